From an optimization exercise on the open Yosys and OpenROAD flow, aimed at small area, a short achievable clock period and few clock cycles per item; shortcuts taken in it are not production practice.
Where RTL was checked, it was by simulation tests only, not by an equivalence proof against the original.
Order is by start time. A run may have started before the one above it ended, and the first run may already hold edits.
Not every run is shown, and edits may drop behaviour that the tests do not exercise.
Function not checked in runs 3 to 7, 11 to 14, 19 to 22, 25, 34, 35, 37, 42 to 44, 54 and 55: the RTL went through the layout flow alone.

<file path="flow/design.v">
module huffman(clk, reset, gray_valid, gray_data , CNT_valid, CNT1, CNT2, CNT3, CNT4, CNT5, CNT6, code_valid, HC1, HC2, HC3, HC4, HC5, HC6 , M1, M2, M3, M4, M5, M6);
input clk;
input reset;
input gray_valid;
input [7:0] gray_data;
output CNT_valid;
output reg [7:0] CNT1, CNT2, CNT3, CNT4, CNT5, CNT6;
output reg code_valid;
output reg [7:0] HC1, HC2, HC3, HC4, HC5, HC6; 	 
output reg [7:0] M1, M2, M3, M4, M5, M6; 		 
reg gray_valid_1T, gray_valid_2T;
reg [7:0] gray_data_1T;
reg [13:0] CNT1_temp, CNT2_temp, CNT3_temp, CNT4_temp, CNT5_temp, CNT6_temp;
reg [2:0] sort_con;
assign CNT_valid = ~gray_valid_1T & gray_valid_2T;
reg [2:0] comb_con;
reg first_sort;
reg hf_add_0_valid;
reg hf_add_1_valid;
reg [6:1] hf_add_0_data;
reg [6:1] hf_add_1_data;
reg [7:0] M1_sel;
reg [7:0] M2_sel;
reg [7:0] M3_sel;
reg [7:0] M4_sel;
reg [7:0] M5_sel;
reg [7:0] M6_sel;
reg [1:0] huffman_state;
always@(posedge clk, posedge reset)begin
	if(reset)begin
		gray_valid_1T <= 0;
		gray_valid_2T <= 0;
		gray_data_1T  <= 0;
	end else begin
		gray_valid_1T <= gray_valid;
		gray_valid_2T <= gray_valid_1T;
		gray_data_1T  <= gray_data;
	end
end
always@(posedge clk, posedge reset)begin
	if(reset)begin
		CNT1 <= 0;
		CNT2 <= 0;
		CNT3 <= 0;
		CNT4 <= 0;
		CNT5 <= 0;
		CNT6 <= 0;
	end else begin
		if(gray_valid_1T)begin
			case(gray_data_1T[2:0])
				3'd1: CNT1 <= CNT1 + 1;
				3'd2: CNT2 <= CNT2 + 1;
				3'd3: CNT3 <= CNT3 + 1;
				3'd4: CNT4 <= CNT4 + 1;
				3'd5: CNT5 <= CNT5 + 1;
				3'd6: CNT6 <= CNT6 + 1;
			endcase
		end
	end
end
always@(posedge clk, posedge reset)begin
	if(reset)begin
		CNT1_temp <= 0;
		CNT2_temp <= 0;
		CNT3_temp <= 0;
		CNT4_temp <= 0;
		CNT5_temp <= 0;
		CNT6_temp <= 0;
		sort_con  <= 0;
		comb_con  <= 0;
		code_valid <= 0;
		first_sort <= 0;
		huffman_state  <= 0;
		hf_add_0_valid <= 0;
		hf_add_1_valid <= 0;
		hf_add_0_data  <= 0;
		hf_add_1_data  <= 0;
	end else begin
		case(huffman_state)
			2'd0: begin
				if(CNT_valid)begin
					CNT1_temp  <= {6'b000001, CNT1};
					CNT2_temp  <= {6'b000010, CNT2};
					CNT3_temp  <= {6'b000100, CNT3};
					CNT4_temp  <= {6'b001000, CNT4};
					CNT5_temp  <= {6'b010000, CNT5};
					CNT6_temp  <= {6'b100000, CNT6};
					first_sort <= 1;
					huffman_state <= 2'd1;
				end
				code_valid <= 0;
			end
			2'd1: begin
				if(~sort_con[0])begin
					if( (CNT1_temp[7:0]>CNT2_temp[7:0]) | (CNT1_temp[7:0]==CNT2_temp[7:0] && CNT1_temp[13:8]<CNT2_temp[13:8] && first_sort) )begin
						CNT1_temp <= CNT2_temp;
						CNT2_temp <= CNT1_temp;
					end
					if( (CNT3_temp[7:0]>CNT4_temp[7:0]) | (CNT3_temp[7:0]==CNT4_temp[7:0] && CNT3_temp[13:8]<CNT4_temp[13:8] && first_sort) )begin
						CNT3_temp <= CNT4_temp;
						CNT4_temp <= CNT3_temp;
					end
					if( (CNT5_temp[7:0]>CNT6_temp[7:0]) | (CNT5_temp[7:0]==CNT6_temp[7:0] && CNT5_temp[13:8]<CNT6_temp[13:8] && first_sort) )begin
						CNT5_temp <= CNT6_temp;
						CNT6_temp <= CNT5_temp;
					end	
				end else begin
					if( (CNT2_temp[7:0]>CNT3_temp[7:0]) | (CNT2_temp[7:0]==CNT3_temp[7:0] && CNT2_temp[13:8]<CNT3_temp[13:8] && first_sort) )begin
						CNT2_temp <= CNT3_temp;
						CNT3_temp <= CNT2_temp;
					end
					if( (CNT4_temp[7:0]>CNT5_temp[7:0]) | (CNT4_temp[7:0]==CNT5_temp[7:0] && CNT4_temp[13:8]<CNT5_temp[13:8] && first_sort) )begin
						CNT4_temp <= CNT5_temp;
						CNT5_temp <= CNT4_temp;
					end
				end
				if(sort_con==5)begin
					sort_con <= 0;
					huffman_state <= 2'd2;
				end else begin
					sort_con <= sort_con + 1;
					huffman_state <= 2'd1;
				end
				hf_add_0_valid <= 0;
				hf_add_1_valid <= 0;
			end
			2'd2: begin
				first_sort <= 0;
				hf_add_0_valid <= 1;
				hf_add_1_valid <= 1;
				hf_add_0_data <= CNT2_temp[13:8];
				hf_add_1_data <= CNT1_temp[13:8];
				CNT1_temp <= CNT2_temp + CNT1_temp;
				CNT2_temp <= CNT3_temp;
				CNT3_temp <= CNT4_temp;
				CNT4_temp <= CNT5_temp;
				CNT5_temp <= CNT6_temp;
				CNT6_temp <= 14'h3fff;
				if(comb_con == 4)begin
					comb_con <= 0;
					huffman_state <= 2'd3;
				end else begin
					comb_con <= comb_con + 1;
					huffman_state <= 2'd1;
				end
			end
			2'd3: begin
				code_valid     <= 1;
				hf_add_0_valid <= 0;
				hf_add_1_valid <= 0;
				huffman_state  <= 2'd0;
			end
		endcase
	end
end
always@(posedge clk, posedge reset)begin
	if(reset)begin
		M1 <= 0; M2 <= 0; M3 <= 0; M4 <= 0; M5 <= 0; M6 <= 0;
		M1_sel <= 0; M2_sel <= 0; M3_sel <= 0; M4_sel<= 0; M5_sel <= 0; M6_sel <= 0;	
	end else begin
		if( (hf_add_0_valid & hf_add_0_data[1]) | (hf_add_1_valid & hf_add_1_data[1]) ) begin M1 <= (M1<<1) + 1; M1_sel <= M1_sel + 1; end
		if( (hf_add_0_valid & hf_add_0_data[2]) | (hf_add_1_valid & hf_add_1_data[2]) ) begin M2 <= (M2<<1) + 1; M2_sel <= M2_sel + 1; end
		if( (hf_add_0_valid & hf_add_0_data[3]) | (hf_add_1_valid & hf_add_1_data[3]) ) begin M3 <= (M3<<1) + 1; M3_sel <= M3_sel + 1; end
		if( (hf_add_0_valid & hf_add_0_data[4]) | (hf_add_1_valid & hf_add_1_data[4]) ) begin M4 <= (M4<<1) + 1; M4_sel <= M4_sel + 1; end
		if( (hf_add_0_valid & hf_add_0_data[5]) | (hf_add_1_valid & hf_add_1_data[5]) ) begin M5 <= (M5<<1) + 1; M5_sel <= M5_sel + 1; end
		if( (hf_add_0_valid & hf_add_0_data[6]) | (hf_add_1_valid & hf_add_1_data[6]) ) begin M6 <= (M6<<1) + 1; M6_sel <= M6_sel + 1; end
	end
end
always@(posedge clk, posedge reset)begin
	if(reset)begin
		HC1 <= 0; HC2 <= 0; HC3 <= 0; HC4 <= 0; HC5 <= 0; HC6 <= 0;
	end else begin
		if(hf_add_1_valid & hf_add_1_data[1]) HC1[M1_sel] <= 1;
		if(hf_add_1_valid & hf_add_1_data[2]) HC2[M2_sel] <= 1;
		if(hf_add_1_valid & hf_add_1_data[3]) HC3[M3_sel] <= 1;
		if(hf_add_1_valid & hf_add_1_data[4]) HC4[M4_sel] <= 1;
		if(hf_add_1_valid & hf_add_1_data[5]) HC5[M5_sel] <= 1;
		if(hf_add_1_valid & hf_add_1_data[6]) HC6[M6_sel] <= 1;
	end
end
endmodule
</file>
<file path="flow/constraint.sdc">
create_clock -name core_clock -period 4.0 [get_ports {clk}]
set_input_delay 0.8000 -clock core_clock [delete_from_list [all_inputs] [get_ports {clk}]]
set_output_delay 0.8000 -clock core_clock [all_outputs]
set_load 0.01 [all_outputs]
</file>
<file path="flow/run.sh">
#!/bin/bash
# synth_recipe.tcl (not shown) runs the flow's synth.tcl, then flattens the netlist and writes it again
# the make line also repeats each setting of config.mk as NAME=value (left out here)
make -C /OpenROAD-flow-scripts/flow DESIGN_CONFIG=/design/flow/config.mk WORK_HOME=/design/flow/orfs CLKGATE_MAP_FILE= SYNTH_SCRIPT=/design/flow/synth_recipe.tcl finish
</file>
<file path="flow/config.mk">
export PLATFORM = sky130hd
export DESIGN_NAME = huffman
export DESIGN_NICKNAME = huffman
export VERILOG_FILES = /design/flow/design.v
export SDC_FILE = /design/flow/constraint.sdc
export NUM_CORES = 4
export LEC_CHECK = 0
export CAP_MARGIN = 20
export CORE_MARGIN = 2
export CORE_UTILIZATION = 40
export SLEW_MARGIN = 20
</file>
==> impl_metrics.ini, run 1 <==
[clocking]
hold_buffers = 0
clk_pin_slew_ps = 60
worst_skew_pair.late_latency_ps = 540
cts_tree = built
cts.sinks = 304
ctsLongestPathBuffers = 3
cts_setup_buffers = 0
cts_root_buffer = sky130_fd_sc_hd__clkbuf_16
tritoncts.num_buffers = 36
ctsResizeCount = 0
cts_max_level = 2

[timing]
maxSlewViolCount = 0
post-route-period-util_pct = 76.8
slew_headroom_pct = 31.6
maxClockFrequency_ghz = 0.325
final-hold-violation-count = 0
hold_ws_ps = 434
report.final.setup_viol = 0
finalCriticalPeriod_ps = 3070
finalClockSkew_ps = 22.0
rsz0062_at_grt = no
slew_at_the_pin_closest_to_its_max_slew_limit_ps = 1030

[detailed_routing]
first_iter_violations = 700
wl_final_um = 40000
remaining_drc_errors = 0
via_per_inst = 5.33
detailedRoute.firstPassIterationCount = 5
routed_wire_length_per_instance_um = 17.1
ant_nets = 0
vias = 12504

[setup_path]
critical_path.max_fanout = 24
arrival_time_worst_endpoint_ps = 3480
critical_path.startpoint_type = flip-flop
worstSetupPathType = flip-flop to flip-flop
timing.critical_path.required_ps = 4410
critical_path.endpoint_type = flip-flop

[placement]
finalWeightedCongestion = 0.803
detailed_place_hpwl_um = 28200
port_buffers = 151

[floorplanning]
die_area_sq_mm = 0.0426
fp-row-count = 74
chipWidth_um = 206
die_height_um = 206
ioPinCount = 157
core_region_area_sq_mm = 0.0406
initial_utilization_pct = 40.3

[finish]
fillers = 3758
design.final.nets = 1906
antenna_cells = 0
final-seq-area_sq_mm = 0.00761
drive_above_1_share_pct = 8.33
syn_to_final_growth_pct = 20.3
multi_input_area_sq_mm = 0.00803

[synthesis]
syn_avg_cell_area_sq_um = 9.98
mappedNetlistArea_sq_mm = 0.0164
synthDistinctLibCells = 86
synth_edf_count = 0
netlist_instances = 1642
synth_ff_type = sky130_fd_sc_hd__dfrtp_1
synth_async_sr_flop_share_pct = 100
synth-seq-area-share_pct = 46.4
yosys_register_bits = 304
yosysWarnings = 1

[run_status]
status = timing/DRC/antenna clean

[global_route]
wire_length_of_the_first_global_routing_pass_um = 66600
grt_remaining_overflow = 0
track_usage_pct = 19.3
antenna_found_initial = 1
first_global_vias = 12626
maximum_number_of_pins_on_one_net_before_global_route_repair = 70

[flow_run]
max_cap_violation_count = 0

[worst_hold_path]
worst_hold_path_type = flip-flop to flip-flop
-- registers in the layout, indices dropped and copies added, names as in the netlist, 14 cells and up --
register	flops
CNT1_temp	14
CNT5_temp	14
CNT4_temp	14
CNT6_temp	14
CNT3_temp	14
CNT2_temp	14
-- metrics by stage --
stage / instance area (sq um) / utilization (%) / std cells / setup WS (ps) / TNS [ps]
final: 19700 / 48.5 / 2344 / 927 / 0
after global routing: 19700 / 48.5 / 2344 / 776 / 0
after CTS: 19700 / 48.5 / 2344 / 945 / 0
after detailed placement: 18500 / 45.4 / 2283 / 941 / 0
after global placement: 18500 / 45.4 / 2283 / 1020 / 0
after floorplan: 16400 / - / 1642 / -843 / -256270
-- critical path, stage by stage (launching register included) --
cell and delay (ps):
sky130_fd_sc_hd__dfrtp_1 430, sky130_fd_sc_hd__inv_1 120, sky130_fd_sc_hd__ha_1 350, sky130_fd_sc_hd__buf_4 230, sky130_fd_sc_hd__nand2_1 70, sky130_fd_sc_hd__buf_4 200, sky130_fd_sc_hd__and2_1 240, sky130_fd_sc_hd__o311a_1 880
sky130_fd_sc_hd__mux2_2 410
-- cells in the final DEF, fill, tap and decap left out, types with 13 or more instances in the layout --
master,count
sky130_fd_sc_hd__a21o_1,13
sky130_fd_sc_hd__a21oi_1,42
sky130_fd_sc_hd__a221o_1,35
sky130_fd_sc_hd__buf_4,18
sky130_fd_sc_hd__clkbuf_16,37
sky130_fd_sc_hd__clkdlybuf4s50_1,151
sky130_fd_sc_hd__dfrtp_1,304
sky130_fd_sc_hd__ha_1,103
sky130_fd_sc_hd__inv_1,107
sky130_fd_sc_hd__mux2_2,30
sky130_fd_sc_hd__mux2i_1,68
sky130_fd_sc_hd__nand2_1,258
sky130_fd_sc_hd__nand2b_1,24
sky130_fd_sc_hd__nand3_1,33
sky130_fd_sc_hd__nand4_1,32
sky130_fd_sc_hd__nor2_1,89
sky130_fd_sc_hd__nor2b_1,13
sky130_fd_sc_hd__nor3_1,16
sky130_fd_sc_hd__o211ai_1,13
sky130_fd_sc_hd__o21ai_0,92
sky130_fd_sc_hd__o21bai_1,26
sky130_fd_sc_hd__xnor2_1,73
sky130_fd_sc_hd__xor2_1,32
-- logic make-up (layout without fill, tap and decap cells) --
group / after synthesis / in the layout / share of synthesized area, %
muxes: 99 / 99 / 6.28
xor gates and xnor gates: 105 / 105 / 5.61
and+or+nand+nor: 522 / 522 / 14.6
adders and majority gates: 106 / 106 / 8.14
DFF: 304 / 304 / 46.4
AOI/OAI and AO/OA: 330 / 330 / 14.3
buffers and inverters: 176 / 346 / 4.63
-- Yosys cell counts, types with 6 or more instances --
master                     count  area [sq um]
sky130_fd_sc_hd__a211oi_1      8          60.1
sky130_fd_sc_hd__a21o_1       13          97.6
sky130_fd_sc_hd__a21oi_1      42           210
sky130_fd_sc_hd__a221o_1      35           350
sky130_fd_sc_hd__a22oi_1       7          52.6
sky130_fd_sc_hd__a31o_2       12           105
sky130_fd_sc_hd__and3_1        9          56.3
sky130_fd_sc_hd__buf_2        15          75.1
sky130_fd_sc_hd__buf_6         6          67.6
sky130_fd_sc_hd__clkbuf_1     36           135
sky130_fd_sc_hd__dfrtp_1     304          7610
sky130_fd_sc_hd__ha_1        105          1310
sky130_fd_sc_hd__inv_1       108           405
sky130_fd_sc_hd__mux2_2       30           338
sky130_fd_sc_hd__mux2i_1      68           681
sky130_fd_sc_hd__nand2_1     258           968
sky130_fd_sc_hd__nand2b_1     24           150
sky130_fd_sc_hd__nand3_1      33           165
sky130_fd_sc_hd__nand4_1      32           200
sky130_fd_sc_hd__nor2_1       89           334
sky130_fd_sc_hd__nor2b_1      13          81.3
sky130_fd_sc_hd__nor3_1       16          80.1
sky130_fd_sc_hd__nor4_1       12          75.1
sky130_fd_sc_hd__o211ai_1     13          97.6
sky130_fd_sc_hd__o21a_1        8          60.1
sky130_fd_sc_hd__o21ai_0      92           460
sky130_fd_sc_hd__o21ai_1      12          60.1
sky130_fd_sc_hd__o21bai_1     26           195
sky130_fd_sc_hd__xnor2_1      73           639
sky130_fd_sc_hd__xor2_1       32           280
-- per-layer routing --
metal	GRT usage [%]	up-vias	share of wire [%]
met3	3.47	68	3.9
met2	31.6	231	47
li1	-	6037	-
met1	26.1	6166	46
met5	0	-	0.030
met4	5.84	2	2.3
-- cell type report --
type / count / share of cell area (%)
multi-input cells: 1162 / 40.7
flip-flops and latches: 304 / 38.6
repair buffers: 174 / 8.86
clock buffers: 43 / 5.01
well taps: 532 / 3.38
inverters: 111 / 2.13
clock inverters: 18 / 1.34
-- worst paths after layout --
kind / from / to / slack [ps] / cells after the start
max: huffman_state[1] / CNT1_temp[9] / 930 / 8
min: gray_valid_1T / gray_valid_2T / 430 / 0
max reg2reg: huffman_state[1] / CNT1_temp[9] / 930 / 8
min reg2reg: gray_valid_1T / gray_valid_2T / 430 / 0
max in group asynchronous: reset / gray_valid_1T / 2410 / 3
min in group asynchronous: reset / CNT1[5] / 730 / 2
Testbench counts, summed over its fixed seeds: cycles 26,688, images 192.
Power of run 1 is not shown: the default activity estimate is doubtful for this run.
==> run 2, diff against run 1 <==
==> flow/design.v (replaced) <==
module huffman(clk, reset, gray_valid, gray_data, CNT_valid, CNT1, CNT2, CNT3, CNT4, CNT5, CNT6,
               code_valid, HC1, HC2, HC3, HC4, HC5, HC6, M1, M2, M3, M4, M5, M6);
input clk;
input reset;
input gray_valid;
input [7:0] gray_data;
output CNT_valid;
output [7:0] CNT1, CNT2, CNT3, CNT4, CNT5, CNT6;
output code_valid;
output [7:0] HC1, HC2, HC3, HC4, HC5, HC6;
output [7:0] M1, M2, M3, M4, M5, M6;
localparam ST_COUNT = 2'd0, ST_SORT = 2'd1, ST_MERGE = 2'd2, ST_DONE = 2'd3;
reg  [1:0] st;
reg  [1:0] mc;           
reg        par;          
reg        gv1;
reg  [7:0] w [0:5];      
reg  [2:0] ptr [1:6];    
reg  [2:0] dep [1:6];    
reg  [4:0] hc  [1:6];    
wire fin = gv1 & ~gray_valid;
assign CNT_valid = fin;
assign CNT1 = w[5]; assign CNT2 = w[4]; assign CNT3 = w[3];
assign CNT4 = w[2]; assign CNT5 = w[1]; assign CNT6 = w[0];
wire [4:0] inv;
genvar gi;
generate for (gi = 0; gi < 5; gi = gi + 1) begin : g_inv
  assign inv[gi] = w[gi] > w[gi+1];
end endgenerate
wire sorted = ~|inv;
wire inv_even = inv[0] | inv[2] | inv[4];
wire inv_odd  = inv[1] | inv[3];
wire rpar = par ? inv_odd : ~inv_even;
wire [4:0] swp = inv & (rpar ? 5'b01010 : 5'b10101);
wire [7:0] sum = w[0] + w[1];
wire [5:2] lt;
generate for (gi = 2; gi < 6; gi = gi + 1) begin : g_lt
  assign lt[gi] = w[gi] < sum;
end endgenerate
wire [2:0] pos = {lt[5], lt[3] & ~lt[5], (lt[2] & ~lt[3]) | (lt[4] & ~lt[5])};
wire counting = (st == ST_COUNT) & ~fin;
wire active   = (st == ST_SORT) | ((st == ST_COUNT) & fin);
wire do_sort  = active & ~sorted;
wire do_merge = (active & sorted) | ((st == ST_MERGE) & (mc != 2'd3));
assign code_valid = (st == ST_MERGE) & (mc == 2'd3);
always @(posedge clk or posedge reset) begin
  if (reset) begin
    st <= ST_COUNT; mc <= 2'd0; par <= 1'b0; gv1 <= 1'b0;
  end else begin
    gv1 <= gray_valid;
    if (do_sort) begin
      st <= ST_SORT;
      par <= ~rpar;
    end
    if (do_merge) begin
      st <= ST_MERGE;
      if (st == ST_MERGE) mc <= mc + 2'd1;
    end
    if (code_valid) st <= ST_DONE;
  end
end
integer i;
always @(posedge clk or posedge reset) begin
  if (reset) begin
    for (i = 0; i < 6; i = i + 1) w[i] <= 8'd0;
  end else if (counting) begin
    if (gray_valid)
      for (i = 0; i < 6; i = i + 1)
        if (gray_data[2:0] == 6 - i) w[i] <= w[i] + 8'd1;
  end else if (do_sort) begin
    for (i = 0; i < 5; i = i + 1)
      if (swp[i]) begin w[i] <= w[i+1]; w[i+1] <= w[i]; end
  end else if (do_merge) begin
    w[0] <= lt[2] ? w[2] : sum;
    w[1] <= lt[3] ? w[3] : lt[2] ? sum : w[2];
    w[2] <= lt[4] ? w[4] : lt[3] ? sum : w[3];
    w[3] <= lt[5] ? w[5] : lt[4] ? sum : w[4];
    w[4] <= lt[5] ? sum : w[5];
    w[5] <= 8'hff;
  end
end
genvar k;
generate for (k = 1; k <= 6; k = k + 1) begin : g_lvl
  wire [2:0] p = ptr[k];
  always @(posedge clk or posedge reset) begin
    if (reset) begin
      ptr[k] <= 6 - k; dep[k] <= 3'd0; hc[k] <= 5'd0;
    end else if (do_sort) begin
      if (p != 3'd5 && swp[p])           ptr[k] <= p + 3'd1;
      else if (p != 3'd0 && swp[p - 1])  ptr[k] <= p - 3'd1;
    end else if (do_merge) begin
      if (p[2:1] == 2'b00) begin
        ptr[k] <= pos;
        dep[k] <= dep[k] + 3'd1;
        if (~p[0]) hc[k] <= hc[k] | (5'd1 << dep[k]);
      end else begin
        ptr[k] <= lt[p] ? p - 3'd2 : p - 3'd1;
      end
    end
  end
end endgenerate
function [7:0] mask_of(input [2:0] d);
  mask_of = (8'd1 << (d + 3'd1)) - 8'd1;
endfunction
function [7:0] code_of(input [4:0] h, input [2:0] d, input [2:0] p);
  code_of = {3'b000, h} | ((p == 3'd0) ? (8'd1 << d) : 8'd0);
endfunction
assign M1 = mask_of(dep[1]); assign HC1 = code_of(hc[1], dep[1], ptr[1]);
assign M2 = mask_of(dep[2]); assign HC2 = code_of(hc[2], dep[2], ptr[2]);
assign M3 = mask_of(dep[3]); assign HC3 = code_of(hc[3], dep[3], ptr[3]);
assign M4 = mask_of(dep[4]); assign HC4 = code_of(hc[4], dep[4], ptr[4]);
assign M5 = mask_of(dep[5]); assign HC5 = code_of(hc[5], dep[5], ptr[5]);
assign M6 = mask_of(dep[6]); assign HC6 = code_of(hc[6], dep[6], ptr[6]);
endmodule
==> run 2 against run 1 <==
  * The layout now fails its checks (setup timing)
  * Synthesized cell count up 4.0%
  * Clock-buffer cell count is 25 lower
  * Register-to-register slack lost 990 ps
  * Non-clock buffer count grew 201
  * Cell count increased by 5.0%
  * Die area is 18% lower
  * Design area decreased by 8.3%
  * Global-route usage up 6.6 points
  * Wire length grew 16%
  * Maximum frequency shrank 24%
  * Via count rose by 15%
==> impl_metrics.ini, run 2 <==
[clocking]
worst_skew_pair.late_latency_ps = 440
cts_root_buffer = sky130_fd_sc_hd__clkbuf_16
cts_tree = built
ctsLongestPathBuffers = 2
cts_max_level = 4
cts.sinks = 120
clk_pin_slew_ps = 60
tritoncts.num_buffers = 17

[setup_path]
cp_cell_sequence = ha_4 -> fa_2 -> nor2b_4 -> nor2_2 -> nor2_1 -> nor2_2 -> xnor2_2 -> inv_4 -> ha_4 -> nand2_1 -> a211oi_2 -> a211o_1 -> maj3_2 -> maj3_2 -> a21o_4 -> buf_12 -> nor2_4 -> buf_4 -> a221o_1 -> nor3_2 -> a211oi_2
arrival_time_worst_endpoint_ps = 4420
worst_path_max_delay_cell = sky130_fd_sc_hd__dfrtp_2
worstSetupPathType = flip-flop to flip-flop
critical_path.endpoint_type = flip-flop
timing.critical_path.required_ps = 4360
critical_path.max_fanout = 7
critical_path.startpoint_type = flip-flop
critPathMaxStageDelay_ps = 420
timing.critical_path.max_delay_family = adder cells
cp_num_buf_inv = 3

[finish]
final_cell_area_sq_mm = 0.0181
layoutNonFillerInstCount = 2461
antenna_cells = 0
commonest_non_fill_non_tap_cells_in_the_layout = sky130_fd_sc_hd__buf_4 (194), sky130_fd_sc_hd__ha_1 (163), sky130_fd_sc_hd__nand2_1 (157)
reg_top3 = w x48, hc x30
design.final.nets = 2188
syn_to_final_growth_pct = 35.1
top_register = w
drive_above_1_share_pct = 20.1
largest_register_ffs = 48
layout_commonest_cell = sky130_fd_sc_hd__buf_4

[global_route]
wire_length_of_the_first_global_routing_pass_um = 73400
grt_remaining_overflow = 0
busiest_layer = met2
first_global_vias = 14028
maximum_number_of_pins_on_one_net_before_global_route_repair = 121
antenna_found_initial = 0
track_usage_pct = 25.9
met1_usage_pct = 32.8
groute.layer.met2.usage_pct = 43.4
gr-usage-met3_pct = 4.35

[timing]
post-route-period-util_pct = 102
maxSlewViolCount = 0
timing.final.ws_setup_ps = -60.5
finalClockSkew_ps = 9.64
maxClockFrequency_ghz = 0.246
finalCriticalPeriod_ps = 4060
report.final.setup_viol = 9
slew_at_the_pin_closest_to_its_max_slew_limit_ps = 822
rsz0062_at_grt = yes
slew_headroom_pct = 44.6
final-hold-violation-count = 0

[detailed_routing]
ant_nets = 0
wl_final_um = 46500
remaining_drc_errors = 0
via_per_inst = 5.87
first_iter_violations = 1039
vias = 14435
detailedRoute.firstPassIterationCount = 5
routed_wire_length_per_instance_um = 18.9

[floorplanning]
core_region_area_sq_mm = 0.0327
die_height_um = 187
die_area_sq_mm = 0.0349
ioPinCount = 157
initial_utilization_pct = 40.9
chipWidth_um = 187
fp-row-count = 66

[run_status]
status = finished with violations
checkFailReasons = setup timing

[synthesis]
netlist_instances = 1708
synthDistinctLibCells = 86
yosys_register_bits = 120
synth-seq-area-share_pct = 22.5
most_common_cell_in_the_synthesized_netlist = sky130_fd_sc_hd__ha_1
yosysTopAreaCellShare_pct = 21.1
yosys-top-cells-area = sky130_fd_sc_hd__dfrtp_1 (21%), sky130_fd_sc_hd__ha_1 (16%), sky130_fd_sc_hd__o21ai_0 (5.0%), sky130_fd_sc_hd__a21oi_1 (4.7%), sky130_fd_sc_hd__nand2_1 (4.5%)
syn_avg_cell_area_sq_um = 7.83
post-synth-top-area-cell = sky130_fd_sc_hd__dfrtp_1
synth_ff_type = sky130_fd_sc_hd__dfrtp_1
synth_edf_count = 0
synth_async_sr_flop_share_pct = 100
netlist_top_cells_count = sky130_fd_sc_hd__ha_1 (170), sky130_fd_sc_hd__nand2_1 (160), sky130_fd_sc_hd__nor2_1 (140)
mappedNetlistArea_sq_mm = 0.0134
yosysWarnings = 5

[flow_run]
max_cap_violation_count = 0

[placement]
port_buffers = 151
placed_cell_area_sq_mm = 0.0168
detailed_place_hpwl_um = 34300
placed_cells_incl_taps = 2411
finalWeightedCongestion = 0.921

[worst_hold_path]
worst_hold_path_type = flip-flop to flip-flop
==> run 2: cell types whose count changed in the layout (fill, tap and decap cells not counted), moves of 44 or more <==
cell	previous run	this run
sky130_fd_sc_hd__buf_4	18	194
sky130_fd_sc_hd__nand2_1	258	157
sky130_fd_sc_hd__a21oi_1	42	119
sky130_fd_sc_hd__ha_1	103	163
sky130_fd_sc_hd__nor2_1	89	133
sky130_fd_sc_hd__dfrtp_1	304	109
sky130_fd_sc_hd__xnor2_1	73	29
==> run 2: kinds of logic after synthesis <==
family | count (synthesis) | share of synthesized area (%)
simple gates | 555 | 19.8
buf+inv | 199 | 5.78
mux | 50 | 4.59
flops | 120 | 22.5
compound gates | 571 | 28.4
xor+xnor | 36 | 2.36
fa+ha+maj | 177 | 16.5
==> run 2: metal layers <==
layer | wire, um | up-vias
li1 | - | 6920
met1 | 20100 | 6942
met2 | 22200 | 481
met3 | 2630 | 92
met4 | 1520 | 0
met5 | 0 | -
==> run 2: per-stage QoR <==
stage | TNS, ps | worst slack (ps) | util (%) | hold slack (ps)
final | -350 | -60.5 | 55.3 | 454
after global routing | -3750 | -250 | 55.3 | 464
after CTS | -99.1 | -25.0 | 53.8 | 460
after detailed placement | -7350 | -269 | 51.3 | 446
after global placement | -6340 | -251 | 51.3 | 440
after floorplan | -26.7 | -26.7 | - | 430
==> run 2: worst paths after layout <==
path                          start  slack [ps]         to  depth (start not counted)
setup / recovery            w[0][0]         -60  ptr[1][2]                         21
hold / removal             hc[4][2]         450   hc[4][2]                          1
setup reg to reg            w[0][0]         -60  ptr[1][2]                         21
hold reg to reg            hc[4][2]         450   hc[4][2]                          1
max in group asynchronous     reset        2540    w[2][1]                          3
min in group asynchronous     reset         900   hc[4][4]                          3
==> run 2: final cells by class <==
type                       instances  area [sq um]
multi-input combinational       1389         10100
sequential                       120          3020
inverter                         103           393
clock inverter                    14           151
timing repair buffer             375          3400
tap                              442           553
clock buffer                      18           439
fill                            3079         14600
==> run 2: what timing repair did <==
item                                    4_1_cts  5_1_grt
hold buffers                                  0        0
gates cloned                                  0        1
pin swaps                                    19       65
gates resized for setup                      42       86
buffers inserted                              5       13
endpoints found under the setup margin       51       55
hold endpoints to repair                      0        0
Testbench counts for the RTL of run 2, summed over its fixed seeds: cycles 20,962, images 192.
Power of run 2 is not shown: default switching activity piles up to over one toggle a cycle in this logic, so the estimate is an artifact.
==> run 3, diff against run 2 <==
==> flow/design.v (replaced) <==
module huffman(clk, reset, gray_valid, gray_data, CNT_valid, CNT1, CNT2, CNT3, CNT4, CNT5, CNT6,
               code_valid, HC1, HC2, HC3, HC4, HC5, HC6, M1, M2, M3, M4, M5, M6);
input clk;
input reset;
input gray_valid;
input [7:0] gray_data;
output CNT_valid;
output [7:0] CNT1, CNT2, CNT3, CNT4, CNT5, CNT6;
output code_valid;
output [7:0] HC1, HC2, HC3, HC4, HC5, HC6;
output [7:0] M1, M2, M3, M4, M5, M6;
reg        gv1;
reg        run;          
reg  [3:0] tc;           
reg  [7:0] w [0:5];      
reg  [5:0] m [0:5];      
reg  [4:0] r [1:6];      
wire fin = gv1 & ~gray_valid;
assign CNT_valid = fin;
assign CNT1 = w[5]; assign CNT2 = w[0]; assign CNT3 = w[1];
assign CNT4 = w[2]; assign CNT5 = w[3]; assign CNT6 = w[4];
wire step   = (fin | run) & (tc < 4'd9);
wire sort   = tc < 4'd5;
wire merge  = ~sort;
assign code_valid = run & (tc == 4'd9);
wire [7:0] sum = w[0] + w[1];
wire [7:0] X   = sort ? w[0] : sum;
wire [5:0] XM  = sort ? m[0] : (m[0] | m[1]);
wire [5:1] uns;
assign uns[1] = tc < 4'd4;
assign uns[2] = tc < 4'd3;
assign uns[3] = tc < 4'd2;
assign uns[4] = tc < 4'd1;
assign uns[5] = 1'b0;
wire [5:1] lt;
genvar gi;
generate for (gi = 1; gi < 6; gi = gi + 1) begin : g_lt
  assign lt[gi] = w[gi] < X;
end endgenerate
wire [5:0] c;
assign c[0] = sort ? (uns[1] | lt[1]) : lt[2];
assign c[1] = sort ? (uns[2] | lt[2]) : lt[3];
assign c[2] = sort ? (uns[3] | lt[3]) : lt[4];
assign c[3] = sort ? (uns[4] | lt[4]) : lt[5];
assign c[4] = sort ? lt[5] : 1'b0;
assign c[5] = 1'b0;
integer i;
always @(posedge clk or posedge reset) begin
  if (reset) begin
    gv1 <= 1'b0; run <= 1'b0; tc <= 4'd0;
  end else begin
    gv1 <= gray_valid;
    if (fin) run <= 1'b1;
    if (step | code_valid) tc <= tc + 4'd1;
  end
end
always @(posedge clk or posedge reset) begin
  if (reset) begin
    for (i = 0; i < 6; i = i + 1) w[i] <= 8'd0;
    m[0] <= 6'b000010; m[1] <= 6'b000100; m[2] <= 6'b001000;
    m[3] <= 6'b010000; m[4] <= 6'b100000; m[5] <= 6'b000001;
  end else if (step) begin
    for (i = 0; i < 6; i = i + 1) begin
      if (c[i]) begin
        w[i] <= sort ? w[i+1] : (i < 4 ? w[i+2] : 8'hff);
        m[i] <= sort ? m[i+1] : (i < 4 ? m[i+2] : 6'd0);
      end else if (i == 0 || c[i-1]) begin
        w[i] <= X;
        m[i] <= XM;
      end else if (merge) begin
        w[i] <= (i < 5) ? w[i+1] : 8'hff;
        m[i] <= (i < 5) ? m[i+1] : 6'd0;
      end
    end
  end else if (gray_valid & ~run) begin
    for (i = 0; i < 5; i = i + 1)
      if (gray_data[2:0] == i + 2) w[i] <= w[i] + 8'd1;
    if (gray_data[2:0] == 3'd1) w[5] <= w[5] + 8'd1;
  end
end
function [4:0] lead(input [4:0] v);    
  lead = {v[4], v[3] & ~v[4], v[2] & ~|v[4:3], v[1] & ~|v[4:2], v[0] & ~|v[4:1]};
endfunction
function [4:0] add_bit(input [4:0] v, input b);   
  reg [4:0] l;
  begin
    l = lead(v);
    add_bit = (v & ~l) | (l & {5{b}}) | {l[3:0], 1'b0};
  end
endfunction
genvar k;
generate for (k = 1; k <= 6; k = k + 1) begin : g_lvl
  wire a = m[0][k-1];
  wire b = m[1][k-1];
  always @(posedge clk or posedge reset) begin
    if (reset) r[k] <= 5'b00001;
    else if (step & merge & (a | b)) r[k] <= add_bit(r[k], a);
  end
end endgenerate
function [7:0] mask_of(input [4:0] v);
  mask_of = {3'b000, |v[4], |v[4:3], |v[4:2], |v[4:1], |v[4:0]};
endfunction
function [7:0] code_of(input [4:0] v, input b);
  code_of = {3'b000, (v & {1'b0, |v[4], |v[4:3], |v[4:2], |v[4:1]}) | (lead(v) & {5{b}})};
endfunction
assign M1 = mask_of(r[1]); assign HC1 = code_of(r[1], m[0][0]);
assign M2 = mask_of(r[2]); assign HC2 = code_of(r[2], m[0][1]);
assign M3 = mask_of(r[3]); assign HC3 = code_of(r[3], m[0][2]);
assign M4 = mask_of(r[4]); assign HC4 = code_of(r[4], m[0][3]);
assign M5 = mask_of(r[5]); assign HC5 = code_of(r[5], m[0][4]);
assign M6 = mask_of(r[6]); assign HC6 = code_of(r[6], m[0][5]);
endmodule
==> run 3 against run 2 <==
  * The layout still fails its checks (setup timing)
  * Sequential share of layout area is 6.0 points higher
  * Clock-buffer cell count up 1
  * Clock skew hardly changed
  * Synthesized cell count is 33% lower
  * Critical path type unchanged
  * Die area down 28%
  * Wire length shrank 30%
  * Maximum frequency fell by 3.2%
  * Flip-flop and latch count unchanged
  * Global-route usage fell by 0.22 points
  * Worst hold slack improved by 20 ps
  * Non-clock buffer count is 104 lower
==> impl_metrics.ini, run 3 <==
[timing]
final.setup.tns_ps = -7750
finalCriticalPeriod_ps = 4190
maxClockFrequency_ghz = 0.238
post-route-period-util_pct = 105
rsz0062_at_grt = yes
report.final.setup_viol = 68
finalClockSkew_ps = 10.1
timing.final.ws_setup_ps = -193
final-hold-violation-count = 0
maxSlewViolCount = 0
hold_ws_ps = 473
slew_headroom_pct = 46.8
slew_at_the_pin_closest_to_its_max_slew_limit_ps = 799

[setup_path]
cp_num_buf_inv = 3
arrival_time_worst_endpoint_ps = 4490
worst_path_max_delay_cell = sky130_fd_sc_hd__dfrtp_2
critical_path.max_fanout = 6
critical-path-top-cell-by-count = sky130_fd_sc_hd__buf_6
critPathMaxStageDelay_ps = 430
timing.critical_path.required_ps = 4290
timing.critical_path.max_delay_family = compound AO/OA/AOI/OAI gates
worstSetupPathType = flip-flop to flip-flop
cp_cell_sequence = ha_4 -> fa_2 -> a21o_1 -> a21oi_2 -> xor2_1 -> nor2_1 -> a21oi_2 -> buf_6 -> buf_6 -> ha_4 -> o211ai_1 -> nor2_1 -> a221o_1 -> a21oi_1 -> o31a_1 -> o2bb2ai_4 -> buf_6 -> mux2_2 -> a222oi_1 -> a221oi_1
critical_path.endpoint_type = flip-flop
critical_path.startpoint_type = flip-flop

[finish]
reg_top3 = w x48, m x36, r x24
fillers = 2102
final_cell_area_sq_mm = 0.0133
syn_to_final_growth_pct = 40.3
top_register = w
antenna_cells = 0
drive_above_1_share_pct = 26.2
layout_commonest_cell = sky130_fd_sc_hd__nand2_1
commonest_non_fill_non_tap_cells_in_the_layout = sky130_fd_sc_hd__nand2_1 (118), sky130_fd_sc_hd__clkdlybuf4s50_1 (115), sky130_fd_sc_hd__buf_4 (113)
largest_register_ffs = 48
finish.utilization_pct = 56.9
layoutNonFillerInstCount = 1687
design.final.nets = 1409

[detailed_routing]
remaining_drc_errors = 0
routed_wire_length_per_instance_um = 19.2
first_iter_violations = 889
wl_final_um = 32400
ant_nets = 0
via_per_inst = 5.80
detailedRoute.firstPassIterationCount = 8
vias = 9785

[placement]
port_buffers = 115
pre_cts_slack_ps = -281
detailed_place_hpwl_um = 21600
placed_cell_area_sq_mm = 0.0115
placed_cells_incl_taps = 1610
finalWeightedCongestion = 0.907

[global_route]
grt_remaining_overflow = 0
maximum_number_of_pins_on_one_net_before_global_route_repair = 59
track_usage_pct = 25.7
antenna_found_initial = 0
wire_length_of_the_first_global_routing_pass_um = 50000
first_global_vias = 8981

[floorplanning]
die_area_sq_mm = 0.0250
fp-row-count = 56
chipWidth_um = 158
initial_utilization_pct = 40.6
die_height_um = 158
ioPinCount = 157
core_region_area_sq_mm = 0.0234

[synthesis]
netlist_instances = 1146
post-synth-top-area-cell = sky130_fd_sc_hd__dfrtp_1
synth_async_sr_flop_share_pct = 100
synth-seq-area-share_pct = 31.8
most_common_cell_in_the_synthesized_netlist = sky130_fd_sc_hd__nand2_1
yosysWarnings = 5
yosys_register_bits = 120
netlist_top_cells_count = sky130_fd_sc_hd__nand2_1 (123), sky130_fd_sc_hd__dfrtp_1 (108), sky130_fd_sc_hd__a21oi_1 (97)
synth_ff_type = sky130_fd_sc_hd__dfrtp_1
yosysTopAreaCellShare_pct = 28.5
synthDistinctLibCells = 71
syn_avg_cell_area_sq_um = 8.29
mappedNetlistArea_sq_mm = 0.00950
synth_edf_count = 0
yosys-top-cells-area = sky130_fd_sc_hd__dfrtp_1 (28%), sky130_fd_sc_hd__ha_1 (5.5%), sky130_fd_sc_hd__mux2i_1 (5.3%), sky130_fd_sc_hd__a21oi_1 (5.1%), sky130_fd_sc_hd__nand2_1 (4.9%)

[worst_hold_path]
worst_hold_path_type = flip-flop to flip-flop

[clocking]
hold_buffers = 0
clk_pin_slew_ps = 60
cts_setup_buffers = 32
ctsResizeCount = 89
cts_tree = built
ctsLongestPathBuffers = 2
tritoncts.num_buffers = 17
cts.sinks = 120
cts_root_buffer = sky130_fd_sc_hd__clkbuf_16
worst_skew_pair.late_latency_ps = 430
cts_max_level = 4

[flow_run]
max_cap_violation_count = 0

[run_status]
checkFailReasons = setup timing
status = finished with violations
-- run 3: changes by cell type after synthesis, sizes merged, moves of 24 or more --
| cell | change |
|---|---|
| ha | -128 |
| inv | -66 |
| o21ai | -66 |
| nor2 | -51 |
| a21o | -40 |
| nand2 | -37 |
| buf | +33 |
| a21oi | -32 |
| nor3 | -27 |
| nand3 | -24 |
| o211ai | -24 |
-- run 3: cell families (layout without fill, tap and decap cells) --
| logic type | Yosys count | after routing | synth area share (%) |
|---|---|---|---|
| AOI/OAI and AO/OA | 371 | 371 | 25.7 |
| xor gates and xnor gates | 35 | 35 | 3.23 |
| adders and majority gates | 45 | 45 | 5.98 |
| buffers and inverters | 152 | 339 | 8.10 |
| DFF | 120 | 120 | 31.8 |
| muxes | 75 | 75 | 8.27 |
| other | 1 | 36 | 0.0395 |
| and+or+nand+nor | 347 | 347 | 16.9 |
-- run 3: path summary, 6_finish.rpt --
check                      slack (ps)     from  cells after the start      end
max reg2reg                      -190  w[0][0]                     20  m[3][1]
min reg2reg                       470  m[5][0]                      2  m[5][0]
min in group asynchronous         860    reset                      2  w[2][2]
max                              -190  w[0][0]                     20  m[3][1]
min                               470  m[5][0]                      2  m[5][0]
max in group asynchronous        2230    reset                      3    tc[2]
-- run 3: worst register-to-register path, delay by kind of cell (launching register included) --
family,cells,cell delay (ps)
xor gates and xnor gates,1,80
DFF,1,430
AOI/OAI and AO/OA,10,1750
and+or+nand+nor,2,260
muxes,1,340
buffers and inverters,3,440
adders and majority gates,3,780
-- run 3: cell type report --
| cell class | instances | area, sq um | share of cell area, % |
|---|---|---|---|
| clock inverter | 13 | 146 | 1.10 |
| inverter | 36 | 138 | 1.03 |
| multi-input combinational | 909 | 6590 | 49.4 |
| sequential | 120 | 3020 | 22.7 |
| timing repair buffer | 271 | 2590 | 19.4 |
| clock buffer | 19 | 443 | 3.32 |
| tap | 319 | 399 | 3.00 |
-- run 3: metal layers --
layer / track usage [%] / up-vias / routed length (um)
met5: 0 / - / 0
met4: 7.72 / 0 / 643
met3: 4.35 / 56 / 2120
met2: 38.9 / 414 / 14600
met1: 37.5 / 4749 / 15000
li1: - / 4566 / -
Power of run 3 is left out for the same reason.
==> run 4, diff against run 3 <==
==> flow/design.v (replaced) <==
module huffman(clk, reset, gray_valid, gray_data, CNT_valid, CNT1, CNT2, CNT3, CNT4, CNT5, CNT6,
               code_valid, HC1, HC2, HC3, HC4, HC5, HC6, M1, M2, M3, M4, M5, M6);
input clk;
input reset;
input gray_valid;
input [7:0] gray_data;
output CNT_valid;
output [7:0] CNT1, CNT2, CNT3, CNT4, CNT5, CNT6;
output code_valid;
output [7:0] HC1, HC2, HC3, HC4, HC5, HC6;
output [7:0] M1, M2, M3, M4, M5, M6;
reg        gv1;
reg        run;          
reg  [3:0] tc;           
reg  [7:0] w [0:5];      
reg  [2:0] p [1:6];      
reg  [4:0] r [1:6];      
wire fin = gv1 & ~gray_valid;
assign CNT_valid = fin;
assign CNT1 = w[5]; assign CNT2 = w[0]; assign CNT3 = w[1];
assign CNT4 = w[2]; assign CNT5 = w[3]; assign CNT6 = w[4];
wire step    = (fin | run) & (tc < 4'd12);
wire combine = (tc > 4'd4) & tc[0];
assign code_valid = run & (tc == 4'd12);
wire [5:1] uns;
assign uns[1] = tc < 4'd4;
assign uns[2] = tc < 4'd3;
assign uns[3] = tc < 4'd2;
assign uns[4] = tc < 4'd1;
assign uns[5] = 1'b0;
wire [5:1] lt;
genvar gi;
generate for (gi = 1; gi < 6; gi = gi + 1) begin : g_lt
  assign lt[gi] = w[gi] < w[0];
end endgenerate
wire [4:0] c = uns | lt;
wire [2:0] q = c[4] ? 3'd5 : c[3] ? 3'd4 : c[2] ? 3'd3 : c[1] ? 3'd2 : c[0] ? 3'd1 : 3'd0;
integer i;
always @(posedge clk or posedge reset) begin
  if (reset) begin
    gv1 <= 1'b0; run <= 1'b0; tc <= 4'd0;
  end else begin
    gv1 <= gray_valid;
    if (fin) run <= 1'b1;
    if (step | code_valid) tc <= tc + 4'd1;
  end
end
always @(posedge clk or posedge reset) begin
  if (reset) begin
    for (i = 0; i < 6; i = i + 1) w[i] <= 8'd0;
  end else if (step) begin
    if (combine) begin
      w[0] <= w[0] + w[1];
      for (i = 1; i < 5; i = i + 1) w[i] <= w[i+1];
      w[5] <= 8'hff;
    end else begin
      for (i = 0; i < 5; i = i + 1)
        if (c[i]) w[i] <= w[i+1];
        else if (i == 0 || c[i-1]) w[i] <= w[0];
      if (c[4]) w[5] <= w[0];
    end
  end else if (gray_valid & ~run) begin
    for (i = 0; i < 5; i = i + 1)
      if (gray_data[2:0] == i + 2) w[i] <= w[i] + 8'd1;
    if (gray_data[2:0] == 3'd1) w[5] <= w[5] + 8'd1;
  end
end
function [4:0] lead(input [4:0] v);    
  lead = {v[4], v[3] & ~v[4], v[2] & ~|v[4:3], v[1] & ~|v[4:2], v[0] & ~|v[4:1]};
endfunction
function [4:0] add_bit(input [4:0] v, input b);   
  reg [4:0] l;
  begin
    l = lead(v);
    add_bit = (v & ~l) | (l & {5{b}}) | {l[3:0], 1'b0};
  end
endfunction
genvar k;
generate for (k = 1; k <= 6; k = k + 1) begin : g_lvl
  wire [2:0] pk = p[k];
  wire top = (pk[2:1] == 2'b00);
  always @(posedge clk or posedge reset) begin
    if (reset) begin
      p[k] <= (k == 1) ? 3'd5 : k - 2;
      r[k] <= 5'b00001;
    end else if (step) begin
      if (combine) begin
        p[k] <= top ? 3'd0 : pk - 3'd1;
        if (top) r[k] <= add_bit(r[k], ~pk[0]);
      end else begin
        if (pk == 3'd0) p[k] <= q;
        else if (c[pk - 3'd1]) p[k] <= pk - 3'd1;
      end
    end
  end
end endgenerate
function [7:0] mask_of(input [4:0] v);
  mask_of = {3'b000, |v[4], |v[4:3], |v[4:2], |v[4:1], |v[4:0]};
endfunction
function [7:0] code_of(input [4:0] v, input b);
  code_of = {3'b000, (v & {1'b0, |v[4], |v[4:3], |v[4:2], |v[4:1]}) | (lead(v) & {5{b}})};
endfunction
wire sw = lt[1];
assign M1 = mask_of(r[1]); assign HC1 = code_of(r[1], (p[1] == 3'd0) ^ sw);
assign M2 = mask_of(r[2]); assign HC2 = code_of(r[2], (p[2] == 3'd0) ^ sw);
assign M3 = mask_of(r[3]); assign HC3 = code_of(r[3], (p[3] == 3'd0) ^ sw);
assign M4 = mask_of(r[4]); assign HC4 = code_of(r[4], (p[4] == 3'd0) ^ sw);
assign M5 = mask_of(r[5]); assign HC5 = code_of(r[5], (p[5] == 3'd0) ^ sw);
assign M6 = mask_of(r[6]); assign HC6 = code_of(r[6], (p[6] == 3'd0) ^ sw);
endmodule
==> run 4 against run 3 <==
  * Now clean on timing, DRC and antenna
  * Flip-flop and latch count is 18 lower
  * Maximum frequency is 8.6% higher
  * Wire length is 23% lower
  * Clock skew is 1.6 ps lower
  * Global-route usage is 3.6 points lower
  * Non-clock buffer count is 128 lower
  * Worst hold slack worse by 0.71 ps
  * Design area is 22% lower
  * Critical path depth is 11 lower
  * Highest routed layer unchanged
==> impl_metrics.ini, run 4 <==
[synthesis]
netlist_top_cells_count = sky130_fd_sc_hd__a21oi_1 (89), sky130_fd_sc_hd__dfrtp_1 (89), sky130_fd_sc_hd__nand2_1 (82)
yosysWarnings = 5
mappedNetlistArea_sq_mm = 0.00871
yosys-top-cells-area = sky130_fd_sc_hd__dfrtp_1 (26%), sky130_fd_sc_hd__ha_1 (9.2%), sky130_fd_sc_hd__a21oi_1 (5.1%), sky130_fd_sc_hd__dfstp_2 (3.9%), sky130_fd_sc_hd__buf_4 (3.9%)
synth_ff_type = sky130_fd_sc_hd__dfrtp_1
synthDistinctLibCells = 80
yosys_register_bits = 102
post-synth-top-area-cell = sky130_fd_sc_hd__dfrtp_1
synth-seq-area-share_pct = 29.5
syn_avg_cell_area_sq_um = 8.42
netlist_instances = 1035
synth_async_sr_flop_share_pct = 100
yosysTopAreaCellShare_pct = 25.6
synth_edf_count = 0

[clocking]
worst_skew_pair.late_latency_ps = 370
clk_pin_slew_ps = 70
cts_tree = built
hold_buffers = 0
cts_root_buffer = sky130_fd_sc_hd__clkbuf_16
ctsLongestPathBuffers = 2
cts_max_level = 3
tritoncts.num_buffers = 9
cts.sinks = 102
cts_setup_buffers = 0
ctsResizeCount = 0

[timing]
maxSlewViolCount = 0
final-hold-violation-count = 0
slew_headroom_pct = 43.3
slew_at_the_pin_closest_to_its_max_slew_limit_ps = 851
post-route-period-util_pct = 96.5
finalCriticalPeriod_ps = 3860
maxClockFrequency_ghz = 0.259
rsz0062_at_grt = yes
report.final.setup_viol = 0
finalClockSkew_ps = 8.49

[global_route]
antenna_found_initial = 0
track_usage_pct = 22.1
wire_length_of_the_first_global_routing_pass_um = 39900
grt_remaining_overflow = 0
maximum_number_of_pins_on_one_net_before_global_route_repair = 60
first_global_vias = 7474

[setup_path]
critPathMaxStageDelay_ps = 500
critical_path_depth = 9
cp_cell_sequence = ha_1 -> nor2b_1 -> o211ai_1 -> a21oi_1 -> nor2_1 -> buf_4 -> xor2_1 -> a21boi_0 -> clkdlybuf4s50_1
ff2ff_path_depth = 10
worstSetupPathType = flip-flop to output pin
worstReg2RegStart = w[0][7]
cp_num_buf_inv = 2
worst_path_max_delay_cell = sky130_fd_sc_hd__clkdlybuf4s50_1
timing.critical_path.required_ps = 3200
critical_path.endpoint_type = output pin
timing.critical_path.max_delay_family = buffers and inverters
rr_endpoint = p[2][1]
critical_path.startpoint_type = flip-flop
critical_path.max_fanout = 8
r2r_setup_slack_ps = 940
arrival_time_worst_endpoint_ps = 3060

[finish]
reg_top3 = w x48, r x24, p x18
syn_to_final_growth_pct = 19.6
largest_register_ffs = 48
commonest_non_fill_non_tap_cells_in_the_layout = sky130_fd_sc_hd__clkdlybuf4s50_1 (115), sky130_fd_sc_hd__a21oi_1 (89), sky130_fd_sc_hd__dfrtp_1 (89)
layout_commonest_cell = sky130_fd_sc_hd__clkdlybuf4s50_1
design.final.nets = 1217
multi_input_area_sq_mm = 0.00556
drive_above_1_share_pct = 9.16
final-seq-area_sq_mm = 0.00257
antenna_cells = 0
fillers = 2148
top_register = w
final_cell_area_sq_mm = 0.0104

[floorplanning]
initial_utilization_pct = 41.0
core_region_area_sq_mm = 0.0212
ioPinCount = 157
die_height_um = 152
die_area_sq_mm = 0.0230
fp-row-count = 53
chipWidth_um = 152

[run_status]
status = timing/DRC/antenna clean

[worst_hold_path]
worst_hold_path_type = flip-flop to flip-flop
hold_path_depth = 1

[detailed_routing]
wl_final_um = 25100
detailedRoute.firstPassIterationCount = 6
routed_wire_length_per_instance_um = 17.7
ant_nets = 0
remaining_drc_errors = 0
via_per_inst = 5.71
vias = 8107
first_iter_violations = 409

[placement]
detailed_place_hpwl_um = 18100
port_buffers = 115
finalWeightedCongestion = 0.863
placed_cell_area_sq_mm = 0.0101

[flow_run]
max_cap_violation_count = 0
==> run 4: changes by cell type after synthesis, sizes merged, moves of 14 or more <==
cell	previous run	this run
nand3	31	55
mux2i	50	20
nand2	123	83
clkbuf	60	22
a31oi	38	21
xnor2	24	8
ha	42	64
a221oi	15	1
inv	36	65
o22a	1	15
dfrtp	108	89
==> run 4: how the worst max path moves through the flow <==
stage / end / startpoint
after global routing: HC6[1] / w[1][1]
after floorplan: gv1 / reset
after detailed placement: HC5[1] / w[1][1]
after global placement: HC5[1] / w[1][1]
after CTS: HC5[2] / w[1][1]
final: HC6[1] / w[1][1]
==> run 4: per-layer routing <==
layer | wire, um | global-route usage (%) | share of wire, %
met4 | 361 | 6.02 | 1.4
met5 | 0 | 0 | 0
met3 | 1100 | 3.20 | 4.4
met1 | 11500 | 29.7 | 46
met2 | 12100 | 37.2 | 48
==> run 4: logic make-up (layout without fill, tap and decap cells) <==
kind of cell | Yosys count | count (layout) | share of synthesized area [%]
adders and majority gates | 65 | 65 | 9.42
xor gates and xnor gates | 20 | 20 | 2.01
other | 1 | 36 | 0.0431
and+or+nand+nor | 301 | 301 | 16.6
buffers and inverters | 148 | 224 | 8.62
muxes | 40 | 40 | 4.88
DFF | 102 | 102 | 29.5
AOI/OAI and AO/OA | 358 | 358 | 28.9
==> run 4: per-stage QoR <==
stage / utilization, % / setup slack (ps) / cells / hold WS, ps / TNS [ps]
final: 49.1 / 138 / 1421 / 473 / 0
after global routing: 49.1 / -76.2 / 1421 / 481 / -636
after CTS: 49.0 / 109 / 1421 / 474 / 0
after detailed placement: 47.5 / 511 / 1405 / 465 / 0
after global placement: 47.5 / 529 / 1405 / 462 / 0
after floorplan: - / 546 / 1070 / 451 / 0
==> run 4: final cells by class <==
| cell class | instances | area share [%] |
|---|---|---|
| multi-input cells | 820 | 53.3 |
| clock inverters | 4 | 0.673 |
| well taps | 275 | 3.30 |
| clock buffers | 12 | 2.37 |
| inverters | 65 | 2.37 |
| flip-flops and latches | 102 | 24.7 |
| repair buffers | 143 | 13.3 |
==> run 4: worst register-to-register path: cells and delay by family (launching register included) <==
family / cells / cell delay, ps
mux: 1 / 170
fa+ha+maj: 1 / 280
buf+inv: 3 / 280
flops: 1 / 350
compound gates: 3 / 740
simple gates: 2 / 1160
Power of run 4 is not shown: the default activity estimate is doubtful for this run.
==> run 5, diff against run 4 <==
--- a/flow/design.v
+++ b/flow/design.v
@@ -6,8 +6,9 @@
 input [7:0] gray_data;
-output CNT_valid;
+output reg CNT_valid;
 output [7:0] CNT1, CNT2, CNT3, CNT4, CNT5, CNT6;
-output code_valid;
+output reg code_valid;
 output [7:0] HC1, HC2, HC3, HC4, HC5, HC6;
 output [7:0] M1, M2, M3, M4, M5, M6;
-reg        gv1;
+reg        pv;           
+reg  [2:0] pd;
 reg        run;          
@@ -17,15 +18,13 @@
 reg  [4:0] r [1:6];      
-wire fin = gv1 & ~gray_valid;
-assign CNT_valid = fin;
 assign CNT1 = w[5]; assign CNT2 = w[0]; assign CNT3 = w[1];
 assign CNT4 = w[2]; assign CNT5 = w[3]; assign CNT6 = w[4];
-wire step    = (fin | run) & (tc < 4'd12);
-wire combine = (tc > 4'd4) & tc[0];
-assign code_valid = run & (tc == 4'd12);
-wire [5:1] uns;
-assign uns[1] = tc < 4'd4;
-assign uns[2] = tc < 4'd3;
-assign uns[3] = tc < 4'd2;
-assign uns[4] = tc < 4'd1;
-assign uns[5] = 1'b0;
+wire go      = run | CNT_valid;
+wire step    = go & (~tc[3] | (tc[2:0] < 3'd5));    
+wire combine = (tc > 4'd4) & tc[0] & (tc != 4'd13);
+wire [4:0] uns;
+assign uns[0] = tc < 4'd4;
+assign uns[1] = tc < 4'd3;
+assign uns[2] = tc < 4'd2;
+assign uns[3] = tc < 4'd1;
+assign uns[4] = 1'b0;
 wire [5:1] lt;
@@ -37,12 +36,29 @@
 wire [2:0] q = c[4] ? 3'd5 : c[3] ? 3'd4 : c[2] ? 3'd3 : c[1] ? 3'd2 : c[0] ? 3'd1 : 3'd0;
-integer i;
+reg  [7:0] wsel;
+always @* begin
+  case (pd)
+    3'd1: wsel = w[5];
+    3'd2: wsel = w[0];
+    3'd3: wsel = w[1];
+    3'd4: wsel = w[2];
+    3'd5: wsel = w[3];
+    default: wsel = w[4];
+  endcase
+end
+wire [7:0] sum = (run ? w[0] : wsel) + (run ? w[1] : 8'd1);
 always @(posedge clk or posedge reset) begin
   if (reset) begin
-    gv1 <= 1'b0; run <= 1'b0; tc <= 4'd0;
+    pv <= 1'b0; pd <= 3'd0; CNT_valid <= 1'b0; code_valid <= 1'b0;
+    run <= 1'b0; tc <= 4'd0;
   end else begin
-    gv1 <= gray_valid;
-    if (fin) run <= 1'b1;
-    if (step | code_valid) tc <= tc + 4'd1;
+    pv <= gray_valid & ~run;
+    pd <= gray_data[2:0];
+    CNT_valid <= pv & ~gray_valid;
+    if (CNT_valid) run <= 1'b1;
+    if (step) tc <= tc + 4'd1;
+    code_valid <= step & (tc == 4'd12);
   end
 end
+wire cnt = pv & (pd != 3'd0) & (pd != 3'd7);
+integer i;
 always @(posedge clk or posedge reset) begin
@@ -52,3 +68,3 @@
     if (combine) begin
-      w[0] <= w[0] + w[1];
+      w[0] <= sum;
       for (i = 1; i < 5; i = i + 1) w[i] <= w[i+1];
@@ -61,6 +77,6 @@
     end
-  end else if (gray_valid & ~run) begin
+  end else if (cnt) begin
     for (i = 0; i < 5; i = i + 1)
-      if (gray_data[2:0] == i + 2) w[i] <= w[i] + 8'd1;
-    if (gray_data[2:0] == 3'd1) w[5] <= w[5] + 8'd1;
+      if (pd == i + 2) w[i] <= sum;
+    if (pd == 3'd1) w[5] <= sum;
   end
@@ -91,3 +107,3 @@
         if (pk == 3'd0) p[k] <= q;
-        else if (c[pk - 3'd1]) p[k] <= pk - 3'd1;
+        else if (pk <= q) p[k] <= pk - 3'd1;
       end
@@ -102,9 +118,8 @@
 endfunction
-wire sw = lt[1];
-assign M1 = mask_of(r[1]); assign HC1 = code_of(r[1], (p[1] == 3'd0) ^ sw);
-assign M2 = mask_of(r[2]); assign HC2 = code_of(r[2], (p[2] == 3'd0) ^ sw);
-assign M3 = mask_of(r[3]); assign HC3 = code_of(r[3], (p[3] == 3'd0) ^ sw);
-assign M4 = mask_of(r[4]); assign HC4 = code_of(r[4], (p[4] == 3'd0) ^ sw);
-assign M5 = mask_of(r[5]); assign HC5 = code_of(r[5], (p[5] == 3'd0) ^ sw);
-assign M6 = mask_of(r[6]); assign HC6 = code_of(r[6], (p[6] == 3'd0) ^ sw);
+assign M1 = mask_of(r[1]); assign HC1 = code_of(r[1], p[1] == 3'd0);
+assign M2 = mask_of(r[2]); assign HC2 = code_of(r[2], p[2] == 3'd0);
+assign M3 = mask_of(r[3]); assign HC3 = code_of(r[3], p[3] == 3'd0);
+assign M4 = mask_of(r[4]); assign HC4 = code_of(r[4], p[4] == 3'd0);
+assign M5 = mask_of(r[5]); assign HC5 = code_of(r[5], p[5] == 3'd0);
+assign M6 = mask_of(r[6]); assign HC6 = code_of(r[6], p[6] == 3'd0);
 endmodule
==> run 5 against run 4 <==
  * Register-to-register slack got worse by 680 ps
  * Worst setup slack improved by 120 ps
  * Synthesized cell count decreased by 6.5%
  * Global-route usage increased by 0.17 points
  * Synthesized area decreased by 1.7%
  * Critical path depth increased by 8
  * Critical path type is now flip-flop to flip-flop
==> impl_metrics.ini, run 5 <==
[setup_path]
critPathMaxStageDelay_ps = 380
critical_path.startpoint_type = flip-flop
critical_path.max_fanout = 9
ff2ff_path_depth = 17
timing.critical_path.required_ps = 4260
timing.critical_path.max_delay_family = compound AO/OA/AOI/OAI gates
r2r_setup_slack_ps = 260
critical-path-top-cell-by-count = sky130_fd_sc_hd__o21ai_0
worstReg2RegStart = w[0][2]
cp_cell_sequence = inv_1 -> ha_1 -> a211o_1 -> a31oi_1 -> or3_1 -> a31oi_1 -> o21ai_0 -> a21oi_1 -> inv_1 -> ha_1 -> nor2b_1 -> o21ai_0 -> nand2b_1 -> a31oi_2 -> o21ai_0 -> a21oi_1 -> nand2_1
worstSetupPathType = flip-flop to flip-flop
rr_endpoint = p[5][2]
worst_path_max_delay_cell = sky130_fd_sc_hd__dfrtp_1
cp_num_buf_inv = 2
critical_path.endpoint_type = flip-flop
arrival_time_worst_endpoint_ps = 4000

[clocking]
cts_setup_buffers = 0
ctsLongestPathBuffers = 2
cts_tree = built
cts_root_buffer = sky130_fd_sc_hd__clkbuf_16
worst_skew_pair.late_latency_ps = 370
cts_max_level = 3
cts.sinks = 107
tritoncts.num_buffers = 9
clk_pin_slew_ps = 80

[timing]
hold_ws_ps = 476
timing.final.ws_setup_ps = 259
post-route-period-util_pct = 93.5
report.final.setup_viol = 0
maxSlewViolCount = 0
slew_at_the_pin_closest_to_its_max_slew_limit_ps = 834
finalClockSkew_ps = 10.6
finalCriticalPeriod_ps = 3740
final.setup.tns_ps = 0
maxClockFrequency_ghz = 0.267
slew_headroom_pct = 44.3
rsz0062_at_grt = no
final-hold-violation-count = 0

[floorplanning]
fp-row-count = 53
die_area_sq_mm = 0.0226
core_region_area_sq_mm = 0.0210
ioPinCount = 157
initial_utilization_pct = 40.7
chipWidth_um = 150
die_height_um = 150

[global_route]
antenna_found_initial = 0
grt_remaining_overflow = 0
wire_length_of_the_first_global_routing_pass_um = 39100
first_global_vias = 7268
track_usage_pct = 22.3
maximum_number_of_pins_on_one_net_before_global_route_repair = 50

[finish]
multi_input_area_sq_mm = 0.00534
drive_above_1_share_pct = 11.9
design.final.nets = 1177
final_cell_area_sq_mm = 0.0104
commonest_non_fill_non_tap_cells_in_the_layout = sky130_fd_sc_hd__clkdlybuf4s50_1 (115), sky130_fd_sc_hd__dfrtp_1 (93), sky130_fd_sc_hd__ha_1 (76)
antenna_cells = 0
fillers = 2010
reg_top3 = w x48, r x24, p x18
syn_to_final_growth_pct = 20.9
top_register = w
final-seq-area_sq_mm = 0.00270
layout_commonest_cell = sky130_fd_sc_hd__clkdlybuf4s50_1
largest_register_ffs = 48

[synthesis]
synth_async_sr_flop_share_pct = 100
synth_edf_count = 0
netlist_instances = 968
synth_ff_type = sky130_fd_sc_hd__dfrtp_1
syn_avg_cell_area_sq_um = 8.85
yosysTopAreaCellShare_pct = 27.5
yosys_register_bits = 107
synth-seq-area-share_pct = 31.5
synthDistinctLibCells = 81
yosysWarnings = 5
netlist_top_cells_count = sky130_fd_sc_hd__dfrtp_1 (94), sky130_fd_sc_hd__ha_1 (76), sky130_fd_sc_hd__nand2_1 (68)
most_common_cell_in_the_synthesized_netlist = sky130_fd_sc_hd__dfrtp_1
yosys-top-cells-area = sky130_fd_sc_hd__dfrtp_1 (27%), sky130_fd_sc_hd__ha_1 (11%), sky130_fd_sc_hd__dfstp_2 (4.0%), sky130_fd_sc_hd__buf_4 (3.9%), sky130_fd_sc_hd__o21ai_0 (3.8%)
post-synth-top-area-cell = sky130_fd_sc_hd__dfrtp_1
mappedNetlistArea_sq_mm = 0.00856

[detailed_routing]
vias = 7695
routed_wire_length_per_instance_um = 18.3
remaining_drc_errors = 0
detailedRoute.firstPassIterationCount = 6
first_iter_violations = 520
drt-met1-wl_um = 11200
via_per_inst = 5.62
detailroute.wirelength.met2_um = 11800
ant_nets = 0
wl_final_um = 25000
route.top_layer_used = met4
detailroute.wirelength.met3_um = 1100

[worst_hold_path]
worst_hold_path_type = flip-flop to flip-flop
hold_path_depth = 1

[flow_run]
max_cap_violation_count = 0

[placement]
pre_cts_slack_ps = 250
port_buffers = 115
placed_cell_area_sq_mm = 0.0100
finalWeightedCongestion = 0.884
detailed_place_hpwl_um = 18500

[run_status]
status = timing/DRC/antenna clean
-- run 5: cell count changes after synthesis, moves of 15 or more --
cell	delta
sky130_fd_sc_hd__a21boi_0	-18
sky130_fd_sc_hd__a21oi_1	-27
sky130_fd_sc_hd__a31oi_1	+31
sky130_fd_sc_hd__inv_1	-24
sky130_fd_sc_hd__nand2b_1	+18
sky130_fd_sc_hd__nand3_1	-35
sky130_fd_sc_hd__nor2_1	-24
sky130_fd_sc_hd__nor2b_1	+20
sky130_fd_sc_hd__o21a_1	+22
sky130_fd_sc_hd__o22a_1	-15
-- run 5: kinds of logic after synthesis --
| logic type | after synthesis | synth area share (%) |
|---|---|---|
| AO/OA/AOI/OAI | 313 | 23.9 |
| AND/OR/NAND/NOR | 283 | 17.3 |
| buffers and inverters | 125 | 7.85 |
| flip-flops | 107 | 31.5 |
| adder cells (fa/ha/maj) | 77 | 11.3 |
| multiplexers | 52 | 7.07 |
| XOR/XNOR | 10 | 1.02 |
| other | 1 | 0.0438 |
-- run 5: layer usage --
metal | vias up | track usage [%]
met2 | 228 | 36.5
met4 | 0 | 10.4
met5 | - | 0
met1 | 3688 | 29.1
met3 | 61 | 2.94
li1 | 3718 | -
-- run 5: through the flow --
stage	util [%]	instances
2_1_floorplan	-	1003
3_3_place_gp	47.6	1353
3_5_place_dp	47.6	1353
4_1_cts	49.2	1369
5_1_grt	49.3	1369
6_report	49.3	1369
-- run 5: area by class of cell --
| cell class | count | share of cell area [%] |
|---|---|---|
| multi-input cells | 771 | 51.6 |
| well taps | 275 | 3.32 |
| inverters | 41 | 1.51 |
| repair buffers | 159 | 14.3 |
| flip-flops and latches | 107 | 26.0 |
| clock inverters | 5 | 0.797 |
| clock buffers | 11 | 2.44 |
-- run 5: how the worst max path moves through the flow --
stage / start / depth (start not counted) / end
floorplan: reset / 1 / CNT_valid
global placement: pd[2] / 14 / w[1][6]
detailed placement: w[0][1] / 14 / p[3][0]
CTS: pd[2] / 14 / w[3][6]
global route: w[0][6] / 18 / p[6][0]
finish: w[0][2] / 17 / p[5][2]
-- run 5: what timing repair did --
item,CTS,global route
endpoints found under the setup margin,0,5
hold buffers,0,0
gates resized for setup,0,3
Power of run 5 is not shown: the default activity estimate is doubtful for this run.
==> run 6, diff against run 5 <==
--- a/flow/config.mk
+++ b/flow/config.mk
@@ -10,2 +10,3 @@
 export CORE_UTILIZATION = 40
+export SETUP_SLACK_MARGIN = 1.6
 export SLEW_MARGIN = 20
==> run 6 against run 5 <==
  * Still clean on timing, DRC and antenna
  * Design area up 27%
  * Sequential share of layout area down 5.2 points
  * Synthesized cell count unchanged
  * Worst setup slack better by 460 ps
  * First-iteration DRC count up 2.1%
  * Worst hold slack worse by 2.1 ps
  * Maximum frequency up 14%
  * Utilization up 13 points
  * Die area unchanged
  * Non-clock buffer count up 175
  * Clock skew down 0.50 ps
==> impl_metrics.ini, run 6 <==
[run_status]
status = timing/DRC/antenna clean

[floorplanning]
ioPinCount = 157
initial_utilization_pct = 40.7
die_area_sq_mm = 0.0226
die_height_um = 150
core_region_area_sq_mm = 0.0210
fp-row-count = 53
chipWidth_um = 150

[global_route]
track_usage_pct = 25.7
grt_remaining_overflow = 0
antenna_found_initial = 0
wire_length_of_the_first_global_routing_pass_um = 45200
maximum_number_of_pins_on_one_net_before_global_route_repair = 39
first_global_vias = 8334

[finish]
commonest_non_fill_non_tap_cells_in_the_layout = sky130_fd_sc_hd__buf_4 (171), sky130_fd_sc_hd__dfrtp_1 (64), sky130_fd_sc_hd__clkdlybuf4s50_1 (63)
layoutNonFillerInstCount = 1545
syn_to_final_growth_pct = 53.3
layout_commonest_cell = sky130_fd_sc_hd__buf_4
drive_above_1_share_pct = 45.2
antenna_cells = 0
top_register = w
reg_top3 = w x48, r x24, p x18
design.final.nets = 1353
largest_register_ffs = 48

[clocking]
cts_max_level = 3
cts_tree = built
worst_skew_pair.late_latency_ps = 360
cts.sinks = 107
tritoncts.num_buffers = 9
ctsLongestPathBuffers = 2
cts_root_buffer = sky130_fd_sc_hd__clkbuf_16
clk_pin_slew_ps = 70
hold_buffers = 0

[setup_path]
critical_path.endpoint_type = flip-flop
cp_num_buf_inv = 3
arrival_time_worst_endpoint_ps = 3560
rr_endpoint = p[3][0]
timing.critical_path.required_ps = 4290
critical_path_depth = 17
critical_path.max_fanout = 5
ff2ff_path_depth = 17
critical_path.startpoint_type = flip-flop
cp_cell_sequence = inv_4 -> buf_4 -> ha_1 -> a211oi_2 -> o21bai_4 -> and3_1 -> nand2_1 -> nand2_4 -> buf_6 -> ha_4 -> nor2b_2 -> o21ai_1 -> nand2b_1 -> a31oi_4 -> nor2b_1 -> o21ai_1 -> a31oi_1
timing.critical_path.max_delay_family = compound AO/OA/AOI/OAI gates
critPathMaxStageDelay_ps = 410
r2r_setup_slack_ps = 720
worstReg2RegStart = w[0][1]
worstSetupPathType = flip-flop to flip-flop
worst_path_max_delay_cell = sky130_fd_sc_hd__dfrtp_2
critical-path-top-cell-by-count = sky130_fd_sc_hd__o21ai_1

[timing]
maxClockFrequency_ghz = 0.305
post-route-period-util_pct = 81.9
finalClockSkew_ps = 10.1
final.setup.tns_ps = 0
rsz0062_at_grt = yes
report.final.setup_viol = 0
maxSlewViolCount = 0
slew_headroom_pct = 39.9
final-hold-violation-count = 0
finalCriticalPeriod_ps = 3280
slew_at_the_pin_closest_to_its_max_slew_limit_ps = 898

[synthesis]
synthDistinctLibCells = 81
yosysTopAreaCellShare_pct = 27.5
mappedNetlistArea_sq_mm = 0.00856
yosys-top-cells-area = sky130_fd_sc_hd__dfrtp_1 (27%), sky130_fd_sc_hd__ha_1 (11%), sky130_fd_sc_hd__dfstp_2 (4.0%), sky130_fd_sc_hd__buf_4 (3.9%), sky130_fd_sc_hd__o21ai_0 (3.8%)
syn_avg_cell_area_sq_um = 8.85
netlist_instances = 968
synth_async_sr_flop_share_pct = 100
synth_edf_count = 0
synth-seq-area-share_pct = 31.5
most_common_cell_in_the_synthesized_netlist = sky130_fd_sc_hd__dfrtp_1
yosysWarnings = 5
post-synth-top-area-cell = sky130_fd_sc_hd__dfrtp_1
yosys_register_bits = 107
synth_ff_type = sky130_fd_sc_hd__dfrtp_1
netlist_top_cells_count = sky130_fd_sc_hd__dfrtp_1 (94), sky130_fd_sc_hd__ha_1 (76), sky130_fd_sc_hd__nand2_1 (68)

[detailed_routing]
vias = 8700
wl_final_um = 29600
via_per_inst = 5.63
detailroute.wirelength.met3_um = 1620
first_iter_violations = 531
detailedRoute.firstPassIterationCount = 6
ant_nets = 0
remaining_drc_errors = 0
detailroute.wirelength.met2_um = 15100
route.top_layer_used = met4
drt-met1-wl_um = 11600
routed_wire_length_per_instance_um = 19.2

[flow_run]
max_cap_violation_count = 0

[placement]
placed_cells_incl_taps = 1334
detailed_place_hpwl_um = 18600
port_buffers = 115
finalWeightedCongestion = 0.857

[worst_hold_path]
hold_path_depth = 1
worst_hold_path_type = flip-flop to flip-flop
run 6: cell counts after synthesis:
Identical to the previous run, type by type.
run 6: cell type report:
class / count / area, sq um
well taps: 275 / 344
flip-flops and latches: 107 / 2730
inverters: 41 / 195
clock inverters: 4 / 50.0
repair buffers: 334 / 2870
clock buffers: 12 / 246
multi-input cells: 772 / 6690
fillers: 1742 / 7900
run 6: per-layer routing:
metal / up-vias / GRT usage (%)
met5: - / 0
met4: 0 / 11.4
met3: 84 / 3.85
met2: 317 / 45.5
met1: 4230 / 30.8
li1: 4069 / -
run 6: worst max-delay path by stage:
| stage | from | slack [ps] | end |
|---|---|---|---|
| 2_1_floorplan | w[0][7] | 850 | p[3][0] |
| 3_3_place_gp | pd[0] | 430 | w[4][7] |
| 3_5_place_dp | pd[0] | 400 | w[4][7] |
| 4_1_cts | pd[2] | 800 | w[1][6] |
| 5_1_grt | pd[2] | 600 | w[3][7] |
| 6_report | w[0][1] | 720 | p[3][0] |
run 6: cell families (layout without fill, tap and decap cells):
logic type	Yosys count	count (layout)	share of synthesized area, %
and+or+nand+nor	283	283	17.3
muxes	52	52	7.07
buffers and inverters	125	391	7.85
DFF	107	107	31.5
xor gates and xnor gates	10	10	1.02
adders and majority gates	77	77	11.3
other	1	36	0.0438
AOI/OAI and AO/OA	313	314	23.9
run 6: metrics by stage:
stage / utilization (%) / hold slack [ps] / worst slack (ps) / area [sq um]
after floorplan: - / 449 / 855 / 9000
after global placement: 48.2 / 460 / 434 / 10100
after detailed placement: 48.2 / 465 / 399 / 10100
after CTS: 59.0 / 477 / 802 / 12400
after global routing: 62.4 / 489 / 598 / 13100
final: 62.4 / 474 / 724 / 13100
run 6: timing repair:
action,CTS,global route
cloned,3,0
pin swaps,68,57
endpoints found under the setup margin,151,138
buffers inserted,146,46
resized for setup,395,112
Power of run 6 is not shown: the default activity estimate is doubtful for this run.
==> run 7, diff against run 6 <==
--- a/flow/design.v
+++ b/flow/design.v
@@ -16,3 +16,3 @@
 reg  [7:0] w [0:5];      
-reg  [2:0] p [1:6];      
+reg  [5:0] m [0:5];      
 reg  [4:0] r [1:6];      
@@ -35,3 +35,2 @@
 wire [4:0] c = uns | lt;
-wire [2:0] q = c[4] ? 3'd5 : c[3] ? 3'd4 : c[2] ? 3'd3 : c[1] ? 3'd2 : c[0] ? 3'd1 : 3'd0;
 reg  [7:0] wsel;
@@ -66,2 +65,4 @@
     for (i = 0; i < 6; i = i + 1) w[i] <= 8'd0;
+    m[0] <= 6'b000010; m[1] <= 6'b000100; m[2] <= 6'b001000;
+    m[3] <= 6'b010000; m[4] <= 6'b100000; m[5] <= 6'b000001;
   end else if (step) begin
@@ -69,9 +70,11 @@
       w[0] <= sum;
-      for (i = 1; i < 5; i = i + 1) w[i] <= w[i+1];
+      m[0] <= m[0] | m[1];
+      for (i = 1; i < 5; i = i + 1) begin w[i] <= w[i+1]; m[i] <= m[i+1]; end
       w[5] <= 8'hff;
+      m[5] <= 6'd0;
     end else begin
       for (i = 0; i < 5; i = i + 1)
-        if (c[i]) w[i] <= w[i+1];
-        else if (i == 0 || c[i-1]) w[i] <= w[0];
-      if (c[4]) w[5] <= w[0];
+        if (c[i]) begin w[i] <= w[i+1]; m[i] <= m[i+1]; end
+        else if (i == 0 || c[i-1]) begin w[i] <= w[0]; m[i] <= m[0]; end
+      if (c[4]) begin w[5] <= w[0]; m[5] <= m[0]; end
     end
@@ -95,17 +98,7 @@
 generate for (k = 1; k <= 6; k = k + 1) begin : g_lvl
-  wire [2:0] pk = p[k];
-  wire top = (pk[2:1] == 2'b00);
+  wire a = m[0][k-1];
+  wire b = m[1][k-1];
   always @(posedge clk or posedge reset) begin
-    if (reset) begin
-      p[k] <= (k == 1) ? 3'd5 : k - 2;
-      r[k] <= 5'b00001;
-    end else if (step) begin
-      if (combine) begin
-        p[k] <= top ? 3'd0 : pk - 3'd1;
-        if (top) r[k] <= add_bit(r[k], ~pk[0]);
-      end else begin
-        if (pk == 3'd0) p[k] <= q;
-        else if (pk <= q) p[k] <= pk - 3'd1;
-      end
-    end
+    if (reset) r[k] <= 5'b00001;
+    else if (step & combine & (a | b)) r[k] <= add_bit(r[k], a);
   end
@@ -118,8 +111,8 @@
 endfunction
-assign M1 = mask_of(r[1]); assign HC1 = code_of(r[1], p[1] == 3'd0);
-assign M2 = mask_of(r[2]); assign HC2 = code_of(r[2], p[2] == 3'd0);
-assign M3 = mask_of(r[3]); assign HC3 = code_of(r[3], p[3] == 3'd0);
-assign M4 = mask_of(r[4]); assign HC4 = code_of(r[4], p[4] == 3'd0);
-assign M5 = mask_of(r[5]); assign HC5 = code_of(r[5], p[5] == 3'd0);
-assign M6 = mask_of(r[6]); assign HC6 = code_of(r[6], p[6] == 3'd0);
+assign M1 = mask_of(r[1]); assign HC1 = code_of(r[1], m[0][0]);
+assign M2 = mask_of(r[2]); assign HC2 = code_of(r[2], m[0][1]);
+assign M3 = mask_of(r[3]); assign HC3 = code_of(r[3], m[0][2]);
+assign M4 = mask_of(r[4]); assign HC4 = code_of(r[4], m[0][3]);
+assign M5 = mask_of(r[5]); assign HC5 = code_of(r[5], m[0][4]);
+assign M6 = mask_of(r[6]); assign HC6 = code_of(r[6], m[0][5]);
 endmodule
--- a/flow/config.mk
+++ b/flow/config.mk
@@ -10,3 +10,2 @@
 export CORE_UTILIZATION = 40
-export SETUP_SLACK_MARGIN = 1.6
 export SLEW_MARGIN = 20
==> run 7 against run 6 <==
  * Still clean
  * Non-clock buffer count is 190 lower
  * Via count is 16% lower
  * Die area is 2.2% lower
  * Global-route usage is 3.7 points lower
  * Design area is 22% lower
  * First-iteration DRC count is 12% higher
  * Wire length is 19% lower
  * Sequential share of layout area is 9.8 points higher
  * Critical path type unchanged
==> impl_metrics.ini, run 7 <==
[clocking]
cts_root_buffer = sky130_fd_sc_hd__clkbuf_16
clk_pin_slew_ps = 60
ctsResizeCount = 0
ctsLongestPathBuffers = 2
worst_skew_pair.late_latency_ps = 430
tritoncts.num_buffers = 17
cts_tree = built
cts_max_level = 4
hold_buffers = 0
cts.sinks = 125
cts_setup_buffers = 0

[detailed_routing]
vias = 7344
routed_wire_length_per_instance_um = 18.2
ant_nets = 0
wl_final_um = 24100
via_per_inst = 5.56
first_iter_violations = 595
remaining_drc_errors = 0
detailedRoute.firstPassIterationCount = 5

[timing]
maxClockFrequency_ghz = 0.268
post-route-period-util_pct = 93.4
finalClockSkew_ps = 10.3
maxSlewViolCount = 0
rsz0062_at_grt = no
slew_headroom_pct = 44.4
finalCriticalPeriod_ps = 3740
report.final.setup_viol = 0
final.setup.tns_ps = 0
final-hold-violation-count = 0
slew_at_the_pin_closest_to_its_max_slew_limit_ps = 834

[setup_path]
arrival_time_worst_endpoint_ps = 4040
timing.critical_path.required_ps = 4300
critical_path.endpoint_type = flip-flop
critical-path-top-cell-by-count = sky130_fd_sc_hd__a21oi_1
ff2ff_path_depth = 12
worst_path_max_delay_cell = sky130_fd_sc_hd__dfrtp_1
critical_path.startpoint_type = flip-flop
critPathMaxStageDelay_ps = 630
cp_cell_sequence = buf_4 -> mux2_2 -> a22oi_1 -> nor2_1 -> a2111oi_0 -> a21oi_1 -> ha_1 -> o21a_1 -> a21oi_1 -> xnor2_1 -> a221oi_1 -> mux2_1
critical_path.max_fanout = 13
worstSetupPathType = flip-flop to flip-flop

[finish]
fillers = 1951
design.final.nets = 1096
syn_to_final_growth_pct = 22.4
drive_above_1_share_pct = 12.9
antenna_cells = 0
final_cell_area_sq_mm = 0.0102
largest_register_ffs = 48
layout_commonest_cell = sky130_fd_sc_hd__clkdlybuf4s50_1
commonest_non_fill_non_tap_cells_in_the_layout = sky130_fd_sc_hd__clkdlybuf4s50_1 (115), sky130_fd_sc_hd__dfrtp_1 (113), sky130_fd_sc_hd__a21oi_1 (86)
top_register = w
reg_top3 = w x48, m x36, r x24

[synthesis]
synth_ff_type = sky130_fd_sc_hd__dfrtp_1
yosys_register_bits = 125
netlist_instances = 937
synth_async_sr_flop_share_pct = 100
yosys-top-cells-area = sky130_fd_sc_hd__dfrtp_1 (34%), sky130_fd_sc_hd__ha_1 (6.7%), sky130_fd_sc_hd__a21oi_1 (5.1%), sky130_fd_sc_hd__mux2_2 (4.3%), sky130_fd_sc_hd__buf_4 (3.9%)
post-synth-top-area-cell = sky130_fd_sc_hd__dfrtp_1
synthDistinctLibCells = 67
yosysTopAreaCellShare_pct = 33.8
synth_edf_count = 0
most_common_cell_in_the_synthesized_netlist = sky130_fd_sc_hd__dfrtp_1
netlist_top_cells_count = sky130_fd_sc_hd__dfrtp_1 (113), sky130_fd_sc_hd__a21oi_1 (86), sky130_fd_sc_hd__nor2_1 (81)
yosysWarnings = 5
syn_avg_cell_area_sq_um = 8.94
mappedNetlistArea_sq_mm = 0.00837
synth-seq-area-share_pct = 37.5

[global_route]
grt_remaining_overflow = 0
track_usage_pct = 22.0
wire_length_of_the_first_global_routing_pass_um = 37700
first_global_vias = 6699
maximum_number_of_pins_on_one_net_before_global_route_repair = 66
antenna_found_initial = 0

[placement]
placed_cell_area_sq_mm = 0.00970
finalWeightedCongestion = 0.845
detailed_place_hpwl_um = 17100
port_buffers = 115

[floorplanning]
fp-row-count = 52
initial_utilization_pct = 41.1
die_height_um = 149
die_area_sq_mm = 0.0221
core_region_area_sq_mm = 0.0204
ioPinCount = 157
chipWidth_um = 149

[run_status]
status = timing/DRC/antenna clean

[worst_hold_path]
worst_hold_path_type = flip-flop to flip-flop
hold_path_depth = 2

[flow_run]
max_cap_violation_count = 0
==> run 7: cell types whose count changed after synthesis, moves of 21 or more <==
cell and change:
sky130_fd_sc_hd__nand2b_1 -21, sky130_fd_sc_hd__nor2_1 +26, sky130_fd_sc_hd__a21oi_1 +24, sky130_fd_sc_hd__ha_1 -31, sky130_fd_sc_hd__a31oi_1 -25
==> run 7: layout make-up <==
class                           instances  area, sq um  share of cell area (%)
Multi-Input combinational cell        717         4700                    45.8
Clock buffer                           18          439                    4.28
Clock inverter                         14          109                    1.06
Inverter                               34          131                    1.28
Tap cell                              270          338                    3.30
Timing Repair Buffer                  144         1390                    13.6
Sequential cell                       125         3140                    30.7
==> run 7: worst paths after layout <==
kind / startpoint / endpoint / slack (ps)
setup / recovery: pd[2] / w[2][7] / 260
hold / removal: m[2][3] / m[2][3] / 480
setup reg to reg: pd[2] / w[2][7] / 260
hold reg to reg: m[2][3] / m[2][3] / 480
max in group asynchronous: reset / async pin / 2800
min in group asynchronous: reset / w[0][6] / 840
==> run 7: per-layer routing <==
layer | track usage, % | routed length [um]
met4 | 6.57 | 369
met2 | 34.0 | 10700
met3 | 3.83 | 1540
met1 | 31.6 | 11500
met5 | 0 | 0
==> run 7: per-stage QoR <==
step	hold slack, ps	cells	setup WS, ps	utilization (%)
finish	477	1322	263	50.3
floorplan	448	972	551	-
global route	487	1322	182	50.3
CTS	476	1322	344	50.3
detailed placement	466	1290	371	47.6
global placement	460	1290	391	47.6
==> run 7: worst max-delay path: cells and delay by family (launching register included) <==
kind | cells | cell delay, ps
simple gates | 1 | 60
mux | 2 | 650
flops | 1 | 630
buf+inv | 1 | 250
xor+xnor | 1 | 330
compound gates | 6 | 1350
fa+ha+maj | 1 | 360
==> run 7: logic make-up (layout without fill, tap and decap cells) <==
logic type	count (synthesis)	count (layout)	share of synthesized area [%]
compound gates	300	300	23.2
simple gates	257	257	14.1
buf+inv	130	210	7.99
flops	125	125	37.5
mux	69	69	9.22
fa+ha+maj	46	46	6.96
xor+xnor	9	9	0.941
other cells	1	36	0.0448
Power of run 7 is not shown: the default activity estimate is doubtful for this run.
==> run 8, diff against run 7 <==
--- a/flow/design.v
+++ b/flow/design.v
@@ -29,2 +29,21 @@
 assign uns[4] = 1'b0;
+function lt8(input [7:0] a, input [7:0] b);   
+  reg [7:0] l, g;
+  reg [3:0] l1, g1;
+  reg [1:0] l2, g2;
+  integer j;
+  begin
+    l = ~a & b;
+    g = a & ~b;
+    for (j = 0; j < 4; j = j + 1) begin
+      l1[j] = l[2*j+1] | ~g[2*j+1] & l[2*j];
+      g1[j] = g[2*j+1] | ~l[2*j+1] & g[2*j];
+    end
+    for (j = 0; j < 2; j = j + 1) begin
+      l2[j] = l1[2*j+1] | ~g1[2*j+1] & l1[2*j];
+      g2[j] = g1[2*j+1] | ~l1[2*j+1] & g1[2*j];
+    end
+    lt8 = l2[1] | ~g2[1] & l2[0];
+  end
+endfunction
 wire [5:1] lt;
@@ -32,17 +51,6 @@
 generate for (gi = 1; gi < 6; gi = gi + 1) begin : g_lt
-  assign lt[gi] = w[gi] < w[0];
+  assign lt[gi] = lt8(w[gi], w[0]);
 end endgenerate
 wire [4:0] c = uns | lt;
-reg  [7:0] wsel;
-always @* begin
-  case (pd)
-    3'd1: wsel = w[5];
-    3'd2: wsel = w[0];
-    3'd3: wsel = w[1];
-    3'd4: wsel = w[2];
-    3'd5: wsel = w[3];
-    default: wsel = w[4];
-  endcase
-end
-wire [7:0] sum = (run ? w[0] : wsel) + (run ? w[1] : 8'd1);
+wire [7:0] sum = w[0] + w[1];
 always @(posedge clk or posedge reset) begin
@@ -60,3 +68,2 @@
 end
-wire cnt = pv & (pd != 3'd0) & (pd != 3'd7);
 integer i;
@@ -80,6 +87,6 @@
     end
-  end else if (cnt) begin
+  end else if (pv) begin
     for (i = 0; i < 5; i = i + 1)
-      if (pd == i + 2) w[i] <= sum;
-    if (pd == 3'd1) w[5] <= sum;
+      if (pd == i + 2) w[i] <= w[i] + 8'd1;
+    if (pd == 3'd1) w[5] <= w[5] + 8'd1;
   end
@@ -109,3 +116,3 @@
 function [7:0] code_of(input [4:0] v, input b);
-  code_of = {3'b000, (v & {1'b0, |v[4], |v[4:3], |v[4:2], |v[4:1]}) | (lead(v) & {5{b}})};
+  code_of = {3'b000, v & ({1'b0, |v[4], |v[4:3], |v[4:2], |v[4:1]} | {5{b}})};
 endfunction
==> run 8 against run 7 <==
  * Still clean on timing, DRC and antenna
  * Design area rose by 2.3%
  * Via count is 11% higher
  * Cell count up 7.7%
  * Clock skew rose by 2.6 ps
  * Synthesized area grew 1.6%
  * Non-clock buffer count up 6
  * First-iteration DRC count increased by 18%
  * Maximum frequency grew 9.6%
  * Flip-flop and latch count stayed put
  * Die area is 1.6% higher
  * Critical path type unchanged
  * Critical endpoint is now w[5][6]
==> impl_metrics.ini, run 8 <==
[setup_path]
timing.critical_path.required_ps = 4300
worstReg2RegStart = tc[0]
rr_endpoint = w[5][6]
cp_cell_sequence = inv_1 -> ha_1 -> nor2b_1 -> o21ai_0 -> nand2b_1 -> buf_4 -> nand2_1 -> nor2_1 -> nor2_1 -> buf_4 -> a311oi_1 -> a21oi_1
critical_path.endpoint_type = flip-flop
arrival_time_worst_endpoint_ps = 3710
r2r_setup_slack_ps = 590
worstSetupPathType = flip-flop to flip-flop
critical_path.startpoint_type = flip-flop
critical_path.max_fanout = 17
ff2ff_path_depth = 12
critPathMaxStageDelay_ps = 700
worst_path_max_delay_cell = sky130_fd_sc_hd__nor2_1

[synthesis]
synthDistinctLibCells = 75
netlist_instances = 1033
yosysWarnings = 5
synth_ff_type = sky130_fd_sc_hd__dfrtp_1
synth_async_sr_flop_share_pct = 100
post-synth-top-area-cell = sky130_fd_sc_hd__dfrtp_1
yosys_register_bits = 125
syn_avg_cell_area_sq_um = 8.24
mappedNetlistArea_sq_mm = 0.00851
netlist_top_cells_count = sky130_fd_sc_hd__dfrtp_1 (113), sky130_fd_sc_hd__nor2_1 (104), sky130_fd_sc_hd__a21oi_1 (98)
yosysTopAreaCellShare_pct = 33.2
synth_edf_count = 0
most_common_cell_in_the_synthesized_netlist = sky130_fd_sc_hd__dfrtp_1
synth-seq-area-share_pct = 36.9
yosys-top-cells-area = sky130_fd_sc_hd__dfrtp_1 (33%), sky130_fd_sc_hd__a21oi_1 (5.8%), sky130_fd_sc_hd__nor2_1 (4.6%), sky130_fd_sc_hd__ha_1 (4.6%), sky130_fd_sc_hd__o21ai_0 (3.9%)

[floorplanning]
ioPinCount = 157
die_area_sq_mm = 0.0225
core_region_area_sq_mm = 0.0210
fp-row-count = 53
die_height_um = 150
initial_utilization_pct = 40.6
chipWidth_um = 150

[clocking]
worst_skew_pair.late_latency_ps = 440
cts_max_level = 4
hold_buffers = 0
cts_setup_buffers = 0
cts_root_buffer = sky130_fd_sc_hd__clkbuf_16
clk_pin_slew_ps = 60
cts_tree = built
cts.sinks = 125
ctsLongestPathBuffers = 2
ctsResizeCount = 0
tritoncts.num_buffers = 17

[detailed_routing]
via_per_inst = 5.73
vias = 8155
ant_nets = 0
remaining_drc_errors = 0
wl_final_um = 26000
routed_wire_length_per_instance_um = 18.3
detailedRoute.firstPassIterationCount = 5
first_iter_violations = 704

[finish]
reg_top3 = w x48, m x36, r x24
design.final.nets = 1179
largest_register_ffs = 48
top_register = w
layout_commonest_cell = sky130_fd_sc_hd__clkdlybuf4s50_1
final-seq-area_sq_mm = 0.00314
syn_to_final_growth_pct = 23.2
drive_above_1_share_pct = 9.23
commonest_non_fill_non_tap_cells_in_the_layout = sky130_fd_sc_hd__clkdlybuf4s50_1 (115), sky130_fd_sc_hd__dfrtp_1 (113), sky130_fd_sc_hd__nor2_1 (103)
multi_input_area_sq_mm = 0.00469
fillers = 2060
finish.utilization_pct = 50.0
antenna_cells = 0

[worst_hold_path]
min_delay_worst_endpoint = pv
worst_hold_path_type = flip-flop to flip-flop
worst_hold_startpoint = run
hold_path_depth = 1

[global_route]
grt_remaining_overflow = 0
track_usage_pct = 23.6
antenna_found_initial = 0
first_global_vias = 7608
maximum_number_of_pins_on_one_net_before_global_route_repair = 126
wire_length_of_the_first_global_routing_pass_um = 41500

[timing]
finalCriticalPeriod_ps = 3410
post-route-period-util_pct = 85.2
report.final.setup_viol = 0
final-hold-violation-count = 0
rsz0062_at_grt = no
slew_at_the_pin_closest_to_its_max_slew_limit_ps = 900
maxSlewViolCount = 0
slew_headroom_pct = 39.8
final.setup.tns_ps = 0
maxClockFrequency_ghz = 0.293
finalClockSkew_ps = 12.9

[placement]
port_buffers = 115
finalWeightedCongestion = 0.895
detailed_place_hpwl_um = 18400

[run_status]
status = timing/DRC/antenna clean

[flow_run]
max_cap_violation_count = 0
[run 8: cell count changes after synthesis, sizes merged, moves of 14 or more]
cell,before,now
mux2,41,4
inv,34,66
nor2,81,104
nand3,26,45
nand2,79,61
nand4,7,23
clkbuf,36,50
ha,45,31
nor2b,6,20
[run 8: critical path: cells and delay by family, from the launching register on]
| family | cells | cell delay [ps] |
|---|---|---|
| buffers and inverters | 3 | 670 |
| DFF | 1 | 450 |
| and+or+nand+nor | 5 | 1350 |
| adders and majority gates | 1 | 310 |
| AOI/OAI and AO/OA | 3 | 510 |
[run 8: logic make-up (layout without fill, tap and decap cells)]
kind of cell,count (synthesis),in the layout,synth area share (%)
AO/OA/AOI/OAI,340,340,25.7
XOR/XNOR,10,10,1.03
adder cells (fa/ha/maj),44,44,6.25
buffers and inverters,169,250,9.57
flip-flops,125,125,36.9
multiplexers,19,19,2.29
other,1,36,0.0441
AND/OR/NAND/NOR,325,325,18.2
[run 8: worst max path at each step]
stage,startpoint,endpoint,slack [ps],depth (start not counted)
3_3_place_gp,tc[0],w[5][2],670,12
4_1_cts,tc[0],w[5][6],620,12
6_report,tc[0],w[5][6],590,12
2_1_floorplan,w[0][5],w[0][7],1050,12
5_1_grt,tc[0],w[5][2],200,12
3_5_place_dp,tc[0],w[5][6],630,12
[run 8: cell type report]
| class | count | share of cell area (%) |
|---|---|---|
| Multi-Input combinational cell | 774 | 44.8 |
| Sequential cell | 125 | 30.0 |
| Timing Repair Buffer | 150 | 13.6 |
| Clock buffer | 18 | 4.19 |
| Tap cell | 275 | 3.28 |
| Inverter | 68 | 2.47 |
| Clock inverter | 14 | 1.73 |
[run 8: layer usage]
layer	track usage [%]	vias up	part of all wire, %
li1	-	3854	-
met3	3.41	62	5.7
met1	32.6	3954	45
met5	0	-	0
met4	9.58	0	2.9
met2	37.3	285	47
[run 8: per-stage QoR]
step	worst slack, ps	area, sq um	hold slack, ps	cells
after floorplan	1050	8640	394	1068
after global placement	669	9870	400	1392
after detailed placement	635	9870	415	1392
after CTS	625	10500	422	1424
after global routing	199	10500	437	1424
final	591	10500	416	1424
Testbench counts for the RTL of run 8, summed over its fixed seeds: cycles 22,080, images 192.
Power of run 8 is not shown: the default activity estimate is doubtful for this run.
==> run 9, diff against run 8 <==
--- a/flow/config.mk
+++ b/flow/config.mk
@@ -10,2 +10,3 @@
 export CORE_UTILIZATION = 40
+export SETUP_SLACK_MARGIN = 1.2
 export SLEW_MARGIN = 20
==> run 9 against run 8 <==
  * Still clean
  * Wire length rose by 4.8%
  * Flip-flop and latch count unchanged
  * Via count grew 3.1%
  * Critical endpoint is now w[3][1]
  * Cell count rose by 3.2%
  * Register-to-register slack better by 660 ps
  * Sequential share of layout area fell by 1.3 points
==> impl_metrics.ini, run 9 <==
[timing]
post-route-period-util_pct = 68.7
slew_headroom_pct = 51.3
maxSlewViolCount = 0
finalClockSkew_ps = 10.6
rsz0062_at_grt = yes
final-hold-violation-count = 0
slew_at_the_pin_closest_to_its_max_slew_limit_ps = 726
report.final.setup_viol = 0
finalCriticalPeriod_ps = 2750
final.setup.tns_ps = 0
hold_ws_ps = 411
maxClockFrequency_ghz = 0.364

[synthesis]
netlist_instances = 1033
netlist_top_cells_count = sky130_fd_sc_hd__dfrtp_1 (113), sky130_fd_sc_hd__nor2_1 (104), sky130_fd_sc_hd__a21oi_1 (98)
post-synth-top-area-cell = sky130_fd_sc_hd__dfrtp_1
mappedNetlistArea_sq_mm = 0.00851
syn_avg_cell_area_sq_um = 8.24
yosysTopAreaCellShare_pct = 33.2
yosys-top-cells-area = sky130_fd_sc_hd__dfrtp_1 (33%), sky130_fd_sc_hd__a21oi_1 (5.8%), sky130_fd_sc_hd__nor2_1 (4.6%), sky130_fd_sc_hd__ha_1 (4.6%), sky130_fd_sc_hd__o21ai_0 (3.9%)
synth_async_sr_flop_share_pct = 100
synth_edf_count = 0
most_common_cell_in_the_synthesized_netlist = sky130_fd_sc_hd__dfrtp_1
synthDistinctLibCells = 75
yosysWarnings = 5
synth_ff_type = sky130_fd_sc_hd__dfrtp_1
synth-seq-area-share_pct = 36.9
yosys_register_bits = 125

[clocking]
cts.sinks = 125
worst_skew_pair.late_latency_ps = 430
cts_root_buffer = sky130_fd_sc_hd__clkbuf_16
ctsLongestPathBuffers = 2
cts_tree = built
tritoncts.num_buffers = 17
hold_buffers = 0
cts_max_level = 4
clk_pin_slew_ps = 60

[finish]
reg_top3 = w x48, m x36, r x24
final_cell_area_sq_mm = 0.0110
top_register = w
layout_commonest_cell = sky130_fd_sc_hd__clkdlybuf4s50_1
drive_above_1_share_pct = 18.3
commonest_non_fill_non_tap_cells_in_the_layout = sky130_fd_sc_hd__clkdlybuf4s50_1 (97), sky130_fd_sc_hd__a21oi_1 (95), sky130_fd_sc_hd__dfrtp_1 (90)
design.final.nets = 1225
fillers = 2049
largest_register_ffs = 48
syn_to_final_growth_pct = 29.8
antenna_cells = 0

[setup_path]
timing.critical_path.max_delay_family = adder cells
ff2ff_path_depth = 10
worst_path_max_delay_cell = sky130_fd_sc_hd__dfrtp_2
arrival_time_worst_endpoint_ps = 3120
critical-path-top-cell-by-count = sky130_fd_sc_hd__maj3_2
worstSetupPathType = flip-flop to flip-flop
critical_path_depth = 10
critical_path.startpoint_type = flip-flop
cp_num_buf_inv = 2
timing.critical_path.required_ps = 4370
critical_path.max_fanout = 5
critPathMaxStageDelay_ps = 440
cp_cell_sequence = nor2b_4 -> maj3_2 -> maj3_2 -> maj3_2 -> a2111oi_4 -> buf_6 -> buf_4 -> nor3_1 -> a311oi_1 -> mux2_4
critical_path.endpoint_type = flip-flop

[global_route]
wire_length_of_the_first_global_routing_pass_um = 41600
first_global_vias = 7527
track_usage_pct = 23.8
maximum_number_of_pins_on_one_net_before_global_route_repair = 56
grt_remaining_overflow = 0
antenna_found_initial = 0

[floorplanning]
ioPinCount = 157
initial_utilization_pct = 40.6
die_height_um = 150
fp-row-count = 53
core_region_area_sq_mm = 0.0210
die_area_sq_mm = 0.0225
chipWidth_um = 150

[detailed_routing]
wl_final_um = 27300
vias = 8405
ant_nets = 0
via_per_inst = 5.72
first_iter_violations = 675
detailedRoute.firstPassIterationCount = 5
routed_wire_length_per_instance_um = 18.6
remaining_drc_errors = 0

[flow_run]
max_cap_violation_count = 0

[worst_hold_path]
worst_hold_path_type = flip-flop to flip-flop
hold_path_depth = 1

[placement]
port_buffers = 115
finalWeightedCongestion = 0.883
placed_cell_area_sq_mm = 0.00986
detailed_place_hpwl_um = 18600

[run_status]
status = timing/DRC/antenna clean
run 9: worst paths after layout:
kind,from,end,slack (ps)
max reg2reg,w[0][4],w[3][1],1250
min,run,pv,410
min reg2reg,run,pv,410
min in group asynchronous,reset,m[5][4],790
max,w[0][4],w[3][1],1250
max in group asynchronous,reset,m[4][5],2450
run 9: repair_timing:
| item | 4_1_cts | 5_1_grt |
|---|---|---|
| pin swaps | 12 | 15 |
| hold endpoints to repair | 0 | 0 |
| setup endpoints to repair | 97 | 102 |
| setup buffers | 28 | 18 |
| gates cloned | 0 | 1 |
| gates resized for setup | 73 | 42 |
run 9: worst register-to-register path: cells and delay by family (launching register included):
family	cells	cell delay [ps]
and+or+nand+nor	2	190
DFF	1	440
muxes	1	210
adders and majority gates	3	980
buffers and inverters	2	280
AOI/OAI and AO/OA	2	600
run 9: metrics by stage:
| stage | std cells | worst slack [ps] | utilization [%] |
|---|---|---|---|
| 2_1_floorplan | 1068 | 1200 | - |
| 3_3_place_gp | 1391 | 646 | 47.1 |
| 3_5_place_dp | 1391 | 604 | 47.1 |
| 4_1_cts | 1451 | 1120 | 51.4 |
| 5_1_grt | 1470 | 1170 | 52.7 |
| 6_report | 1470 | 1250 | 52.7 |
run 9: logic make-up after synthesis:
kind of cell / after synthesis / synth area share (%)
fa+ha+maj: 44 / 6.25
simple gates: 325 / 18.2
other cells: 1 / 0.0441
flops: 125 / 36.9
compound gates: 340 / 25.7
xor+xnor: 10 / 1.03
buf+inv: 169 / 9.57
mux: 19 / 2.29
run 9: final cells by class:
class	count	area, sq um	area share, %
multi-input combinational	774	4940	44.7
sequential	125	3170	28.7
timing repair buffer	196	1750	15.9
clock buffer	19	443	4.01
tap	275	344	3.11
inverter	68	264	2.39
clock inverter	13	139	1.26
run 9: per-layer routing:
metal / up-vias / GRT usage [%] / part of all wire [%]
met1: 4051 / 31.9 / 44
met5: - / 0 / 0
li1: 3948 / - / -
met2: 353 / 38.5 / 47
met4: 0 / 7.74 / 2.5
met3: 53 / 4.73 / 6.5
Power of run 9 is not shown: the default activity estimate is doubtful for this run.
==> run 10, diff against run 9 <==
--- a/flow/config.mk
+++ b/flow/config.mk
@@ -10,3 +10,3 @@
 export CORE_UTILIZATION = 40
-export SETUP_SLACK_MARGIN = 1.2
+export SETUP_SLACK_MARGIN = 1.6
 export SLEW_MARGIN = 20
==> run 10 against run 9 <==
  * Still clean
  * Cell count increased by 9.4%
  * Sequential share of layout area decreased by 4.6 points
  * Die area is the same
  * Critical path depth fell by 1
  * Clock-buffer cell count down 2
  * Clock skew about the same
  * Worst setup slack worse by 28 ps
  * Global-route usage is 3.1 points higher
  * Worst hold slack improved by 9.3 ps
  * Maximum frequency shrank 1.0%
  * Synthesized area did not move
  * Highest routed layer unchanged
==> impl_metrics.ini, run 10 <==
[setup_path]
rr_endpoint = w[3][2]
critical_path.endpoint_type = flip-flop
ff2ff_path_depth = 9
cp_num_buf_inv = 1
timing.critical_path.max_delay_family = adder cells
r2r_setup_slack_ps = 1220
critical_path.max_fanout = 5
critPathMaxStageDelay_ps = 510
worstReg2RegStart = w[0][4]
timing.critical_path.required_ps = 4310
critical-path-top-cell-by-count = sky130_fd_sc_hd__maj3_2
arrival_time_worst_endpoint_ps = 3090
worstSetupPathType = flip-flop to flip-flop
critical_path.startpoint_type = flip-flop
cp_cell_sequence = nor2b_4 -> maj3_2 -> maj3_2 -> maj3_2 -> a2111oi_4 -> buf_4 -> mux2_4 -> o21ai_2 -> a21oi_1
worst_path_max_delay_cell = sky130_fd_sc_hd__dfrtp_4

[floorplanning]
initial_utilization_pct = 40.6
fp-row-count = 53
chipWidth_um = 150
ioPinCount = 157
die_area_sq_mm = 0.0225
die_height_um = 150
core_region_area_sq_mm = 0.0210

[detailed_routing]
ant_nets = 0
wl_final_um = 31200
vias = 9250
first_iter_violations = 628
remaining_drc_errors = 0
detailedRoute.firstPassIterationCount = 6
via_per_inst = 5.75
routed_wire_length_per_instance_um = 19.4

[finish]
reg_top3 = w x48, m x36, r x24
fillers = 1715
layout_commonest_cell = sky130_fd_sc_hd__buf_4
largest_register_ffs = 48
final-seq-area_sq_mm = 0.00320
multi_input_area_sq_mm = 0.00572
antenna_cells = 0
drive_above_1_share_pct = 39.5
design.final.nets = 1363
commonest_non_fill_non_tap_cells_in_the_layout = sky130_fd_sc_hd__buf_4 (150), sky130_fd_sc_hd__a21oi_1 (77), sky130_fd_sc_hd__dfrtp_1 (71)
top_register = w
syn_to_final_growth_pct = 55.9

[global_route]
maximum_number_of_pins_on_one_net_before_global_route_repair = 69
wire_length_of_the_first_global_routing_pass_um = 47500
grt_remaining_overflow = 0
track_usage_pct = 26.8
antenna_found_initial = 0
first_global_vias = 8736

[timing]
rsz0062_at_grt = yes
final-hold-violation-count = 0
hold_ws_ps = 420
finalClockSkew_ps = 11.0
maxClockFrequency_ghz = 0.360
slew_at_the_pin_closest_to_its_max_slew_limit_ps = 909
report.final.setup_viol = 0
finalCriticalPeriod_ps = 2780
slew_headroom_pct = 39.3
final.setup.tns_ps = 0
post-route-period-util_pct = 69.4
maxSlewViolCount = 0

[synthesis]
yosys-top-cells-area = sky130_fd_sc_hd__dfrtp_1 (33%), sky130_fd_sc_hd__a21oi_1 (5.8%), sky130_fd_sc_hd__nor2_1 (4.6%), sky130_fd_sc_hd__ha_1 (4.6%), sky130_fd_sc_hd__o21ai_0 (3.9%)
netlist_top_cells_count = sky130_fd_sc_hd__dfrtp_1 (113), sky130_fd_sc_hd__nor2_1 (104), sky130_fd_sc_hd__a21oi_1 (98)
mappedNetlistArea_sq_mm = 0.00851
synthDistinctLibCells = 75
synth_edf_count = 0
syn_avg_cell_area_sq_um = 8.24
synth-seq-area-share_pct = 36.9
most_common_cell_in_the_synthesized_netlist = sky130_fd_sc_hd__dfrtp_1
post-synth-top-area-cell = sky130_fd_sc_hd__dfrtp_1
yosysTopAreaCellShare_pct = 33.2
yosys_register_bits = 125
synth_ff_type = sky130_fd_sc_hd__dfrtp_1
yosysWarnings = 5
synth_async_sr_flop_share_pct = 100
netlist_instances = 1033

[run_status]
status = timing/DRC/antenna clean

[flow_run]
max_cap_violation_count = 0

[placement]
port_buffers = 115
finalWeightedCongestion = 0.891
detailed_place_hpwl_um = 18200

[worst_hold_path]
worst_hold_path_type = flip-flop to flip-flop
min_delay_worst_endpoint = pv
worst_hold_startpoint = run
hold_path_depth = 1

[clocking]
cts_max_level = 4
clk_pin_slew_ps = 60
cts_tree = built
ctsLongestPathBuffers = 2
hold_buffers = 0
cts.sinks = 125
tritoncts.num_buffers = 17
ctsResizeCount = 310
cts_root_buffer = sky130_fd_sc_hd__clkbuf_16
cts_setup_buffers = 153
worst_skew_pair.late_latency_ps = 430
-- run 10: cell count changes in the layout (fill, tap and decap cells not counted), sizes merged --
cell and change:
buf +157, nor2 +1, dlygate4sd2 +12, bufinv +4, clkdlybuf4s15 +2, clkinvlp -3, dlymetal6s2s +3, clkdlybuf4s50 -41
inv +1, clkbuf +2
-- run 10: final cells by class --
type / count / area share [%]
Multi-Input combinational cell: 775 / 43.1
Tap cell: 275 / 2.59
Inverter: 68 / 2.16
Timing Repair Buffer: 333 / 22.9
Clock inverter: 15 / 1.93
Clock buffer: 17 / 3.21
Sequential cell: 125 / 24.1
-- run 10: metrics by stage --
| stage | cell area (sq um) | util [%] | worst slack (ps) | cells |
|---|---|---|---|---|
| 2_1_floorplan | 8780 | - | 1250 | 1068 |
| 3_3_place_gp | 9870 | 47.1 | 844 | 1379 |
| 3_5_place_dp | 9870 | 47.1 | 841 | 1379 |
| 4_1_cts | 12300 | 58.7 | 1330 | 1566 |
| 5_1_grt | 13300 | 63.3 | 1160 | 1608 |
| 6_report | 13300 | 63.3 | 1220 | 1608 |
-- run 10: routing by layer --
layer  part of all wire (%)  track usage (%)  vias to the layer above  wire length (um)
met2                     50             44.6                      405             15500
met3                    6.4             4.66                       82              1990
li1                       -                -                     4230                 -
met1                     41             35.2                     4533             12800
met4                    3.1             9.48                        0               957
met5                      0                0                        -                 0
-- run 10: kinds of logic (layout without fill, tap and decap cells) --
logic type               count (synthesis)  after routing  share of synthesized area [%]
buffers and inverters                  169            433                           9.57
AO/OA/AOI/OAI                          340            340                           25.7
multiplexers                            19             19                           2.29
AND/OR/NAND/NOR                        325            326                           18.2
other                                    1             36                         0.0441
flip-flops                             125            125                           36.9
adder cells (fa/ha/maj)                 44             44                           6.25
XOR/XNOR                                10             10                           1.03
-- run 10: how the worst max path moves through the flow --
| stage | from | end | depth (start not counted) |
|---|---|---|---|
| 2_1_floorplan | w[0][5] | w[3][2] | 8 |
| 3_3_place_gp | w[0][4] | w[3][1] | 8 |
| 3_5_place_dp | w[0][4] | w[3][1] | 8 |
| 4_1_cts | w[0][4] | w[3][5] | 9 |
| 5_1_grt | w[0][4] | w[3][1] | 10 |
| 6_report | w[0][4] | w[3][2] | 9 |
Power of run 10 is not shown: the default activity estimate is doubtful for this run.
==> run 11, diff against run 10 <==
--- a/flow/design.v
+++ b/flow/design.v
@@ -29,21 +29,2 @@
 assign uns[4] = 1'b0;
-function lt8(input [7:0] a, input [7:0] b);   
-  reg [7:0] l, g;
-  reg [3:0] l1, g1;
-  reg [1:0] l2, g2;
-  integer j;
-  begin
-    l = ~a & b;
-    g = a & ~b;
-    for (j = 0; j < 4; j = j + 1) begin
-      l1[j] = l[2*j+1] | ~g[2*j+1] & l[2*j];
-      g1[j] = g[2*j+1] | ~l[2*j+1] & g[2*j];
-    end
-    for (j = 0; j < 2; j = j + 1) begin
-      l2[j] = l1[2*j+1] | ~g1[2*j+1] & l1[2*j];
-      g2[j] = g1[2*j+1] | ~l1[2*j+1] & g1[2*j];
-    end
-    lt8 = l2[1] | ~g2[1] & l2[0];
-  end
-endfunction
 wire [5:1] lt;
@@ -51,3 +32,3 @@
 generate for (gi = 1; gi < 6; gi = gi + 1) begin : g_lt
-  assign lt[gi] = lt8(w[gi], w[0]);
+  assign lt[gi] = w[gi] < w[0];
 end endgenerate
@@ -69,7 +50,5 @@
 integer i;
-always @(posedge clk or posedge reset) begin
+always @(posedge clk) begin
   if (reset) begin
     for (i = 0; i < 6; i = i + 1) w[i] <= 8'd0;
-    m[0] <= 6'b000010; m[1] <= 6'b000100; m[2] <= 6'b001000;
-    m[3] <= 6'b010000; m[4] <= 6'b100000; m[5] <= 6'b000001;
   end else if (step) begin
@@ -77,11 +56,9 @@
       w[0] <= sum;
-      m[0] <= m[0] | m[1];
-      for (i = 1; i < 5; i = i + 1) begin w[i] <= w[i+1]; m[i] <= m[i+1]; end
+      for (i = 1; i < 5; i = i + 1) w[i] <= w[i+1];
       w[5] <= 8'hff;
-      m[5] <= 6'd0;
     end else begin
       for (i = 0; i < 5; i = i + 1)
-        if (c[i]) begin w[i] <= w[i+1]; m[i] <= m[i+1]; end
-        else if (i == 0 || c[i-1]) begin w[i] <= w[0]; m[i] <= m[0]; end
-      if (c[4]) begin w[5] <= w[0]; m[5] <= m[0]; end
+        if (c[i]) w[i] <= w[i+1];
+        else if (i == 0 || c[i-1]) w[i] <= w[0];
+      if (c[4]) w[5] <= w[0];
     end
@@ -91,2 +68,18 @@
     if (pd == 3'd1) w[5] <= w[5] + 8'd1;
+  end
+end
+always @* m[5] = ~(m[0] | m[1] | m[2] | m[3] | m[4]);
+always @(posedge clk or posedge reset) begin
+  if (reset) begin
+    m[0] <= 6'b000010; m[1] <= 6'b000100; m[2] <= 6'b001000;
+    m[3] <= 6'b010000; m[4] <= 6'b100000;
+  end else if (step) begin
+    if (combine) begin
+      m[0] <= m[0] | m[1];
+      for (i = 1; i < 5; i = i + 1) m[i] <= m[i+1];
+    end else begin
+      for (i = 0; i < 5; i = i + 1)
+        if (c[i]) m[i] <= m[i+1];
+        else if (i == 0 || c[i-1]) m[i] <= m[0];
+    end
   end
@@ -113,3 +106,3 @@
 function [7:0] mask_of(input [4:0] v);
-  mask_of = {3'b000, |v[4], |v[4:3], |v[4:2], |v[4:1], |v[4:0]};
+  mask_of = {3'b000, |v[4], |v[4:3], |v[4:2], |v[4:1], 1'b1};   
 endfunction
--- a/flow/config.mk
+++ b/flow/config.mk
@@ -10,3 +10,3 @@
 export CORE_UTILIZATION = 40
-export SETUP_SLACK_MARGIN = 1.6
+export SETUP_SLACK_MARGIN = 1.4
 export SLEW_MARGIN = 20
==> run 11 against run 10 <==
  * Utilization decreased by 12 points
  * Design area decreased by 15%
  * Non-clock buffer count decreased by 150
  * Maximum frequency increased by 8.1%
  * Synthesized cell count increased by 3.5%
  * Register-to-register slack improved by 220 ps
  * First-iteration DRC count increased by 7.2%
  * Worst hold slack improved by 8.7 ps
  * Via count decreased by 5.9%
  * Critical path depth decreased by 5
  * Critical path type is now flip-flop to output pin
  * Critical endpoint is now HC4[0]
  * Largest cell class unchanged
  * Highest routed layer unchanged
==> impl_metrics.ini, run 11 <==
[synthesis]
synth_async_sr_flop_share_pct = 59.7
post-synth-top-area-cell = sky130_fd_sc_hd__dfrtp_1
syn_avg_cell_area_sq_um = 8.21
yosys_register_bits = 119
yosys-top-cells-area = sky130_fd_sc_hd__dfrtp_1 (17%), sky130_fd_sc_hd__dfxtp_1 (11%), sky130_fd_sc_hd__ha_1 (7.4%), sky130_fd_sc_hd__nor2_1 (5.8%), sky130_fd_sc_hd__a21oi_1 (5.6%)
synth_ff_type = sky130_fd_sc_hd__dfrtp_1
yosysWarnings = 6
most_common_cell_in_the_synthesized_netlist = sky130_fd_sc_hd__nor2_1
mappedNetlistArea_sq_mm = 0.00878
netlist_top_cells_count = sky130_fd_sc_hd__nor2_1 (135), sky130_fd_sc_hd__a21oi_1 (99), sky130_fd_sc_hd__nand2_1 (67)
synthDistinctLibCells = 84
netlist_instances = 1069
synth-seq-area-share_pct = 31.3
synth_edf_count = 0
yosysTopAreaCellShare_pct = 17.1

[setup_path]
cp_cell_sequence = or3_4 -> or2_4 -> o21a_1 -> buf_2
worst_path_max_delay_cell = sky130_fd_sc_hd__or3_4
timing.critical_path.required_ps = 3200
timing.critical_path.max_delay_family = simple AND/OR/NAND/NOR gates
critical_path.startpoint_type = flip-flop
cp_num_buf_inv = 1
critical_path.endpoint_type = output pin
arrival_time_worst_endpoint_ps = 1770
worstSetupPathType = flip-flop to output pin
critical_path.max_fanout = 4
critPathMaxStageDelay_ps = 410

[global_route]
antenna_found_initial = 0
wire_length_of_the_first_global_routing_pass_um = 44600
track_usage_pct = 23.8
grt_remaining_overflow = 0
groute.layer.met2.usage_pct = 36.0
busiest_layer = met2
maximum_number_of_pins_on_one_net_before_global_route_repair = 49
first_global_vias = 7977
gr-usage-met3_pct = 4.86
met1_usage_pct = 33.9

[clocking]
cts_tree = built
cts_max_level = 4
ctsLongestPathBuffers = 2
worst_skew_pair.late_latency_ps = 430
tritoncts.num_buffers = 17
cts_root_buffer = sky130_fd_sc_hd__clkbuf_16
cts.sinks = 119
hold_buffers = 0
clk_pin_slew_ps = 50

[timing]
finalClockSkew_ps = 17.7
maxSlewViolCount = 0
slew_headroom_pct = 42.6
finalCriticalPeriod_ps = 2570
maxClockFrequency_ghz = 0.389
final.setup.tns_ps = 0
report.final.setup_viol = 0
rsz0062_at_grt = yes
post-route-period-util_pct = 64.2
timing.final.ws_setup_ps = 1430
hold_ws_ps = 429
final-hold-violation-count = 0
slew_at_the_pin_closest_to_its_max_slew_limit_ps = 861

[flow_run]
max_cap_violation_count = 0

[finish]
fillers = 2019
antenna_cells = 0
largest_register_ffs = 48
design.final.nets = 1272
multi_input_area_sq_mm = 0.00569
commonest_non_fill_non_tap_cells_in_the_layout = sky130_fd_sc_hd__nor2_1 (116), sky130_fd_sc_hd__a21oi_1 (94), sky130_fd_sc_hd__clkdlybuf4s50_1 (89)
final-seq-area_sq_mm = 0.00278
syn_to_final_growth_pct = 28.0
layout_commonest_cell = sky130_fd_sc_hd__nor2_1
reg_top3 = w x48, m x30, r x24
top_register = w
drive_above_1_share_pct = 21.0

[floorplanning]
die_area_sq_mm = 0.0231
fp-row-count = 54
die_height_um = 152
core_region_area_sq_mm = 0.0217
ioPinCount = 157
initial_utilization_pct = 40.5
chipWidth_um = 152

[detailed_routing]
first_iter_violations = 673
wl_final_um = 28000
via_per_inst = 5.80
detailedRoute.firstPassIterationCount = 6
routed_wire_length_per_instance_um = 18.7
ant_nets = 0
vias = 8708
remaining_drc_errors = 0

[run_status]
status = timing/DRC/antenna clean

[placement]
detailed_place_hpwl_um = 18600
finalWeightedCongestion = 0.887
port_buffers = 109
pre_cts_slack_ps = 978

[worst_hold_path]
worst_hold_path_type = flip-flop to flip-flop
-- run 11: cell types whose count changed after synthesis, moves of 10 or more --
cell,change
sky130_fd_sc_hd__ha_1,+21
sky130_fd_sc_hd__dfrtp_1,-53
sky130_fd_sc_hd__o32ai_1,+13
sky130_fd_sc_hd__nand4_1,-13
sky130_fd_sc_hd__inv_1,-18
sky130_fd_sc_hd__nand3_1,-13
sky130_fd_sc_hd__o22ai_1,-16
sky130_fd_sc_hd__clkbuf_1,-16
sky130_fd_sc_hd__buf_2,+11
sky130_fd_sc_hd__nor2b_1,-10
sky130_fd_sc_hd__dfxtp_1,+48
sky130_fd_sc_hd__nor2_1,+31
sky130_fd_sc_hd__a22oi_1,-14
-- run 11: cell families after synthesis --
family / Yosys count / synth area share [%]
AO/OA/AOI/OAI: 353 / 27.5
XOR/XNOR: 13 / 1.30
multiplexers: 30 / 3.55
flip-flops: 119 / 31.3
AND/OR/NAND/NOR: 347 / 19.3
other: 2 / 0.0856
adder cells (fa/ha/maj): 53 / 7.64
buffers and inverters: 152 / 9.32
-- run 11: path summary, 6_finish.rpt --
kind / start / end / slack [ps] / depth (start not counted)
worst min register to register: run / pv / 430 / 1
worst max register to register: w[0][2] / w[1][6] / 1440 / 9
worst min-delay path: run / pv / 430 / 1
worst max-delay path: r[4][3] / HC4[0] / 1430 / 4
min in group asynchronous: reset / code_valid / 870 / 2
max in group asynchronous: reset / async pin / 2310 / 3
-- run 11: layer usage --
metal	part of all wire, %	up-vias
li1	-	4121
met1	46	4180
met2	44	359
met3	7.1	48
met4	2.2	0
met5	0	-
-- run 11: metrics by stage --
step	std cells	area, sq um	util, %
after global placement	1420	9950	45.9
after CTS	1480	10900	50.1
after floorplan	1109	8930	-
final	1501	11200	51.8
after global routing	1501	11200	51.8
after detailed placement	1420	9950	45.9
-- run 11: cell type report --
cell class,count,area share [%]
Timing Repair Buffer,183,14.8
Tap cell,280,3.12
Inverter,47,1.61
Clock buffer,24,4.20
Multi-Input combinational cell,840,50.6
Clock inverter,8,0.891
Sequential cell,119,24.8
-- run 11: timing repair --
item                       CTS  global route
setup endpoints to repair   85            74
gates cloned                 1             1
buffers inserted            27            20
pin swaps                   17            30
resized for setup          109            55
Power of run 11 is not shown: the default activity estimate is doubtful for this run.
==> run 12, diff against run 11 <==
--- a/flow/design.v
+++ b/flow/design.v
@@ -29,2 +29,21 @@
 assign uns[4] = 1'b0;
+function lt8(input [7:0] a, input [7:0] b);   
+  reg [7:0] l, g;
+  reg [3:0] l1, g1;
+  reg [1:0] l2, g2;
+  integer j;
+  begin
+    l = ~a & b;
+    g = a & ~b;
+    for (j = 0; j < 4; j = j + 1) begin
+      l1[j] = l[2*j+1] | ~g[2*j+1] & l[2*j];
+      g1[j] = g[2*j+1] | ~l[2*j+1] & g[2*j];
+    end
+    for (j = 0; j < 2; j = j + 1) begin
+      l2[j] = l1[2*j+1] | ~g1[2*j+1] & l1[2*j];
+      g2[j] = g1[2*j+1] | ~l1[2*j+1] & g1[2*j];
+    end
+    lt8 = l2[1] | ~g2[1] & l2[0];
+  end
+endfunction
 wire [5:1] lt;
@@ -32,3 +51,3 @@
 generate for (gi = 1; gi < 6; gi = gi + 1) begin : g_lt
-  assign lt[gi] = w[gi] < w[0];
+  assign lt[gi] = lt8(w[gi], w[0]);
 end endgenerate
--- a/flow/config.mk
+++ b/flow/config.mk
@@ -10,3 +10,3 @@
 export CORE_UTILIZATION = 40
-export SETUP_SLACK_MARGIN = 1.4
+export SETUP_SLACK_MARGIN = 1.3
 export SLEW_MARGIN = 20
==> run 12 against run 11 <==
  * Still clean
  * Cell count rose by 1.1%
  * Global-route usage barely moved
  * Synthesized area fell by 3.8%
  * Via count fell by 2.2%
  * Die area fell by 3.7%
  * Clock-buffer cell count fell by 6
  * Sequential share of layout area rose by 0.17 points
  * Worst setup slack got worse by 100 ps
  * Wire length fell by 5.1%
  * Critical path type is now flip-flop to flip-flop
==> impl_metrics.ini, run 12 <==
[timing]
post-route-period-util_pct = 66.8
report.final.setup_viol = 0
rsz0062_at_grt = yes
slew_at_the_pin_closest_to_its_max_slew_limit_ps = 688
finalCriticalPeriod_ps = 2670
final-hold-violation-count = 0
maxSlewViolCount = 0
slew_headroom_pct = 53.7
hold_ws_ps = 437
maxClockFrequency_ghz = 0.374
finalClockSkew_ps = 9.03
final.setup.tns_ps = 0

[setup_path]
critPathMaxStageDelay_ps = 420
ff2ff_path_depth = 19
cp_cell_sequence = or3_4 -> or2_4 -> nor2_4 -> buf_6 -> buf_6 -> buf_4 -> buf_6 -> buf_6 -> buf_6 -> buf_6 -> buf_6 -> buf_4 -> buf_4 -> buf_4 -> buf_6 -> buf_6 -> buf_6 -> buf_6 -> a31oi_4
timing.critical_path.required_ps = 4330
critical_path.endpoint_type = flip-flop
arrival_time_worst_endpoint_ps = 3000
critical-path-top-cell-by-count = sky130_fd_sc_hd__buf_6
r2r_setup_slack_ps = 1330
worstSetupPathType = flip-flop to flip-flop
critical_path.max_fanout = 4
critical_path.startpoint_type = flip-flop
worstReg2RegStart = r[5][3]
worst_path_max_delay_cell = sky130_fd_sc_hd__or3_4

[synthesis]
synthDistinctLibCells = 86
synth-seq-area-share_pct = 32.6
synth_top_family_by_area = compound AO/OA/AOI/OAI gates
synthMuxAreaShare_pct = 2.52
synth_ff_type = sky130_fd_sc_hd__dfrtp_1
synth_async_sr_flop_share_pct = 59.7
synth_adder_area_share_pct = 5.67
synth_xor_area_share_pct = 1.14
netlist_instances = 1070
yosys-top-cells-area = sky130_fd_sc_hd__dfrtp_1 (18%), sky130_fd_sc_hd__dfxtp_1 (11%), sky130_fd_sc_hd__a21oi_1 (5.7%), sky130_fd_sc_hd__buf_4 (4.7%), sky130_fd_sc_hd__ha_1 (4.6%)
post_synth_and_or_nand_nor_area_fraction_pct = 19.6
netlist_top_cells_count = sky130_fd_sc_hd__nor2_1 (101), sky130_fd_sc_hd__a21oi_1 (97), sky130_fd_sc_hd__o21ai_0 (72)
yosys_register_bits = 119
yosysTopAreaCellShare_pct = 17.8
post-synth-top-area-cell = sky130_fd_sc_hd__dfrtp_1
yosysWarnings = 6
share_of_the_synthesized_area_in_compound_gates_ao_oa_aoi_oai_pct = 27.6
most_common_cell_in_the_synthesized_netlist = sky130_fd_sc_hd__nor2_1
syn_avg_cell_area_sq_um = 7.89
synth_edf_count = 0
mappedNetlistArea_sq_mm = 0.00844

[worst_hold_path]
worst_hold_path_type = flip-flop to flip-flop
hold_path_depth = 1
min_delay_worst_endpoint = pv
worst_hold_startpoint = run

[finish]
reg_top3 = w x48, m x30, r x24
top_register = w
syn_to_final_growth_pct = 31.9
antenna_cells = 0
drive_above_1_share_pct = 20.9
layout_commonest_cell = sky130_fd_sc_hd__a21oi_1
largest_register_ffs = 48
design.final.nets = 1272
final_cell_area_sq_mm = 0.0111
commonest_non_fill_non_tap_cells_in_the_layout = sky130_fd_sc_hd__a21oi_1 (97), sky130_fd_sc_hd__clkdlybuf4s50_1 (89), sky130_fd_sc_hd__buf_4 (87)

[placement]
port_buffers = 109
placed_cell_area_sq_mm = 0.00960
finalWeightedCongestion = 0.850
detailed_place_hpwl_um = 17600

[clocking]
tritoncts.num_buffers = 17
hold_buffers = 0
ctsLongestPathBuffers = 2
cts.sinks = 119
cts_root_buffer = sky130_fd_sc_hd__clkbuf_16
clk_pin_slew_ps = 60
cts_max_level = 4
cts_tree = built
worst_skew_pair.late_latency_ps = 430

[floorplanning]
die_area_sq_mm = 0.0223
die_height_um = 149
core_region_area_sq_mm = 0.0209
chipWidth_um = 149
initial_utilization_pct = 40.4
ioPinCount = 157
fp-row-count = 53

[detailed_routing]
ant_nets = 0
via_per_inst = 5.62
remaining_drc_errors = 0
first_iter_violations = 616
detailedRoute.firstPassIterationCount = 5
vias = 8519
wl_final_um = 26600
routed_wire_length_per_instance_um = 17.5

[run_status]
status = timing/DRC/antenna clean

[global_route]
grt_remaining_overflow = 0
gr-usage-met3_pct = 4.16
maximum_number_of_pins_on_one_net_before_global_route_repair = 43
antenna_found_initial = 0
busiest_layer = met2
wire_length_of_the_first_global_routing_pass_um = 42200
first_global_vias = 7917
groute.layer.met2.usage_pct = 39.9
met1_usage_pct = 31.0
track_usage_pct = 23.8

[flow_run]
max_cap_violation_count = 0
[run 12: logic make-up (layout without fill, tap and decap cells)]
group           after synthesis  in the layout
compound gates              354            355
buf+inv                     181            312
xor+xnor                     11             11
flops                       119            119
other cells                   2             42
mux                          21             21
simple gates                343            343
fa+ha+maj                    39             39
[run 12: metal layers]
metal  share of wire (%)  up-vias
li1                    -     4102
met4                 2.6        0
met5                   0        -
met1                  45     4065
met2                  47      308
met3                 5.6       44
[run 12: through the flow]
step / util (%) / cells / setup WS [ps]
2_1_floorplan: - / 1110 / 1340
3_3_place_gp: 45.9 / 1407 / 876
3_5_place_dp: 45.9 / 1407 / 781
4_1_cts: 51.7 / 1497 / 1190
5_1_grt: 53.3 / 1517 / 1200
6_report: 53.3 / 1517 / 1330
[run 12: worst max-delay path, delay by kind of cell (launching register included)]
kind	cells	cell delay [ps]
compound gates	1	70
simple gates	3	800
buf+inv	15	1260
flops	1	400
[run 12: cell type report]
type / count / area, sq um
clock inverters: 14 / 174
inverters: 67 / 258
clock buffers: 18 / 439
repair buffers: 213 / 1950
flip-flops and latches: 119 / 2780
fillers: 1971 / 9750
well taps: 275 / 344
multi-input cells: 811 / 5200
[run 12: repair_timing]
action | CTS | global route
cloned | 1 | 0
setup endpoints to repair | 104 | 78
pin swaps | 17 | 20
resized for setup | 79 | 61
buffers inserted | 57 | 20
[run 12: how the worst max path moves through the flow]
stage | start | end | slack, ps | depth (start not counted)
6_report | r[5][3] | flip-flop | 1330 | 19
3_5_place_dp | tc[0] | w[3][2] | 780 | 10
3_3_place_gp | tc[0] | w[3][2] | 880 | 10
2_1_floorplan | reset | w[1][5] | 1340 | 5
5_1_grt | r[3][3] | HC3[0] | 1200 | 8
4_1_cts | r[6][4] | HC6[0] | 1190 | 7
Power of run 12 is not shown: the default activity estimate is doubtful for this run.
==> run 13, diff against run 12 <==
--- a/flow/design.v
+++ b/flow/design.v
@@ -29,21 +29,2 @@
 assign uns[4] = 1'b0;
-function lt8(input [7:0] a, input [7:0] b);   
-  reg [7:0] l, g;
-  reg [3:0] l1, g1;
-  reg [1:0] l2, g2;
-  integer j;
-  begin
-    l = ~a & b;
-    g = a & ~b;
-    for (j = 0; j < 4; j = j + 1) begin
-      l1[j] = l[2*j+1] | ~g[2*j+1] & l[2*j];
-      g1[j] = g[2*j+1] | ~l[2*j+1] & g[2*j];
-    end
-    for (j = 0; j < 2; j = j + 1) begin
-      l2[j] = l1[2*j+1] | ~g1[2*j+1] & l1[2*j];
-      g2[j] = g1[2*j+1] | ~l1[2*j+1] & g1[2*j];
-    end
-    lt8 = l2[1] | ~g2[1] & l2[0];
-  end
-endfunction
 wire [5:1] lt;
@@ -51,3 +32,3 @@
 generate for (gi = 1; gi < 6; gi = gi + 1) begin : g_lt
-  assign lt[gi] = lt8(w[gi], w[0]);
+  assign lt[gi] = w[gi] < w[0];
 end endgenerate
--- a/flow/config.mk
+++ b/flow/config.mk
@@ -10,3 +10,3 @@
 export CORE_UTILIZATION = 40
-export SETUP_SLACK_MARGIN = 1.3
+export SETUP_SLACK_MARGIN = 1.55
 export SLEW_MARGIN = 20
==> run 13 against run 12 <==
  * Utilization is 4.1 points higher
  * Flip-flop and latch count did not move
  * Wire length increased by 15%
  * Still clean on timing, DRC and antenna
  * Worst setup slack improved by 120 ps
  * Critical path type is now flip-flop to output pin
  * Non-clock buffer count grew 61
  * Cell count rose by 5.1%
  * Critical path depth shrank 15
==> impl_metrics.ini, run 13 <==
[run_status]
status = timing/DRC/antenna clean

[timing]
report.final.setup_viol = 0
maxSlewViolCount = 0
maxClockFrequency_ghz = 0.392
finalCriticalPeriod_ps = 2550
final-hold-violation-count = 0
timing.final.ws_setup_ps = 1450
slew_headroom_pct = 46.3
slew_at_the_pin_closest_to_its_max_slew_limit_ps = 799
finalClockSkew_ps = 6.89
rsz0062_at_grt = yes
post-route-period-util_pct = 63.8
final.setup.tns_ps = 0

[detailed_routing]
ant_nets = 0
route.top_layer_used = met4
detailroute.wirelength.met2_um = 13400
detailroute.wirelength.met3_um = 2480
vias = 9269
wl_final_um = 30600
detailedRoute.firstPassIterationCount = 5
first_iter_violations = 1025
remaining_drc_errors = 0
via_per_inst = 5.81
drt-met1-wl_um = 13600
routed_wire_length_per_instance_um = 19.2

[finish]
design.final.nets = 1366
layout_commonest_cell = sky130_fd_sc_hd__buf_4
layoutNonFillerInstCount = 1595
reg_top3 = w x48, m x30, r x24
top_register = w
largest_register_ffs = 48
finish.utilization_pct = 57.4
commonest_non_fill_non_tap_cells_in_the_layout = sky130_fd_sc_hd__buf_4 (139), sky130_fd_sc_hd__nor2_1 (110), sky130_fd_sc_hd__a21oi_1 (85)
drive_above_1_share_pct = 31.8
syn_to_final_growth_pct = 41.8
antenna_cells = 0

[synthesis]
synth_ff_type = sky130_fd_sc_hd__dfrtp_1
syn_avg_cell_area_sq_um = 8.21
synth-seq-area-share_pct = 31.3
yosysTopAreaCellShare_pct = 17.1
synth_edf_count = 0
synth_xor_area_share_pct = 1.30
synth_async_sr_flop_share_pct = 59.7
netlist_instances = 1069
most_common_cell_in_the_synthesized_netlist = sky130_fd_sc_hd__nor2_1
synth_top_family_by_area = compound AO/OA/AOI/OAI gates
post_synth_and_or_nand_nor_area_fraction_pct = 19.3
yosysWarnings = 6
yosys_register_bits = 119
netlist_top_cells_count = sky130_fd_sc_hd__nor2_1 (135), sky130_fd_sc_hd__a21oi_1 (99), sky130_fd_sc_hd__nand2_1 (67)
share_of_the_synthesized_area_in_compound_gates_ao_oa_aoi_oai_pct = 27.5
post-synth-top-area-cell = sky130_fd_sc_hd__dfrtp_1
synth_adder_area_share_pct = 7.64
yosys-top-cells-area = sky130_fd_sc_hd__dfrtp_1 (17%), sky130_fd_sc_hd__dfxtp_1 (11%), sky130_fd_sc_hd__ha_1 (7.4%), sky130_fd_sc_hd__nor2_1 (5.8%), sky130_fd_sc_hd__a21oi_1 (5.6%)
synthDistinctLibCells = 84
mappedNetlistArea_sq_mm = 0.00878
synthMuxAreaShare_pct = 3.55

[global_route]
maximum_number_of_pins_on_one_net_before_global_route_repair = 45
antenna_found_initial = 0
grt_remaining_overflow = 0
track_usage_pct = 25.3
groute.layer.met2.usage_pct = 38.6
first_global_vias = 8467
gr-usage-met3_pct = 4.27
met1_usage_pct = 35.9
wire_length_of_the_first_global_routing_pass_um = 47000
busiest_layer = met2

[worst_hold_path]
worst_hold_path_type = flip-flop to flip-flop
min_delay_worst_endpoint = pv
worst_hold_startpoint = run
hold_path_depth = 1

[clocking]
tritoncts.num_buffers = 17
ctsLongestPathBuffers = 2
worst_skew_pair.late_latency_ps = 430
cts_tree = built
cts_root_buffer = sky130_fd_sc_hd__clkbuf_16
clk_pin_slew_ps = 60
cts_max_level = 4
cts.sinks = 119

[setup_path]
critical_path.max_fanout = 3
arrival_time_worst_endpoint_ps = 1750
worstSetupPathType = flip-flop to output pin
rr_endpoint = w[4][2]
critical_path.startpoint_type = flip-flop
ff2ff_path_depth = 11
timing.critical_path.required_ps = 3200
worstReg2RegStart = w[0][5]
critical_path.endpoint_type = output pin
r2r_setup_slack_ps = 1470

[floorplanning]
core_region_area_sq_mm = 0.0217
chipWidth_um = 152
ioPinCount = 157
initial_utilization_pct = 40.5
die_area_sq_mm = 0.0231
fp-row-count = 54
die_height_um = 152

[placement]
pre_cts_slack_ps = 971
finalWeightedCongestion = 0.897
placed_cells_incl_taps = 1418
detailed_place_hpwl_um = 18400
port_buffers = 109

[flow_run]
max_cap_violation_count = 0
==> run 13: changes by cell type in the layout (fill, tap and decap cells not counted), moves of 20 or more <==
cell                              previous run  this run
sky130_fd_sc_hd__buf_4                      87       139
sky130_fd_sc_hd__inv_1                      58        26
sky130_fd_sc_hd__nor2_1                     82       110
sky130_fd_sc_hd__clkdlybuf4s50_1            89        64
sky130_fd_sc_hd__o21ai_0                    70        50
==> run 13: logic make-up (layout without fill, tap and decap cells) <==
group                    after synthesis  after routing
other                                  2             42
buffers and inverters                152            353
AO/OA/AOI/OAI                        353            353
flip-flops                           119            119
multiplexers                          30             30
AND/OR/NAND/NOR                      347            352
XOR/XNOR                              13             13
adder cells (fa/ha/maj)               53             53
==> run 13: worst max-delay path: stages, from the launching register on <==
cell                      delay, ps
sky130_fd_sc_hd__dfrtp_2        400
sky130_fd_sc_hd__or3_4          390
sky130_fd_sc_hd__or2_4          240
sky130_fd_sc_hd__o21a_1         160
sky130_fd_sc_hd__buf_2          130
==> run 13: area by class of cell <==
class	count	area, sq um
clock buffer	18	429
clock inverter	14	163
fill	1932	9240
inverter	47	189
multi-input combinational	843	6120
sequential	119	2790
tap	280	350
timing repair buffer	274	2410
==> run 13: through the flow <==
stage          hold WS, ps  instance area, sq um
2_1_floorplan          395                  8960
3_3_place_gp           423                  9930
3_5_place_dp           417                  9930
4_1_cts                434                 11800
5_1_grt                439                 12400
6_report               437                 12400
==> run 13: timing repair <==
| item | 4_1_cts | 5_1_grt |
|---|---|---|
| setup endpoints to repair | 148 | 104 |
| pin swaps | 46 | 56 |
| buffers inserted | 111 | 28 |
| hold buffers | 0 | 0 |
| gates resized for setup | 211 | 117 |
| gates cloned | 4 | 2 |
==> run 13: worst max path at each step <==
stage,slack (ps),to,from,cells past startpoint
floorplan,1540,w[3][1],w[0][7],11
global placement,960,w[4][1],w[0][5],10
detailed placement,970,w[4][1],w[0][5],10
CTS,1410,HC4[0],r[4][3],4
global route,1380,w[4][7],w[0][5],11
finish,1450,HC4[0],r[4][4],4
Power of run 13 is not shown: the default activity estimate is doubtful for this run.
==> run 14, diff against run 13 <==
--- a/flow/config.mk
+++ b/flow/config.mk
@@ -9,4 +9,4 @@
 export CORE_MARGIN = 2
-export CORE_UTILIZATION = 40
-export SETUP_SLACK_MARGIN = 1.55
+export CORE_UTILIZATION = 65
+export SETUP_SLACK_MARGIN = 1.4
 export SLEW_MARGIN = 20
==> run 14 against run 13 <==
  * Still clean
  * Worst hold slack improved by 0.60 ps
  * Design area down 7.0%
  * Die area decreased by 38%
  * Wire length decreased by 0.44%
  * Critical path depth grew 6
  * Critical endpoint is now w[3][0]
  * Largest cell class unchanged
==> impl_metrics.ini, run 14 <==
[global_route]
wire_length_of_the_first_global_routing_pass_um = 44000
antenna_found_initial = 0
track_usage_pct = 38.8
first_global_vias = 8460
maximum_number_of_pins_on_one_net_before_global_route_repair = 45
grt_remaining_overflow = 0

[synthesis]
synth-seq-area-share_pct = 31.3
syn_avg_cell_area_sq_um = 8.21
synth_ff_type = sky130_fd_sc_hd__dfrtp_1
synth_async_sr_flop_share_pct = 59.7
synthDistinctLibCells = 84
netlist_instances = 1069
synth_edf_count = 0
most_common_cell_in_the_synthesized_netlist = sky130_fd_sc_hd__nor2_1
post-synth-top-area-cell = sky130_fd_sc_hd__dfrtp_1
netlist_top_cells_count = sky130_fd_sc_hd__nor2_1 (135), sky130_fd_sc_hd__a21oi_1 (99), sky130_fd_sc_hd__nand2_1 (67)
yosysTopAreaCellShare_pct = 17.1
yosysWarnings = 6
yosys_register_bits = 119
mappedNetlistArea_sq_mm = 0.00878
yosys-top-cells-area = sky130_fd_sc_hd__dfrtp_1 (17%), sky130_fd_sc_hd__dfxtp_1 (11%), sky130_fd_sc_hd__ha_1 (7.4%), sky130_fd_sc_hd__nor2_1 (5.8%), sky130_fd_sc_hd__a21oi_1 (5.6%)

[setup_path]
critical_path_depth = 10
ff2ff_path_depth = 10
cp_num_buf_inv = 2
arrival_time_worst_endpoint_ps = 3010
critPathMaxStageDelay_ps = 390
worstSetupPathType = flip-flop to flip-flop
timing.critical_path.required_ps = 4350
r2r_setup_slack_ps = 1340
critical_path.startpoint_type = flip-flop
worst_path_max_delay_cell = sky130_fd_sc_hd__a2111o_1
timing.critical_path.max_delay_family = compound AO/OA/AOI/OAI gates
critical_path.endpoint_type = flip-flop
cp_cell_sequence = inv_1 -> ha_1 -> o21a_1 -> nor2_1 -> o32a_1 -> o31ai_4 -> buf_6 -> and2_4 -> a2111o_1 -> a21oi_1
critical_path.max_fanout = 9

[timing]
rsz0062_at_grt = yes
final-hold-violation-count = 0
final.setup.tns_ps = 0
post-route-period-util_pct = 66.5
maxSlewViolCount = 0
report.final.setup_viol = 0
slew_at_the_pin_closest_to_its_max_slew_limit_ps = 639
finalCriticalPeriod_ps = 2660
slew_headroom_pct = 57.2
maxClockFrequency_ghz = 0.376
finalClockSkew_ps = 12.1

[finish]
syn_to_final_growth_pct = 31.8
largest_register_ffs = 48
top_register = w
antenna_cells = 0
layout_commonest_cell = sky130_fd_sc_hd__nor2_1
final_cell_area_sq_mm = 0.0116
commonest_non_fill_non_tap_cells_in_the_layout = sky130_fd_sc_hd__nor2_1 (116), sky130_fd_sc_hd__buf_4 (102), sky130_fd_sc_hd__a21oi_1 (95)
design.final.nets = 1310
drive_above_1_share_pct = 23.7
reg_top3 = w x48, m x30, r x24

[detailed_routing]
wl_final_um = 30400
routed_wire_length_per_instance_um = 21.2
via_per_inst = 6.81
ant_nets = 0
vias = 9774
remaining_drc_errors = 0
detailedRoute.firstPassIterationCount = 6
first_iter_violations = 1463

[clocking]
ctsLongestPathBuffers = 2
cts_root_buffer = sky130_fd_sc_hd__clkbuf_16
cts_max_level = 4
cts_tree = built
tritoncts.num_buffers = 17
worst_skew_pair.late_latency_ps = 430
cts.sinks = 119
clk_pin_slew_ps = 60
hold_buffers = 0

[floorplanning]
chipWidth_um = 120
ioPinCount = 157
die_area_sq_mm = 0.0145
die_height_um = 120
core_region_area_sq_mm = 0.0132
fp-row-count = 42
initial_utilization_pct = 66.6

[flow_run]
max_cap_violation_count = 0

[run_status]
status = timing/DRC/antenna clean

[worst_hold_path]
worst_hold_path_type = flip-flop to flip-flop
hold_path_depth = 1

[placement]
finalWeightedCongestion = 0.960
detailed_place_hpwl_um = 17300
placed_cell_area_sq_mm = 0.00982
port_buffers = 109
## run 14: cell counts after synthesis
Identical to the previous run, type by type.
## run 14: worst register-to-register path, cell delays in order, from the launching register on
cell and delay (ps):
sky130_fd_sc_hd__dfxtp_1 310, sky130_fd_sc_hd__inv_1 300, sky130_fd_sc_hd__ha_1 310, sky130_fd_sc_hd__o21a_1 170, sky130_fd_sc_hd__nor2_1 230, sky130_fd_sc_hd__o32a_1 350, sky130_fd_sc_hd__o31ai_4 90, sky130_fd_sc_hd__buf_6 140
sky130_fd_sc_hd__and2_4 160, sky130_fd_sc_hd__a2111o_1 390, sky130_fd_sc_hd__a21oi_1 150
## run 14: layout make-up
class                           instances  area (sq um)
Clock inverter                         14           221
Tap cell                              176           220
Multi-Input combinational cell        841          5760
Inverter                               47           195
Fill cell                             679          1620
Sequential cell                       119          2780
Clock buffer                           18           429
Timing Repair Buffer                  220          1960
## run 14: path summary, 6_finish.rpt
| kind | from | end |
|---|---|---|
| setup / recovery | w[0][2] | w[3][0] |
| hold / removal | run | pv |
| setup reg to reg | w[0][2] | w[3][0] |
| hold reg to reg | run | pv |
| max in group asynchronous | reset | m[0][1] |
| min in group asynchronous | reset | m[3][5] |
## run 14: cell families after synthesis
group	synth area share [%]
AO/OA/AOI/OAI	27.5
AND/OR/NAND/NOR	19.3
buffers and inverters	9.32
flip-flops	31.3
adder cells (fa/ha/maj)	7.64
multiplexers	3.55
XOR/XNOR	1.30
other	0.0856
## run 14: metal layers
| metal | wire length (um) | vias up | share of wire, % | track usage, % |
|---|---|---|---|---|
| met1 | 11300 | 4616 | 37 | 51.1 |
| li1 | - | 4182 | - | - |
| met2 | 13500 | 809 | 44 | 59.7 |
| met3 | 4070 | 167 | 13 | 8.87 |
| met5 | 0 | - | 0 | 0 |
| met4 | 1560 | 0 | 5.1 | 20.1 |
## run 14: timing repair
action / 4_1_cts / 5_1_grt
setup buffers: 53 / 30
cloned: 2 / 1
endpoints found under the setup margin: 130 / 73
gates resized for setup: 117 / 59
pin swaps: 23 / 33
## run 14: through the flow
stage,setup slack (ps),hold slack [ps],instances,util [%]
after floorplan,1410,395,1109,-
after global placement,894,419,1317,74.4
after detailed placement,863,411,1317,74.4
after CTS,1230,432,1404,84.1
after global routing,1290,455,1435,87.7
final,1340,438,1435,87.7
Power of run 14 is not shown: the default activity estimate is doubtful for this run.
==> run 15, diff against run 14 <==
--- a/flow/design.v
+++ b/flow/design.v
@@ -11,4 +11,3 @@
 output [7:0] M1, M2, M3, M4, M5, M6;
-reg        pv;           
-reg  [2:0] pd;
+reg        gv1;          
 reg        run;          
@@ -38,8 +37,7 @@
   if (reset) begin
-    pv <= 1'b0; pd <= 3'd0; CNT_valid <= 1'b0; code_valid <= 1'b0;
+    gv1 <= 1'b0; CNT_valid <= 1'b0; code_valid <= 1'b0;
     run <= 1'b0; tc <= 4'd0;
   end else begin
-    pv <= gray_valid & ~run;
-    pd <= gray_data[2:0];
-    CNT_valid <= pv & ~gray_valid;
+    gv1 <= gray_valid;
+    CNT_valid <= gv1 & ~gray_valid;
     if (CNT_valid) run <= 1'b1;
@@ -64,6 +62,6 @@
     end
-  end else if (pv) begin
+  end else if (gray_valid & ~run) begin
     for (i = 0; i < 5; i = i + 1)
-      if (pd == i + 2) w[i] <= w[i] + 8'd1;
-    if (pd == 3'd1) w[5] <= w[5] + 8'd1;
+      if (gray_data[2:0] == i + 2) w[i] <= w[i] + 8'd1;
+    if (gray_data[2:0] == 3'd1) w[5] <= w[5] + 8'd1;
   end
--- a/flow/config.mk
+++ b/flow/config.mk
@@ -9,3 +9,3 @@
 export CORE_MARGIN = 2
-export CORE_UTILIZATION = 65
+export CORE_UTILIZATION = 40
 export SETUP_SLACK_MARGIN = 1.4
==> run 15 against run 14 <==
  * Still clean on timing, DRC and antenna
  * Flip-flop and latch count fell by 3
  * Maximum frequency rose by 3.0%
  * Register-to-register slack improved by 80 ps
  * Largest cell class unchanged
==> impl_metrics.ini, run 15 <==
[synthesis]
synth_xor_area_share_pct = 1.13
yosysTopAreaCellShare_pct = 16.7
yosysWarnings = 6
netlist_top_cells_count = sky130_fd_sc_hd__a21oi_1 (109), sky130_fd_sc_hd__nor2_1 (94), sky130_fd_sc_hd__nand2_1 (74)
synth_adder_area_share_pct = 7.87
netlist_instances = 1054
synthDistinctLibCells = 83
synthMuxAreaShare_pct = 3.80
synth_top_family_by_area = compound AO/OA/AOI/OAI gates
yosys-top-cells-area = sky130_fd_sc_hd__dfrtp_1 (17%), sky130_fd_sc_hd__dfxtp_1 (11%), sky130_fd_sc_hd__ha_1 (7.6%), sky130_fd_sc_hd__a21oi_1 (6.4%), sky130_fd_sc_hd__buf_4 (4.7%)
yosys_register_bits = 116
synth_ff_type = sky130_fd_sc_hd__dfrtp_1
syn_avg_cell_area_sq_um = 8.08
post-synth-top-area-cell = sky130_fd_sc_hd__dfrtp_1
post_synth_and_or_nand_nor_area_fraction_pct = 18.3
share_of_the_synthesized_area_in_compound_gates_ao_oa_aoi_oai_pct = 26.9
mappedNetlistArea_sq_mm = 0.00852
synth_async_sr_flop_share_pct = 58.6
synth_edf_count = 0
most_common_cell_in_the_synthesized_netlist = sky130_fd_sc_hd__a21oi_1
synth-seq-area-share_pct = 31.4

[setup_path]
arrival_time_worst_endpoint_ps = 2900
critical_path.startpoint_type = flip-flop
timing.critical_path.required_ps = 4320
worstSetupPathType = flip-flop to flip-flop
ff2ff_path_depth = 11
critical_path_depth = 11
worstReg2RegStart = w[0][5]
r2r_setup_slack_ps = 1420
critPathMaxStageDelay_ps = 390
rr_endpoint = w[4][0]
cp_cell_sequence = clkinvlp_4 -> buf_6 -> ha_4 -> nand4_1 -> nor2_2 -> a211oi_2 -> buf_4 -> nor2_4 -> a31o_2 -> nor2_1 -> a2111oi_2
timing.critical_path.max_delay_family = compound AO/OA/AOI/OAI gates
critical_path.endpoint_type = flip-flop
crit_path_end = w[4][0]
startpoint = w[0][5]
cp_num_buf_inv = 3
worst_path_max_delay_cell = sky130_fd_sc_hd__a31o_2
critical_path.max_fanout = 17

[timing]
finalCriticalPeriod_ps = 2580
rsz0062_at_grt = yes
final-hold-violation-count = 0
report.final.setup_viol = 0
maxClockFrequency_ghz = 0.387
hold_ws_ps = 461
finalClockSkew_ps = 12.7
slew_at_the_pin_closest_to_its_max_slew_limit_ps = 857
slew_headroom_pct = 42.9
post-route-period-util_pct = 64.5
maxSlewViolCount = 0
final.setup.tns_ps = 0

[detailed_routing]
via_per_inst = 5.60
ant_nets = 0
vias = 8586
first_iter_violations = 705
wl_final_um = 27000
detailedRoute.firstPassIterationCount = 5
routed_wire_length_per_instance_um = 17.6
remaining_drc_errors = 0

[floorplanning]
die_area_sq_mm = 0.0225
initial_utilization_pct = 40.6
fp-row-count = 53
die_height_um = 150
core_region_area_sq_mm = 0.0210
ioPinCount = 157
chipWidth_um = 150

[worst_hold_path]
worst_hold_path_type = flip-flop to flip-flop

[global_route]
antenna_found_initial = 0
first_global_vias = 7643
maximum_number_of_pins_on_one_net_before_global_route_repair = 69
grt_remaining_overflow = 0
track_usage_pct = 23.5
wire_length_of_the_first_global_routing_pass_um = 41400

[finish]
design.final.nets = 1308
layoutNonFillerInstCount = 1532
largest_register_ffs = 48
drive_above_1_share_pct = 25.1
commonest_non_fill_non_tap_cells_in_the_layout = sky130_fd_sc_hd__buf_4 (116), sky130_fd_sc_hd__a21oi_1 (106), sky130_fd_sc_hd__clkdlybuf4s50_1 (82)
reg_top3 = w x48, m x30, r x24
layout_commonest_cell = sky130_fd_sc_hd__buf_4
antenna_cells = 0
top_register = w
fillers = 1944
syn_to_final_growth_pct = 35.7

[clocking]
worst_skew_pair.late_latency_ps = 430
hold_buffers = 0
cts_root_buffer = sky130_fd_sc_hd__clkbuf_16
cts_tree = built
ctsLongestPathBuffers = 2
clk_pin_slew_ps = 60
cts.sinks = 116
tritoncts.num_buffers = 17
cts_max_level = 4

[placement]
detailed_place_hpwl_um = 16900
finalWeightedCongestion = 0.851
port_buffers = 109
placed_cells_incl_taps = 1390

[run_status]
status = timing/DRC/antenna clean

[flow_run]
max_cap_violation_count = 0
-- run 15: cell types whose count changed in the layout (fill, tap and decap cells not counted), moves of 6 or more --
cell,previous run,this run
sky130_fd_sc_hd__a21oi_1,95,106
sky130_fd_sc_hd__and3_1,13,7
sky130_fd_sc_hd__buf_4,102,116
sky130_fd_sc_hd__inv_1,27,41
sky130_fd_sc_hd__nand2_1,65,71
sky130_fd_sc_hd__nand3_1,32,47
sky130_fd_sc_hd__nor2_1,116,76
sky130_fd_sc_hd__nor3_1,15,25
-- run 15: through the flow --
stage	cell area, sq um	utilization (%)	setup WS, ps
after floorplan	8690	-	1400
after global placement	9640	46.0	1080
after detailed placement	9640	46.0	1060
after CTS	11100	52.8	1230
after global routing	11600	55.1	1300
final	11600	55.1	1420
-- run 15: cell families after synthesis --
group | after synthesis
simple gates | 324
other cells | 2
buf+inv | 167
compound gates | 350
flops | 116
mux | 31
xor+xnor | 11
fa+ha+maj | 53
-- run 15: metal layers --
metal  wire, um  up-vias  track usage [%]
met4        825        0             8.21
li1           -     4126                -
met3       1500       57             5.00
met1      12200     4109             31.6
met5          0        -                0
met2      12500      294             37.3
-- run 15: final cells by class --
cell class / instances / area, sq um / share of cell area (%)
clock buffer: 21 / 480 / 4.16
clock inverter: 11 / 148 / 1.28
inverter: 57 / 230 / 1.99
multi-input combinational: 813 / 5540 / 47.9
sequential: 116 / 2710 / 23.4
tap: 275 / 344 / 2.98
timing repair buffer: 239 / 2110 / 18.2
-- run 15: how the worst min path moves through the flow --
stage               from   endpoint  slack, ps  cells after the start
4_1_cts              gv1  CNT_valid        460                      1
2_1_floorplan        gv1  CNT_valid        440                      1
3_5_place_dp         gv1  CNT_valid        450                      1
5_1_grt        flip-flop  flip-flop        490                      2
3_3_place_gp         gv1  CNT_valid        440                      1
6_report             gv1  CNT_valid        460                      1
-- run 15: what timing repair did --
action,in CTS,in global routing
setup buffers,79,28
endpoints found under the setup margin,128,95
cloned,2,1
pin swaps,22,38
resized for setup,107,73
Testbench counts for the RTL of run 15, summed over its fixed seeds: cycles 22,080, images 192.
Power of run 15 is not shown: the default activity estimate is doubtful for this run.
==> run 16, diff against run 15 <==
--- a/flow/config.mk
+++ b/flow/config.mk
@@ -10,3 +10,3 @@
 export CORE_UTILIZATION = 40
-export SETUP_SLACK_MARGIN = 1.4
+export SETUP_SLACK_MARGIN = 1.25
 export SLEW_MARGIN = 20
==> run 16 against run 15 <==
  * Via count fell by 4.2%
  * First-iteration DRC count fell by 20%
  * Clock skew is 1.5 ps lower
  * Worst setup slack got worse by 190 ps
  * Still clean on timing, DRC and antenna
  * Wire length shrank 4.2%
  * Design area shrank 6.6%
  * Die area unchanged
  * Global-route usage shrank 0.90 points
==> impl_metrics.ini, run 16 <==
[run_status]
status = timing/DRC/antenna clean

[global_route]
busiest_layer = met2
met1_usage_pct = 30.3
first_global_vias = 7506
wire_length_of_the_first_global_routing_pass_um = 40000
groute.layer.met2.usage_pct = 37.3
grt_remaining_overflow = 0
antenna_found_initial = 0
track_usage_pct = 22.6
gr-usage-met3_pct = 4.24
maximum_number_of_pins_on_one_net_before_global_route_repair = 46

[synthesis]
synth_ff_type = sky130_fd_sc_hd__dfrtp_1
yosys_register_bits = 116
yosysTopAreaCellShare_pct = 16.7
yosys-top-cells-area = sky130_fd_sc_hd__dfrtp_1 (17%), sky130_fd_sc_hd__dfxtp_1 (11%), sky130_fd_sc_hd__ha_1 (7.6%), sky130_fd_sc_hd__a21oi_1 (6.4%), sky130_fd_sc_hd__buf_4 (4.7%)
netlist_instances = 1054
syn_avg_cell_area_sq_um = 8.08
post-synth-top-area-cell = sky130_fd_sc_hd__dfrtp_1
mappedNetlistArea_sq_mm = 0.00852
synth_edf_count = 0
most_common_cell_in_the_synthesized_netlist = sky130_fd_sc_hd__a21oi_1
synthDistinctLibCells = 83
yosysWarnings = 6
netlist_top_cells_count = sky130_fd_sc_hd__a21oi_1 (109), sky130_fd_sc_hd__nor2_1 (94), sky130_fd_sc_hd__nand2_1 (74)
synth-seq-area-share_pct = 31.4
synth_async_sr_flop_share_pct = 58.6

[worst_hold_path]
hold_path_depth = 2
worst_hold_path_type = flip-flop to flip-flop

[timing]
slew_at_the_pin_closest_to_its_max_slew_limit_ps = 1080
hold_ws_ps = 467
slew_headroom_pct = 27.8
maxClockFrequency_ghz = 0.360
finalClockSkew_ps = 11.2
final-hold-violation-count = 0
maxSlewViolCount = 0
timing.final.ws_setup_ps = 1220
rsz0062_at_grt = yes
finalCriticalPeriod_ps = 2780
report.final.setup_viol = 0
final.setup.tns_ps = 0
post-route-period-util_pct = 69.4

[setup_path]
worst_path_max_delay_cell = sky130_fd_sc_hd__clkdlybuf4s50_1
arrival_time_worst_endpoint_ps = 1980
cp_num_buf_inv = 2
worstSetupPathType = flip-flop to output pin
r2r_setup_slack_ps = 1310
rr_endpoint = w[2][2]
cp_cell_sequence = inv_1 -> a21boi_0 -> clkdlybuf4s50_1
timing.critical_path.max_delay_family = buffers and inverters
critical_path.endpoint_type = output pin
timing.critical_path.required_ps = 3200
critical_path.max_fanout = 8
critical_path.startpoint_type = flip-flop
critPathMaxStageDelay_ps = 600
startpoint = m[0][3]
ff2ff_path_depth = 12
worstReg2RegStart = w[0][5]

[detailed_routing]
vias = 8227
detailedRoute.firstPassIterationCount = 5
first_iter_violations = 565
routed_wire_length_per_instance_um = 17.6
remaining_drc_errors = 0
ant_nets = 0
wl_final_um = 25900
via_per_inst = 5.60

[finish]
layout_commonest_cell = sky130_fd_sc_hd__a21oi_1
fillers = 2016
design.final.nets = 1245
largest_register_ffs = 48
antenna_cells = 0
finish.utilization_pct = 51.5
commonest_non_fill_non_tap_cells_in_the_layout = sky130_fd_sc_hd__a21oi_1 (106), sky130_fd_sc_hd__clkdlybuf4s50_1 (94), sky130_fd_sc_hd__nor2_1 (79)
reg_top3 = w x48, m x30, r x24
syn_to_final_growth_pct = 26.7
drive_above_1_share_pct = 18.3
top_register = w

[floorplanning]
ioPinCount = 157
die_height_um = 150
die_area_sq_mm = 0.0225
core_region_area_sq_mm = 0.0210
chipWidth_um = 150
initial_utilization_pct = 40.6
fp-row-count = 53

[clocking]
cts_tree = built
clk_pin_slew_ps = 60
cts.sinks = 116
cts_root_buffer = sky130_fd_sc_hd__clkbuf_16
hold_buffers = 0
cts_max_level = 4
worst_skew_pair.late_latency_ps = 420
tritoncts.num_buffers = 17
ctsLongestPathBuffers = 2

[flow_run]
max_cap_violation_count = 0

[placement]
detailed_place_hpwl_um = 17000
finalWeightedCongestion = 0.824
port_buffers = 109
pre_cts_slack_ps = 880
[run 16: cell counts after synthesis]
Identical to the previous run, type by type.
[run 16: metal layers]
metal | vias to the layer above | wire length, um
li1 | 3993 | -
met1 | 3917 | 11900
met2 | 278 | 12200
met3 | 39 | 1360
met4 | 0 | 480
met5 | - | 0
[run 16: final cells by class]
class                      count  area, sq um  area share, %
sequential                   116         2700           25.0
timing repair buffer         177         1590           14.8
tap                          275          344           3.19
inverter                      57          226           2.10
clock inverter                12          179           1.66
multi-input combinational    812         5290           49.0
clock buffer                  20          457           4.23
[run 16: kinds of logic (layout without fill, tap and decap cells)]
| kind of cell | Yosys count | count (layout) | synth area share [%] |
|---|---|---|---|
| compound gates | 350 | 350 | 26.9 |
| simple gates | 324 | 325 | 18.3 |
| other cells | 2 | 42 | 0.0882 |
| flops | 116 | 116 | 31.4 |
| buf+inv | 167 | 266 | 10.4 |
| xor+xnor | 11 | 11 | 1.13 |
| mux | 31 | 31 | 3.80 |
| fa+ha+maj | 53 | 53 | 7.87 |
[run 16: how the worst max path moves through the flow]
| stage | to | slack [ps] | depth (start not counted) |
|---|---|---|---|
| 2_1_floorplan | w[3][2] | 1300 | 11 |
| 3_3_place_gp | w[0][4] | 930 | 9 |
| 3_5_place_dp | w[4][0] | 880 | 9 |
| 4_1_cts | HC3[0] | 1100 | 7 |
| 5_1_grt | HC4[2] | 1100 | 3 |
| 6_report | HC4[2] | 1220 | 3 |
[run 16: worst register-to-register path, delay by kind of cell (launching register included)]
kind | cells | cell delay [ps]
buffers and inverters | 4 | 620
adders and majority gates | 1 | 300
and+or+nand+nor | 1 | 360
AOI/OAI and AO/OA | 6 | 990
DFF | 1 | 320
[run 16: stage by stage]
stage          cell area, sq um  cells
2_1_floorplan              8670   1094
3_3_place_gp               9610   1390
3_5_place_dp               9610   1390
4_1_cts                   10600   1463
5_1_grt                   10800   1469
6_report                  10800   1469
[run 16: timing repair]
| action | in CTS | in global routing |
|---|---|---|
| endpoints found under the setup margin | 86 | 91 |
| gates cloned | 0 | 1 |
| pin swaps | 11 | 12 |
| setup buffers | 41 | 5 |
| endpoints found under the hold margin | 0 | 0 |
| gates resized for setup | 52 | 45 |
Power of run 16 is not shown: the default activity estimate is doubtful for this run.
==> run 17, diff against run 16 <==
--- a/flow/config.mk
+++ b/flow/config.mk
@@ -10,3 +10,4 @@
 export CORE_UTILIZATION = 40
-export SETUP_SLACK_MARGIN = 1.25
+export SETUP_SLACK_MARGIN = 1.4
 export SLEW_MARGIN = 20
+export TNS_END_PERCENT = 5
==> run 17 against run 16 <==
  * Clock skew is essentially flat
  * Die area did not move
  * First-iteration DRC count rose by 10%
  * Clock-buffer cell count is the same
  * Synthesized cell count unchanged
  * Critical path type unchanged
  * Cell count increased by 3.4%
  * Still clean
  * Worst setup slack improved by 97 ps
  * Maximum frequency increased by 3.6%
  * Flip-flop and latch count is the same
  * Synthesized area unchanged
  * Critical path depth stayed put
==> impl_metrics.ini, run 17 <==
[run_status]
status = timing/DRC/antenna clean

[synthesis]
syn_avg_cell_area_sq_um = 8.08
synth-seq-area-share_pct = 31.4
netlist_top_cells_count = sky130_fd_sc_hd__a21oi_1 (109), sky130_fd_sc_hd__nor2_1 (94), sky130_fd_sc_hd__nand2_1 (74)
most_common_cell_in_the_synthesized_netlist = sky130_fd_sc_hd__a21oi_1
yosysWarnings = 6
netlist_instances = 1054
yosys_register_bits = 116
synthDistinctLibCells = 83
synth_edf_count = 0
yosysTopAreaCellShare_pct = 16.7
yosys-top-cells-area = sky130_fd_sc_hd__dfrtp_1 (17%), sky130_fd_sc_hd__dfxtp_1 (11%), sky130_fd_sc_hd__ha_1 (7.6%), sky130_fd_sc_hd__a21oi_1 (6.4%), sky130_fd_sc_hd__buf_4 (4.7%)
synth_async_sr_flop_share_pct = 58.6
synth_ff_type = sky130_fd_sc_hd__dfrtp_1
mappedNetlistArea_sq_mm = 0.00852
post-synth-top-area-cell = sky130_fd_sc_hd__dfrtp_1

[timing]
slew_at_the_pin_closest_to_its_max_slew_limit_ps = 738
maxClockFrequency_ghz = 0.373
post-route-period-util_pct = 66.9
finalClockSkew_ps = 10.8
report.final.setup_viol = 0
rsz0062_at_grt = yes
final.setup.tns_ps = 0
maxSlewViolCount = 0
finalCriticalPeriod_ps = 2680
slew_headroom_pct = 50.7
timing.final.ws_setup_ps = 1320
final-hold-violation-count = 0

[worst_hold_path]
hold_path_depth = 2
worst_hold_path_type = flip-flop to flip-flop

[detailed_routing]
wl_final_um = 26600
ant_nets = 0
detailedRoute.firstPassIterationCount = 4
remaining_drc_errors = 0
first_iter_violations = 623
via_per_inst = 5.54
vias = 8410
routed_wire_length_per_instance_um = 17.5

[setup_path]
worstSetupPathType = flip-flop to output pin
critical_path.max_fanout = 7
worst_path_max_delay_cell = sky130_fd_sc_hd__clkdlybuf4s50_1
critical_path.endpoint_type = output pin
timing.critical_path.max_delay_family = buffers and inverters
cp_cell_sequence = or3_4 -> o21a_1 -> clkdlybuf4s50_1
critPathMaxStageDelay_ps = 470
critical_path.startpoint_type = flip-flop
timing.critical_path.required_ps = 3200
ff2ff_path_depth = 12
arrival_time_worst_endpoint_ps = 1880
critical_path_depth = 3
cp_num_buf_inv = 1

[finish]
top_register = w
layout_commonest_cell = sky130_fd_sc_hd__a21oi_1
finish.utilization_pct = 53.4
syn_to_final_growth_pct = 31.4
largest_register_ffs = 48
layoutNonFillerInstCount = 1519
reg_top3 = w x48, m x30, r x24
drive_above_1_share_pct = 21.1
design.final.nets = 1295
antenna_cells = 0
commonest_non_fill_non_tap_cells_in_the_layout = sky130_fd_sc_hd__a21oi_1 (107), sky130_fd_sc_hd__buf_4 (99), sky130_fd_sc_hd__clkdlybuf4s50_1 (96)

[floorplanning]
die_area_sq_mm = 0.0225
fp-row-count = 53
core_region_area_sq_mm = 0.0210
chipWidth_um = 150
die_height_um = 150
initial_utilization_pct = 40.6
ioPinCount = 157

[clocking]
cts_tree = built
worst_skew_pair.late_latency_ps = 420
tritoncts.num_buffers = 17
cts.sinks = 116
clk_pin_slew_ps = 60
cts_max_level = 4
cts_root_buffer = sky130_fd_sc_hd__clkbuf_16
ctsLongestPathBuffers = 2

[global_route]
first_global_vias = 7833
antenna_found_initial = 0
wire_length_of_the_first_global_routing_pass_um = 41300
maximum_number_of_pins_on_one_net_before_global_route_repair = 46
track_usage_pct = 23.3
grt_remaining_overflow = 0

[placement]
placed_cells_incl_taps = 1390
finalWeightedCongestion = 0.824
detailed_place_hpwl_um = 17000
pre_cts_slack_ps = 880
port_buffers = 109

[flow_run]
max_cap_violation_count = 0
run 17: cell counts after synthesis:
No cell type changed its count.
run 17: cell type report:
class / instances / area (sq um)
clock buffer: 20 / 457
clock inverter: 12 / 179
fill: 1971 / 9760
inverter: 57 / 219
multi-input combinational: 812 / 5280
sequential: 116 / 2700
tap: 275 / 344
timing repair buffer: 227 / 2020
run 17: cells by family after synthesis:
kind of cell	Yosys count	synth area share, %
AO/OA/AOI/OAI	350	26.9
XOR/XNOR	11	1.13
adder cells (fa/ha/maj)	53	7.87
buffers and inverters	167	10.4
flip-flops	116	31.4
multiplexers	31	3.80
other	2	0.0882
AND/OR/NAND/NOR	324	18.3
run 17: metrics by stage:
step,hold WS (ps),area (sq um)
6_report,467,11200
5_1_grt,481,11200
4_1_cts,467,11100
3_5_place_dp,448,9610
3_3_place_gp,444,9610
2_1_floorplan,439,8670
run 17: timing repair:
| item | in CTS | in global routing |
|---|---|---|
| buffers inserted | 92 | 4 |
| pin swaps | 18 | 11 |
| gates cloned | 0 | 1 |
| hold buffers | 0 | 0 |
| setup endpoints to repair | 127 | 131 |
| resized for setup | 91 | 21 |
run 17: worst paths after layout:
path	start	endpoint	slack [ps]
min in group asynchronous	reset	m[1][3]	770
worst min-delay path	flip-flop	flip-flop	470
worst min register to register	flip-flop	flip-flop	470
worst max-delay path	r[6][3]	HC6[1]	1320
max in group asynchronous	reset	r[3][4]	2210
worst max register to register	w[0][5]	w[2][2]	1340
run 17: worst register-to-register path, cell delays in order, from the launching register on:
cell and delay (ps):
sky130_fd_sc_hd__dfxtp_1 320, sky130_fd_sc_hd__buf_6 110, sky130_fd_sc_hd__clkinvlp_4 170, sky130_fd_sc_hd__ha_1 340
sky130_fd_sc_hd__and3_1 200, sky130_fd_sc_hd__a221oi_2 240, sky130_fd_sc_hd__o31ai_2 90, sky130_fd_sc_hd__buf_4 170
sky130_fd_sc_hd__o2111ai_1 150, sky130_fd_sc_hd__a21boi_2 110, sky130_fd_sc_hd__buf_6 190, sky130_fd_sc_hd__or3_1 350
sky130_fd_sc_hd__o32ai_1 110
run 17: routing by layer:
metal | vias up | global-route usage [%] | wire, um
met5 | - | 0 | 0
met1 | 4026 | 30.6 | 11900
li1 | 4087 | - | -
met2 | 267 | 39.2 | 12900
met4 | 0 | 6.51 | 420
met3 | 30 | 4.27 | 1340
Power of run 17 is not shown: the default activity estimate is doubtful for this run.
==> run 18, diff against run 17 <==
--- a/flow/config.mk
+++ b/flow/config.mk
@@ -10,3 +10,3 @@
 export CORE_UTILIZATION = 40
-export SETUP_SLACK_MARGIN = 1.4
+export SETUP_SLACK_MARGIN = 1.6
 export SLEW_MARGIN = 20
==> run 18 against run 17 <==
  * Clock skew up 1.3 ps
  * Synthesized area unchanged
  * Non-clock buffer count is 36 higher
  * Critical path depth increased by 18
  * Sequential share of layout area decreased by 0.93 points
==> impl_metrics.ini, run 18 <==
[clocking]
tritoncts.num_buffers = 17
cts_root_buffer = sky130_fd_sc_hd__clkbuf_16
hold_buffers = 0
cts.sinks = 116
cts_max_level = 4
ctsLongestPathBuffers = 2
cts_tree = built
ctsResizeCount = 125
worst_skew_pair.late_latency_ps = 430
clk_pin_slew_ps = 60
cts_setup_buffers = 121

[detailed_routing]
vias = 8556
wl_final_um = 27300
remaining_drc_errors = 0
first_iter_violations = 667
via_per_inst = 5.50
detailedRoute.firstPassIterationCount = 6
ant_nets = 0
routed_wire_length_per_instance_um = 17.5

[global_route]
first_global_vias = 8025
track_usage_pct = 24.0
wire_length_of_the_first_global_routing_pass_um = 42500
grt_remaining_overflow = 0
maximum_number_of_pins_on_one_net_before_global_route_repair = 46
antenna_found_initial = 0

[flow_run]
max_cap_violation_count = 0

[synthesis]
synth_async_sr_flop_share_pct = 58.6
yosysWarnings = 6
yosys_register_bits = 116
synth_ff_type = sky130_fd_sc_hd__dfrtp_1
netlist_instances = 1054
most_common_cell_in_the_synthesized_netlist = sky130_fd_sc_hd__a21oi_1
synth-seq-area-share_pct = 31.4
syn_avg_cell_area_sq_um = 8.08
synthDistinctLibCells = 83
yosys-top-cells-area = sky130_fd_sc_hd__dfrtp_1 (17%), sky130_fd_sc_hd__dfxtp_1 (11%), sky130_fd_sc_hd__ha_1 (7.6%), sky130_fd_sc_hd__a21oi_1 (6.4%), sky130_fd_sc_hd__buf_4 (4.7%)
synth_edf_count = 0
yosysTopAreaCellShare_pct = 16.7
post-synth-top-area-cell = sky130_fd_sc_hd__dfrtp_1
netlist_top_cells_count = sky130_fd_sc_hd__a21oi_1 (109), sky130_fd_sc_hd__nor2_1 (94), sky130_fd_sc_hd__nand2_1 (74)
mappedNetlistArea_sq_mm = 0.00852

[finish]
syn_to_final_growth_pct = 36.8
layout_commonest_cell = sky130_fd_sc_hd__buf_4
largest_register_ffs = 48
antenna_cells = 0
commonest_non_fill_non_tap_cells_in_the_layout = sky130_fd_sc_hd__buf_4 (142), sky130_fd_sc_hd__a21oi_1 (106), sky130_fd_sc_hd__clkdlybuf4s50_1 (89)
top_register = w
finish.utilization_pct = 55.6
layoutNonFillerInstCount = 1556
reg_top3 = w x48, m x30, r x24
fillers = 1920
design.final.nets = 1332
drive_above_1_share_pct = 25.4
final_cell_area_sq_mm = 0.0117

[timing]
slew_headroom_pct = 49.9
timing.final.ws_setup_ps = 1350
hold_ws_ps = 467
rsz0062_at_grt = yes
finalClockSkew_ps = 12.1
final-hold-violation-count = 0
post-route-period-util_pct = 66.3
maxSlewViolCount = 0
slew_at_the_pin_closest_to_its_max_slew_limit_ps = 751
final.setup.tns_ps = 0
report.final.setup_viol = 0
maxClockFrequency_ghz = 0.377
finalCriticalPeriod_ps = 2650

[setup_path]
worstSetupPathType = flip-flop to flip-flop
timing.critical_path.required_ps = 4350
critical_path.endpoint_type = flip-flop
worstReg2RegStart = r[4][4]
arrival_time_worst_endpoint_ps = 3000
critical_path.startpoint_type = flip-flop
startpoint = r[4][4]
critical_path.max_fanout = 3
r2r_setup_slack_ps = 1350

[placement]
finalWeightedCongestion = 0.824
detailed_place_hpwl_um = 17000
pre_cts_slack_ps = 880
placed_cell_area_sq_mm = 0.00961
port_buffers = 109
placed_cells_incl_taps = 1390

[floorplanning]
initial_utilization_pct = 40.6
ioPinCount = 157
die_height_um = 150
chipWidth_um = 150
die_area_sq_mm = 0.0225
core_region_area_sq_mm = 0.0210
fp-row-count = 53

[worst_hold_path]
worst_hold_path_type = flip-flop to flip-flop

[run_status]
status = timing/DRC/antenna clean
run 18: cell counts after synthesis:
No cell type changed its count.
run 18: logic make-up after synthesis:
| family | after synthesis | synth area share (%) |
|---|---|---|
| AO/OA/AOI/OAI | 350 | 26.9 |
| AND/OR/NAND/NOR | 324 | 18.3 |
| buffers and inverters | 167 | 10.4 |
| flip-flops | 116 | 31.4 |
| adder cells (fa/ha/maj) | 53 | 7.87 |
| multiplexers | 31 | 3.80 |
| XOR/XNOR | 11 | 1.13 |
| other | 2 | 0.0882 |
run 18: worst max-delay path, stage by stage (launching register included):
cell and delay (ps):
sky130_fd_sc_hd__dfrtp_2 380, sky130_fd_sc_hd__nor2_4 50, sky130_fd_sc_hd__inv_2 70, sky130_fd_sc_hd__nor2_4 40, sky130_fd_sc_hd__inv_2 70, sky130_fd_sc_hd__or2_4 120, sky130_fd_sc_hd__nor2_4 40, sky130_fd_sc_hd__buf_4 130
sky130_fd_sc_hd__buf_4 130, sky130_fd_sc_hd__buf_4 130, sky130_fd_sc_hd__buf_4 130, sky130_fd_sc_hd__buf_4 120, sky130_fd_sc_hd__buf_4 120, sky130_fd_sc_hd__buf_4 120, sky130_fd_sc_hd__buf_4 120, sky130_fd_sc_hd__buf_4 120
sky130_fd_sc_hd__buf_4 120, sky130_fd_sc_hd__buf_4 120, sky130_fd_sc_hd__buf_4 120, sky130_fd_sc_hd__buf_4 120, sky130_fd_sc_hd__buf_6 110, sky130_fd_sc_hd__a31oi_4 110
run 18: routing by layer:
metal | vias up | part of all wire [%] | GRT usage [%]
li1 | 4166 | - | -
met1 | 4057 | 44 | 31.7
met2 | 277 | 47 | 40.0
met3 | 56 | 5.8 | 4.30
met4 | 0 | 2.6 | 7.36
met5 | - | 0 | 0
run 18: final timing paths:
check | to | cells after the start
min reg2reg | flip-flop | 2
min | flip-flop | 2
max reg2reg | flip-flop | 21
max in group asynchronous | tc[0] | 3
min in group asynchronous | m[1][3] | 2
max | flip-flop | 21
run 18: layout make-up:
cell class / instances / area, sq um / area share (%)
inverters: 57 / 226 / 1.94
clock buffers: 20 / 457 / 3.92
flip-flops and latches: 116 / 2700 / 23.2
repair buffers: 263 / 2270 / 19.5
multi-input cells: 813 / 5480 / 47.0
clock inverters: 12 / 179 / 1.53
well taps: 275 / 344 / 2.95
Power of run 18 is not shown: the default activity estimate is doubtful for this run.
==> run 19, diff against run 18 <==
--- a/flow/design.v
+++ b/flow/design.v
@@ -16,3 +16,4 @@
 reg  [5:0] m [0:5];      
-reg  [4:0] r [1:6];      
+reg  [3:0] t [1:6];      
+reg  [3:0] h [1:6];      
 assign CNT1 = w[5]; assign CNT2 = w[0]; assign CNT3 = w[1];
@@ -35,2 +36,4 @@
 wire [7:0] sum = w[0] + w[1];
+wire [7:0] mo [1:6];
+wire [7:0] ho [1:6];
 always @(posedge clk or posedge reset) begin
@@ -84,12 +87,2 @@
 end
-function [4:0] lead(input [4:0] v);    
-  lead = {v[4], v[3] & ~v[4], v[2] & ~|v[4:3], v[1] & ~|v[4:2], v[0] & ~|v[4:1]};
-endfunction
-function [4:0] add_bit(input [4:0] v, input b);   
-  reg [4:0] l;
-  begin
-    l = lead(v);
-    add_bit = (v & ~l) | (l & {5{b}}) | {l[3:0], 1'b0};
-  end
-endfunction
 genvar k;
@@ -98,19 +91,22 @@
   wire b = m[1][k-1];
+  wire [3:0] nxt = {t[k][2:0], 1'b1} & ~t[k];    
   always @(posedge clk or posedge reset) begin
-    if (reset) r[k] <= 5'b00001;
-    else if (step & combine & (a | b)) r[k] <= add_bit(r[k], a);
+    if (reset) begin
+      t[k] <= 4'd0;
+      h[k] <= 4'd0;
+    end else if (step & combine & (a | b)) begin
+      t[k] <= {t[k][2:0], 1'b1};
+      if (a) h[k] <= h[k] | nxt;
+    end
   end
+  wire [4:0] nx5 = {t[k], 1'b1} & ~{1'b0, t[k]};
+  assign mo[k] = {3'b000, t[k], 1'b1};
+  assign ho[k] = {3'b000, {1'b0, h[k]} | (nx5 & {5{a}})};
 end endgenerate
-function [7:0] mask_of(input [4:0] v);
-  mask_of = {3'b000, |v[4], |v[4:3], |v[4:2], |v[4:1], 1'b1};   
-endfunction
-function [7:0] code_of(input [4:0] v, input b);
-  code_of = {3'b000, v & ({1'b0, |v[4], |v[4:3], |v[4:2], |v[4:1]} | {5{b}})};
-endfunction
-assign M1 = mask_of(r[1]); assign HC1 = code_of(r[1], m[0][0]);
-assign M2 = mask_of(r[2]); assign HC2 = code_of(r[2], m[0][1]);
-assign M3 = mask_of(r[3]); assign HC3 = code_of(r[3], m[0][2]);
-assign M4 = mask_of(r[4]); assign HC4 = code_of(r[4], m[0][3]);
-assign M5 = mask_of(r[5]); assign HC5 = code_of(r[5], m[0][4]);
-assign M6 = mask_of(r[6]); assign HC6 = code_of(r[6], m[0][5]);
+assign M1 = mo[1]; assign HC1 = ho[1];
+assign M2 = mo[2]; assign HC2 = ho[2];
+assign M3 = mo[3]; assign HC3 = ho[3];
+assign M4 = mo[4]; assign HC4 = ho[4];
+assign M5 = mo[5]; assign HC5 = ho[5];
+assign M6 = mo[6]; assign HC6 = ho[6];
 endmodule
--- a/flow/config.mk
+++ b/flow/config.mk
@@ -10,4 +10,3 @@
 export CORE_UTILIZATION = 40
-export SETUP_SLACK_MARGIN = 1.6
+export SETUP_SLACK_MARGIN = 1.7
 export SLEW_MARGIN = 20
-export TNS_END_PERCENT = 5
==> run 19 against run 18 <==
  * First-iteration DRC count up 17%
  * Utilization up 3.3 points
  * Global-route usage up 0.57 points
  * Worst setup slack worse by 10 ps
  * Non-clock buffer count down 26
  * Worst hold slack worse by 3.9 ps
  * Critical path type unchanged
  * Highest routed layer unchanged
==> impl_metrics.ini, run 19 <==
[timing]
slew_headroom_pct = 49.3
slew_at_the_pin_closest_to_its_max_slew_limit_ps = 761
rsz0062_at_grt = yes
maxSlewViolCount = 0
final.setup.tns_ps = 0
final-hold-violation-count = 0
hold_ws_ps = 463
post-route-period-util_pct = 66.5
maxClockFrequency_ghz = 0.376
report.final.setup_viol = 0
finalCriticalPeriod_ps = 2660
timing.final.ws_setup_ps = 1340
finalClockSkew_ps = 9.13

[floorplanning]
initial_utilization_pct = 40.8
core_region_area_sq_mm = 0.0210
die_area_sq_mm = 0.0226
die_height_um = 150
fp-row-count = 53
chipWidth_um = 150
ioPinCount = 157

[clocking]
tritoncts.num_buffers = 17
cts_tree = built
hold_buffers = 0
cts_root_buffer = sky130_fd_sc_hd__clkbuf_16
clk_pin_slew_ps = 60
cts_max_level = 4
cts.sinks = 134
ctsLongestPathBuffers = 2
worst_skew_pair.late_latency_ps = 430

[setup_path]
timing.critical_path.max_delay_family = compound AO/OA/AOI/OAI gates
cp_num_buf_inv = 3
critical-path-top-cell-by-count = sky130_fd_sc_hd__buf_6
worstReg2RegStart = w[0][3]
startpoint = w[0][3]
worstSetupPathType = flip-flop to flip-flop
cp_cell_sequence = clkinv_8 -> ha_4 -> or4_4 -> a21oi_4 -> o32ai_4 -> o2111a_2 -> buf_6 -> buf_6 -> nor3_2 -> a311oi_1 -> a32o_1
critical_path.max_fanout = 6
critical_path.startpoint_type = flip-flop
critPathMaxStageDelay_ps = 490
worst_path_max_delay_cell = sky130_fd_sc_hd__or4_4
critical_path.endpoint_type = flip-flop
arrival_time_worst_endpoint_ps = 2980
r2r_setup_slack_ps = 1340
timing.critical_path.required_ps = 4320

[finish]
commonest_non_fill_non_tap_cells_in_the_layout = sky130_fd_sc_hd__buf_4 (86), sky130_fd_sc_hd__dfrtp_1 (72), sky130_fd_sc_hd__nand2_1 (69)
largest_register_ffs = 48
fillers = 1773
design.final.nets = 1236
drive_above_1_share_pct = 34.5
layout_commonest_cell = sky130_fd_sc_hd__buf_4
reg_top3 = w x48, m x30
syn_to_final_growth_pct = 44.4
top_register = w
antenna_cells = 0

[global_route]
wire_length_of_the_first_global_routing_pass_um = 43100
track_usage_pct = 24.6
maximum_number_of_pins_on_one_net_before_global_route_repair = 46
antenna_found_initial = 0
first_global_vias = 7682
grt_remaining_overflow = 0

[synthesis]
post-synth-top-area-cell = sky130_fd_sc_hd__dfrtp_1
yosys-top-cells-area = sky130_fd_sc_hd__dfrtp_1 (24%), sky130_fd_sc_hd__dfxtp_1 (11%), sky130_fd_sc_hd__ha_1 (7.7%), sky130_fd_sc_hd__a21oi_1 (4.5%), sky130_fd_sc_hd__buf_4 (3.8%)
most_common_cell_in_the_synthesized_netlist = sky130_fd_sc_hd__dfrtp_1
synthDistinctLibCells = 78
syn_avg_cell_area_sq_um = 8.89
mappedNetlistArea_sq_mm = 0.00858
synth_ff_type = sky130_fd_sc_hd__dfrtp_1
netlist_top_cells_count = sky130_fd_sc_hd__dfrtp_1 (81), sky130_fd_sc_hd__a21oi_1 (78), sky130_fd_sc_hd__nand2_1 (71)
synth_async_sr_flop_share_pct = 64.2
synth-seq-area-share_pct = 36.3
netlist_instances = 965
synth_edf_count = 0
yosysWarnings = 7
yosysTopAreaCellShare_pct = 23.6
yosys_register_bits = 134

[detailed_routing]
vias = 8403
ant_nets = 0
routed_wire_length_per_instance_um = 19.6
first_iter_violations = 779
detailedRoute.firstPassIterationCount = 5
wl_final_um = 28500
via_per_inst = 5.76
remaining_drc_errors = 0

[placement]
pre_cts_slack_ps = 717
detailed_place_hpwl_um = 16300
finalWeightedCongestion = 0.857
port_buffers = 109

[flow_run]
max_cap_violation_count = 0

[run_status]
status = timing/DRC/antenna clean

[worst_hold_path]
worst_hold_startpoint = gv1
worst_hold_path_type = flip-flop to flip-flop
[run 19: logic make-up after synthesis]
kind of cell,synth area share (%)
AOI/OAI and AO/OA,25.3
DFF,36.3
other,0.0875
adders and majority gates,7.96
muxes,4.81
buffers and inverters,8.78
xor gates and xnor gates,1.22
and+or+nand+nor,15.5
[run 19: final timing paths]
check / end / cells past startpoint
max in group asynchronous: m[0][0] / 3
min reg2reg: CNT_valid / 1
min in group asynchronous: code_valid / 2
max reg2reg: w[1][6] / 11
min: CNT_valid / 1
max: w[1][6] / 11
[run 19: layout make-up]
cell class	instances	area, sq um	area share, %
Clock buffer	18	429	3.46
Clock inverter	14	189	1.52
Inverter	52	234	1.89
Multi-Input combinational cell	729	5720	46.1
Sequential cell	134	3200	25.9
Tap cell	275	344	2.78
Timing Repair Buffer	237	2270	18.3
[run 19: per-stage QoR]
stage,instances,util [%],instance area (sq um)
2_1_floorplan,1005,-,8810
3_3_place_gp,1312,46.6,9800
3_5_place_dp,1312,46.6,9800
4_1_cts,1429,55.8,11700
5_1_grt,1459,58.9,12400
6_report,1459,58.9,12400
[run 19: worst reg2reg max path, delay by kind of cell, from the launching register on]
kind            cells  cell delay, ps
simple gates        2             620
buf+inv             3             400
compound gates      5             920
flops               1             430
fa+ha+maj           1             190
[run 19: routing by layer]
metal	GRT usage [%]	vias up	part of all wire (%)
met5	0	-	0
li1	-	3876	-
met2	37.9	419	45
met4	10.9	0	4.7
met1	33.0	4015	42
met3	5.52	93	8.0
[run 19: timing repair]
action	CTS	global route
pin swaps	38	47
gates cloned	8	1
endpoints found under the setup margin	179	131
resized for setup	184	147
buffers inserted	77	29
Power of run 19 is not shown: the default activity estimate is doubtful for this run.
==> run 20, diff against run 19 <==
--- a/flow/config.mk
+++ b/flow/config.mk
@@ -10,3 +10,3 @@
 export CORE_UTILIZATION = 40
-export SETUP_SLACK_MARGIN = 1.7
+export SETUP_SLACK_MARGIN = 1.4
 export SLEW_MARGIN = 20
==> run 20 against run 19 <==
  * Non-clock buffer count decreased by 46
  * Cell count decreased by 3.2%
  * Worst hold slack improved by 1.7 ps
  * Wire length decreased by 8.5%
  * Maximum frequency increased by 0.12%
  * Synthesized cell count unchanged
  * Clock-buffer cell count unchanged
  * Utilization decreased by 3.9 points
  * Flip-flop and latch count unchanged
  * Synthesized area unchanged
  * Design area decreased by 6.6%
  * Critical path type unchanged
  * Highest routed layer unchanged
==> impl_metrics.ini, run 20 <==
[run_status]
status = timing/DRC/antenna clean

[synthesis]
most_common_cell_in_the_synthesized_netlist = sky130_fd_sc_hd__dfrtp_1
syn_avg_cell_area_sq_um = 8.89
synth_ff_type = sky130_fd_sc_hd__dfrtp_1
synthDistinctLibCells = 78
mappedNetlistArea_sq_mm = 0.00858
synth_edf_count = 0
netlist_instances = 965
yosys-top-cells-area = sky130_fd_sc_hd__dfrtp_1 (24%), sky130_fd_sc_hd__dfxtp_1 (11%), sky130_fd_sc_hd__ha_1 (7.7%), sky130_fd_sc_hd__a21oi_1 (4.5%), sky130_fd_sc_hd__buf_4 (3.8%)
post-synth-top-area-cell = sky130_fd_sc_hd__dfrtp_1
yosysWarnings = 7
synth_async_sr_flop_share_pct = 64.2
synth-seq-area-share_pct = 36.3
netlist_top_cells_count = sky130_fd_sc_hd__dfrtp_1 (81), sky130_fd_sc_hd__a21oi_1 (78), sky130_fd_sc_hd__nand2_1 (71)
yosys_register_bits = 134
yosysTopAreaCellShare_pct = 23.6

[clocking]
cts_root_buffer = sky130_fd_sc_hd__clkbuf_16
clk_pin_slew_ps = 60
hold_buffers = 0
cts.sinks = 134
tritoncts.num_buffers = 17
ctsLongestPathBuffers = 2
cts_max_level = 4
ctsResizeCount = 51
worst_skew_pair.late_latency_ps = 430
cts_setup_buffers = 29
cts_tree = built

[placement]
port_buffers = 109
pre_cts_slack_ps = 788
detailed_place_hpwl_um = 16400
finalWeightedCongestion = 0.834

[finish]
non_clock_inverter_total_of_the_final_layout = 52
design.final.nets = 1190
top_register = w
layout.non_clock_buffers = 191
clock_tree_cell_share_of_total_cell_area_pct = 5.40
fillers = 1866
final-seq-area_sq_mm = 0.00315
multi_input_area_share_pct = 47.2
nFlopsAndLatches = 134
commonest_non_fill_non_tap_cells_in_the_layout = sky130_fd_sc_hd__clkdlybuf4s50_1 (106), sky130_fd_sc_hd__dfrtp_1 (74), sky130_fd_sc_hd__nand2_1 (69)
multi_input_gates = 729
buf_share_pct = 15.5
num-clock-buffers = 18
syn_to_final_growth_pct = 34.9
largest_register_ffs = 48
dominant_cells = multi-input gates
reg_top3 = w x48, m x30
drive_above_1_share_pct = 24.0
layout_commonest_cell = sky130_fd_sc_hd__clkdlybuf4s50_1
multi_input_area_sq_mm = 0.00546
antenna_cells = 0
seq_share_pct = 27.2

[floorplanning]
fp-row-count = 53
die_height_um = 150
core_region_area_sq_mm = 0.0210
die_area_sq_mm = 0.0226
chipWidth_um = 150
ioPinCount = 157
initial_utilization_pct = 40.8
floorplan.tapcells = 275

[global_route]
grt_remaining_overflow = 0
antenna_found_initial = 0
wire_length_of_the_first_global_routing_pass_um = 40100
track_usage_pct = 22.6
first_global_vias = 7317
maximum_number_of_pins_on_one_net_before_global_route_repair = 57

[timing]
timing.final.ws_setup_ps = 1340
report.final.setup_viol = 0
final-hold-violation-count = 0
maxSlewViolCount = 0
rsz0062_at_grt = yes
slew_headroom_pct = 50.3
final.setup.tns_ps = 0
finalClockSkew_ps = 7.31
maxClockFrequency_ghz = 0.376
post-route-period-util_pct = 66.4
finalCriticalPeriod_ps = 2660
slew_at_the_pin_closest_to_its_max_slew_limit_ps = 737

[flow_run]
max_cap_violation_count = 0

[setup_path]
critPathMaxStageDelay_ps = 490
critical_path.endpoint_type = flip-flop
worstSetupPathType = flip-flop to flip-flop
arrival_time_worst_endpoint_ps = 3030
critical_path.max_fanout = 8
cp_cell_sequence = clkinvlp_4 -> ha_4 -> or4_4 -> a21oi_4 -> o32ai_4 -> o2111a_2 -> buf_12 -> mux2i_4 -> a2111oi_4 -> a31o_2
critical_path.startpoint_type = flip-flop
timing.critical_path.required_ps = 4370
worst_path_max_delay_cell = sky130_fd_sc_hd__or4_4

[detailed_routing]
remaining_drc_errors = 0
detailedRoute.firstPassIterationCount = 5
wl_final_um = 26100
via_per_inst = 5.63
vias = 7954
first_iter_violations = 619
ant_nets = 0
routed_wire_length_per_instance_um = 18.5

[worst_hold_path]
worst_hold_path_type = flip-flop to flip-flop
-- run 20: cell types whose count changed in the layout (fill, tap and decap cells not counted), moves of 10 or more --
| cell | previous run | this run |
|---|---|---|
| sky130_fd_sc_hd__dlygate4sd2_1 | 14 | 1 |
| sky130_fd_sc_hd__buf_6 | 29 | 14 |
| sky130_fd_sc_hd__buf_4 | 86 | 64 |
| sky130_fd_sc_hd__nor3_1 | 17 | 27 |
| sky130_fd_sc_hd__clkdlybuf4s50_1 | 68 | 106 |
| sky130_fd_sc_hd__dfxtp_1 | 5 | 40 |
| sky130_fd_sc_hd__dfxtp_2 | 35 | 5 |
-- run 20: stage by stage --
| step | hold slack [ps] | area, sq um | instances | util, % |
|---|---|---|---|---|
| floorplan | 439 | 8740 | 1005 | - |
| global placement | 447 | 9830 | 1322 | 46.8 |
| detailed placement | 451 | 9830 | 1322 | 46.8 |
| CTS | 471 | 10900 | 1387 | 52.1 |
| global route | 499 | 11600 | 1413 | 55.1 |
| finish | 465 | 11600 | 1413 | 55.1 |
-- run 20: metal layers --
metal	up-vias	global-route usage (%)	part of all wire, %
li1	3764	-	-
met1	3831	30.9	45
met2	308	35.2	46
met3	51	4.70	6.4
met4	0	8.30	2.5
met5	-	0	0
-- run 20: logic make-up after synthesis --
family	after synthesis	synth area share, %
mux	40	4.81
xor+xnor	12	1.22
fa+ha+maj	54	7.96
simple gates	267	15.5
other cells	2	0.0875
buf+inv	146	8.78
flops	134	36.3
compound gates	310	25.3
-- run 20: worst max-delay path: cells and delay by family (launching register included) --
| family | cells | cell delay (ps) |
|---|---|---|
| multiplexers | 1 | 190 |
| AO/OA/AOI/OAI | 5 | 1000 |
| flip-flops | 1 | 350 |
| adder cells (fa/ha/maj) | 1 | 220 |
| AND/OR/NAND/NOR | 1 | 490 |
| buffers and inverters | 2 | 330 |
-- run 20: final timing paths --
kind                         start        end  cells past startpoint  slack (ps)
setup / recovery           w[0][2]    w[1][0]                     10        1340
hold / removal                 gv1  CNT_valid                      1         460
setup reg to reg           w[0][2]    w[1][0]                     10        1340
hold reg to reg                gv1  CNT_valid                      1         460
max in group asynchronous    reset    m[2][3]                      3        2720
min in group asynchronous    reset    h[3][0]                      2         490
Power of run 20 is not shown: the default activity estimate is doubtful for this run.
==> run 21, diff against run 20 <==
--- a/flow/design.v
+++ b/flow/design.v
@@ -20,11 +20,9 @@
 assign CNT4 = w[2]; assign CNT5 = w[3]; assign CNT6 = w[4];
-wire go      = run | CNT_valid;
-wire step    = go & (~tc[3] | (tc[2:0] < 3'd5));    
-wire combine = (tc > 4'd4) & tc[0] & (tc != 4'd13);
-wire [4:0] uns;
-assign uns[0] = tc < 4'd4;
-assign uns[1] = tc < 4'd3;
-assign uns[2] = tc < 4'd2;
-assign uns[3] = tc < 4'd1;
-assign uns[4] = 1'b0;
+reg        ins;          
+reg        cmb;          
+reg  [3:0] uns;          
+wire       step = ins | cmb;
+function lt8(input [7:0] a, input [7:0] b);
+  lt8 = (a[7:4] < b[7:4]) | ((a[7:4] == b[7:4]) & (a[3:0] < b[3:0]));
+endfunction
 wire [5:1] lt;
@@ -32,5 +30,6 @@
 generate for (gi = 1; gi < 6; gi = gi + 1) begin : g_lt
-  assign lt[gi] = w[gi] < w[0];
+  assign lt[gi] = lt8(w[gi], w[0]);
 end endgenerate
-wire [4:0] c = uns | lt;
+wire cntg = gray_valid & ~run;       
+wire [4:0] c = {5{ins}} & ({1'b0, uns} | lt);
 wire [7:0] sum = w[0] + w[1];
@@ -41,3 +40,3 @@
     gv1 <= 1'b0; CNT_valid <= 1'b0; code_valid <= 1'b0;
-    run <= 1'b0; tc <= 4'd0;
+    run <= 1'b0; tc <= 4'd0; ins <= 1'b0; cmb <= 1'b0; uns <= 4'b1111;
   end else begin
@@ -45,4 +44,7 @@
     CNT_valid <= gv1 & ~gray_valid;
-    if (CNT_valid) run <= 1'b1;
+    if (gv1 & ~gray_valid) run <= 1'b1;
     if (step) tc <= tc + 4'd1;
+    if (step) uns <= {1'b0, uns[3:1]};
+    ins <= (gv1 & ~gray_valid) | step & (tc < 4'd4 | (tc[0] & tc < 4'd12));
+    cmb <= step & ~tc[0] & (tc > 4'd3) & (tc < 4'd11);
     code_valid <= step & (tc == 4'd12);
@@ -50,21 +52,38 @@
 end
+function [7:0] inc8(input [7:0] v);   
+  integer j;
+  reg cy;
+  begin
+    cy = 1'b1;
+    for (j = 0; j < 8; j = j + 1) begin
+      inc8[j] = v[j] ^ cy;
+      cy = cy & v[j];
+    end
+  end
+endfunction
 integer i;
-always @(posedge clk) begin
+reg [7:0] wa [0:5];
+reg [5:0] ma [0:4];
+always @* begin
+  for (i = 0; i < 6; i = i + 1) wa[i] = w[i];
+  for (i = 0; i < 5; i = i + 1) ma[i] = m[i];
+  if (cmb) begin
+    wa[0] = sum;
+    ma[0] = m[0] | m[1];
+    for (i = 1; i < 5; i = i + 1) begin wa[i] = w[i+1]; ma[i] = m[i+1]; end
+    wa[5] = 8'hff;
+  end else if (cntg) begin
+    for (i = 0; i < 5; i = i + 1)
+      if (gray_data[2:0] == i + 2) wa[i] = inc8(w[i]);
+    if (gray_data[2:0] == 3'd1) wa[5] = inc8(w[5]);
+  end
+end
+always @(posedge clk or posedge reset) begin
   if (reset) begin
     for (i = 0; i < 6; i = i + 1) w[i] <= 8'd0;
-  end else if (step) begin
-    if (combine) begin
-      w[0] <= sum;
-      for (i = 1; i < 5; i = i + 1) w[i] <= w[i+1];
-      w[5] <= 8'hff;
-    end else begin
-      for (i = 0; i < 5; i = i + 1)
-        if (c[i]) w[i] <= w[i+1];
-        else if (i == 0 || c[i-1]) w[i] <= w[0];
-      if (c[4]) w[5] <= w[0];
-    end
-  end else if (gray_valid & ~run) begin
-    for (i = 0; i < 5; i = i + 1)
-      if (gray_data[2:0] == i + 2) w[i] <= w[i] + 8'd1;
-    if (gray_data[2:0] == 3'd1) w[5] <= w[5] + 8'd1;
+  end else begin
+    w[0] <= c[0] ? w[1] : wa[0];
+    for (i = 1; i < 5; i = i + 1)
+      w[i] <= c[i] ? w[i+1] : c[i-1] ? w[0] : wa[i];
+    w[5] <= c[4] ? w[0] : wa[5];
   end
@@ -76,11 +95,6 @@
     m[3] <= 6'b010000; m[4] <= 6'b100000;
-  end else if (step) begin
-    if (combine) begin
-      m[0] <= m[0] | m[1];
-      for (i = 1; i < 5; i = i + 1) m[i] <= m[i+1];
-    end else begin
-      for (i = 0; i < 5; i = i + 1)
-        if (c[i]) m[i] <= m[i+1];
-        else if (i == 0 || c[i-1]) m[i] <= m[0];
-    end
+  end else begin
+    m[0] <= c[0] ? m[1] : ma[0];
+    for (i = 1; i < 5; i = i + 1)
+      m[i] <= c[i] ? m[i+1] : c[i-1] ? m[0] : ma[i];
   end
@@ -96,3 +110,3 @@
       h[k] <= 4'd0;
-    end else if (step & combine & (a | b)) begin
+    end else if (cmb & (a | b)) begin
       t[k] <= {t[k][2:0], 1'b1};
==> run 21 against run 20 <==
  * Clock-buffer cell count up 3
  * Worst hold slack improved by 5.3 ps
  * Flip-flop and latch count up 6
  * Die area up 6.2%
  * Global-route usage fell by 0.85 points
  * Utilization shrank 2.3 points
  * Largest cell class unchanged
==> impl_metrics.ini, run 21 <==
[run_status]
status = timing/DRC/antenna clean

[timing]
finalClockSkew_ps = 10.3
report.final.setup_viol = 0
rsz0062_at_grt = yes
slew_headroom_pct = 51.4
final.setup.tns_ps = 0
maxSlewViolCount = 0
maxClockFrequency_ghz = 0.369
finalCriticalPeriod_ps = 2710
post-route-period-util_pct = 67.7
slew_at_the_pin_closest_to_its_max_slew_limit_ps = 729
final-hold-violation-count = 0

[synthesis]
post-synth-top-area-cell = sky130_fd_sc_hd__dfrtp_1
yosys_register_bits = 140
most_common_cell_in_the_synthesized_netlist = sky130_fd_sc_hd__dfrtp_1
yosys-top-cells-area = sky130_fd_sc_hd__dfrtp_1 (36%), sky130_fd_sc_hd__ha_1 (11%), sky130_fd_sc_hd__mux2i_1 (4.1%), sky130_fd_sc_hd__o21ai_0 (4.1%), sky130_fd_sc_hd__nand2_1 (4.0%)
synth_async_sr_flop_share_pct = 100
yosysWarnings = 8
synth_edf_count = 0
netlist_instances = 971
synth-seq-area-share_pct = 38.5
syn_avg_cell_area_sq_um = 9.41
synth_ff_type = sky130_fd_sc_hd__dfrtp_1
synthDistinctLibCells = 70
netlist_top_cells_count = sky130_fd_sc_hd__dfrtp_1 (131), sky130_fd_sc_hd__nand2_1 (98), sky130_fd_sc_hd__ha_1 (81)
mappedNetlistArea_sq_mm = 0.00913
yosysTopAreaCellShare_pct = 35.9

[detailed_routing]
ant_nets = 0
remaining_drc_errors = 0
wl_final_um = 26400
vias = 8000
routed_wire_length_per_instance_um = 18.5
via_per_inst = 5.61
first_iter_violations = 610
detailedRoute.firstPassIterationCount = 6

[finish]
largest_register_ffs = 48
layout_commonest_cell = sky130_fd_sc_hd__dfrtp_1
top_register = w
antenna_cells = 0
drive_above_1_share_pct = 19.6
syn_to_final_growth_pct = 30.0
final_cell_area_sq_mm = 0.0119
design.final.nets = 1221
reg_top3 = w x48, m x30
commonest_non_fill_non_tap_cells_in_the_layout = sky130_fd_sc_hd__dfrtp_1 (120), sky130_fd_sc_hd__clkdlybuf4s50_1 (109), sky130_fd_sc_hd__nand2_1 (94)

[placement]
placed_cell_area_sq_mm = 0.0104
detailed_place_hpwl_um = 17600
port_buffers = 109
finalWeightedCongestion = 0.858

[setup_path]
cp_cell_sequence = clkinvlp_4 -> buf_12 -> ha_4 -> nor2b_4 -> o211ai_1 -> buf_4 -> a21o_1 -> buf_6 -> o41ai_4 -> buf_4 -> nand3_4 -> mux2_4
ff2ff_path_depth = 12
arrival_time_worst_endpoint_ps = 3020
r2r_setup_slack_ps = 1290
startpoint = w[0][5]
rr_endpoint = w[3][2]
critical-path-top-cell-by-count = sky130_fd_sc_hd__buf_4
critical_path.endpoint_type = flip-flop
critPathMaxStageDelay_ps = 390
critical_path.max_fanout = 8
critical_path.startpoint_type = flip-flop
worstReg2RegStart = w[0][5]
worstSetupPathType = flip-flop to flip-flop
worst_path_max_delay_cell = sky130_fd_sc_hd__dfrtp_1
timing.critical_path.required_ps = 4310

[clocking]
hold_buffers = 0
worst_skew_pair.late_latency_ps = 430
cts_max_level = 4
tritoncts.num_buffers = 17
cts_root_buffer = sky130_fd_sc_hd__clkbuf_16
ctsLongestPathBuffers = 2
cts.sinks = 140
clk_pin_slew_ps = 60
cts_tree = built

[floorplanning]
die_area_sq_mm = 0.0241
chipWidth_um = 155
die_height_um = 155
core_region_area_sq_mm = 0.0225
ioPinCount = 157
fp-row-count = 55
initial_utilization_pct = 40.6

[worst_hold_path]
hold_path_depth = 1
worst_hold_startpoint = h[4][1]
min_delay_worst_endpoint = h[4][1]
worst_hold_path_type = flip-flop to flip-flop

[flow_run]
max_cap_violation_count = 0

[global_route]
grt_remaining_overflow = 0
wire_length_of_the_first_global_routing_pass_um = 41200
first_global_vias = 7593
antenna_found_initial = 0
maximum_number_of_pins_on_one_net_before_global_route_repair = 53
track_usage_pct = 21.7
## run 21: changes by cell type in the layout (fill, tap and decap cells not counted), moves of 18 or more
cell                      before  now
sky130_fd_sc_hd__a21oi_1      67   18
sky130_fd_sc_hd__dfrtp_1      74  120
sky130_fd_sc_hd__dfxtp_1      40    0
sky130_fd_sc_hd__ha_1         42   77
sky130_fd_sc_hd__o21a_1       33    3
sky130_fd_sc_hd__nand2_1      69   94
sky130_fd_sc_hd__a31oi_1       2   26
sky130_fd_sc_hd__o21ai_1       7   29
sky130_fd_sc_hd__a41o_1        1   19
## run 21: cell families after synthesis
family	Yosys count	share of synthesized area [%]
simple gates	258	13.3
flops	140	38.5
buf+inv	144	8.18
other cells	2	0.0822
mux	50	5.70
compound gates	279	21.4
fa+ha+maj	83	11.4
xor+xnor	15	1.44
## run 21: layout make-up
class                           instances  area (sq um)
Clock buffer                           21           470
Clock inverter                         10           139
Fill cell                            2037         10600
Inverter                               53           218
Multi-Input combinational cell        730          5370
Sequential cell                       140          3530
Tap cell                              285           357
Timing Repair Buffer                  186          1790
## run 21: repair_timing
item	4_1_cts	5_1_grt
buffers inserted	15	32
endpoints found under the setup margin	93	67
gates resized for setup	30	81
pin swaps	7	36
hold endpoints to repair	0	0
gates cloned	0	4
## run 21: how the worst max path moves through the flow
stage	end	slack, ps	cells past startpoint
final	w[3][2]	1290	12
after detailed placement	w[0][1]	960	7
after floorplan	CNT_valid	1460	1
after global routing	w[3][1]	1200	12
after global placement	w[2][6]	950	7
after CTS	w[3][1]	1400	11
## run 21: stage by stage
step | hold WS (ps) | utilization [%] | instances | worst slack (ps)
floorplan | 438 | - | 1011 | 1460
global placement | 448 | 46.4 | 1343 | 952
detailed placement | 457 | 46.4 | 1343 | 957
CTS | 472 | 50.1 | 1389 | 1400
global route | 489 | 52.8 | 1425 | 1200
finish | 470 | 52.8 | 1425 | 1290
## run 21: critical path: cells and delay by family, from the launching register on
family                   cells  cell delay, ps
AO/OA/AOI/OAI                3             520
adder cells (fa/ha/maj)      1             260
buffers and inverters        5             760
flip-flops                   1             390
multiplexers                 1             370
AND/OR/NAND/NOR              2             280
## run 21: routing by layer
metal	global-route usage, %	vias to the layer above	wire [um]
li1	-	3760	-
met1	28.9	3940	11800
met2	35.4	256	12500
met3	3.76	44	1340
met4	8.42	0	658
met5	0	-	0
Power of run 21 is not shown: the default activity estimate is doubtful for this run.
==> run 22, diff against run 21 <==
--- a/flow/config.mk
+++ b/flow/config.mk
@@ -10,3 +10,3 @@
 export CORE_UTILIZATION = 40
-export SETUP_SLACK_MARGIN = 1.4
+export SETUP_SLACK_MARGIN = 1.6
 export SLEW_MARGIN = 20
==> run 22 against run 21 <==
  * First-iteration DRC count is 20% lower
  * Die area did not move
  * Via count grew 6.5%
  * Maximum frequency is 2.4% higher
  * Design area rose by 9.4%
  * Still clean
  * Non-clock buffer count is 81 higher
==> impl_metrics.ini, run 22 <==
[run_status]
status = timing/DRC/antenna clean

[placement]
port_buffers = 109
finalWeightedCongestion = 0.814
detailed_place_hpwl_um = 17200

[finish]
drive_above_1_share_pct = 30.6
top_register = w
layout_commonest_cell = sky130_fd_sc_hd__dfrtp_1
commonest_non_fill_non_tap_cells_in_the_layout = sky130_fd_sc_hd__dfrtp_1 (113), sky130_fd_sc_hd__buf_4 (100), sky130_fd_sc_hd__nand2_1 (87)
antenna_cells = 0
design.final.nets = 1305
syn_to_final_growth_pct = 42.3
fillers = 1895
largest_register_ffs = 48
reg_top3 = w x48, m x30

[synthesis]
mappedNetlistArea_sq_mm = 0.00913
post_synth_and_or_nand_nor_area_fraction_pct = 13.3
yosys_register_bits = 140
share_of_the_synthesized_area_in_compound_gates_ao_oa_aoi_oai_pct = 21.4
synth_top_family_by_area = compound AO/OA/AOI/OAI gates
synth_async_sr_flop_share_pct = 100
synthDistinctLibCells = 70
post-synth-top-area-cell = sky130_fd_sc_hd__dfrtp_1
netlist_top_cells_count = sky130_fd_sc_hd__dfrtp_1 (131), sky130_fd_sc_hd__nand2_1 (98), sky130_fd_sc_hd__ha_1 (81)
syn_avg_cell_area_sq_um = 9.41
synth_xor_area_share_pct = 1.44
yosys-top-cells-area = sky130_fd_sc_hd__dfrtp_1 (36%), sky130_fd_sc_hd__ha_1 (11%), sky130_fd_sc_hd__mux2i_1 (4.1%), sky130_fd_sc_hd__o21ai_0 (4.1%), sky130_fd_sc_hd__nand2_1 (4.0%)
yosysTopAreaCellShare_pct = 35.9
netlist_instances = 971
synth-seq-area-share_pct = 38.5
synth_adder_area_share_pct = 11.4
synth_edf_count = 0
yosysWarnings = 8
synth_ff_type = sky130_fd_sc_hd__dfrtp_1
synthMuxAreaShare_pct = 5.70
most_common_cell_in_the_synthesized_netlist = sky130_fd_sc_hd__dfrtp_1

[floorplanning]
die_area_sq_mm = 0.0241
ioPinCount = 157
initial_utilization_pct = 40.6
chipWidth_um = 155
fp-row-count = 55
die_height_um = 155
core_region_area_sq_mm = 0.0225

[clocking]
worst_skew_pair.late_latency_ps = 440
cts.sinks = 140
ctsLongestPathBuffers = 2
cts_max_level = 4
clk_pin_slew_ps = 70
tritoncts.num_buffers = 17
cts_tree = built
cts_root_buffer = sky130_fd_sc_hd__clkbuf_16
hold_buffers = 0

[setup_path]
rr_endpoint = w[0][1]
ff2ff_path_depth = 8
r2r_setup_slack_ps = 1360
critical_path.endpoint_type = flip-flop
crit_path_end = w[0][1]
worstReg2RegStart = w[0][7]
timing.critical_path.required_ps = 4320
worstSetupPathType = flip-flop to flip-flop
arrival_time_worst_endpoint_ps = 2970
startpoint = w[0][7]
critical_path.max_fanout = 6
critical_path.startpoint_type = flip-flop

[detailed_routing]
ant_nets = 0
wl_final_um = 29300
via_per_inst = 5.64
remaining_drc_errors = 0
routed_wire_length_per_instance_um = 19.4
vias = 8523
first_iter_violations = 491
detailedRoute.firstPassIterationCount = 5

[worst_hold_path]
worst_hold_path_type = flip-flop to flip-flop

[timing]
post-route-period-util_pct = 66.1
final.setup.tns_ps = 0
final-hold-violation-count = 0
finalClockSkew_ps = 10.4
maxSlewViolCount = 0
finalCriticalPeriod_ps = 2640
hold_ws_ps = 468
slew_headroom_pct = 42.5
rsz0062_at_grt = yes
maxClockFrequency_ghz = 0.378
report.final.setup_viol = 0
slew_at_the_pin_closest_to_its_max_slew_limit_ps = 861

[global_route]
track_usage_pct = 23.4
first_global_vias = 8126
grt_remaining_overflow = 0
antenna_found_initial = 0
wire_length_of_the_first_global_routing_pass_um = 44100
maximum_number_of_pins_on_one_net_before_global_route_repair = 73

[flow_run]
max_cap_violation_count = 0
run 22: final cells by class:
cell class,instances,area (sq um),share of cell area (%)
timing repair buffer,267,2550,19.6
inverter,53,221,1.70
clock inverter,15,150,1.16
multi-input combinational,733,5750,44.2
sequential,140,3540,27.3
tap,285,357,2.74
clock buffer,17,425,3.27
run 22: stage by stage:
stage                     instance area [sq um]  instances  utilization, %  worst slack (ps)
after floorplan                            9290       1011               -              1460
after global placement                    10400       1336            46.2               993
after detailed placement                  10400       1336            46.2               948
after CTS                                 12300       1475            54.7              1440
after global routing                      13000       1510            57.7              1280
final                                     13000       1510            57.7              1360
run 22: worst min-delay path by stage:
stage,from,endpoint,slack [ps],depth (start not counted)
5_1_grt,h[5][1],h[5][1],480,1
3_3_place_gp,h[1][1],h[1][1],450,1
2_1_floorplan,h[1][1],h[1][1],440,1
3_5_place_dp,h[4][0],h[4][0],460,1
6_report,h[5][0],h[5][0],470,1
4_1_cts,h[4][0],h[4][0],470,1
run 22: repair_timing:
| action | 4_1_cts | 5_1_grt |
|---|---|---|
| buffers inserted | 102 | 32 |
| endpoints found under the setup margin | 107 | 82 |
| gates cloned | 5 | 3 |
| pin swaps | 41 | 43 |
| resized for setup | 154 | 112 |
run 22: critical path, stage by stage (launching register included):
cell and delay (ps):
sky130_fd_sc_hd__dfrtp_1 400, sky130_fd_sc_hd__clkinvlp_4 180, sky130_fd_sc_hd__buf_4 180, sky130_fd_sc_hd__ha_4 270, sky130_fd_sc_hd__nand2_1 100, sky130_fd_sc_hd__o21a_1 260, sky130_fd_sc_hd__o31a_1 380, sky130_fd_sc_hd__or3_4 460
sky130_fd_sc_hd__mux2_4 310
run 22: kinds of logic after synthesis:
family,after synthesis
adder cells (fa/ha/maj),83
AO/OA/AOI/OAI,279
buffers and inverters,144
other,2
flip-flops,140
multiplexers,50
XOR/XNOR,15
AND/OR/NAND/NOR,258
run 22: routing by layer:
layer,up-vias,track usage (%),part of all wire [%]
li1,3942,-,-
met1,4154,30.7,43
met3,79,4.51,5.9
met5,-,0,0
met4,0,10.4,4.4
met2,348,37.8,46
Power of run 22 is not shown: the default activity estimate is doubtful for this run.
==> run 23, diff against run 22 <==
==> flow/design.v: back to that of run 15 <==
--- a/flow/config.mk
+++ b/flow/config.mk
@@ -10,3 +10,4 @@
 export CORE_UTILIZATION = 40
-export SETUP_SLACK_MARGIN = 1.6
+export PLACE_DENSITY = 0.75
+export SETUP_SLACK_MARGIN = 1.3
 export SLEW_MARGIN = 20
==> run 23 against run 22 <==
  * Still clean
  * Critical path depth unchanged
  * Register-to-register slack lost 60 ps
  * Utilization is 4.1 points lower
  * Die area is 6.6% lower
  * Via count up 2.2%
  * Critical path type is now flip-flop to output pin
  * Largest cell class unchanged
==> impl_metrics.ini, run 23 <==
[clocking]
cts_max_level = 4
cts_tree = built
ctsLongestPathBuffers = 2
cts.sinks = 116
worst_skew_pair.late_latency_ps = 420
clk_pin_slew_ps = 60
tritoncts.num_buffers = 17
hold_buffers = 0
cts_root_buffer = sky130_fd_sc_hd__clkbuf_16

[setup_path]
cp_num_buf_inv = 3
critical_path.max_fanout = 4
rr_endpoint = w[1][7]
timing.critical_path.max_delay_family = simple AND/OR/NAND/NOR gates
timing.critical_path.required_ps = 3200
critical_path.startpoint_type = flip-flop
r2r_setup_slack_ps = 1300
cp_cell_sequence = nor2_4 -> inv_2 -> nor2_4 -> inv_2 -> or2_2 -> nor2_2 -> nor2_1 -> clkdlybuf4s15_1
ff2ff_path_depth = 10
worst_path_max_delay_cell = sky130_fd_sc_hd__dfrtp_2
critPathMaxStageDelay_ps = 430
critical_path.endpoint_type = output pin
arrival_time_worst_endpoint_ps = 1950
worstReg2RegStart = w[0][3]
worstSetupPathType = flip-flop to output pin

[detailed_routing]
wl_final_um = 26800
detailroute.wirelength.met2_um = 12400
detailedRoute.firstPassIterationCount = 6
first_iter_violations = 691
remaining_drc_errors = 0
drt-met1-wl_um = 11200
via_per_inst = 5.74
vias = 8713
route.top_layer_used = met4
detailroute.wirelength.met3_um = 2190
routed_wire_length_per_instance_um = 17.7
ant_nets = 0

[timing]
finalCriticalPeriod_ps = 2750
finalClockSkew_ps = 6.92
rsz0062_at_grt = yes
report.final.setup_viol = 0
slew_at_the_pin_closest_to_its_max_slew_limit_ps = 829
timing.final.ws_setup_ps = 1250
slew_headroom_pct = 44.7
final-hold-violation-count = 0
maxClockFrequency_ghz = 0.363
final.setup.tns_ps = 0
maxSlewViolCount = 0
post-route-period-util_pct = 68.8
hold_ws_ps = 468

[finish]
final_cell_area_sq_mm = 0.0112
antenna_cells = 0
final-seq-area_sq_mm = 0.00270
reg_top3 = w x48, m x30, r x24
multi_input_area_sq_mm = 0.00537
fillers = 1903
layout_commonest_cell = sky130_fd_sc_hd__buf_4
top_register = w
largest_register_ffs = 48
finish.utilization_pct = 53.7
drive_above_1_share_pct = 21.9
syn_to_final_growth_pct = 32.0
layoutNonFillerInstCount = 1517
commonest_non_fill_non_tap_cells_in_the_layout = sky130_fd_sc_hd__buf_4 (113), sky130_fd_sc_hd__a21oi_1 (106), sky130_fd_sc_hd__clkdlybuf4s50_1 (90)
design.final.nets = 1293

[floorplanning]
ioPinCount = 157
die_area_sq_mm = 0.0225
fp-row-count = 53
die_height_um = 150
chipWidth_um = 150
core_region_area_sq_mm = 0.0210
initial_utilization_pct = 40.6

[flow_run]
max_cap_violation_count = 0

[global_route]
maximum_number_of_pins_on_one_net_before_global_route_repair = 65
first_global_vias = 7797
antenna_found_initial = 0
grt_remaining_overflow = 0
wire_length_of_the_first_global_routing_pass_um = 40700
met1_usage_pct = 29.6
busiest_layer = met2
groute.layer.met2.usage_pct = 37.1
track_usage_pct = 22.8
gr-usage-met3_pct = 4.57

[synthesis]
netlist_instances = 1054
most_common_cell_in_the_synthesized_netlist = sky130_fd_sc_hd__a21oi_1
synth_edf_count = 0
syn_avg_cell_area_sq_um = 8.08
yosysTopAreaCellShare_pct = 16.7
mappedNetlistArea_sq_mm = 0.00852
post-synth-top-area-cell = sky130_fd_sc_hd__dfrtp_1
yosys_register_bits = 116
netlist_top_cells_count = sky130_fd_sc_hd__a21oi_1 (109), sky130_fd_sc_hd__nor2_1 (94), sky130_fd_sc_hd__nand2_1 (74)
synth_ff_type = sky130_fd_sc_hd__dfrtp_1
synthDistinctLibCells = 83
synth-seq-area-share_pct = 31.4
yosys-top-cells-area = sky130_fd_sc_hd__dfrtp_1 (17%), sky130_fd_sc_hd__dfxtp_1 (11%), sky130_fd_sc_hd__ha_1 (7.6%), sky130_fd_sc_hd__a21oi_1 (6.4%), sky130_fd_sc_hd__buf_4 (4.7%)
yosysWarnings = 6
synth_async_sr_flop_share_pct = 58.6

[placement]
placed_cells_incl_taps = 1392
port_buffers = 109
finalWeightedCongestion = 0.869
pre_cts_slack_ps = 933
placed_cell_area_sq_mm = 0.00961
detailed_place_hpwl_um = 16700

[worst_hold_path]
hold_path_depth = 2
worst_hold_path_type = flip-flop to flip-flop

[run_status]
status = timing/DRC/antenna clean
## run 23: cell count changes in the layout (fill, tap and decap cells not counted), sizes merged, moves of 14 or more
| cell | before | now |
|---|---|---|
| dfrtp | 131 | 57 |
| o21a | 5 | 19 |
| o21ai | 89 | 73 |
| nand2 | 98 | 75 |
| a41o | 19 | 1 |
| nor2 | 59 | 100 |
| a21oi | 21 | 110 |
| a31o | 24 | 2 |
| buf | 153 | 117 |
| dlygate4sd2 | 26 | 7 |
| nand3 | 18 | 48 |
| mux2i | 37 | 23 |
| dfxtp | 0 | 48 |
| ha | 81 | 52 |
## run 23: cell type report
cell class	count	area share [%]
flip-flops and latches	116	24.0
multi-input cells	811	47.8
clock buffers	20	3.97
well taps	275	3.06
clock inverters	12	1.60
inverters	57	2.01
repair buffers	226	17.5
## run 23: worst register-to-register path, stage by stage (launching register included)
cell and delay (ps):
sky130_fd_sc_hd__dfxtp_1 330, sky130_fd_sc_hd__inv_1 220, sky130_fd_sc_hd__ha_4 370, sky130_fd_sc_hd__o211ai_1 160
sky130_fd_sc_hd__a2111oi_4 470, sky130_fd_sc_hd__o211ai_1 180, sky130_fd_sc_hd__a2bb2oi_1 210, sky130_fd_sc_hd__buf_4 180
sky130_fd_sc_hd__clkbuf_4 200, sky130_fd_sc_hd__a21oi_1 60, sky130_fd_sc_hd__o32ai_1 220
## run 23: cells by family (layout without fill, tap and decap cells)
kind of cell | Yosys count | count (layout) | share of synthesized area (%)
AOI/OAI and AO/OA | 350 | 350 | 26.9
xor gates and xnor gates | 11 | 11 | 1.13
adders and majority gates | 53 | 53 | 7.87
buffers and inverters | 167 | 315 | 10.4
DFF | 116 | 116 | 31.4
muxes | 31 | 31 | 3.80
other | 2 | 42 | 0.0882
and+or+nand+nor | 324 | 324 | 18.3
## run 23: how the worst max path moves through the flow
stage                 start      end  slack, ps  cells after the start
floorplan           w[0][5]  w[3][2]       1300                     11
global placement    w[0][5]  w[0][1]        910                      8
detailed placement    tc[0]  w[4][0]        930                      9
CTS                 r[4][3]   HC4[0]       1110                      8
global route        r[4][3]   HC4[0]       1160                      8
finish              r[4][3]   HC4[0]       1250                      8
## run 23: what timing repair did
action / in CTS / in global routing
resized for setup: 65 / 59
setup endpoints to repair: 87 / 83
pin swaps: 15 / 11
buffers inserted: 66 / 27
Testbench counts for the RTL of run 23, summed over its fixed seeds: cycles 22,080, images 192.
Power of run 23 is not shown: the default activity estimate is doubtful for this run.
==> run 24, diff against run 23 <==
--- a/flow/config.mk
+++ b/flow/config.mk
@@ -7,2 +7,3 @@
 export LEC_CHECK = 0
+export ABC_AREA = 1
 export CAP_MARGIN = 20
@@ -10,4 +11,3 @@
 export CORE_UTILIZATION = 40
-export PLACE_DENSITY = 0.75
-export SETUP_SLACK_MARGIN = 1.3
+export SETUP_SLACK_MARGIN = 1.6
 export SLEW_MARGIN = 20
==> run 24 against run 23 <==
  * Clock skew up 1.3 ps
  * Cell count up 15%
  * Worst setup slack better by 370 ps
  * Clock-buffer cell count down 2
==> impl_metrics.ini, run 24 <==
[run_status]
status = timing/DRC/antenna clean

[finish]
largest_register_ffs = 48
layoutNonFillerInstCount = 1749
design.final.nets = 1525
syn_to_final_growth_pct = 33.5
fillers = 2032
layout_commonest_cell = sky130_fd_sc_hd__nand2_1
drive_above_1_share_pct = 16.8
top_register = w
antenna_cells = 0
commonest_non_fill_non_tap_cells_in_the_layout = sky130_fd_sc_hd__nand2_1 (315), sky130_fd_sc_hd__nor2_1 (163), sky130_fd_sc_hd__inv_1 (141)
reg_top3 = w x48, m x30, r x24

[synthesis]
post-synth-top-area-cell = sky130_fd_sc_hd__dfrtp_1
synthDistinctLibCells = 47
synth_ff_type = sky130_fd_sc_hd__dfrtp_1
synth_async_sr_flop_share_pct = 58.6
netlist_instances = 1305
synth-seq-area-share_pct = 30.9
most_common_cell_in_the_synthesized_netlist = sky130_fd_sc_hd__nand2_1
yosysWarnings = 6
yosys-top-cells-area = sky130_fd_sc_hd__dfrtp_1 (16%), sky130_fd_sc_hd__nand2_1 (15%), sky130_fd_sc_hd__dfxtp_1 (11%), sky130_fd_sc_hd__ha_1 (7.5%), sky130_fd_sc_hd__nor2_1 (7.5%)
syn_avg_cell_area_sq_um = 6.63
netlist_top_cells_count = sky130_fd_sc_hd__nand2_1 (340), sky130_fd_sc_hd__nor2_1 (172), sky130_fd_sc_hd__inv_1 (150)
yosysTopAreaCellShare_pct = 16.5
mappedNetlistArea_sq_mm = 0.00865
synth_edf_count = 0
yosys_register_bits = 116

[timing]
timing.final.ws_setup_ps = 1610
maxSlewViolCount = 0
finalClockSkew_ps = 8.18
final.setup.tns_ps = 0
final-hold-violation-count = 0
post-route-period-util_pct = 59.7
rsz0062_at_grt = yes
slew_at_the_pin_closest_to_its_max_slew_limit_ps = 752
report.final.setup_viol = 0
maxClockFrequency_ghz = 0.419
finalCriticalPeriod_ps = 2390
hold_ws_ps = 457
slew_headroom_pct = 49.9

[setup_path]
critical-path-top-cell-by-count = sky130_fd_sc_hd__buf_4
critical_path.startpoint_type = flip-flop
arrival_time_worst_endpoint_ps = 1590
timing.critical_path.max_delay_family = buffers and inverters
critical_path.max_fanout = 3
critPathMaxStageDelay_ps = 390
cp_cell_sequence = nor2_4 -> buf_4 -> buf_4 -> a21oi_1 -> dlygate4sd2_1
worstReg2RegStart = w[0][1]
timing.critical_path.required_ps = 3200
worstSetupPathType = flip-flop to output pin
critical_path.endpoint_type = output pin
worst_path_max_delay_cell = sky130_fd_sc_hd__dfrtp_1
cp_num_buf_inv = 3
startpoint = r[3][4]

[placement]
finalWeightedCongestion = 0.883
detailed_place_hpwl_um = 17700
port_buffers = 109
placed_cells_incl_taps = 1661
pre_cts_slack_ps = 955

[global_route]
track_usage_pct = 23.0
first_global_vias = 7961
antenna_found_initial = 0
grt_remaining_overflow = 0
maximum_number_of_pins_on_one_net_before_global_route_repair = 61
wire_length_of_the_first_global_routing_pass_um = 41300

[clocking]
cts_root_buffer = sky130_fd_sc_hd__clkbuf_16
cts_max_level = 4
tritoncts.num_buffers = 17
ctsLongestPathBuffers = 2
hold_buffers = 0
clk_pin_slew_ps = 60
cts.sinks = 116
worst_skew_pair.late_latency_ps = 420
cts_tree = built

[floorplanning]
chipWidth_um = 151
ioPinCount = 157
initial_utilization_pct = 40.9
die_area_sq_mm = 0.0228
fp-row-count = 53
core_region_area_sq_mm = 0.0212
die_height_um = 151

[detailed_routing]
ant_nets = 0
first_iter_violations = 493
wl_final_um = 26900
remaining_drc_errors = 0
detailedRoute.firstPassIterationCount = 5
routed_wire_length_per_instance_um = 15.4
via_per_inst = 5.11
vias = 8930

[worst_hold_path]
worst_hold_startpoint = gv1
worst_hold_path_type = flip-flop to flip-flop

[flow_run]
max_cap_violation_count = 0
run 24: tightest hold or removal path, cell delays in order, from the launching register on:
cell and delay (ps):
sky130_fd_sc_hd__dfrtp_1 320, sky130_fd_sc_hd__inv_1 30, sky130_fd_sc_hd__nor2_1 70
run 24: layout make-up:
| type | count | area, sq um | area share (%) |
|---|---|---|---|
| repair buffers | 176 | 1760 | 15.2 |
| clock inverters | 14 | 221 | 1.92 |
| flip-flops and latches | 116 | 2700 | 23.4 |
| well taps | 275 | 344 | 2.98 |
| clock buffers | 18 | 439 | 3.80 |
| inverters | 161 | 638 | 5.53 |
| multi-input cells | 989 | 5440 | 47.1 |
run 24: cells by family after synthesis:
family | synth area share (%)
and+or+nand+nor | 33.0
buffers and inverters | 13.4
AOI/OAI and AO/OA | 13.0
DFF | 30.9
adders and majority gates | 7.75
xor gates and xnor gates | 1.62
other | 0.0868
muxes | 0.130
run 24: what timing repair did:
item                       in CTS  in global routing
setup buffers                  27                 25
pin swaps                      15                 34
resized for setup              99                121
setup endpoints to repair     126                114
gates cloned                    2                  2
run 24: per-layer routing:
layer	vias to the layer above	part of all wire [%]	GRT usage, %
met2	289	48	37.5
met1	4129	44	30.5
met3	53	5.0	3.64
li1	4459	-	-
met4	0	3.2	9.25
met5	-	0	0
run 24: final timing paths:
check,end,slack [ps],cells after the start
worst max-delay path,HC3[2],1610,5
worst min-delay path,CNT_valid,460,2
worst max register to register,w[3][1],1660,17
worst min register to register,CNT_valid,460,2
max in group asynchronous,m[3][4],2120,3
min in group asynchronous,r[5][2],1110,2
run 24: stage by stage:
step | util [%] | instance area [sq um]
CTS | 51.8 | 11000
global placement | 46.3 | 9800
detailed placement | 46.3 | 9800
global route | 54.6 | 11500
finish | 54.6 | 11500
floorplan | - | 8800
Power of run 24 is not shown: the default activity estimate is doubtful for this run.
==> run 25, diff against run 24 <==
==> flow/design.v: back to that of run 21 <==
--- a/flow/config.mk
+++ b/flow/config.mk
@@ -11,3 +11,3 @@
 export CORE_UTILIZATION = 40
-export SETUP_SLACK_MARGIN = 1.6
+export SETUP_SLACK_MARGIN = 1.5
 export SLEW_MARGIN = 20
==> run 25 against run 24 <==
  * First-iteration DRC count is 70% higher
  * Flip-flop and latch count rose by 24
  * Synthesized area up 12%
  * Synthesized cell count increased by 1.0%
  * Critical path type unchanged
  * Design area increased by 6.2%
  * Clock-buffer cell count decreased by 1
  * Maximum frequency fell by 5.3%
  * Register-to-register slack lost 120 ps
  * Via count is 2.9% higher
  * Critical path depth shrank 2
==> impl_metrics.ini, run 25 <==
[run_status]
status = timing/DRC/antenna clean

[synthesis]
yosysTopAreaCellShare_pct = 33.9
netlist_instances = 1318
synth_async_sr_flop_share_pct = 100
mappedNetlistArea_sq_mm = 0.00968
yosys_register_bits = 140
synth_ff_type = sky130_fd_sc_hd__dfrtp_1
synth_edf_count = 0
netlist_top_cells_count = sky130_fd_sc_hd__nand2_1 (435), sky130_fd_sc_hd__inv_1 (141), sky130_fd_sc_hd__dfrtp_1 (131)
synth-seq-area-share_pct = 36.3
synthDistinctLibCells = 42
most_common_cell_in_the_synthesized_netlist = sky130_fd_sc_hd__nand2_1
yosysWarnings = 8
yosys-top-cells-area = sky130_fd_sc_hd__dfrtp_1 (34%), sky130_fd_sc_hd__nand2_1 (17%), sky130_fd_sc_hd__ha_1 (10%), sky130_fd_sc_hd__nand3_1 (6.6%), sky130_fd_sc_hd__o21ai_0 (6.0%)
syn_avg_cell_area_sq_um = 7.34
post-synth-top-area-cell = sky130_fd_sc_hd__dfrtp_1

[finish]
antenna_cells = 0
commonest_non_fill_non_tap_cells_in_the_layout = sky130_fd_sc_hd__nand2_1 (427), sky130_fd_sc_hd__inv_1 (129), sky130_fd_sc_hd__nand3_1 (124)
syn_to_final_growth_pct = 26.6
multi_input_area_sq_mm = 0.00539
layoutNonFillerInstCount = 1807
largest_register_ffs = 48
top_register = w
layout_commonest_cell = sky130_fd_sc_hd__nand2_1
design.final.nets = 1569
reg_top3 = w x48, m x30
drive_above_1_share_pct = 12.6
final-seq-area_sq_mm = 0.00353
fillers = 2276

[detailed_routing]
vias = 9187
wl_final_um = 28600
detailedRoute.firstPassIterationCount = 5
routed_wire_length_per_instance_um = 15.8
remaining_drc_errors = 0
via_per_inst = 5.08
first_iter_violations = 836
ant_nets = 0

[clocking]
tritoncts.num_buffers = 17
clk_pin_slew_ps = 60
cts_max_level = 4
cts_tree = built
worst_skew_pair.late_latency_ps = 430
cts_root_buffer = sky130_fd_sc_hd__clkbuf_16
ctsLongestPathBuffers = 2
cts.sinks = 140

[timing]
final-hold-violation-count = 0
final.setup.tns_ps = 0
slew_at_the_pin_closest_to_its_max_slew_limit_ps = 733
maxSlewViolCount = 0
report.final.setup_viol = 0
post-route-period-util_pct = 63.0
maxClockFrequency_ghz = 0.397
slew_headroom_pct = 51.1
finalCriticalPeriod_ps = 2520
finalClockSkew_ps = 8.94
rsz0062_at_grt = yes

[setup_path]
worstSetupPathType = flip-flop to output pin
crit_path_end = CNT2[3]
critPathMaxStageDelay_ps = 570
critical_path_depth = 3
timing.critical_path.required_ps = 3200
ff2ff_path_depth = 14
cp_cell_sequence = buf_4 -> buf_4 -> clkdlybuf4s50_1
critical-path-top-cell-by-count = sky130_fd_sc_hd__buf_4
worst_path_max_delay_cell = sky130_fd_sc_hd__clkdlybuf4s50_1
r2r_setup_slack_ps = 1540
timing.critical_path.max_delay_family = buffers and inverters
critical_path.startpoint_type = flip-flop
critical_path.endpoint_type = output pin
critical_path.max_fanout = 8
worstReg2RegStart = w[0][5]
cp_num_buf_inv = 3
arrival_time_worst_endpoint_ps = 1720
rr_endpoint = w[0][4]
startpoint = w[0][3]

[floorplanning]
chipWidth_um = 160
fp-row-count = 56
initial_utilization_pct = 41.0
core_region_area_sq_mm = 0.0236
die_area_sq_mm = 0.0255
die_height_um = 160
ioPinCount = 157

[global_route]
wire_length_of_the_first_global_routing_pass_um = 46600
first_global_vias = 8589
antenna_found_initial = 0
maximum_number_of_pins_on_one_net_before_global_route_repair = 47
track_usage_pct = 22.7
grt_remaining_overflow = 0

[placement]
finalWeightedCongestion = 0.871
placed_cells_incl_taps = 1726
port_buffers = 109
detailed_place_hpwl_um = 20100

[worst_hold_path]
worst_hold_path_type = flip-flop to flip-flop
hold_path_depth = 2

[flow_run]
max_cap_violation_count = 0
run 25: cell types whose count changed after synthesis, sizes merged, moves of 10 or more:
cell | before | now
nand2 | 350 | 445
dfrtp | 57 | 131
clkbuf | 6 | 16
dfxtp | 48 | 0
buf | 76 | 63
ha | 52 | 81
nor3 | 19 | 7
a21oi | 35 | 23
nor2 | 182 | 47
o211ai | 8 | 19
nand3 | 92 | 129
o22ai | 13 | 3
run 25: logic make-up (layout without fill, tap and decap cells):
group,after synthesis,after routing,share of synthesized area (%)
AND/OR/NAND/NOR,664,665,29.9
buffers and inverters,231,360,11.3
AO/OA/AOI/OAI,192,192,11.1
flip-flops,140,140,36.3
adder cells (fa/ha/maj),82,82,10.7
XOR/XNOR,7,7,0.633
other,2,42,0.0776
run 25: timing repair:
action                     4_1_cts  5_1_grt
cloned                           2        0
resized for setup               62       28
hold buffers                     0        0
pin swaps                        3        9
setup endpoints to repair       98       72
setup buffers                   25       23
run 25: metrics by stage:
step	util (%)	hold slack [ps]	worst slack, ps	area [sq um]
2_1_floorplan	-	424	1460	9830
3_3_place_gp	46.5	436	1150	11000
3_5_place_dp	46.5	444	1110	11000
6_report	51.9	454	1480	12300
5_1_grt	51.9	487	1440	12300
4_1_cts	50.7	460	1440	12000
run 25: worst min-delay path by stage:
stage | start | end
floorplan | h[1][0] | h[1][0]
global placement | h[2][2] | h[2][2]
detailed placement | h[2][2] | h[2][2]
CTS | h[2][2] | h[2][2]
global route | h[6][0] | h[6][0]
finish | h[2][0] | h[2][0]
run 25: tightest hold or removal path, delay by kind of cell (launching register included):
family                 cells  cell delay [ps]
buffers and inverters      1               40
AOI/OAI and AO/OA          1               60
DFF                        1              320
run 25: cell type report:
type | instances | share of cell area (%)
repair buffers | 176 | 13.6
inverters | 152 | 5.08
well taps | 319 | 3.26
clock buffers | 17 | 3.47
flip-flops and latches | 140 | 28.8
multi-input cells | 988 | 44.0
clock inverters | 14 | 1.70
repair inverters | 1 | 0.0612
run 25: layer usage:
layer	routed length, um	vias up	GRT usage (%)
met2	12900	277	35.5
met5	0	-	0
met3	1830	42	3.96
met1	13300	4315	32.0
li1	-	4553	-
met4	560	0	6.69
Power of run 25 is not shown: the default activity estimate is doubtful for this run.
==> run 26, diff against run 25 <==
==> flow/design.v: back to that of run 15 <==
--- a/flow/config.mk
+++ b/flow/config.mk
@@ -11,3 +11,3 @@
 export CORE_UTILIZATION = 40
-export SETUP_SLACK_MARGIN = 1.5
+export SETUP_SLACK_MARGIN = 1.4
 export SLEW_MARGIN = 20
==> run 26 against run 25 <==
  * Worst hold slack better by 6.8 ps
  * Flip-flop and latch count fell by 24
  * Design area decreased by 12%
  * Largest cell class unchanged
  * Highest routed layer unchanged
==> impl_metrics.ini, run 26 <==
[run_status]
status = timing/DRC/antenna clean

[setup_path]
critical_path.max_fanout = 3
critical_path.endpoint_type = output pin
ff2ff_path_depth = 15
worst_path_max_delay_cell = sky130_fd_sc_hd__clkdlybuf4s50_1
timing.critical_path.required_ps = 3200
cp_num_buf_inv = 2
worstReg2RegStart = w[0][5]
worstSetupPathType = flip-flop to output pin
timing.critical_path.max_delay_family = buffers and inverters
rr_endpoint = w[0][6]
critPathMaxStageDelay_ps = 460
cp_cell_sequence = nor2_2 -> nand3_1 -> o21ai_2 -> inv_1 -> clkdlybuf4s50_1
r2r_setup_slack_ps = 1520
critical_path.startpoint_type = flip-flop
arrival_time_worst_endpoint_ps = 1760

[detailed_routing]
via_per_inst = 5.12
detailedRoute.firstPassIterationCount = 5
remaining_drc_errors = 0
vias = 8773
wl_final_um = 25600
first_iter_violations = 507
routed_wire_length_per_instance_um = 14.9
ant_nets = 0

[finish]
drive_above_1_share_pct = 10.7
design.final.nets = 1490
antenna_cells = 0
fillers = 2129
syn_to_final_growth_pct = 25.2
top_register = w
reg_top3 = w x48, m x30, r x24
multi_input_area_sq_mm = 0.00514
layout_commonest_cell = sky130_fd_sc_hd__nand2_1
commonest_non_fill_non_tap_cells_in_the_layout = sky130_fd_sc_hd__nand2_1 (337), sky130_fd_sc_hd__nor2_1 (166), sky130_fd_sc_hd__inv_1 (146)
final-seq-area_sq_mm = 0.00269
largest_register_ffs = 48

[worst_hold_path]
worst_hold_startpoint = gv1
worst_hold_path_type = flip-flop to flip-flop
min_delay_worst_endpoint = CNT_valid
hold_path_depth = 2

[floorplanning]
core_region_area_sq_mm = 0.0212
initial_utilization_pct = 40.9
ioPinCount = 157
fp-row-count = 53
die_height_um = 151
chipWidth_um = 151
die_area_sq_mm = 0.0228

[timing]
finalCriticalPeriod_ps = 2560
post-route-period-util_pct = 64.1
slew_at_the_pin_closest_to_its_max_slew_limit_ps = 794
maxSlewViolCount = 0
slew_headroom_pct = 47.1
final-hold-violation-count = 0
rsz0062_at_grt = yes
maxClockFrequency_ghz = 0.390
final.setup.tns_ps = 0
report.final.setup_viol = 0
finalClockSkew_ps = 10.8

[global_route]
grt_remaining_overflow = 0
first_global_vias = 7802
wire_length_of_the_first_global_routing_pass_um = 40800
antenna_found_initial = 0
maximum_number_of_pins_on_one_net_before_global_route_repair = 67
track_usage_pct = 22.8

[clocking]
cts_root_buffer = sky130_fd_sc_hd__clkbuf_16
worst_skew_pair.late_latency_ps = 430
cts.sinks = 116
cts_max_level = 4
cts_tree = built
tritoncts.num_buffers = 17
ctsLongestPathBuffers = 2
clk_pin_slew_ps = 60

[synthesis]
yosys-top-cells-area = sky130_fd_sc_hd__dfrtp_1 (16%), sky130_fd_sc_hd__nand2_1 (15%), sky130_fd_sc_hd__dfxtp_1 (11%), sky130_fd_sc_hd__ha_1 (7.5%), sky130_fd_sc_hd__nor2_1 (7.5%)
post-synth-top-area-cell = sky130_fd_sc_hd__dfrtp_1
synth-seq-area-share_pct = 30.9
yosysTopAreaCellShare_pct = 16.5
synth_ff_type = sky130_fd_sc_hd__dfrtp_1
most_common_cell_in_the_synthesized_netlist = sky130_fd_sc_hd__nand2_1
synthDistinctLibCells = 47
netlist_instances = 1305
syn_avg_cell_area_sq_um = 6.63
yosys_register_bits = 116
synth_async_sr_flop_share_pct = 58.6
yosysWarnings = 6
synth_edf_count = 0
netlist_top_cells_count = sky130_fd_sc_hd__nand2_1 (340), sky130_fd_sc_hd__nor2_1 (172), sky130_fd_sc_hd__inv_1 (150)
mappedNetlistArea_sq_mm = 0.00865

[placement]
detailed_place_hpwl_um = 17800
finalWeightedCongestion = 0.876
port_buffers = 109

[flow_run]
max_cap_violation_count = 0
==> run 26: worst max path at each step <==
stage          slack, ps  depth (start not counted)     from       to
3_5_place_dp         900                         10  w[0][6]  w[4][2]
3_3_place_gp         870                         10  w[0][6]  w[4][2]
5_1_grt             1340                         15  w[0][5]  w[0][4]
6_report            1440                          5  r[6][4]   HC6[0]
4_1_cts             1380                         14  w[0][7]  w[3][1]
2_1_floorplan       1580                          5    reset  w[0][0]
==> run 26: cell families after synthesis <==
logic type | Yosys count | share of synthesized area [%]
adders and majority gates | 53 | 7.75
xor gates and xnor gates | 16 | 1.62
other | 2 | 0.0868
buffers and inverters | 243 | 13.4
AOI/OAI and AO/OA | 203 | 13.0
DFF | 116 | 30.9
and+or+nand+nor | 671 | 33.0
muxes | 1 | 0.130
==> run 26: layout make-up <==
type                       instances  area share (%)
inverter                         161            5.81
clock buffer                      17            3.93
sequential                       116            24.8
multi-input combinational        988            47.5
clock inverter                    15            2.00
timing repair buffer             142            12.8
tap                              275            3.18
==> run 26: what timing repair did <==
item | in CTS | in global routing
endpoints found under the setup margin | 94 | 88
gates resized for setup | 49 | 33
setup buffers | 14 | 6
hold buffers | 0 | 0
cloned | 1 | 1
pin swaps | 7 | 5
==> run 26: tightest hold or removal path: cells and delay by family, from the launching register on <==
kind                   cells  cell delay [ps]
buffers and inverters      1               30
flip-flops                 1              320
AND/OR/NAND/NOR            1               70
==> run 26: stage by stage <==
| step | cells | hold slack (ps) | util [%] | cell area, sq um | setup WS (ps) |
|---|---|---|---|---|---|
| after floorplan | 1345 | 434 | - | 8800 | 1580 |
| after global placement | 1660 | 441 | 46.2 | 9780 | 874 |
| after detailed placement | 1660 | 448 | 46.2 | 9780 | 896 |
| after CTS | 1707 | 461 | 50.4 | 10700 | 1380 |
| after global routing | 1714 | 507 | 51.2 | 10800 | 1340 |
| final | 1714 | 461 | 51.2 | 10800 | 1440 |
==> run 26: routing by layer <==
metal  vias up  share of wire [%]  GRT usage [%]  wire length (um)
met2       280                 47           37.9             12000
met3        52                6.1           3.73              1550
met4         0                2.5           8.08               652
met1      4050                 45           29.9             11400
met5         -                  0              0                 0
li1       4391                  -              -                 -
Testbench counts for the RTL of run 26, summed over its fixed seeds: cycles 22,080, images 192.
Power of run 26 is not shown: the default activity estimate is doubtful for this run.
==> run 27, diff against run 26 <==
--- a/flow/config.mk
+++ b/flow/config.mk
@@ -11,3 +11,3 @@
 export CORE_UTILIZATION = 40
-export SETUP_SLACK_MARGIN = 1.4
+export SETUP_SLACK_MARGIN = 1.8
 export SLEW_MARGIN = 20
==> run 27 against run 26 <==
  * Non-clock buffer count increased by 86
  * Cell count increased by 5.1%
  * Register-to-register slack improved by 180 ps
  * Via count increased by 6.1%
  * Maximum frequency increased by 12%
  * Wire length increased by 12%
  * Worst setup slack improved by 270 ps
  * Clock-buffer cell count unchanged
  * Clock skew decreased by 2.1 ps
  * Die area unchanged
  * Synthesized area unchanged
  * Worst hold slack got worse by 6.5 ps
  * Critical endpoint is now m[3][0]
  * Largest cell class unchanged
==> impl_metrics.ini, run 27 <==
[run_status]
status = timing/DRC/antenna clean

[finish]
layout_commonest_cell = sky130_fd_sc_hd__nand2_1
syn_to_final_growth_pct = 40.2
layoutNonFillerInstCount = 1801
drive_above_1_share_pct = 26.3
design.final.nets = 1577
finish.utilization_pct = 57.3
antenna_cells = 0
top_register = w
fillers = 1961
final_cell_area_sq_mm = 0.0121
commonest_non_fill_non_tap_cells_in_the_layout = sky130_fd_sc_hd__nand2_1 (312), sky130_fd_sc_hd__nor2_1 (154), sky130_fd_sc_hd__inv_1 (131)
reg_top3 = w x48, m x30, r x24
largest_register_ffs = 48

[global_route]
track_usage_pct = 24.6
first_global_vias = 8442
groute.layer.met2.usage_pct = 41.1
antenna_found_initial = 0
wire_length_of_the_first_global_routing_pass_um = 43800
maximum_number_of_pins_on_one_net_before_global_route_repair = 59
met1_usage_pct = 31.8
gr-usage-met3_pct = 3.61
busiest_layer = met2
grt_remaining_overflow = 0

[timing]
maxSlewViolCount = 0
final.setup.tns_ps = 0
slew_headroom_pct = 65.2
maxClockFrequency_ghz = 0.435
hold_ws_ps = 455
slew_at_the_pin_closest_to_its_max_slew_limit_ps = 522
rsz0062_at_grt = yes
finalClockSkew_ps = 8.74
finalCriticalPeriod_ps = 2300
report.final.setup_viol = 0
post-route-period-util_pct = 57.4
final-hold-violation-count = 0
timing.final.ws_setup_ps = 1700

[synthesis]
synth-seq-area-share_pct = 30.9
synth_ff_type = sky130_fd_sc_hd__dfrtp_1
synth_xor_area_share_pct = 1.62
synth_top_family_by_area = simple AND/OR/NAND/NOR gates
synthMuxAreaShare_pct = 0.130
synth_async_sr_flop_share_pct = 58.6
yosys_register_bits = 116
syn_avg_cell_area_sq_um = 6.63
netlist_instances = 1305
synth_adder_area_share_pct = 7.75
post_synth_and_or_nand_nor_area_fraction_pct = 33.0
most_common_cell_in_the_synthesized_netlist = sky130_fd_sc_hd__nand2_1
post-synth-top-area-cell = sky130_fd_sc_hd__dfrtp_1
synthDistinctLibCells = 47
yosys-top-cells-area = sky130_fd_sc_hd__dfrtp_1 (16%), sky130_fd_sc_hd__nand2_1 (15%), sky130_fd_sc_hd__dfxtp_1 (11%), sky130_fd_sc_hd__ha_1 (7.5%), sky130_fd_sc_hd__nor2_1 (7.5%)
synth_edf_count = 0
mappedNetlistArea_sq_mm = 0.00865
yosysTopAreaCellShare_pct = 16.5
share_of_the_synthesized_area_in_compound_gates_ao_oa_aoi_oai_pct = 13.0
yosysWarnings = 6
netlist_top_cells_count = sky130_fd_sc_hd__nand2_1 (340), sky130_fd_sc_hd__nor2_1 (172), sky130_fd_sc_hd__inv_1 (150)

[detailed_routing]
wl_final_um = 28800
via_per_inst = 5.17
detailroute.wirelength.met2_um = 13800
vias = 9308
drt-met1-wl_um = 12400
routed_wire_length_per_instance_um = 16.0
ant_nets = 0
route.top_layer_used = met4
detailroute.wirelength.met3_um = 1720
remaining_drc_errors = 0
first_iter_violations = 669
detailedRoute.firstPassIterationCount = 6

[worst_hold_path]
worst_hold_path_type = flip-flop to flip-flop
worst_hold_startpoint = gv1
hold_path_depth = 2
min_delay_worst_endpoint = CNT_valid

[floorplanning]
ioPinCount = 157
die_area_sq_mm = 0.0228
initial_utilization_pct = 40.9
fp-row-count = 53
core_region_area_sq_mm = 0.0212
die_height_um = 151
chipWidth_um = 151

[clocking]
cts_root_buffer = sky130_fd_sc_hd__clkbuf_16
hold_buffers = 0
cts_tree = built
cts.sinks = 116
tritoncts.num_buffers = 17
ctsLongestPathBuffers = 2
worst_skew_pair.late_latency_ps = 430
cts_max_level = 4
clk_pin_slew_ps = 60

[setup_path]
crit_path_end = m[3][0]
timing.critical_path.required_ps = 4320
critical_path.endpoint_type = flip-flop
startpoint = w[0][7]
critical_path.startpoint_type = flip-flop
rr_endpoint = m[3][0]
arrival_time_worst_endpoint_ps = 2610
worstSetupPathType = flip-flop to flip-flop
ff2ff_path_depth = 14
r2r_setup_slack_ps = 1700
worstReg2RegStart = w[0][7]
critical_path.max_fanout = 6

[placement]
placed_cell_area_sq_mm = 0.00980
finalWeightedCongestion = 0.886
port_buffers = 109
pre_cts_slack_ps = 1130
placed_cells_incl_taps = 1662
detailed_place_hpwl_um = 17900

[flow_run]
max_cap_violation_count = 0
==> run 27: cell count changes in the layout (fill, tap and decap cells not counted), moves of 18 or more <==
| cell | delta |
|---|---|
| sky130_fd_sc_hd__buf_4 | +54 |
| sky130_fd_sc_hd__dfxtp_2 | +28 |
| sky130_fd_sc_hd__clkdlybuf4s50_1 | -71 |
| sky130_fd_sc_hd__dlygate4sd2_1 | +25 |
| sky130_fd_sc_hd__clkbuf_2 | +18 |
| sky130_fd_sc_hd__nand2_1 | -25 |
| sky130_fd_sc_hd__dfxtp_1 | -35 |
| sky130_fd_sc_hd__buf_6 | +23 |
==> run 27: logic make-up (layout without fill, tap and decap cells) <==
group | after synthesis | in the layout
flops | 116 | 116
xor+xnor | 16 | 16
fa+ha+maj | 53 | 53
mux | 1 | 1
other cells | 2 | 42
buf+inv | 243 | 421
compound gates | 203 | 203
simple gates | 671 | 674
==> run 27: final cells by class <==
class | instances | area, sq um | area share (%)
well taps | 275 | 344 | 2.84
inverters | 161 | 671 | 5.53
multi-input cells | 989 | 5670 | 46.7
clock buffers | 17 | 425 | 3.51
clock inverters | 15 | 158 | 1.30
repair buffers | 228 | 2110 | 17.4
flip-flops and latches | 116 | 2750 | 22.7
==> run 27: critical path, stage by stage, from the launching register on <==
cell,delay (ps)
sky130_fd_sc_hd__dfxtp_4,380
sky130_fd_sc_hd__clkinvlp_4,140
sky130_fd_sc_hd__buf_6,160
sky130_fd_sc_hd__ha_4,260
sky130_fd_sc_hd__nand2_2,60
sky130_fd_sc_hd__nor2_1,190
sky130_fd_sc_hd__nor3_4,70
sky130_fd_sc_hd__nand2_4,90
sky130_fd_sc_hd__buf_12,100
sky130_fd_sc_hd__nand3_4,120
sky130_fd_sc_hd__o21ai_4,260
sky130_fd_sc_hd__buf_4,170
sky130_fd_sc_hd__inv_2,60
sky130_fd_sc_hd__nand2_1,60
sky130_fd_sc_hd__nand2_1,50
==> run 27: timing repair <==
| item | CTS | global route |
|---|---|---|
| hold endpoints to repair | 0 | 0 |
| pin swaps | 33 | 58 |
| buffers inserted | 53 | 44 |
| cloned | 7 | 3 |
| setup endpoints to repair | 205 | 165 |
| resized for setup | 280 | 182 |
Power of run 27 is not shown: the default activity estimate is doubtful for this run.
==> run 28, diff against run 27 <==
--- a/flow/config.mk
+++ b/flow/config.mk
@@ -11,3 +11,5 @@
 export CORE_UTILIZATION = 40
-export SETUP_SLACK_MARGIN = 1.8
+export CTS_CLUSTER_DIAMETER = 150
+export CTS_CLUSTER_SIZE = 40
+export SETUP_SLACK_MARGIN = 1.6
 export SLEW_MARGIN = 20
==> run 28 against run 27 <==
  * Utilization is 2.8 points lower
  * First-iteration DRC count is 26% lower
  * Synthesized area stayed put
  * Via count is 4.1% lower
  * Clock skew is 0.56 ps lower
  * Non-clock buffer count is 52 lower
  * Register-to-register slack worse by 40 ps
  * Critical path type is now flip-flop to output pin
==> impl_metrics.ini, run 28 <==
[synthesis]
yosysWarnings = 6
yosys_register_bits = 116
synth_ff_type = sky130_fd_sc_hd__dfrtp_1
synthDistinctLibCells = 47
synth_edf_count = 0
synth-seq-area-share_pct = 30.9
syn_avg_cell_area_sq_um = 6.63
netlist_top_cells_count = sky130_fd_sc_hd__nand2_1 (340), sky130_fd_sc_hd__nor2_1 (172), sky130_fd_sc_hd__inv_1 (150)
most_common_cell_in_the_synthesized_netlist = sky130_fd_sc_hd__nand2_1
synth_async_sr_flop_share_pct = 58.6
yosys-top-cells-area = sky130_fd_sc_hd__dfrtp_1 (16%), sky130_fd_sc_hd__nand2_1 (15%), sky130_fd_sc_hd__dfxtp_1 (11%), sky130_fd_sc_hd__ha_1 (7.5%), sky130_fd_sc_hd__nor2_1 (7.5%)
mappedNetlistArea_sq_mm = 0.00865
post-synth-top-area-cell = sky130_fd_sc_hd__dfrtp_1
yosysTopAreaCellShare_pct = 16.5
netlist_instances = 1305

[global_route]
grt_remaining_overflow = 0
maximum_number_of_pins_on_one_net_before_global_route_repair = 61
antenna_found_initial = 0
wire_length_of_the_first_global_routing_pass_um = 41300
first_global_vias = 7961
track_usage_pct = 23.0

[setup_path]
critical_path.max_fanout = 3
critical_path.startpoint_type = flip-flop
worstReg2RegStart = w[0][1]
rr_endpoint = w[3][1]
arrival_time_worst_endpoint_ps = 1590
worstSetupPathType = flip-flop to output pin
critical_path.endpoint_type = output pin
ff2ff_path_depth = 17
timing.critical_path.required_ps = 3200
r2r_setup_slack_ps = 1660

[placement]
detailed_place_hpwl_um = 17700
port_buffers = 109
finalWeightedCongestion = 0.883
placed_cell_area_sq_mm = 0.00980

[floorplanning]
chipWidth_um = 151
die_area_sq_mm = 0.0228
core_region_area_sq_mm = 0.0212
die_height_um = 151
initial_utilization_pct = 40.9
ioPinCount = 157
fp-row-count = 53

[timing]
final-hold-violation-count = 0
finalClockSkew_ps = 8.18
maxSlewViolCount = 0
rsz0062_at_grt = yes
post-route-period-util_pct = 59.7
slew_at_the_pin_closest_to_its_max_slew_limit_ps = 752
report.final.setup_viol = 0
slew_headroom_pct = 49.9
hold_ws_ps = 457
finalCriticalPeriod_ps = 2390
maxClockFrequency_ghz = 0.419
final.setup.tns_ps = 0

[detailed_routing]
detailedRoute.firstPassIterationCount = 5
ant_nets = 0
first_iter_violations = 493
wl_final_um = 26900
via_per_inst = 5.11
routed_wire_length_per_instance_um = 15.4
vias = 8930
remaining_drc_errors = 0

[finish]
reg_top3 = w x48, m x30, r x24
commonest_non_fill_non_tap_cells_in_the_layout = sky130_fd_sc_hd__nand2_1 (315), sky130_fd_sc_hd__nor2_1 (163), sky130_fd_sc_hd__inv_1 (141)
drive_above_1_share_pct = 16.8
layout_commonest_cell = sky130_fd_sc_hd__nand2_1
largest_register_ffs = 48
syn_to_final_growth_pct = 33.5
top_register = w
design.final.nets = 1525
final_cell_area_sq_mm = 0.0115
antenna_cells = 0
finish.utilization_pct = 54.6
fillers = 2032

[worst_hold_path]
min_delay_worst_endpoint = CNT_valid
hold_path_depth = 2
worst_hold_startpoint = gv1
worst_hold_path_type = flip-flop to flip-flop

[flow_run]
max_cap_violation_count = 0

[clocking]
clk_pin_slew_ps = 60
hold_buffers = 0
worst_skew_pair.late_latency_ps = 420
cts_root_buffer = sky130_fd_sc_hd__clkbuf_16
tritoncts.num_buffers = 17
cts_max_level = 4
cts_tree = built
cts.sinks = 116
ctsLongestPathBuffers = 2

[run_status]
status = timing/DRC/antenna clean
-- run 28: worst max path at each step --
| stage | startpoint | endpoint | slack [ps] | depth (start not counted) |
|---|---|---|---|---|
| after detailed placement | w[0][3] | w[4][3] | 950 | 13 |
| final | r[3][4] | HC3[2] | 1610 | 5 |
| after global routing | w[0][1] | w[0][2] | 1480 | 17 |
| after floorplan | w[0][6] | w[3][4] | 1770 | 11 |
| after global placement | w[0][3] | w[4][1] | 970 | 13 |
| after CTS | r[3][3] | HC3[0] | 1590 | 5 |
-- run 28: metrics by stage --
| step | cells | worst slack (ps) |
|---|---|---|
| floorplan | 1345 | 1770 |
| global placement | 1661 | 968 |
| detailed placement | 1661 | 955 |
| CTS | 1722 | 1590 |
| global route | 1749 | 1480 |
| finish | 1749 | 1610 |
-- run 28: metal layers --
metal	global-route usage [%]	vias up	share of wire [%]
met5	0	-	0
met4	9.25	0	3.2
met3	3.64	53	5.0
met2	37.5	289	48
met1	30.5	4129	44
li1	-	4459	-
-- run 28: worst max-delay path, stage by stage (launching register included) --
cell                            delay (ps)
sky130_fd_sc_hd__dfrtp_1               390
sky130_fd_sc_hd__nor2_4                 70
sky130_fd_sc_hd__buf_4                 130
sky130_fd_sc_hd__buf_4                 120
sky130_fd_sc_hd__a21oi_1               160
sky130_fd_sc_hd__dlygate4sd2_1         290
-- run 28: final cells by class --
cell class / instances / area (sq um) / share of cell area, %
Clock buffer: 18 / 439 / 3.80
Clock inverter: 14 / 221 / 1.92
Inverter: 161 / 638 / 5.53
Multi-Input combinational cell: 989 / 5440 / 47.1
Sequential cell: 116 / 2700 / 23.4
Tap cell: 275 / 344 / 2.98
Timing Repair Buffer: 176 / 1760 / 15.2
-- run 28: cells by family after synthesis --
kind of cell	after synthesis	share of synthesized area, %
and+or+nand+nor	671	33.0
buffers and inverters	243	13.4
AOI/OAI and AO/OA	203	13.0
DFF	116	30.9
adders and majority gates	53	7.75
xor gates and xnor gates	16	1.62
other	2	0.0868
muxes	1	0.130
-- run 28: timing repair --
| item | in CTS | in global routing |
|---|---|---|
| endpoints found under the setup margin | 126 | 114 |
| hold endpoints to repair | 0 | 0 |
| buffers inserted | 27 | 25 |
| pin swaps | 15 | 34 |
| gates resized for setup | 99 | 121 |
| cloned | 2 | 2 |
Power of run 28 is not shown: the default activity estimate is doubtful for this run.
==> run 29, diff against run 28 <==
--- a/flow/design.v
+++ b/flow/design.v
@@ -11,3 +11,4 @@
 output [7:0] M1, M2, M3, M4, M5, M6;
-reg        gv1;          
+reg        pv;           
+reg  [2:0] pd;
 reg        run;          
@@ -28,2 +29,21 @@
 assign uns[4] = 1'b0;
+function lt8(input [7:0] a, input [7:0] b);   
+  reg [7:0] l, g;
+  reg [3:0] l1, g1;
+  reg [1:0] l2, g2;
+  integer j;
+  begin
+    l = ~a & b;
+    g = a & ~b;
+    for (j = 0; j < 4; j = j + 1) begin
+      l1[j] = l[2*j+1] | ~g[2*j+1] & l[2*j];
+      g1[j] = g[2*j+1] | ~l[2*j+1] & g[2*j];
+    end
+    for (j = 0; j < 2; j = j + 1) begin
+      l2[j] = l1[2*j+1] | ~g1[2*j+1] & l1[2*j];
+      g2[j] = g1[2*j+1] | ~l1[2*j+1] & g1[2*j];
+    end
+    lt8 = l2[1] | ~g2[1] & l2[0];
+  end
+endfunction
 wire [5:1] lt;
@@ -31,3 +51,3 @@
 generate for (gi = 1; gi < 6; gi = gi + 1) begin : g_lt
-  assign lt[gi] = w[gi] < w[0];
+  assign lt[gi] = lt8(w[gi], w[0]);
 end endgenerate
@@ -35,9 +55,22 @@
 wire [7:0] sum = w[0] + w[1];
+reg  [7:0] wsel;
+always @* begin
+  case (pd)
+    3'd1: wsel = w[5];
+    3'd2: wsel = w[0];
+    3'd3: wsel = w[1];
+    3'd4: wsel = w[2];
+    3'd5: wsel = w[3];
+    default: wsel = w[4];
+  endcase
+end
+wire [7:0] winc = wsel + 8'd1;
 always @(posedge clk or posedge reset) begin
   if (reset) begin
-    gv1 <= 1'b0; CNT_valid <= 1'b0; code_valid <= 1'b0;
+    pv <= 1'b0; pd <= 3'd0; CNT_valid <= 1'b0; code_valid <= 1'b0;
     run <= 1'b0; tc <= 4'd0;
   end else begin
-    gv1 <= gray_valid;
-    CNT_valid <= gv1 & ~gray_valid;
+    pv <= gray_valid & ~run;
+    pd <= gray_data[2:0];
+    CNT_valid <= pv & ~gray_valid;
     if (CNT_valid) run <= 1'b1;
@@ -62,6 +95,6 @@
     end
-  end else if (gray_valid & ~run) begin
+  end else if (pv) begin
     for (i = 0; i < 5; i = i + 1)
-      if (gray_data[2:0] == i + 2) w[i] <= w[i] + 8'd1;
-    if (gray_data[2:0] == 3'd1) w[5] <= w[5] + 8'd1;
+      if (pd == i + 2) w[i] <= winc;
+    if (pd == 3'd1) w[5] <= winc;
   end
--- a/flow/config.mk
+++ b/flow/config.mk
@@ -11,4 +11,2 @@
 export CORE_UTILIZATION = 40
-export CTS_CLUSTER_DIAMETER = 150
-export CTS_CLUSTER_SIZE = 40
 export SETUP_SLACK_MARGIN = 1.6
==> run 29 against run 28 <==
  * Still clean on timing, DRC and antenna
  * Clock skew grew 3.1 ps
  * Design area shrank 5.0%
  * Register-to-register slack gained 30 ps
  * Sequential share of layout area grew 1.9 points
  * Utilization shrank 2.2 points
  * First-iteration DRC count grew 28%
  * Synthesized cell count shrank 4.1%
  * Worst setup slack gained 29 ps
  * Cell count shrank 3.4%
  * Maximum frequency grew 1.2%
  * Highest routed layer unchanged
==> impl_metrics.ini, run 29 <==
[finish]
reg_top3 = w x48, m x30, r x24
design.final.nets = 1440
final-seq-area_sq_mm = 0.00278
antenna_cells = 0
multi_input_area_sq_mm = 0.00482
drive_above_1_share_pct = 17.2
syn_to_final_growth_pct = 29.1
fillers = 2113
commonest_non_fill_non_tap_cells_in_the_layout = sky130_fd_sc_hd__nand2_1 (243), sky130_fd_sc_hd__inv_1 (184), sky130_fd_sc_hd__o21ai_0 (126)
layout_commonest_cell = sky130_fd_sc_hd__nand2_1
top_register = w
largest_register_ffs = 48

[global_route]
grt_remaining_overflow = 0
first_global_vias = 7975
maximum_number_of_pins_on_one_net_before_global_route_repair = 79
track_usage_pct = 23.4
antenna_found_initial = 0
wire_length_of_the_first_global_routing_pass_um = 41300

[synthesis]
mappedNetlistArea_sq_mm = 0.00850
most_common_cell_in_the_synthesized_netlist = sky130_fd_sc_hd__nand2_1
yosysTopAreaCellShare_pct = 17.7
synth_async_sr_flop_share_pct = 59.7
netlist_instances = 1252
synth-seq-area-share_pct = 32.4
synth_ff_type = sky130_fd_sc_hd__dfrtp_1
synth_edf_count = 0
yosysWarnings = 6
synthDistinctLibCells = 47
post-synth-top-area-cell = sky130_fd_sc_hd__dfrtp_1
syn_avg_cell_area_sq_um = 6.79
yosys-top-cells-area = sky130_fd_sc_hd__dfrtp_1 (18%), sky130_fd_sc_hd__dfxtp_1 (11%), sky130_fd_sc_hd__nand2_1 (11%), sky130_fd_sc_hd__inv_1 (8.3%), sky130_fd_sc_hd__o21ai_0 (8.1%)
netlist_top_cells_count = sky130_fd_sc_hd__nand2_1 (255), sky130_fd_sc_hd__inv_1 (188), sky130_fd_sc_hd__o21ai_0 (138)
yosys_register_bits = 119

[timing]
final-hold-violation-count = 0
report.final.setup_viol = 0
maxClockFrequency_ghz = 0.424
post-route-period-util_pct = 58.9
finalCriticalPeriod_ps = 2360
timing.final.ws_setup_ps = 1640
finalClockSkew_ps = 11.3
slew_at_the_pin_closest_to_its_max_slew_limit_ps = 643
rsz0062_at_grt = yes
slew_headroom_pct = 57.2
maxSlewViolCount = 0
final.setup.tns_ps = 0

[detailed_routing]
ant_nets = 0
first_iter_violations = 630
vias = 8775
remaining_drc_errors = 0
routed_wire_length_per_instance_um = 15.9
detailedRoute.firstPassIterationCount = 7
wl_final_um = 26900
via_per_inst = 5.19

[setup_path]
arrival_time_worst_endpoint_ps = 1560
worstSetupPathType = flip-flop to output pin
timing.critical_path.required_ps = 3200
cp_cell_sequence = nor2_2 -> nand2_2 -> clkdlybuf4s50_1
critical_path.endpoint_type = output pin
timing.critical_path.max_delay_family = buffers and inverters
critical_path.max_fanout = 3
cp_num_buf_inv = 1
critical_path.startpoint_type = flip-flop
worst_path_max_delay_cell = sky130_fd_sc_hd__clkdlybuf4s50_1
critPathMaxStageDelay_ps = 480

[floorplanning]
core_region_area_sq_mm = 0.0210
fp-row-count = 53
die_area_sq_mm = 0.0224
die_height_um = 150
ioPinCount = 157
initial_utilization_pct = 40.5
chipWidth_um = 150

[clocking]
worst_skew_pair.late_latency_ps = 420
cts_root_buffer = sky130_fd_sc_hd__clkbuf_16
cts_tree = built
tritoncts.num_buffers = 17
ctsLongestPathBuffers = 2
clk_pin_slew_ps = 50
cts.sinks = 119
cts_max_level = 4

[run_status]
status = timing/DRC/antenna clean

[placement]
pre_cts_slack_ps = 1150
port_buffers = 109
finalWeightedCongestion = 0.949
detailed_place_hpwl_um = 18500

[flow_run]
max_cap_violation_count = 0

[worst_hold_path]
worst_hold_path_type = flip-flop to flip-flop
==> run 29: cell types whose count changed in the layout (fill, tap and decap cells not counted), sizes merged, moves of 26 or more <==
| cell | delta |
|---|---|
| a21oi | +30 |
| ha | -26 |
| inv | +44 |
| nand2 | -83 |
| nor2 | -36 |
| o21ai | +42 |
==> run 29: cells by family after synthesis <==
group / share of synthesized area, %
xor gates and xnor gates: 0.516
adders and majority gates: 4.06
other: 0.0884
AOI/OAI and AO/OA: 18.7
and+or+nand+nor: 27.7
buffers and inverters: 16.4
DFF: 32.4
muxes: 0.133
==> run 29: worst paths after layout <==
check | from | endpoint | slack (ps) | cells past startpoint
min | run | pv | 420 | 1
max reg2reg | pd[0] | w[3][1] | 1690 | 11
min in group asynchronous | reset | tc[2] | 1060 | 2
min reg2reg | run | pv | 420 | 1
max in group asynchronous | reset | async pin | 2170 | 3
max | r[6][3] | M6[2] | 1640 | 3
==> run 29: what timing repair did <==
item | in CTS | in global routing
resized for setup | 88 | 74
hold buffers | 0 | 0
endpoints found under the setup margin | 139 | 110
gates cloned | 0 | 3
buffers inserted | 31 | 27
pin swaps | 11 | 21
==> run 29: metrics by stage <==
step | cell area, sq um | hold slack, ps | std cells | utilization, %
after floorplan | 8650 | 393 | 1292 | -
after global placement | 9520 | 402 | 1597 | 45.4
after detailed placement | 9520 | 400 | 1597 | 45.4
after CTS | 10500 | 409 | 1660 | 50.2
after global routing | 11000 | 436 | 1690 | 52.3
final | 11000 | 420 | 1690 | 52.3
==> run 29: layer usage <==
metal  GRT usage (%)  vias up  share of wire, %
li1                -     4267                 -
met2            39.0      349                46
met3            3.51       68               6.7
met4            9.86        0               3.5
met1            30.4     4091                44
met5               0        -                 0
==> run 29: worst register-to-register path: cells and delay by family (launching register included) <==
kind,cells,cell delay (ps)
flops,1,380
buf+inv,2,210
fa+ha+maj,1,310
simple gates,3,410
compound gates,5,880
==> run 29: final cells by class <==
class / count / area share (%)
well taps: 275 / 3.14
flip-flops and latches: 119 / 25.3
clock inverters: 13 / 1.85
inverters: 202 / 7.27
repair buffers: 176 / 14.6
multi-input cells: 886 / 43.9
clock buffers: 19 / 3.95
Testbench counts for the RTL of run 29, summed over its fixed seeds: cycles 22,080, images 192.
Power of run 29 is not shown: the default activity estimate is doubtful for this run.
==> run 30, diff against run 29 <==
--- a/flow/config.mk
+++ b/flow/config.mk
@@ -11,3 +11,3 @@
 export CORE_UTILIZATION = 40
-export SETUP_SLACK_MARGIN = 1.6
+export SETUP_SLACK_MARGIN = 1.4
 export SLEW_MARGIN = 20
==> run 30 against run 29 <==
  * Maximum frequency is 7.2% lower
  * Wire length is 3.1% lower
  * Clock-buffer cell count is 2 higher
  * Critical path type unchanged
==> impl_metrics.ini, run 30 <==
[run_status]
status = timing/DRC/antenna clean

[finish]
final_cell_area_sq_mm = 0.0106
antenna_cells = 0
final-seq-area_sq_mm = 0.00277
top_register = w
drive_above_1_share_pct = 13.2
fillers = 2123
largest_register_ffs = 48
syn_to_final_growth_pct = 24.4
multi_input_area_sq_mm = 0.00467
reg_top3 = w x48, m x30, r x24
commonest_non_fill_non_tap_cells_in_the_layout = sky130_fd_sc_hd__nand2_1 (251), sky130_fd_sc_hd__inv_1 (184), sky130_fd_sc_hd__o21ai_0 (127)
layout_commonest_cell = sky130_fd_sc_hd__nand2_1
design.final.nets = 1408

[setup_path]
worst_path_max_delay_cell = sky130_fd_sc_hd__clkdlybuf4s50_1
cp_num_buf_inv = 2
critical_path.startpoint_type = flip-flop
critPathMaxStageDelay_ps = 470
critical_path.max_fanout = 3
rr_endpoint = w[1][3]
cp_cell_sequence = nor2_4 -> nand2_1 -> o21ai_1 -> inv_1 -> clkdlybuf4s50_1
critical_path_depth = 5
worstReg2RegStart = tc[0]
arrival_time_worst_endpoint_ps = 1740
worstSetupPathType = flip-flop to output pin
r2r_setup_slack_ps = 1550
timing.critical_path.max_delay_family = buffers and inverters
timing.critical_path.required_ps = 3200
critical_path.endpoint_type = output pin
ff2ff_path_depth = 12

[global_route]
antenna_found_initial = 0
wire_length_of_the_first_global_routing_pass_um = 40900
first_global_vias = 7666
grt_remaining_overflow = 0
maximum_number_of_pins_on_one_net_before_global_route_repair = 83
track_usage_pct = 23.3

[worst_hold_path]
min_delay_worst_endpoint = pv
worst_hold_startpoint = run
worst_hold_path_type = flip-flop to flip-flop
hold_path_depth = 1

[floorplanning]
chipWidth_um = 150
fp-row-count = 53
initial_utilization_pct = 40.5
die_area_sq_mm = 0.0224
die_height_um = 150
ioPinCount = 157
core_region_area_sq_mm = 0.0210

[clocking]
cts_root_buffer = sky130_fd_sc_hd__clkbuf_16
hold_buffers = 0
ctsLongestPathBuffers = 2
cts_max_level = 4
tritoncts.num_buffers = 17
cts_tree = built
worst_skew_pair.late_latency_ps = 430
clk_pin_slew_ps = 60
cts.sinks = 119

[timing]
slew_at_the_pin_closest_to_its_max_slew_limit_ps = 908
post-route-period-util_pct = 63.5
report.final.setup_viol = 0
slew_headroom_pct = 39.5
rsz0062_at_grt = yes
finalCriticalPeriod_ps = 2540
hold_ws_ps = 417
maxClockFrequency_ghz = 0.394
final.setup.tns_ps = 0
final-hold-violation-count = 0
finalClockSkew_ps = 9.74
maxSlewViolCount = 0

[synthesis]
post-synth-top-area-cell = sky130_fd_sc_hd__dfrtp_1
synth_ff_type = sky130_fd_sc_hd__dfrtp_1
netlist_top_cells_count = sky130_fd_sc_hd__nand2_1 (255), sky130_fd_sc_hd__inv_1 (188), sky130_fd_sc_hd__o21ai_0 (138)
synthDistinctLibCells = 47
yosysTopAreaCellShare_pct = 17.7
syn_avg_cell_area_sq_um = 6.79
synth-seq-area-share_pct = 32.4
synth_async_sr_flop_share_pct = 59.7
yosysWarnings = 6
most_common_cell_in_the_synthesized_netlist = sky130_fd_sc_hd__nand2_1
yosys_register_bits = 119
synth_edf_count = 0
mappedNetlistArea_sq_mm = 0.00850
netlist_instances = 1252
yosys-top-cells-area = sky130_fd_sc_hd__dfrtp_1 (18%), sky130_fd_sc_hd__dfxtp_1 (11%), sky130_fd_sc_hd__nand2_1 (11%), sky130_fd_sc_hd__inv_1 (8.3%), sky130_fd_sc_hd__o21ai_0 (8.1%)

[detailed_routing]
wl_final_um = 26100
routed_wire_length_per_instance_um = 15.7
ant_nets = 0
first_iter_violations = 619
via_per_inst = 5.09
detailedRoute.firstPassIterationCount = 5
remaining_drc_errors = 0
vias = 8443

[placement]
detailed_place_hpwl_um = 18500
placed_cell_area_sq_mm = 0.00951
port_buffers = 109
finalWeightedCongestion = 0.928

[flow_run]
max_cap_violation_count = 0
run 30: logic make-up after synthesis:
family / share of synthesized area, %
adder cells (fa/ha/maj): 4.06
buffers and inverters: 16.4
XOR/XNOR: 0.516
other: 0.0884
AND/OR/NAND/NOR: 27.7
multiplexers: 0.133
AO/OA/AOI/OAI: 18.7
flip-flops: 32.4
run 30: worst max path at each step:
stage                 start       to  slack (ps)
floorplan             reset  w[1][1]        1560
global placement      tc[0]  w[0][7]        1160
detailed placement    tc[0]  w[0][7]        1100
CTS                 m[0][3]   HC4[3]        1400
global route        r[5][3]   HC5[1]        1360
finish              r[5][3]   HC5[1]        1460
run 30: worst reg2reg max path, delay by kind of cell, from the launching register on:
family | cells | cell delay, ps
adders and majority gates | 1 | 220
DFF | 1 | 430
and+or+nand+nor | 7 | 1120
AOI/OAI and AO/OA | 1 | 260
buffers and inverters | 3 | 320
run 30: stage by stage:
stage	util, %	worst slack (ps)	cells
5_1_grt	50.4	1360	1658
3_3_place_gp	45.4	1160	1596
3_5_place_dp	45.4	1100	1596
6_report	50.4	1460	1658
2_1_floorplan	-	1560	1292
4_1_cts	49.3	1400	1645
run 30: per-layer routing:
metal	track usage, %	part of all wire (%)
met3	3.45	5.7
met1	30.5	45
met5	0	0
met4	7.92	2.1
met2	39.4	47
run 30: layout make-up:
| class | count | share of cell area, % |
|---|---|---|
| inverter | 202 | 7.33 |
| clock inverter | 11 | 1.61 |
| timing repair buffer | 145 | 13.0 |
| multi-input combinational | 885 | 44.2 |
| sequential | 119 | 26.2 |
| clock buffer | 21 | 4.36 |
| tap | 275 | 3.26 |
run 30: repair_timing:
item,CTS,global route
gates resized for setup,37,40
endpoints found under the setup margin,83,72
buffers inserted,17,11
cloned,0,2
pin swaps,4,4
Power of run 30 is not shown: the default activity estimate is doubtful for this run.
==> run 31, diff against run 30 <==
--- a/flow/config.mk
+++ b/flow/config.mk
@@ -11,3 +11,3 @@
 export CORE_UTILIZATION = 40
-export SETUP_SLACK_MARGIN = 1.4
+export SETUP_SLACK_MARGIN = 1.75
 export SLEW_MARGIN = 20
==> run 31 against run 30 <==
  * Design area increased by 11%
  * Clock-buffer cell count decreased by 2
  * Clock skew increased by 1.3 ps
  * Utilization increased by 5.6 points
  * Synthesized cell count unchanged
  * Critical path type unchanged
  * Highest routed layer unchanged
==> impl_metrics.ini, run 31 <==
[detailed_routing]
remaining_drc_errors = 0
wl_final_um = 28500
vias = 9086
first_iter_violations = 620
via_per_inst = 5.18
routed_wire_length_per_instance_um = 16.3
ant_nets = 0
detailedRoute.firstPassIterationCount = 5

[timing]
final-hold-violation-count = 0
finalCriticalPeriod_ps = 2300
hold_ws_ps = 420
final.setup.tns_ps = 0
report.final.setup_viol = 0
timing.final.ws_setup_ps = 1700
slew_headroom_pct = 56.9
maxSlewViolCount = 0
post-route-period-util_pct = 57.5
maxClockFrequency_ghz = 0.434
finalClockSkew_ps = 11.0
rsz0062_at_grt = yes
slew_at_the_pin_closest_to_its_max_slew_limit_ps = 646

[setup_path]
critPathMaxStageDelay_ps = 390
cp_cell_sequence = nor2_2 -> buf_6 -> nand3_4 -> o21ai_2 -> inv_1 -> buf_2
worstSetupPathType = flip-flop to output pin
critical_path.endpoint_type = output pin
arrival_time_worst_endpoint_ps = 1500
worst_path_max_delay_cell = sky130_fd_sc_hd__dfrtp_1
critical_path.startpoint_type = flip-flop
critical_path.max_fanout = 3
timing.critical_path.required_ps = 3200

[worst_hold_path]
worst_hold_path_type = flip-flop to flip-flop

[global_route]
groute.layer.met2.usage_pct = 41.2
track_usage_pct = 24.8
busiest_layer = met2
met1_usage_pct = 32.1
antenna_found_initial = 0
maximum_number_of_pins_on_one_net_before_global_route_repair = 79
grt_remaining_overflow = 0
wire_length_of_the_first_global_routing_pass_um = 43400
first_global_vias = 8256
gr-usage-met3_pct = 3.75

[clocking]
clk_pin_slew_ps = 50
worst_skew_pair.late_latency_ps = 430
cts_max_level = 4
cts_root_buffer = sky130_fd_sc_hd__clkbuf_16
tritoncts.num_buffers = 17
cts_tree = built
cts.sinks = 119
ctsLongestPathBuffers = 2

[placement]
finalWeightedCongestion = 0.949
pre_cts_slack_ps = 1150
port_buffers = 109
detailed_place_hpwl_um = 18500

[finish]
antenna_cells = 0
drive_above_1_share_pct = 26.6
layout_commonest_cell = sky130_fd_sc_hd__nand2_1
top_register = w
largest_register_ffs = 48
commonest_non_fill_non_tap_cells_in_the_layout = sky130_fd_sc_hd__nand2_1 (236), sky130_fd_sc_hd__inv_1 (180), sky130_fd_sc_hd__o21ai_0 (120)
syn_to_final_growth_pct = 38.1
fillers = 2036
reg_top3 = w x48, m x30, r x24
design.final.nets = 1504

[run_status]
status = timing/DRC/antenna clean

[synthesis]
yosysTopAreaCellShare_pct = 17.7
mappedNetlistArea_sq_mm = 0.00850
yosys-top-cells-area = sky130_fd_sc_hd__dfrtp_1 (18%), sky130_fd_sc_hd__dfxtp_1 (11%), sky130_fd_sc_hd__nand2_1 (11%), sky130_fd_sc_hd__inv_1 (8.3%), sky130_fd_sc_hd__o21ai_0 (8.1%)
syn_avg_cell_area_sq_um = 6.79
yosys_register_bits = 119
netlist_instances = 1252
synth_ff_type = sky130_fd_sc_hd__dfrtp_1
post-synth-top-area-cell = sky130_fd_sc_hd__dfrtp_1
synth_async_sr_flop_share_pct = 59.7
synth-seq-area-share_pct = 32.4
synthDistinctLibCells = 47
synth_edf_count = 0
yosysWarnings = 6
most_common_cell_in_the_synthesized_netlist = sky130_fd_sc_hd__nand2_1
netlist_top_cells_count = sky130_fd_sc_hd__nand2_1 (255), sky130_fd_sc_hd__inv_1 (188), sky130_fd_sc_hd__o21ai_0 (138)

[flow_run]
max_cap_violation_count = 0

[floorplanning]
ioPinCount = 157
initial_utilization_pct = 40.5
die_height_um = 150
die_area_sq_mm = 0.0224
fp-row-count = 53
chipWidth_um = 150
core_region_area_sq_mm = 0.0210
## run 31: cell types whose count changed in the layout (fill, tap and decap cells not counted), sizes merged, moves of 3 or more
cell / before / now
clkbuf: 21 / 27
clkdlybuf4s50: 96 / 50
clkinv: 4 / 7
clkdlybuf4s15: 0 / 5
buf: 36 / 145
dlygate4sd2: 5 / 24
## run 31: kinds of logic (layout without fill, tap and decap cells)
kind of cell,Yosys count,count (layout),synth area share [%]
AOI/OAI and AO/OA,287,288,18.7
xor gates and xnor gates,5,5,0.516
muxes,1,1,0.133
other,2,42,0.0884
buffers and inverters,290,474,16.4
and+or+nand+nor,521,523,27.7
DFF,119,119,32.4
adders and majority gates,27,27,4.06
## run 31: timing repair
action | 4_1_cts | 5_1_grt
hold buffers | 0 | 0
pin swaps | 24 | 53
hold endpoints to repair | 0 | 0
cloned | 4 | 0
buffers inserted | 64 | 57
gates resized for setup | 233 | 130
setup endpoints to repair | 188 | 125
## run 31: cell type report
type                    instances  area, sq um  area share [%]
clock buffers                  19          433            3.69
clock inverters                13          203            1.73
inverters                     202          816            6.95
multi-input cells             886         4990            42.5
flip-flops and latches        119         2830            24.1
well taps                     275          344            2.93
repair buffers                239         2110            18.0
repair inverters                1         8.76          0.0747
## run 31: critical path, delay by kind of cell, from the launching register on
kind	cells	cell delay, ps
DFF	1	390
AOI/OAI and AO/OA	1	150
buffers and inverters	3	330
and+or+nand+nor	2	220
## run 31: metrics by stage
| stage | cell area [sq um] | instances | util (%) |
|---|---|---|---|
| global placement | 9520 | 1597 | 45.4 |
| detailed placement | 9520 | 1597 | 45.4 |
| floorplan | 8650 | 1292 | - |
| CTS | 11000 | 1697 | 52.3 |
| finish | 11700 | 1754 | 56.0 |
| global route | 11700 | 1754 | 56.0 |
## run 31: routing by layer
| metal | wire, um | up-vias |
|---|---|---|
| li1 | - | 4395 |
| met2 | 13400 | 371 |
| met1 | 12100 | 4252 |
| met4 | 1100 | 0 |
| met5 | 0 | - |
| met3 | 1970 | 68 |
## run 31: worst paths after layout
kind                            startpoint   endpoint  slack, ps  depth (start not counted)
worst max register to register       pd[2]    w[4][6]       1780                         14
worst min-delay path                   run         pv        420                          1
max in group asynchronous            reset  async pin       2160                          3
worst max-delay path               r[5][3]     HC5[0]       1700                          6
min in group asynchronous            reset      tc[2]       1070                          2
worst min register to register         run         pv        420                          1
Power of run 31 is not shown: the default activity estimate is doubtful for this run.
==> run 32, diff against run 31 <==
==> flow/flow/run.sh (new file) <==
#!/bin/bash
# The standard layout (standard.sh, which runs ORFS with the standard
# synthesis), except that the port buffers are the platform's smallest
# buffer instead of the delay cell buffer_ports picks by default. Every port
# still gets its own buffer. make's full output goes to standard.log here;
# ORFS keeps each step's log under orfs/logs.
set -euo pipefail
bash standard.sh "BUFFER_PORTS_ARGS=-buffer_cell sky130_fd_sc_hd__buf_1" finish > standard.log 2>&1
==> flow/standard.sh (new file) <==
#!/bin/bash
# synth_recipe.tcl (not shown) runs the flow's synth.tcl, then flattens the netlist and writes it again
# the make line also repeats each setting of config.mk as NAME=value (left out here)
make -C /OpenROAD-flow-scripts/flow DESIGN_CONFIG=/design/flow/config.mk WORK_HOME=/design/flow/orfs CLKGATE_MAP_FILE= SYNTH_SCRIPT=/design/flow/synth_recipe.tcl "${@:-finish}"
--- a/flow/config.mk
+++ b/flow/config.mk
@@ -11,3 +11,3 @@
 export CORE_UTILIZATION = 40
-export SETUP_SLACK_MARGIN = 1.75
+export SETUP_SLACK_MARGIN = 1.5
 export SLEW_MARGIN = 20
removed: flow/run.sh
==> run 32 against run 31 <==
  * Critical endpoint is now m[3][0]
  * First-iteration DRC count fell by 11%
  * Worst hold slack got worse by 3.3 ps
  * Design area fell by 17%
  * Highest routed layer unchanged
  * Synthesized area did not move
  * Sequential share of layout area rose by 4.5 points
  * Utilization fell by 9.8 points
  * Maximum frequency fell by 4.5%
  * Global-route usage fell by 1.9 points
  * Die area did not move
  * Flip-flop and latch count did not move
  * Cell count fell by 6.3%
  * Via count fell by 7.4%
==> impl_metrics.ini, run 32 <==
[run_status]
status = timing/DRC/antenna clean

[synthesis]
most_common_cell_in_the_synthesized_netlist = sky130_fd_sc_hd__nand2_1
yosysWarnings = 6
synth_ff_type = sky130_fd_sc_hd__dfrtp_1
synth_edf_count = 0
mappedNetlistArea_sq_mm = 0.00850
syn_avg_cell_area_sq_um = 6.79
post-synth-top-area-cell = sky130_fd_sc_hd__dfrtp_1
synth_async_sr_flop_share_pct = 59.7
synthDistinctLibCells = 47
synth-seq-area-share_pct = 32.4
yosysTopAreaCellShare_pct = 17.7
netlist_top_cells_count = sky130_fd_sc_hd__nand2_1 (255), sky130_fd_sc_hd__inv_1 (188), sky130_fd_sc_hd__o21ai_0 (138)
netlist_instances = 1252
yosys_register_bits = 119
yosys-top-cells-area = sky130_fd_sc_hd__dfrtp_1 (18%), sky130_fd_sc_hd__dfxtp_1 (11%), sky130_fd_sc_hd__nand2_1 (11%), sky130_fd_sc_hd__inv_1 (8.3%), sky130_fd_sc_hd__o21ai_0 (8.1%)

[timing]
report.final.setup_viol = 0
slew_headroom_pct = 35.9
maxSlewViolCount = 0
final-hold-violation-count = 0
post-route-period-util_pct = 60.3
maxClockFrequency_ghz = 0.415
timing.final.ws_setup_ps = 1590
finalCriticalPeriod_ps = 2410
finalClockSkew_ps = 10.2
final.setup.tns_ps = 0
slew_at_the_pin_closest_to_its_max_slew_limit_ps = 961
rsz0062_at_grt = no

[global_route]
first_global_vias = 7590
antenna_found_initial = 0
maximum_number_of_pins_on_one_net_before_global_route_repair = 84
track_usage_pct = 22.9
grt_remaining_overflow = 0
wire_length_of_the_first_global_routing_pass_um = 40000

[worst_hold_path]
worst_hold_path_type = flip-flop to flip-flop

[floorplanning]
ioPinCount = 157
fp-row-count = 53
die_height_um = 150
chipWidth_um = 150
die_area_sq_mm = 0.0224
initial_utilization_pct = 40.5
core_region_area_sq_mm = 0.0210

[setup_path]
critical_path.startpoint_type = flip-flop
worstSetupPathType = flip-flop to flip-flop
critical_path.endpoint_type = flip-flop
arrival_time_worst_endpoint_ps = 2710
timing.critical_path.required_ps = 4300
critical_path.max_fanout = 12

[detailed_routing]
ant_nets = 0
via_per_inst = 5.12
routed_wire_length_per_instance_um = 15.5
vias = 8412
first_iter_violations = 549
remaining_drc_errors = 0
detailedRoute.firstPassIterationCount = 5
wl_final_um = 25500

[placement]
detailed_place_hpwl_um = 18400
finalWeightedCongestion = 0.910
pre_cts_slack_ps = 1110
port_buffers = 109

[finish]
syn_to_final_growth_pct = 13.9
commonest_non_fill_non_tap_cells_in_the_layout = sky130_fd_sc_hd__nand2_1 (250), sky130_fd_sc_hd__inv_1 (183), sky130_fd_sc_hd__o21ai_0 (135)
finish.utilization_pct = 46.2
final-seq-area_sq_mm = 0.00277
layout_commonest_cell = sky130_fd_sc_hd__nand2_1
antenna_cells = 0
largest_register_ffs = 48
reg_top3 = w x48, m x30, r x24
design.final.nets = 1393
multi_input_area_sq_mm = 0.00460
fillers = 2183
drive_above_1_share_pct = 11.9
top_register = w

[clocking]
worst_skew_pair.late_latency_ps = 430
cts_max_level = 4
clk_pin_slew_ps = 60
cts_root_buffer = sky130_fd_sc_hd__clkbuf_16
tritoncts.num_buffers = 17
cts_tree = built
cts.sinks = 119
ctsLongestPathBuffers = 2

[flow_run]
max_cap_violation_count = 0
==> run 32: repair_timing <==
action,CTS,global route
hold buffers,0,0
buffers inserted,7,9
resized for setup,19,32
setup endpoints to repair,78,87
pin swaps,2,4
==> run 32: path summary, 6_finish.rpt <==
| kind | start | end | slack (ps) | cells past startpoint |
|---|---|---|---|---|
| worst max-delay path | tc[0] | m[3][0] | 1590 | 11 |
| worst min-delay path | run | pv | 420 | 1 |
| worst max register to register | tc[0] | m[3][0] | 1590 | 11 |
| worst min register to register | run | pv | 420 | 1 |
| max in group asynchronous | reset | async pin | 2230 | 3 |
| min in group asynchronous | reset | tc[1] | 750 | 2 |
==> run 32: layout make-up <==
class                           count  share of cell area [%]
Clock inverter                     13                    1.27
Timing Repair Buffer              132                    6.18
Clock buffer                       19                    4.68
Tap cell                          275                    3.55
Sequential cell                   119                    28.6
Inverter                          202                    8.12
Multi-Input combinational cell    883                    47.6
==> run 32: cell families after synthesis <==
kind of cell	share of synthesized area [%]
DFF	32.4
adders and majority gates	4.06
buffers and inverters	16.4
and+or+nand+nor	27.7
muxes	0.133
AOI/OAI and AO/OA	18.7
other	0.0884
xor gates and xnor gates	0.516
==> run 32: stage by stage <==
stage	hold WS (ps)	instances	cell area [sq um]
floorplan	393	1292	8650
global placement	399	1595	8820
detailed placement	405	1595	8820
CTS	414	1634	9500
global route	431	1643	9680
finish	417	1643	9680
==> run 32: per-layer routing <==
layer,up-vias,track usage [%],share of wire (%)
li1,4161,-,-
met5,-,0,0
met2,292,37.9,48
met3,34,4.18,5.5
met1,3925,30.0,45
met4,0,7.97,2.1
==> run 32: critical path, cell delays in order (launching register included) <==
cell and delay (ps):
sky130_fd_sc_hd__dfrtp_2 400, sky130_fd_sc_hd__inv_1 100, sky130_fd_sc_hd__ha_1 230, sky130_fd_sc_hd__a21oi_2 180
sky130_fd_sc_hd__nand3_4 210, sky130_fd_sc_hd__buf_4 220, sky130_fd_sc_hd__nand3_1 70, sky130_fd_sc_hd__buf_4 200
sky130_fd_sc_hd__clkinvlp_4 220, sky130_fd_sc_hd__buf_12 190, sky130_fd_sc_hd__o211ai_1 140, sky130_fd_sc_hd__o21ai_0 110
Power of run 32 is not shown: the default activity estimate is doubtful for this run.
==> run 33, diff against run 32 <==
--- a/flow/config.mk
+++ b/flow/config.mk
@@ -11,3 +11,3 @@
 export CORE_UTILIZATION = 40
-export SETUP_SLACK_MARGIN = 1.5
+export SETUP_SLACK_MARGIN = 1.75
 export SLEW_MARGIN = 20
==> run 33 against run 32 <==
  * Utilization increased by 6.1 points
  * Still clean on timing, DRC and antenna
  * Clock skew decreased by 2.2 ps
  * Global-route usage increased by 1.0 points
  * Highest routed layer unchanged
  * Flip-flop and latch count unchanged
  * Critical path depth decreased by 6
  * Critical endpoint is now HC1[0]
  * Worst setup slack improved by 150 ps
  * Wire length increased by 9.6%
==> impl_metrics.ini, run 33 <==
[detailed_routing]
route.top_layer_used = met4
ant_nets = 0
vias = 9000
via_per_inst = 5.19
detailedRoute.firstPassIterationCount = 5
detailroute.wirelength.met2_um = 13100
first_iter_violations = 681
detailroute.wirelength.met3_um = 1990
remaining_drc_errors = 0
wl_final_um = 28000
drt-met1-wl_um = 12000
routed_wire_length_per_instance_um = 16.1

[clocking]
cts.sinks = 119
tritoncts.num_buffers = 17
cts_tree = built
cts_max_level = 4
ctsLongestPathBuffers = 2
clk_pin_slew_ps = 60
cts_root_buffer = sky130_fd_sc_hd__clkbuf_16
hold_buffers = 0
worst_skew_pair.late_latency_ps = 430

[floorplanning]
die_height_um = 150
die_area_sq_mm = 0.0224
core_region_area_sq_mm = 0.0210
chipWidth_um = 150
ioPinCount = 157
initial_utilization_pct = 40.5
fp-row-count = 53

[worst_hold_path]
worst_hold_startpoint = run
hold_path_depth = 1
min_delay_worst_endpoint = pv
worst_hold_path_type = flip-flop to flip-flop

[setup_path]
r2r_setup_slack_ps = 1820
worstSetupPathType = flip-flop to output pin
arrival_time_worst_endpoint_ps = 1460
worstReg2RegStart = w[0][1]
critical_path.endpoint_type = output pin
critical_path.startpoint_type = flip-flop
ff2ff_path_depth = 13
critical_path.max_fanout = 3
rr_endpoint = w[3][2]
timing.critical_path.required_ps = 3200

[placement]
pre_cts_slack_ps = 1170
detailed_place_hpwl_um = 18400
placed_cells_incl_taps = 1597
finalWeightedCongestion = 0.891
port_buffers = 109
placed_cell_area_sq_mm = 0.00884

[finish]
layoutNonFillerInstCount = 1733
reg_top3 = w x48, m x30, r x24
design.final.nets = 1483
largest_register_ffs = 48
fillers = 2098
final_cell_area_sq_mm = 0.0110
syn_to_final_growth_pct = 29.0
final-seq-area_sq_mm = 0.00279
commonest_non_fill_non_tap_cells_in_the_layout = sky130_fd_sc_hd__nand2_1 (235), sky130_fd_sc_hd__inv_1 (180), sky130_fd_sc_hd__o21ai_0 (116)
layout_commonest_cell = sky130_fd_sc_hd__nand2_1
drive_above_1_share_pct = 22.5
top_register = w
multi_input_area_sq_mm = 0.00502
antenna_cells = 0

[timing]
slew_at_the_pin_closest_to_its_max_slew_limit_ps = 972
final.setup.tns_ps = 0
slew_headroom_pct = 35.2
rsz0062_at_grt = yes
post-route-period-util_pct = 56.4
report.final.setup_viol = 0
final-hold-violation-count = 0
maxClockFrequency_ghz = 0.443
maxSlewViolCount = 0
timing.final.ws_setup_ps = 1740
finalCriticalPeriod_ps = 2260
finalClockSkew_ps = 7.94

[synthesis]
yosysWarnings = 6
yosys_register_bits = 119
most_common_cell_in_the_synthesized_netlist = sky130_fd_sc_hd__nand2_1
netlist_instances = 1252
synth_async_sr_flop_share_pct = 59.7
syn_avg_cell_area_sq_um = 6.79
netlist_top_cells_count = sky130_fd_sc_hd__nand2_1 (255), sky130_fd_sc_hd__inv_1 (188), sky130_fd_sc_hd__o21ai_0 (138)
synth_edf_count = 0
post-synth-top-area-cell = sky130_fd_sc_hd__dfrtp_1
mappedNetlistArea_sq_mm = 0.00850
synthDistinctLibCells = 47
synth-seq-area-share_pct = 32.4
yosysTopAreaCellShare_pct = 17.7
yosys-top-cells-area = sky130_fd_sc_hd__dfrtp_1 (18%), sky130_fd_sc_hd__dfxtp_1 (11%), sky130_fd_sc_hd__nand2_1 (11%), sky130_fd_sc_hd__inv_1 (8.3%), sky130_fd_sc_hd__o21ai_0 (8.1%)
synth_ff_type = sky130_fd_sc_hd__dfrtp_1

[global_route]
wire_length_of_the_first_global_routing_pass_um = 41200
track_usage_pct = 23.9
maximum_number_of_pins_on_one_net_before_global_route_repair = 85
grt_remaining_overflow = 0
antenna_found_initial = 0
first_global_vias = 7735

[flow_run]
max_cap_violation_count = 0

[run_status]
status = timing/DRC/antenna clean
[run 33: changes by cell type in the layout (fill, tap and decap cells not counted), moves of 9 or more]
cell,before,now
sky130_fd_sc_hd__nor2_1,126,114
sky130_fd_sc_hd__o21ai_0,135,116
sky130_fd_sc_hd__nor2_4,6,20
sky130_fd_sc_hd__a21oi_1,59,49
sky130_fd_sc_hd__nand3_1,58,49
sky130_fd_sc_hd__nand2_1,250,235
sky130_fd_sc_hd__buf_4,21,97
sky130_fd_sc_hd__o21ai_2,2,12
sky130_fd_sc_hd__nand2_2,10,20
[run 33: final cells by class]
type,count,area share (%)
flip-flops and latches,119,25.4
clock buffers,21,4.11
repair inverters,2,0.148
multi-input cells,885,45.8
well taps,275,3.14
repair buffers,218,12.6
inverters,202,7.42
clock inverters,11,1.36
[run 33: worst max-delay path by stage]
stage | start | end | depth (start not counted)
after floorplan | w[0][1] | w[0][6] | 14
after global placement | tc[0] | w[5][4] | 12
after detailed placement | tc[0] | w[5][3] | 12
after CTS | run | w[0][2] | 9
after global routing | r[2][4] | HC2[1] | 7
final | r[1][3] | HC1[0] | 5
[run 33: stage by stage]
stage,util (%),hold slack [ps]
after global routing,52.3,430
after detailed placement,42.2,403
final,52.3,411
after floorplan,-,393
after CTS,47.8,412
after global placement,42.2,399
[run 33: repair_timing]
item                       in CTS  in global routing
setup endpoints to repair     116                111
gates resized for setup        89                119
buffers inserted               39                 59
cloned                          2                  4
pin swaps                      17                 48
[run 33: cell families after synthesis]
group,synth area share (%)
AOI/OAI and AO/OA,18.7
xor gates and xnor gates,0.516
adders and majority gates,4.06
buffers and inverters,16.4
DFF,32.4
muxes,0.133
other,0.0884
and+or+nand+nor,27.7
[run 33: layer usage]
layer	up-vias	track usage [%]
met5	-	0
met4	0	8.30
met3	68	4.54
met2	377	39.7
met1	4194	31.1
li1	4361	-
[run 33: worst max-delay path: stages, from the launching register on]
cell and delay, ps:
sky130_fd_sc_hd__dfrtp_1 410, sky130_fd_sc_hd__nor2_4 150, sky130_fd_sc_hd__nand3_2 110, sky130_fd_sc_hd__o21ai_2 170, sky130_fd_sc_hd__inv_1 60, sky130_fd_sc_hd__clkbuf_2 120
Power of run 33 is not shown: the default activity estimate is doubtful for this run.
==> run 34, diff against run 33 <==
--- a/flow/design.v
+++ b/flow/design.v
@@ -20,11 +20,7 @@
 assign CNT4 = w[2]; assign CNT5 = w[3]; assign CNT6 = w[4];
-wire go      = run | CNT_valid;
-wire step    = go & (~tc[3] | (tc[2:0] < 3'd5));    
-wire combine = (tc > 4'd4) & tc[0] & (tc != 4'd13);
-wire [4:0] uns;
-assign uns[0] = tc < 4'd4;
-assign uns[1] = tc < 4'd3;
-assign uns[2] = tc < 4'd2;
-assign uns[3] = tc < 4'd1;
-assign uns[4] = 1'b0;
+reg        ins;          
+reg        combine;      
+reg  [3:0] uns3;         
+wire       step = ins | combine;
+wire [4:0] uns  = {1'b0, uns3};
 function lt8(input [7:0] a, input [7:0] b);   
@@ -70,3 +66,3 @@
     pv <= 1'b0; pd <= 3'd0; CNT_valid <= 1'b0; code_valid <= 1'b0;
-    run <= 1'b0; tc <= 4'd0;
+    run <= 1'b0; tc <= 4'd0; ins <= 1'b0; combine <= 1'b0; uns3 <= 4'b1111;
   end else begin
@@ -77,2 +73,5 @@
     if (step) tc <= tc + 4'd1;
+    if (step) uns3 <= {1'b0, uns3[3:1]};
+    ins <= (pv & ~gray_valid) | step & (tc < 4'd4 | (tc[0] & tc < 4'd12));
+    combine <= step & ~tc[0] & (tc > 4'd3) & (tc < 4'd11);
     code_valid <= step & (tc == 4'd12);
--- a/flow/config.mk
+++ b/flow/config.mk
@@ -11,3 +11,3 @@
 export CORE_UTILIZATION = 40
-export SETUP_SLACK_MARGIN = 1.75
+export SETUP_SLACK_MARGIN = 1.65
 export SLEW_MARGIN = 20
==> run 34 against run 33 <==
  * Highest routed layer unchanged
  * Clock skew increased by 3.5 ps
  * Design area is 4.9% lower
  * Global-route usage is 0.097 points higher
  * Still clean
  * Clock-buffer cell count decreased by 2
  * Flip-flop and latch count up 6
  * Largest cell class unchanged
==> impl_metrics.ini, run 34 <==
[run_status]
status = timing/DRC/antenna clean

[placement]
finalWeightedCongestion = 0.916
port_buffers = 109
detailed_place_hpwl_um = 19200

[clocking]
cts_tree = built
cts_max_level = 4
tritoncts.num_buffers = 17
clk_pin_slew_ps = 60
cts_root_buffer = sky130_fd_sc_hd__clkbuf_16
ctsLongestPathBuffers = 2
worst_skew_pair.late_latency_ps = 420
cts.sinks = 125

[synthesis]
syn_avg_cell_area_sq_um = 6.46
synth_edf_count = 0
synth-seq-area-share_pct = 34.0
yosys_register_bits = 125
mappedNetlistArea_sq_mm = 0.00856
yosysWarnings = 6
yosysTopAreaCellShare_pct = 18.1
synth_ff_type = sky130_fd_sc_hd__dfrtp_1
yosys-top-cells-area = sky130_fd_sc_hd__dfrtp_1 (18%), sky130_fd_sc_hd__nand2_1 (16%), sky130_fd_sc_hd__dfxtp_1 (11%), sky130_fd_sc_hd__inv_1 (8.7%), sky130_fd_sc_hd__o21ai_0 (7.6%)
most_common_cell_in_the_synthesized_netlist = sky130_fd_sc_hd__nand2_1
netlist_instances = 1325
synth_async_sr_flop_share_pct = 61.6
post-synth-top-area-cell = sky130_fd_sc_hd__dfrtp_1
netlist_top_cells_count = sky130_fd_sc_hd__nand2_1 (370), sky130_fd_sc_hd__inv_1 (198), sky130_fd_sc_hd__nor2_1 (155)
synthDistinctLibCells = 46

[timing]
finalClockSkew_ps = 11.5
final.setup.tns_ps = 0
post-route-period-util_pct = 60.3
maxSlewViolCount = 0
rsz0062_at_grt = yes
report.final.setup_viol = 0
slew_at_the_pin_closest_to_its_max_slew_limit_ps = 785
slew_headroom_pct = 47.7
maxClockFrequency_ghz = 0.414
finalCriticalPeriod_ps = 2410
final-hold-violation-count = 0

[setup_path]
ff2ff_path_depth = 14
startpoint = r[6][4]
arrival_time_worst_endpoint_ps = 1610
worstReg2RegStart = pd[1]
worstSetupPathType = flip-flop to output pin
critical_path.startpoint_type = flip-flop
critical_path.max_fanout = 3
timing.critical_path.required_ps = 3200
critical_path.endpoint_type = output pin

[floorplanning]
die_area_sq_mm = 0.0226
chipWidth_um = 150
core_region_area_sq_mm = 0.0210
ioPinCount = 157
die_height_um = 150
fp-row-count = 53
initial_utilization_pct = 40.7

[global_route]
first_global_vias = 7957
antenna_found_initial = 0
wire_length_of_the_first_global_routing_pass_um = 42200
maximum_number_of_pins_on_one_net_before_global_route_repair = 95
track_usage_pct = 24.0
grt_remaining_overflow = 0

[finish]
final-seq-area_sq_mm = 0.00293
largest_register_ffs = 48
layout_commonest_cell = sky130_fd_sc_hd__nand2_1
fillers = 2155
top_register = w
antenna_cells = 0
syn_to_final_growth_pct = 21.7
design.final.nets = 1518
reg_top3 = w x48, m x30, r x24
drive_above_1_share_pct = 16.7
multi_input_area_sq_mm = 0.00476
commonest_non_fill_non_tap_cells_in_the_layout = sky130_fd_sc_hd__nand2_1 (354), sky130_fd_sc_hd__inv_1 (180), sky130_fd_sc_hd__nor2_1 (134)

[flow_run]
max_cap_violation_count = 0

[detailed_routing]
first_iter_violations = 803
remaining_drc_errors = 0
vias = 8989
routed_wire_length_per_instance_um = 15.2
wl_final_um = 27000
via_per_inst = 5.08
ant_nets = 0
detailedRoute.firstPassIterationCount = 5

[worst_hold_path]
worst_hold_startpoint = run
hold_path_depth = 1
worst_hold_path_type = flip-flop to flip-flop
==> run 34: path summary, 6_finish.rpt <==
path / endpoint / slack (ps)
min in group asynchronous: tc[0] / 570
setup / recovery: HC6[0] / 1590
hold / removal: pv / 420
max in group asynchronous: m[2][3] / 2570
setup reg to reg: w[2][4] / 1760
hold reg to reg: pv / 420
==> run 34: routing by layer <==
metal | up-vias | track usage, % | share of wire [%]
met2 | 356 | 36.2 | 44
met4 | 0 | 9.10 | 2.7
li1 | 4439 | - | -
met1 | 4139 | 34.0 | 46
met3 | 55 | 4.55 | 7.6
met5 | - | 0 | 0
==> run 34: cell type report <==
cell class,count,share of cell area [%]
Multi-Input combinational cell,949,45.7
Clock inverter,13,1.36
Timing Repair Buffer,181,9.70
Inverter,207,7.73
Tap cell,275,3.30
Sequential cell,125,28.1
Clock buffer,19,4.15
==> run 34: cells by family (layout without fill, tap and decap cells) <==
family | Yosys count | after routing | synth area share, %
and+or+nand+nor | 610 | 610 | 29.0
DFF | 125 | 125 | 34.0
AOI/OAI and AO/OA | 266 | 266 | 17.1
other | 2 | 42 | 0.0877
buffers and inverters | 291 | 420 | 15.4
xor gates and xnor gates | 5 | 5 | 0.512
adders and majority gates | 26 | 26 | 3.89
==> run 34: per-stage QoR <==
stage,worst slack (ps),instance area (sq um),instances,util (%),hold WS (ps)
floorplan,1850,8710,1365,-,393
global placement,1260,9040,1680,43.0,404
detailed placement,1170,9040,1680,43.0,410
CTS,1560,9970,1742,47.4,418
global route,1480,10400,1769,49.6,423
finish,1590,10400,1769,49.6,416
==> run 34: timing repair <==
item,CTS,global route
resized for setup,54,95
pin swaps,9,24
cloned,0,1
setup buffers,30,26
endpoints found under the hold margin,0,0
hold buffers,0,0
endpoints found under the setup margin,81,90
==> run 34: critical path, stage by stage, from the launching register on <==
cell	delay, ps
sky130_fd_sc_hd__dfrtp_1	390
sky130_fd_sc_hd__nor2_2	150
sky130_fd_sc_hd__inv_2	60
sky130_fd_sc_hd__nor2_4	90
sky130_fd_sc_hd__inv_2	40
sky130_fd_sc_hd__nor2_1	70
sky130_fd_sc_hd__inv_1	70
sky130_fd_sc_hd__o21ai_2	150
sky130_fd_sc_hd__inv_1	50
sky130_fd_sc_hd__clkbuf_2	120
Power of run 34 is not shown: the default activity estimate is doubtful for this run.
==> run 35, diff against run 34 <==
--- a/flow/design.v
+++ b/flow/design.v
@@ -101,3 +101,3 @@
 always @* m[5] = ~(m[0] | m[1] | m[2] | m[3] | m[4]);
-always @(posedge clk or posedge reset) begin
+always @(posedge clk) begin
   if (reset) begin
@@ -130,3 +130,3 @@
   wire b = m[1][k-1];
-  always @(posedge clk or posedge reset) begin
+  always @(posedge clk) begin
     if (reset) r[k] <= 5'b00001;
--- a/flow/config.mk
+++ b/flow/config.mk
@@ -11,3 +11,3 @@
 export CORE_UTILIZATION = 40
-export SETUP_SLACK_MARGIN = 1.65
+export SETUP_SLACK_MARGIN = 1.5
 export SLEW_MARGIN = 20
==> run 35 against run 34 <==
  * Synthesized cell count rose by 1.1%
  * Worst hold slack improved by 12 ps
  * Sequential share of layout area fell by 1.4 points
  * Flip-flop and latch count did not move
  * Cell count fell by 1.9%
  * Register-to-register slack got worse by 180 ps
  * Utilization fell by 2.7 points
  * Clock skew barely moved
  * Via count fell by 2.1%
  * First-iteration DRC count fell by 18%
  * Design area fell by 6.1%
==> impl_metrics.ini, run 35 <==
[floorplanning]
fp-row-count = 53
initial_utilization_pct = 40.6
chipWidth_um = 150
core_region_area_sq_mm = 0.0209
die_area_sq_mm = 0.0224
ioPinCount = 157
die_height_um = 150

[synthesis]
mappedNetlistArea_sq_mm = 0.00848
synthDistinctLibCells = 50
synth_ff_type = sky130_fd_sc_hd__dfxtp_1
synth-seq-area-share_pct = 30.6
netlist_top_cells_count = sky130_fd_sc_hd__nand2_1 (324), sky130_fd_sc_hd__inv_1 (175), sky130_fd_sc_hd__nor2_1 (163)
synth_edf_count = 0
yosys_register_bits = 125
yosysTopAreaCellShare_pct = 25.5
netlist_instances = 1340
most_common_cell_in_the_synthesized_netlist = sky130_fd_sc_hd__nand2_1
post-synth-top-area-cell = sky130_fd_sc_hd__dfxtp_1
yosys-top-cells-area = sky130_fd_sc_hd__dfxtp_1 (25%), sky130_fd_sc_hd__nand2_1 (14%), sky130_fd_sc_hd__o21ai_0 (8.1%), sky130_fd_sc_hd__inv_1 (7.7%), sky130_fd_sc_hd__nor2_1 (7.2%)
syn_avg_cell_area_sq_um = 6.33
synth_async_sr_flop_share_pct = 13.6
yosysWarnings = 6

[detailed_routing]
remaining_drc_errors = 0
first_iter_violations = 657
wl_final_um = 26100
vias = 8797
ant_nets = 0
detailedRoute.firstPassIterationCount = 6
routed_wire_length_per_instance_um = 15.0
via_per_inst = 5.07

[clocking]
tritoncts.num_buffers = 17
cts_root_buffer = sky130_fd_sc_hd__clkbuf_16
cts_tree = built
cts_max_level = 4
worst_skew_pair.late_latency_ps = 440
clk_pin_slew_ps = 60
cts.sinks = 125
hold_buffers = 0
ctsLongestPathBuffers = 2

[timing]
rsz0062_at_grt = yes
report.final.setup_viol = 0
maxSlewViolCount = 0
final.setup.tns_ps = 0
slew_at_the_pin_closest_to_its_max_slew_limit_ps = 607
finalCriticalPeriod_ps = 2420
slew_headroom_pct = 59.5
post-route-period-util_pct = 60.5
maxClockFrequency_ghz = 0.413
final-hold-violation-count = 0
finalClockSkew_ps = 11.5

[setup_path]
critical-path-top-cell-by-count = sky130_fd_sc_hd__nand2_1
worstSetupPathType = flip-flop to flip-flop
cp_cell_sequence = clkinv_4 -> buf_4 -> nand4_1 -> nand2_1 -> nor2_1 -> a21oi_2 -> ha_2 -> nand2_2 -> clkinv_1 -> nand2_1 -> nand2_1 -> nor2_4 -> inv_2 -> a21oi_2
critical_path.max_fanout = 8
arrival_time_worst_endpoint_ps = 2790
critical_path.endpoint_type = flip-flop
worst_path_max_delay_cell = sky130_fd_sc_hd__dfrtp_2
critical_path.startpoint_type = flip-flop
critPathMaxStageDelay_ps = 520
timing.critical_path.required_ps = 4370

[global_route]
first_global_vias = 7490
track_usage_pct = 23.0
antenna_found_initial = 0
maximum_number_of_pins_on_one_net_before_global_route_repair = 49
grt_remaining_overflow = 0
wire_length_of_the_first_global_routing_pass_um = 39900

[finish]
largest_register_ffs = 48
commonest_non_fill_non_tap_cells_in_the_layout = sky130_fd_sc_hd__nand2_1 (320), sky130_fd_sc_hd__inv_1 (167), sky130_fd_sc_hd__nor2_1 (152)
layout_commonest_cell = sky130_fd_sc_hd__nand2_1
antenna_cells = 0
drive_above_1_share_pct = 11.1
design.final.nets = 1484
syn_to_final_growth_pct = 15.4
top_register = w
reg_top3 = w x48, m x30, r x24

[flow_run]
max_cap_violation_count = 0

[placement]
detailed_place_hpwl_um = 19100
port_buffers = 109
finalWeightedCongestion = 0.912

[run_status]
status = timing/DRC/antenna clean

[worst_hold_path]
worst_hold_path_type = flip-flop to flip-flop
## run 35: path summary, 6_finish.rpt
check | from | endpoint | slack (ps) | cells after the start
setup / recovery | pd[2] | w[0][4] | 1580 | 14
hold / removal | run | pv | 430 | 1
setup reg to reg | pd[2] | w[0][4] | 1580 | 14
hold reg to reg | run | pv | 430 | 1
max in group asynchronous | reset | uns3[3] | 2570 | 4
min in group asynchronous | reset | CNT_valid | 670 | 3
## run 35: metal layers
layer / global-route usage (%) / vias to the layer above / share of wire (%)
li1: - / 4436 / -
met1: 30.5 / 3979 / 44
met2: 37.2 / 335 / 46
met3: 3.93 / 47 / 7.6
met4: 8.71 / 0 / 2.6
met5: 0 / - / 0
## run 35: cell type report
type,count,area (sq um)
multi-input cells,976,4890
inverters,193,756
flip-flops and latches,125,2610
well taps,275,344
clock inverters,13,108
fillers,2277,11100
repair buffers,134,622
clock buffers,19,453
## run 35: per-stage QoR
step | utilization, % | hold slack, ps | cells | setup WS [ps] | area, sq um
final | 46.9 | 428 | 1735 | 1580 | 9790
after global routing | 46.9 | 460 | 1735 | 1470 | 9790
after CTS | 45.6 | 428 | 1721 | 1490 | 9520
after detailed placement | 42.7 | 419 | 1688 | 1150 | 8920
after global placement | 42.7 | 410 | 1688 | 1220 | 8920
after floorplan | - | 393 | 1380 | 1580 | 8630
## run 35: timing repair
action / in CTS / in global routing
endpoints found under the setup margin: 51 / 72
resized for setup: 15 / 48
pin swaps: 0 / 5
setup buffers: 1 / 14
## run 35: logic make-up (layout without fill, tap and decap cells)
logic type | after synthesis | count (layout) | share of synthesized area (%)
AOI/OAI and AO/OA | 297 | 297 | 19.7
xor gates and xnor gates | 5 | 5 | 0.516
adders and majority gates | 26 | 26 | 3.92
buffers and inverters | 279 | 359 | 15.1
DFF | 125 | 125 | 30.6
other | 2 | 42 | 0.0885
and+or+nand+nor | 606 | 606 | 30.1
## run 35: critical path: cells and delay by family (launching register included)
kind	cells	cell delay, ps
and+or+nand+nor	7	830
buffers and inverters	4	560
DFF	1	520
AOI/OAI and AO/OA	2	240
adders and majority gates	1	210
Power of run 35 is not shown: the default activity estimate is doubtful for this run.
==> run 36, diff against run 35 <==
--- a/flow/design.v
+++ b/flow/design.v
@@ -20,7 +20,11 @@
 assign CNT4 = w[2]; assign CNT5 = w[3]; assign CNT6 = w[4];
-reg        ins;          
-reg        combine;      
-reg  [3:0] uns3;         
-wire       step = ins | combine;
-wire [4:0] uns  = {1'b0, uns3};
+wire go      = run | CNT_valid;
+wire step    = go & (~tc[3] | (tc[2:0] < 3'd5));    
+wire combine = (tc > 4'd4) & tc[0] & (tc != 4'd13);
+wire [4:0] uns;
+assign uns[0] = tc < 4'd4;
+assign uns[1] = tc < 4'd3;
+assign uns[2] = tc < 4'd2;
+assign uns[3] = tc < 4'd1;
+assign uns[4] = 1'b0;
 function lt8(input [7:0] a, input [7:0] b);   
@@ -66,3 +70,3 @@
     pv <= 1'b0; pd <= 3'd0; CNT_valid <= 1'b0; code_valid <= 1'b0;
-    run <= 1'b0; tc <= 4'd0; ins <= 1'b0; combine <= 1'b0; uns3 <= 4'b1111;
+    run <= 1'b0; tc <= 4'd0;
   end else begin
@@ -73,5 +77,2 @@
     if (step) tc <= tc + 4'd1;
-    if (step) uns3 <= {1'b0, uns3[3:1]};
-    ins <= (pv & ~gray_valid) | step & (tc < 4'd4 | (tc[0] & tc < 4'd12));
-    combine <= step & ~tc[0] & (tc > 4'd3) & (tc < 4'd11);
     code_valid <= step & (tc == 4'd12);
@@ -101,3 +102,3 @@
 always @* m[5] = ~(m[0] | m[1] | m[2] | m[3] | m[4]);
-always @(posedge clk) begin
+always @(posedge clk or posedge reset) begin
   if (reset) begin
@@ -130,3 +131,3 @@
   wire b = m[1][k-1];
-  always @(posedge clk) begin
+  always @(posedge clk or posedge reset) begin
     if (reset) r[k] <= 5'b00001;
--- a/flow/config.mk
+++ b/flow/config.mk
@@ -11,3 +11,3 @@
 export CORE_UTILIZATION = 40
-export SETUP_SLACK_MARGIN = 1.5
+export SETUP_SLACK_MARGIN = 1.35
 export SLEW_MARGIN = 20
==> run 36 against run 35 <==
  * Worst hold slack worse by 11 ps
  * Clock-buffer cell count unchanged
  * Sequential share of layout area up 2.2 points
  * Via count down 5.0%
==> impl_metrics.ini, run 36 <==
[setup_path]
critical_path.startpoint_type = flip-flop
critical_path.endpoint_type = flip-flop
timing.critical_path.required_ps = 4310
cp_num_buf_inv = 3
worstSetupPathType = flip-flop to flip-flop
timing.critical_path.max_delay_family = simple AND/OR/NAND/NOR gates
critical_path.max_fanout = 11
worstReg2RegStart = tc[0]
worst_path_max_delay_cell = sky130_fd_sc_hd__dfrtp_1
critical_path_depth = 12
critPathMaxStageDelay_ps = 430
ff2ff_path_depth = 12
cp_cell_sequence = inv_1 -> ha_1 -> a21oi_1 -> nand3_4 -> inv_2 -> nor3_2 -> nand2_2 -> nand2_4 -> o21ai_4 -> inv_2 -> nor2_1 -> a21oi_1
rr_endpoint = w[5][3]
r2r_setup_slack_ps = 1500
arrival_time_worst_endpoint_ps = 2810

[global_route]
gr-usage-met3_pct = 4.09
met1_usage_pct = 30.0
track_usage_pct = 22.9
first_global_vias = 7568
grt_remaining_overflow = 0
groute.layer.met2.usage_pct = 38.0
busiest_layer = met2
antenna_found_initial = 0
wire_length_of_the_first_global_routing_pass_um = 40000
maximum_number_of_pins_on_one_net_before_global_route_repair = 84

[placement]
placed_cell_area_sq_mm = 0.00882
detailed_place_hpwl_um = 18400
finalWeightedCongestion = 0.910
port_buffers = 109
placed_cells_incl_taps = 1595

[finish]
final-seq-area_sq_mm = 0.00276
syn_to_final_growth_pct = 12.7
reg_top3 = w x48, m x30, r x24
drive_above_1_share_pct = 10.8
finish.utilization_pct = 45.7
layoutNonFillerInstCount = 1641
fillers = 2205
antenna_cells = 0
commonest_non_fill_non_tap_cells_in_the_layout = sky130_fd_sc_hd__nand2_1 (252), sky130_fd_sc_hd__inv_1 (184), sky130_fd_sc_hd__o21ai_0 (137)
final_cell_area_sq_mm = 0.00957
design.final.nets = 1391
largest_register_ffs = 48
multi_input_area_sq_mm = 0.00455
top_register = w
layout_commonest_cell = sky130_fd_sc_hd__nand2_1

[clocking]
ctsLongestPathBuffers = 2
cts_tree = built
cts_max_level = 4
clk_pin_slew_ps = 60
cts_root_buffer = sky130_fd_sc_hd__clkbuf_16
worst_skew_pair.late_latency_ps = 430
hold_buffers = 0
tritoncts.num_buffers = 17
cts.sinks = 119

[synthesis]
yosys-top-cells-area = sky130_fd_sc_hd__dfrtp_1 (18%), sky130_fd_sc_hd__dfxtp_1 (11%), sky130_fd_sc_hd__nand2_1 (11%), sky130_fd_sc_hd__inv_1 (8.3%), sky130_fd_sc_hd__o21ai_0 (8.1%)
synth_async_sr_flop_share_pct = 59.7
synthDistinctLibCells = 47
netlist_instances = 1252
most_common_cell_in_the_synthesized_netlist = sky130_fd_sc_hd__nand2_1
netlist_top_cells_count = sky130_fd_sc_hd__nand2_1 (255), sky130_fd_sc_hd__inv_1 (188), sky130_fd_sc_hd__o21ai_0 (138)
post-synth-top-area-cell = sky130_fd_sc_hd__dfrtp_1
synth-seq-area-share_pct = 32.4
syn_avg_cell_area_sq_um = 6.79
yosys_register_bits = 119
mappedNetlistArea_sq_mm = 0.00850
synth_ff_type = sky130_fd_sc_hd__dfrtp_1
yosysWarnings = 6
synth_edf_count = 0
yosysTopAreaCellShare_pct = 17.7

[floorplanning]
die_area_sq_mm = 0.0224
initial_utilization_pct = 40.5
ioPinCount = 157
core_region_area_sq_mm = 0.0210
die_height_um = 150
chipWidth_um = 150
fp-row-count = 53

[detailed_routing]
first_iter_violations = 510
remaining_drc_errors = 0
routed_wire_length_per_instance_um = 15.5
via_per_inst = 5.09
vias = 8359
ant_nets = 0
wl_final_um = 25400
detailedRoute.firstPassIterationCount = 5

[timing]
final-hold-violation-count = 0
post-route-period-util_pct = 62.5
maxClockFrequency_ghz = 0.400
slew_at_the_pin_closest_to_its_max_slew_limit_ps = 950
report.final.setup_viol = 0
rsz0062_at_grt = no
finalCriticalPeriod_ps = 2500
slew_headroom_pct = 36.7
final.setup.tns_ps = 0
maxSlewViolCount = 0
finalClockSkew_ps = 9.98

[worst_hold_path]
worst_hold_startpoint = run
hold_path_depth = 1
worst_hold_path_type = flip-flop to flip-flop
min_delay_worst_endpoint = pv

[run_status]
status = timing/DRC/antenna clean

[flow_run]
max_cap_violation_count = 0
run 36: metrics by stage:
| step | setup slack (ps) | hold slack (ps) |
|---|---|---|
| final | 1500 | 417 |
| after global routing | 1340 | 431 |
| after CTS | 1390 | 414 |
| after detailed placement | 1110 | 405 |
| after global placement | 1160 | 399 |
| after floorplan | 1560 | 393 |
run 36: cell families (layout without fill, tap and decap cells):
logic type / after synthesis / count (layout) / share of synthesized area, %
multiplexers: 1 / 1 / 0.133
XOR/XNOR: 5 / 5 / 0.516
AND/OR/NAND/NOR: 521 / 521 / 27.7
AO/OA/AOI/OAI: 287 / 287 / 18.7
other: 2 / 42 / 0.0884
adder cells (fa/ha/maj): 27 / 27 / 4.06
buffers and inverters: 290 / 364 / 16.4
flip-flops: 119 / 119 / 32.4
run 36: timing repair:
item / CTS / global route
endpoints found under the hold margin: 0 / 0
resized for setup: 10 / 14
pin swaps: 0 / 2
endpoints found under the setup margin: 37 / 58
buffers inserted: 5 / 9
run 36: worst max path at each step:
stage / start / endpoint / slack [ps]
global route: tc[0] / w[5][4] / 1340
global placement: tc[0] / w[5][7] / 1160
detailed placement: tc[0] / w[5][5] / 1110
floorplan: reset / w[1][1] / 1560
finish: tc[0] / w[5][3] / 1500
CTS: tc[0] / w[4][1] / 1390
run 36: final cells by class:
cell class | instances | area share (%)
multi-input cells | 883 | 47.5
flip-flops and latches | 119 | 28.9
inverters | 202 | 8.06
repair buffers | 130 | 5.96
clock buffers | 19 | 4.73
well taps | 275 | 3.59
clock inverters | 13 | 1.28
run 36: metal layers:
layer	wire [um]	vias to the layer above
met4	675	0
met5	0	-
met3	1430	49
met1	11500	3884
li1	-	4154
met2	11800	272
Testbench counts for the RTL of run 36, summed over its fixed seeds: cycles 22,080, images 192.
Power of run 36 is not shown: the default activity estimate is doubtful for this run.
==> run 37, diff against run 36 <==
--- a/flow/design.v
+++ b/flow/design.v
@@ -20,11 +20,7 @@
 assign CNT4 = w[2]; assign CNT5 = w[3]; assign CNT6 = w[4];
-wire go      = run | CNT_valid;
-wire step    = go & (~tc[3] | (tc[2:0] < 3'd5));    
-wire combine = (tc > 4'd4) & tc[0] & (tc != 4'd13);
-wire [4:0] uns;
-assign uns[0] = tc < 4'd4;
-assign uns[1] = tc < 4'd3;
-assign uns[2] = tc < 4'd2;
-assign uns[3] = tc < 4'd1;
-assign uns[4] = 1'b0;
+reg        ins;          
+reg        combine;      
+reg  [3:0] uns3;         
+wire       step = ins | combine;
+wire [4:0] uns  = {1'b0, uns3};
 function lt8(input [7:0] a, input [7:0] b);   
@@ -70,3 +66,3 @@
     pv <= 1'b0; pd <= 3'd0; CNT_valid <= 1'b0; code_valid <= 1'b0;
-    run <= 1'b0; tc <= 4'd0;
+    run <= 1'b0; tc <= 4'd0; ins <= 1'b0; combine <= 1'b0; uns3 <= 4'b1111;
   end else begin
@@ -77,2 +73,5 @@
     if (step) tc <= tc + 4'd1;
+    if (step) uns3 <= {1'b0, uns3[3:1]};
+    ins <= (pv & ~gray_valid) | step & (tc < 4'd4 | (tc[0] & tc < 4'd12));
+    combine <= step & ~tc[0] & (tc > 4'd3) & (tc < 4'd11);
     code_valid <= step & (tc == 4'd12);
--- a/flow/config.mk
+++ b/flow/config.mk
@@ -11,3 +11,3 @@
 export CORE_UTILIZATION = 40
-export SETUP_SLACK_MARGIN = 1.35
+export SETUP_SLACK_MARGIN = 1.5
 export SLEW_MARGIN = 20
==> run 37 against run 36 <==
  * Wire length increased by 2.4%
  * Synthesized cell count increased by 5.8%
  * Maximum frequency increased by 1.9%
  * Worst setup slack improved by 47 ps
  * Global-route usage increased by 0.47 points
  * Synthesized area increased by 0.77%
  * Non-clock buffer count increased by 16
  * Sequential share of layout area increased by 0.35 points
  * Register-to-register slack improved by 120 ps
  * First-iteration DRC count increased by 75%
  * Critical path type is now flip-flop to output pin
  * Highest routed layer unchanged
==> impl_metrics.ini, run 37 <==
[synthesis]
synth-seq-area-share_pct = 34.0
synth_edf_count = 0
post-synth-top-area-cell = sky130_fd_sc_hd__dfrtp_1
synth_async_sr_flop_share_pct = 61.6
synth_ff_type = sky130_fd_sc_hd__dfrtp_1
synth_xor_area_share_pct = 0.512
most_common_cell_in_the_synthesized_netlist = sky130_fd_sc_hd__nand2_1
share_of_the_synthesized_area_in_compound_gates_ao_oa_aoi_oai_pct = 17.1
post_synth_and_or_nand_nor_area_fraction_pct = 29.0
yosys-top-cells-area = sky130_fd_sc_hd__dfrtp_1 (18%), sky130_fd_sc_hd__nand2_1 (16%), sky130_fd_sc_hd__dfxtp_1 (11%), sky130_fd_sc_hd__inv_1 (8.7%), sky130_fd_sc_hd__o21ai_0 (7.6%)
yosysWarnings = 6
synthMuxAreaShare_pct = 0
synth_adder_area_share_pct = 3.89
yosys_register_bits = 125
netlist_top_cells_count = sky130_fd_sc_hd__nand2_1 (370), sky130_fd_sc_hd__inv_1 (198), sky130_fd_sc_hd__nor2_1 (155)
mappedNetlistArea_sq_mm = 0.00856
synthDistinctLibCells = 46
netlist_instances = 1325
syn_avg_cell_area_sq_um = 6.46
synth_top_family_by_area = simple AND/OR/NAND/NOR gates
yosysTopAreaCellShare_pct = 18.1

[global_route]
grt_remaining_overflow = 0
antenna_found_initial = 0
maximum_number_of_pins_on_one_net_before_global_route_repair = 95
first_global_vias = 7711
track_usage_pct = 23.4
wire_length_of_the_first_global_routing_pass_um = 41000

[clocking]
tritoncts.num_buffers = 17
worst_skew_pair.late_latency_ps = 430
cts.sinks = 125
clk_pin_slew_ps = 60
cts_max_level = 4
cts_tree = built
ctsLongestPathBuffers = 2
cts_root_buffer = sky130_fd_sc_hd__clkbuf_16

[placement]
finalWeightedCongestion = 0.916
port_buffers = 109
detailed_place_hpwl_um = 19200

[timing]
finalCriticalPeriod_ps = 2450
post-route-period-util_pct = 61.3
rsz0062_at_grt = yes
slew_headroom_pct = 48.0
final.setup.tns_ps = 0
slew_at_the_pin_closest_to_its_max_slew_limit_ps = 780
finalClockSkew_ps = 12.4
report.final.setup_viol = 0
maxSlewViolCount = 0
maxClockFrequency_ghz = 0.408
final-hold-violation-count = 0

[finish]
antenna_cells = 0
syn_to_final_growth_pct = 17.0
commonest_non_fill_non_tap_cells_in_the_layout = sky130_fd_sc_hd__nand2_1 (359), sky130_fd_sc_hd__inv_1 (186), sky130_fd_sc_hd__nor2_1 (142)
design.final.nets = 1483
top_register = w
reg_top3 = w x48, m x30, r x24
layout_commonest_cell = sky130_fd_sc_hd__nand2_1
drive_above_1_share_pct = 11.9
largest_register_ffs = 48

[worst_hold_path]
worst_hold_startpoint = run
worst_hold_path_type = flip-flop to flip-flop

[setup_path]
ff2ff_path_depth = 8
worst_path_max_delay_cell = sky130_fd_sc_hd__dfrtp_1
arrival_time_worst_endpoint_ps = 1650
rr_endpoint = w[1][1]
crit_path_end = HC6[0]
critPathMaxStageDelay_ps = 400
critical_path.max_fanout = 3
r2r_setup_slack_ps = 1620
cp_cell_sequence = nor2_2 -> inv_2 -> nor2_4 -> inv_2 -> nor2_1 -> inv_1 -> o21ai_2 -> inv_1 -> clkbuf_2
worstSetupPathType = flip-flop to output pin
timing.critical_path.required_ps = 3200
worstReg2RegStart = combine
critical_path.endpoint_type = output pin
startpoint = r[6][3]
critical_path.startpoint_type = flip-flop

[detailed_routing]
detailedRoute.firstPassIterationCount = 6
vias = 8780
ant_nets = 0
wl_final_um = 26000
routed_wire_length_per_instance_um = 15.0
via_per_inst = 5.06
first_iter_violations = 893
remaining_drc_errors = 0

[floorplanning]
fp-row-count = 53
die_height_um = 150
die_area_sq_mm = 0.0226
chipWidth_um = 150
ioPinCount = 157
core_region_area_sq_mm = 0.0210
initial_utilization_pct = 40.7

[flow_run]
max_cap_violation_count = 0

[run_status]
status = timing/DRC/antenna clean
## run 37: metal layers
layer / track usage (%) / vias up / routed length, um
li1: - / 4371 / -
met1: 33.6 / 4024 / 12200
met2: 35.3 / 333 / 11200
met3: 4.15 / 52 / 1980
met4: 7.97 / 0 / 665
met5: 0 / - / 0
## run 37: worst max-delay path, delay by kind of cell, from the launching register on
family                 cells  cell delay, ps
AO/OA/AOI/OAI              1             150
buffers and inverters      5             340
flip-flops                 1             400
AND/OR/NAND/NOR            3             330
## run 37: stage by stage
stage	cells	worst slack (ps)	instance area [sq um]	utilization, %	hold WS (ps)
final	1734	1550	10000	47.7	416
after global routing	1734	1410	10000	47.7	423
after CTS	1713	1460	9670	46.0	418
after detailed placement	1680	1170	9040	43.0	410
after global placement	1680	1260	9040	43.0	404
after floorplan	1365	1850	8710	-	393
## run 37: how the worst min path moves through the flow
stage,to,depth (start not counted)
finish,pv,1
global route,pv,1
CTS,pv,1
detailed placement,pv,1
global placement,pv,1
floorplan,pv,1
## run 37: kinds of logic (layout without fill, tap and decap cells)
family / count (synthesis) / in the layout
AOI/OAI and AO/OA: 266 / 266
buffers and inverters: 291 / 385
DFF: 125 / 125
other: 2 / 42
and+or+nand+nor: 610 / 610
xor gates and xnor gates: 5 / 5
adders and majority gates: 26 / 26
## run 37: layout make-up
| cell class | instances | area [sq um] |
|---|---|---|
| fillers | 2210 | 11000 |
| multi-input cells | 949 | 4680 |
| flip-flops and latches | 125 | 2930 |
| inverters | 207 | 805 |
| repair buffers | 146 | 693 |
| clock buffers | 19 | 433 |
| well taps | 275 | 344 |
| clock inverters | 13 | 141 |
## run 37: repair_timing
action / CTS / global route
buffers inserted: 1 / 21
hold buffers: 0 / 0
pin swaps: 0 / 13
setup endpoints to repair: 47 / 73
resized for setup: 24 / 70
Power of run 37 is not shown: the default activity estimate is doubtful for this run.
==> run 38, diff against run 37 <==
--- a/flow/design.v
+++ b/flow/design.v
@@ -20,7 +20,11 @@
 assign CNT4 = w[2]; assign CNT5 = w[3]; assign CNT6 = w[4];
-reg        ins;          
-reg        combine;      
-reg  [3:0] uns3;         
-wire       step = ins | combine;
-wire [4:0] uns  = {1'b0, uns3};
+wire go      = run | CNT_valid;
+wire step    = go & (~tc[3] | (tc[2:0] < 3'd5));    
+wire combine = (tc > 4'd4) & tc[0] & (tc != 4'd13);
+wire [4:0] uns;
+assign uns[0] = tc < 4'd4;
+assign uns[1] = tc < 4'd3;
+assign uns[2] = tc < 4'd2;
+assign uns[3] = tc < 4'd1;
+assign uns[4] = 1'b0;
 function lt8(input [7:0] a, input [7:0] b);   
@@ -66,3 +70,3 @@
     pv <= 1'b0; pd <= 3'd0; CNT_valid <= 1'b0; code_valid <= 1'b0;
-    run <= 1'b0; tc <= 4'd0; ins <= 1'b0; combine <= 1'b0; uns3 <= 4'b1111;
+    run <= 1'b0; tc <= 4'd0;
   end else begin
@@ -73,5 +77,2 @@
     if (step) tc <= tc + 4'd1;
-    if (step) uns3 <= {1'b0, uns3[3:1]};
-    ins <= (pv & ~gray_valid) | step & (tc < 4'd4 | (tc[0] & tc < 4'd12));
-    combine <= step & ~tc[0] & (tc > 4'd3) & (tc < 4'd11);
     code_valid <= step & (tc == 4'd12);
--- a/flow/config.mk
+++ b/flow/config.mk
@@ -8,3 +8,3 @@
 export ABC_AREA = 1
-export CAP_MARGIN = 20
+export CAP_MARGIN = 5
 export CORE_MARGIN = 2
@@ -12,2 +12,2 @@
 export SETUP_SLACK_MARGIN = 1.5
-export SLEW_MARGIN = 20
+export SLEW_MARGIN = 5
==> run 38 against run 37 <==
  * Still clean
  * Worst hold slack about the same
  * Cell count decreased by 5.2%
  * Design area decreased by 3.4%
  * Non-clock buffer count decreased by 14
  * Register-to-register slack got worse by 30 ps
  * Clock-buffer cell count unchanged
  * Critical endpoint is now m[3][0]
==> impl_metrics.ini, run 38 <==
[run_status]
status = timing/DRC/antenna clean

[detailed_routing]
detailroute.wirelength.met2_um = 12200
remaining_drc_errors = 0
detailroute.wirelength.met3_um = 1400
vias = 8412
first_iter_violations = 549
detailedRoute.firstPassIterationCount = 5
routed_wire_length_per_instance_um = 15.5
ant_nets = 0
drt-met1-wl_um = 11400
via_per_inst = 5.12
wl_final_um = 25500
route.top_layer_used = met4

[setup_path]
cp_cell_sequence = inv_1 -> ha_1 -> a21oi_2 -> nand3_4 -> buf_4 -> nand3_1 -> buf_4 -> clkinvlp_4 -> buf_12 -> o211ai_1 -> o21ai_0
worst_path_max_delay_cell = sky130_fd_sc_hd__dfrtp_2
timing.critical_path.required_ps = 4300
critical_path.max_fanout = 12
worstSetupPathType = flip-flop to flip-flop
ff2ff_path_depth = 11
critical_path.endpoint_type = flip-flop
critical_path.startpoint_type = flip-flop
critPathMaxStageDelay_ps = 400
arrival_time_worst_endpoint_ps = 2710
critical-path-top-cell-by-count = sky130_fd_sc_hd__buf_4

[floorplanning]
core_region_area_sq_mm = 0.0210
die_height_um = 150
die_area_sq_mm = 0.0224
initial_utilization_pct = 40.5
fp-row-count = 53
chipWidth_um = 150
ioPinCount = 157

[synthesis]
yosys_register_bits = 119
post-synth-top-area-cell = sky130_fd_sc_hd__dfrtp_1
yosysTopAreaCellShare_pct = 17.7
synth_async_sr_flop_share_pct = 59.7
synth_ff_type = sky130_fd_sc_hd__dfrtp_1
netlist_instances = 1252
synthDistinctLibCells = 47
most_common_cell_in_the_synthesized_netlist = sky130_fd_sc_hd__nand2_1
mappedNetlistArea_sq_mm = 0.00850
synth_edf_count = 0
yosysWarnings = 6
yosys-top-cells-area = sky130_fd_sc_hd__dfrtp_1 (18%), sky130_fd_sc_hd__dfxtp_1 (11%), sky130_fd_sc_hd__nand2_1 (11%), sky130_fd_sc_hd__inv_1 (8.3%), sky130_fd_sc_hd__o21ai_0 (8.1%)
netlist_top_cells_count = sky130_fd_sc_hd__nand2_1 (255), sky130_fd_sc_hd__inv_1 (188), sky130_fd_sc_hd__o21ai_0 (138)
syn_avg_cell_area_sq_um = 6.79
synth-seq-area-share_pct = 32.4

[timing]
timing.final.ws_setup_ps = 1590
slew_headroom_pct = 35.9
final-hold-violation-count = 0
report.final.setup_viol = 0
rsz0062_at_grt = no
maxSlewViolCount = 0
finalCriticalPeriod_ps = 2410
finalClockSkew_ps = 10.2
slew_at_the_pin_closest_to_its_max_slew_limit_ps = 961
maxClockFrequency_ghz = 0.415
post-route-period-util_pct = 60.3
final.setup.tns_ps = 0

[finish]
largest_register_ffs = 48
top_register = w
commonest_non_fill_non_tap_cells_in_the_layout = sky130_fd_sc_hd__nand2_1 (250), sky130_fd_sc_hd__inv_1 (183), sky130_fd_sc_hd__o21ai_0 (135)
fillers = 2183
drive_above_1_share_pct = 11.9
design.final.nets = 1393
antenna_cells = 0
layout_commonest_cell = sky130_fd_sc_hd__nand2_1
syn_to_final_growth_pct = 13.9
reg_top3 = w x48, m x30, r x24

[placement]
detailed_place_hpwl_um = 18400
pre_cts_slack_ps = 1110
finalWeightedCongestion = 0.910
port_buffers = 109

[worst_hold_path]
hold_path_depth = 1
worst_hold_path_type = flip-flop to flip-flop

[clocking]
ctsLongestPathBuffers = 2
clk_pin_slew_ps = 60
cts.sinks = 119
hold_buffers = 0
cts_root_buffer = sky130_fd_sc_hd__clkbuf_16
cts_max_level = 4
worst_skew_pair.late_latency_ps = 430
tritoncts.num_buffers = 17
cts_tree = built

[global_route]
track_usage_pct = 22.9
grt_remaining_overflow = 0
antenna_found_initial = 0
maximum_number_of_pins_on_one_net_before_global_route_repair = 84
first_global_vias = 7590
wire_length_of_the_first_global_routing_pass_um = 40000

[flow_run]
max_cap_violation_count = 0
-- run 38: through the flow --
stage                     instances  instance area (sq um)  utilization (%)  hold slack [ps]
final                          1643                   9680             46.2              417
after global routing           1643                   9680             46.2              431
after CTS                      1634                   9500             45.4              414
after detailed placement       1595                   8820             42.1              405
after global placement         1595                   8820             42.1              399
after floorplan                1292                   8650                -              393
-- run 38: layout make-up --
class	count	area (sq um)	share of cell area [%]
well taps	275	344	3.55
flip-flops and latches	119	2770	28.6
inverters	202	786	8.12
repair buffers	132	598	6.18
clock buffers	19	453	4.68
clock inverters	13	123	1.27
multi-input cells	883	4600	47.6
-- run 38: what timing repair did --
action,in CTS,in global routing
pin swaps,2,4
endpoints found under the setup margin,78,87
gates resized for setup,19,32
cloned,0,0
setup buffers,7,9
-- run 38: critical path, delay by kind of cell (launching register included) --
family	cells	cell delay [ps]
compound gates	3	430
simple gates	2	280
flops	1	400
fa+ha+maj	1	230
buf+inv	5	930
-- run 38: path summary, 6_finish.rpt --
path	to	slack [ps]	start
max	m[3][0]	1590	tc[0]
min	pv	420	run
max reg2reg	m[3][0]	1590	tc[0]
min reg2reg	pv	420	run
max in group asynchronous	async pin	2230	reset
min in group asynchronous	tc[1]	750	reset
-- run 38: logic make-up (layout without fill, tap and decap cells) --
| family | after synthesis | after routing | share of synthesized area, % |
|---|---|---|---|
| buf+inv | 290 | 366 | 16.4 |
| fa+ha+maj | 27 | 27 | 4.06 |
| xor+xnor | 5 | 5 | 0.516 |
| simple gates | 521 | 521 | 27.7 |
| mux | 1 | 1 | 0.133 |
| other cells | 2 | 42 | 0.0884 |
| flops | 119 | 119 | 32.4 |
| compound gates | 287 | 287 | 18.7 |
-- run 38: layer usage --
metal	GRT usage (%)	vias to the layer above
li1	-	4161
met1	30.0	3925
met2	37.9	292
met3	4.18	34
met4	7.97	0
met5	0	-
Testbench counts for the RTL of run 38, summed over its fixed seeds: cycles 22,080, images 192.
Power of run 38 is not shown: the default activity estimate is doubtful for this run.
==> run 39, diff against run 38 <==
--- a/flow/config.mk
+++ b/flow/config.mk
@@ -8,3 +8,3 @@
 export ABC_AREA = 1
-export CAP_MARGIN = 5
+export CAP_MARGIN = 20
 export CORE_MARGIN = 2
@@ -12,2 +12,3 @@
 export SETUP_SLACK_MARGIN = 1.5
-export SLEW_MARGIN = 5
+export SLEW_MARGIN = 20
+export TNS_END_PERCENT = 10
==> run 39 against run 38 <==
  * Cell count is the same
  * Wire length is essentially flat
  * Worst hold slack is essentially flat
  * Synthesized area is the same
  * Non-clock buffer count is the same
  * Utilization shrank 0.13 points
  * Register-to-register slack is essentially flat
==> impl_metrics.ini, run 39 <==
[synthesis]
synthDistinctLibCells = 47
yosys-top-cells-area = sky130_fd_sc_hd__dfrtp_1 (18%), sky130_fd_sc_hd__dfxtp_1 (11%), sky130_fd_sc_hd__nand2_1 (11%), sky130_fd_sc_hd__inv_1 (8.3%), sky130_fd_sc_hd__o21ai_0 (8.1%)
yosysTopAreaCellShare_pct = 17.7
syn_avg_cell_area_sq_um = 6.79
share_of_the_synthesized_area_in_compound_gates_ao_oa_aoi_oai_pct = 18.7
netlist_instances = 1252
synth_top_family_by_area = simple AND/OR/NAND/NOR gates
synth_edf_count = 0
synth_xor_area_share_pct = 0.515
synth_ff_type = sky130_fd_sc_hd__dfrtp_1
synthMuxAreaShare_pct = 0.133
netlist_top_cells_count = sky130_fd_sc_hd__nand2_1 (255), sky130_fd_sc_hd__inv_1 (188), sky130_fd_sc_hd__o21ai_0 (138)
post_synth_and_or_nand_nor_area_fraction_pct = 27.7
mappedNetlistArea_sq_mm = 0.00850
synth-seq-area-share_pct = 32.4
synth_async_sr_flop_share_pct = 59.7
yosys_register_bits = 119
synth_adder_area_share_pct = 4.06
yosysWarnings = 6
post-synth-top-area-cell = sky130_fd_sc_hd__dfrtp_1
most_common_cell_in_the_synthesized_netlist = sky130_fd_sc_hd__nand2_1

[placement]
port_buffers = 109
finalWeightedCongestion = 0.910
detailed_place_hpwl_um = 18400

[finish]
reg_top3 = w x48, m x30, r x24
largest_register_ffs = 48
design.final.nets = 1393
commonest_non_fill_non_tap_cells_in_the_layout = sky130_fd_sc_hd__nand2_1 (251), sky130_fd_sc_hd__inv_1 (183), sky130_fd_sc_hd__o21ai_0 (137)
top_register = w
drive_above_1_share_pct = 11.5
antenna_cells = 0
syn_to_final_growth_pct = 13.6
layout_commonest_cell = sky130_fd_sc_hd__nand2_1

[floorplanning]
chipWidth_um = 150
fp-row-count = 53
ioPinCount = 157
initial_utilization_pct = 40.5
core_region_area_sq_mm = 0.0210
die_area_sq_mm = 0.0224
die_height_um = 150

[detailed_routing]
ant_nets = 0
wl_final_um = 25500
vias = 8424
first_iter_violations = 565
remaining_drc_errors = 0
via_per_inst = 5.13
routed_wire_length_per_instance_um = 15.5
detailedRoute.firstPassIterationCount = 5

[worst_hold_path]
worst_hold_path_type = flip-flop to flip-flop

[global_route]
maximum_number_of_pins_on_one_net_before_global_route_repair = 84
track_usage_pct = 22.9
wire_length_of_the_first_global_routing_pass_um = 40000
grt_remaining_overflow = 0
first_global_vias = 7581
antenna_found_initial = 0

[timing]
finalClockSkew_ps = 11.0
maxClockFrequency_ghz = 0.417
final.setup.tns_ps = 0
maxSlewViolCount = 0
post-route-period-util_pct = 60.0
rsz0062_at_grt = yes
slew_headroom_pct = 36.5
slew_at_the_pin_closest_to_its_max_slew_limit_ps = 952
final-hold-violation-count = 0
finalCriticalPeriod_ps = 2400
report.final.setup_viol = 0

[clocking]
cts_max_level = 4
clk_pin_slew_ps = 60
hold_buffers = 0
tritoncts.num_buffers = 17
cts_tree = built
cts_root_buffer = sky130_fd_sc_hd__clkbuf_16
ctsLongestPathBuffers = 2
worst_skew_pair.late_latency_ps = 430
cts.sinks = 119

[setup_path]
worstSetupPathType = flip-flop to output pin
critPathMaxStageDelay_ps = 420
cp_num_buf_inv = 2
timing.critical_path.required_ps = 3200
worst_path_max_delay_cell = sky130_fd_sc_hd__dfrtp_1
timing.critical_path.max_delay_family = flip-flops
critical_path.max_fanout = 6
critical_path.startpoint_type = flip-flop
arrival_time_worst_endpoint_ps = 1600
critical_path.endpoint_type = output pin
cp_cell_sequence = nor2_1 -> nand3_1 -> o21ai_0 -> inv_1 -> buf_1

[flow_run]
max_cap_violation_count = 0

[run_status]
status = timing/DRC/antenna clean
run 39: final cells by class:
cell class / instances / area [sq um]
fillers: 2191 / 11300
multi-input cells: 883 / 4580
flip-flops and latches: 119 / 2770
inverters: 202 / 786
repair buffers: 132 / 598
clock buffers: 19 / 453
well taps: 275 / 344
clock inverters: 13 / 123
run 39: per-layer routing:
metal / up-vias / GRT usage [%] / share of wire [%]
met1: 3928 / 30.0 / 44
li1: 4164 / - / -
met2: 286 / 37.9 / 47
met4: 0 / 7.97 / 2.3
met3: 46 / 4.18 / 6.3
met5: - / 0 / 0
run 39: cells by family after synthesis:
family / after synthesis
and+or+nand+nor: 521
AOI/OAI and AO/OA: 287
muxes: 1
DFF: 119
adders and majority gates: 27
buffers and inverters: 290
other: 2
xor gates and xnor gates: 5
run 39: timing repair:
item | 4_1_cts | 5_1_grt
gates resized for setup | 16 | 24
pin swaps | 2 | 3
buffers inserted | 7 | 9
cloned | 0 | 0
setup endpoints to repair | 78 | 87
run 39: stage by stage:
| stage | setup WS, ps | instances | hold WS, ps | utilization (%) | instance area [sq um] |
|---|---|---|---|---|---|
| 2_1_floorplan | 1560 | 1292 | 393 | - | 8650 |
| 3_3_place_gp | 1160 | 1595 | 399 | 42.1 | 8820 |
| 3_5_place_dp | 1110 | 1595 | 405 | 42.1 | 8820 |
| 4_1_cts | 1450 | 1634 | 414 | 45.3 | 9500 |
| 5_1_grt | 1440 | 1643 | 431 | 46.1 | 9650 |
| 6_report | 1600 | 1643 | 417 | 46.1 | 9650 |
run 39: path summary, 6_finish.rpt:
check / startpoint / to / slack, ps / cells after the start
max in group asynchronous: reset / async pin / 2240 / 3
min in group asynchronous: reset / r[1][1] / 750 / 2
worst max register to register: tc[0] / m[3][0] / 1600 / 11
worst min-delay path: run / pv / 420 / 1
worst max-delay path: r[4][4] / HC4[0] / 1600 / 5
worst min register to register: run / pv / 420 / 1
Power of run 39 is not shown: the default activity estimate is doubtful for this run.
==> run 40, diff against run 39 <==
--- a/flow/config.mk
+++ b/flow/config.mk
@@ -11,4 +11,4 @@
 export CORE_UTILIZATION = 40
+export CTS_BUF_LIST = sky130_fd_sc_hd__clkbuf_8
 export SETUP_SLACK_MARGIN = 1.5
 export SLEW_MARGIN = 20
-export TNS_END_PERCENT = 10
==> run 40 against run 39 <==
  * Still clean
  * Clock skew up 4.7 ps
  * Register-to-register slack got worse by 20 ps
  * Non-clock buffer count is 3 higher
  * Sequential share of layout area up 0.44 points
  * Critical path depth is 6 higher
  * Wire length rose by 1.2%
  * Synthesized area did not move
  * Die area stayed put
  * Critical path type is now flip-flop to flip-flop
  * Critical endpoint is now m[3][0]
==> impl_metrics.ini, run 40 <==
[clocking]
cts_max_level = 4
ctsLongestPathBuffers = 2
cts_tree = built
hold_buffers = 0
worst_skew_pair.late_latency_ps = 470
clk_pin_slew_ps = 80
cts_root_buffer = sky130_fd_sc_hd__clkbuf_8
cts.sinks = 119
tritoncts.num_buffers = 17

[detailed_routing]
remaining_drc_errors = 0
ant_nets = 0
first_iter_violations = 641
routed_wire_length_per_instance_um = 15.7
via_per_inst = 5.16
detailroute.wirelength.met3_um = 1820
wl_final_um = 25900
route.top_layer_used = met4
detailroute.wirelength.met2_um = 12200
drt-met1-wl_um = 11200
detailedRoute.firstPassIterationCount = 5
vias = 8497

[setup_path]
critical_path.endpoint_type = flip-flop
critical-path-top-cell-by-count = sky130_fd_sc_hd__buf_4
critical_path.max_fanout = 12
timing.critical_path.max_delay_family = buffers and inverters
cp_cell_sequence = inv_1 -> ha_1 -> a21oi_2 -> nand3_4 -> buf_4 -> nand3_1 -> buf_4 -> clkinvlp_4 -> buf_12 -> o211ai_1 -> o21ai_0
worstSetupPathType = flip-flop to flip-flop
cp_num_buf_inv = 5
critical_path.startpoint_type = flip-flop
arrival_time_worst_endpoint_ps = 2760
timing.critical_path.required_ps = 4330
worst_path_max_delay_cell = sky130_fd_sc_hd__dfrtp_2
critPathMaxStageDelay_ps = 410

[floorplanning]
ioPinCount = 157
die_area_sq_mm = 0.0224
core_region_area_sq_mm = 0.0210
fp-row-count = 53
die_height_um = 150
initial_utilization_pct = 40.5
chipWidth_um = 150

[flow_run]
max_cap_violation_count = 0

[synthesis]
yosys-top-cells-area = sky130_fd_sc_hd__dfrtp_1 (18%), sky130_fd_sc_hd__dfxtp_1 (11%), sky130_fd_sc_hd__nand2_1 (11%), sky130_fd_sc_hd__inv_1 (8.3%), sky130_fd_sc_hd__o21ai_0 (8.1%)
synth-seq-area-share_pct = 32.4
post-synth-top-area-cell = sky130_fd_sc_hd__dfrtp_1
mappedNetlistArea_sq_mm = 0.00850
netlist_instances = 1252
synth_async_sr_flop_share_pct = 59.7
synth_edf_count = 0
yosysTopAreaCellShare_pct = 17.7
synthDistinctLibCells = 47
syn_avg_cell_area_sq_um = 6.79
yosysWarnings = 6
most_common_cell_in_the_synthesized_netlist = sky130_fd_sc_hd__nand2_1
netlist_top_cells_count = sky130_fd_sc_hd__nand2_1 (255), sky130_fd_sc_hd__inv_1 (188), sky130_fd_sc_hd__o21ai_0 (138)
yosys_register_bits = 119
synth_ff_type = sky130_fd_sc_hd__dfrtp_1

[finish]
design.final.nets = 1397
top_register = w
antenna_cells = 0
commonest_non_fill_non_tap_cells_in_the_layout = sky130_fd_sc_hd__nand2_1 (251), sky130_fd_sc_hd__inv_1 (183), sky130_fd_sc_hd__o21ai_0 (130)
reg_top3 = w x48, m x30, r x24
drive_above_1_share_pct = 12.1
syn_to_final_growth_pct = 12.4
finish.utilization_pct = 45.6
largest_register_ffs = 48
layout_commonest_cell = sky130_fd_sc_hd__nand2_1

[global_route]
antenna_found_initial = 0
track_usage_pct = 22.9
first_global_vias = 7512
maximum_number_of_pins_on_one_net_before_global_route_repair = 84
grt_remaining_overflow = 0
wire_length_of_the_first_global_routing_pass_um = 39900

[timing]
finalClockSkew_ps = 15.8
final.setup.tns_ps = 0
rsz0062_at_grt = yes
finalCriticalPeriod_ps = 2420
post-route-period-util_pct = 60.5
final-hold-violation-count = 0
maxClockFrequency_ghz = 0.413
slew_at_the_pin_closest_to_its_max_slew_limit_ps = 969
report.final.setup_viol = 0
maxSlewViolCount = 0
slew_headroom_pct = 35.4

[placement]
port_buffers = 109
detailed_place_hpwl_um = 18400
finalWeightedCongestion = 0.910

[run_status]
status = timing/DRC/antenna clean

[worst_hold_path]
worst_hold_path_type = flip-flop to flip-flop
run 40: cell types whose count changed in the layout (fill, tap and decap cells not counted), moves of 2 or more:
cell	delta
sky130_fd_sc_hd__dfxtp_4	+3
sky130_fd_sc_hd__dfxtp_1	-2
sky130_fd_sc_hd__o21ai_0	-7
sky130_fd_sc_hd__clkbuf_16	-17
sky130_fd_sc_hd__nor2_4	+3
sky130_fd_sc_hd__buf_4	+2
sky130_fd_sc_hd__o21ai_1	+7
sky130_fd_sc_hd__clkbuf_8	+17
sky130_fd_sc_hd__nor2_1	-2
run 40: final timing paths:
check                            from       to  slack, ps  cells past startpoint
worst min register to register    run       pv        420                      1
worst max register to register  tc[0]  m[3][0]       1580                     11
worst min-delay path              run       pv        420                      1
worst max-delay path            tc[0]  m[3][0]       1580                     11
max in group asynchronous       reset    pd[0]       2270                      3
min in group asynchronous       reset    tc[1]        710                      2
run 40: metrics by stage:
step | instance area, sq um | setup WS [ps] | hold slack [ps] | instances
floorplan | 8650 | 1560 | 393 | 1292
global placement | 8820 | 1160 | 399 | 1595
detailed placement | 8820 | 1110 | 405 | 1595
CTS | 9320 | 1500 | 416 | 1634
global route | 9550 | 1500 | 434 | 1647
finish | 9550 | 1580 | 419 | 1647
run 40: layer usage:
layer  GRT usage [%]  up-vias
met3            4.36       44
met4            6.70        0
li1                -     4168
met5               0        -
met1            30.1     3934
met2            38.4      351
run 40: cell families after synthesis:
| group | count (synthesis) | synth area share [%] |
|---|---|---|
| XOR/XNOR | 5 | 0.516 |
| AO/OA/AOI/OAI | 287 | 18.7 |
| multiplexers | 1 | 0.133 |
| AND/OR/NAND/NOR | 521 | 27.7 |
| adder cells (fa/ha/maj) | 27 | 4.06 |
| buffers and inverters | 290 | 16.4 |
| flip-flops | 119 | 32.4 |
| other | 2 | 0.0884 |
run 40: cell type report:
class                      count  area, sq um
fill                        2201        11400
multi-input combinational    884         4620
sequential                   119         2780
inverter                     202          786
timing repair buffer         135          633
tap                          275          344
clock buffer                  19          262
clock inverter                13          123
run 40: what timing repair did:
item	CTS	global route
gates resized for setup	20	39
pin swaps	1	4
setup endpoints to repair	79	92
gates cloned	0	1
buffers inserted	7	12
Power of run 40 is not shown: the default activity estimate is doubtful for this run.
==> run 41, diff against run 40 <==
--- a/flow/config.mk
+++ b/flow/config.mk
@@ -11,3 +11,3 @@
 export CORE_UTILIZATION = 40
-export CTS_BUF_LIST = sky130_fd_sc_hd__clkbuf_8
+export GPL_TIMING_DRIVEN = 0
 export SETUP_SLACK_MARGIN = 1.5
==> run 41 against run 40 <==
  * Still clean
  * Synthesized cell count unchanged
  * Maximum frequency up 0.26%
  * Global-route usage grew 1.3 points
  * Largest cell class unchanged
==> impl_metrics.ini, run 41 <==
[finish]
syn_to_final_growth_pct = 19.6
antenna_cells = 0
design.final.nets = 1466
layout_commonest_cell = sky130_fd_sc_hd__nand2_1
fillers = 2205
drive_above_1_share_pct = 15.4
commonest_non_fill_non_tap_cells_in_the_layout = sky130_fd_sc_hd__nand2_1 (251), sky130_fd_sc_hd__inv_1 (187), sky130_fd_sc_hd__o21ai_0 (133)
reg_top3 = w x48, m x30, r x24
largest_register_ffs = 48
top_register = w

[timing]
finalClockSkew_ps = 9.29
final.setup.tns_ps = 0
maxSlewViolCount = 0
final-hold-violation-count = 0
maxClockFrequency_ghz = 0.414
rsz0062_at_grt = yes
report.final.setup_viol = 0
slew_headroom_pct = 54.7
slew_at_the_pin_closest_to_its_max_slew_limit_ps = 680
post-route-period-util_pct = 60.4
finalCriticalPeriod_ps = 2420

[setup_path]
critical_path.endpoint_type = output pin
cp_num_buf_inv = 3
critical_path.startpoint_type = flip-flop
critPathMaxStageDelay_ps = 510
cp_cell_sequence = buf_2 -> inv_1 -> a21oi_1 -> clkbuf_2
worstSetupPathType = flip-flop to output pin
worst_path_max_delay_cell = sky130_fd_sc_hd__dfstp_2
critical_path.max_fanout = 9
arrival_time_worst_endpoint_ps = 1620
timing.critical_path.required_ps = 3200
timing.critical_path.max_delay_family = flip-flops

[detailed_routing]
remaining_drc_errors = 0
first_iter_violations = 660
via_per_inst = 5.05
detailedRoute.firstPassIterationCount = 6
ant_nets = 0
vias = 8659
wl_final_um = 26900
routed_wire_length_per_instance_um = 15.7

[global_route]
busiest_layer = met2
groute.layer.met2.usage_pct = 39.3
track_usage_pct = 24.2
antenna_found_initial = 0
maximum_number_of_pins_on_one_net_before_global_route_repair = 81
met1_usage_pct = 31.6
first_global_vias = 7680
wire_length_of_the_first_global_routing_pass_um = 41400
gr-usage-met3_pct = 4.18
grt_remaining_overflow = 0

[synthesis]
netlist_instances = 1252
synth_adder_area_share_pct = 4.06
synth_xor_area_share_pct = 0.515
synthDistinctLibCells = 47
post_synth_and_or_nand_nor_area_fraction_pct = 27.7
synth_edf_count = 0
synth-seq-area-share_pct = 32.4
most_common_cell_in_the_synthesized_netlist = sky130_fd_sc_hd__nand2_1
post-synth-top-area-cell = sky130_fd_sc_hd__dfrtp_1
share_of_the_synthesized_area_in_compound_gates_ao_oa_aoi_oai_pct = 18.7
netlist_top_cells_count = sky130_fd_sc_hd__nand2_1 (255), sky130_fd_sc_hd__inv_1 (188), sky130_fd_sc_hd__o21ai_0 (138)
yosys_register_bits = 119
yosysTopAreaCellShare_pct = 17.7
mappedNetlistArea_sq_mm = 0.00850
yosys-top-cells-area = sky130_fd_sc_hd__dfrtp_1 (18%), sky130_fd_sc_hd__dfxtp_1 (11%), sky130_fd_sc_hd__nand2_1 (11%), sky130_fd_sc_hd__inv_1 (8.3%), sky130_fd_sc_hd__o21ai_0 (8.1%)
synth_async_sr_flop_share_pct = 59.7
synthMuxAreaShare_pct = 0.133
yosysWarnings = 6
syn_avg_cell_area_sq_um = 6.79
synth_ff_type = sky130_fd_sc_hd__dfrtp_1
synth_top_family_by_area = simple AND/OR/NAND/NOR gates

[run_status]
status = timing/DRC/antenna clean

[worst_hold_path]
worst_hold_path_type = flip-flop to flip-flop

[placement]
finalWeightedCongestion = 0.932
detailed_place_hpwl_um = 20200
port_buffers = 109

[clocking]
cts_max_level = 4
worst_skew_pair.late_latency_ps = 430
clk_pin_slew_ps = 60
cts_tree = built
ctsLongestPathBuffers = 2
tritoncts.num_buffers = 17
hold_buffers = 0
cts_root_buffer = sky130_fd_sc_hd__clkbuf_16
cts.sinks = 119

[floorplanning]
fp-row-count = 53
initial_utilization_pct = 40.5
die_height_um = 150
core_region_area_sq_mm = 0.0210
die_area_sq_mm = 0.0224
ioPinCount = 157
chipWidth_um = 150

[flow_run]
max_cap_violation_count = 0
==> run 41: changes by cell type in the layout (fill, tap and decap cells not counted), moves of 5 or more <==
cell and change:
sky130_fd_sc_hd__clkbuf_8 -16, sky130_fd_sc_hd__buf_4 +40, sky130_fd_sc_hd__clkbuf_1 +5, sky130_fd_sc_hd__buf_2 +11
sky130_fd_sc_hd__clkbuf_16 +17, sky130_fd_sc_hd__dfrtp_1 +5, sky130_fd_sc_hd__clkbuf_2 +6, sky130_fd_sc_hd__buf_6 +11
==> run 41: path summary, 6_finish.rpt <==
check                      slack (ps)  cells past startpoint    start      end
max                              1580                      4  m[0][1]   HC2[2]
min                               410                      1      run       pv
max reg2reg                      1620                      9    tc[1]  r[5][4]
min reg2reg                       410                      1      run       pv
max in group asynchronous        2370                      3    reset    tc[0]
min in group asynchronous        1090                      3    reset  r[4][1]
==> run 41: through the flow <==
| stage | cell area (sq um) | std cells | hold slack (ps) | setup slack (ps) | utilization [%] |
|---|---|---|---|---|---|
| 6_report | 10200 | 1716 | 409 | 1580 | 48.5 |
| 5_1_grt | 10200 | 1716 | 433 | 1460 | 48.5 |
| 4_1_cts | 10000 | 1708 | 411 | 1510 | 47.8 |
| 3_5_place_dp | 9410 | 1676 | 401 | 1190 | 44.9 |
| 3_3_place_gp | 9400 | 1676 | 400 | 454 | 44.9 |
| 2_1_floorplan | 8650 | 1292 | 393 | 1560 | - |
==> run 41: cells by family after synthesis <==
group,Yosys count
simple gates,521
other cells,2
compound gates,287
xor+xnor,5
buf+inv,290
fa+ha+maj,27
flops,119
mux,1
==> run 41: area by class of cell <==
| type | count | area [sq um] | share of cell area (%) |
|---|---|---|---|
| multi-input combinational | 883 | 4560 | 44.9 |
| sequential | 119 | 2770 | 27.2 |
| inverter | 202 | 771 | 7.59 |
| buffer | 88 | 661 | 6.50 |
| timing repair buffer | 117 | 470 | 4.63 |
| clock buffer | 21 | 460 | 4.53 |
| tap | 275 | 344 | 3.39 |
| clock inverter | 11 | 125 | 1.23 |
==> run 41: layer usage <==
layer	wire length, um	part of all wire [%]
met1	12000	45
met3	1640	6.1
met2	12300	46
met5	0	0
met4	928	3.4
==> run 41: what timing repair did <==
action                     CTS  global route
pin swaps                    0             3
setup buffers                0             8
setup endpoints to repair   25            77
resized for setup           11            42
Power of run 41 is not shown: the default activity estimate is doubtful for this run.
==> run 42, diff against run 41 <==
--- a/flow/design.v
+++ b/flow/design.v
@@ -6,3 +6,3 @@
 input [7:0] gray_data;
-output reg CNT_valid;
+output CNT_valid;
 output [7:0] CNT1, CNT2, CNT3, CNT4, CNT5, CNT6;
@@ -11,4 +11,3 @@
 output [7:0] M1, M2, M3, M4, M5, M6;
-reg        pv;           
-reg  [2:0] pd;
+reg        gv1;          
 reg        run;          
@@ -20,2 +19,3 @@
 assign CNT4 = w[2]; assign CNT5 = w[3]; assign CNT6 = w[4];
+assign CNT_valid = gv1 & ~gray_valid;
 wire go      = run | CNT_valid;
@@ -57,3 +57,3 @@
 always @* begin
-  case (pd)
+  case (gray_data[2:0])
     3'd1: wsel = w[5];
@@ -69,8 +69,6 @@
   if (reset) begin
-    pv <= 1'b0; pd <= 3'd0; CNT_valid <= 1'b0; code_valid <= 1'b0;
+    gv1 <= 1'b0; code_valid <= 1'b0;
     run <= 1'b0; tc <= 4'd0;
   end else begin
-    pv <= gray_valid & ~run;
-    pd <= gray_data[2:0];
-    CNT_valid <= pv & ~gray_valid;
+    gv1 <= gray_valid;
     if (CNT_valid) run <= 1'b1;
@@ -95,6 +93,6 @@
     end
-  end else if (pv) begin
+  end else if (gray_valid & ~run) begin
     for (i = 0; i < 5; i = i + 1)
-      if (pd == i + 2) w[i] <= winc;
-    if (pd == 3'd1) w[5] <= winc;
+      if (gray_data[2:0] == i + 2) w[i] <= winc;
+    if (gray_data[2:0] == 3'd1) w[5] <= winc;
   end
--- a/flow/config.mk
+++ b/flow/config.mk
@@ -11,3 +11,2 @@
 export CORE_UTILIZATION = 40
-export GPL_TIMING_DRIVEN = 0
 export SETUP_SLACK_MARGIN = 1.5
==> run 42 against run 41 <==
  * Register-to-register slack worse by 40 ps
  * First-iteration DRC count is 7.6% lower
  * Non-clock buffer count is 66 lower
  * Cell count is 3.1% lower
  * Synthesized area is 3.1% lower
  * Utilization is 1.0 points lower
  * Via count is 1.6% lower
  * Wire length is 5.4% lower
  * Clock-buffer cell count is 1 lower
  * Worst setup slack worse by 8.6 ps
  * Critical endpoint is now m[2][0]
  * Largest cell class unchanged
==> impl_metrics.ini, run 42 <==
[run_status]
status = timing/DRC/antenna clean

[detailed_routing]
detailedRoute.firstPassIterationCount = 5
vias = 8520
ant_nets = 0
detailroute.wirelength.met2_um = 11800
route.top_layer_used = met4
drt-met1-wl_um = 11100
via_per_inst = 5.13
routed_wire_length_per_instance_um = 15.3
remaining_drc_errors = 0
detailroute.wirelength.met3_um = 1690
first_iter_violations = 610
wl_final_um = 25400

[finish]
antenna_cells = 0
reg_top3 = w x48, m x30, r x24
layoutNonFillerInstCount = 1662
largest_register_ffs = 48
drive_above_1_share_pct = 11.5
final_cell_area_sq_mm = 0.00960
finish.utilization_pct = 47.4
design.final.nets = 1417
top_register = w
layout_commonest_cell = sky130_fd_sc_hd__nand2_1
syn_to_final_growth_pct = 16.6
fillers = 2127
commonest_non_fill_non_tap_cells_in_the_layout = sky130_fd_sc_hd__nand2_1 (274), sky130_fd_sc_hd__inv_1 (198), sky130_fd_sc_hd__o21ai_0 (146)

[placement]
pre_cts_slack_ps = 709
port_buffers = 109
detailed_place_hpwl_um = 18600
placed_cell_area_sq_mm = 0.00869
finalWeightedCongestion = 0.952
placed_cells_incl_taps = 1614

[synthesis]
post_synth_and_or_nand_nor_area_fraction_pct = 27.4
share_of_the_synthesized_area_in_compound_gates_ao_oa_aoi_oai_pct = 19.0
most_common_cell_in_the_synthesized_netlist = sky130_fd_sc_hd__nand2_1
synth_xor_area_share_pct = 0.426
synthMuxAreaShare_pct = 0.137
yosysWarnings = 6
synth_edf_count = 0
synth_async_sr_flop_share_pct = 58.3
yosys_register_bits = 115
post-synth-top-area-cell = sky130_fd_sc_hd__dfrtp_1
synth-seq-area-share_pct = 32.2
yosysTopAreaCellShare_pct = 17.0
yosys-top-cells-area = sky130_fd_sc_hd__dfrtp_1 (17%), sky130_fd_sc_hd__nand2_1 (13%), sky130_fd_sc_hd__dfxtp_1 (12%), sky130_fd_sc_hd__o21ai_0 (9.5%), sky130_fd_sc_hd__inv_1 (9.3%)
syn_avg_cell_area_sq_um = 6.49
synth_top_family_by_area = simple AND/OR/NAND/NOR gates
mappedNetlistArea_sq_mm = 0.00823
synth_ff_type = sky130_fd_sc_hd__dfrtp_1
synthDistinctLibCells = 41
synth_adder_area_share_pct = 4.20
netlist_instances = 1268
netlist_top_cells_count = sky130_fd_sc_hd__nand2_1 (279), sky130_fd_sc_hd__inv_1 (204), sky130_fd_sc_hd__o21ai_0 (156)

[setup_path]
r2r_setup_slack_ps = 1580
critical_path.max_fanout = 12
worstSetupPathType = flip-flop to flip-flop
critical_path.endpoint_type = flip-flop
crit_path_end = m[2][0]
critical_path.startpoint_type = flip-flop
timing.critical_path.required_ps = 4290
startpoint = w[0][7]
worstReg2RegStart = w[0][7]
ff2ff_path_depth = 10
arrival_time_worst_endpoint_ps = 2710
rr_endpoint = m[2][0]

[clocking]
cts_tree = built
cts_root_buffer = sky130_fd_sc_hd__clkbuf_16
tritoncts.num_buffers = 17
worst_skew_pair.late_latency_ps = 420
hold_buffers = 0
cts.sinks = 115
clk_pin_slew_ps = 60
cts_max_level = 4
ctsLongestPathBuffers = 2

[timing]
final.setup.tns_ps = 0
final-hold-violation-count = 0
rsz0062_at_grt = yes
post-route-period-util_pct = 60.6
report.final.setup_viol = 0
slew_at_the_pin_closest_to_its_max_slew_limit_ps = 909
maxSlewViolCount = 0
finalClockSkew_ps = 8.02
slew_headroom_pct = 39.4
finalCriticalPeriod_ps = 2420
hold_ws_ps = 478
timing.final.ws_setup_ps = 1580
maxClockFrequency_ghz = 0.413

[global_route]
track_usage_pct = 23.2
grt_remaining_overflow = 0
wire_length_of_the_first_global_routing_pass_um = 40000
antenna_found_initial = 0
maximum_number_of_pins_on_one_net_before_global_route_repair = 84
first_global_vias = 7653

[floorplanning]
chipWidth_um = 147
die_height_um = 147
die_area_sq_mm = 0.0217
initial_utilization_pct = 40.7
fp-row-count = 52
ioPinCount = 157
core_region_area_sq_mm = 0.0202

[flow_run]
max_cap_violation_count = 0

[worst_hold_path]
worst_hold_startpoint = run
hold_path_depth = 1
worst_hold_path_type = flip-flop to flip-flop
[run 42: cell count changes in the layout (fill, tap and decap cells not counted), moves of 6 or more]
cell                       change
sky130_fd_sc_hd__nand4_1      -11
sky130_fd_sc_hd__o21ai_1      -11
sky130_fd_sc_hd__inv_1        +11
sky130_fd_sc_hd__nand2_1      +23
sky130_fd_sc_hd__buf_4        -34
sky130_fd_sc_hd__buf_6        -10
sky130_fd_sc_hd__a31oi_1       +9
sky130_fd_sc_hd__clkbuf_2      -6
sky130_fd_sc_hd__o21ai_0      +13
sky130_fd_sc_hd__buf_2        -11
[run 42: area by class of cell]
cell class / instances / area [sq um] / area share [%]
repair buffers: 139 / 649 / 6.76
inverters: 214 / 821 / 8.55
clock inverters: 12 / 158 / 1.64
multi-input cells: 892 / 4520 / 47.1
well taps: 270 / 338 / 3.52
clock buffers: 20 / 437 / 4.55
flip-flops and latches: 115 / 2680 / 27.9
[run 42: cell families (layout without fill, tap and decap cells)]
family,after synthesis,count (layout)
mux,1,1
other cells,2,42
simple gates,532,532
flops,115,115
fa+ha+maj,27,27
xor+xnor,4,4
compound gates,286,286
buf+inv,301,385
[run 42: metal layers]
metal	vias to the layer above	track usage [%]
met3	62	4.14
met5	-	0
met2	314	37.8
met1	3931	30.5
li1	4213	-
met4	0	9.71
[run 42: how the worst min path moves through the flow]
stage,slack (ps),end
after floorplan,450,run
after global placement,470,run
after detailed placement,470,run
after CTS,480,run
after global routing,500,run
final,480,run
[run 42: critical path, stage by stage, from the launching register on]
cell,delay (ps)
sky130_fd_sc_hd__dfxtp_4,380
sky130_fd_sc_hd__inv_2,180
sky130_fd_sc_hd__nand2_1,100
sky130_fd_sc_hd__nand3_1,100
sky130_fd_sc_hd__o211ai_1,100
sky130_fd_sc_hd__nor2_1,270
sky130_fd_sc_hd__nand3_2,340
sky130_fd_sc_hd__o21ai_2,300
sky130_fd_sc_hd__inv_1,250
sky130_fd_sc_hd__o211ai_1,170
sky130_fd_sc_hd__o21ai_1,100
[run 42: repair_timing]
| item | 4_1_cts | 5_1_grt |
|---|---|---|
| resized for setup | 24 | 49 |
| hold endpoints to repair | 0 | 0 |
| pin swaps | 1 | 4 |
| cloned | 0 | 0 |
| setup endpoints to repair | 93 | 100 |
| buffers inserted | 2 | 14 |
Power of run 42 is not shown: the default activity estimate is doubtful for this run.
==> run 43, diff against run 42 <==
--- a/flow/design.v
+++ b/flow/design.v
@@ -29,21 +29,2 @@
 assign uns[4] = 1'b0;
-function lt8(input [7:0] a, input [7:0] b);   
-  reg [7:0] l, g;
-  reg [3:0] l1, g1;
-  reg [1:0] l2, g2;
-  integer j;
-  begin
-    l = ~a & b;
-    g = a & ~b;
-    for (j = 0; j < 4; j = j + 1) begin
-      l1[j] = l[2*j+1] | ~g[2*j+1] & l[2*j];
-      g1[j] = g[2*j+1] | ~l[2*j+1] & g[2*j];
-    end
-    for (j = 0; j < 2; j = j + 1) begin
-      l2[j] = l1[2*j+1] | ~g1[2*j+1] & l1[2*j];
-      g2[j] = g1[2*j+1] | ~l1[2*j+1] & g1[2*j];
-    end
-    lt8 = l2[1] | ~g2[1] & l2[0];
-  end
-endfunction
 wire [5:1] lt;
@@ -51,3 +32,3 @@
 generate for (gi = 1; gi < 6; gi = gi + 1) begin : g_lt
-  assign lt[gi] = lt8(w[gi], w[0]);
+  assign lt[gi] = w[gi] < w[0];
 end endgenerate
@@ -55,14 +36,2 @@
 wire [7:0] sum = w[0] + w[1];
-reg  [7:0] wsel;
-always @* begin
-  case (gray_data[2:0])
-    3'd1: wsel = w[5];
-    3'd2: wsel = w[0];
-    3'd3: wsel = w[1];
-    3'd4: wsel = w[2];
-    3'd5: wsel = w[3];
-    default: wsel = w[4];
-  endcase
-end
-wire [7:0] winc = wsel + 8'd1;
 always @(posedge clk or posedge reset) begin
@@ -95,4 +64,4 @@
     for (i = 0; i < 5; i = i + 1)
-      if (gray_data[2:0] == i + 2) w[i] <= winc;
-    if (gray_data[2:0] == 3'd1) w[5] <= winc;
+      if (gray_data[2:0] == i + 2) w[i] <= w[i] + 8'd1;
+    if (gray_data[2:0] == 3'd1) w[5] <= w[5] + 8'd1;
   end
--- a/flow/config.mk
+++ b/flow/config.mk
@@ -11,2 +11,3 @@
 export CORE_UTILIZATION = 40
+export CTS_BUF_LIST = sky130_fd_sc_hd__clkbuf_8
 export SETUP_SLACK_MARGIN = 1.5
==> run 43 against run 42 <==
  * Worst setup slack better by 3.5 ps
  * Clock skew grew 9.7 ps
  * Still clean on timing, DRC and antenna
  * Die area grew 5.5%
  * Clock-buffer cell count fell by 1
==> impl_metrics.ini, run 43 <==
[timing]
report.final.setup_viol = 0
timing.final.ws_setup_ps = 1580
maxSlewViolCount = 0
hold_ws_ps = 482
finalClockSkew_ps = 17.7
maxClockFrequency_ghz = 0.413
finalCriticalPeriod_ps = 2420
slew_at_the_pin_closest_to_its_max_slew_limit_ps = 763
final.setup.tns_ps = 0
final-hold-violation-count = 0
rsz0062_at_grt = yes
post-route-period-util_pct = 60.5
slew_headroom_pct = 49.1

[finish]
final_cell_area_sq_mm = 0.0100
top_register = w
finish.utilization_pct = 47.4
layoutNonFillerInstCount = 1721
antenna_cells = 0
reg_top3 = w x48, m x30, r x24
design.final.nets = 1497
fillers = 2256
commonest_non_fill_non_tap_cells_in_the_layout = sky130_fd_sc_hd__nand2_1 (298), sky130_fd_sc_hd__inv_1 (164), sky130_fd_sc_hd__nor2_1 (137)
largest_register_ffs = 48
layout_commonest_cell = sky130_fd_sc_hd__nand2_1
drive_above_1_share_pct = 11.1
syn_to_final_growth_pct = 15.3

[placement]
port_buffers = 109
detailed_place_hpwl_um = 17000
finalWeightedCongestion = 0.871
placed_cell_area_sq_mm = 0.00909
pre_cts_slack_ps = 885
placed_cells_incl_taps = 1656

[floorplanning]
die_height_um = 151
ioPinCount = 157
chipWidth_um = 151
initial_utilization_pct = 41.1
die_area_sq_mm = 0.0229
fp-row-count = 53
core_region_area_sq_mm = 0.0212

[synthesis]
synth_ff_type = sky130_fd_sc_hd__dfrtp_1
yosys_register_bits = 115
most_common_cell_in_the_synthesized_netlist = sky130_fd_sc_hd__nand2_1
mappedNetlistArea_sq_mm = 0.00870
synth-seq-area-share_pct = 30.5
syn_avg_cell_area_sq_um = 6.66
yosysWarnings = 6
netlist_top_cells_count = sky130_fd_sc_hd__nand2_1 (305), sky130_fd_sc_hd__inv_1 (172), sky130_fd_sc_hd__nor2_1 (147)
yosys-top-cells-area = sky130_fd_sc_hd__dfrtp_1 (16%), sky130_fd_sc_hd__nand2_1 (13%), sky130_fd_sc_hd__dfxtp_1 (11%), sky130_fd_sc_hd__o21ai_0 (8.0%), sky130_fd_sc_hd__ha_1 (7.5%)
yosysTopAreaCellShare_pct = 16.1
post-synth-top-area-cell = sky130_fd_sc_hd__dfrtp_1
netlist_instances = 1307
synthDistinctLibCells = 49
synth_edf_count = 0
synth_async_sr_flop_share_pct = 58.3

[clocking]
cts_max_level = 4
ctsLongestPathBuffers = 2
cts.sinks = 115
tritoncts.num_buffers = 17
cts_tree = built
hold_buffers = 0
clk_pin_slew_ps = 90
worst_skew_pair.late_latency_ps = 460
cts_root_buffer = sky130_fd_sc_hd__clkbuf_8

[run_status]
status = timing/DRC/antenna clean

[worst_hold_path]
worst_hold_path_type = flip-flop to flip-flop

[detailed_routing]
first_iter_violations = 478
wl_final_um = 24800
via_per_inst = 4.99
vias = 8591
routed_wire_length_per_instance_um = 14.4
detailedRoute.firstPassIterationCount = 5
ant_nets = 0
remaining_drc_errors = 0

[setup_path]
critical_path.endpoint_type = flip-flop
worstSetupPathType = flip-flop to flip-flop
r2r_setup_slack_ps = 1580
timing.critical_path.required_ps = 4340
arrival_time_worst_endpoint_ps = 2760
critical_path.max_fanout = 7
critical_path.startpoint_type = flip-flop

[global_route]
track_usage_pct = 21.5
wire_length_of_the_first_global_routing_pass_um = 38500
maximum_number_of_pins_on_one_net_before_global_route_repair = 90
antenna_found_initial = 0
grt_remaining_overflow = 0
first_global_vias = 7724

[flow_run]
max_cap_violation_count = 0
[run 43: metal layers]
layer	GRT usage, %	up-vias	part of all wire, %
met2	37.0	209	48
met3	3.56	29	5.5
met5	0	-	0
met1	27.6	3964	45
met4	6.45	0	1.9
li1	-	4389	-
[run 43: worst paths after layout]
| check | end | cells past startpoint | startpoint |
|---|---|---|---|
| hold reg to reg | m[4][5] | 2 | m[4][5] |
| hold / removal | m[4][5] | 2 | m[4][5] |
| max in group asynchronous | async pin | 3 | reset |
| min in group asynchronous | gv1 | 2 | reset |
| setup / recovery | m[3][0] | 12 | w[0][7] |
| setup reg to reg | m[3][0] | 12 | w[0][7] |
[run 43: cells by family after synthesis]
kind of cell	after synthesis	share of synthesized area, %
AND/OR/NAND/NOR	619	30.7
buffers and inverters	267	14.6
AO/OA/AOI/OAI	238	15.1
flip-flops	115	30.5
adder cells (fa/ha/maj)	53	7.71
XOR/XNOR	12	1.21
other	2	0.0863
multiplexers	1	0.129
[run 43: worst max-delay path: stages, from the launching register on]
cell and delay (ps):
sky130_fd_sc_hd__dfxtp_4 380, sky130_fd_sc_hd__clkinvlp_4 210, sky130_fd_sc_hd__buf_6 190, sky130_fd_sc_hd__ha_1 290
sky130_fd_sc_hd__nand2_1 110, sky130_fd_sc_hd__nor2_2 140, sky130_fd_sc_hd__nand2_2 90, sky130_fd_sc_hd__a21oi_4 250
sky130_fd_sc_hd__nand2_4 150, sky130_fd_sc_hd__nand2_8 120, sky130_fd_sc_hd__clkinvlp_4 160, sky130_fd_sc_hd__o211ai_1 120
sky130_fd_sc_hd__nand2_1 70
[run 43: what timing repair did]
action | 4_1_cts | 5_1_grt
gates cloned | 1 | 3
endpoints found under the setup margin | 85 | 81
gates resized for setup | 31 | 45
pin swaps | 4 | 7
setup buffers | 18 | 11
endpoints found under the hold margin | 0 | 0
[run 43: final cells by class]
cell class	instances	area (sq um)	area share, %
inverter	181	721	7.18
tap	275	344	3.43
clock buffer	19	262	2.61
multi-input combinational	969	5140	51.2
timing repair buffer	149	726	7.23
sequential	115	2670	26.6
clock inverter	13	171	1.71
Power of run 43 is not shown: the default activity estimate is doubtful for this run.
==> run 44, diff against run 43 <==
--- a/flow/design.v
+++ b/flow/design.v
@@ -29,2 +29,21 @@
 assign uns[4] = 1'b0;
+function lt8(input [7:0] a, input [7:0] b);   
+  reg [7:0] l, g;
+  reg [3:0] l1, g1;
+  reg [1:0] l2, g2;
+  integer j;
+  begin
+    l = ~a & b;
+    g = a & ~b;
+    for (j = 0; j < 4; j = j + 1) begin
+      l1[j] = l[2*j+1] | ~g[2*j+1] & l[2*j];
+      g1[j] = g[2*j+1] | ~l[2*j+1] & g[2*j];
+    end
+    for (j = 0; j < 2; j = j + 1) begin
+      l2[j] = l1[2*j+1] | ~g1[2*j+1] & l1[2*j];
+      g2[j] = g1[2*j+1] | ~l1[2*j+1] & g1[2*j];
+    end
+    lt8 = l2[1] | ~g2[1] & l2[0];
+  end
+endfunction
 wire [5:1] lt;
@@ -32,3 +51,3 @@
 generate for (gi = 1; gi < 6; gi = gi + 1) begin : g_lt
-  assign lt[gi] = w[gi] < w[0];
+  assign lt[gi] = lt8(w[gi], w[0]);
 end endgenerate
@@ -36,2 +55,14 @@
 wire [7:0] sum = w[0] + w[1];
+reg  [7:0] wsel;
+always @* begin
+  case (gray_data[2:0])
+    3'd1: wsel = w[5];
+    3'd2: wsel = w[0];
+    3'd3: wsel = w[1];
+    3'd4: wsel = w[2];
+    3'd5: wsel = w[3];
+    default: wsel = w[4];
+  endcase
+end
+wire [7:0] winc = wsel + 8'd1;
 always @(posedge clk or posedge reset) begin
@@ -64,4 +95,4 @@
     for (i = 0; i < 5; i = i + 1)
-      if (gray_data[2:0] == i + 2) w[i] <= w[i] + 8'd1;
-    if (gray_data[2:0] == 3'd1) w[5] <= w[5] + 8'd1;
+      if (gray_data[2:0] == i + 2) w[i] <= winc;
+    if (gray_data[2:0] == 3'd1) w[5] <= winc;
   end
==> run 44 against run 43 <==
  * Non-clock buffer count decreased by 10
  * Worst setup slack improved by 47 ps
  * Global-route usage increased by 1.7 points
  * Worst hold slack about the same
  * Sequential share of layout area increased by 1.8 points
  * Synthesized cell count decreased by 3.0%
  * Still clean on timing, DRC and antenna
  * Wire length increased by 2.7%
  * First-iteration DRC count increased by 5.2%
  * Flip-flop and latch count unchanged
  * Critical path type unchanged
==> impl_metrics.ini, run 44 <==
[run_status]
status = timing/DRC/antenna clean

[timing]
slew_headroom_pct = 39.5
rsz0062_at_grt = no
report.final.setup_viol = 0
maxClockFrequency_ghz = 0.421
final-hold-violation-count = 0
final.setup.tns_ps = 0
hold_ws_ps = 482
maxSlewViolCount = 0
post-route-period-util_pct = 59.3
slew_at_the_pin_closest_to_its_max_slew_limit_ps = 907
finalClockSkew_ps = 13.1
finalCriticalPeriod_ps = 2370

[finish]
top_register = w
layout_commonest_cell = sky130_fd_sc_hd__nand2_1
syn_to_final_growth_pct = 14.3
reg_top3 = w x48, m x30, r x24
commonest_non_fill_non_tap_cells_in_the_layout = sky130_fd_sc_hd__nand2_1 (275), sky130_fd_sc_hd__inv_1 (200), sky130_fd_sc_hd__o21ai_0 (146)
finish.utilization_pct = 46.5
design.final.nets = 1417
final_cell_area_sq_mm = 0.00941
antenna_cells = 0
largest_register_ffs = 48
drive_above_1_share_pct = 11.6

[setup_path]
critPathMaxStageDelay_ps = 410
critical_path.endpoint_type = flip-flop
worstSetupPathType = flip-flop to flip-flop
worst_path_max_delay_cell = sky130_fd_sc_hd__dfrtp_1
critical_path.max_fanout = 14
timing.critical_path.required_ps = 4330
cp_cell_sequence = buf_4 -> o21ai_0 -> nand2_1 -> inv_2 -> nand2_2 -> o21ai_1 -> inv_2 -> o21ai_0 -> a31oi_1
arrival_time_worst_endpoint_ps = 2700
critical_path.startpoint_type = flip-flop
timing.critical_path.max_delay_family = compound AO/OA/AOI/OAI gates
cp_num_buf_inv = 3

[synthesis]
yosys-top-cells-area = sky130_fd_sc_hd__dfrtp_1 (17%), sky130_fd_sc_hd__nand2_1 (13%), sky130_fd_sc_hd__dfxtp_1 (12%), sky130_fd_sc_hd__o21ai_0 (9.5%), sky130_fd_sc_hd__inv_1 (9.3%)
synthMuxAreaShare_pct = 0.137
most_common_cell_in_the_synthesized_netlist = sky130_fd_sc_hd__nand2_1
synth_adder_area_share_pct = 4.20
synth_top_family_by_area = simple AND/OR/NAND/NOR gates
synth_ff_type = sky130_fd_sc_hd__dfrtp_1
synth_edf_count = 0
synth_async_sr_flop_share_pct = 58.3
yosysTopAreaCellShare_pct = 17.0
synth-seq-area-share_pct = 32.2
synth_xor_area_share_pct = 0.426
netlist_top_cells_count = sky130_fd_sc_hd__nand2_1 (279), sky130_fd_sc_hd__inv_1 (204), sky130_fd_sc_hd__o21ai_0 (156)
share_of_the_synthesized_area_in_compound_gates_ao_oa_aoi_oai_pct = 19.0
post-synth-top-area-cell = sky130_fd_sc_hd__dfrtp_1
synthDistinctLibCells = 41
yosysWarnings = 6
syn_avg_cell_area_sq_um = 6.49
netlist_instances = 1268
yosys_register_bits = 115
post_synth_and_or_nand_nor_area_fraction_pct = 27.4
mappedNetlistArea_sq_mm = 0.00823

[clocking]
tritoncts.num_buffers = 17
ctsLongestPathBuffers = 2
cts_max_level = 4
clk_pin_slew_ps = 80
cts_tree = built
worst_skew_pair.late_latency_ps = 460
cts.sinks = 115
cts_root_buffer = sky130_fd_sc_hd__clkbuf_8

[placement]
placed_cell_area_sq_mm = 0.00869
finalWeightedCongestion = 0.952
port_buffers = 109
detailed_place_hpwl_um = 18600

[worst_hold_path]
worst_hold_path_type = primary input to flip-flop

[detailed_routing]
routed_wire_length_per_instance_um = 15.3
detailedRoute.firstPassIterationCount = 5
via_per_inst = 5.12
ant_nets = 0
first_iter_violations = 503
vias = 8514
remaining_drc_errors = 0
wl_final_um = 25400

[floorplanning]
chipWidth_um = 147
initial_utilization_pct = 40.7
ioPinCount = 157
die_area_sq_mm = 0.0217
die_height_um = 147
fp-row-count = 52
core_region_area_sq_mm = 0.0202

[global_route]
maximum_number_of_pins_on_one_net_before_global_route_repair = 84
grt_remaining_overflow = 0
antenna_found_initial = 0
wire_length_of_the_first_global_routing_pass_um = 40200
track_usage_pct = 23.2
first_global_vias = 7646

[flow_run]
max_cap_violation_count = 0
[run 44: worst register-to-register path, cell delays in order (launching register included)]
cell	delay, ps
sky130_fd_sc_hd__dfrtp_1	410
sky130_fd_sc_hd__buf_4	140
sky130_fd_sc_hd__o21ai_0	180
sky130_fd_sc_hd__nand2_1	120
sky130_fd_sc_hd__inv_2	270
sky130_fd_sc_hd__nand2_2	240
sky130_fd_sc_hd__o21ai_1	380
sky130_fd_sc_hd__inv_2	210
sky130_fd_sc_hd__o21ai_0	230
sky130_fd_sc_hd__a31oi_1	70
[run 44: area by class of cell]
cell class                 count  area, sq um
fill                        2142        10800
multi-input combinational    892         4520
sequential                   115         2670
inverter                     214          823
timing repair buffer         139          658
tap                          270          338
clock buffer                  17          234
clock inverter                15          169
[run 44: cells by family after synthesis]
| kind of cell | count (synthesis) |
|---|---|
| other cells | 2 |
| mux | 1 |
| flops | 115 |
| compound gates | 286 |
| fa+ha+maj | 27 |
| simple gates | 532 |
| xor+xnor | 4 |
| buf+inv | 301 |
[run 44: timing repair]
item | 4_1_cts | 5_1_grt
endpoints found under the setup margin | 91 | 101
pin swaps | 1 | 4
resized for setup | 23 | 50
hold buffers | 0 | 0
buffers inserted | 2 | 14
hold endpoints to repair | 0 | 0
[run 44: path summary, 6_finish.rpt]
| check | to | depth (start not counted) | slack, ps | start |
|---|---|---|---|---|
| setup reg to reg | w[5][6] | 9 | 1630 | tc[1] |
| hold / removal | gv1 | 1 | 480 | gray_valid |
| hold reg to reg | run | 1 | 480 | run |
| setup / recovery | w[5][6] | 9 | 1630 | tc[1] |
| min in group asynchronous | r[2][1] | 2 | 640 | reset |
| max in group asynchronous | async pin | 3 | 2410 | reset |
[run 44: metal layers]
metal	part of all wire (%)	global-route usage, %	up-vias
met5	0	0	-
met4	2.7	8.17	0
met3	5.4	4.04	55
met2	47	38.3	305
met1	45	30.8	3943
li1	-	-	4211
[run 44: metrics by stage]
| stage | cells | setup WS, ps |
|---|---|---|
| after detailed placement | 1614 | 709 |
| final | 1662 | 1630 |
| after global routing | 1662 | 1490 |
| after CTS | 1648 | 1520 |
| after floorplan | 1308 | 1520 |
| after global placement | 1614 | 757 |
Power of run 44 is not shown: the default activity estimate is doubtful for this run.
==> run 45, diff against run 44 <==
--- a/flow/design.v
+++ b/flow/design.v
@@ -100,3 +100,3 @@
 always @* m[5] = ~(m[0] | m[1] | m[2] | m[3] | m[4]);
-always @(posedge clk or posedge reset) begin
+always @(posedge clk) begin
   if (reset) begin
@@ -129,3 +129,3 @@
   wire b = m[1][k-1];
-  always @(posedge clk or posedge reset) begin
+  always @(posedge clk) begin
     if (reset) r[k] <= 5'b00001;
==> run 45 against run 44 <==
  * Wire length is 1.8% higher
  * Utilization increased by 0.96 points
  * Non-clock buffer count stayed put
  * Synthesized cell count grew 2.9%
  * Critical path type is now primary input to flip-flop
  * Worst hold slack got worse by 12 ps
  * Still clean
  * Flip-flop and latch count stayed put
  * Worst setup slack worse by 5.5 ps
  * First-iteration DRC count grew 62%
  * Synthesized area shrank 2.7%
  * Register-to-register slack about the same
  * Largest cell class unchanged
==> impl_metrics.ini, run 45 <==
[finish]
largest_register_ffs = 48
drive_above_1_share_pct = 10.4
design.final.nets = 1452
layout_commonest_cell = sky130_fd_sc_hd__nand2_1
top_register = w
antenna_cells = 0
fillers = 2140

[synthesis]
netlist_instances = 1305
yosys_register_bits = 115
syn_avg_cell_area_sq_um = 6.14
mappedNetlistArea_sq_mm = 0.00801
synth_edf_count = 0
yosysWarnings = 6
synth_async_sr_flop_share_pct = 6.09
synth_ff_type = sky130_fd_sc_hd__dfxtp_1
post-synth-top-area-cell = sky130_fd_sc_hd__dfxtp_1
synth_adder_area_share_pct = 4.31
yosysTopAreaCellShare_pct = 27.0
synth-seq-area-share_pct = 29.2
netlist_top_cells_count = sky130_fd_sc_hd__nand2_1 (299), sky130_fd_sc_hd__inv_1 (185), sky130_fd_sc_hd__nor2_1 (169)
synthDistinctLibCells = 43
synthMuxAreaShare_pct = 0
share_of_the_synthesized_area_in_compound_gates_ao_oa_aoi_oai_pct = 21.4
yosys-top-cells-area = sky130_fd_sc_hd__dfxtp_1 (27%), sky130_fd_sc_hd__nand2_1 (14%), sky130_fd_sc_hd__o21ai_0 (9.3%), sky130_fd_sc_hd__inv_1 (8.7%), sky130_fd_sc_hd__nor2_1 (7.9%)

[setup_path]
ff2ff_path_depth = 12
critical-path-top-cell-by-count = sky130_fd_sc_hd__nand2_1
critPathMaxStageDelay_ps = 200
worst_path_max_delay_cell = sky130_fd_sc_hd__a21oi_2
rr_endpoint = w[1][4]
critical_path_depth = 18
critical_path.startpoint_type = primary input
startpoint = gray_data[2]
cp_num_buf_inv = 5
worstReg2RegStart = tc[0]
timing.critical_path.required_ps = 4370
cp_cell_sequence = buf_1 -> buf_4 -> inv_4 -> nand2_2 -> nor2_4 -> buf_4 -> nand2_1 -> nand2_1 -> nor2_1 -> a21oi_2 -> ha_4 -> nand2_1 -> nor2_4 -> nand3_1 -> nand3_4 -> nand3_1 -> nand2_1 -> inv_1
timing.critical_path.max_delay_family = simple AND/OR/NAND/NOR gates
crit_path_end = w[1][6]
r2r_setup_slack_ps = 1630

[global_route]
busiest_layer = met2
track_usage_pct = 24.0
first_global_vias = 7698
wire_length_of_the_first_global_routing_pass_um = 40400
antenna_found_initial = 0
met1_usage_pct = 30.6

[timing]
final-hold-violation-count = 0
finalCriticalPeriod_ps = 2380
finalClockSkew_ps = 17.0
slew_headroom_pct = 61.9
maxClockFrequency_ghz = 0.420
rsz0062_at_grt = yes

[detailed_routing]
routed_wire_length_per_instance_um = 15.3
via_per_inst = 5.09
detailedRoute.firstPassIterationCount = 7
ant_nets = 0
first_iter_violations = 814
remaining_drc_errors = 0

[placement]
pre_cts_slack_ps = 641
port_buffers = 109

[clocking]
cts_root_buffer = sky130_fd_sc_hd__clkbuf_8
cts_max_level = 4
worst_skew_pair.late_latency_ps = 470
cts.sinks = 115
cts_tree = built
hold_buffers = 0

[run_status]
status = timing/DRC/antenna clean

[worst_hold_path]
min_delay_worst_endpoint = m[4][3]

[floorplanning]
chipWidth_um = 145
ioPinCount = 157
die_height_um = 145
die_area_sq_mm = 0.0212
run 45: cell count changes after synthesis, sizes merged, moves of 17 or more:
cell / change
nor2: +23
dfrtp: -49
a21oi: +32
dfxtp: +60
inv: -17
run 45: layout make-up:
class                           instances  area [sq um]  share of cell area (%)
Multi-Input combinational cell        944          4760                    51.4
Sequential cell                       115          2360                    25.4
Inverter                              197           752                    8.12
Timing Repair Buffer                  139           672                    7.25
Tap cell                              265           332                    3.58
Clock buffer                           19           262                    2.82
Clock inverter                         13           134                    1.44
run 45: stage by stage:
| stage | utilization (%) | instances | hold slack [ps] | area, sq um |
|---|---|---|---|---|
| floorplan | - | 1345 | 434 | 8170 |
| global placement | 43.3 | 1642 | 451 | 8450 |
| detailed placement | 43.3 | 1642 | 458 | 8450 |
| CTS | 46.1 | 1681 | 469 | 8990 |
| global route | 47.5 | 1692 | 484 | 9270 |
| finish | 47.5 | 1692 | 470 | 9270 |
run 45: worst register-to-register path: stages (launching register included):
cell and delay, ps:
sky130_fd_sc_hd__dfrtp_2 440, sky130_fd_sc_hd__inv_1 90, sky130_fd_sc_hd__ha_1 190, sky130_fd_sc_hd__inv_1 160, sky130_fd_sc_hd__o211ai_1 200, sky130_fd_sc_hd__nor2_4 290, sky130_fd_sc_hd__nor2_4 110, sky130_fd_sc_hd__nand2_1 100
sky130_fd_sc_hd__nand3_1 60, sky130_fd_sc_hd__buf_4 190, sky130_fd_sc_hd__inv_1 190, sky130_fd_sc_hd__nand3_1 100, sky130_fd_sc_hd__and2_1 160
run 45: cells by family (layout without fill, tap and decap cells):
logic type / Yosys count / in the layout
buf+inv: 286 / 368
simple gates: 557 / 557
xor+xnor: 5 / 5
fa+ha+maj: 27 / 27
flops: 115 / 115
other cells: 2 / 42
compound gates: 313 / 313
run 45: metal layers:
layer	vias up	routed length [um]	share of wire (%)
li1	4330	-	-
met1	3893	11200	43
met2	328	12100	47
met3	58	1880	7.3
met4	0	709	2.7
met5	-	0	0
run 45: what timing repair did:
| action | 4_1_cts | 5_1_grt |
|---|---|---|
| hold endpoints to repair | 0 | 0 |
| resized for setup | 32 | 62 |
| setup endpoints to repair | 92 | 100 |
| setup buffers | 7 | 11 |
| pin swaps | 5 | 5 |
| gates cloned | 0 | 0 |
Testbench counts for the RTL of run 45, summed over its fixed seeds: cycles 21,888, images 192.
Power of run 45 is not shown: the default activity estimate is doubtful for this run.
==> run 46, diff against run 45 <==
--- a/flow/config.mk
+++ b/flow/config.mk
@@ -12,3 +12,3 @@
 export CTS_BUF_LIST = sky130_fd_sc_hd__clkbuf_8
-export SETUP_SLACK_MARGIN = 1.5
+export SETUP_SLACK_MARGIN = 1.6
 export SLEW_MARGIN = 20
==> run 46 against run 45 <==
  * Clock skew rose by 0.71 ps
  * Global-route usage rose by 0.091 points
  * Wire length rose by 3.1%
  * Synthesized cell count did not move
  * Worst hold slack barely moved
  * Synthesized area did not move
  * Die area did not move
  * Critical endpoint is now HC4[0]
  * Highest routed layer unchanged
  * Design area rose by 3.1%
  * Utilization rose by 1.5 points
==> impl_metrics.ini, run 46 <==
[run_status]
status = timing/DRC/antenna clean

[setup_path]
worst_path_max_delay_cell = sky130_fd_sc_hd__dfxtp_2
critical_path.endpoint_type = output pin
critical_path.startpoint_type = flip-flop
worstSetupPathType = flip-flop to output pin
critical_path_depth = 7
critical_path.max_fanout = 4
rr_endpoint = w[5][1]
timing.critical_path.max_delay_family = simple AND/OR/NAND/NOR gates
r2r_setup_slack_ps = 1710
cp_cell_sequence = nor2_4 -> nand2_4 -> nor2_4 -> inv_2 -> o21ai_2 -> inv_1 -> clkbuf_2
ff2ff_path_depth = 10
arrival_time_worst_endpoint_ps = 1550
startpoint = r[4][3]
cp_num_buf_inv = 3
crit_path_end = HC4[0]
critical-path-top-cell-by-count = sky130_fd_sc_hd__nor2_4
critPathMaxStageDelay_ps = 350
timing.critical_path.required_ps = 3200
worstReg2RegStart = tc[0]

[floorplanning]
ioPinCount = 157
die_area_sq_mm = 0.0212
initial_utilization_pct = 41.0
core_region_area_sq_mm = 0.0195
die_height_um = 145
chipWidth_um = 145
fp-row-count = 51

[synthesis]
yosysTopAreaCellShare_pct = 27.0
netlist_instances = 1305
synthMuxAreaShare_pct = 0
synthDistinctLibCells = 43
synth_xor_area_share_pct = 0.547
synth_async_sr_flop_share_pct = 6.09
mappedNetlistArea_sq_mm = 0.00801
share_of_the_synthesized_area_in_compound_gates_ao_oa_aoi_oai_pct = 21.4
synth_top_family_by_area = simple AND/OR/NAND/NOR gates
syn_avg_cell_area_sq_um = 6.14
netlist_top_cells_count = sky130_fd_sc_hd__nand2_1 (299), sky130_fd_sc_hd__inv_1 (185), sky130_fd_sc_hd__nor2_1 (169)
most_common_cell_in_the_synthesized_netlist = sky130_fd_sc_hd__nand2_1
post_synth_and_or_nand_nor_area_fraction_pct = 28.2
post-synth-top-area-cell = sky130_fd_sc_hd__dfxtp_1
synth_ff_type = sky130_fd_sc_hd__dfxtp_1
yosys_register_bits = 115
yosys-top-cells-area = sky130_fd_sc_hd__dfxtp_1 (27%), sky130_fd_sc_hd__nand2_1 (14%), sky130_fd_sc_hd__o21ai_0 (9.3%), sky130_fd_sc_hd__inv_1 (8.7%), sky130_fd_sc_hd__nor2_1 (7.9%)
yosysWarnings = 6
synth_edf_count = 0
synth-seq-area-share_pct = 29.2
synth_adder_area_share_pct = 4.31

[global_route]
grt_remaining_overflow = 0
track_usage_pct = 24.1
wire_length_of_the_first_global_routing_pass_um = 40500
maximum_number_of_pins_on_one_net_before_global_route_repair = 56
antenna_found_initial = 0
first_global_vias = 7488

[placement]
finalWeightedCongestion = 0.954
port_buffers = 109
detailed_place_hpwl_um = 18900

[detailed_routing]
detailroute.wirelength.met2_um = 12700
wl_final_um = 26700
via_per_inst = 5.07
drt-met1-wl_um = 11200
remaining_drc_errors = 0
first_iter_violations = 734
detailedRoute.firstPassIterationCount = 7
vias = 8628
ant_nets = 0
route.top_layer_used = met4
routed_wire_length_per_instance_um = 15.7
detailroute.wirelength.met3_um = 2000

[clocking]
cts.sinks = 115
cts_root_buffer = sky130_fd_sc_hd__clkbuf_8
worst_skew_pair.late_latency_ps = 460
clk_pin_slew_ps = 70
hold_buffers = 0
cts_tree = built
ctsLongestPathBuffers = 2
tritoncts.num_buffers = 17
cts_max_level = 4

[finish]
antenna_cells = 0
layout_commonest_cell = sky130_fd_sc_hd__nand2_1
fillers = 2132
top_register = w
largest_register_ffs = 48
final-seq-area_sq_mm = 0.00238
syn_to_final_growth_pct = 19.3
commonest_non_fill_non_tap_cells_in_the_layout = sky130_fd_sc_hd__nand2_1 (284), sky130_fd_sc_hd__inv_1 (176), sky130_fd_sc_hd__nor2_1 (143)
multi_input_area_sq_mm = 0.00491
reg_top3 = w x48, m x30, r x24
drive_above_1_share_pct = 13.3
design.final.nets = 1461

[timing]
report.final.setup_viol = 0
final-hold-violation-count = 0
rsz0062_at_grt = yes
post-route-period-util_pct = 58.7
final.setup.tns_ps = 0
maxClockFrequency_ghz = 0.426
maxSlewViolCount = 0
finalClockSkew_ps = 17.7
finalCriticalPeriod_ps = 2350
slew_at_the_pin_closest_to_its_max_slew_limit_ps = 653
slew_headroom_pct = 56.4

[flow_run]
max_cap_violation_count = 0

[worst_hold_path]
worst_hold_path_type = flip-flop to flip-flop
## run 46: worst register-to-register path: stages, from the launching register on
cell	delay, ps
sky130_fd_sc_hd__dfrtp_2	460
sky130_fd_sc_hd__inv_1	110
sky130_fd_sc_hd__ha_1	160
sky130_fd_sc_hd__inv_2	70
sky130_fd_sc_hd__o2111ai_4	410
sky130_fd_sc_hd__nor2_4	110
sky130_fd_sc_hd__a21oi_1	270
sky130_fd_sc_hd__nand2_2	230
sky130_fd_sc_hd__inv_1	190
sky130_fd_sc_hd__o21ai_0	100
sky130_fd_sc_hd__a21oi_1	120
## run 46: worst min path at each step
stage / startpoint / to / slack, ps / cells after the start
after floorplan: m[3][3] / m[3][3] / 430 / 2
final: m[4][0] / m[4][0] / 470 / 2
after CTS: m[3][3] / m[3][3] / 470 / 2
after detailed placement: m[3][3] / m[3][3] / 450 / 2
after global routing: m[4][3] / m[4][3] / 490 / 2
after global placement: m[3][3] / m[3][3] / 450 / 2
## run 46: timing repair
action	in CTS	in global routing
resized for setup	66	84
gates cloned	0	1
buffers inserted	13	17
pin swaps	5	18
endpoints found under the setup margin	112	104
## run 46: final cells by class
type                    count  share of cell area [%]
clock inverters            13                    1.66
inverters                 197                    8.02
multi-input cells         944                    51.4
flip-flops and latches    115                    24.9
repair inverters            1                  0.0524
repair buffers            147                    7.71
clock buffers              19                    2.74
well taps                 265                    3.47
## run 46: cell families (layout without fill, tap and decap cells)
| family | Yosys count | count (layout) |
|---|---|---|
| buffers and inverters | 286 | 377 |
| other | 2 | 42 |
| adder cells (fa/ha/maj) | 27 | 27 |
| AND/OR/NAND/NOR | 557 | 557 |
| AO/OA/AOI/OAI | 313 | 313 |
| XOR/XNOR | 5 | 5 |
| flip-flops | 115 | 115 |
## run 46: through the flow
stage / setup WS [ps] / hold slack [ps] / instances / instance area, sq um / util, %
global placement: 612 / 452 / 1638 / 8450 / 43.3
CTS: 1590 / 465 / 1683 / 9160 / 46.9
floorplan: 1540 / 434 / 1345 / 8210 / -
finish: 1650 / 470 / 1701 / 9550 / 48.9
detailed placement: 608 / 454 / 1638 / 8450 / 43.3
global route: 1570 / 488 / 1701 / 9550 / 48.9
## run 46: per-layer routing
layer  GRT usage, %  vias up
met5              0        -
met4           7.21        0
met3           4.89       57
met2           41.1      333
met1           30.9     3891
li1               -     4347
Power of run 46 is not shown: the default activity estimate is doubtful for this run.
==> run 47, diff against run 46 <==
--- a/flow/config.mk
+++ b/flow/config.mk
@@ -12,3 +12,3 @@
 export CTS_BUF_LIST = sky130_fd_sc_hd__clkbuf_8
-export SETUP_SLACK_MARGIN = 1.6
+export SETUP_SLACK_MARGIN = 1.45
 export SLEW_MARGIN = 20
==> run 47 against run 46 <==
  * Wire length decreased by 2.4%
  * Worst hold slack better by 4.7 ps
  * Die area is the same
  * Utilization down 1.9 points
  * First-iteration DRC count grew 13%
  * Via count rose by 0.28%
  * Critical path type is now flip-flop to flip-flop
  * Largest cell class unchanged
  * Highest routed layer unchanged
==> impl_metrics.ini, run 47 <==
[run_status]
status = timing/DRC/antenna clean

[detailed_routing]
ant_nets = 0
detailedRoute.firstPassIterationCount = 8
remaining_drc_errors = 0
first_iter_violations = 830
routed_wire_length_per_instance_um = 15.4
wl_final_um = 26100
vias = 8652
via_per_inst = 5.12

[finish]
syn_to_final_growth_pct = 14.8
drive_above_1_share_pct = 9.70
reg_top3 = w x48, m x30, r x24
largest_register_ffs = 48
design.final.nets = 1448
top_register = w
layout_commonest_cell = sky130_fd_sc_hd__nand2_1
commonest_non_fill_non_tap_cells_in_the_layout = sky130_fd_sc_hd__nand2_1 (291), sky130_fd_sc_hd__inv_1 (180), sky130_fd_sc_hd__nor2_1 (148)

[setup_path]
critical_path.max_fanout = 14
timing.critical_path.max_delay_family = buffers and inverters
critical-path-top-cell-by-count = sky130_fd_sc_hd__nand2_1
cp_num_buf_inv = 4
arrival_time_worst_endpoint_ps = 2850
startpoint = w[0][2]
worstSetupPathType = flip-flop to flip-flop
timing.critical_path.required_ps = 4350
worstReg2RegStart = w[0][2]
cp_cell_sequence = clkinvlp_4 -> buf_4 -> nand3_1 -> nand3b_1 -> nand2_1 -> nand2_1 -> nand3_2 -> buf_4 -> inv_2 -> o21ai_0 -> nand2_1 -> nor2_1 -> nor2_1
critPathMaxStageDelay_ps = 490
critical_path.startpoint_type = flip-flop
worst_path_max_delay_cell = sky130_fd_sc_hd__dfxtp_2
critical_path.endpoint_type = flip-flop

[synthesis]
synthDistinctLibCells = 43
yosys-top-cells-area = sky130_fd_sc_hd__dfxtp_1 (27%), sky130_fd_sc_hd__nand2_1 (14%), sky130_fd_sc_hd__o21ai_0 (9.3%), sky130_fd_sc_hd__inv_1 (8.7%), sky130_fd_sc_hd__nor2_1 (7.9%)
post-synth-top-area-cell = sky130_fd_sc_hd__dfxtp_1
synth_edf_count = 0
most_common_cell_in_the_synthesized_netlist = sky130_fd_sc_hd__nand2_1
yosysWarnings = 6
synth_async_sr_flop_share_pct = 6.09
netlist_top_cells_count = sky130_fd_sc_hd__nand2_1 (299), sky130_fd_sc_hd__inv_1 (185), sky130_fd_sc_hd__nor2_1 (169)
syn_avg_cell_area_sq_um = 6.14
netlist_instances = 1305
yosysTopAreaCellShare_pct = 27.0
synth-seq-area-share_pct = 29.2
yosys_register_bits = 115
mappedNetlistArea_sq_mm = 0.00801
synth_ff_type = sky130_fd_sc_hd__dfxtp_1

[floorplanning]
initial_utilization_pct = 41.0
ioPinCount = 157
die_height_um = 145
fp-row-count = 51
chipWidth_um = 145
die_area_sq_mm = 0.0212
core_region_area_sq_mm = 0.0195

[timing]
final.setup.tns_ps = 0
maxSlewViolCount = 0
report.final.setup_viol = 0
slew_at_the_pin_closest_to_its_max_slew_limit_ps = 756
post-route-period-util_pct = 62.6
maxClockFrequency_ghz = 0.400
rsz0062_at_grt = yes
slew_headroom_pct = 49.6
final-hold-violation-count = 0
finalCriticalPeriod_ps = 2500
finalClockSkew_ps = 17.4

[worst_hold_path]
worst_hold_startpoint = m[3][2]
worst_hold_path_type = flip-flop to flip-flop

[global_route]
track_usage_pct = 23.8
grt_remaining_overflow = 0
antenna_found_initial = 0
wire_length_of_the_first_global_routing_pass_um = 40000
maximum_number_of_pins_on_one_net_before_global_route_repair = 50
first_global_vias = 7548

[placement]
detailed_place_hpwl_um = 18600
finalWeightedCongestion = 0.933
port_buffers = 109

[clocking]
clk_pin_slew_ps = 80
cts_root_buffer = sky130_fd_sc_hd__clkbuf_8
cts_max_level = 4
worst_skew_pair.late_latency_ps = 460
tritoncts.num_buffers = 17
cts_tree = built
hold_buffers = 0
cts.sinks = 115
ctsLongestPathBuffers = 2

[flow_run]
max_cap_violation_count = 0
[run 47: cell counts after synthesis]
Identical to the previous run, type by type.
[run 47: path summary, 6_finish.rpt]
| check | end | slack (ps) | cells after the start |
|---|---|---|---|
| max in group asynchronous | tc[1] | 2740 | 3 |
| setup / recovery | w[2][4] | 1500 | 13 |
| setup reg to reg | w[2][4] | 1500 | 13 |
| hold reg to reg | m[3][2] | 470 | 2 |
| hold / removal | m[3][2] | 470 | 2 |
| min in group asynchronous | code_valid | 1070 | 3 |
[run 47: routing by layer]
layer / track usage, % / routed length (um) / vias up
li1: - / - / 4326
met2: 38.5 / 12000 / 373
met3: 4.67 / 2110 / 56
met4: 10.3 / 926 / 0
met1: 30.9 / 11100 / 3897
met5: 0 / 0 / -
[run 47: cells by family after synthesis]
| family | Yosys count | synth area share, % |
|---|---|---|
| other | 2 | 0.0938 |
| xor gates and xnor gates | 5 | 0.547 |
| DFF | 115 | 29.2 |
| AOI/OAI and AO/OA | 313 | 21.4 |
| adders and majority gates | 27 | 4.31 |
| and+or+nand+nor | 557 | 28.2 |
| buffers and inverters | 286 | 16.3 |
[run 47: worst min-delay path: stages, from the launching register on]
cell and delay, ps:
sky130_fd_sc_hd__dfxtp_1 310, sky130_fd_sc_hd__inv_1 60, sky130_fd_sc_hd__a21oi_1 60
[run 47: layout make-up]
type                    count  area, sq um
inverters                 197          752
flip-flops and latches    115         2350
clock buffers              18          248
well taps                 265          332
multi-input cells         944         4710
clock inverters            14          161
fillers                  2108        10300
diodes                      1         2.50
repair buffers            135          629
[run 47: timing repair]
item,4_1_cts,5_1_grt
endpoints found under the setup margin,77,88
gates resized for setup,31,50
endpoints found under the hold margin,0,0
pin swaps,0,6
setup buffers,0,15
[run 47: per-stage QoR]
stage          hold WS, ps  util [%]  std cells  area, sq um  worst slack, ps
3_3_place_gp           452      43.2       1641         8430              653
2_1_floorplan          434         -       1345         8160             1470
6_report               475      47.1       1689         9190             1500
5_1_grt                496      47.1       1688         9190             1390
3_5_place_dp           467      43.2       1641         8430              637
4_1_cts                476      45.7       1673         8920             1440
Power of run 47 is not shown: the default activity estimate is doubtful for this run.
==> run 48, diff against run 47 <==
==> flow/flow/run.sh (replaced) <==
#!/bin/bash
# The standard layout (standard.sh), with two changes:
#  1. After the standard synthesis, its combinational cells are mapped again
#     for area by Yosys/ABC (flow/remap.sh). Registers and tie cells are kept
#     as they are: same instances, names and cell types.
#  2. The port buffers are the platform's smallest buffer instead of the
#     delay cell buffer_ports picks by default. Every port still gets its own
#     buffer.
# Each tool's full output goes to a log file here (synth.log, remap.log,
# standard.log); ORFS also keeps each step's log under orfs/logs.
set -euo pipefail
R="$PWD/orfs/results/${FLOW_PLATFORM}/huffman/base"
bash standard.sh "$R/1_2_yosys.v" > synth.log 2>&1
cp "$R/1_2_yosys.v" synth_standard.v
bash flow/remap.sh synth_standard.v synth_remapped.v > remap.log 2>&1
cp synth_remapped.v "$R/1_2_yosys.v"
bash standard.sh "BUFFER_PORTS_ARGS=-buffer_cell sky130_fd_sc_hd__buf_1" finish > standard.log 2>&1
==> flow/flow/remap.sh (new file) <==
#!/bin/bash
# remap.sh IN OUT: map IN's combinational cells again, for area, keeping its
# flip-flops and tie cells (instances, names, cell types) as they are.
set -euo pipefail
IN=$1; OUT=$2
LIB="$FLOW_HOME/platforms/$FLOW_PLATFORM/lib/sky130_fd_sc_hd__tt_025C_1v80.lib"
YOSYS="$FLOW_HOME/../tools/install/yosys/bin/yosys"
[ -x "$YOSYS" ] || YOSYS=yosys
# cells kept whole: flip-flops, latches and tie cells
KEEP=$(grep -oE "sky130_fd_sc_hd__(df|sdf|edf|dl|conb)[a-z0-9_]*" "$IN" | sort -u | tr '\n' ' ')
DONT_USE="sky130_fd_sc_hd__lpflow_bleeder_1 sky130_fd_sc_hd__lpflow_clkbufkapwr_1 sky130_fd_sc_hd__lpflow_clkbufkapwr_16 sky130_fd_sc_hd__lpflow_clkbufkapwr_2 sky130_fd_sc_hd__lpflow_clkbufkapwr_4 sky130_fd_sc_hd__lpflow_clkbufkapwr_8 sky130_fd_sc_hd__lpflow_clkinvkapwr_1 sky130_fd_sc_hd__lpflow_clkinvkapwr_16 sky130_fd_sc_hd__lpflow_clkinvkapwr_2 sky130_fd_sc_hd__lpflow_clkinvkapwr_4 sky130_fd_sc_hd__lpflow_clkinvkapwr_8 sky130_fd_sc_hd__lpflow_decapkapwr_12 sky130_fd_sc_hd__lpflow_decapkapwr_3 sky130_fd_sc_hd__lpflow_decapkapwr_4 sky130_fd_sc_hd__lpflow_decapkapwr_6 sky130_fd_sc_hd__lpflow_decapkapwr_8 sky130_fd_sc_hd__lpflow_inputiso0n_1 sky130_fd_sc_hd__lpflow_inputiso0p_1 sky130_fd_sc_hd__lpflow_inputiso1n_1 sky130_fd_sc_hd__lpflow_inputiso1p_1 sky130_fd_sc_hd__lpflow_inputisolatch_1 sky130_fd_sc_hd__lpflow_isobufsrc_1 sky130_fd_sc_hd__lpflow_isobufsrc_16 sky130_fd_sc_hd__lpflow_isobufsrc_2 sky130_fd_sc_hd__lpflow_isobufsrc_4 sky130_fd_sc_hd__lpflow_isobufsrc_8 sky130_fd_sc_hd__lpflow_isobufsrckapwr_16 sky130_fd_sc_hd__lpflow_lsbuf_lh_hl_isowell_tap_1 sky130_fd_sc_hd__lpflow_lsbuf_lh_hl_isowell_tap_2 sky130_fd_sc_hd__lpflow_lsbuf_lh_hl_isowell_tap_4 sky130_fd_sc_hd__lpflow_lsbuf_lh_isowell_4 sky130_fd_sc_hd__lpflow_lsbuf_lh_isowell_tap_1 sky130_fd_sc_hd__lpflow_lsbuf_lh_isowell_tap_2 sky130_fd_sc_hd__lpflow_lsbuf_lh_isowell_tap_4 sky130_fd_sc_hd__probe_p_8 sky130_fd_sc_hd__probec_p_8 "
DU_ARGS=""
for c in $DONT_USE; do DU_ARGS="$DU_ARGS -dont_use $c"; done
cat > remap.ys <<EOY
read_liberty -lib $LIB
read_verilog $IN
read_liberty -overwrite -ignore_miss_func $LIB
setattr -mod -set blackbox 1 $KEEP
hierarchy -top $FLOW_TOP
flatten
opt_clean -purge
abc -liberty $LIB $DU_ARGS -script +strash;dch;amap
opt_clean -purge
stat -liberty $LIB
write_verilog -noattr -nohex -nodec $OUT
EOY
"$YOSYS" -s remap.ys
--- a/flow/config.mk
+++ b/flow/config.mk
@@ -12,3 +12,3 @@
 export CTS_BUF_LIST = sky130_fd_sc_hd__clkbuf_8
-export SETUP_SLACK_MARGIN = 1.45
+export SETUP_SLACK_MARGIN = 1.5
 export SLEW_MARGIN = 20
==> run 48 against run 47 <==
  * Utilization increased by 18 points
  * First-iteration DRC count rose by 14%
  * Worst setup slack worse by 410 ps
  * Critical endpoint is now w[2][7]
  * Clock-buffer cell count is 4 higher
  * Clock skew fell by 7.0 ps
  * Cell count is 19% lower
  * Sequential share of layout area down 1.6 points
  * Non-clock buffer count grew 100
  * Design area rose by 7.8%
  * Global-route usage up 5.9 points
  * Flip-flop and latch count stayed put
  * Via count decreased by 5.8%
==> impl_metrics.ini, run 48 <==
[placement]
detailed_place_hpwl_um = 16100
port_buffers = 109
finalWeightedCongestion = 0.895

[setup_path]
critical_path.max_fanout = 6
startpoint = gray_data[2]
timing.critical_path.required_ps = 4290
rr_endpoint = w[1][1]
worst_path_max_delay_cell = sky130_fd_sc_hd__o22ai_4
critical-path-top-cell-by-count = sky130_fd_sc_hd__nor2_4
worstReg2RegStart = w[0][1]
worstSetupPathType = primary input to flip-flop
critPathMaxStageDelay_ps = 300
critical_path.startpoint_type = primary input
ff2ff_path_depth = 19
cp_cell_sequence = buf_1 -> buf_6 -> clkinv_16 -> o22ai_4 -> o22ai_2 -> o221ai_2 -> clkinv_2 -> nor2_4 -> nand2_2 -> nor2_4 -> nand2_4 -> nor2_4 -> nand2_4 -> nor2_4 -> a211oi_4 -> buf_6 -> a2111oi_4 -> a211oi_1
r2r_setup_slack_ps = 1110
critical_path.endpoint_type = flip-flop
arrival_time_worst_endpoint_ps = 3200

[timing]
slew_headroom_pct = 41.1
maxClockFrequency_ghz = 0.344
slew_at_the_pin_closest_to_its_max_slew_limit_ps = 884
rsz0062_at_grt = yes
finalCriticalPeriod_ps = 2910
report.final.setup_viol = 0
maxSlewViolCount = 0
final.setup.tns_ps = 0
post-route-period-util_pct = 72.8
finalClockSkew_ps = 10.4
final-hold-violation-count = 0

[detailed_routing]
routed_wire_length_per_instance_um = 19.0
ant_nets = 0
vias = 8146
first_iter_violations = 944
detailedRoute.firstPassIterationCount = 6
wl_final_um = 25900
remaining_drc_errors = 0
via_per_inst = 5.97

[run_status]
status = timing/DRC/antenna clean

[finish]
syn_to_final_growth_pct = 58.7
drive_above_1_share_pct = 32.7
antenna_cells = 0
commonest_non_fill_non_tap_cells_in_the_layout = sky130_fd_sc_hd__nor2_1 (126), sky130_fd_sc_hd__buf_1 (104), sky130_fd_sc_hd__dfxtp_1 (91)
fillers = 1292
layout_commonest_cell = sky130_fd_sc_hd__nor2_1
largest_register_ffs = 48
design.final.nets = 1174
reg_top3 = w x48, m x30, r x24
top_register = w

[global_route]
antenna_found_initial = 0
wire_length_of_the_first_global_routing_pass_um = 38400
gr-usage-met3_pct = 6.44
met1_usage_pct = 37.9
first_global_vias = 7241
groute.layer.met2.usage_pct = 47.2
busiest_layer = met2
track_usage_pct = 29.7
grt_remaining_overflow = 0
maximum_number_of_pins_on_one_net_before_global_route_repair = 68

[floorplanning]
initial_utilization_pct = 41.1
die_height_um = 129
ioPinCount = 157
core_region_area_sq_mm = 0.0152
chipWidth_um = 129
fp-row-count = 45
die_area_sq_mm = 0.0166

[clocking]
cts_tree = built
hold_buffers = 0
worst_skew_pair.late_latency_ps = 450
clk_pin_slew_ps = 70
cts_max_level = 4
cts_root_buffer = sky130_fd_sc_hd__clkbuf_8
cts.sinks = 115
tritoncts.num_buffers = 17
ctsLongestPathBuffers = 2

[synthesis]
mappedNetlistArea_sq_mm = 0.00624
yosysWarnings = 6
syn_avg_cell_area_sq_um = 7.23
netlist_instances = 863

[flow_run]
max_cap_violation_count = 0

[worst_hold_path]
hold_path_depth = 2
worst_hold_path_type = flip-flop to flip-flop
-- run 48: cell count changes in the layout (fill, tap and decap cells not counted), sizes merged, moves of 44 or more --
cell,change
nand2,-265
inv,-187
clkinv,+118
buf,+98
o21ai,-90
nand3,-56
nor3,+44
-- run 48: what timing repair did --
| item | CTS | global route |
|---|---|---|
| setup buffers | 79 | 26 |
| resized for setup | 157 | 70 |
| pin swaps | 51 | 35 |
| endpoints found under the setup margin | 105 | 111 |
| cloned | 4 | 2 |
-- run 48: worst max-delay path by stage --
stage / to / cells past startpoint
5_1_grt: w[0][5] / 17
4_1_cts: w[1][1] / 16
3_5_place_dp: w[3][7] / 15
2_1_floorplan: w[3][7] / 15
3_3_place_gp: w[1][2] / 12
6_report: w[2][7] / 18
-- run 48: layout make-up --
class	count	area (sq um)	share of cell area, %
multi-input combinational	663	4560	46.1
sequential	115	2380	24.0
timing repair buffer	235	1570	15.8
inverter	126	641	6.47
clock buffer	22	303	3.06
tap	188	235	2.37
clock inverter	10	176	1.78
timing repair inverter	5	41.3	0.417
-- run 48: worst max-delay path: cells and delay by family --
kind / cells / cell delay [ps]
buffers and inverters: 5 / 590
AND/OR/NAND/NOR: 7 / 820
AO/OA/AOI/OAI: 6 / 970
-- run 48: metal layers --
| layer | wire, um | part of all wire [%] | vias up |
|---|---|---|---|
| met1 | 10500 | 40 | 3756 |
| met3 | 2210 | 8.5 | 127 |
| met4 | 1530 | 5.9 | 0 |
| li1 | - | - | 3791 |
| met5 | 0 | 0 | - |
| met2 | 11700 | 45 | 472 |
-- run 48: per-stage QoR --
step	hold slack (ps)	cell area [sq um]	std cells	setup WS [ps]	utilization, %
final	466	9910	1364	1090	65.2
after global placement	456	7750	1221	450	51.0
after CTS	471	9500	1336	1140	62.5
after detailed placement	458	7750	1221	436	51.0
after global routing	483	9910	1364	999	65.2
after floorplan	438	6950	903	1170	-
Power of run 48 is not shown: the default activity estimate is doubtful for this run.
==> run 49, diff against run 48 <==
==> flow/flow/run.sh (replaced) <==
#!/bin/bash
# The standard layout (standard.sh, which runs ORFS with the standard
# synthesis), except that the port buffers are the platform's smallest
# buffer instead of the delay cell buffer_ports picks by default. Every port
# still gets its own buffer. make's full output goes to standard.log here;
# ORFS keeps each step's log under orfs/logs.
set -euo pipefail
bash standard.sh "BUFFER_PORTS_ARGS=-buffer_cell sky130_fd_sc_hd__buf_1" finish > standard.log 2>&1
--- a/flow/config.mk
+++ b/flow/config.mk
@@ -10,3 +10,3 @@
 export CORE_MARGIN = 2
-export CORE_UTILIZATION = 40
+export CORE_UTILIZATION = 50
 export CTS_BUF_LIST = sky130_fd_sc_hd__clkbuf_8
removed: flow/flow/remap.sh
==> run 49 against run 48 <==
  * Still clean
  * Design area is 6.3% lower
  * Sequential share of layout area grew 1.3 points
  * Clock skew is 2.1 ps lower
  * Global-route usage increased by 0.72 points
  * Largest cell class unchanged
==> impl_metrics.ini, run 49 <==
[run_status]
status = timing/DRC/antenna clean

[setup_path]
cp_cell_sequence = clkinvlp_4 -> buf_4 -> o22ai_1 -> inv_1 -> nand2_1 -> nand3_1 -> nand2_1 -> nor2_1 -> nand2_1 -> nand3_1 -> buf_4 -> clkinvlp_4 -> nand3_1 -> and2_1
worstSetupPathType = flip-flop to flip-flop
critical_path.endpoint_type = flip-flop
arrival_time_worst_endpoint_ps = 2720
critical_path.max_fanout = 11
cp_num_buf_inv = 5
critical_path.startpoint_type = flip-flop
timing.critical_path.max_delay_family = simple AND/OR/NAND/NOR gates
worst_path_max_delay_cell = sky130_fd_sc_hd__dfxtp_2
ff2ff_path_depth = 14
timing.critical_path.required_ps = 4350
critPathMaxStageDelay_ps = 490
critical_path_depth = 14

[timing]
final-hold-violation-count = 0
maxClockFrequency_ghz = 0.421
final.setup.tns_ps = 0
slew_headroom_pct = 54.9
finalCriticalPeriod_ps = 2380
maxSlewViolCount = 0
finalClockSkew_ps = 8.38
post-route-period-util_pct = 59.4
slew_at_the_pin_closest_to_its_max_slew_limit_ps = 675
rsz0062_at_grt = no
report.final.setup_viol = 0

[detailed_routing]
first_iter_violations = 662
vias = 8664
via_per_inst = 5.27
remaining_drc_errors = 0
detailedRoute.firstPassIterationCount = 5
wl_final_um = 25800
routed_wire_length_per_instance_um = 15.7
ant_nets = 0

[worst_hold_path]
hold_path_depth = 2
worst_hold_path_type = flip-flop to flip-flop

[global_route]
first_global_vias = 7468
antenna_found_initial = 0
wire_length_of_the_first_global_routing_pass_um = 39600
maximum_number_of_pins_on_one_net_before_global_route_repair = 56
grt_remaining_overflow = 0
track_usage_pct = 30.5

[finish]
commonest_non_fill_non_tap_cells_in_the_layout = sky130_fd_sc_hd__nand2_1 (288), sky130_fd_sc_hd__inv_1 (180), sky130_fd_sc_hd__nor2_1 (145)
syn_to_final_growth_pct = 16.0
final_cell_area_sq_mm = 0.00929
largest_register_ffs = 48
reg_top3 = w x48, m x30, r x24
top_register = w
fillers = 1677
antenna_cells = 0
finish.utilization_pct = 58.9
design.final.nets = 1453
layout_commonest_cell = sky130_fd_sc_hd__nand2_1
drive_above_1_share_pct = 10.9

[floorplanning]
core_region_area_sq_mm = 0.0158
initial_utilization_pct = 50.8
ioPinCount = 157
die_area_sq_mm = 0.0170
die_height_um = 131
fp-row-count = 46
chipWidth_um = 131

[synthesis]
synthDistinctLibCells = 43
syn_avg_cell_area_sq_um = 6.14
netlist_instances = 1305
yosysTopAreaCellShare_pct = 27.0
yosys-top-cells-area = sky130_fd_sc_hd__dfxtp_1 (27%), sky130_fd_sc_hd__nand2_1 (14%), sky130_fd_sc_hd__o21ai_0 (9.3%), sky130_fd_sc_hd__inv_1 (8.7%), sky130_fd_sc_hd__nor2_1 (7.9%)
synth_async_sr_flop_share_pct = 6.09
mappedNetlistArea_sq_mm = 0.00801
yosysWarnings = 6
netlist_top_cells_count = sky130_fd_sc_hd__nand2_1 (299), sky130_fd_sc_hd__inv_1 (185), sky130_fd_sc_hd__nor2_1 (169)
synth_ff_type = sky130_fd_sc_hd__dfxtp_1
most_common_cell_in_the_synthesized_netlist = sky130_fd_sc_hd__nand2_1
post-synth-top-area-cell = sky130_fd_sc_hd__dfxtp_1
synth_edf_count = 0
synth-seq-area-share_pct = 29.2
yosys_register_bits = 115

[clocking]
tritoncts.num_buffers = 17
worst_skew_pair.late_latency_ps = 450
cts.sinks = 115
cts_max_level = 4
clk_pin_slew_ps = 70
cts_root_buffer = sky130_fd_sc_hd__clkbuf_8
ctsLongestPathBuffers = 2
cts_tree = built

[placement]
detailed_place_hpwl_um = 18400
port_buffers = 109
finalWeightedCongestion = 0.931
placed_cell_area_sq_mm = 0.00840

[flow_run]
max_cap_violation_count = 0
==> run 49: logic make-up (layout without fill, tap and decap cells) <==
group                      Yosys count  count (layout)  synth area share (%)
and+or+nand+nor                    557             557                  28.2
AOI/OAI and AO/OA                  313             313                  21.4
buffers and inverters              286             369                  16.3
DFF                                115             115                  29.2
adders and majority gates           27              27                  4.31
xor gates and xnor gates             5               5                 0.547
other                                2              42                0.0938
==> run 49: final cells by class <==
type | instances | area (sq um) | area share [%]
Timing Repair Buffer | 140 | 671 | 7.22
Inverter | 197 | 753 | 8.11
Tap cell | 216 | 270 | 2.91
Clock buffer | 23 | 317 | 3.41
Sequential cell | 115 | 2350 | 25.3
Clock inverter | 9 | 125 | 1.35
Multi-Input combinational cell | 944 | 4800 | 51.7
==> run 49: path summary, 6_finish.rpt <==
check / to / startpoint / slack, ps
setup / recovery: w[1][4] / w[0][2] / 1620
hold / removal: m[3][3] / m[3][3] / 470
setup reg to reg: w[1][4] / w[0][2] / 1620
hold reg to reg: m[3][3] / m[3][3] / 470
max in group asynchronous: tc[0] / reset / 2770
min in group asynchronous: tc[3] / reset / 1010
==> run 49: routing by layer <==
metal	share of wire [%]	vias to the layer above	routed length, um	global-route usage, %
met1	41	3921	10700	39.2
met3	7.2	67	1860	5.01
met5	0	-	0	0
met2	47	345	12300	50.4
met4	4.0	0	1030	13.7
li1	-	4331	-	-
==> run 49: tightest hold or removal path: cells and delay by family (launching register included) <==
family                 cells  cell delay, ps
buffers and inverters      1              50
AO/OA/AOI/OAI              1              50
flip-flops                 1             330
==> run 49: repair_timing <==
action	4_1_cts	5_1_grt
hold buffers	0	0
setup endpoints to repair	97	98
setup buffers	3	15
pin swaps	4	12
resized for setup	35	62
==> run 49: metrics by stage <==
| stage | setup WS, ps | std cells | hold slack (ps) |
|---|---|---|---|
| after floorplan | 1530 | 1345 | 434 |
| after global placement | 692 | 1594 | 454 |
| after detailed placement | 668 | 1594 | 461 |
| after CTS | 1490 | 1629 | 470 |
| after global routing | 1460 | 1644 | 477 |
| final | 1620 | 1644 | 470 |
Power of run 49 is not shown: the default activity estimate is doubtful for this run.
==> run 50, diff against run 49 <==
--- a/flow/config.mk
+++ b/flow/config.mk
@@ -10,3 +10,3 @@
 export CORE_MARGIN = 2
-export CORE_UTILIZATION = 50
+export CORE_UTILIZATION = 55
 export CTS_BUF_LIST = sky130_fd_sc_hd__clkbuf_8
==> run 50 against run 49 <==
  * Cell count fell by 1.9%
  * Worst setup slack got worse by 55 ps
  * Via count barely moved
  * Flip-flop and latch count did not move
  * Critical path type unchanged
  * Synthesized cell count did not move
  * Design area fell by 1.4%
  * Largest cell class unchanged
  * Worst hold slack barely moved
  * Maximum frequency fell by 2.3%
  * Synthesized area did not move
  * Global-route usage rose by 0.77 points
  * Still clean on timing, DRC and antenna
  * First-iteration DRC count rose by 3.6%
  * Clock skew rose by 11 ps
==> impl_metrics.ini, run 50 <==
[timing]
maxClockFrequency_ghz = 0.411
slew_at_the_pin_closest_to_its_max_slew_limit_ps = 700
rsz0062_at_grt = no
finalCriticalPeriod_ps = 2430
final-hold-violation-count = 0
final.setup.tns_ps = 0
slew_headroom_pct = 53.3
post-route-period-util_pct = 60.8
report.final.setup_viol = 0
hold_ws_ps = 469
finalClockSkew_ps = 19.3
maxSlewViolCount = 0

[floorplanning]
die_area_sq_mm = 0.0155
ioPinCount = 157
core_region_area_sq_mm = 0.0144
chipWidth_um = 125
fp-row-count = 44
initial_utilization_pct = 55.7
die_height_um = 125

[synthesis]
most_common_cell_in_the_synthesized_netlist = sky130_fd_sc_hd__nand2_1
yosys-top-cells-area = sky130_fd_sc_hd__dfxtp_1 (27%), sky130_fd_sc_hd__nand2_1 (14%), sky130_fd_sc_hd__o21ai_0 (9.3%), sky130_fd_sc_hd__inv_1 (8.7%), sky130_fd_sc_hd__nor2_1 (7.9%)
yosys_register_bits = 115
synth_edf_count = 0
synth_async_sr_flop_share_pct = 6.09
mappedNetlistArea_sq_mm = 0.00801
netlist_instances = 1305
synth-seq-area-share_pct = 29.2
yosysWarnings = 6
synth_ff_type = sky130_fd_sc_hd__dfxtp_1
syn_avg_cell_area_sq_um = 6.14
post-synth-top-area-cell = sky130_fd_sc_hd__dfxtp_1
yosysTopAreaCellShare_pct = 27.0
netlist_top_cells_count = sky130_fd_sc_hd__nand2_1 (299), sky130_fd_sc_hd__inv_1 (185), sky130_fd_sc_hd__nor2_1 (169)
synthDistinctLibCells = 43

[finish]
syn_to_final_growth_pct = 14.4
finish.utilization_pct = 63.7
design.final.nets = 1453
commonest_non_fill_non_tap_cells_in_the_layout = sky130_fd_sc_hd__nand2_1 (291), sky130_fd_sc_hd__inv_1 (181), sky130_fd_sc_hd__nor2_1 (145)
fillers = 1445
antenna_cells = 0
reg_top3 = w x48, m x30, r x24
largest_register_ffs = 48
drive_above_1_share_pct = 10.5
layout_commonest_cell = sky130_fd_sc_hd__nand2_1
top_register = w

[setup_path]
critPathMaxStageDelay_ps = 470
critical-path-top-cell-by-count = sky130_fd_sc_hd__buf_4
arrival_time_worst_endpoint_ps = 2760
cp_cell_sequence = inv_1 -> ha_1 -> inv_2 -> o2111ai_4 -> buf_4 -> nor2_4 -> a21oi_1 -> nand2_2 -> buf_4 -> o21ai_0 -> a31oi_1
worstSetupPathType = flip-flop to flip-flop
critical_path.endpoint_type = flip-flop
critical_path.startpoint_type = flip-flop
ff2ff_path_depth = 11
worst_path_max_delay_cell = sky130_fd_sc_hd__dfrtp_2
critical_path.max_fanout = 7
timing.critical_path.required_ps = 4330

[global_route]
grt_remaining_overflow = 0
wire_length_of_the_first_global_routing_pass_um = 38800
antenna_found_initial = 0
track_usage_pct = 31.2
first_global_vias = 7588
maximum_number_of_pins_on_one_net_before_global_route_repair = 47

[worst_hold_path]
hold_path_depth = 2
worst_hold_path_type = flip-flop to flip-flop

[placement]
detailed_place_hpwl_um = 17700
port_buffers = 109
finalWeightedCongestion = 0.918

[detailed_routing]
routed_wire_length_per_instance_um = 15.4
remaining_drc_errors = 0
vias = 8670
ant_nets = 0
detailedRoute.firstPassIterationCount = 6
wl_final_um = 24900
first_iter_violations = 686
via_per_inst = 5.38

[clocking]
cts_max_level = 4
cts_tree = built
cts_root_buffer = sky130_fd_sc_hd__clkbuf_8
ctsLongestPathBuffers = 2
tritoncts.num_buffers = 17
cts.sinks = 115
worst_skew_pair.late_latency_ps = 460
clk_pin_slew_ps = 90

[flow_run]
max_cap_violation_count = 0

[run_status]
status = timing/DRC/antenna clean
==> run 50: final cells by class <==
type / instances / area, sq um / area share (%)
Multi-Input combinational cell: 944 / 4750 / 51.9
Sequential cell: 115 / 2350 / 25.7
Inverter: 197 / 752 / 8.21
Timing Repair Buffer: 140 / 654 / 7.14
Clock buffer: 20 / 275 / 3.01
Tap cell: 184 / 230 / 2.51
Clock inverter: 12 / 139 / 1.52
==> run 50: repair_timing <==
item                                    in CTS  in global routing
endpoints found under the setup margin      95                 86
resized for setup                           38                 55
setup buffers                                4                 16
pin swaps                                    4                 13
hold buffers                                 0                  0
==> run 50: worst paths after layout <==
kind	endpoint	from	slack (ps)
worst max-delay path	w[5][2]	tc[0]	1570
worst min-delay path	m[2][0]	m[2][0]	470
worst max register to register	w[5][2]	tc[0]	1570
worst min register to register	m[2][0]	m[2][0]	470
max in group asynchronous	tc[0]	reset	2860
min in group asynchronous	tc[2]	reset	970
==> run 50: layer usage <==
| layer | vias up | GRT usage [%] | wire, um |
|---|---|---|---|
| li1 | 4347 | - | - |
| met1 | 3906 | 38.8 | 10300 |
| met2 | 349 | 53.0 | 11900 |
| met3 | 68 | 4.64 | 1700 |
| met4 | 0 | 15.1 | 1030 |
| met5 | - | 0 | 0 |
==> run 50: cells by family (layout without fill, tap and decap cells) <==
kind of cell	count (synthesis)	after routing	synth area share [%]
AOI/OAI and AO/OA	313	313	21.4
xor gates and xnor gates	5	5	0.547
adders and majority gates	27	27	4.31
buffers and inverters	286	369	16.3
DFF	115	115	29.2
other	2	42	0.0938
and+or+nand+nor	557	557	28.2
==> run 50: critical path: cells and delay by family (launching register included) <==
family | cells | cell delay [ps]
AOI/OAI and AO/OA | 4 | 880
buffers and inverters | 4 | 580
DFF | 1 | 470
and+or+nand+nor | 2 | 210
adders and majority gates | 1 | 160
==> run 50: through the flow <==
stage               cell area, sq um  instances  worst slack, ps
detailed placement              8330       1560              653
global placement                8330       1560              674
CTS                             8890       1596             1490
floorplan                       8170       1345             1530
finish                          9160       1612             1570
global route                    9160       1612             1480
Power of run 50 is not shown: the default activity estimate is doubtful for this run.
==> run 51, diff against run 50 <==
--- a/flow/config.mk
+++ b/flow/config.mk
@@ -7,6 +7,5 @@
 export LEC_CHECK = 0
-export ABC_AREA = 1
 export CAP_MARGIN = 20
 export CORE_MARGIN = 2
-export CORE_UTILIZATION = 55
+export CORE_UTILIZATION = 50
 export CTS_BUF_LIST = sky130_fd_sc_hd__clkbuf_8
==> run 51 against run 50 <==
  * Flip-flop and latch count is the same
  * Register-to-register slack lost 240 ps
  * Worst hold slack better by 9.3 ps
  * Wire length increased by 8.6%
  * Clock-buffer cell count fell by 3
  * Die area grew 10%
  * Non-clock buffer count grew 113
  * First-iteration DRC count rose by 21%
  * Via count decreased by 2.2%
  * Still clean on timing, DRC and antenna
  * Global-route usage down 0.97 points
  * Highest routed layer unchanged
  * Largest cell class unchanged
==> impl_metrics.ini, run 51 <==
[synthesis]
most_common_cell_in_the_synthesized_netlist = sky130_fd_sc_hd__nor2_1
yosysWarnings = 6
netlist_instances = 1022
synth_adder_area_share_pct = 5.44
post_synth_and_or_nand_nor_area_fraction_pct = 21.5
synthMuxAreaShare_pct = 6.18
synth_xor_area_share_pct = 1.31
synth_edf_count = 0
post-synth-top-area-cell = sky130_fd_sc_hd__dfxtp_1
netlist_top_cells_count = sky130_fd_sc_hd__nor2_1 (133), sky130_fd_sc_hd__dfxtp_1 (108), sky130_fd_sc_hd__nand2_1 (65)
yosys_register_bits = 115
synth-seq-area-share_pct = 29.0
yosys-top-cells-area = sky130_fd_sc_hd__dfxtp_1 (27%), sky130_fd_sc_hd__nor2_1 (6.2%), sky130_fd_sc_hd__buf_4 (4.6%), sky130_fd_sc_hd__mux2i_1 (4.2%), sky130_fd_sc_hd__ha_1 (4.0%)
synth_async_sr_flop_share_pct = 6.09
syn_avg_cell_area_sq_um = 7.88
synth_ff_type = sky130_fd_sc_hd__dfxtp_1
synth_top_family_by_area = compound AO/OA/AOI/OAI gates
synthDistinctLibCells = 92
mappedNetlistArea_sq_mm = 0.00805
yosysTopAreaCellShare_pct = 26.8

[finish]
multi_input_area_sq_mm = 0.00571
layoutNonFillerInstCount = 1453
drive_above_1_share_pct = 30.2
clock_tree_cell_share_of_total_cell_area_pct = 3.72
final-seq-area_sq_mm = 0.00240
fillers = 1400
layout_commonest_cell = sky130_fd_sc_hd__nor2_1
reg_top3 = w x48, m x30, r x24
non_clock_inverter_total_of_the_final_layout = 54
num-clock-buffers = 17
final_cell_area_sq_mm = 0.0108
top_register = w
syn_to_final_growth_pct = 33.7
seq_share_pct = 22.3
layout.non_clock_buffers = 253
commonest_non_fill_non_tap_cells_in_the_layout = sky130_fd_sc_hd__nor2_1 (112), sky130_fd_sc_hd__buf_4 (103), sky130_fd_sc_hd__buf_1 (101)
dominant_cells = multi-input gates
multi_input_area_share_pct = 53.1
design.final.nets = 1262
buf_share_pct = 16.4
largest_register_ffs = 48
multi_input_gates = 783

[setup_path]
worstSetupPathType = primary input to flip-flop
critical_path.startpoint_type = primary input
worstReg2RegStart = w[0][0]
rr_endpoint = w[1][2]
r2r_setup_slack_ps = 1330
critical_path.max_fanout = 4
ff2ff_path_depth = 10
timing.critical_path.required_ps = 4310
critical_path.endpoint_type = flip-flop
arrival_time_worst_endpoint_ps = 3110

[global_route]
first_global_vias = 7192
track_usage_pct = 30.2
antenna_found_initial = 0
grt_remaining_overflow = 0
wire_length_of_the_first_global_routing_pass_um = 39900
maximum_number_of_pins_on_one_net_before_global_route_repair = 51

[detailed_routing]
remaining_drc_errors = 0
first_iter_violations = 832
wl_final_um = 27000
ant_nets = 0
vias = 8475
detailedRoute.firstPassIterationCount = 5
routed_wire_length_per_instance_um = 18.6

[timing]
final.setup.tns_ps = 0
post-route-period-util_pct = 70.1
finalCriticalPeriod_ps = 2800
report.final.setup_viol = 0
maxClockFrequency_ghz = 0.357
maxSlewViolCount = 0
finalClockSkew_ps = 16.2
rsz0062_at_grt = yes
final-hold-violation-count = 0
slew_at_the_pin_closest_to_its_max_slew_limit_ps = 980
slew_headroom_pct = 34.6

[floorplanning]
initial_utilization_pct = 50.9
core_region_area_sq_mm = 0.0158
fp-row-count = 46
die_height_um = 131
floorplan.tapcells = 216
die_area_sq_mm = 0.0171
chipWidth_um = 131
ioPinCount = 157

[clocking]
clk_pin_slew_ps = 80
cts.sinks = 115
cts_root_buffer = sky130_fd_sc_hd__clkbuf_8
cts_tree = built
ctsLongestPathBuffers = 2
cts_max_level = 4
worst_skew_pair.late_latency_ps = 450
tritoncts.num_buffers = 17

[worst_hold_path]
worst_hold_path_type = flip-flop to flip-flop
hold_path_depth = 2

[placement]
placed_cells_incl_taps = 1305
port_buffers = 109
placed_cell_area_sq_mm = 0.00860
detailed_place_hpwl_um = 17100
pre_cts_slack_ps = 449
finalWeightedCongestion = 0.910

[flow_run]
max_cap_violation_count = 0

[run_status]
status = timing/DRC/antenna clean
## run 51: cell types whose count changed after synthesis, sizes merged, moves of 20 or more
| cell | previous run | this run |
|---|---|---|
| a21oi | 94 | 64 |
| a311oi | 0 | 25 |
| clkbuf | 16 | 40 |
| inv | 196 | 53 |
| mux2i | 0 | 34 |
| nand2 | 302 | 65 |
| nand2b | 0 | 20 |
| nand3 | 61 | 37 |
| nor2 | 174 | 134 |
| nor2b | 0 | 22 |
| nor3 | 5 | 26 |
| o21ai | 162 | 35 |
## run 51: how the worst max path moves through the flow
stage / start / to / slack [ps] / depth (start not counted)
finish: gray_data[1] / w[1][4] / 1200 / 16
global route: gray_data[1] / w[1][4] / 1090 / 16
CTS: gray_data[1] / w[2][5] / 1230 / 11
detailed placement: gray_data[0] / w[0][5] / 450 / 9
global placement: gray_data[0] / w[4][7] / 450 / 9
floorplan: gray_data[0] / w[2][5] / 1110 / 9
## run 51: critical path: stages
cell	delay, ps
sky130_fd_sc_hd__buf_12	100
sky130_fd_sc_hd__buf_8	110
sky130_fd_sc_hd__or2_4	250
sky130_fd_sc_hd__o221a_1	250
sky130_fd_sc_hd__a2bb2oi_2	140
sky130_fd_sc_hd__buf_4	120
sky130_fd_sc_hd__buf_6	80
sky130_fd_sc_hd__buf_6	90
sky130_fd_sc_hd__ha_4	140
sky130_fd_sc_hd__inv_2	40
sky130_fd_sc_hd__nor4_4	210
sky130_fd_sc_hd__xor2_1	290
sky130_fd_sc_hd__nor2_4	110
sky130_fd_sc_hd__buf_12	140
sky130_fd_sc_hd__a211oi_2	150
sky130_fd_sc_hd__a211oi_1	70
## run 51: metal layers
layer / track usage [%] / share of wire (%)
met1: 45.4 / 46
met4: 8.14 / 1.5
met2: 43.4 / 43
met3: 6.68 / 9.6
met5: 0 / 0
## run 51: repair_timing
| action | in CTS | in global routing |
|---|---|---|
| gates resized for setup | 118 | 100 |
| pin swaps | 35 | 46 |
| setup buffers | 71 | 43 |
| hold buffers | 0 | 0 |
| hold endpoints to repair | 0 | 0 |
| setup endpoints to repair | 95 | 105 |
| gates cloned | 1 | 1 |
## run 51: stage by stage
step / util, % / hold WS (ps)
global route: 68.0 / 489
global placement: 54.3 / 457
floorplan: - / 441
finish: 68.0 / 479
detailed placement: 54.3 / 465
CTS: 63.2 / 477
Power of run 51 is not shown: the default activity estimate is doubtful for this run.
==> run 52, diff against run 51 <==
--- a/flow/config.mk
+++ b/flow/config.mk
@@ -7,2 +7,3 @@
 export LEC_CHECK = 0
+export ABC_AREA = 1
 export CAP_MARGIN = 20
@@ -13 +14,2 @@
 export SLEW_MARGIN = 20
+export TNS_END_PERCENT = 5
==> run 52 against run 51 <==
  * Clock skew is 6.6 ps lower
  * First-iteration DRC count is 20% lower
  * Global-route usage is 0.15 points higher
  * Still clean
  * Critical endpoint is now w[3][5]
  * Synthesized area is 0.56% lower
  * Cell count is 13% higher
  * Wire length is 5.1% lower
  * Flip-flop and latch count stayed put
==> impl_metrics.ini, run 52 <==
[run_status]
status = timing/DRC/antenna clean

[clocking]
clk_pin_slew_ps = 70
ctsLongestPathBuffers = 2
cts_root_buffer = sky130_fd_sc_hd__clkbuf_8
cts_tree = built
worst_skew_pair.late_latency_ps = 450
tritoncts.num_buffers = 17
cts.sinks = 115
cts_max_level = 4

[setup_path]
worst_path_max_delay_cell = sky130_fd_sc_hd__dfxtp_2
ff2ff_path_depth = 12
worstSetupPathType = flip-flop to flip-flop
cp_cell_sequence = clkinvlp_4 -> buf_4 -> nand3_1 -> nand3b_1 -> nand2_1 -> nand2_1 -> nand2_1 -> nor2_1 -> nand2_1 -> nand3_1 -> nor2_1 -> a21oi_1
critical_path.max_fanout = 9
timing.critical_path.required_ps = 4310
arrival_time_worst_endpoint_ps = 2780
critical_path.endpoint_type = flip-flop
critical-path-top-cell-by-count = sky130_fd_sc_hd__nand2_1
critPathMaxStageDelay_ps = 490
critical_path.startpoint_type = flip-flop

[floorplanning]
initial_utilization_pct = 50.8
ioPinCount = 157
chipWidth_um = 131
fp-row-count = 46
core_region_area_sq_mm = 0.0158
die_area_sq_mm = 0.0170
die_height_um = 131

[placement]
placed_cell_area_sq_mm = 0.00840
detailed_place_hpwl_um = 18400
placed_cells_incl_taps = 1594
port_buffers = 109
finalWeightedCongestion = 0.931

[finish]
antenna_cells = 0
drive_above_1_share_pct = 9.76
layout_commonest_cell = sky130_fd_sc_hd__nand2_1
final_cell_area_sq_mm = 0.00922
layoutNonFillerInstCount = 1640
syn_to_final_growth_pct = 15.2
fillers = 1677
commonest_non_fill_non_tap_cells_in_the_layout = sky130_fd_sc_hd__nand2_1 (290), sky130_fd_sc_hd__inv_1 (180), sky130_fd_sc_hd__nor2_1 (148)
largest_register_ffs = 48
design.final.nets = 1449
top_register = w
reg_top3 = w x48, m x30, r x24

[synthesis]
netlist_top_cells_count = sky130_fd_sc_hd__nand2_1 (299), sky130_fd_sc_hd__inv_1 (185), sky130_fd_sc_hd__nor2_1 (169)
mappedNetlistArea_sq_mm = 0.00801
synth_async_sr_flop_share_pct = 6.09
synth_ff_type = sky130_fd_sc_hd__dfxtp_1
syn_avg_cell_area_sq_um = 6.14
post-synth-top-area-cell = sky130_fd_sc_hd__dfxtp_1
most_common_cell_in_the_synthesized_netlist = sky130_fd_sc_hd__nand2_1
synth-seq-area-share_pct = 29.2
yosys-top-cells-area = sky130_fd_sc_hd__dfxtp_1 (27%), sky130_fd_sc_hd__nand2_1 (14%), sky130_fd_sc_hd__o21ai_0 (9.3%), sky130_fd_sc_hd__inv_1 (8.7%), sky130_fd_sc_hd__nor2_1 (7.9%)
synth_edf_count = 0
synthDistinctLibCells = 43
yosysWarnings = 6
yosysTopAreaCellShare_pct = 27.0
netlist_instances = 1305
yosys_register_bits = 115

[timing]
slew_at_the_pin_closest_to_its_max_slew_limit_ps = 670
hold_ws_ps = 474
maxSlewViolCount = 0
final.setup.tns_ps = 0
slew_headroom_pct = 55.3
finalClockSkew_ps = 9.54
report.final.setup_viol = 0
rsz0062_at_grt = yes
final-hold-violation-count = 0
post-route-period-util_pct = 61.7
maxClockFrequency_ghz = 0.405
finalCriticalPeriod_ps = 2470

[global_route]
track_usage_pct = 30.4
first_global_vias = 7443
grt_remaining_overflow = 0
wire_length_of_the_first_global_routing_pass_um = 39500
antenna_found_initial = 0
maximum_number_of_pins_on_one_net_before_global_route_repair = 56

[detailed_routing]
detailroute.wirelength.met3_um = 1550
drt-met1-wl_um = 11000
detailedRoute.firstPassIterationCount = 6
routed_wire_length_per_instance_um = 15.7
remaining_drc_errors = 0
wl_final_um = 25700
detailroute.wirelength.met2_um = 12300
route.top_layer_used = met4
ant_nets = 0
vias = 8609
first_iter_violations = 665
via_per_inst = 5.25

[flow_run]
max_cap_violation_count = 0

[worst_hold_path]
hold_path_depth = 2
worst_hold_path_type = flip-flop to flip-flop
-- run 52: cell count changes after synthesis, sizes merged, moves of 22 or more --
cell	change
a21oi	+30
nand2	+237
inv	+143
nor2b	-22
o21ai	+127
nand3	+24
a311oi	-25
clkbuf	-24
mux2i	-34
nor2	+40
-- run 52: repair_timing --
action / CTS / global route
buffers inserted: 0 / 14
pin swaps: 0 / 8
hold buffers: 0 / 0
endpoints found under the setup margin: 97 / 117
resized for setup: 19 / 66
-- run 52: path summary, 6_finish.rpt --
path                       startpoint       to  slack, ps
setup reg to reg              w[0][2]  w[3][5]       1530
hold reg to reg               m[4][2]  m[4][2]        470
hold / removal                m[4][2]  m[4][2]        470
setup / recovery              w[0][2]  w[3][5]       1530
min in group asynchronous       reset    tc[1]       1000
max in group asynchronous       reset    tc[0]       2780
-- run 52: layout make-up --
| type | count | area [sq um] | share of cell area [%] |
|---|---|---|---|
| Clock inverter | 9 | 125 | 1.36 |
| Inverter | 197 | 756 | 8.19 |
| Clock buffer | 23 | 317 | 3.43 |
| Timing Repair Buffer | 136 | 656 | 7.11 |
| Sequential cell | 115 | 2340 | 25.4 |
| Tap cell | 216 | 270 | 2.93 |
| Multi-Input combinational cell | 944 | 4750 | 51.6 |
-- run 52: kinds of logic (layout without fill, tap and decap cells) --
family          after synthesis  count (layout)  share of synthesized area (%)
simple gates                557             557                           28.2
compound gates              313             313                           21.4
buf+inv                     286             365                           16.3
flops                       115             115                           29.2
fa+ha+maj                    27              27                           4.31
xor+xnor                      5               5                          0.547
other cells                   2              42                         0.0938
-- run 52: per-stage QoR --
stage | setup WS (ps) | util, %
global placement | 692 | 53.3
finish | 1530 | 58.5
global route | 1400 | 58.5
CTS | 1340 | 56.5
floorplan | 1530 | -
detailed placement | 668 | 53.3
-- run 52: critical path, delay by kind of cell, from the launching register on --
family	cells	cell delay, ps
buffers and inverters	2	410
DFF	1	490
AOI/OAI and AO/OA	1	90
and+or+nand+nor	9	1340
-- run 52: routing by layer --
layer / GRT usage [%] / up-vias
met5: 0 / -
met4: 13.8 / 0
met3: 4.97 / 53
met2: 50.2 / 286
met1: 39.2 / 3950
li1: - / 4320
Power of run 52 is not shown: the default activity estimate is doubtful for this run.
==> run 53, diff against run 52 <==
--- a/flow/config.mk
+++ b/flow/config.mk
@@ -10,6 +10,5 @@
 export CORE_MARGIN = 2
-export CORE_UTILIZATION = 50
+export CORE_UTILIZATION = 45
 export CTS_BUF_LIST = sky130_fd_sc_hd__clkbuf_8
-export SETUP_SLACK_MARGIN = 1.5
+export SETUP_SLACK_MARGIN = 1.55
 export SLEW_MARGIN = 20
-export TNS_END_PERCENT = 5
==> run 53 against run 52 <==
  * Clock skew up 1.9 ps
  * Cell count up 0.67%
  * Critical path depth down 2
  * Worst hold slack worse by 5.7 ps
  * Global-route usage down 3.1 points
  * Die area up 11%
  * Still clean on timing, DRC and antenna
  * Worst setup slack better by 120 ps
  * Utilization down 4.6 points
==> impl_metrics.ini, run 53 <==
[global_route]
track_usage_pct = 27.3
antenna_found_initial = 0
maximum_number_of_pins_on_one_net_before_global_route_repair = 58
grt_remaining_overflow = 0
first_global_vias = 7549
wire_length_of_the_first_global_routing_pass_um = 39500

[timing]
finalClockSkew_ps = 11.4
maxSlewViolCount = 0
report.final.setup_viol = 0
final-hold-violation-count = 0
rsz0062_at_grt = yes
maxClockFrequency_ghz = 0.426
finalCriticalPeriod_ps = 2350
slew_headroom_pct = 57.9
final.setup.tns_ps = 0
post-route-period-util_pct = 58.6
slew_at_the_pin_closest_to_its_max_slew_limit_ps = 631

[synthesis]
most_common_cell_in_the_synthesized_netlist = sky130_fd_sc_hd__nand2_1
yosysWarnings = 6
synth_async_sr_flop_share_pct = 6.09
netlist_instances = 1305
synth_edf_count = 0
syn_avg_cell_area_sq_um = 6.14
synth-seq-area-share_pct = 29.2
synthDistinctLibCells = 43
mappedNetlistArea_sq_mm = 0.00801
yosysTopAreaCellShare_pct = 27.0
yosys-top-cells-area = sky130_fd_sc_hd__dfxtp_1 (27%), sky130_fd_sc_hd__nand2_1 (14%), sky130_fd_sc_hd__o21ai_0 (9.3%), sky130_fd_sc_hd__inv_1 (8.7%), sky130_fd_sc_hd__nor2_1 (7.9%)
synth_ff_type = sky130_fd_sc_hd__dfxtp_1
yosys_register_bits = 115
post-synth-top-area-cell = sky130_fd_sc_hd__dfxtp_1
netlist_top_cells_count = sky130_fd_sc_hd__nand2_1 (299), sky130_fd_sc_hd__inv_1 (185), sky130_fd_sc_hd__nor2_1 (169)

[setup_path]
worst_path_max_delay_cell = sky130_fd_sc_hd__nor2_2
ff2ff_path_depth = 9
critical_path.startpoint_type = primary input
critPathMaxStageDelay_ps = 340
critical-path-top-cell-by-count = sky130_fd_sc_hd__a21oi_1
critical_path_depth = 10
r2r_setup_slack_ps = 1700
cp_cell_sequence = buf_1 -> o21ai_1 -> nand2_1 -> buf_8 -> nor2_2 -> a21oi_1 -> nand2_2 -> inv_1 -> o21ai_0 -> a21oi_1
timing.critical_path.max_delay_family = simple AND/OR/NAND/NOR gates
critical_path.max_fanout = 25
worstSetupPathType = primary input to flip-flop
arrival_time_worst_endpoint_ps = 2680
critical_path.endpoint_type = flip-flop
timing.critical_path.required_ps = 4340
cp_num_buf_inv = 3

[clocking]
ctsLongestPathBuffers = 2
worst_skew_pair.late_latency_ps = 450
tritoncts.num_buffers = 17
cts.sinks = 115
hold_buffers = 0
clk_pin_slew_ps = 70
cts_max_level = 4
cts_tree = built
cts_root_buffer = sky130_fd_sc_hd__clkbuf_8

[floorplanning]
chipWidth_um = 137
die_height_um = 137
ioPinCount = 157
initial_utilization_pct = 46.1
fp-row-count = 48
die_area_sq_mm = 0.0189
core_region_area_sq_mm = 0.0174

[finish]
layout_commonest_cell = sky130_fd_sc_hd__nand2_1
top_register = w
fillers = 1858
commonest_non_fill_non_tap_cells_in_the_layout = sky130_fd_sc_hd__nand2_1 (287), sky130_fd_sc_hd__inv_1 (179), sky130_fd_sc_hd__nor2_1 (145)
syn_to_final_growth_pct = 16.9
reg_top3 = w x48, m x30, r x24
design.final.nets = 1451
largest_register_ffs = 48
layoutNonFillerInstCount = 1651
antenna_cells = 0
drive_above_1_share_pct = 11.2

[detailed_routing]
wl_final_um = 25900
vias = 8629
via_per_inst = 5.23
ant_nets = 0
detailedRoute.firstPassIterationCount = 6
first_iter_violations = 654
routed_wire_length_per_instance_um = 15.7
remaining_drc_errors = 0

[worst_hold_path]
worst_hold_path_type = flip-flop to flip-flop
hold_path_depth = 2

[placement]
port_buffers = 109
detailed_place_hpwl_um = 18600
finalWeightedCongestion = 0.955
placed_cells_incl_taps = 1599

[run_status]
status = timing/DRC/antenna clean

[flow_run]
max_cap_violation_count = 0
## run 53: cell counts after synthesis
Identical to the previous run, type by type.
## run 53: final timing paths
check,start,to
worst max-delay path,gray_valid,w[5][1]
worst min-delay path,m[3][3],m[3][3]
worst max register to register,tc[3],w[5][1]
worst min register to register,m[3][3],m[3][3]
max in group asynchronous,reset,tc[0]
min in group asynchronous,reset,tc[0]
## run 53: final cells by class
class | count | area (sq um) | share of cell area [%]
clock inverter | 13 | 95.1 | 1.02
clock buffer | 19 | 262 | 2.79
multi-input combinational | 944 | 4870 | 52.0
sequential | 115 | 2360 | 25.2
inverter | 197 | 764 | 8.17
timing repair buffer | 138 | 727 | 7.77
tap | 225 | 282 | 3.01
## run 53: layer usage
metal / vias to the layer above / part of all wire [%] / GRT usage [%]
met5: - / 0 / 0
met4: 0 / 2.3 / 9.34
met3: 43 / 5.9 / 4.49
met2: 314 / 49 / 46.7
met1: 3937 / 43 / 34.8
li1: 4335 / - / -
## run 53: kinds of logic (layout without fill, tap and decap cells)
kind of cell             Yosys count  in the layout  share of synthesized area [%]
AND/OR/NAND/NOR                  557            557                           28.2
buffers and inverters            286            367                           16.3
XOR/XNOR                           5              5                          0.547
AO/OA/AOI/OAI                    313            313                           21.4
other                              2             42                         0.0938
adder cells (fa/ha/maj)           27             27                           4.31
flip-flops                       115            115                           29.2
## run 53: tightest hold or removal path: stages (launching register included)
cell                      delay, ps
sky130_fd_sc_hd__dfxtp_1        330
sky130_fd_sc_hd__inv_1           50
sky130_fd_sc_hd__a21oi_1         50
## run 53: timing repair
| item | 4_1_cts | 5_1_grt |
|---|---|---|
| pin swaps | 3 | 12 |
| setup endpoints to repair | 109 | 95 |
| resized for setup | 48 | 73 |
| setup buffers | 4 | 16 |
## run 53: per-stage QoR
step           util [%]  setup slack [ps]  hold slack (ps)  area [sq um]
2_1_floorplan         -              1540              434          8210
3_3_place_gp       48.5               631              453          8410
3_5_place_dp       48.5               622              458          8410
4_1_cts            51.5              1570              467          8940
5_1_grt            53.9              1530              491          9360
6_report           53.9              1650              469          9360
Power of run 53 is not shown: the default activity estimate is doubtful for this run.
==> run 54, diff against run 53 <==
--- a/flow/design.v
+++ b/flow/design.v
@@ -16,3 +16,4 @@
 reg  [5:0] m [0:5];      
-reg  [4:0] r [1:6];      
+reg  [3:0] t [1:6];      
+reg  [3:0] h [1:6];      
 assign CNT1 = w[5]; assign CNT2 = w[0]; assign CNT3 = w[1];
@@ -55,2 +56,4 @@
 wire [7:0] sum = w[0] + w[1];
+wire [7:0] mo [1:6];
+wire [7:0] ho [1:6];
 reg  [7:0] wsel;
@@ -115,12 +118,2 @@
 end
-function [4:0] lead(input [4:0] v);    
-  lead = {v[4], v[3] & ~v[4], v[2] & ~|v[4:3], v[1] & ~|v[4:2], v[0] & ~|v[4:1]};
-endfunction
-function [4:0] add_bit(input [4:0] v, input b);   
-  reg [4:0] l;
-  begin
-    l = lead(v);
-    add_bit = (v & ~l) | (l & {5{b}}) | {l[3:0], 1'b0};
-  end
-endfunction
 genvar k;
@@ -129,19 +122,22 @@
   wire b = m[1][k-1];
+  wire [3:0] nxt = {t[k][2:0], 1'b1} & ~t[k];    
   always @(posedge clk) begin
-    if (reset) r[k] <= 5'b00001;
-    else if (step & combine & (a | b)) r[k] <= add_bit(r[k], a);
+    if (reset) begin
+      t[k] <= 4'd0;
+      h[k] <= 4'd0;
+    end else if (step & combine & (a | b)) begin
+      t[k] <= {t[k][2:0], 1'b1};
+      if (a) h[k] <= h[k] | nxt;
+    end
   end
+  wire [4:0] nx5 = {t[k], 1'b1} & ~{1'b0, t[k]};
+  assign mo[k] = {3'b000, t[k], 1'b1};
+  assign ho[k] = {3'b000, {1'b0, h[k]} | (nx5 & {5{a}})};
 end endgenerate
-function [7:0] mask_of(input [4:0] v);
-  mask_of = {3'b000, |v[4], |v[4:3], |v[4:2], |v[4:1], 1'b1};   
-endfunction
-function [7:0] code_of(input [4:0] v, input b);
-  code_of = {3'b000, v & ({1'b0, |v[4], |v[4:3], |v[4:2], |v[4:1]} | {5{b}})};
-endfunction
-assign M1 = mask_of(r[1]); assign HC1 = code_of(r[1], m[0][0]);
-assign M2 = mask_of(r[2]); assign HC2 = code_of(r[2], m[0][1]);
-assign M3 = mask_of(r[3]); assign HC3 = code_of(r[3], m[0][2]);
-assign M4 = mask_of(r[4]); assign HC4 = code_of(r[4], m[0][3]);
-assign M5 = mask_of(r[5]); assign HC5 = code_of(r[5], m[0][4]);
-assign M6 = mask_of(r[6]); assign HC6 = code_of(r[6], m[0][5]);
+assign M1 = mo[1]; assign HC1 = ho[1];
+assign M2 = mo[2]; assign HC2 = ho[2];
+assign M3 = mo[3]; assign HC3 = ho[3];
+assign M4 = mo[4]; assign HC4 = ho[4];
+assign M5 = mo[5]; assign HC5 = ho[5];
+assign M6 = mo[6]; assign HC6 = ho[6];
 endmodule
--- a/flow/config.mk
+++ b/flow/config.mk
@@ -10,5 +10,5 @@
 export CORE_MARGIN = 2
-export CORE_UTILIZATION = 45
+export CORE_UTILIZATION = 50
 export CTS_BUF_LIST = sky130_fd_sc_hd__clkbuf_8
-export SETUP_SLACK_MARGIN = 1.55
+export SETUP_SLACK_MARGIN = 1.5
 export SLEW_MARGIN = 20
==> run 54 against run 53 <==
  * First-iteration DRC count shrank 3.2%
  * Clock-buffer cell count shrank 2
  * Clock skew grew 11 ps
  * Largest cell class unchanged
==> impl_metrics.ini, run 54 <==
[run_status]
status = timing/DRC/antenna clean

[detailed_routing]
wl_final_um = 25900
detailroute.wirelength.met3_um = 1470
via_per_inst = 5.36
vias = 8747
first_iter_violations = 633
drt-met1-wl_um = 11300
remaining_drc_errors = 0
detailedRoute.firstPassIterationCount = 8
routed_wire_length_per_instance_um = 15.9
route.top_layer_used = met4
ant_nets = 0
detailroute.wirelength.met2_um = 12300

[setup_path]
critical_path.endpoint_type = flip-flop
critical_path.startpoint_type = flip-flop
cp_cell_sequence = inv_1 -> ha_1 -> inv_2 -> a21oi_1 -> nor2_1 -> nand2_4 -> buf_4 -> nand4_1 -> nand2_2 -> nand2_2 -> inv_1 -> nand3_1 -> nand3_1 -> inv_1
timing.critical_path.max_delay_family = simple AND/OR/NAND/NOR gates
timing.critical_path.required_ps = 4370
worstSetupPathType = flip-flop to flip-flop
cp_num_buf_inv = 5
worst_path_max_delay_cell = sky130_fd_sc_hd__dfrtp_2
arrival_time_worst_endpoint_ps = 2750
critical_path.max_fanout = 12
critical-path-top-cell-by-count = sky130_fd_sc_hd__inv_1
critPathMaxStageDelay_ps = 450

[synthesis]
post-synth-top-area-cell = sky130_fd_sc_hd__dfxtp_1
mappedNetlistArea_sq_mm = 0.00843
yosysTopAreaCellShare_pct = 29.9
yosys_register_bits = 133
syn_avg_cell_area_sq_um = 6.57
synth-seq-area-share_pct = 32.0
yosysWarnings = 7
yosys-top-cells-area = sky130_fd_sc_hd__dfxtp_1 (30%), sky130_fd_sc_hd__nand2_1 (13%), sky130_fd_sc_hd__inv_1 (7.4%), sky130_fd_sc_hd__a21oi_1 (6.0%), sky130_fd_sc_hd__o21ai_0 (6.0%)
synth_async_sr_flop_share_pct = 5.26
most_common_cell_in_the_synthesized_netlist = sky130_fd_sc_hd__nand2_1
netlist_instances = 1283
netlist_top_cells_count = sky130_fd_sc_hd__nand2_1 (290), sky130_fd_sc_hd__inv_1 (166), sky130_fd_sc_hd__dfxtp_1 (126)
synthDistinctLibCells = 48
synth_edf_count = 0
synth_ff_type = sky130_fd_sc_hd__dfxtp_1

[finish]
syn_to_final_growth_pct = 14.2
antenna_cells = 0
layout_commonest_cell = sky130_fd_sc_hd__nand2_1
final-seq-area_sq_mm = 0.00271
drive_above_1_share_pct = 12.1
commonest_non_fill_non_tap_cells_in_the_layout = sky130_fd_sc_hd__nand2_1 (280), sky130_fd_sc_hd__inv_1 (163), sky130_fd_sc_hd__dfxtp_1 (117)
multi_input_area_sq_mm = 0.00484
reg_top3 = w x48, m x30
largest_register_ffs = 48
top_register = w
design.final.nets = 1436
fillers = 1727

[timing]
maxSlewViolCount = 0
post-route-period-util_pct = 59.3
slew_at_the_pin_closest_to_its_max_slew_limit_ps = 659
slew_headroom_pct = 55.9
hold_ws_ps = 447
finalCriticalPeriod_ps = 2370
rsz0062_at_grt = yes
maxClockFrequency_ghz = 0.421
finalClockSkew_ps = 22.1
report.final.setup_viol = 0
final.setup.tns_ps = 0
final-hold-violation-count = 0

[floorplanning]
die_area_sq_mm = 0.0179
chipWidth_um = 134
die_height_um = 134
initial_utilization_pct = 51.0
ioPinCount = 157
fp-row-count = 47
core_region_area_sq_mm = 0.0165

[global_route]
maximum_number_of_pins_on_one_net_before_global_route_repair = 69
first_global_vias = 7676
antenna_found_initial = 0
busiest_layer = met2
grt_remaining_overflow = 0
groute.layer.met2.usage_pct = 47.4
track_usage_pct = 28.4
gr-usage-met3_pct = 4.16
wire_length_of_the_first_global_routing_pass_um = 40400
met1_usage_pct = 36.6

[placement]
finalWeightedCongestion = 0.930
port_buffers = 109
detailed_place_hpwl_um = 18500

[clocking]
cts_max_level = 4
tritoncts.num_buffers = 17
cts_root_buffer = sky130_fd_sc_hd__clkbuf_8
cts_tree = built
cts.sinks = 133
ctsLongestPathBuffers = 2
hold_buffers = 0
clk_pin_slew_ps = 90
worst_skew_pair.late_latency_ps = 460

[worst_hold_path]
worst_hold_path_type = flip-flop to flip-flop

[flow_run]
max_cap_violation_count = 0
## run 54: cell types whose count changed in the layout (fill, tap and decap cells not counted), moves of 9 or more
cell and change:
sky130_fd_sc_hd__a31oi_1 +9, sky130_fd_sc_hd__buf_4 +15, sky130_fd_sc_hd__dfxtp_1 +20, sky130_fd_sc_hd__inv_1 -16, sky130_fd_sc_hd__nand3_1 +26, sky130_fd_sc_hd__nand4_1 +10, sky130_fd_sc_hd__nor2_1 -57, sky130_fd_sc_hd__nor2_4 -11
sky130_fd_sc_hd__o21ai_0 -41, sky130_fd_sc_hd__o21ai_1 +18, sky130_fd_sc_hd__o31ai_1 +10
## run 54: area by class of cell
cell class                      instances  area share, %
Clock buffer                           17           2.43
Clock inverter                         15           1.58
Sequential cell                       133           28.1
Timing Repair Buffer                  146           7.38
Inverter                              183           7.40
Tap cell                              220           2.86
Multi-Input combinational cell        917           50.2
## run 54: stage by stage
stage                     setup WS (ps)  util [%]  cell area, sq um  instances
final                              1630      58.3              9630       1631
after global routing               1430      58.3              9630       1631
after detailed placement            696      53.2              8790       1574
after CTS                          1490      56.2              9290       1608
after global placement              733      53.2              8790       1574
after floorplan                    1510         -              8590       1323
## run 54: final timing paths
kind,startpoint,endpoint,slack (ps),cells after the start
max,tc[0],w[1][4],1630,14
min,h[2][0],h[2][0],450,2
max reg2reg,tc[0],w[1][4],1630,14
min reg2reg,h[2][0],h[2][0],450,2
max in group asynchronous,reset,tc[1],2820,3
min in group asynchronous,reset,run,490,2
## run 54: cell families after synthesis
| kind of cell | Yosys count | share of synthesized area, % |
|---|---|---|
| adder cells (fa/ha/maj) | 27 | 4.09 |
| other | 2 | 0.0891 |
| AND/OR/NAND/NOR | 532 | 27.6 |
| XOR/XNOR | 2 | 0.208 |
| flip-flops | 133 | 32.0 |
| buffers and inverters | 276 | 15.5 |
| AO/OA/AOI/OAI | 311 | 20.5 |
## run 54: what timing repair did
action,4_1_cts,5_1_grt
cloned,1,2
pin swaps,2,13
resized for setup,28,46
endpoints found under the setup margin,123,92
buffers inserted,1,21
## run 54: tightest hold or removal path: cells and delay by family (launching register included)
| kind | cells | cell delay, ps |
|---|---|---|
| buffers and inverters | 1 | 50 |
| AOI/OAI and AO/OA | 1 | 60 |
| DFF | 1 | 300 |
Power of run 54 is not shown: the default activity estimate is doubtful for this run.
==> run 55, diff against run 54 <==
--- a/flow/config.mk
+++ b/flow/config.mk
@@ -12,3 +12,3 @@
 export CTS_BUF_LIST = sky130_fd_sc_hd__clkbuf_8
-export SETUP_SLACK_MARGIN = 1.5
+export SETUP_SLACK_MARGIN = 1.65
 export SLEW_MARGIN = 20
==> run 55 against run 54 <==
  * Still clean
  * Non-clock buffer count is 25 higher
  * Clock skew is 4.7 ps lower
  * Worst setup slack better by 93 ps
==> impl_metrics.ini, run 55 <==
[timing]
slew_headroom_pct = 53.2
rsz0062_at_grt = yes
finalClockSkew_ps = 17.5
finalCriticalPeriod_ps = 2280
final.setup.tns_ps = 0
report.final.setup_viol = 0
slew_at_the_pin_closest_to_its_max_slew_limit_ps = 699
maxClockFrequency_ghz = 0.439
hold_ws_ps = 452
post-route-period-util_pct = 57.0
timing.final.ws_setup_ps = 1720
final-hold-violation-count = 0
maxSlewViolCount = 0

[flow_run]
max_cap_violation_count = 0

[global_route]
antenna_found_initial = 0
maximum_number_of_pins_on_one_net_before_global_route_repair = 66
track_usage_pct = 29.5
grt_remaining_overflow = 0
first_global_vias = 7775
wire_length_of_the_first_global_routing_pass_um = 41700

[finish]
top_register = w
syn_to_final_growth_pct = 19.5
reg_top3 = w x48, m x30
commonest_non_fill_non_tap_cells_in_the_layout = sky130_fd_sc_hd__nand2_1 (272), sky130_fd_sc_hd__inv_1 (156), sky130_fd_sc_hd__dfxtp_1 (116)
antenna_cells = 0
design.final.nets = 1461
layout_commonest_cell = sky130_fd_sc_hd__nand2_1
largest_register_ffs = 48
drive_above_1_share_pct = 16.0

[floorplanning]
core_region_area_sq_mm = 0.0165
die_area_sq_mm = 0.0179
chipWidth_um = 134
ioPinCount = 157
die_height_um = 134
fp-row-count = 47
initial_utilization_pct = 51.0

[synthesis]
post-synth-top-area-cell = sky130_fd_sc_hd__dfxtp_1
syn_avg_cell_area_sq_um = 6.57
mappedNetlistArea_sq_mm = 0.00843
synthDistinctLibCells = 48
synth-seq-area-share_pct = 32.0
yosysWarnings = 7
netlist_instances = 1283
synth_edf_count = 0
synth_ff_type = sky130_fd_sc_hd__dfxtp_1
yosysTopAreaCellShare_pct = 29.9
synth_async_sr_flop_share_pct = 5.26
yosys-top-cells-area = sky130_fd_sc_hd__dfxtp_1 (30%), sky130_fd_sc_hd__nand2_1 (13%), sky130_fd_sc_hd__inv_1 (7.4%), sky130_fd_sc_hd__a21oi_1 (6.0%), sky130_fd_sc_hd__o21ai_0 (6.0%)
netlist_top_cells_count = sky130_fd_sc_hd__nand2_1 (290), sky130_fd_sc_hd__inv_1 (166), sky130_fd_sc_hd__dfxtp_1 (126)
most_common_cell_in_the_synthesized_netlist = sky130_fd_sc_hd__nand2_1
yosys_register_bits = 133

[setup_path]
critical_path.max_fanout = 8
critPathMaxStageDelay_ps = 420
cp_cell_sequence = inv_1 -> o31ai_1 -> buf_1
critical_path.startpoint_type = flip-flop
critical_path.endpoint_type = output pin
worst_path_max_delay_cell = sky130_fd_sc_hd__dfxtp_2
arrival_time_worst_endpoint_ps = 1480
worstSetupPathType = flip-flop to output pin
timing.critical_path.required_ps = 3200

[detailed_routing]
wl_final_um = 27100
routed_wire_length_per_instance_um = 16.3
via_per_inst = 5.38
first_iter_violations = 722
ant_nets = 0
detailedRoute.firstPassIterationCount = 5
vias = 8912
remaining_drc_errors = 0

[clocking]
clk_pin_slew_ps = 80
hold_buffers = 0
ctsLongestPathBuffers = 2
cts.sinks = 133
cts_root_buffer = sky130_fd_sc_hd__clkbuf_8
worst_skew_pair.late_latency_ps = 460
cts_tree = built
cts_max_level = 4
tritoncts.num_buffers = 17

[placement]
port_buffers = 109
pre_cts_slack_ps = 847
finalWeightedCongestion = 0.899
detailed_place_hpwl_um = 18600

[worst_hold_path]
worst_hold_path_type = flip-flop to flip-flop

[run_status]
status = timing/DRC/antenna clean
run 55: cell types whose count changed in the layout (fill, tap and decap cells not counted), sizes merged:
cell / delta
nand3: -1
clkbuf: -1
nand2: +1
clkinv: -3
clkinvlp: +3
buf: +26
run 55: area by class of cell:
type,instances,area (sq um)
clock buffers,17,234
clock inverters,15,154
fillers,1693,6450
inverters,183,732
multi-input cells,917,5020
flip-flops and latches,133,2720
well taps,220,275
repair buffers,171,940
run 55: kinds of logic after synthesis:
family                   share of synthesized area [%]
buffers and inverters                             15.5
flip-flops                                        32.0
adder cells (fa/ha/maj)                           4.09
other                                           0.0891
AO/OA/AOI/OAI                                     20.5
XOR/XNOR                                         0.208
AND/OR/NAND/NOR                                   27.6
run 55: path summary, 6_finish.rpt:
check	from	end	slack, ps	cells past startpoint
setup / recovery	m[0][5]	HC6[2]	1720	3
hold / removal	h[5][0]	h[5][0]	450	2
setup reg to reg	w[0][0]	m[2][0]	1760	12
hold reg to reg	h[5][0]	h[5][0]	450	2
max in group asynchronous	reset	tc[0]	2860	3
min in group asynchronous	reset	code_valid	690	3
run 55: per-layer routing:
layer	GRT usage (%)	routed length (um)
met2	50.7	13100
met4	11.2	850
met1	37.1	11500
met3	4.80	1510
met5	0	0
run 55: per-stage QoR:
step                      instance area, sq um  utilization [%]  instances
after floorplan                           8690                -       1323
after global routing                     10100             61.0       1656
final                                    10100             61.0       1656
after detailed placement                  8860             53.6       1576
after global placement                    8860             53.6       1576
after CTS                                 9580             58.0       1623
run 55: worst max-delay path, delay by kind of cell (launching register included):
kind	cells	cell delay (ps)
AOI/OAI and AO/OA	1	290
DFF	1	420
buffers and inverters	2	310
run 55: timing repair:
| item | 4_1_cts | 5_1_grt |
|---|---|---|
| resized for setup | 55 | 76 |
| pin swaps | 7 | 18 |
| buffers inserted | 13 | 32 |
| setup endpoints to repair | 143 | 105 |
| cloned | 2 | 1 |
Power of run 55 is not shown: the default activity estimate is doubtful for this run.

## what the ideal ports hide
How much do the figures lean on ideal ports? The routed layouts below were timed once more, with nothing changed but the port constraints. Step 1 sets driving cells, clkbuf_16 on the clock port and buf_2 on the other inputs (assumed; they add their load-dependent delay and slew). Step 2 adds t to the input delays and takes it off the output delays; t is the mean of the earliest and latest rising clock arrival at the registers after step 1. Input paths then give back, and output paths get back, about the clock's delay inside the block. Slacks: ideal ports / drivers / drivers and shift; pairs: ideal ports / drivers.
run | shift t [ns] | setup slack, ns | clock arrival spread, ns | slew at the worst register clock pin (ns)
run 1 | 0.579 | 0.927 / 0.927 / 0.927 | 0.024 / 0.024 | 0.06 / 0.06
run 2 | 0.490 | -0.061 / -0.061 / -0.061 | 0.010 / 0.010 | 0.06 / 0.06
run 3 | 0.471 | -0.193 / -0.193 / -0.193 | 0.010 / 0.010 | 0.06 / 0.06
run 4 | 0.410 | 0.138 / 0.090 / 0.500 | 0.008 / 0.009 | 0.07 / 0.07
run 5 | 0.404 | 0.259 / 0.259 / 0.259 | 0.010 / 0.011 | 0.08 / 0.08
run 6 | 0.406 | 0.724 / 0.724 / 0.724 | 0.010 / 0.010 | 0.08 / 0.08
run 7 | 0.467 | 0.263 / 0.263 / 0.263 | 0.010 / 0.011 | 0.07 / 0.07
run 8 | 0.476 | 0.591 / 0.591 / 0.591 | 0.013 / 0.013 | 0.07 / 0.07
run 9 | 0.474 | 1.252 / 1.240 / 1.252 | 0.010 / 0.011 | 0.06 / 0.06
run 10 | 0.468 | 1.224 / 1.224 / 1.224 | 0.011 / 0.011 | 0.07 / 0.07
run 11 | 0.468 | 1.431 / 1.386 / 1.234 | 0.019 / 0.020 | 0.06 / 0.06
run 12 | 0.471 | 1.328 / 1.285 / 1.328 | 0.009 / 0.009 | 0.06 / 0.06
run 13 | 0.478 | 1.448 / 1.399 / 1.360 | 0.007 / 0.007 | 0.06 / 0.06
run 14 | 0.472 | 1.340 / 1.340 / 1.340 | 0.012 / 0.012 | 0.06 / 0.06
run 15 | 0.467 | 1.419 / 1.409 / 1.066 | 0.013 / 0.013 | 0.06 / 0.06
run 16 | 0.464 | 1.225 / 1.179 / 1.029 | 0.011 / 0.012 | 0.06 / 0.06
run 17 | 0.465 | 1.322 / 1.276 / 0.877 | 0.011 / 0.011 | 0.06 / 0.06
run 18 | 0.469 | 1.349 / 1.332 / 1.036 | 0.012 / 0.012 | 0.06 / 0.06
run 19 | 0.475 | 1.339 / 1.339 / 1.054 | 0.010 / 0.010 | 0.07 / 0.07
run 20 | 0.465 | 1.342 / 1.342 / 1.111 | 0.007 / 0.008 | 0.06 / 0.06
run 21 | 0.474 | 1.293 / 1.293 / 1.117 | 0.010 / 0.010 | 0.06 / 0.06
run 22 | 0.476 | 1.356 / 1.356 / 1.090 | 0.011 / 0.011 | 0.07 / 0.07
run 23 | 0.464 | 1.247 / 1.202 / 0.958 | 0.007 / 0.007 | 0.06 / 0.06
run 24 | 0.464 | 1.613 / 1.567 / 1.381 | 0.008 / 0.009 | 0.06 / 0.06
run 25 | 0.470 | 1.480 / 1.433 / 1.329 | 0.010 / 0.011 | 0.07 / 0.07
run 26 | 0.469 | 1.437 / 1.389 / 1.109 | 0.011 / 0.011 | 0.06 / 0.06
run 27 | 0.475 | 1.702 / 1.672 / 1.344 | 0.010 / 0.010 | 0.06 / 0.06
run 28 | 0.464 | 1.613 / 1.567 / 1.381 | 0.008 / 0.009 | 0.06 / 0.06
run 29 | 0.469 | 1.643 / 1.592 / 1.558 | 0.012 / 0.012 | 0.06 / 0.06
run 30 | 0.474 | 1.461 / 1.413 / 1.368 | 0.009 / 0.010 | 0.06 / 0.06
run 31 | 0.469 | 1.698 / 1.650 / 1.541 | 0.011 / 0.011 | 0.06 / 0.06
run 32 | 0.474 | 1.590 / 1.580 / 1.590 | 0.010 / 0.011 | 0.06 / 0.06
run 33 | 0.477 | 1.743 / 1.697 / 1.709 | 0.008 / 0.008 | 0.06 / 0.06
run 34 | 0.468 | 1.586 / 1.538 / 1.760 | 0.013 / 0.013 | 0.06 / 0.06
run 35 | 0.477 | 1.578 / 1.578 / 1.578 | 0.011 / 0.011 | 0.07 / 0.07
run 36 | 0.472 | 1.502 / 1.502 / 1.502 | 0.010 / 0.010 | 0.06 / 0.06
run 37 | 0.468 | 1.549 / 1.502 / 1.623 | 0.014 / 0.014 | 0.06 / 0.06
run 38 | 0.474 | 1.590 / 1.580 / 1.590 | 0.010 / 0.011 | 0.06 / 0.06
run 39 | 0.474 | 1.600 / 1.551 / 1.601 | 0.011 / 0.011 | 0.06 / 0.06
run 40 | 0.502 | 1.579 / 1.561 / 1.579 | 0.016 / 0.016 | 0.09 / 0.09
run 41 | 0.474 | 1.585 / 1.537 / 1.543 | 0.009 / 0.010 | 0.06 / 0.06
run 42 | 0.469 | 1.576 / 1.574 / 1.166 | 0.008 / 0.009 | 0.06 / 0.06
run 43 | 0.489 | 1.580 / 1.580 / 1.228 | 0.017 / 0.018 | 0.09 / 0.09
run 44 | 0.491 | 1.627 / 1.595 / 1.165 | 0.013 / 0.013 | 0.08 / 0.08
run 45 | 0.502 | 1.621 / 1.626 / 1.124 | 0.017 / 0.017 | 0.09 / 0.09
run 46 | 0.494 | 1.651 / 1.612 / 1.158 | 0.018 / 0.018 | 0.08 / 0.08
run 47 | 0.496 | 1.497 / 1.497 / 1.110 | 0.017 / 0.017 | 0.08 / 0.08
run 48 | 0.490 | 1.089 / 1.108 / 0.618 | 0.011 / 0.012 | 0.08 / 0.08
run 49 | 0.486 | 1.624 / 1.594 / 1.195 | 0.009 / 0.009 | 0.07 / 0.07
run 50 | 0.489 | 1.569 / 1.569 / 1.172 | 0.019 / 0.019 | 0.09 / 0.09
run 51 | 0.486 | 1.197 / 1.191 / 0.705 | 0.016 / 0.016 | 0.08 / 0.08
run 52 | 0.482 | 1.531 / 1.531 / 1.151 | 0.009 / 0.009 | 0.08 / 0.08
run 53 | 0.483 | 1.655 / 1.651 / 1.186 | 0.011 / 0.012 | 0.08 / 0.08
run 54 | 0.497 | 1.627 / 1.600 / 1.172 | 0.022 / 0.022 | 0.09 / 0.09
run 55 | 0.494 | 1.720 / 1.675 / 1.284 | 0.017 / 0.017 | 0.09 / 0.09
The setup slack of run 45, which loses most, moves by +0.005 ns with the drivers and by -0.497 ns with both steps.
